What follows belongs to an exercise in optimizing a design on an open flow for small area and a short achievable clock period; a production flow would make more cautious choices. Where RTL was checked, it was by simulation tests only, not by an equivalence proof against the original. The runs stand in the order in which they began. Some may have run side by side, so a run need not build on the results above it, and the first need not be the original design. The series may have gaps, and a smaller design here may also do less where the tests do not look. For runs 2 to 14, 16, 18, 19, 40 to 43, 51 to 54, 63, 64 and 73 to 78, only the layout was checked, not whether the RTL still works. Power is estimated from default activity; no workload was simulated.

==> design/flow/design.v <==
`timescale 1ns / 1ps
module config_manager(
    input wire clk, 
    input wire reset, 
    input wire cfg_we, 
    input wire [1:0] cfg_addr, 
    input wire [31:0] cfg_wdata, 
    output reg [31:0] trading_threshold, 
    output reg [31:0] risk_min, 
    output reg [31:0] risk_max
    );
    always @(posedge clk or posedge reset) begin 
        if (reset) begin 
            trading_threshold <= 32'd1000;  
            risk_min <= 32'd1000;  
            risk_max <= 32'd5000;  
        end else if (cfg_we) begin 
            case (cfg_addr) 
                2'd0: trading_threshold <= cfg_wdata; 
                2'd1: risk_min <= cfg_wdata; 
                2'd2: risk_max <= cfg_wdata; 
                default: ; 
            endcase 
        end 
    end 
endmodule
`timescale 1ns / 1ps
module market_data_interface(
    input wire clk, 
    input wire reset, 
    input wire [63:0] raw_market_data, 
    input wire raw_valid, 
    output reg [63:0] parsed_data, 
    output reg parsed_valid
    );
    reg [63:0] stage1_data; 
    reg stage1_valid;
    always @(posedge clk or posedge reset) begin 
        if (reset) begin 
            stage1_data <= 64'b0;
            stage1_valid <= 1'b0;
        end else if (raw_valid) begin 
            stage1_data <= raw_market_data;
            stage1_valid <= 1'b1;
        end else begin 
            stage1_valid <= 1'b0;
        end 
    end
    always @(posedge clk or posedge reset) begin 
        if (reset) begin 
            parsed_data <= 64'b0; 
            parsed_valid <= 1'b0; 
        end else begin 
            parsed_data <= stage1_data; 
            parsed_valid <= stage1_valid; 
        end 
    end 
endmodule
`timescale 1ns / 1ps
module trading_engine(
    input wire clk, 
    input wire reset, 
    input wire [31:0] trading_threshold, 
    input wire [63:0] market_data, 
    input wire data_valid, 
    output reg [63:0] candidate_order, 
    output reg candidate_valid
    );
    reg [7:0] stage1_msg_type; 
    reg [23:0] stage1_instrument_id;
    reg [31:0] stage1_price; 
    reg stage1_valid; 
    always @(posedge clk or posedge reset) begin 
        if (reset) begin 
            stage1_msg_type <= 8'b0; 
            stage1_instrument_id <= 24'b0; 
            stage1_price <= 32'b0; 
            stage1_valid <= 1'b0; 
        end else if (data_valid) begin 
            stage1_msg_type <= market_data[63:56]; 
            stage1_instrument_id <= market_data[55:32]; 
            stage1_price <= market_data[31:0]; 
            stage1_valid <= 1'b1;
        end else begin
            stage1_valid <= 1'b0; 
        end 
     end 
     always @(posedge clk or posedge reset) begin
        if (reset) begin 
            candidate_order <= 64'b0; 
            candidate_valid <= 1'b0; 
        end else if (stage1_valid) begin 
            if (stage1_msg_type == 8'h01 && stage1_price < trading_threshold) begin 
                candidate_order <= {stage1_msg_type, stage1_instrument_id, stage1_price}; 
                candidate_valid <= 1'b1; 
            end else begin 
                candidate_valid <= 1'b0; 
            end 
        end else begin 
            candidate_valid <= 1'b0; 
        end     
     end   
endmodule
`timescale 1ns / 1ps
module risk_manager(
    input wire clk, 
    input wire reset, 
    input wire [31:0] risk_min, 
    input wire [31:0] risk_max, 
    input wire [63:0] candidate_order, 
    input wire candidate_valid, 
    output reg [63:0] approved_order, 
    output reg approved_valid
    );
    reg [31:0] stage1_price; 
    reg [63:0] stage1_order; 
    reg stage1_valid; 
    always @(posedge clk or posedge reset) begin 
        if (reset) begin 
            stage1_price <= 32'b0; 
            stage1_order <= 64'b0; 
            stage1_valid <= 1'b0; 
        end else if (candidate_valid) begin 
            stage1_price <= candidate_order[31:0]; 
            stage1_order <= candidate_order; 
            stage1_valid <= 1'b1; 
        end else begin 
            stage1_valid <= 1'b0; 
        end 
    end 
    always @(posedge clk or posedge reset) begin 
        if (reset) begin 
            approved_order <= 64'b0; 
            approved_valid <= 1'b0; 
        end else if (stage1_valid) begin 
            if (stage1_price >= risk_min && stage1_price <= risk_max) begin 
                approved_order <= stage1_order; 
                approved_valid <= 1'b1; 
            end else begin 
                approved_valid <= 1'b0; 
            end 
        end else begin  
            approved_valid <= 1'b0; 
        end
    end  
endmodule
`timescale 1ns / 1ps
module order_formatter(
    input wire clk, 
    input wire reset, 
    input wire [63:0] approved_order, 
    input wire approved_valid, 
    output reg [127:0] formatted_order, 
    output reg formatted_valid
    );
    reg [31:0] order_seq; 
    reg approved_valid_pipe; 
    reg [63:0] approved_order_pipe; 
    always @(posedge clk or posedge reset) begin 
        if (reset) begin 
            approved_order_pipe <= 64'b0; 
            approved_valid_pipe <= 1'b0; 
        end else begin 
            approved_order_pipe <= approved_order; 
            approved_valid_pipe <= approved_valid; 
        end 
    end 
    always @(posedge clk or posedge reset) begin 
        if (reset) begin 
            order_seq <= 32'd0;
            formatted_order <= 128'b0; 
            formatted_valid <= 1'b0; 
        end else if (approved_valid_pipe) begin 
            order_seq <= order_seq + 1; 
            formatted_order <= {order_seq, approved_order_pipe, 32'd0};
            formatted_valid <= 1'b1; 
        end else begin 
            formatted_valid <= 1'b0;
        end 
     end 
endmodule
`timescale 1ns / 1ps
module async_fifo(
    input wire wr_clk, 
    input wire rd_clk, 
    input wire reset, 
    input wire [127:0] wr_data, 
    input wire wr_en, 
    output reg [127:0] rd_data,
    output reg rd_valid, 
    output reg fifo_full, 
    output reg fifo_empty
    );
    parameter DEPTH = 16; 
    parameter ADDR_WIDTH = 4;  
    reg [127:0] mem [0:DEPTH-1]; 
    reg [ADDR_WIDTH:0] wr_ptr; 
    reg [ADDR_WIDTH:0] rd_ptr; 
    always @(posedge wr_clk or posedge reset) begin 
        if (reset) begin 
            wr_ptr <= 0; 
        end else if (wr_en && !fifo_full) begin 
            mem[wr_ptr[ADDR_WIDTH-1:0]] <= wr_data; 
            wr_ptr <= wr_ptr + 1; 
        end
    end 
    always @(posedge rd_clk or posedge reset) begin  
        if (reset) begin 
            rd_ptr <= 0; 
            rd_valid <= 1'b0; 
        end else begin 
            if (!fifo_empty) begin 
                rd_data <= mem[rd_ptr[ADDR_WIDTH-1:0]]; 
                rd_ptr <= rd_ptr + 1; 
                rd_valid <= 1'b1; 
            end else begin 
                rd_valid <= 1'b0; 
            end 
        end 
    end 
    always @(*) begin
        fifo_empty = (wr_ptr == rd_ptr); 
        fifo_full = ((wr_ptr - rd_ptr) == DEPTH); 
    end 
endmodule
`timescale 1ns / 1ps
module network_interface(
    input wire core_clk, 
    input wire reset, 
    input wire [127:0] formatted_order, 
    input wire formatted_valid, 
    output wire [127:0] tx_data,
    output wire tx_valid
    );
    wire fifo_full;
    wire fifo_empty; 
    wire rd_valid; 
    wire [127:0] rd_data; 
    async_fifo fifo_inst(
        .wr_clk(core_clk), 
        .rd_clk(core_clk), 
        .reset(reset), 
        .wr_data(formatted_order), 
        .wr_en(formatted_valid), 
        .rd_data(rd_data), 
        .rd_valid(rd_valid), 
        .fifo_full(fifo_full), 
        .fifo_empty(fifo_empty)
    ); 
    assign tx_data = rd_data; 
    assign tx_valid = rd_valid; 
endmodule
`timescale 1ns / 1ps
module mg_transceiver(
    input wire tx_clk, 
    input wire reset, 
    input wire [127:0] tx_data_in, 
    input wire tx_valid_in, 
    output reg [127:0] mg_tx_data, 
    output reg mg_tx_valid
    );
    always @(posedge tx_clk or posedge reset) begin 
        if (reset) begin 
            mg_tx_data <= 128'b0;
            mg_tx_valid <= 1'b0; 
        end else begin 
            mg_tx_data <= tx_data_in; 
            mg_tx_valid <= tx_valid_in; 
        end 
     end 
endmodule
`timescale 1ns / 1ps
module hft_fpga_low_latency(
    input wire core_clk, 
    input wire reset, 
    input wire cfg_we, 
    input wire [1:0] cfg_addr, 
    input wire [31:0] cfg_wdata, 
    input wire [63:0] raw_market_data, 
    input wire raw_valid, 
    output wire [127:0] mg_tx_data, 
    output wire mg_tx_valid
    );
    wire [63:0] parsed_data; 
    wire parsed_valid;
    wire [63:0] candidate_order; 
    wire candidate_valid; 
    wire [63:0] approved_order; 
    wire approved_valid; 
    wire [127:0] formatted_order; 
    wire formatted_valid; 
    wire [31:0] trading_threshold; 
    wire [31:0] risk_min; 
    wire [31:0] risk_max;
    config_manager u_config_manager (
        .clk(core_clk), 
        .reset(reset), 
        .cfg_we(cfg_we), 
        .cfg_addr(cfg_addr), 
        .cfg_wdata(cfg_wdata), 
        .trading_threshold(trading_threshold), 
        .risk_min(risk_min), 
        .risk_max(risk_max)
    ); 
    market_data_interface u_market_data_interface (
        .clk(core_clk), 
        .reset(reset), 
        .raw_market_data(raw_market_data), 
        .raw_valid(raw_valid), 
        .parsed_data(parsed_data), 
        .parsed_valid(parsed_valid)
    );
    trading_engine u_trading_engine (
        .clk(core_clk), 
        .reset(reset), 
        .trading_threshold(trading_threshold), 
        .market_data(parsed_data), 
        .data_valid(parsed_valid), 
        .candidate_order(candidate_order), 
        .candidate_valid(candidate_valid)
    ); 
    risk_manager u_risk_manager (
        .clk(core_clk), 
        .reset(reset), 
        .risk_min(risk_min), 
        .risk_max(risk_max), 
        .candidate_order(candidate_order), 
        .candidate_valid(candidate_valid), 
        .approved_order(approved_order), 
        .approved_valid(approved_valid)
    ); 
    order_formatter u_order_formatter (
        .clk(core_clk), 
        .reset(reset), 
        .approved_order(approved_order),
        .approved_valid(approved_valid), 
        .formatted_order(formatted_order), 
        .formatted_valid(formatted_valid)
    ); 
    wire [127:0] tx_data; 
    wire tx_valid; 
    network_interface u_network_interface (
        .core_clk(core_clk), 
        .reset(reset), 
        .formatted_order(formatted_order), 
        .formatted_valid(formatted_valid), 
        .tx_data(tx_data), 
        .tx_valid(tx_valid)
    ); 
    mg_transceiver u_mg_transceiver (
        .tx_clk(core_clk), 
        .reset(reset), 
        .tx_data_in(tx_data), 
        .tx_valid_in(tx_valid), 
        .mg_tx_data(mg_tx_data), 
        .mg_tx_valid(mg_tx_valid)
    ); 
endmodule
==> design/flow/run.sh <==
#!/bin/bash
# synth_recipe.tcl (not shown) runs the flow's synth.tcl, then flattens the netlist and writes it again
# the make line also repeats each setting of config.mk as NAME=value (left out here)
make -C /OpenROAD-flow-scripts/flow DESIGN_CONFIG=/design/flow/config.mk WORK_HOME=/design/flow/orfs CLKGATE_MAP_FILE= SYNTH_SCRIPT=/design/flow/synth_recipe.tcl finish
==> design/flow/config.mk <==
export PLATFORM = sky130hd
export DESIGN_NAME = hft_fpga_low_latency
export DESIGN_NICKNAME = hft_fpga_low_latency
export VERILOG_FILES = /design/flow/design.v
export SDC_FILE = /design/flow/constraint.sdc
export NUM_CORES = 4
export LEC_CHECK = 0
export CAP_MARGIN = 20
export CORE_MARGIN = 2
export CORE_UTILIZATION = 40
export SLEW_MARGIN = 20
==> design/flow/constraint.sdc <==
create_clock -name core_clock -period 4.0 [get_ports {core_clk}]
set_input_delay 0.8000 -clock core_clock [delete_from_list [all_inputs] [get_ports {core_clk}]]
set_output_delay 0.8000 -clock core_clock [all_outputs]
set_load 0.01 [all_outputs]
==> results of run 1 <==
-- final timing paths --
check	startpoint	endpoint	slack, ps
worst max-delay path	u_network_interface.fifo_inst.rd_ptr[1]	u_network_interface.fifo_inst.mem[12][120]	480
worst min-delay path	u_network_interface.fifo_inst.rd_data[93]	u_mg_transceiver.mg_tx_data[93]	350
worst max register to register	u_network_interface.fifo_inst.rd_ptr[1]	u_network_interface.fifo_inst.mem[12][120]	480
worst min register to register	u_network_interface.fifo_inst.rd_data[93]	u_mg_transceiver.mg_tx_data[93]	350
max in group asynchronous	reset	u_market_data_interface.parsed_valid	2080
min in group asynchronous	reset	u_order_formatter.formatted_order[41]	940
-- cell families (layout without fill, tap and decap cells) --
| kind of cell | after synthesis | count (layout) | share of synthesized area |
|---|---|---|---|
| and+or+nand+nor | 605 | 605 | 0.0318 |
| AOI/OAI and AO/OA | 953 | 953 | 0.0783 |
| buffers and inverters | 405 | 962 | 0.0204 |
| DFF | 2420 | 2420 | 0.777 |
| muxes | 561 | 561 | 0.0729 |
| xor gates and xnor gates | 41 | 41 | 0.00406 |
| other | 1 | 44 | 0.0000424 |
| adders and majority gates | 109 | 109 | 0.0154 |
-- critical path: cells and delay by family, from the launching register on --
kind,cells,cell delay [ps]
buffers and inverters,3,670
AO/OA/AOI/OAI,4,710
flip-flops,1,440
AND/OR/NAND/NOR,3,970
adder cells (fa/ha/maj),1,370
-- report_power, final --
group	internal (mW)	total [mW]	leakage (nW)	switching, mW
logic	3.13	9.90	9.54	6.77
registers	28.2	29.0	28.6	0.869
clock network	12.8	22.2	3.83	9.46
-- metal layers --
layer,vias up,GRT usage
li1,20600,-
met3,409,0.0426
met4,4,0.0639
met1,25600,0.302
met5,-,0
met2,2694,0.341
-- final cells by class --
type,instances,area [µm²],area share
clock buffers,329,6640,0.0641
flip-flops and latches,2420,68800,0.664
repair buffers,409,4600,0.0444
multi-input cells,2301,18300,0.176
inverters,111,420,0.00406
clock inverters,113,1180,0.0114
well taps,2958,3700,0.0357
diodes,12,30.0,0.000290
-- flip-flops by register name (all words and copies together), names as in the netlist, 5 cells and up --
signal / cells
u_network_interface.fifo_inst.mem: 1536
u_mg_transceiver.mg_tx_data: 96
u_network_interface.fifo_inst.rd_data: 96
u_order_formatter.formatted_order: 96
u_market_data_interface.parsed_data: 64
u_market_data_interface.stage1_data: 64
u_order_formatter.approved_order_pipe: 64
u_risk_manager.approved_order: 64
u_risk_manager.stage1_order: 64
u_trading_engine.candidate_order: 64
u_config_manager.risk_max: 32
u_config_manager.risk_min: 32
u_config_manager.trading_threshold: 32
u_order_formatter.order_seq: 32
u_trading_engine.stage1_price: 32
u_trading_engine.stage1_instrument_id: 24
u_trading_engine.stage1_msg_type: 8
u_network_interface.fifo_inst.rd_ptr: 5
u_network_interface.fifo_inst.wr_ptr: 5
-- per-stage QoR --
stage / setup slack, ps / utilization
global route: 317 / 0.471
global placement: 542 / 0.436
detailed placement: 584 / 0.436
CTS: 555 / 0.471
floorplan: -7600 / -
finish: 483 / 0.471
-- cell usage in the layout (no fill, tap or decap), drive strengths merged, types with 9 or more instances in the layout --
master,count
o21ai,139
xor2,13
clkdlybuf4s50,197
nor2,174
ha,109
buf,212
dfstp,17
conb,32
a221o,9
a22oi,319
and2,22
mux2,498
edfxtp,1632
inv,116
clkinv,79
a31oi,36
nor2b,12
clkbuf,329
a41oi,10
mux2i,61
nand4,45
a22o,74
a221oi,84
a222oi,83
a21o,12
and3,52
nand3,67
xnor2,28
a21oi,124
nand2,190
clkinvlp,10
diode,12
a211oi,22
nor3,17
bufinv,19
dfrtp,771
==> impl_metrics.xml, run 1 <==
<?xml version="1.0" encoding="UTF-8"?>
<metrics>
  <group name="setup_path">
    <metric name="crit_type" unit="">flip-flop to flip-flop</metric>
    <metric name="crit_path_end_kind" unit="">flip-flop</metric>
    <metric name="crit_fanout" unit="">25</metric>
    <metric name="critPathArrivalTime" unit="ps">4050</metric>
    <metric name="critical-path-slowest-cell" unit="">sky130_fd_sc_hd__and3_4</metric>
    <metric name="worst_path_required" unit="ps">4530</metric>
    <metric name="chain_of_cells_forming_the_critical_path" unit="">inv_1, ha_1, nor2b_1, o21ai_0, a21oi_1, a32oi_1, o21ai_1, nor2_1, buf_4, and3_4, buf_12</metric>
    <metric name="cp_slowest_stage_delay" unit="ps">640</metric>
    <metric name="startpoint_type" unit="">flip-flop</metric>
    <metric name="r2r.worst_path.cells" unit="">11</metric>
  </group>
  <group name="routing">
    <metric name="first_pass_drt_iterations" unit="">9</metric>
    <metric name="wl_met2" unit="µm">114000</metric>
    <metric name="wirelength" unit="µm">246000</metric>
    <metric name="drc" unit="">0</metric>
    <metric name="via_count" unit="">49300</metric>
    <metric name="final_antenna_net_count" unit="">0</metric>
    <metric name="route.met3.wl" unit="µm">24000</metric>
    <metric name="initialDrtViolationCount" unit="">6568</metric>
    <metric name="wl_met1" unit="µm">100000</metric>
    <metric name="route.detailed.vias_per_inst" unit="">5.70</metric>
    <metric name="dr.max_layer_used" unit="">met5</metric>
    <metric name="routedWlPerCell" unit="µm">28.4</metric>
  </group>
  <group name="timing">
    <metric name="rsz0062_at_grt" unit="">false</metric>
    <metric name="tightestPinTransition" unit="ps">930</metric>
    <metric name="relSlewSlack" unit="">0.380</metric>
    <metric name="setup_viol_count_final" unit="">0</metric>
    <metric name="fin_worst_hold_slack" unit="ps">346</metric>
    <metric name="finalHoldViolations" unit="">0</metric>
    <metric name="fin_crit_sh" unit="">0.879</metric>
    <metric name="timing.final.crit_period" unit="ps">3520</metric>
    <metric name="skew" unit="ps">49.7</metric>
    <metric name="final_slew_violations" unit="">0</metric>
    <metric name="final.setup.tns" unit="ps">0</metric>
    <metric name="maxClockFrequency" unit="GHz">0.284</metric>
  </group>
  <group name="job">
    <metric name="maxCapViolCount" unit="">0</metric>
  </group>
  <group name="logic_synthesis">
    <metric name="cell_count_after_synthesis" unit="">5095</metric>
    <metric name="synth_top_flop_cell" unit="">sky130_fd_sc_hd__edfxtp_1</metric>
    <metric name="postSynthAreaPerCell" unit="µm²">17.4</metric>
    <metric name="synth_top_area_cell" unit="">sky130_fd_sc_hd__edfxtp_1</metric>
    <metric name="largest_cells_by_area_after_synthesis" unit="">sky130_fd_sc_hd__edfxtp_1 55%, sky130_fd_sc_hd__dfrtp_1 22%, sky130_fd_sc_hd__mux2_2 5.7%</metric>
    <metric name="count_of_yosys_warnings_during_synthesis" unit="">8</metric>
    <metric name="async_reset_ff_frac" unit="">0.326</metric>
    <metric name="number_of_synthesized_flops_with_an_enable_pin" unit="">1632</metric>
    <metric name="synthDistinctLibCells" unit="">63</metric>
    <metric name="synth_common_cells" unit="">1632 x sky130_fd_sc_hd__edfxtp_1, 771 x sky130_fd_sc_hd__dfrtp_1, 448 x sky130_fd_sc_hd__mux2_2</metric>
    <metric name="seq_area_frac_synth" unit="">0.777</metric>
    <metric name="netlist.area_leader.share" unit="">0.554</metric>
    <metric name="synth_seq_cells" unit="">2420</metric>
    <metric name="post-synth-top-count-cell" unit="">sky130_fd_sc_hd__edfxtp_1</metric>
    <metric name="post_synth_instance_area" unit="µm²">88500</metric>
  </group>
  <group name="outcome">
    <metric name="outcome" unit="">finished clean</metric>
  </group>
  <group name="clock_tree">
    <metric name="post_cts_resize_count" unit="">0</metric>
    <metric name="clkSinkCount" unit="">2420</metric>
    <metric name="insertion_delay" unit="ps">870</metric>
    <metric name="cts_hold_repair.buffers" unit="">0</metric>
    <metric name="max-clock-path-buffers" unit="">3</metric>
    <metric name="cts-htree-levels" unit="">4</metric>
    <metric name="cts_tree" unit="">done</metric>
    <metric name="cts_buffer_count" unit="">232</metric>
    <metric name="cts_setup_buffers" unit="">0</metric>
    <metric name="clock_tree.root_cell" unit="">sky130_fd_sc_hd__clkbuf_16</metric>
    <metric name="clkTransAtPathRegs" unit="ps">70</metric>
  </group>
  <group name="floorplanning">
    <metric name="chipWidth" unit="µm">474</metric>
    <metric name="ios" unit="">231</metric>
    <metric name="floorplan.initialDensity" unit="">0.403</metric>
    <metric name="fp.dieH" unit="µm">474</metric>
    <metric name="floorplan_die_area" unit="µm²">225000</metric>
    <metric name="row_count" unit="">172</metric>
    <metric name="design.core.area" unit="µm²">220000</metric>
  </group>
  <group name="cells_and_area">
    <metric name="finish.instance_area" unit="µm²">104000</metric>
    <metric name="fillerInstances" unit="">18400</metric>
    <metric name="layoutNonFillerInstCount" unit="">8653</metric>
    <metric name="area_growth_syn_to_layout" unit="%">17.1</metric>
    <metric name="layout.nets" unit="">5686</metric>
    <metric name="drive_gt1_frac" unit="">0.201</metric>
  </group>
  <group name="placement">
    <metric name="placed_cells" unit="">8199</metric>
    <metric name="dp_hpwl" unit="µm">145000</metric>
    <metric name="io_buffers" unit="">198</metric>
    <metric name="post_dp_cell_area" unit="µm²">95700</metric>
    <metric name="place_congestion" unit="">0.845</metric>
  </group>
  <group name="global_route">
    <metric name="gr-total-overflow" unit="">0</metric>
    <metric name="largest_net_degree_at_the_start_of_global_routing" unit="">90</metric>
    <metric name="grt_antenna_before_repair" unit="">11</metric>
    <metric name="grt_pass1_vias" unit="">48700</metric>
    <metric name="grt_use_total" unit="">0.215</metric>
    <metric name="grt_pass1_wl" unit="µm">351000</metric>
  </group>
  <group name="power">
    <metric name="power_per_cell_area" unit="nW/µm²">591</metric>
    <metric name="cellLeakagePower" unit="nW">41.9</metric>
    <metric name="power_after_layout" unit="mW">61.2</metric>
    <metric name="max-vdd-ir-drop" unit="V">0.000571</metric>
  </group>
  <group name="worst_hold_path">
    <metric name="hold_crit_class" unit="">flip-flop to flip-flop</metric>
    <metric name="hold_path_cells" unit="">0</metric>
  </group>
</metrics>
Testbench counts, summed over its fixed seeds: latency cycles 35,673, orders 3,243.
==> run 2, diff against run 1 <==
==> design/flow/design.v (replaced) <==
`timescale 1ns / 1ps
module hft_fpga_low_latency(
    input wire core_clk,
    input wire reset,
    input wire cfg_we,
    input wire [1:0] cfg_addr,
    input wire [31:0] cfg_wdata,
    input wire [63:0] raw_market_data,
    input wire raw_valid,
    output wire [127:0] mg_tx_data,
    output wire mg_tx_valid
    );
    reg [31:0] trading_threshold;
    reg [31:0] risk_min;
    reg [31:0] risk_max;
    always @(posedge core_clk or posedge reset) begin
        if (reset) begin
            trading_threshold <= 32'd1000;
            risk_min <= 32'd1000;
            risk_max <= 32'd5000;
        end else if (cfg_we) begin
            case (cfg_addr)
                2'd0: trading_threshold <= cfg_wdata;
                2'd1: risk_min <= cfg_wdata;
                2'd2: risk_max <= cfg_wdata;
                default: ;
            endcase
        end
    end
    wire [31:0] price = raw_market_data[31:0];
    wire approve = raw_valid && (raw_market_data[63:56] == 8'h01) &&
                   (price < trading_threshold) &&
                   (price >= risk_min) && (price <= risk_max);
    reg [63:0] order_data;
    always @(posedge core_clk) begin
        order_data <= raw_market_data;
    end
    reg [31:0] order_seq;
    reg order_valid;
    always @(posedge core_clk or posedge reset) begin
        if (reset) begin
            order_seq <= 32'hffff_ffff;
            order_valid <= 1'b0;
        end else begin
            order_valid <= approve;
            if (approve)
                order_seq <= order_seq + 32'd1;
        end
    end
    assign mg_tx_data = {order_seq, order_data, 32'h0000_0000};
    assign mg_tx_valid = order_valid;
endmodule
==> impl_metrics.xml, run 2 <==
<?xml version="1.0" encoding="UTF-8"?>
<metrics>
  <group name="outcome">
    <metric name="outcome" unit="">finished clean</metric>
  </group>
  <group name="setup_path">
    <metric name="cp_slowest_stage_delay" unit="ps">500</metric>
    <metric name="path_delay_family" unit="">simple AND/OR/NAND/NOR gates</metric>
    <metric name="crit_fanout" unit="">30</metric>
    <metric name="critical_path.n_buffers_inverters" unit="">2</metric>
    <metric name="crit-reg2reg-launch" unit="">risk_max[9]</metric>
  </group>
  <group name="floorplanning">
    <metric name="ios" unit="">231</metric>
    <metric name="chipWidth" unit="µm">156</metric>
  </group>
  <group name="worst_hold_path">
    <metric name="min-delay-start" unit="">risk_min[22]</metric>
    <metric name="min_delay_worst_endpoint" unit="">risk_min[22]</metric>
  </group>
  <group name="global_route">
    <metric name="busiest_layer" unit="">met2</metric>
    <metric name="grt_pass1_vias" unit="">6559</metric>
    <metric name="grt_use_total" unit="">0.182</metric>
  </group>
  <group name="cells_and_area">
    <metric name="multi_input_area" unit="µm²">4030</metric>
    <metric name="area_growth_syn_to_layout" unit="%">30.9</metric>
    <metric name="mostFrequentLayoutCell" unit="">sky130_fd_sc_hd__clkdlybuf4s50_1</metric>
  </group>
  <group name="job">
    <metric name="maxCapViolCount" unit="">0</metric>
  </group>
  <group name="timing">
    <metric name="finalHoldViolations" unit="">0</metric>
    <metric name="final.setup.tns" unit="ps">0</metric>
    <metric name="relSlewSlack" unit="">0.354</metric>
    <metric name="setup_viol_count_final" unit="">0</metric>
  </group>
  <group name="logic_synthesis">
    <metric name="seq_area_frac_synth" unit="">0.498</metric>
    <metric name="synthDistinctLibCells" unit="">45</metric>
    <metric name="netlist.area_leader.share" unit="">0.218</metric>
    <metric name="number_of_synthesized_flops_with_an_enable_pin" unit="">0</metric>
    <metric name="postSynthAreaPerCell" unit="µm²">10.9</metric>
    <metric name="cell_count_after_synthesis" unit="">842</metric>
    <metric name="synth_common_cells" unit="">104 x sky130_fd_sc_hd__inv_1, 96 x sky130_fd_sc_hd__ha_1, 80 x sky130_fd_sc_hd__dfrtp_1</metric>
    <metric name="synth_top_flop_cell" unit="">sky130_fd_sc_hd__dfrtp_1</metric>
  </group>
  <group name="routing">
    <metric name="final_antenna_net_count" unit="">0</metric>
    <metric name="first_pass_drt_iterations" unit="">4</metric>
  </group>
  <group name="power">
    <metric name="power_after_layout" unit="mW">5.03</metric>
  </group>
  <group name="placement">
    <metric name="placed_cells" unit="">1314</metric>
  </group>
  <group name="clock_tree">
    <metric name="cts-htree-levels" unit="">4</metric>
  </group>
</metrics>
run 2: cell count changes after synthesis, sizes merged, moves of 80 or more:
cell / before / now
nor2: 174 / 7
clkbuf: 180 / 14
a22oi: 319 / 0
nand2: 190 / 67
a222oi: 83 / 0
o21ai: 139 / 44
dfrtp: 771 / 80
a21oi: 124 / 40
a221oi: 84 / 4
mux2: 498 / 66
edfxtp: 1632 / 0
run 2: worst max-delay path by stage:
stage,start,to
after floorplan,raw_market_data[31],order_seq[15]
after global placement,raw_market_data[8],order_seq[18]
after detailed placement,raw_market_data[30],order_seq[15]
after CTS,raw_market_data[30],order_seq[15]
after global routing,raw_market_data[9],order_seq[15]
final,raw_market_data[30],order_seq[15]
run 2: cell families after synthesis:
logic type | share of synthesized area
AO/OA/AOI/OAI | 0.0659
other | 0.000408
buffers and inverters | 0.0786
multiplexers | 0.0809
adder cells (fa/ha/maj) | 0.131
XOR/XNOR | 0.0296
AND/OR/NAND/NOR | 0.116
flip-flops | 0.498
run 2: power breakdown:
group / internal, mW / switching (mW) / total, mW
clock network: 0.959 / 0.798 / 1.76
logic: 0.487 / 0.529 / 1.02
registers: 2.18 / 0.0797 / 2.26
total: 3.62 / 1.41 / 5.03
==> run 3, diff against run 2 <==
==> design/flow/design.v (replaced) <==
`timescale 1ns / 1ps
module ucmp_lt #(
    parameter W = 32
    ) (
    input wire [W-1:0] a,
    input wire [W-1:0] b,
    output wire lt
    );
    localparam L = $clog2(W);
    wire [W-1:0] l [0:L];
    wire [W-1:0] e [0:L];
    assign l[0] = ~a & b;
    assign e[0] = ~(a ^ b);
    genvar k, i;
    generate
        for (k = 1; k <= L; k = k + 1) begin : lvl
            for (i = 0; i < (W >> k); i = i + 1) begin : node
                assign l[k][i] = l[k-1][2*i+1] | (e[k-1][2*i+1] & l[k-1][2*i]);
                assign e[k][i] = e[k-1][2*i+1] & e[k-1][2*i];
            end
            if ((W >> k) < W) begin : pad
                assign l[k][W-1:(W >> k)] = {(W - (W >> k)){1'b0}};
                assign e[k][W-1:(W >> k)] = {(W - (W >> k)){1'b0}};
            end
        end
    endgenerate
    assign lt = l[L][0];
endmodule
`timescale 1ns / 1ps
module hft_fpga_low_latency(
    input wire core_clk,
    input wire reset,
    input wire cfg_we,
    input wire [1:0] cfg_addr,
    input wire [31:0] cfg_wdata,
    input wire [63:0] raw_market_data,
    input wire raw_valid,
    output wire [127:0] mg_tx_data,
    output wire mg_tx_valid
    );
    reg [31:0] trading_threshold;
    reg [31:0] risk_min;
    reg [31:0] risk_max;
    always @(posedge core_clk) begin
        if (reset) begin
            trading_threshold <= 32'd1000;
            risk_min <= 32'd1000;
            risk_max <= 32'd5000;
        end else if (cfg_we) begin
            case (cfg_addr)
                2'd0: trading_threshold <= cfg_wdata;
                2'd1: risk_min <= cfg_wdata;
                2'd2: risk_max <= cfg_wdata;
                default: ;
            endcase
        end
    end
    wire [31:0] price = raw_market_data[31:0];
    wire below_threshold;    
    wire below_min;          
    wire above_max;          
    ucmp_lt #(.W(32)) u_cmp_thr (.a(price), .b(trading_threshold), .lt(below_threshold));
    ucmp_lt #(.W(32)) u_cmp_min (.a(price), .b(risk_min), .lt(below_min));
    ucmp_lt #(.W(32)) u_cmp_max (.a(risk_max), .b(price), .lt(above_max));
    wire approve = raw_valid && (raw_market_data[63:56] == 8'h01) &&
                   below_threshold && !below_min && !above_max;
    reg [55:0] order_data;
    always @(posedge core_clk) begin
        order_data <= raw_market_data[55:0];
    end
    reg [31:0] order_seq;
    reg order_valid;
    always @(posedge core_clk or posedge reset) begin
        if (reset) begin
            order_seq <= 32'd0;
            order_valid <= 1'b0;
        end else begin
            order_valid <= approve;
            order_seq <= order_seq + {31'd0, order_valid};
        end
    end
    assign mg_tx_data = {order_seq, 8'h01, order_data, 32'h0000_0000};
    assign mg_tx_valid = order_valid;
endmodule
==> design/flow/flow/run.sh (new file) <==
#!/bin/bash
# Standard ORFS layout, with plain buf_1 cells as the port buffers
# (the default port buffer is a 10 um2 delay buffer).
set -euo pipefail
bash standard.sh synth > synth.log 2>&1
bash standard.sh finish BUFFER_PORTS_ARGS="-buffer_cell sky130_fd_sc_hd__buf_1" > layout.log 2>&1
==> design/flow/standard.sh (new file) <==
#!/bin/bash
# synth_recipe.tcl (not shown) runs the flow's synth.tcl, then flattens the netlist and writes it again
# the make line also repeats each setting of config.mk as NAME=value (left out here)
make -C /OpenROAD-flow-scripts/flow DESIGN_CONFIG=/design/flow/config.mk WORK_HOME=/design/flow/orfs CLKGATE_MAP_FILE= SYNTH_SCRIPT=/design/flow/synth_recipe.tcl "${@:-finish}"
--- a/design/flow/config.mk
+++ b/design/flow/config.mk
@@ -8,4 +8,5 @@
 export CAP_MARGIN = 20
 export CORE_MARGIN = 2
 export CORE_UTILIZATION = 40
+export CTS_BUF_LIST = sky130_fd_sc_hd__clkbuf_4 sky130_fd_sc_hd__clkbuf_8
 export SLEW_MARGIN = 20
removed: design/flow/run.sh
==> impl_metrics.xml, run 3 <==
<?xml version="1.0" encoding="UTF-8"?>
<metrics>
  <group name="logic_synthesis">
    <metric name="synth_seq_cells" unit="">185</metric>
    <metric name="number_of_synthesized_flops_with_an_enable_pin" unit="">0</metric>
    <metric name="synth_fa_ha_area_frac" unit="">0.142</metric>
    <metric name="cell_count_after_synthesis" unit="">931</metric>
    <metric name="count_of_yosys_warnings_during_synthesis" unit="">2</metric>
    <metric name="main_combinational_cell_family_by_area_after_synthesis" unit="">simple AND/OR/NAND/NOR gates</metric>
  </group>
  <group name="job">
    <metric name="maxCapViolCount" unit="">0</metric>
  </group>
  <group name="routing">
    <metric name="first_pass_drt_iterations" unit="">5</metric>
    <metric name="wirelength" unit="µm">20800</metric>
    <metric name="wl_met2" unit="µm">9880</metric>
    <metric name="initialDrtViolationCount" unit="">270</metric>
    <metric name="routedWlPerCell" unit="µm">14.9</metric>
    <metric name="dr.max_layer_used" unit="">met4</metric>
    <metric name="route.met3.wl" unit="µm">1400</metric>
  </group>
  <group name="power">
    <metric name="power_dissipated_by_switching_net_loads" unit="mW">0.954</metric>
    <metric name="power.combinational.total" unit="mW">0.378</metric>
    <metric name="cellLeakagePower" unit="nW">4.13</metric>
    <metric name="power_sequential" unit="mW">1.94</metric>
  </group>
  <group name="floorplanning">
    <metric name="fp.dieH" unit="µm">149</metric>
    <metric name="chipWidth" unit="µm">149</metric>
  </group>
  <group name="clock_tree">
    <metric name="post_cts_resize_count" unit="">0</metric>
    <metric name="max-clock-path-buffers" unit="">2</metric>
    <metric name="cts_setup_buffers" unit="">0</metric>
  </group>
  <group name="setup_path">
    <metric name="crit-reg2reg-launch" unit="">risk_max[31]</metric>
    <metric name="critPathArrivalTime" unit="ps">2920</metric>
    <metric name="path_delay_family" unit="">compound AO/OA/AOI/OAI gates</metric>
  </group>
  <group name="timing">
    <metric name="timing.final.crit_period" unit="ps">2610</metric>
    <metric name="rsz0062_at_grt" unit="">false</metric>
  </group>
  <group name="worst_hold_path">
    <metric name="hold_crit_class" unit="">input pin to asynchronous set/reset pin</metric>
  </group>
  <group name="cells_and_area">
    <metric name="mostFrequentLayoutCells" unit="">221 x sky130_fd_sc_hd__nand2_1, 189 x sky130_fd_sc_hd__buf_1, 152 x sky130_fd_sc_hd__dfxtp_1</metric>
    <metric name="fillerInstances" unit="">2068</metric>
  </group>
  <group name="outcome">
    <metric name="outcome" unit="">finished clean</metric>
  </group>
  <group name="placement">
    <metric name="place_congestion" unit="">0.833</metric>
  </group>
  <group name="global_route">
    <metric name="fraction_of_met2_tracks_used_by_global_routing" unit="">0.313</metric>
  </group>
</metrics>
==> run 3: cell count changes in the layout (fill, tap and decap cells not counted), sizes merged, moves of 19 or more <==
| cell | delta |
|---|---|
| a21oi | +68 |
| buf | +183 |
| clkdlybuf4s50 | -198 |
| dfrtp | -47 |
| dfstp | -49 |
| dfxtp | +88 |
| inv | -41 |
| mux2 | -66 |
| nand2 | +154 |
| o21ai | -32 |
| xor2 | -19 |
==> run 3: path summary, 6_finish.rpt <==
check / slack, ps / cells after the start / endpoint
setup reg to reg: 1480 / 8 / order_valid
hold / removal: 420 / 2 / order_seq[13]
min in group core_clock: 430 / 1 / order_data[35]
hold reg to reg: 460 / 2 / risk_max[5]
max in group asynchronous: 2820 / 3 / order_seq[27]
setup / recovery: 1390 / 8 / order_valid
==> run 3: area by class of cell <==
class | count | share of cell area
repair buffers | 195 | 0.0782
inverters | 68 | 0.0265
well taps | 270 | 0.0351
diodes | 2 | 0.000520
clock buffers | 18 | 0.0251
multi-input cells | 645 | 0.412
flip-flops and latches | 185 | 0.402
clock inverters | 14 | 0.0204
==> run 3: through the flow <==
stage,hold slack (ps),util,area (µm²)
3_5_place_dp,447,0.451,9180
3_3_place_gp,443,0.451,9180
4_1_cts,400,0.472,9610
6_report,420,0.472,9620
2_1_floorplan,431,-,8500
5_1_grt,401,0.472,9620
==> run 4, diff against run 3 <==
--- a/design/flow/config.mk
+++ b/design/flow/config.mk
@@ -5,6 +5,7 @@
 export SDC_FILE = /design/flow/constraint.sdc
 export NUM_CORES = 4
 export LEC_CHECK = 0
+export ABC_CLOCK_PERIOD_IN_PS = 1500
 export CAP_MARGIN = 20
 export CORE_MARGIN = 2
 export CORE_UTILIZATION = 40
==> impl_metrics.xml, run 4 <==
<?xml version="1.0" encoding="UTF-8"?>
<metrics>
  <group name="power">
    <metric name="cellLeakagePower" unit="nW">4.13</metric>
    <metric name="dominant_power_group" unit="">sequential cells</metric>
    <metric name="max-vdd-ir-drop" unit="V">0.000234</metric>
    <metric name="power.share.switching" unit="">0.259</metric>
    <metric name="power.share.clock" unit="">0.372</metric>
  </group>
  <group name="routing">
    <metric name="dr.max_layer_used" unit="">met4</metric>
    <metric name="wirelength" unit="µm">20800</metric>
    <metric name="via_count" unit="">6722</metric>
    <metric name="route.detailed.vias_per_inst" unit="">4.81</metric>
    <metric name="first_pass_drt_iterations" unit="">5</metric>
  </group>
  <group name="logic_synthesis">
    <metric name="cell_count_after_synthesis" unit="">931</metric>
    <metric name="seq_area_frac_synth" unit="">0.463</metric>
    <metric name="synth_top_flop_cell" unit="">sky130_fd_sc_hd__dfxtp_1</metric>
  </group>
  <group name="outcome">
    <metric name="outcome" unit="">finished clean</metric>
  </group>
  <group name="global_route">
    <metric name="grt_pass1_wl" unit="µm">33000</metric>
    <metric name="grt_pass1_vias" unit="">6472</metric>
  </group>
  <group name="placement">
    <metric name="placed_cells" unit="">1363</metric>
  </group>
  <group name="cells_and_area">
    <metric name="drive_gt1_frac" unit="">0.0409</metric>
    <metric name="seq_area_frac" unit="">0.402</metric>
    <metric name="mostFrequentLayoutCells" unit="">221 x sky130_fd_sc_hd__nand2_1, 189 x sky130_fd_sc_hd__buf_1, 152 x sky130_fd_sc_hd__dfxtp_1</metric>
    <metric name="seqCellArea" unit="µm²">3870</metric>
    <metric name="finish.instance_area" unit="µm²">9620</metric>
    <metric name="layout.nets" unit="">1309</metric>
  </group>
  <group name="floorplanning">
    <metric name="fp.dieH" unit="µm">149</metric>
    <metric name="floorplan_die_area" unit="µm²">22100</metric>
  </group>
  <group name="clock_tree">
    <metric name="cts_hold_repair.buffers" unit="">0</metric>
    <metric name="clkSinkCount" unit="">185</metric>
    <metric name="cts-htree-levels" unit="">4</metric>
    <metric name="insertion_delay" unit="ps">460</metric>
  </group>
  <group name="setup_path">
    <metric name="crit_path_end_kind" unit="">flip-flop</metric>
    <metric name="cp_slowest_stage_delay" unit="ps">510</metric>
    <metric name="critical-path-slowest-cell" unit="">sky130_fd_sc_hd__nor4b_1</metric>
  </group>
  <group name="timing">
    <metric name="rsz0062_at_grt" unit="">false</metric>
    <metric name="skew" unit="ps">14.1</metric>
  </group>
</metrics>
==> run 4: cell counts in the layout (fill, tap and decap cells not counted) <==
Identical to the previous run, type by type.
==> run 4: path summary, 6_finish.rpt <==
path                                     start             end  slack, ps  cells after the start
max reg2reg                       risk_max[31]     order_valid       1480                      8
min                                      reset   order_seq[13]        420                      2
max in group asynchronous                reset   order_seq[27]       2820                      3
min in group core_clock    raw_market_data[35]  order_data[35]        430                      1
min reg2reg                        risk_max[5]     risk_max[5]        460                      2
max                        raw_market_data[31]     order_valid       1390                      8
==> run 4: through the flow <==
step | setup slack, ps | hold slack, ps | util
global placement | 1100 | 443 | 0.451
finish | 1390 | 420 | 0.472
detailed placement | 983 | 447 | 0.451
CTS | 1470 | 400 | 0.472
global route | 1250 | 401 | 0.472
floorplan | 1420 | 431 | -
==> run 4: logic make-up (layout without fill, tap and decap cells) <==
| family | after synthesis | count (layout) | synth area share |
|---|---|---|---|
| compound gates | 155 | 155 | 0.105 |
| xor+xnor | 30 | 30 | 0.0314 |
| fa+ha+maj | 95 | 95 | 0.142 |
| buf+inv | 139 | 295 | 0.0813 |
| flops | 185 | 185 | 0.463 |
| other cells | 2 | 42 | 0.000898 |
| simple gates | 325 | 325 | 0.176 |
==> run 5, diff against run 4 <==
--- a/design/flow/config.mk
+++ b/design/flow/config.mk
@@ -10,4 +10,5 @@
 export CORE_MARGIN = 2
 export CORE_UTILIZATION = 40
 export CTS_BUF_LIST = sky130_fd_sc_hd__clkbuf_4 sky130_fd_sc_hd__clkbuf_8
+export SETUP_SLACK_MARGIN = 2.2
 export SLEW_MARGIN = 20
==> impl_metrics.xml, run 5 <==
<?xml version="1.0" encoding="UTF-8"?>
<metrics>
  <group name="outcome">
    <metric name="outcome" unit="">finished clean</metric>
  </group>
  <group name="placement">
    <metric name="placed_cells" unit="">1363</metric>
    <metric name="place_congestion" unit="">0.805</metric>
    <metric name="post_dp_cell_area" unit="µm²">9300</metric>
    <metric name="dp_worst_setup_slack" unit="ps">1070</metric>
  </group>
  <group name="setup_path">
    <metric name="critPathArrivalTime" unit="ps">2560</metric>
    <metric name="crit_path_end_kind" unit="">flip-flop</metric>
    <metric name="path_delay_family" unit="">simple AND/OR/NAND/NOR gates</metric>
    <metric name="critical-path-slowest-cell" unit="">sky130_fd_sc_hd__or4_4</metric>
  </group>
  <group name="routing">
    <metric name="first_pass_drt_iterations" unit="">4</metric>
    <metric name="final_antenna_net_count" unit="">0</metric>
  </group>
  <group name="floorplanning">
    <metric name="fp.dieH" unit="µm">149</metric>
    <metric name="row_count" unit="">52</metric>
  </group>
  <group name="logic_synthesis">
    <metric name="postSynthAreaPerCell" unit="µm²">8.98</metric>
    <metric name="synth_top_area_cell" unit="">sky130_fd_sc_hd__dfxtp_1</metric>
    <metric name="main_combinational_cell_family_by_area_after_synthesis" unit="">simple AND/OR/NAND/NOR gates</metric>
    <metric name="count_of_yosys_warnings_during_synthesis" unit="">2</metric>
    <metric name="synthDistinctLibCells" unit="">52</metric>
    <metric name="largest_cells_by_area_after_synthesis" unit="">sky130_fd_sc_hd__dfxtp_1 36%, sky130_fd_sc_hd__ha_1 14%, sky130_fd_sc_hd__nand2_1 9.9%</metric>
  </group>
  <group name="job">
    <metric name="maxCapViolCount" unit="">0</metric>
  </group>
  <group name="timing">
    <metric name="rsz0062_at_grt" unit="">true</metric>
    <metric name="maxClockFrequency" unit="GHz">0.449</metric>
    <metric name="fin_crit_sh" unit="">0.557</metric>
    <metric name="skew" unit="ps">10.8</metric>
    <metric name="tightestPinTransition" unit="ps">845</metric>
  </group>
  <group name="clock_tree">
    <metric name="max-clock-path-buffers" unit="">2</metric>
    <metric name="cts-htree-levels" unit="">4</metric>
    <metric name="insertion_delay" unit="ps">470</metric>
    <metric name="clkTransAtPathRegs" unit="ps">90</metric>
    <metric name="clock_tree.root_cell" unit="">sky130_fd_sc_hd__clkbuf_8</metric>
  </group>
  <group name="global_route">
    <metric name="gr-total-overflow" unit="">0</metric>
  </group>
  <group name="cells_and_area">
    <metric name="finish.instance_area" unit="µm²">10300</metric>
  </group>
  <group name="power">
    <metric name="power.share.clock" unit="">0.352</metric>
    <metric name="max-vdd-ir-drop" unit="V">0.000187</metric>
  </group>
</metrics>
[run 5: metal layers]
metal	global-route usage	vias up	share of wire
met5	0	-	0
met2	0.332	145	0.50
li1	-	3512	-
met1	0.233	3190	0.43
met4	0.0514	0	0.014
met3	0.0408	23	0.051
[run 5: layout make-up]
| type | count | area [µm²] |
|---|---|---|
| Fill cell | 1974 | 10100 |
| Multi-Input combinational cell | 645 | 4190 |
| Sequential cell | 185 | 3870 |
| Timing Repair Buffer | 244 | 1220 |
| Tap cell | 270 | 338 |
| Clock buffer | 20 | 263 |
| Inverter | 68 | 255 |
| Clock inverter | 12 | 126 |
| Antenna cell | 1 | 2.50 |
[run 5: path summary, 6_finish.rpt]
| check | slack [ps] | cells past startpoint | start | to |
|---|---|---|---|---|
| setup / recovery | 1770 | 8 | raw_market_data[26] | order_valid |
| hold reg to reg | 460 | 2 | risk_max[17] | risk_max[17] |
| max in group asynchronous | 2850 | 3 | reset | order_seq[19] |
| setup reg to reg | 1830 | 8 | risk_max[27] | order_valid |
| hold / removal | 370 | 2 | reset | order_valid |
| min in group core_clock | 410 | 1 | raw_market_data[33] | order_data[33] |
[run 5: what timing repair did]
action,4_1_cts,5_1_grt
pin swaps,11,12
gates cloned,0,0
setup endpoints to repair,66,73
endpoints found under the hold margin,0,0
buffers inserted,37,12
gates resized for setup,29,60
==> run 6, diff against run 5 <==
--- a/design/flow/design.v
+++ b/design/flow/design.v
@@ -1,31 +1,3 @@
-`timescale 1ns / 1ps
-module ucmp_lt #(
-    parameter W = 32
-    ) (
-    input wire [W-1:0] a,
-    input wire [W-1:0] b,
-    output wire lt
-    );
-    localparam L = $clog2(W);
-    wire [W-1:0] l [0:L];
-    wire [W-1:0] e [0:L];
-    assign l[0] = ~a & b;
-    assign e[0] = ~(a ^ b);
-    genvar k, i;
-    generate
-        for (k = 1; k <= L; k = k + 1) begin : lvl
-            for (i = 0; i < (W >> k); i = i + 1) begin : node
-                assign l[k][i] = l[k-1][2*i+1] | (e[k-1][2*i+1] & l[k-1][2*i]);
-                assign e[k][i] = e[k-1][2*i+1] & e[k-1][2*i];
-            end
-            if ((W >> k) < W) begin : pad
-                assign l[k][W-1:(W >> k)] = {(W - (W >> k)){1'b0}};
-                assign e[k][W-1:(W >> k)] = {(W - (W >> k)){1'b0}};
-            end
-        end
-    endgenerate
-    assign lt = l[L][0];
-endmodule
 `timescale 1ns / 1ps
 module hft_fpga_low_latency(
     input wire core_clk,
@@ -59,9 +31,9 @@
     wire below_threshold;    
     wire below_min;          
     wire above_max;          
-    ucmp_lt #(.W(32)) u_cmp_thr (.a(price), .b(trading_threshold), .lt(below_threshold));
-    ucmp_lt #(.W(32)) u_cmp_min (.a(price), .b(risk_min), .lt(below_min));
-    ucmp_lt #(.W(32)) u_cmp_max (.a(risk_max), .b(price), .lt(above_max));
+    assign below_threshold = price < trading_threshold;
+    assign below_min = price < risk_min;
+    assign above_max = risk_max < price;
     wire approve = raw_valid && (raw_market_data[63:56] == 8'h01) &&
                    below_threshold && !below_min && !above_max;
     reg [55:0] order_data;
--- a/design/flow/config.mk
+++ b/design/flow/config.mk
@@ -5,7 +5,7 @@
 export SDC_FILE = /design/flow/constraint.sdc
 export NUM_CORES = 4
 export LEC_CHECK = 0
-export ABC_CLOCK_PERIOD_IN_PS = 1500
+export ABC_AREA = 1
 export CAP_MARGIN = 20
 export CORE_MARGIN = 2
 export CORE_UTILIZATION = 40
==> impl_metrics.xml, run 6 <==
<?xml version="1.0" encoding="UTF-8"?>
<metrics>
  <group name="power">
    <metric name="power.share.switching" unit="">0.298</metric>
    <metric name="power_sequential" unit="mW">1.95</metric>
    <metric name="dominant_power_group" unit="">sequential cells</metric>
  </group>
  <group name="timing">
    <metric name="fin_ws" unit="ps">2060</metric>
    <metric name="relSlewSlack" unit="">0.637</metric>
    <metric name="setup_viol_count_final" unit="">0</metric>
    <metric name="fin_worst_hold_slack" unit="ps">396</metric>
    <metric name="final.setup.tns" unit="ps">0</metric>
    <metric name="fin_crit_sh" unit="">0.484</metric>
  </group>
  <group name="logic_synthesis">
    <metric name="number_of_synthesized_flops_with_an_enable_pin" unit="">0</metric>
    <metric name="synth_common_cells" unit="">152 x sky130_fd_sc_hd__dfxtp_1, 129 x sky130_fd_sc_hd__nand2_1, 122 x sky130_fd_sc_hd__inv_1</metric>
    <metric name="count_of_yosys_warnings_during_synthesis" unit="">1</metric>
    <metric name="synth_top_area_cell" unit="">sky130_fd_sc_hd__dfxtp_1</metric>
    <metric name="postSynthAreaPerCell" unit="µm²">8.59</metric>
    <metric name="synth_seq_cells" unit="">185</metric>
  </group>
  <group name="floorplanning">
    <metric name="row_count" unit="">53</metric>
    <metric name="floorplan.initialDensity" unit="">0.407</metric>
    <metric name="chipWidth" unit="µm">150</metric>
    <metric name="design.core.area" unit="µm²">21000</metric>
  </group>
  <group name="setup_path">
    <metric name="worst-r2r-setup-slack" unit="ps">2150</metric>
    <metric name="critical_path.n_buffers_inverters" unit="">2</metric>
    <metric name="worst_path_required" unit="ps">3200</metric>
  </group>
  <group name="worst_hold_path">
    <metric name="hold_crit_class" unit="">input pin to asynchronous set/reset pin</metric>
  </group>
  <group name="clock_tree">
    <metric name="max-clock-path-buffers" unit="">2</metric>
    <metric name="cts-htree-levels" unit="">4</metric>
    <metric name="clock_tree.root_cell" unit="">sky130_fd_sc_hd__clkbuf_8</metric>
  </group>
  <group name="routing">
    <metric name="wirelength" unit="µm">20500</metric>
    <metric name="routedWlPerCell" unit="µm">13.4</metric>
    <metric name="first_pass_drt_iterations" unit="">4</metric>
    <metric name="drc" unit="">0</metric>
  </group>
  <group name="placement">
    <metric name="placed_cells" unit="">1438</metric>
  </group>
  <group name="job">
    <metric name="maxCapViolCount" unit="">0</metric>
  </group>
  <group name="outcome">
    <metric name="outcome" unit="">finished clean</metric>
  </group>
  <group name="global_route">
    <metric name="grt_antenna_before_repair" unit="">1</metric>
  </group>
</metrics>
==> run 6: cell count changes in the layout (fill, tap and decap cells not counted), sizes merged, moves of 9 or more <==
cell	previous run	this run
xor2	6	20
nand2	221	131
a21oi	108	96
o21ai	12	91
nand3	27	18
inv	77	129
buf	203	171
clkbuf	61	97
xnor2	24	10
nor2	16	105
==> run 6: metrics by stage <==
stage	cell area [µm²]	power (mW)
2_1_floorplan	8770	2.30
3_3_place_gp	9460	2.43
3_5_place_dp	9460	2.44
4_1_cts	10300	3.69
5_1_grt	10600	3.88
6_report	10600	3.66
==> run 6: layer usage <==
metal  global-route usage  part of all wire
met1                0.238              0.46
met2                0.304              0.48
met3               0.0376             0.048
met4               0.0453            0.0088
met5                    0                 0
==> run 6: cells by family after synthesis <==
group,after synthesis,share of synthesized area
buffers and inverters,192,0.102
flip-flops,185,0.452
XOR/XNOR,30,0.0307
AND/OR/NAND/NOR,288,0.151
adder cells (fa/ha/maj),95,0.139
other,2,0.000878
AO/OA/AOI/OAI,204,0.124
==> run 6: cell type report <==
type / count / area [µm²]
Tap cell: 275 / 344
Sequential cell: 185 / 3890
Clock buffer: 17 / 234
Antenna cell: 1 / 2.50
Timing Repair Buffer: 251 / 1370
Timing Repair inverter: 2 / 15.0
Inverter: 124 / 475
Fill cell: 2025 / 10400
Clock inverter: 15 / 156
Multi-Input combinational cell: 657 / 4140
==> run 7, diff against run 6 <==
--- a/design/flow/config.mk
+++ b/design/flow/config.mk
@@ -10,5 +10,4 @@
 export CORE_MARGIN = 2
 export CORE_UTILIZATION = 40
 export CTS_BUF_LIST = sky130_fd_sc_hd__clkbuf_4 sky130_fd_sc_hd__clkbuf_8
-export SETUP_SLACK_MARGIN = 2.2
 export SLEW_MARGIN = 20
==> impl_metrics.xml, run 7 <==
<?xml version="1.0" encoding="UTF-8"?>
<metrics>
  <group name="outcome">
    <metric name="outcome" unit="">finished clean</metric>
  </group>
  <group name="setup_path">
    <metric name="critPathArrivalTime" unit="ps">2370</metric>
    <metric name="startpoint_type" unit="">flip-flop</metric>
    <metric name="timing.critical_path.to" unit="">order_seq[30]</metric>
    <metric name="worst-r2r-setup-slack" unit="ps">2000</metric>
  </group>
  <group name="placement">
    <metric name="placed_cells" unit="">1438</metric>
    <metric name="post_dp_cell_area" unit="µm²">9410</metric>
    <metric name="place_congestion" unit="">0.798</metric>
  </group>
  <group name="logic_synthesis">
    <metric name="post-synth-top-count-cell" unit="">sky130_fd_sc_hd__dfxtp_1</metric>
    <metric name="count_of_yosys_warnings_during_synthesis" unit="">1</metric>
    <metric name="number_of_synthesized_flops_with_an_enable_pin" unit="">0</metric>
    <metric name="seq_area_frac_synth" unit="">0.452</metric>
  </group>
  <group name="routing">
    <metric name="wirelength" unit="µm">18900</metric>
    <metric name="drc" unit="">0</metric>
    <metric name="route.detailed.vias_per_inst" unit="">4.62</metric>
  </group>
  <group name="timing">
    <metric name="fin_crit_sh" unit="">0.500</metric>
    <metric name="tightestPinTransition" unit="ps">772</metric>
    <metric name="rsz0062_at_grt" unit="">false</metric>
    <metric name="fin_worst_hold_slack" unit="ps">315</metric>
    <metric name="timing.final.crit_period" unit="ps">2000</metric>
    <metric name="maxClockFrequency" unit="GHz">0.500</metric>
    <metric name="fin_ws" unit="ps">2000</metric>
  </group>
  <group name="clock_tree">
    <metric name="cts_hold_repair.buffers" unit="">0</metric>
    <metric name="insertion_delay" unit="ps">470</metric>
    <metric name="clock_tree.root_cell" unit="">sky130_fd_sc_hd__clkbuf_8</metric>
    <metric name="clkSinkCount" unit="">185</metric>
  </group>
  <group name="worst_hold_path">
    <metric name="hold_crit_class" unit="">input pin to asynchronous set/reset pin</metric>
  </group>
  <group name="global_route">
    <metric name="grt_pass1_wl" unit="µm">30300</metric>
    <metric name="busiest_layer" unit="">met2</metric>
  </group>
  <group name="floorplanning">
    <metric name="chipWidth" unit="µm">150</metric>
  </group>
  <group name="power">
    <metric name="power.share.clock" unit="">0.351</metric>
    <metric name="max-vdd-ir-drop" unit="V">0.000188</metric>
  </group>
  <group name="job">
    <metric name="maxCapViolCount" unit="">0</metric>
  </group>
  <group name="cells_and_area">
    <metric name="final_util" unit="">0.468</metric>
  </group>
</metrics>
[run 7: cell types whose count changed in the layout (fill, tap and decap cells not counted), sizes merged]
| cell | change |
|---|---|
| buf | +27 |
| clkbuf | -80 |
| diode | -1 |
| bufinv | +1 |
| clkinvlp | -4 |
| inv | +1 |
[run 7: critical path, stage by stage, from the launching register on]
cell and delay [ps]:
sky130_fd_sc_hd__dfrtp_1 460, sky130_fd_sc_hd__ha_1 210, sky130_fd_sc_hd__ha_1 190, sky130_fd_sc_hd__nand2_1 120
sky130_fd_sc_hd__nor2_4 160, sky130_fd_sc_hd__nand4_4 150, sky130_fd_sc_hd__nor2_4 170, sky130_fd_sc_hd__nand3_4 130
sky130_fd_sc_hd__nor2_4 120, sky130_fd_sc_hd__nand3_2 70, sky130_fd_sc_hd__xnor2_1 120
[run 7: layout make-up]
class,count,area [µm²],area share
clock buffer,17,234,0.0238
inverter,124,467,0.0474
sequential,185,3870,0.393
timing repair buffer,198,793,0.0805
tap,275,344,0.0349
clock inverter,15,181,0.0184
multi-input combinational,657,3960,0.402
[run 7: cell families after synthesis]
family | share of synthesized area
AOI/OAI and AO/OA | 0.124
xor gates and xnor gates | 0.0307
adders and majority gates | 0.139
buffers and inverters | 0.102
DFF | 0.452
other | 0.000878
and+or+nand+nor | 0.151
==> run 8, diff against run 7 <==
--- a/design/flow/design.v
+++ b/design/flow/design.v
@@ -42,13 +42,21 @@
     end
     reg [31:0] order_seq;
     reg order_valid;
+    wire [31:0] seq_ones_below;
+    assign seq_ones_below[0] = 1'b1;
+    genvar gi;
+    generate
+        for (gi = 1; gi < 32; gi = gi + 1) begin : g_ones
+            assign seq_ones_below[gi] = &order_seq[gi-1:0];
+        end
+    endgenerate
     always @(posedge core_clk or posedge reset) begin
         if (reset) begin
             order_seq <= 32'd0;
             order_valid <= 1'b0;
         end else begin
             order_valid <= approve;
-            order_seq <= order_seq + {31'd0, order_valid};
+            order_seq <= order_seq ^ ({32{order_valid}} & seq_ones_below);
         end
     end
     assign mg_tx_data = {order_seq, 8'h01, order_data, 32'h0000_0000};
==> impl_metrics.xml, run 8 <==
<?xml version="1.0" encoding="UTF-8"?>
<metrics>
  <group name="job">
    <metric name="maxCapViolCount" unit="">0</metric>
  </group>
  <group name="clock_tree">
    <metric name="cts_buffer_count" unit="">17</metric>
    <metric name="insertion_delay" unit="ps">460</metric>
    <metric name="clkTransAtPathRegs" unit="ps">90</metric>
    <metric name="cts_hold_repair.buffers" unit="">0</metric>
  </group>
  <group name="global_route">
    <metric name="largest_net_degree_at_the_start_of_global_routing" unit="">50</metric>
    <metric name="busiest_layer" unit="">met2</metric>
    <metric name="grt_pass1_vias" unit="">6168</metric>
    <metric name="gr-total-overflow" unit="">0</metric>
  </group>
  <group name="timing">
    <metric name="timing.final.crit_period" unit="ps">1990</metric>
    <metric name="fin_ws" unit="ps">2010</metric>
    <metric name="setup_viol_count_final" unit="">0</metric>
    <metric name="fin_crit_sh" unit="">0.497</metric>
    <metric name="final.setup.tns" unit="ps">0</metric>
  </group>
  <group name="placement">
    <metric name="io_buffers" unit="">190</metric>
    <metric name="post_dp_cell_area" unit="µm²">9370</metric>
  </group>
  <group name="logic_synthesis">
    <metric name="synthDistinctLibCells" unit="">40</metric>
    <metric name="count_of_yosys_warnings_during_synthesis" unit="">1</metric>
    <metric name="netlist.area_leader.share" unit="">0.358</metric>
  </group>
  <group name="power">
    <metric name="power_dissipated_by_switching_net_loads" unit="mW">0.981</metric>
    <metric name="pwr.group.clock" unit="mW">1.43</metric>
    <metric name="power.combinational.total" unit="mW">0.424</metric>
    <metric name="max-vdd-ir-drop" unit="V">0.000187</metric>
  </group>
  <group name="routing">
    <metric name="final_antenna_net_count" unit="">0</metric>
    <metric name="wirelength" unit="µm">18900</metric>
    <metric name="route.detailed.vias_per_inst" unit="">4.58</metric>
  </group>
  <group name="setup_path">
    <metric name="worst-r2r-setup-slack" unit="ps">2330</metric>
    <metric name="critical-path-slowest-cell" unit="">sky130_fd_sc_hd__dfrtp_1</metric>
    <metric name="path_delay_family" unit="">flip-flops</metric>
    <metric name="critPathArrivalTime" unit="ps">1190</metric>
  </group>
  <group name="outcome">
    <metric name="outcome" unit="">finished clean</metric>
  </group>
  <group name="cells_and_area">
    <metric name="layout.nets" unit="">1371</metric>
    <metric name="count_of_inserted_antenna_diode_cells" unit="">0</metric>
    <metric name="finish.instance_area" unit="µm²">9830</metric>
  </group>
</metrics>
==> run 8: routing by layer <==
layer	vias up	wire (µm)
met5	-	0
met4	0	133
met3	12	907
met2	147	8610
met1	3019	9280
li1	3520	-
==> run 8: logic make-up after synthesis <==
logic type / Yosys count / share of synthesized area
AOI/OAI and AO/OA: 210 / 0.129
xor gates and xnor gates: 24 / 0.0247
buffers and inverters: 202 / 0.107
adders and majority gates: 94 / 0.138
DFF: 185 / 0.455
and+or+nand+nor: 269 / 0.145
other: 2 / 0.000884
==> run 8: area by class of cell <==
cell class	instances	area (µm²)
fillers	2130	11100
flip-flops and latches	185	3870
multi-input cells	637	3860
repair buffers	200	788
inverters	134	503
well taps	275	344
clock buffers	21	277
clock inverters	11	180
==> run 8: worst reg2reg max path, delay by kind of cell, from the launching register on <==
family | cells | cell delay (ps)
AO/OA/AOI/OAI | 2 | 260
buffers and inverters | 1 | 50
AND/OR/NAND/NOR | 7 | 690
flip-flops | 1 | 320
adder cells (fa/ha/maj) | 1 | 280
==> run 8: path summary, 6_finish.rpt <==
path,startpoint,end,cells past startpoint
max reg2reg,trading_threshold[5],order_valid,11
max in group asynchronous,reset,order_seq[27],3
min in group core_clock,raw_market_data[53],order_data[53],1
min reg2reg,risk_min[10],risk_min[10],2
max,order_valid,mg_tx_valid,1
min,reset,order_valid,2
==> run 9, diff against run 8 <==
--- a/design/flow/config.mk
+++ b/design/flow/config.mk
@@ -9,5 +9,7 @@
 export CAP_MARGIN = 20
 export CORE_MARGIN = 2
 export CORE_UTILIZATION = 40
-export CTS_BUF_LIST = sky130_fd_sc_hd__clkbuf_4 sky130_fd_sc_hd__clkbuf_8
+export CTS_BUF_LIST = sky130_fd_sc_hd__clkbuf_16
+export CTS_CLUSTER_DIAMETER = 200
+export CTS_CLUSTER_SIZE = 40
 export SLEW_MARGIN = 20
==> impl_metrics.xml, run 9 <==
<?xml version="1.0" encoding="UTF-8"?>
<metrics>
  <group name="logic_synthesis">
    <metric name="largest_cells_by_area_after_synthesis" unit="">sky130_fd_sc_hd__dfxtp_1 36%, sky130_fd_sc_hd__ha_1 14%, sky130_fd_sc_hd__dfrtp_1 9.7%</metric>
    <metric name="cell_count_after_synthesis" unit="">986</metric>
    <metric name="seq_area_frac_synth" unit="">0.455</metric>
    <metric name="async_reset_ff_frac" unit="">0.178</metric>
    <metric name="number_of_synthesized_flops_with_an_enable_pin" unit="">0</metric>
    <metric name="synthDistinctLibCells" unit="">40</metric>
    <metric name="post_synth_instance_area" unit="µm²">8500</metric>
  </group>
  <group name="global_route">
    <metric name="grt_antenna_before_repair" unit="">0</metric>
    <metric name="grt_pass1_wl" unit="µm">29900</metric>
    <metric name="busiest_layer" unit="">met2</metric>
    <metric name="gr-total-overflow" unit="">0</metric>
    <metric name="grt_use_total" unit="">0.169</metric>
  </group>
  <group name="routing">
    <metric name="drc" unit="">0</metric>
    <metric name="via_count" unit="">6722</metric>
    <metric name="dr.max_layer_used" unit="">met4</metric>
    <metric name="first_pass_drt_iterations" unit="">4</metric>
    <metric name="routedWlPerCell" unit="µm">12.9</metric>
  </group>
  <group name="cells_and_area">
    <metric name="nNonClkBuffers" unit="">200</metric>
    <metric name="layout.nets" unit="">1371</metric>
    <metric name="multi_input_gate_count" unit="">637</metric>
  </group>
  <group name="clock_tree">
    <metric name="clkTransAtPathRegs" unit="ps">60</metric>
    <metric name="cts_tree" unit="">done</metric>
    <metric name="cts_setup_buffers" unit="">0</metric>
    <metric name="clock_tree.root_cell" unit="">sky130_fd_sc_hd__clkbuf_16</metric>
  </group>
  <group name="floorplanning">
    <metric name="floorplan.initialDensity" unit="">0.406</metric>
  </group>
  <group name="timing">
    <metric name="fin_worst_hold_slack" unit="ps">347</metric>
    <metric name="finalHoldViolations" unit="">0</metric>
    <metric name="rsz0062_at_grt" unit="">false</metric>
    <metric name="maxClockFrequency" unit="GHz">0.511</metric>
    <metric name="tightestPinTransition" unit="ps">668</metric>
  </group>
  <group name="placement">
    <metric name="post_dp_cell_area" unit="µm²">9370</metric>
    <metric name="dp_hpwl" unit="µm">14300</metric>
  </group>
  <group name="setup_path">
    <metric name="critPathArrivalTime" unit="ps">2310</metric>
  </group>
  <group name="outcome">
    <metric name="outcome" unit="">finished clean</metric>
  </group>
</metrics>
-- run 9: cell counts after synthesis --
No cell type changed its count.
-- run 9: worst paths after layout --
kind,start,end,slack (ps),cells after the start
worst max-delay path,cfg_addr[1],trading_threshold[29],2040,7
worst min-delay path,reset,order_valid,350,2
worst max register to register,trading_threshold[5],order_valid,2340,11
worst min register to register,risk_min[10],risk_min[10],460,2
max in group asynchronous,reset,order_seq[24],2800,3
min in group core_clock,risk_min[10],risk_min[10],460,2
-- run 9: cells by family after synthesis --
logic type	Yosys count	synth area share
XOR/XNOR	24	0.0247
AND/OR/NAND/NOR	269	0.145
AO/OA/AOI/OAI	210	0.129
other	2	0.000884
adder cells (fa/ha/maj)	94	0.138
buffers and inverters	202	0.107
flip-flops	185	0.455
-- run 9: power breakdown --
part / switching [mW] / leakage (nW) / internal, mW
Sequential: 0.0215 / 1.72 / 1.92
Combinational: 0.273 / 2.54 / 0.150
Clock: 0.740 / 0.305 / 1.02
-- run 9: metrics by stage --
step                      power (mW)  setup WS (ps)  cells
after floorplan                 2.28           1310   1024
after global placement          2.40           1670   1431
after detailed placement        2.41           1610   1431
after CTS                       4.19           2020   1463
after global routing            4.33           1880   1463
final                           4.13           2040   1463
==> run 10, diff against run 9 <==
--- a/design/flow/config.mk
+++ b/design/flow/config.mk
@@ -9,7 +9,6 @@
 export CAP_MARGIN = 20
 export CORE_MARGIN = 2
 export CORE_UTILIZATION = 40
-export CTS_BUF_LIST = sky130_fd_sc_hd__clkbuf_16
-export CTS_CLUSTER_DIAMETER = 200
-export CTS_CLUSTER_SIZE = 40
+export CTS_BUF_LIST = sky130_fd_sc_hd__clkbuf_4 sky130_fd_sc_hd__clkbuf_8
+export SETUP_SLACK_MARGIN = 2.15
 export SLEW_MARGIN = 20
==> impl_metrics.xml, run 10 <==
<?xml version="1.0" encoding="UTF-8"?>
<metrics>
  <group name="outcome">
    <metric name="outcome" unit="">finished clean</metric>
  </group>
  <group name="setup_path">
    <metric name="crit_startpoint" unit="">order_seq[23]</metric>
    <metric name="crit_fanout" unit="">2</metric>
    <metric name="critPathArrivalTime" unit="ps">1020</metric>
    <metric name="cp_slowest_stage_delay" unit="ps">430</metric>
  </group>
  <group name="timing">
    <metric name="setup_viol_count_final" unit="">0</metric>
  </group>
  <group name="cells_and_area">
    <metric name="drive_gt1_frac" unit="">0.132</metric>
    <metric name="largest_register_ff_count" unit="">56</metric>
  </group>
  <group name="routing">
    <metric name="routedWlPerCell" unit="µm">13.1</metric>
    <metric name="final_antenna_net_count" unit="">0</metric>
    <metric name="wl_met2" unit="µm">9010</metric>
    <metric name="first_pass_drt_iterations" unit="">4</metric>
    <metric name="route.detailed.vias_per_inst" unit="">4.60</metric>
  </group>
  <group name="global_route">
    <metric name="grt_use_total" unit="">0.178</metric>
    <metric name="fraction_of_met2_tracks_used_by_global_routing" unit="">0.279</metric>
    <metric name="gr-total-overflow" unit="">0</metric>
  </group>
  <group name="power">
    <metric name="power.combinational.total" unit="mW">0.445</metric>
    <metric name="power_dissipated_by_switching_net_loads" unit="mW">0.997</metric>
    <metric name="cellLeakagePower" unit="nW">4.85</metric>
    <metric name="power_sequential" unit="mW">1.94</metric>
    <metric name="power.share.switching" unit="">0.256</metric>
  </group>
  <group name="logic_synthesis">
    <metric name="post_synth_mux_area_share" unit="">0</metric>
    <metric name="largest_cells_by_area_after_synthesis" unit="">sky130_fd_sc_hd__dfxtp_1 36%, sky130_fd_sc_hd__ha_1 14%, sky130_fd_sc_hd__dfrtp_1 9.7%</metric>
    <metric name="postSynthAreaPerCell" unit="µm²">8.62</metric>
    <metric name="post_synth_instance_area" unit="µm²">8500</metric>
    <metric name="cell_count_after_synthesis" unit="">986</metric>
  </group>
  <group name="floorplanning">
    <metric name="floorplan.initialDensity" unit="">0.406</metric>
    <metric name="chipWidth" unit="µm">150</metric>
  </group>
  <group name="clock_tree">
    <metric name="insertion_delay" unit="ps">470</metric>
    <metric name="clkTransAtPathRegs" unit="ps">110</metric>
    <metric name="max-clock-path-buffers" unit="">2</metric>
  </group>
  <group name="placement">
    <metric name="dp_hpwl" unit="µm">14100</metric>
    <metric name="place_congestion" unit="">0.760</metric>
  </group>
  <group name="job">
    <metric name="maxCapViolCount" unit="">0</metric>
  </group>
</metrics>
run 10: changes by cell type in the layout (fill, tap and decap cells not counted), sizes merged, moves of 2 or more:
cell and delta:
buf +9, clkbuf +31, diode +2, inv -5, clkinvlp +6, bufinv +3
run 10: layout make-up:
class                           instances  area [µm²]  area share
Antenna cell                            2        5.00    0.000483
Clock buffer                           18         241      0.0233
Tap cell                              275         344      0.0332
Timing Repair inverter                  3        20.0     0.00193
Clock inverter                         14         241      0.0233
Timing Repair Buffer                  240        1190       0.115
Sequential cell                       185        3870       0.374
Inverter                              134         517      0.0499
Multi-Input combinational cell        637        3930       0.379
run 10: worst min path at each step:
| stage | end | slack, ps | cells after the start |
|---|---|---|---|
| after global routing | order_seq[15] | 370 | 2 |
| after floorplan | risk_min[10] | 430 | 2 |
| after CTS | order_data[42] | 390 | 1 |
| after global placement | trading_threshold[13] | 440 | 2 |
| after detailed placement | risk_min[23] | 450 | 2 |
| final | order_seq[21] | 390 | 2 |
run 10: through the flow:
step	power (mW)	util	hold slack (ps)	std cells
finish	3.90	0.495	391	1508
global route	4.10	0.494	368	1507
CTS	3.93	0.482	385	1491
detailed placement	2.41	0.447	448	1428
global placement	2.40	0.447	445	1428
floorplan	2.28	-	433	1024
==> run 11, diff against run 10 <==
--- a/design/flow/config.mk
+++ b/design/flow/config.mk
@@ -10,5 +10,5 @@
 export CORE_MARGIN = 2
 export CORE_UTILIZATION = 40
 export CTS_BUF_LIST = sky130_fd_sc_hd__clkbuf_4 sky130_fd_sc_hd__clkbuf_8
-export SETUP_SLACK_MARGIN = 2.15
+export SETUP_SLACK_MARGIN = 2.3
 export SLEW_MARGIN = 20
==> impl_metrics.xml, run 11 <==
<?xml version="1.0" encoding="UTF-8"?>
<metrics>
  <group name="worst_hold_path">
    <metric name="hold_crit_class" unit="">input pin to flip-flop</metric>
  </group>
  <group name="routing">
    <metric name="drc" unit="">0</metric>
    <metric name="wl_met1" unit="µm">9350</metric>
    <metric name="routedWlPerCell" unit="µm">13.3</metric>
    <metric name="first_pass_drt_iterations" unit="">5</metric>
    <metric name="route.detailed.vias_per_inst" unit="">4.58</metric>
  </group>
  <group name="setup_path">
    <metric name="worst_path_required" unit="ps">3200</metric>
    <metric name="startpoint_type" unit="">flip-flop</metric>
    <metric name="path_delay_family" unit="">flip-flops</metric>
    <metric name="cp_slowest_stage_delay" unit="ps">450</metric>
  </group>
  <group name="floorplanning">
    <metric name="fp.dieH" unit="µm">150</metric>
    <metric name="design.core.area" unit="µm²">21000</metric>
  </group>
  <group name="global_route">
    <metric name="grt_pass1_wl" unit="µm">31500</metric>
    <metric name="grt_pass1_vias" unit="">6448</metric>
    <metric name="fraction_of_met2_tracks_used_by_global_routing" unit="">0.299</metric>
    <metric name="gr-total-overflow" unit="">0</metric>
    <metric name="gr-usage-met1" unit="">0.233</metric>
  </group>
  <group name="cells_and_area">
    <metric name="mostFrequentLayoutCell" unit="">sky130_fd_sc_hd__nand2_1</metric>
    <metric name="nNonClkBuffers" unit="">250</metric>
    <metric name="seq_area_frac" unit="">0.363</metric>
    <metric name="final.signal_inverter_count" unit="">135</metric>
    <metric name="layout.nets" unit="">1422</metric>
    <metric name="clock_cell_share_of_area" unit="">0.0400</metric>
    <metric name="largest_register_ff_count" unit="">56</metric>
  </group>
  <group name="logic_synthesis">
    <metric name="post_synth_instance_area" unit="µm²">8500</metric>
    <metric name="count_of_yosys_warnings_during_synthesis" unit="">1</metric>
    <metric name="synth_common_cells" unit="">161 x sky130_fd_sc_hd__nand2_1, 152 x sky130_fd_sc_hd__dfxtp_1, 133 x sky130_fd_sc_hd__inv_1</metric>
    <metric name="postSynthAreaPerCell" unit="µm²">8.62</metric>
    <metric name="netlist.area_leader.share" unit="">0.358</metric>
  </group>
  <group name="power">
    <metric name="max-vdd-ir-drop" unit="V">0.000197</metric>
  </group>
  <group name="timing">
    <metric name="final_slew_violations" unit="">0</metric>
    <metric name="maxClockFrequency" unit="GHz">0.544</metric>
    <metric name="skew" unit="ps">13.3</metric>
  </group>
  <group name="outcome">
    <metric name="outcome" unit="">finished clean</metric>
  </group>
</metrics>
[run 11: cell counts after synthesis]
No cell type changed its count.
[run 11: metrics by stage]
stage,power [mW],area [µm²],setup WS [ps],instances
6_report,3.79,10700,2160,1514
5_1_grt,4.00,10700,2110,1514
2_1_floorplan,2.29,8730,2210,1024
3_5_place_dp,2.42,9440,1360,1429
3_3_place_gp,2.41,9440,1400,1429
4_1_cts,3.82,10300,2110,1494
[run 11: cells by family after synthesis]
logic type	share of synthesized area
AND/OR/NAND/NOR	0.145
XOR/XNOR	0.0247
AO/OA/AOI/OAI	0.129
adder cells (fa/ha/maj)	0.138
buffers and inverters	0.107
other	0.000884
flip-flops	0.455
[run 11: repair_timing]
action / CTS / global route
endpoints found under the setup margin: 199 / 146
buffers inserted: 32 / 20
resized for setup: 106 / 82
cloned: 1 / 0
pin swaps: 1 / 9
[run 11: final timing paths]
check | startpoint | end | slack, ps | cells past startpoint
min | raw_market_data[48] | order_data[48] | 430 | 1
min reg2reg | trading_threshold[10] | trading_threshold[10] | 460 | 2
min in group asynchronous | reset | order_valid | 650 | 3
max | order_valid | mg_tx_valid | 2160 | 1
max in group asynchronous | reset | order_seq[23] | 2660 | 4
max reg2reg | order_seq[3] | order_seq[26] | 2300 | 9
[run 11: power by group]
group / internal (mW) / switching [mW]
clock network: 0.683 / 0.691
logic: 0.181 / 0.285
registers: 1.92 / 0.0232
==> run 12, diff against run 11 <==
--- a/design/flow/design.v
+++ b/design/flow/design.v
@@ -1,3 +1,29 @@
+`timescale 1ns / 1ps
+module ucmp_lt #(
+    parameter W = 32
+    ) (
+    input wire [W-1:0] a,
+    input wire [W-1:0] b,
+    output wire lt
+    );
+    localparam L = $clog2(W);
+    wire [W-1:0] l [0:L];    
+    wire [W-1:0] g [0:L];    
+    assign l[0] = ~a & b;
+    assign g[0] = a & ~b;
+    genvar k, i;
+    generate
+        for (k = 1; k <= L; k = k + 1) begin : lvl
+            for (i = 0; i < (W >> k); i = i + 1) begin : node
+                assign l[k][i] = l[k-1][2*i+1] | (~g[k-1][2*i+1] & l[k-1][2*i]);
+                assign g[k][i] = g[k-1][2*i+1] | (~l[k-1][2*i+1] & g[k-1][2*i]);
+            end
+            assign l[k][W-1:(W >> k)] = {(W - (W >> k)){1'b0}};
+            assign g[k][W-1:(W >> k)] = {(W - (W >> k)){1'b0}};
+        end
+    endgenerate
+    assign lt = l[L][0];
+endmodule
 `timescale 1ns / 1ps
 module hft_fpga_low_latency(
     input wire core_clk,
@@ -31,9 +57,9 @@
     wire below_threshold;    
     wire below_min;          
     wire above_max;          
-    assign below_threshold = price < trading_threshold;
-    assign below_min = price < risk_min;
-    assign above_max = risk_max < price;
+    ucmp_lt #(.W(32)) u_cmp_thr (.a(price), .b(trading_threshold), .lt(below_threshold));
+    ucmp_lt #(.W(32)) u_cmp_min (.a(price), .b(risk_min), .lt(below_min));
+    ucmp_lt #(.W(32)) u_cmp_max (.a(risk_max), .b(price), .lt(above_max));
     wire approve = raw_valid && (raw_market_data[63:56] == 8'h01) &&
                    below_threshold && !below_min && !above_max;
     reg [55:0] order_data;
--- a/design/flow/config.mk
+++ b/design/flow/config.mk
@@ -10,5 +10,4 @@
 export CORE_MARGIN = 2
 export CORE_UTILIZATION = 40
 export CTS_BUF_LIST = sky130_fd_sc_hd__clkbuf_4 sky130_fd_sc_hd__clkbuf_8
-export SETUP_SLACK_MARGIN = 2.3
 export SLEW_MARGIN = 20
==> impl_metrics.xml, run 12 <==
<?xml version="1.0" encoding="UTF-8"?>
<metrics>
  <group name="outcome">
    <metric name="outcome" unit="">finished clean</metric>
  </group>
  <group name="cells_and_area">
    <metric name="count_of_inserted_antenna_diode_cells" unit="">0</metric>
    <metric name="finish.instance_area" unit="µm²">9460</metric>
    <metric name="final.signal_inverter_count" unit="">127</metric>
    <metric name="drive_gt1_frac" unit="">0.0400</metric>
    <metric name="layoutNonFillerInstCount" unit="">1594</metric>
    <metric name="final_util" unit="">0.469</metric>
    <metric name="multi_input_area" unit="µm²">3580</metric>
  </group>
  <group name="routing">
    <metric name="wirelength" unit="µm">19200</metric>
    <metric name="via_count" unit="">7295</metric>
    <metric name="route.detailed.vias_per_inst" unit="">4.58</metric>
  </group>
  <group name="clock_tree">
    <metric name="insertion_delay" unit="ps">450</metric>
    <metric name="clock_tree.root_cell" unit="">sky130_fd_sc_hd__clkbuf_8</metric>
    <metric name="clkTransAtPathRegs" unit="ps">90</metric>
    <metric name="cts_setup_buffers" unit="">0</metric>
  </group>
  <group name="timing">
    <metric name="rsz0062_at_grt" unit="">false</metric>
    <metric name="setup_viol_count_final" unit="">0</metric>
    <metric name="fin_worst_hold_slack" unit="ps">417</metric>
    <metric name="tightestPinTransition" unit="ps">933</metric>
  </group>
  <group name="placement">
    <metric name="placed_cells" unit="">1562</metric>
    <metric name="dp_hpwl" unit="µm">14200</metric>
  </group>
  <group name="global_route">
    <metric name="globalRouteMet3Util" unit="">0.0360</metric>
    <metric name="largest_net_degree_at_the_start_of_global_routing" unit="">57</metric>
    <metric name="busiest_layer" unit="">met2</metric>
  </group>
  <group name="power">
    <metric name="max-vdd-ir-drop" unit="V">0.000219</metric>
    <metric name="power_per_cell_area" unit="nW/µm²">392</metric>
    <metric name="cellLeakagePower" unit="nW">4.49</metric>
    <metric name="power.share.switching" unit="">0.264</metric>
    <metric name="power.share.clock" unit="">0.358</metric>
  </group>
  <group name="setup_path">
    <metric name="cp_slowest_stage_delay" unit="ps">920</metric>
    <metric name="chain_of_cells_forming_the_critical_path" unit="">buf_1, nor3_2, clkinv_1, buf_4, nor2_1, nor2_1</metric>
  </group>
  <group name="floorplanning">
    <metric name="fp.dieH" unit="µm">147</metric>
  </group>
  <group name="job">
    <metric name="maxCapViolCount" unit="">0</metric>
  </group>
  <group name="logic_synthesis">
    <metric name="seq_area_frac_synth" unit="">0.473</metric>
  </group>
</metrics>
==> run 12: cell count changes after synthesis, sizes merged, moves of 5 or more <==
cell	previous run	this run
ha	94	1
nor2	44	140
a21oi	124	85
nand3	26	51
nand2	165	293
nand4	13	3
nor3	13	8
inv	134	125
a21boi	1	7
o21ai	66	107
==> run 12: logic make-up (layout without fill, tap and decap cells) <==
group           after synthesis  after routing  synth area share
xor+xnor                     24             24            0.0257
compound gates              220            220             0.142
fa+ha+maj                     1              1           0.00153
other cells                   2             40          0.000918
buf+inv                     195            356             0.108
flops                       185            185             0.473
simple gates                498            498             0.249
==> run 12: power groups by stage <==
stage                     clock [mW]  combinational [mW]  sequential, mW
final                           1.33               0.425            1.96
after global routing            1.45               0.492            1.97
after CTS                       1.37               0.429            1.96
after detailed placement           0               0.427            2.00
after global placement             0               0.422            2.00
after floorplan                    0               0.290            2.01
==> run 12: how the worst max path moves through the flow <==
stage	from	end	slack (ps)	cells after the start
floorplan	reset	trading_threshold[8]	1280	4
global placement	cfg_addr[0]	risk_min[22]	1230	7
detailed placement	cfg_addr[0]	risk_min[23]	1180	7
CTS	cfg_addr[0]	risk_min[23]	1690	7
global route	cfg_we	trading_threshold[17]	1150	6
finish	cfg_addr[0]	trading_threshold[4]	1430	6
==> run 13, diff against run 12 <==
--- a/design/flow/config.mk
+++ b/design/flow/config.mk
@@ -10,4 +10,5 @@
 export CORE_MARGIN = 2
 export CORE_UTILIZATION = 40
 export CTS_BUF_LIST = sky130_fd_sc_hd__clkbuf_4 sky130_fd_sc_hd__clkbuf_8
+export SETUP_SLACK_MARGIN = 2.15
 export SLEW_MARGIN = 20
==> impl_metrics.xml, run 13 <==
<?xml version="1.0" encoding="UTF-8"?>
<metrics>
  <group name="logic_synthesis">
    <metric name="synthDistinctLibCells" unit="">35</metric>
    <metric name="synth_fa_ha_area_frac" unit="">0.00153</metric>
    <metric name="synth_common_cells" unit="">290 x sky130_fd_sc_hd__nand2_1, 152 x sky130_fd_sc_hd__dfxtp_1, 134 x sky130_fd_sc_hd__nor2_1</metric>
    <metric name="synth_seq_cells" unit="">185</metric>
    <metric name="post_synth_mux_area_share" unit="">0</metric>
    <metric name="cell_count_after_synthesis" unit="">1125</metric>
    <metric name="async_reset_ff_frac" unit="">0.178</metric>
    <metric name="largest_cells_by_area_after_synthesis" unit="">sky130_fd_sc_hd__dfxtp_1 37%, sky130_fd_sc_hd__nand2_1 13%, sky130_fd_sc_hd__dfrtp_1 10%</metric>
  </group>
  <group name="power">
    <metric name="pwr.group.clock" unit="mW">1.32</metric>
    <metric name="power.share.clock" unit="">0.357</metric>
    <metric name="power_after_layout" unit="mW">3.70</metric>
  </group>
  <group name="outcome">
    <metric name="outcome" unit="">finished clean</metric>
  </group>
  <group name="routing">
    <metric name="via_count" unit="">7459</metric>
    <metric name="drc" unit="">0</metric>
    <metric name="route.detailed.vias_per_inst" unit="">4.55</metric>
    <metric name="wirelength" unit="µm">19100</metric>
  </group>
  <group name="worst_hold_path">
    <metric name="hold_crit_class" unit="">input pin to flip-flop</metric>
  </group>
  <group name="timing">
    <metric name="fin_crit_sh" unit="">0.467</metric>
    <metric name="fin_worst_hold_slack" unit="ps">408</metric>
    <metric name="fin_ws" unit="ps">2130</metric>
  </group>
  <group name="placement">
    <metric name="dp_worst_setup_slack" unit="ps">1500</metric>
    <metric name="post_dp_cell_area" unit="µm²">9050</metric>
  </group>
  <group name="global_route">
    <metric name="grt_use_total" unit="">0.177</metric>
  </group>
  <group name="cells_and_area">
    <metric name="layout.nets" unit="">1461</metric>
    <metric name="count_of_inserted_antenna_diode_cells" unit="">0</metric>
    <metric name="nNonClkBuffers" unit="">243</metric>
    <metric name="seqCellArea" unit="µm²">3870</metric>
    <metric name="multi_input_area" unit="µm²">3610</metric>
    <metric name="fillerInstances" unit="">2074</metric>
  </group>
  <group name="clock_tree">
    <metric name="insertion_delay" unit="ps">470</metric>
    <metric name="cts-htree-levels" unit="">4</metric>
  </group>
  <group name="floorplanning">
    <metric name="floorplan.initialDensity" unit="">0.406</metric>
    <metric name="fp.dieH" unit="µm">147</metric>
  </group>
  <group name="setup_path">
    <metric name="critPathArrivalTime" unit="ps">1070</metric>
  </group>
</metrics>
run 13: cell count changes in the layout (fill, tap and decap cells not counted), sizes merged:
cell      previous run  this run
buf                197       227
clkbuf              21        35
clkinv               9         3
inv                125       131
clkinvlp             1         5
bufinv               3         2
run 13: what timing repair did:
action                                  CTS  global route
resized for setup                         7            34
setup buffers                            27            18
gates cloned                              1             0
endpoints found under the setup margin   52            48
pin swaps                                 0             8
run 13: layer usage:
layer,GRT usage,share of wire,vias up
met3,0.0326,0.048,17
li1,-,-,3945
met4,0.0505,0.011,0
met1,0.241,0.48,3310
met2,0.291,0.46,187
met5,0,0,-
run 13: path summary, 6_finish.rpt:
| kind | start | slack [ps] | to | depth (start not counted) |
|---|---|---|---|---|
| setup / recovery | order_valid | 2130 | mg_tx_valid | 1 |
| setup reg to reg | order_seq[1] | 2260 | order_seq[31] | 10 |
| max in group asynchronous | reset | 3050 | order_seq[28] | 3 |
| hold reg to reg | risk_min[0] | 460 | risk_min[0] | 2 |
| min in group asynchronous | reset | 610 | order_seq[11] | 3 |
| hold / removal | raw_market_data[44] | 410 | order_data[44] | 1 |
run 13: kinds of logic after synthesis:
family,Yosys count
buf+inv,195
flops,185
fa+ha+maj,1
simple gates,498
xor+xnor,24
other cells,2
compound gates,220
==> run 14, diff against run 13 <==
--- a/design/flow/config.mk
+++ b/design/flow/config.mk
@@ -9,6 +9,8 @@
 export CAP_MARGIN = 20
 export CORE_MARGIN = 2
 export CORE_UTILIZATION = 40
-export CTS_BUF_LIST = sky130_fd_sc_hd__clkbuf_4 sky130_fd_sc_hd__clkbuf_8
+export CTS_BUF_LIST = sky130_fd_sc_hd__clkbuf_8
+export CTS_CLUSTER_DIAMETER = 150
+export CTS_CLUSTER_SIZE = 30
 export SETUP_SLACK_MARGIN = 2.15
 export SLEW_MARGIN = 20
==> impl_metrics.xml, run 14 <==
<?xml version="1.0" encoding="UTF-8"?>
<metrics>
  <group name="worst_hold_path">
    <metric name="hold_crit_class" unit="">input pin to flip-flop</metric>
  </group>
  <group name="setup_path">
    <metric name="worst_r2r_endpoint" unit="">order_seq[31]</metric>
    <metric name="chain_of_cells_forming_the_critical_path" unit="">buf_2</metric>
    <metric name="critical_path.n_buffers_inverters" unit="">1</metric>
    <metric name="worstSetupPathDepth" unit="">1</metric>
  </group>
  <group name="logic_synthesis">
    <metric name="cell_count_after_synthesis" unit="">1125</metric>
    <metric name="synth_top_area_cell" unit="">sky130_fd_sc_hd__dfxtp_1</metric>
    <metric name="synthXorXnorAreaFrac" unit="">0.0257</metric>
    <metric name="postSynthAreaPerCell" unit="µm²">7.27</metric>
    <metric name="post-synth-top-count-cell" unit="">sky130_fd_sc_hd__nand2_1</metric>
    <metric name="number_of_synthesized_flops_with_an_enable_pin" unit="">0</metric>
  </group>
  <group name="cells_and_area">
    <metric name="area_growth_syn_to_layout" unit="%">21.0</metric>
    <metric name="finish.instance_area" unit="µm²">9900</metric>
    <metric name="mostFrequentLayoutCells" unit="">289 x sky130_fd_sc_hd__nand2_1, 168 x sky130_fd_sc_hd__buf_1, 152 x sky130_fd_sc_hd__dfxtp_1</metric>
    <metric name="drive_gt1_frac" unit="">0.0941</metric>
    <metric name="layout.nets" unit="">1461</metric>
  </group>
  <group name="timing">
    <metric name="relSlewSlack" unit="">0.557</metric>
    <metric name="setup_viol_count_final" unit="">0</metric>
    <metric name="fin_ws" unit="ps">2130</metric>
  </group>
  <group name="global_route">
    <metric name="gr-total-overflow" unit="">0</metric>
    <metric name="fraction_of_met2_tracks_used_by_global_routing" unit="">0.291</metric>
    <metric name="grt_antenna_before_repair" unit="">0</metric>
    <metric name="grt_pass1_wl" unit="µm">31200</metric>
    <metric name="globalRouteMet3Util" unit="">0.0326</metric>
  </group>
  <group name="power">
    <metric name="power.share.clock" unit="">0.355</metric>
    <metric name="power_dissipated_by_switching_net_loads" unit="mW">1.04</metric>
  </group>
  <group name="clock_tree">
    <metric name="clock_tree.root_cell" unit="">sky130_fd_sc_hd__clkbuf_8</metric>
    <metric name="cts_tree" unit="">done</metric>
    <metric name="max-clock-path-buffers" unit="">2</metric>
  </group>
  <group name="floorplanning">
    <metric name="design.core.area" unit="µm²">20200</metric>
  </group>
  <group name="routing">
    <metric name="route.detailed.vias_per_inst" unit="">4.54</metric>
  </group>
  <group name="outcome">
    <metric name="outcome" unit="">finished clean</metric>
  </group>
  <group name="placement">
    <metric name="io_buffers" unit="">190</metric>
    <metric name="dp_worst_setup_slack" unit="ps">1500</metric>
  </group>
</metrics>
-- run 14: timing repair --
item | 4_1_cts | 5_1_grt
endpoints found under the setup margin | 52 | 48
setup buffers | 27 | 18
gates resized for setup | 7 | 34
hold buffers | 0 | 0
gates cloned | 1 | 0
pin swaps | 0 | 8
-- run 14: power groups by stage --
stage                     Clock [mW]  Combinational (mW)  Sequential [mW]
final                           1.31               0.424             1.96
after global placement             0               0.418             2.00
after global routing            1.43               0.493             1.97
after detailed placement           0               0.423             2.00
after floorplan                    0               0.291             2.01
after CTS                       1.36               0.428             1.96
-- run 14: how the worst min path moves through the flow --
stage                        startpoint        endpoint  slack (ps)  cells past startpoint
detailed placement          risk_min[0]     risk_min[0]         440                      2
global route        raw_market_data[36]  order_data[36]         390                      1
finish              raw_market_data[44]  order_data[44]         410                      1
CTS                 raw_market_data[44]  order_data[44]         380                      1
floorplan                   risk_min[0]     risk_min[0]         430                      2
global placement            risk_min[0]     risk_min[0]         440                      2
-- run 14: final cells by class --
class / instances / area, µm² / area share
clock buffer: 18 / 248 / 0.0250
clock inverter: 14 / 161 / 0.0163
inverter: 127 / 482 / 0.0487
multi-input combinational: 783 / 3610 / 0.364
sequential: 185 / 3870 / 0.391
tap: 270 / 338 / 0.0341
timing repair buffer: 243 / 1190 / 0.120
timing repair inverter: 1 / 7.51 / 0.000758
==> run 15, diff against run 14 <==
--- a/design/flow/design.v
+++ b/design/flow/design.v
@@ -1,12 +1,12 @@
 `timescale 1ns / 1ps
 module ucmp_lt #(
-    parameter W = 32
+    parameter W = 32,
+    parameter L = 5          
     ) (
     input wire [W-1:0] a,
     input wire [W-1:0] b,
     output wire lt
     );
-    localparam L = $clog2(W);
     wire [W-1:0] l [0:L];    
     wire [W-1:0] g [0:L];    
     assign l[0] = ~a & b;
--- a/design/flow/config.mk
+++ b/design/flow/config.mk
@@ -9,8 +9,6 @@
 export CAP_MARGIN = 20
 export CORE_MARGIN = 2
 export CORE_UTILIZATION = 40
-export CTS_BUF_LIST = sky130_fd_sc_hd__clkbuf_8
-export CTS_CLUSTER_DIAMETER = 150
-export CTS_CLUSTER_SIZE = 30
+export CTS_BUF_LIST = sky130_fd_sc_hd__clkbuf_4 sky130_fd_sc_hd__clkbuf_8
 export SETUP_SLACK_MARGIN = 2.15
 export SLEW_MARGIN = 20
==> impl_metrics.xml, run 15 <==
<?xml version="1.0" encoding="UTF-8"?>
<metrics>
  <group name="logic_synthesis">
    <metric name="async_reset_ff_frac" unit="">0.178</metric>
    <metric name="synth_top_area_cell" unit="">sky130_fd_sc_hd__dfxtp_1</metric>
    <metric name="synth_top_flop_cell" unit="">sky130_fd_sc_hd__dfxtp_1</metric>
    <metric name="main_combinational_cell_family_by_area_after_synthesis" unit="">simple AND/OR/NAND/NOR gates</metric>
    <metric name="synth_fa_ha_area_frac" unit="">0.00153</metric>
  </group>
  <group name="clock_tree">
    <metric name="clkTransAtPathRegs" unit="ps">110</metric>
    <metric name="clkSinkCount" unit="">185</metric>
    <metric name="cts-htree-levels" unit="">4</metric>
    <metric name="clock_tree.root_cell" unit="">sky130_fd_sc_hd__clkbuf_8</metric>
    <metric name="cts_tree" unit="">done</metric>
  </group>
  <group name="power">
    <metric name="power_after_layout" unit="mW">3.70</metric>
    <metric name="power_per_cell_area" unit="nW/µm²">374</metric>
  </group>
  <group name="cells_and_area">
    <metric name="layout.nets" unit="">1461</metric>
    <metric name="drive_gt1_frac" unit="">0.0948</metric>
    <metric name="final_util" unit="">0.491</metric>
    <metric name="mostFrequentLayoutCell" unit="">sky130_fd_sc_hd__nand2_1</metric>
  </group>
  <group name="setup_path">
    <metric name="critical-path-slowest-cell" unit="">sky130_fd_sc_hd__dfrtp_1</metric>
    <metric name="startpoint_type" unit="">flip-flop</metric>
    <metric name="cp_slowest_stage_delay" unit="ps">440</metric>
    <metric name="path_delay_family" unit="">flip-flops</metric>
  </group>
  <group name="floorplanning">
    <metric name="chipWidth" unit="µm">147</metric>
  </group>
  <group name="routing">
    <metric name="wirelength" unit="µm">19100</metric>
    <metric name="final_antenna_net_count" unit="">0</metric>
    <metric name="routedWlPerCell" unit="µm">11.7</metric>
    <metric name="drc" unit="">0</metric>
  </group>
  <group name="global_route">
    <metric name="gr-usage-met1" unit="">0.241</metric>
    <metric name="grt_pass1_wl" unit="µm">31200</metric>
    <metric name="grt_pass1_vias" unit="">6605</metric>
    <metric name="busiest_layer" unit="">met2</metric>
    <metric name="grt_antenna_before_repair" unit="">0</metric>
  </group>
  <group name="timing">
    <metric name="relSlewSlack" unit="">0.557</metric>
    <metric name="rsz0062_at_grt" unit="">true</metric>
    <metric name="final.setup.tns" unit="ps">0</metric>
  </group>
  <group name="outcome">
    <metric name="outcome" unit="">finished clean</metric>
  </group>
</metrics>
## run 15: cell counts after synthesis
No cell type changed its count.
## run 15: final cells by class
type | instances | area (µm²)
repair buffers | 243 | 1190
clock inverters | 13 | 158
flip-flops and latches | 185 | 3870
multi-input cells | 783 | 3610
clock buffers | 19 | 255
repair inverters | 1 | 7.51
fillers | 2074 | 10300
inverters | 127 | 482
well taps | 270 | 338
## run 15: per-stage QoR
step | setup WS [ps] | hold WS [ps]
3_5_place_dp | 1500 | 445
2_1_floorplan | 2170 | 430
3_3_place_gp | 1560 | 441
4_1_cts | 2100 | 378
5_1_grt | 2090 | 388
6_report | 2130 | 408
## run 15: where the power goes
group,total (mW),switching [mW],internal (mW)
sequential,1.96,0.0322,1.93
combinational,0.424,0.284,0.140
clock,1.32,0.720,0.600
## run 15: worst min path at each step
| stage | depth (start not counted) | endpoint | slack [ps] |
|---|---|---|---|
| after detailed placement | 2 | risk_min[0] | 440 |
| after floorplan | 2 | risk_min[0] | 430 |
| after global routing | 1 | order_data[36] | 390 |
| after global placement | 2 | risk_min[0] | 440 |
| final | 1 | order_data[44] | 410 |
| after CTS | 1 | order_data[44] | 380 |
## run 15: metal layers
metal	part of all wire	wire length (µm)
met1	0.48	9160
met2	0.46	8840
met3	0.048	918
met4	0.011	213
met5	0	0
Testbench counts for the RTL of run 15, summed over its fixed seeds: latency cycles 3,243, orders 3,243.
==> run 16, diff against run 15 <==
--- a/design/flow/design.v
+++ b/design/flow/design.v
@@ -68,6 +68,7 @@
     end
     reg [31:0] order_seq;
     reg order_valid;
+    reg order_count;
     wire [31:0] seq_ones_below;
     assign seq_ones_below[0] = 1'b1;
     genvar gi;
@@ -76,13 +77,16 @@
             assign seq_ones_below[gi] = &order_seq[gi-1:0];
         end
     endgenerate
+    always @(posedge core_clk) begin
+        order_count <= approve && !reset;
+    end
     always @(posedge core_clk or posedge reset) begin
         if (reset) begin
             order_seq <= 32'd0;
             order_valid <= 1'b0;
         end else begin
             order_valid <= approve;
-            order_seq <= order_seq ^ ({32{order_valid}} & seq_ones_below);
+            order_seq <= order_seq ^ ({32{order_count}} & seq_ones_below);
         end
     end
     assign mg_tx_data = {order_seq, 8'h01, order_data, 32'h0000_0000};
==> impl_metrics.xml, run 16 <==
<?xml version="1.0" encoding="UTF-8"?>
<metrics>
  <group name="logic_synthesis">
    <metric name="synthDistinctLibCells" unit="">34</metric>
    <metric name="post-synth-top-count-cell" unit="">sky130_fd_sc_hd__nand2_1</metric>
    <metric name="number_of_synthesized_flops_with_an_enable_pin" unit="">0</metric>
    <metric name="synth_common_cells" unit="">312 x sky130_fd_sc_hd__nand2_1, 155 x sky130_fd_sc_hd__inv_1, 153 x sky130_fd_sc_hd__dfxtp_1</metric>
    <metric name="post_synth_instance_area" unit="µm²">8380</metric>
    <metric name="synth_seq_cells" unit="">186</metric>
  </group>
  <group name="clock_tree">
    <metric name="cts_tree" unit="">done</metric>
    <metric name="clkTransAtPathRegs" unit="ps">100</metric>
    <metric name="max-clock-path-buffers" unit="">2</metric>
  </group>
  <group name="cells_and_area">
    <metric name="finish.instance_area" unit="µm²">9980</metric>
    <metric name="drive_gt1_frac" unit="">0.0990</metric>
    <metric name="seqCellArea" unit="µm²">3890</metric>
    <metric name="layout.nets" unit="">1484</metric>
    <metric name="multi_input_area" unit="µm²">3650</metric>
  </group>
  <group name="setup_path">
    <metric name="timing.critical_path.to" unit="">mg_tx_data[113]</metric>
    <metric name="worstSetupPathDepth" unit="">1</metric>
    <metric name="r2r.worst_path.cells" unit="">11</metric>
    <metric name="crit_type" unit="">flip-flop to output port</metric>
    <metric name="startpoint_type" unit="">flip-flop</metric>
    <metric name="worst_path_required" unit="ps">3200</metric>
  </group>
  <group name="routing">
    <metric name="wl_met2" unit="µm">10000</metric>
    <metric name="routedWlPerCell" unit="µm">12.4</metric>
    <metric name="wirelength" unit="µm">20600</metric>
    <metric name="first_pass_drt_iterations" unit="">5</metric>
    <metric name="wl_met1" unit="µm">9550</metric>
  </group>
  <group name="placement">
    <metric name="post_dp_cell_area" unit="µm²">9250</metric>
  </group>
  <group name="outcome">
    <metric name="outcome" unit="">finished clean</metric>
  </group>
  <group name="floorplanning">
    <metric name="fp.dieH" unit="µm">149</metric>
  </group>
  <group name="timing">
    <metric name="final.setup.tns" unit="ps">0</metric>
    <metric name="rsz0062_at_grt" unit="">true</metric>
    <metric name="relSlewSlack" unit="">0.552</metric>
  </group>
  <group name="global_route">
    <metric name="fraction_of_met2_tracks_used_by_global_routing" unit="">0.322</metric>
    <metric name="globalRouteMet3Util" unit="">0.0405</metric>
  </group>
  <group name="power">
    <metric name="power_after_layout" unit="mW">3.63</metric>
  </group>
</metrics>
==> run 16: logic make-up (layout without fill, tap and decap cells) <==
| kind of cell | after synthesis | count (layout) | share of synthesized area |
|---|---|---|---|
| DFF | 186 | 186 | 0.464 |
| buffers and inverters | 227 | 421 | 0.120 |
| and+or+nand+nor | 500 | 500 | 0.247 |
| AOI/OAI and AO/OA | 217 | 217 | 0.136 |
| xor gates and xnor gates | 29 | 29 | 0.0303 |
| adders and majority gates | 1 | 1 | 0.00149 |
| other | 2 | 40 | 0.000897 |
==> run 16: final cells by class <==
class / count / area share
Sequential cell: 186 / 0.390
Multi-Input combinational cell: 787 / 0.366
Timing Repair Buffer: 232 / 0.112
Inverter: 156 / 0.0591
Tap cell: 270 / 0.0338
Clock buffer: 20 / 0.0263
Clock inverter: 12 / 0.0117
Timing Repair inverter: 1 / 0.000752
==> run 16: repair_timing <==
| action | 4_1_cts | 5_1_grt |
|---|---|---|
| endpoints found under the setup margin | 48 | 53 |
| endpoints found under the hold margin | 0 | 0 |
| cloned | 1 | 0 |
| hold buffers | 0 | 0 |
| gates resized for setup | 20 | 33 |
| setup buffers | 24 | 10 |
| pin swaps | 0 | 0 |
==> run 16: power breakdown <==
part | internal [mW] | switching (mW)
Combinational | 0.143 | 0.297
Clock | 0.532 | 0.688
Sequential | 1.94 | 0.0310
Total | 2.61 | 1.02
==> run 17, diff against run 16 <==
--- a/design/flow/design.v
+++ b/design/flow/design.v
@@ -68,7 +68,6 @@
     end
     reg [31:0] order_seq;
     reg order_valid;
-    reg order_count;
     wire [31:0] seq_ones_below;
     assign seq_ones_below[0] = 1'b1;
     genvar gi;
@@ -77,16 +76,13 @@
             assign seq_ones_below[gi] = &order_seq[gi-1:0];
         end
     endgenerate
-    always @(posedge core_clk) begin
-        order_count <= approve && !reset;
-    end
     always @(posedge core_clk or posedge reset) begin
         if (reset) begin
             order_seq <= 32'd0;
             order_valid <= 1'b0;
         end else begin
             order_valid <= approve;
-            order_seq <= order_seq ^ ({32{order_count}} & seq_ones_below);
+            order_seq <= order_seq ^ ({32{order_valid}} & seq_ones_below);
         end
     end
     assign mg_tx_data = {order_seq, 8'h01, order_data, 32'h0000_0000};
==> design/flow/flow/run.sh (replaced) <==
#!/bin/bash
# Standard ORFS layout, with plain buf_1 cells as the port buffers
# (the default port buffer is a 10 um2 delay buffer) and one tie cell per
# constant value instead of one per constant output.
set -euo pipefail
bash standard.sh synth > synth.log 2>&1
bash standard.sh finish BUFFER_PORTS_ARGS="-buffer_cell sky130_fd_sc_hd__buf_1" SKIP_REPAIR_TIE_FANOUT=1 > layout.log 2>&1
==> impl_metrics.xml, run 17 <==
<?xml version="1.0" encoding="UTF-8"?>
<metrics>
  <group name="global_route">
    <metric name="busiest_layer" unit="">met2</metric>
    <metric name="fraction_of_met2_tracks_used_by_global_routing" unit="">0.298</metric>
    <metric name="grt_pass1_vias" unit="">6825</metric>
  </group>
  <group name="logic_synthesis">
    <metric name="synthDistinctLibCells" unit="">35</metric>
    <metric name="number_of_synthesized_flops_with_an_enable_pin" unit="">0</metric>
    <metric name="netlist.area_leader.share" unit="">0.372</metric>
    <metric name="postSynthAreaPerCell" unit="µm²">7.27</metric>
    <metric name="seq_area_frac_synth" unit="">0.473</metric>
    <metric name="async_reset_ff_frac" unit="">0.178</metric>
  </group>
  <group name="setup_path">
    <metric name="crit_fanout" unit="">2</metric>
    <metric name="worst_r2r_endpoint" unit="">order_seq[31]</metric>
    <metric name="critical_path.n_buffers_inverters" unit="">1</metric>
    <metric name="crit_type" unit="">flip-flop to output port</metric>
    <metric name="crit-reg2reg-launch" unit="">order_seq[0]</metric>
    <metric name="path_delay_family" unit="">flip-flops</metric>
    <metric name="crit_startpoint" unit="">order_valid</metric>
  </group>
  <group name="clock_tree">
    <metric name="clock_tree.root_cell" unit="">sky130_fd_sc_hd__clkbuf_8</metric>
    <metric name="cts-htree-levels" unit="">4</metric>
    <metric name="cts_tree" unit="">done</metric>
    <metric name="max-clock-path-buffers" unit="">2</metric>
  </group>
  <group name="placement">
    <metric name="place_congestion" unit="">0.786</metric>
    <metric name="post_dp_cell_area" unit="µm²">8900</metric>
    <metric name="dp_hpwl" unit="µm">14000</metric>
  </group>
  <group name="power">
    <metric name="power.share.switching" unit="">0.278</metric>
    <metric name="dominant_power_group" unit="">sequential cells</metric>
    <metric name="power_dissipated_by_switching_net_loads" unit="mW">1.00</metric>
  </group>
  <group name="routing">
    <metric name="wl_met1" unit="µm">9610</metric>
    <metric name="dr.max_layer_used" unit="">met4</metric>
  </group>
  <group name="outcome">
    <metric name="outcome" unit="">finished clean</metric>
  </group>
  <group name="timing">
    <metric name="relSlewSlack" unit="">0.528</metric>
    <metric name="fin_crit_sh" unit="">0.464</metric>
    <metric name="timing.final.crit_period" unit="ps">1850</metric>
  </group>
  <group name="cells_and_area">
    <metric name="final_util" unit="">0.481</metric>
  </group>
  <group name="worst_hold_path">
    <metric name="hold_path_cells" unit="">1</metric>
  </group>
</metrics>
## run 17: repair_timing
item                                    4_1_cts  5_1_grt
endpoints found under the setup margin       23       58
hold buffers                                  0        0
endpoints found under the hold margin         0        0
gates resized for setup                       4       26
buffers inserted                             22       23
pin swaps                                     0        8
## run 17: cell families after synthesis
family,share of synthesized area
AOI/OAI and AO/OA,0.142
xor gates and xnor gates,0.0257
adders and majority gates,0.00153
buffers and inverters,0.108
DFF,0.473
other,0.000918
and+or+nand+nor,0.249
## run 17: worst max-delay path by stage
stage,endpoint,slack (ps),cells after the start
floorplan,trading_threshold[30],2170,5
global placement,risk_max[18],1760,5
detailed placement,trading_threshold[1],1750,5
CTS,mg_tx_valid,2130,1
global route,order_valid,2080,14
finish,mg_tx_valid,2150,1
## run 17: stage by stage
step	setup slack [ps]	hold slack (ps)	power, mW	cells
6_report	2150	424	3.60	1603
2_1_floorplan	2170	430	2.30	1125
4_1_cts	2130	392	3.66	1580
3_5_place_dp	1750	456	2.42	1526
3_3_place_gp	1760	442	2.42	1526
5_1_grt	2080	392	3.80	1603
## run 17: final cells by class
type / count / area (µm²)
fill: 2079 / 10500
sequential: 185 / 3870
multi-input combinational: 745 / 3470
timing repair buffer: 244 / 1150
inverter: 127 / 479
tap: 270 / 338
clock buffer: 20 / 269
clock inverter: 12 / 118
Testbench counts for the RTL of run 17, summed over its fixed seeds: latency cycles 3,243, orders 3,243.
==> run 18, diff against run 17 <==
--- a/design/flow/design.v
+++ b/design/flow/design.v
@@ -68,6 +68,7 @@
     end
     reg [31:0] order_seq;
     reg order_valid;
+    reg order_count;
     wire [31:0] seq_ones_below;
     assign seq_ones_below[0] = 1'b1;
     genvar gi;
@@ -76,13 +77,16 @@
             assign seq_ones_below[gi] = &order_seq[gi-1:0];
         end
     endgenerate
+    always @(posedge core_clk) begin
+        order_count <= approve && !reset;
+    end
     always @(posedge core_clk or posedge reset) begin
         if (reset) begin
             order_seq <= 32'd0;
             order_valid <= 1'b0;
         end else begin
             order_valid <= approve;
-            order_seq <= order_seq ^ ({32{order_valid}} & seq_ones_below);
+            order_seq <= order_seq ^ ({32{order_count}} & seq_ones_below);
         end
     end
     assign mg_tx_data = {order_seq, 8'h01, order_data, 32'h0000_0000};
==> impl_metrics.xml, run 18 <==
<?xml version="1.0" encoding="UTF-8"?>
<metrics>
  <group name="outcome">
    <metric name="outcome" unit="">finished clean</metric>
  </group>
  <group name="timing">
    <metric name="final.setup.tns" unit="ps">0</metric>
    <metric name="setup_viol_count_final" unit="">0</metric>
    <metric name="timing.final.crit_period" unit="ps">1820</metric>
    <metric name="rsz0062_at_grt" unit="">true</metric>
    <metric name="fin_crit_sh" unit="">0.455</metric>
  </group>
  <group name="cells_and_area">
    <metric name="n_sequential_cell" unit="">186</metric>
    <metric name="seq_area_frac" unit="">0.396</metric>
    <metric name="finish.instance_area" unit="µm²">9840</metric>
    <metric name="final_util" unit="">0.483</metric>
    <metric name="share_of_cell_area_taken_by_multi_input_logic_gates" unit="">0.358</metric>
  </group>
  <group name="logic_synthesis">
    <metric name="cell_count_after_synthesis" unit="">1162</metric>
    <metric name="synth_seq_cells" unit="">186</metric>
    <metric name="post_synth_mux_area_share" unit="">0</metric>
    <metric name="synthXorXnorAreaFrac" unit="">0.0303</metric>
    <metric name="synth_common_cells" unit="">312 x sky130_fd_sc_hd__nand2_1, 155 x sky130_fd_sc_hd__inv_1, 153 x sky130_fd_sc_hd__dfxtp_1</metric>
    <metric name="netlist.area_leader.share" unit="">0.366</metric>
  </group>
  <group name="floorplanning">
    <metric name="floorplan.initialDensity" unit="">0.411</metric>
    <metric name="nWellTaps" unit="">270</metric>
    <metric name="chipWidth" unit="µm">149</metric>
  </group>
  <group name="placement">
    <metric name="dp_worst_setup_slack" unit="ps">1660</metric>
    <metric name="dp_hpwl" unit="µm">14700</metric>
    <metric name="post_dp_cell_area" unit="µm²">9100</metric>
    <metric name="placed_cells" unit="">1559</metric>
  </group>
  <group name="global_route">
    <metric name="grt_antenna_before_repair" unit="">0</metric>
    <metric name="gr-total-overflow" unit="">0</metric>
    <metric name="globalRouteMet3Util" unit="">0.0405</metric>
  </group>
  <group name="clock_tree">
    <metric name="max-clock-path-buffers" unit="">2</metric>
    <metric name="cts-htree-levels" unit="">4</metric>
  </group>
  <group name="setup_path">
    <metric name="crit-reg2reg-launch" unit="">order_seq[2]</metric>
    <metric name="startpoint_type" unit="">flip-flop</metric>
    <metric name="crit_path_end_kind" unit="">output port</metric>
  </group>
  <group name="worst_hold_path">
    <metric name="min-delay-start" unit="">raw_market_data[51]</metric>
  </group>
  <group name="routing">
    <metric name="final_antenna_net_count" unit="">0</metric>
  </group>
</metrics>
-- run 18: changes by cell type after synthesis, sizes merged, moves of 3 or more --
cell / delta
o21a: -3
nor2: -30
inv: +30
nand2: +23
a31oi: -3
xnor2: +6
a21oi: +5
buf: +3
nand4: +5
-- run 18: logic make-up (layout without fill, tap and decap cells) --
logic type,after synthesis,in the layout
and+or+nand+nor,500,500
buffers and inverters,227,416
AOI/OAI and AO/OA,217,217
DFF,186,186
xor gates and xnor gates,29,29
other,2,2
adders and majority gates,1,1
-- run 18: repair_timing --
action,CTS,global route
setup buffers,23,7
endpoints found under the hold margin,0,0
setup endpoints to repair,29,65
pin swaps,0,2
gates resized for setup,12,43
-- run 18: how the worst max path moves through the flow --
stage / from / to / slack (ps) / depth (start not counted)
4_1_cts: order_seq[7] / mg_tx_data[103] / 2150 / 1
2_1_floorplan: raw_market_data[31] / order_count / 2180 / 11
6_report: order_seq[4] / mg_tx_data[100] / 2180 / 1
5_1_grt: order_seq[4] / mg_tx_data[100] / 2120 / 1
3_3_place_gp: reset / risk_max[1] / 1660 / 5
3_5_place_dp: reset / risk_min[20] / 1660 / 5
-- run 18: power breakdown --
part | switching (mW) | total (mW) | internal, mW
Combinational | 0.297 | 0.438 | 0.142
Sequential | 0.0312 | 1.97 | 1.94
Clock | 0.724 | 1.30 | 0.579
Total | 1.05 | 3.71 | 2.66
==> run 19, diff against run 18 <==
--- a/design/flow/config.mk
+++ b/design/flow/config.mk
@@ -8,7 +8,7 @@
 export ABC_AREA = 1
 export CAP_MARGIN = 20
 export CORE_MARGIN = 2
-export CORE_UTILIZATION = 40
+export CORE_UTILIZATION = 65
 export CTS_BUF_LIST = sky130_fd_sc_hd__clkbuf_4 sky130_fd_sc_hd__clkbuf_8
 export SETUP_SLACK_MARGIN = 2.15
 export SLEW_MARGIN = 20
==> impl_metrics.xml, run 19 <==
<?xml version="1.0" encoding="UTF-8"?>
<metrics>
  <group name="timing">
    <metric name="skew" unit="ps">8.53</metric>
    <metric name="maxClockFrequency" unit="GHz">0.543</metric>
  </group>
  <group name="setup_path">
    <metric name="worst_r2r_endpoint" unit="">order_seq[22]</metric>
    <metric name="crit_type" unit="">flip-flop to output port</metric>
    <metric name="critPathArrivalTime" unit="ps">1040</metric>
    <metric name="path_delay_family" unit="">flip-flops</metric>
    <metric name="startpoint_type" unit="">flip-flop</metric>
    <metric name="worst-r2r-setup-slack" unit="ps">2290</metric>
  </group>
  <group name="cells_and_area">
    <metric name="layout.nets" unit="">1437</metric>
    <metric name="area_growth_syn_to_layout" unit="%">14.5</metric>
    <metric name="drive_gt1_frac" unit="">0.0854</metric>
    <metric name="layoutNonFillerInstCount" unit="">1519</metric>
    <metric name="finish.instance_area" unit="µm²">9590</metric>
  </group>
  <group name="clock_tree">
    <metric name="cts_tree" unit="">done</metric>
    <metric name="cts_buffer_count" unit="">17</metric>
    <metric name="clock_tree.root_cell" unit="">sky130_fd_sc_hd__clkbuf_8</metric>
  </group>
  <group name="power">
    <metric name="power_per_cell_area" unit="nW/µm²">380</metric>
    <metric name="max-vdd-ir-drop" unit="V">0.000374</metric>
  </group>
  <group name="floorplanning">
    <metric name="ios" unit="">231</metric>
  </group>
  <group name="logic_synthesis">
    <metric name="post_synth_instance_area" unit="µm²">8380</metric>
    <metric name="number_of_synthesized_flops_with_an_enable_pin" unit="">0</metric>
    <metric name="largest_cells_by_area_after_synthesis" unit="">sky130_fd_sc_hd__dfxtp_1 37%, sky130_fd_sc_hd__nand2_1 14%, sky130_fd_sc_hd__dfrtp_1 9.9%</metric>
    <metric name="synthDistinctLibCells" unit="">34</metric>
  </group>
  <group name="routing">
    <metric name="dr.max_layer_used" unit="">met4</metric>
    <metric name="final_antenna_net_count" unit="">0</metric>
    <metric name="routedWlPerCell" unit="µm">12.4</metric>
    <metric name="route.detailed.vias_per_inst" unit="">5.10</metric>
    <metric name="route.met3.wl" unit="µm">1080</metric>
    <metric name="via_count" unit="">7743</metric>
  </group>
  <group name="global_route">
    <metric name="grt_antenna_before_repair" unit="">0</metric>
    <metric name="grt_use_total" unit="">0.272</metric>
    <metric name="fraction_of_met2_tracks_used_by_global_routing" unit="">0.469</metric>
    <metric name="globalRouteMet3Util" unit="">0.0654</metric>
  </group>
  <group name="outcome">
    <metric name="outcome" unit="">finished clean</metric>
  </group>
</metrics>
## run 19: changes by cell type in the layout (fill, tap and decap cells not counted), sizes merged
cell / change
clkbuf: +3
buf: -4
clkinvlp: +2
inv: -6
clkinv: +1
## run 19: power by group
part | switching, mW | internal (mW)
logic | 0.295 | 0.141
clock network | 0.653 | 0.591
registers | 0.0313 | 1.94
## run 19: kinds of logic after synthesis
family                   Yosys count  share of synthesized area
flip-flops                       186                      0.464
AND/OR/NAND/NOR                  500                      0.247
adder cells (fa/ha/maj)            1                    0.00149
XOR/XNOR                          29                     0.0303
buffers and inverters            227                      0.120
other                              2                   0.000897
AO/OA/AOI/OAI                    217                      0.136
## run 19: worst max path at each step
stage                              startpoint                    end  slack, ps  cells past startpoint
after CTS                       order_seq[24]        mg_tx_data[120]       2130                      1
after global placement                  reset   trading_threshold[4]       1550                      5
final                           order_seq[24]        mg_tx_data[120]       2160                      1
after floorplan           raw_market_data[31]            order_count       2180                     11
after detailed placement                reset  trading_threshold[31]       1540                      5
after global routing            order_seq[24]        mg_tx_data[120]       2110                      1
## run 19: layout make-up
type | count | area [µm²] | area share
sequential | 186 | 3890 | 0.406
multi-input combinational | 749 | 3490 | 0.364
timing repair buffer | 224 | 1000 | 0.104
inverter | 156 | 598 | 0.0623
clock buffer | 21 | 270 | 0.0282
tap | 172 | 215 | 0.0224
clock inverter | 11 | 120 | 0.0125
==> run 20, diff against run 19 <==
==> design/flow/design.v (replaced) <==
`timescale 1ns / 1ps
module cla_carry #(
    parameter W = 32,
    parameter L = 5          
    ) (
    input wire [W-1:0] g,
    input wire [W-1:0] p,
    output wire c
    );
    wire [W-1:0] gk [0:L];   
    wire [W-1:0] pk [0:L];   
    assign gk[0] = g;
    assign pk[0] = p;
    genvar k, i;
    generate
        for (k = 1; k <= L; k = k + 1) begin : lvl
            for (i = 0; i < (W >> k); i = i + 1) begin : node
                assign gk[k][i] = gk[k-1][2*i+1] | (pk[k-1][2*i+1] & gk[k-1][2*i]);
                assign pk[k][i] = pk[k-1][2*i+1] & pk[k-1][2*i];
            end
            assign gk[k][W-1:(W >> k)] = {(W - (W >> k)){1'b0}};
            assign pk[k][W-1:(W >> k)] = {(W - (W >> k)){1'b0}};
        end
    endgenerate
    assign c = gk[L][0];
endmodule
`timescale 1ns / 1ps
module hft_fpga_low_latency(
    input wire core_clk,
    input wire reset,
    input wire cfg_we,
    input wire [1:0] cfg_addr,
    input wire [31:0] cfg_wdata,
    input wire [63:0] raw_market_data,
    input wire raw_valid,
    output wire [127:0] mg_tx_data,
    output wire mg_tx_valid
    );
    reg [31:0] threshold_n;      
    reg [31:0] risk_min_n;       
    reg [31:0] risk_max_n;       
    always @(posedge core_clk) begin
        if (reset) begin
            threshold_n <= ~32'd1000;
            risk_min_n <= ~32'd1000;
            risk_max_n <= ~32'd5000;
        end else if (cfg_we) begin
            case (cfg_addr)
                2'd0: threshold_n <= ~cfg_wdata;
                2'd1: risk_min_n <= ~cfg_wdata;
                2'd2: risk_max_n <= ~cfg_wdata;
                default: ;
            endcase
        end
    end
    wire [31:0] price = raw_market_data[31:0];
    wire below_threshold;    
    wire below_min;          
    wire above_max;          
    cla_carry #(.W(32), .L(5)) u_cmp_thr (
        .g(~(threshold_n | price)), .p(~(threshold_n & price)), .c(below_threshold));
    cla_carry #(.W(32), .L(5)) u_cmp_min (
        .g(~(risk_min_n | price)), .p(~(risk_min_n & price)), .c(below_min));
    cla_carry #(.W(32), .L(5)) u_cmp_max (
        .g(price & risk_max_n), .p(price | risk_max_n), .c(above_max));
    wire approve = raw_valid && (raw_market_data[63:56] == 8'h01) &&
                   below_threshold && !below_min && !above_max;
    reg [55:0] order_data;
    always @(posedge core_clk) begin
        order_data <= raw_market_data[55:0];
    end
    reg [31:0] order_seq;
    reg order_valid;
    reg order_count;
    wire [31:0] seq_ones_below;
    assign seq_ones_below[0] = 1'b1;
    genvar gi;
    generate
        for (gi = 1; gi < 32; gi = gi + 1) begin : g_ones
            assign seq_ones_below[gi] = &order_seq[gi-1:0];
        end
    endgenerate
    always @(posedge core_clk) begin
        order_count <= approve && !reset;
    end
    always @(posedge core_clk or posedge reset) begin
        if (reset) begin
            order_seq <= 32'd0;
            order_valid <= 1'b0;
        end else begin
            order_valid <= approve;
            order_seq <= order_seq ^ ({32{order_count}} & seq_ones_below);
        end
    end
    assign mg_tx_data = {order_seq, 8'h01, order_data, 32'h0000_0000};
    assign mg_tx_valid = order_valid;
endmodule
--- a/design/flow/config.mk
+++ b/design/flow/config.mk
@@ -8,7 +8,7 @@
 export ABC_AREA = 1
 export CAP_MARGIN = 20
 export CORE_MARGIN = 2
-export CORE_UTILIZATION = 65
+export CORE_UTILIZATION = 40
 export CTS_BUF_LIST = sky130_fd_sc_hd__clkbuf_4 sky130_fd_sc_hd__clkbuf_8
 export SETUP_SLACK_MARGIN = 2.15
 export SLEW_MARGIN = 20
==> impl_metrics.xml, run 20 <==
<?xml version="1.0" encoding="UTF-8"?>
<metrics>
  <group name="outcome">
    <metric name="outcome" unit="">finished clean</metric>
  </group>
  <group name="floorplanning">
    <metric name="ios" unit="">231</metric>
    <metric name="fp.dieH" unit="µm">142</metric>
    <metric name="chipWidth" unit="µm">142</metric>
    <metric name="floorplan_die_area" unit="µm²">20100</metric>
  </group>
  <group name="setup_path">
    <metric name="cp_slowest_stage_delay" unit="ps">430</metric>
    <metric name="crit_path_end_kind" unit="">output port</metric>
    <metric name="startpoint_type" unit="">flip-flop</metric>
    <metric name="crit_type" unit="">flip-flop to output port</metric>
  </group>
  <group name="cells_and_area">
    <metric name="area_growth_syn_to_layout" unit="%">18.2</metric>
    <metric name="largest_register_ff_count" unit="">56</metric>
    <metric name="finish.instance_area" unit="µm²">8980</metric>
  </group>
  <group name="logic_synthesis">
    <metric name="seq_area_frac_synth" unit="">0.512</metric>
    <metric name="synth_fa_ha_area_frac" unit="">0.00165</metric>
    <metric name="synthSimpleGateAreaFrac" unit="">0.194</metric>
    <metric name="synth_top_area_cell" unit="">sky130_fd_sc_hd__dfxtp_1</metric>
    <metric name="count_of_yosys_warnings_during_synthesis" unit="">2</metric>
    <metric name="post_synthesis_compound_gate_area_fraction" unit="">0.175</metric>
    <metric name="synth_seq_cells" unit="">186</metric>
    <metric name="postSynthAreaPerCell" unit="µm²">8.02</metric>
  </group>
  <group name="timing">
    <metric name="final_slew_violations" unit="">0</metric>
    <metric name="maxClockFrequency" unit="GHz">0.546</metric>
    <metric name="tightestPinTransition" unit="ps">876</metric>
    <metric name="final.setup.tns" unit="ps">0</metric>
  </group>
  <group name="global_route">
    <metric name="grt_antenna_before_repair" unit="">0</metric>
  </group>
  <group name="power">
    <metric name="power_per_cell_area" unit="nW/µm²">402</metric>
    <metric name="comb_power_share" unit="">0.097</metric>
    <metric name="power_dissipated_by_switching_net_loads" unit="mW">0.976</metric>
  </group>
  <group name="routing">
    <metric name="final_antenna_net_count" unit="">0</metric>
  </group>
  <group name="placement">
    <metric name="post_dp_cell_area" unit="µm²">8230</metric>
    <metric name="placed_cells" unit="">1307</metric>
  </group>
  <group name="clock_tree">
    <metric name="clock_tree.root_cell" unit="">sky130_fd_sc_hd__clkbuf_8</metric>
    <metric name="clkTransAtPathRegs" unit="ps">110</metric>
    <metric name="cts-htree-levels" unit="">4</metric>
  </group>
</metrics>
-- run 20: cell types whose count changed after synthesis, sizes merged, moves of 6 or more --
cell	previous run	this run
a21oi	90	114
inv	155	55
nand2	316	172
clkbuf	28	20
nand3	53	33
or2	1	7
a21boi	6	0
buf	43	51
o22ai	0	8
o21ai	105	123
-- run 20: cell type report --
class / instances / area [µm²]
fill: 1877 / 9660
sequential: 186 / 3890
multi-input combinational: 634 / 3100
timing repair buffer: 231 / 1080
tap: 234 / 293
clock buffer: 18 / 241
inverter: 56 / 213
clock inverter: 14 / 160
-- run 20: repair_timing --
item,CTS,global route
pin swaps,1,5
endpoints found under the setup margin,67,57
buffers inserted,26,8
gates resized for setup,14,39
-- run 20: worst paths after layout --
path                                           from              end  slack [ps]  depth (start not counted)
min in group core_clock         raw_market_data[33]   order_data[33]         430                          1
worst max register to register         order_seq[0]    order_seq[15]        2290                         11
worst min register to register        risk_max_n[4]    risk_max_n[4]         480                          2
max in group asynchronous                     reset     order_seq[8]        2920                          3
worst max-delay path                  order_seq[28]  mg_tx_data[124]        2170                          1
worst min-delay path                          reset      order_valid         330                          2
-- run 20: metal layers --
layer | part of all wire | routed length (µm) | global-route usage
met5 | 0 | 0 | 0
met4 | 0.0068 | 121 | 0.0442
met3 | 0.049 | 873 | 0.0378
met2 | 0.47 | 8340 | 0.297
met1 | 0.48 | 8570 | 0.241
Testbench counts for the RTL of run 20, summed over its fixed seeds: latency cycles 3,243, orders 3,243.
==> run 21, diff against run 20 <==
--- a/design/flow/config.mk
+++ b/design/flow/config.mk
@@ -10,5 +10,5 @@
 export CORE_MARGIN = 2
 export CORE_UTILIZATION = 40
 export CTS_BUF_LIST = sky130_fd_sc_hd__clkbuf_4 sky130_fd_sc_hd__clkbuf_8
-export SETUP_SLACK_MARGIN = 2.15
+export SETUP_SLACK_MARGIN = 2.05
 export SLEW_MARGIN = 20
==> impl_metrics.xml, run 21 <==
<?xml version="1.0" encoding="UTF-8"?>
<metrics>
  <group name="power">
    <metric name="max-vdd-ir-drop" unit="V">0.000205</metric>
    <metric name="power_dissipated_by_switching_net_loads" unit="mW">0.974</metric>
    <metric name="dominant_power_group" unit="">sequential cells</metric>
    <metric name="pwr.group.clock" unit="mW">1.28</metric>
    <metric name="power.share.clock" unit="">0.355</metric>
    <metric name="power_per_cell_area" unit="nW/µm²">416</metric>
  </group>
  <group name="cells_and_area">
    <metric name="mostFrequentLayoutCell" unit="">sky130_fd_sc_hd__buf_1</metric>
    <metric name="finish.instance_area" unit="µm²">8660</metric>
    <metric name="area_growth_syn_to_layout" unit="%">14.0</metric>
    <metric name="layout.nets" unit="">1197</metric>
  </group>
  <group name="routing">
    <metric name="first_pass_drt_iterations" unit="">5</metric>
    <metric name="wl_met1" unit="µm">8450</metric>
    <metric name="initialDrtViolationCount" unit="">272</metric>
    <metric name="routedWlPerCell" unit="µm">13.0</metric>
  </group>
  <group name="logic_synthesis">
    <metric name="synth_seq_cells" unit="">186</metric>
    <metric name="number_of_synthesized_flops_with_an_enable_pin" unit="">0</metric>
    <metric name="cell_count_after_synthesis" unit="">947</metric>
    <metric name="count_of_yosys_warnings_during_synthesis" unit="">2</metric>
    <metric name="post-synth-top-count-cell" unit="">sky130_fd_sc_hd__nand2_1</metric>
  </group>
  <group name="timing">
    <metric name="fin_crit_sh" unit="">0.468</metric>
    <metric name="fin_worst_hold_slack" unit="ps">333</metric>
    <metric name="final_slew_violations" unit="">0</metric>
    <metric name="skew" unit="ps">21.2</metric>
    <metric name="tightestPinTransition" unit="ps">873</metric>
  </group>
  <group name="setup_path">
    <metric name="critical_path.n_buffers_inverters" unit="">1</metric>
    <metric name="critical-path-slowest-cell" unit="">sky130_fd_sc_hd__dfrtp_1</metric>
    <metric name="chain_of_cells_forming_the_critical_path" unit="">buf_1</metric>
  </group>
  <group name="global_route">
    <metric name="busiest_layer" unit="">met2</metric>
    <metric name="grt_pass1_wl" unit="µm">28400</metric>
  </group>
  <group name="floorplanning">
    <metric name="row_count" unit="">50</metric>
  </group>
  <group name="clock_tree">
    <metric name="insertion_delay" unit="ps">450</metric>
    <metric name="cts_buffer_count" unit="">17</metric>
  </group>
  <group name="placement">
    <metric name="io_buffers" unit="">190</metric>
  </group>
  <group name="outcome">
    <metric name="outcome" unit="">finished clean</metric>
  </group>
</metrics>
-- run 21: cells by family (layout without fill, tap and decap cells) --
group / Yosys count / in the layout / share of synthesized area
other cells: 2 / 2 / 0.000989
compound gates: 258 / 258 / 0.175
simple gates: 345 / 345 / 0.194
buf+inv: 127 / 287 / 0.0839
fa+ha+maj: 1 / 1 / 0.00165
xor+xnor: 28 / 28 / 0.0323
flops: 186 / 186 / 0.512
-- run 21: worst max-delay path by stage --
stage	startpoint	endpoint	slack [ps]	depth (start not counted)
2_1_floorplan	reset	risk_max_n[3]	2160	5
3_3_place_gp	cfg_addr[1]	risk_max_n[26]	1380	8
3_5_place_dp	cfg_addr[1]	risk_max_n[26]	1330	8
4_1_cts	order_seq[5]	mg_tx_data[101]	2060	1
5_1_grt	raw_market_data[31]	order_count	2060	10
6_report	order_seq[10]	mg_tx_data[106]	2130	1
-- run 21: area by class of cell --
class                   count  share of cell area
repair buffers            199              0.0903
well taps                 234              0.0338
clock inverters            14              0.0185
clock buffers              18              0.0279
flip-flops and latches    186               0.450
inverters                  56              0.0246
multi-input cells         634               0.355
-- run 21: repair_timing --
item,in CTS,in global routing
resized for setup,2,7
setup buffers,2,0
setup endpoints to repair,22,23
pin swaps,1,0
cloned,0,0
==> run 22, diff against run 21 <==
--- a/design/flow/design.v
+++ b/design/flow/design.v
@@ -81,16 +81,19 @@
         end
     endgenerate
     always @(posedge core_clk) begin
-        order_count <= approve && !reset;
+        if (reset) begin
+            order_seq <= 32'd0;
+            order_count <= 1'b0;
+        end else begin
+            order_seq <= order_seq ^ ({32{order_count}} & seq_ones_below);
+            order_count <= approve;
+        end
     end
     always @(posedge core_clk or posedge reset) begin
-        if (reset) begin
-            order_seq <= 32'd0;
+        if (reset)
             order_valid <= 1'b0;
-        end else begin
+        else
             order_valid <= approve;
-            order_seq <= order_seq ^ ({32{order_count}} & seq_ones_below);
-        end
     end
     assign mg_tx_data = {order_seq, 8'h01, order_data, 32'h0000_0000};
     assign mg_tx_valid = order_valid;
==> impl_metrics.xml, run 22 <==
<?xml version="1.0" encoding="UTF-8"?>
<metrics>
  <group name="outcome">
    <metric name="outcome" unit="">finished clean</metric>
  </group>
  <group name="setup_path">
    <metric name="worst-r2r-setup-slack" unit="ps">2280</metric>
    <metric name="r2r.worst_path.cells" unit="">9</metric>
    <metric name="critical-path-slowest-cell" unit="">sky130_fd_sc_hd__dfxtp_1</metric>
    <metric name="crit_path_end_kind" unit="">output port</metric>
  </group>
  <group name="logic_synthesis">
    <metric name="async_reset_ff_frac" unit="">0.00538</metric>
    <metric name="postSynthAreaPerCell" unit="µm²">7.66</metric>
    <metric name="synth_fa_ha_area_frac" unit="">0.00164</metric>
    <metric name="synth_top_area_cell" unit="">sky130_fd_sc_hd__dfxtp_1</metric>
    <metric name="post_synthesis_compound_gate_area_fraction" unit="">0.196</metric>
    <metric name="main_combinational_cell_family_by_area_after_synthesis" unit="">simple AND/OR/NAND/NOR gates</metric>
  </group>
  <group name="cells_and_area">
    <metric name="nClkBuffers" unit="">19</metric>
    <metric name="layout.cells.largest_class" unit="">sequential cells</metric>
    <metric name="layoutNonFillerInstCount" unit="">1392</metric>
    <metric name="finish.instance_area" unit="µm²">8730</metric>
    <metric name="largest_register_ff_count" unit="">56</metric>
    <metric name="layout.nets" unit="">1248</metric>
    <metric name="fillerInstances" unit="">1950</metric>
    <metric name="final.signal_inverter_count" unit="">65</metric>
  </group>
  <group name="timing">
    <metric name="skew" unit="ps">11.7</metric>
    <metric name="final.setup.tns" unit="ps">0</metric>
    <metric name="finalHoldViolations" unit="">0</metric>
    <metric name="relSlewSlack" unit="">0.289</metric>
  </group>
  <group name="placement">
    <metric name="dp_hpwl" unit="µm">12400</metric>
  </group>
  <group name="clock_tree">
    <metric name="cts_tree" unit="">done</metric>
    <metric name="post_cts_resize_count" unit="">1</metric>
  </group>
  <group name="global_route">
    <metric name="grt_pass1_wl" unit="µm">28800</metric>
    <metric name="fraction_of_met2_tracks_used_by_global_routing" unit="">0.293</metric>
    <metric name="gr-usage-met1" unit="">0.231</metric>
  </group>
  <group name="floorplanning">
    <metric name="floorplan.initialDensity" unit="">0.408</metric>
    <metric name="ios" unit="">231</metric>
  </group>
  <group name="power">
    <metric name="power_per_cell_area" unit="nW/µm²">411</metric>
    <metric name="power.share.switching" unit="">0.265</metric>
  </group>
  <group name="worst_hold_path">
    <metric name="hold_crit_class" unit="">input pin to asynchronous set/reset pin</metric>
  </group>
</metrics>
[run 22: cell count changes after synthesis, moves of 6 or more]
cell / previous run / this run
sky130_fd_sc_hd__dfrtp_1: 33 / 1
sky130_fd_sc_hd__xor2_1: 15 / 0
sky130_fd_sc_hd__o21ai_0: 123 / 130
sky130_fd_sc_hd__xnor2_1: 13 / 1
sky130_fd_sc_hd__a21oi_1: 114 / 133
sky130_fd_sc_hd__or2_0: 0 / 6
sky130_fd_sc_hd__nand2_1: 172 / 190
sky130_fd_sc_hd__dfxtp_1: 153 / 185
sky130_fd_sc_hd__inv_1: 54 / 60
[run 22: worst max path at each step]
stage	slack, ps	cells past startpoint	to	from
2_1_floorplan	2220	6	risk_min_n[10]	cfg_addr[0]
3_3_place_gp	1590	8	threshold_n[20]	cfg_we
3_5_place_dp	1550	7	threshold_n[10]	cfg_addr[1]
4_1_cts	2050	7	threshold_n[10]	cfg_addr[1]
5_1_grt	2050	1	mg_tx_data[112]	order_seq[16]
6_report	2120	1	mg_tx_data[112]	order_seq[16]
[run 22: routing by layer]
| metal | share of wire | vias to the layer above |
|---|---|---|
| met2 | 0.45 | 170 |
| met4 | 0.015 | 0 |
| met1 | 0.48 | 3008 |
| li1 | - | 3599 |
| met3 | 0.051 | 18 |
| met5 | 0 | - |
Testbench counts for the RTL of run 22, summed over its fixed seeds: latency cycles 3,243, orders 3,243.
==> run 23, diff against run 22 <==
--- a/design/flow/config.mk
+++ b/design/flow/config.mk
@@ -10,5 +10,5 @@
 export CORE_MARGIN = 2
 export CORE_UTILIZATION = 40
 export CTS_BUF_LIST = sky130_fd_sc_hd__clkbuf_4 sky130_fd_sc_hd__clkbuf_8
-export SETUP_SLACK_MARGIN = 2.05
+export SETUP_SLACK_MARGIN = 2.1
 export SLEW_MARGIN = 20
==> impl_metrics.xml, run 23 <==
<?xml version="1.0" encoding="UTF-8"?>
<metrics>
  <group name="global_route">
    <metric name="grt_pass1_wl" unit="µm">29100</metric>
    <metric name="grt_pass1_vias" unit="">6053</metric>
    <metric name="fraction_of_met2_tracks_used_by_global_routing" unit="">0.298</metric>
    <metric name="gr-usage-met1" unit="">0.233</metric>
    <metric name="grt_use_total" unit="">0.179</metric>
    <metric name="gr-total-overflow" unit="">0</metric>
  </group>
  <group name="clock_tree">
    <metric name="clkSinkCount" unit="">186</metric>
    <metric name="cts_tree" unit="">done</metric>
    <metric name="clock_tree.root_cell" unit="">sky130_fd_sc_hd__clkbuf_8</metric>
  </group>
  <group name="logic_synthesis">
    <metric name="seq_area_frac_synth" unit="">0.487</metric>
    <metric name="synth_top_area_cell" unit="">sky130_fd_sc_hd__dfxtp_1</metric>
    <metric name="synth_common_cells" unit="">190 x sky130_fd_sc_hd__nand2_1, 185 x sky130_fd_sc_hd__dfxtp_1, 133 x sky130_fd_sc_hd__a21oi_1</metric>
    <metric name="post-synth-top-count-cell" unit="">sky130_fd_sc_hd__nand2_1</metric>
    <metric name="number_of_synthesized_flops_with_an_enable_pin" unit="">0</metric>
    <metric name="netlist.area_leader.share" unit="">0.484</metric>
  </group>
  <group name="cells_and_area">
    <metric name="multi_input_area" unit="µm²">3250</metric>
    <metric name="finish.instance_area" unit="µm²">8740</metric>
    <metric name="mostFrequentLayoutCell" unit="">sky130_fd_sc_hd__nand2_1</metric>
  </group>
  <group name="setup_path">
    <metric name="path_delay_family" unit="">flip-flops</metric>
    <metric name="crit_type" unit="">flip-flop to output port</metric>
    <metric name="crit-reg2reg-launch" unit="">order_count</metric>
  </group>
  <group name="floorplanning">
    <metric name="floorplan_die_area" unit="µm²">20300</metric>
    <metric name="fp.dieH" unit="µm">142</metric>
    <metric name="ios" unit="">231</metric>
  </group>
  <group name="placement">
    <metric name="dp_hpwl" unit="µm">12400</metric>
    <metric name="place_congestion" unit="">0.792</metric>
    <metric name="post_dp_cell_area" unit="µm²">8260</metric>
  </group>
  <group name="timing">
    <metric name="timing.final.crit_period" unit="ps">1840</metric>
    <metric name="fin_crit_sh" unit="">0.460</metric>
    <metric name="skew" unit="ps">11.4</metric>
    <metric name="final.setup.tns" unit="ps">0</metric>
  </group>
  <group name="outcome">
    <metric name="outcome" unit="">finished clean</metric>
  </group>
  <group name="power">
    <metric name="internal_power" unit="mW">2.64</metric>
    <metric name="cellLeakagePower" unit="nW">3.65</metric>
  </group>
</metrics>
run 23: cell type report:
class	instances	area share
well taps	234	0.0335
repair inverters	1	0.000859
diodes	1	0.000286
clock inverters	12	0.0157
repair buffers	200	0.0920
multi-input cells	676	0.372
flip-flops and latches	186	0.428
clock buffers	19	0.0292
inverters	64	0.0283
run 23: what timing repair did:
item / in CTS / in global routing
pin swaps: 0 / 1
cloned: 1 / 0
resized for setup: 8 / 10
setup buffers: 0 / 4
setup endpoints to repair: 27 / 42
run 23: stage by stage:
step	hold slack (ps)	cells	worst slack [ps]	total power, mW	utilization
4_1_cts	383	1388	2100	3.64	0.462
3_3_place_gp	452	1356	1590	2.36	0.440
5_1_grt	386	1392	2090	3.77	0.466
2_1_floorplan	442	999	2220	2.25	-
3_5_place_dp	460	1356	1550	2.36	0.440
6_report	419	1393	2160	3.59	0.466
run 23: layer usage:
layer,wire [µm],part of all wire
met5,0,0
met4,274,0.015
met3,762,0.043
met2,8040,0.45
met1,8710,0.49
run 23: worst paths after layout:
path / endpoint / slack, ps / cells after the start
max: mg_tx_data[108] / 2160 / 1
min: order_data[35] / 420 / 1
max reg2reg: order_seq[19] / 2280 / 9
min reg2reg: threshold_n[30] / 480 / 2
max in group asynchronous: order_valid / 3230 / 2
min in group asynchronous: order_valid / 430 / 2
==> run 24, diff against run 23 <==
--- a/design/flow/config.mk
+++ b/design/flow/config.mk
@@ -10,5 +10,5 @@
 export CORE_MARGIN = 2
 export CORE_UTILIZATION = 40
 export CTS_BUF_LIST = sky130_fd_sc_hd__clkbuf_4 sky130_fd_sc_hd__clkbuf_8
-export SETUP_SLACK_MARGIN = 2.1
+export SETUP_SLACK_MARGIN = 2.3
 export SLEW_MARGIN = 20
==> impl_metrics.xml, run 24 <==
<?xml version="1.0" encoding="UTF-8"?>
<metrics>
  <group name="setup_path">
    <metric name="crit-reg2reg-launch" unit="">order_seq[1]</metric>
    <metric name="worst-r2r-setup-slack" unit="ps">2200</metric>
    <metric name="critPathArrivalTime" unit="ps">1000</metric>
    <metric name="worst_path_required" unit="ps">3200</metric>
  </group>
  <group name="logic_synthesis">
    <metric name="seq_area_frac_synth" unit="">0.487</metric>
    <metric name="synthXorXnorAreaFrac" unit="">0.00114</metric>
    <metric name="synthSimpleGateAreaFrac" unit="">0.223</metric>
  </group>
  <group name="power">
    <metric name="power.share.clock" unit="">0.363</metric>
    <metric name="power_after_layout" unit="mW">3.69</metric>
    <metric name="internal_power" unit="mW">2.73</metric>
    <metric name="power_dissipated_by_switching_net_loads" unit="mW">0.955</metric>
    <metric name="comb_power_share" unit="">0.103</metric>
    <metric name="dominant_power_group" unit="">sequential cells</metric>
  </group>
  <group name="cells_and_area">
    <metric name="area_growth_syn_to_layout" unit="%">27.8</metric>
    <metric name="mostFrequentLayoutCell" unit="">sky130_fd_sc_hd__nand2_1</metric>
    <metric name="finish.instance_area" unit="µm²">9780</metric>
    <metric name="fillerInstances" unit="">1822</metric>
  </group>
  <group name="global_route">
    <metric name="grt_pass1_wl" unit="µm">28600</metric>
    <metric name="busiest_layer" unit="">met2</metric>
    <metric name="grt_pass1_vias" unit="">6076</metric>
    <metric name="grt_use_total" unit="">0.176</metric>
  </group>
  <group name="clock_tree">
    <metric name="clkTransAtPathRegs" unit="ps">100</metric>
    <metric name="clock_tree.root_cell" unit="">sky130_fd_sc_hd__clkbuf_8</metric>
    <metric name="cts-htree-levels" unit="">4</metric>
  </group>
  <group name="timing">
    <metric name="finalHoldViolations" unit="">0</metric>
  </group>
  <group name="worst_hold_path">
    <metric name="hold_crit_class" unit="">input pin to flip-flop</metric>
  </group>
  <group name="routing">
    <metric name="wl_met1" unit="µm">8490</metric>
    <metric name="route.met3.wl" unit="µm">905</metric>
    <metric name="via_count" unit="">6854</metric>
    <metric name="final_antenna_net_count" unit="">0</metric>
  </group>
  <group name="placement">
    <metric name="placed_cells" unit="">1355</metric>
  </group>
  <group name="floorplanning">
    <metric name="chipWidth" unit="µm">142</metric>
    <metric name="floorplan_die_area" unit="µm²">20300</metric>
  </group>
  <group name="outcome">
    <metric name="outcome" unit="">finished clean</metric>
  </group>
</metrics>
run 24: cell count changes in the layout (fill, tap and decap cells not counted), moves of 7 or more:
cell and change:
sky130_fd_sc_hd__buf_1 -110, sky130_fd_sc_hd__buf_6 +57, sky130_fd_sc_hd__buf_2 +42, sky130_fd_sc_hd__dfxtp_1 -38
sky130_fd_sc_hd__buf_4 +36, sky130_fd_sc_hd__dfxtp_2 +34, sky130_fd_sc_hd__clkbuf_2 +17, sky130_fd_sc_hd__nor2_1 -7
sky130_fd_sc_hd__o21ai_0 -7
run 24: final cells by class:
type | instances | area share
Antenna cell | 1 | 0.000256
Tap cell | 234 | 0.0299
Clock inverter | 12 | 0.0166
Sequential cell | 186 | 0.389
Timing Repair Buffer | 243 | 0.164
Multi-Input combinational cell | 676 | 0.349
Clock buffer | 19 | 0.0267
Inverter | 64 | 0.0252
run 24: what timing repair did:
| item | 4_1_cts | 5_1_grt |
|---|---|---|
| buffers inserted | 31 | 17 |
| gates resized for setup | 171 | 105 |
| endpoints found under the hold margin | 0 | 0 |
| setup endpoints to repair | 136 | 189 |
| hold buffers | 0 | 0 |
| pin swaps | 1 | 29 |
==> run 25, diff against run 24 <==
--- a/design/flow/config.mk
+++ b/design/flow/config.mk
@@ -8,7 +8,7 @@
 export ABC_AREA = 1
 export CAP_MARGIN = 20
 export CORE_MARGIN = 2
-export CORE_UTILIZATION = 40
+export CORE_UTILIZATION = 60
 export CTS_BUF_LIST = sky130_fd_sc_hd__clkbuf_4 sky130_fd_sc_hd__clkbuf_8
-export SETUP_SLACK_MARGIN = 2.3
+export SETUP_SLACK_MARGIN = 2.2
 export SLEW_MARGIN = 20
==> impl_metrics.xml, run 25 <==
<?xml version="1.0" encoding="UTF-8"?>
<metrics>
  <group name="routing">
    <metric name="routedWlPerCell" unit="µm">12.6</metric>
    <metric name="wirelength" unit="µm">17000</metric>
    <metric name="via_count" unit="">6870</metric>
    <metric name="first_pass_drt_iterations" unit="">6</metric>
    <metric name="drc" unit="">0</metric>
  </group>
  <group name="power">
    <metric name="cellLeakagePower" unit="nW">3.96</metric>
    <metric name="power.combinational.total" unit="mW">0.352</metric>
  </group>
  <group name="logic_synthesis">
    <metric name="synth_top_flop_cell" unit="">sky130_fd_sc_hd__dfxtp_1</metric>
    <metric name="synth_seq_cells" unit="">186</metric>
    <metric name="postSynthAreaPerCell" unit="µm²">7.66</metric>
    <metric name="netlist.area_leader.share" unit="">0.484</metric>
    <metric name="cell_count_after_synthesis" unit="">999</metric>
    <metric name="async_reset_ff_frac" unit="">0.00538</metric>
    <metric name="number_of_synthesized_flops_with_an_enable_pin" unit="">0</metric>
    <metric name="post_synth_instance_area" unit="µm²">7650</metric>
  </group>
  <group name="timing">
    <metric name="fin_worst_hold_slack" unit="ps">424</metric>
    <metric name="skew" unit="ps">11.3</metric>
    <metric name="fin_crit_sh" unit="">0.440</metric>
  </group>
  <group name="clock_tree">
    <metric name="clkSinkCount" unit="">186</metric>
    <metric name="insertion_delay" unit="ps">450</metric>
    <metric name="post_cts_resize_count" unit="">51</metric>
    <metric name="cts_setup_buffers" unit="">3</metric>
  </group>
  <group name="outcome">
    <metric name="outcome" unit="">finished clean</metric>
  </group>
  <group name="cells_and_area">
    <metric name="mostFrequentLayoutCell" unit="">sky130_fd_sc_hd__nand2_1</metric>
    <metric name="count_of_inserted_antenna_diode_cells" unit="">0</metric>
    <metric name="final_util" unit="">0.719</metric>
  </group>
  <group name="floorplanning">
    <metric name="floorplan_die_area" unit="µm²">13700</metric>
    <metric name="fp.dieH" unit="µm">117</metric>
    <metric name="design.core.area" unit="µm²">12500</metric>
  </group>
  <group name="setup_path">
    <metric name="worst_path_required" unit="ps">3200</metric>
    <metric name="cp_slowest_stage_delay" unit="ps">380</metric>
  </group>
  <group name="global_route">
    <metric name="gr-total-overflow" unit="">0</metric>
  </group>
  <group name="placement">
    <metric name="post_dp_cell_area" unit="µm²">8190</metric>
    <metric name="placed_cells" unit="">1294</metric>
  </group>
</metrics>
[run 25: changes by cell type in the layout (fill, tap and decap cells not counted), sizes merged]
cell	change
clkinvlp	+2
inv	-4
buf	-22
clkbuf	+1
diode	-1
[run 25: worst paths after layout]
| check | startpoint | end | slack [ps] | depth (start not counted) |
|---|---|---|---|---|
| min in group core_clock | raw_market_data[52] | order_data[52] | 440 | 1 |
| setup reg to reg | order_seq[0] | order_seq[13] | 2340 | 12 |
| max in group asynchronous | reset | order_valid | 3250 | 2 |
| hold reg to reg | order_seq[30] | order_seq[30] | 470 | 2 |
| setup / recovery | order_valid | mg_tx_valid | 2240 | 1 |
| hold / removal | reset | order_valid | 420 | 2 |
[run 25: kinds of logic after synthesis]
group	share of synthesized area
flops	0.487
fa+ha+maj	0.00163
other cells	0.000981
buf+inv	0.0898
xor+xnor	0.00114
compound gates	0.196
simple gates	0.223
[run 25: final cells by class]
cell class,instances,area [µm²],share of cell area
Timing Repair Buffer,220,1030,0.115
Clock inverter,10,140,0.0156
Tap cell,172,215,0.0239
Clock buffer,21,289,0.0321
Sequential cell,186,3790,0.421
Multi-Input combinational cell,676,3290,0.366
Inverter,64,248,0.0275
[run 25: metal layers]
layer	vias to the layer above	share of wire	global-route usage
li1	3619	-	-
met1	3062	0.44	0.309
met2	170	0.49	0.431
met3	19	0.053	0.0556
met4	0	0.018	0.0925
met5	-	0	0
==> run 26, diff against run 25 <==
--- a/design/flow/config.mk
+++ b/design/flow/config.mk
@@ -8,7 +8,7 @@
 export ABC_AREA = 1
 export CAP_MARGIN = 20
 export CORE_MARGIN = 2
-export CORE_UTILIZATION = 60
+export CORE_UTILIZATION = 40
 export CTS_BUF_LIST = sky130_fd_sc_hd__clkbuf_4 sky130_fd_sc_hd__clkbuf_8
 export SETUP_SLACK_MARGIN = 2.2
 export SLEW_MARGIN = 20
==> impl_metrics.xml, run 26 <==
<?xml version="1.0" encoding="UTF-8"?>
<metrics>
  <group name="outcome">
    <metric name="outcome" unit="">finished clean</metric>
  </group>
  <group name="routing">
    <metric name="via_count" unit="">6925</metric>
    <metric name="wl_met2" unit="µm">8300</metric>
    <metric name="routedWlPerCell" unit="µm">12.8</metric>
    <metric name="initialDrtViolationCount" unit="">285</metric>
    <metric name="drc" unit="">0</metric>
  </group>
  <group name="setup_path">
    <metric name="chain_of_cells_forming_the_critical_path" unit="">buf_6</metric>
  </group>
  <group name="floorplanning">
    <metric name="floorplan_die_area" unit="µm²">20300</metric>
    <metric name="chipWidth" unit="µm">142</metric>
    <metric name="fp.dieH" unit="µm">142</metric>
    <metric name="ios" unit="">231</metric>
  </group>
  <group name="power">
    <metric name="comb_power_share" unit="">0.098</metric>
    <metric name="power_per_cell_area" unit="nW/µm²">395</metric>
    <metric name="power_sequential" unit="mW">1.97</metric>
    <metric name="cellLeakagePower" unit="nW">3.97</metric>
    <metric name="power_after_layout" unit="mW">3.59</metric>
    <metric name="power_dissipated_by_switching_net_loads" unit="mW">0.951</metric>
    <metric name="power.share.clock" unit="">0.353</metric>
  </group>
  <group name="logic_synthesis">
    <metric name="netlist.area_leader.share" unit="">0.484</metric>
    <metric name="synth_top_area_cell" unit="">sky130_fd_sc_hd__dfxtp_1</metric>
    <metric name="synth_fa_ha_area_frac" unit="">0.00164</metric>
    <metric name="synth_top_flop_cell" unit="">sky130_fd_sc_hd__dfxtp_1</metric>
    <metric name="synthDistinctLibCells" unit="">43</metric>
    <metric name="post_synthesis_compound_gate_area_fraction" unit="">0.196</metric>
    <metric name="cell_count_after_synthesis" unit="">999</metric>
    <metric name="largest_cells_by_area_after_synthesis" unit="">sky130_fd_sc_hd__dfxtp_1 48%, sky130_fd_sc_hd__nand2_1 9.3%, sky130_fd_sc_hd__a21oi_1 8.7%</metric>
    <metric name="synth_common_cells" unit="">190 x sky130_fd_sc_hd__nand2_1, 185 x sky130_fd_sc_hd__dfxtp_1, 133 x sky130_fd_sc_hd__a21oi_1</metric>
    <metric name="number_of_synthesized_flops_with_an_enable_pin" unit="">0</metric>
  </group>
  <group name="cells_and_area">
    <metric name="final_util" unit="">0.483</metric>
    <metric name="finish.instance_area" unit="µm²">9070</metric>
  </group>
  <group name="global_route">
    <metric name="grt_antenna_before_repair" unit="">1</metric>
  </group>
  <group name="timing">
    <metric name="finalHoldViolations" unit="">0</metric>
    <metric name="tightestPinTransition" unit="ps">1050</metric>
  </group>
  <group name="clock_tree">
    <metric name="cts_tree" unit="">done</metric>
  </group>
</metrics>
-- run 26: cell counts after synthesis --
No cell type changed its count.
-- run 26: repair_timing --
item / in CTS / in global routing
gates cloned: 1 / 0
pin swaps: 0 / 1
setup buffers: 12 / 14
endpoints found under the setup margin: 61 / 102
resized for setup: 65 / 40
-- run 26: path summary, 6_finish.rpt --
check	start	to	slack (ps)	cells past startpoint
worst max-delay path	order_valid	mg_tx_valid	2240	1
worst min-delay path	raw_market_data[35]	order_data[35]	420	1
worst max register to register	order_count	order_seq[19]	2370	9
worst min register to register	order_seq[31]	order_seq[31]	470	2
max in group asynchronous	reset	order_valid	3230	2
min in group asynchronous	reset	order_valid	430	2
-- run 26: cell families after synthesis --
group | after synthesis
simple gates | 382
compound gates | 290
flops | 186
buf+inv | 137
other cells | 2
xor+xnor | 1
fa+ha+maj | 1
-- run 26: layer usage --
metal,GRT usage,vias up
li1,-,3647
met1,0.235,3098
met2,0.302,164
met3,0.0384,16
met4,0.0552,0
met5,0,-
-- run 26: final cells by class --
cell class              instances  area [µm²]  share of cell area
repair inverters                1        7.51            0.000827
inverters                      64         248              0.0273
clock buffers                  19         255              0.0281
flip-flops and latches        186        3780               0.417
well taps                     234         293              0.0323
diodes                          1        2.50            0.000276
repair buffers                222        1070               0.117
clock inverters                12         138              0.0152
multi-input cells             676        3280               0.362
==> run 27, diff against run 26 <==
--- a/design/flow/config.mk
+++ b/design/flow/config.mk
@@ -5,7 +5,7 @@
 export SDC_FILE = /design/flow/constraint.sdc
 export NUM_CORES = 4
 export LEC_CHECK = 0
-export ABC_AREA = 1
+export ABC_AREA = 0
 export CAP_MARGIN = 20
 export CORE_MARGIN = 2
 export CORE_UTILIZATION = 40
==> impl_metrics.xml, run 27 <==
<?xml version="1.0" encoding="UTF-8"?>
<metrics>
  <group name="outcome">
    <metric name="outcome" unit="">finished clean</metric>
  </group>
  <group name="placement">
    <metric name="place_congestion" unit="">0.840</metric>
    <metric name="dp_worst_setup_slack" unit="ps">874</metric>
    <metric name="dp_hpwl" unit="µm">12700</metric>
    <metric name="placed_cells" unit="">1131</metric>
  </group>
  <group name="setup_path">
    <metric name="path_delay_family" unit="">simple AND/OR/NAND/NOR gates</metric>
    <metric name="startpoint_type" unit="">input pin</metric>
    <metric name="cp_slowest_stage_delay" unit="ps">500</metric>
    <metric name="chain_of_cells_forming_the_critical_path" unit="">buf_8, nor2_1, or3_1, or4_4, a211oi_2, o221ai_2, a2111oi_4, nor4_1</metric>
  </group>
  <group name="routing">
    <metric name="routedWlPerCell" unit="µm">15.7</metric>
  </group>
  <group name="clock_tree">
    <metric name="clkSinkCount" unit="">186</metric>
    <metric name="max-clock-path-buffers" unit="">2</metric>
  </group>
  <group name="timing">
    <metric name="setup_viol_count_final" unit="">0</metric>
    <metric name="final.setup.tns" unit="ps">0</metric>
    <metric name="skew" unit="ps">6.25</metric>
    <metric name="maxClockFrequency" unit="GHz">0.453</metric>
  </group>
  <group name="logic_synthesis">
    <metric name="synthXorXnorAreaFrac" unit="">0.0373</metric>
    <metric name="main_combinational_cell_family_by_area_after_synthesis" unit="">compound AO/OA/AOI/OAI gates</metric>
    <metric name="post_synthesis_compound_gate_area_fraction" unit="">0.214</metric>
    <metric name="post_synth_instance_area" unit="µm²">7270</metric>
    <metric name="synth_top_flop_cell" unit="">sky130_fd_sc_hd__dfxtp_1</metric>
    <metric name="number_of_synthesized_flops_with_an_enable_pin" unit="">0</metric>
  </group>
  <group name="power">
    <metric name="power_after_layout" unit="mW">3.59</metric>
    <metric name="power.combinational.total" unit="mW">0.381</metric>
    <metric name="cellLeakagePower" unit="nW">3.71</metric>
    <metric name="power.share.clock" unit="">0.344</metric>
  </group>
  <group name="cells_and_area">
    <metric name="clock_cell_share_of_area" unit="">0.0432</metric>
    <metric name="seq_area_frac" unit="">0.424</metric>
    <metric name="largest_register_ff_count" unit="">56</metric>
    <metric name="layoutNonFillerInstCount" unit="">1207</metric>
    <metric name="multi_input_area" unit="µm²">3180</metric>
  </group>
  <group name="floorplanning">
    <metric name="nWellTaps" unit="">229</metric>
  </group>
  <group name="global_route">
    <metric name="gr-total-overflow" unit="">0</metric>
    <metric name="grt_pass1_vias" unit="">5683</metric>
  </group>
</metrics>
==> run 27: changes by cell type after synthesis, moves of 19 or more <==
cell and delta:
sky130_fd_sc_hd__a21oi_1 -120, sky130_fd_sc_hd__inv_1 -52, sky130_fd_sc_hd__nor2_1 -23, sky130_fd_sc_hd__o211ai_1 +82
sky130_fd_sc_hd__o21ai_0 -129, sky130_fd_sc_hd__o22ai_1 +19, sky130_fd_sc_hd__nand3_1 -19, sky130_fd_sc_hd__nand2_1 -65
==> run 27: metrics by stage <==
stage,utilization,hold WS [ps]
3_5_place_dp,0.439,472
2_1_floorplan,-,455
6_report,0.502,419
5_1_grt,0.502,395
3_3_place_gp,0.439,469
4_1_cts,0.482,392
==> run 27: path summary, 6_finish.rpt <==
check / startpoint / to / slack, ps / cells after the start
setup / recovery: raw_market_data[11] / order_count / 1790 / 8
hold / removal: reset / order_valid / 420 / 2
setup reg to reg: risk_max_n[11] / order_count / 1840 / 7
hold reg to reg: risk_min_n[2] / risk_min_n[2] / 500 / 2
max in group asynchronous: reset / order_valid / 3200 / 2
min in group core_clock: raw_market_data[37] / order_data[37] / 420 / 1
==> run 27: layer usage <==
layer | vias up | track usage | routed length (µm)
met1 | 2998 | 0.249 | 8380
met4 | 2 | 0.0569 | 262
met3 | 17 | 0.0490 | 1110
met5 | - | 0 | 12
met2 | 181 | 0.301 | 9130
li1 | 3202 | - | -
==> run 28, diff against run 27 <==
--- a/design/flow/config.mk
+++ b/design/flow/config.mk
@@ -5,10 +5,10 @@
 export SDC_FILE = /design/flow/constraint.sdc
 export NUM_CORES = 4
 export LEC_CHECK = 0
-export ABC_AREA = 0
+export ABC_AREA = 1
 export CAP_MARGIN = 20
 export CORE_MARGIN = 2
 export CORE_UTILIZATION = 40
 export CTS_BUF_LIST = sky130_fd_sc_hd__clkbuf_4 sky130_fd_sc_hd__clkbuf_8
-export SETUP_SLACK_MARGIN = 2.2
+export SETUP_SLACK_MARGIN = 2.25
 export SLEW_MARGIN = 20
==> impl_metrics.xml, run 28 <==
<?xml version="1.0" encoding="UTF-8"?>
<metrics>
  <group name="global_route">
    <metric name="gr-usage-met1" unit="">0.233</metric>
    <metric name="grt_antenna_before_repair" unit="">2</metric>
    <metric name="fraction_of_met2_tracks_used_by_global_routing" unit="">0.297</metric>
    <metric name="gr-total-overflow" unit="">0</metric>
  </group>
  <group name="floorplanning">
    <metric name="ios" unit="">231</metric>
    <metric name="floorplan.initialDensity" unit="">0.408</metric>
  </group>
  <group name="power">
    <metric name="pwr.group.clock" unit="mW">1.26</metric>
  </group>
  <group name="routing">
    <metric name="wl_met2" unit="µm">8620</metric>
    <metric name="first_pass_drt_iterations" unit="">6</metric>
    <metric name="final_antenna_net_count" unit="">0</metric>
  </group>
  <group name="setup_path">
    <metric name="worst_path_required" unit="ps">3200</metric>
    <metric name="critical-path-slowest-cell" unit="">sky130_fd_sc_hd__dfrtp_1</metric>
    <metric name="crit_type" unit="">flip-flop to output port</metric>
  </group>
  <group name="logic_synthesis">
    <metric name="count_of_yosys_warnings_during_synthesis" unit="">2</metric>
    <metric name="cell_count_after_synthesis" unit="">999</metric>
    <metric name="synth_seq_cells" unit="">186</metric>
    <metric name="netlist.area_leader.share" unit="">0.484</metric>
    <metric name="post-synth-top-count-cell" unit="">sky130_fd_sc_hd__nand2_1</metric>
  </group>
  <group name="cells_and_area">
    <metric name="area_growth_syn_to_layout" unit="%">26.1</metric>
    <metric name="multi_input_gate_count" unit="">676</metric>
    <metric name="seqCellArea" unit="µm²">3790</metric>
    <metric name="layout.buffer.nonclock.area_share" unit="">0.161</metric>
    <metric name="layout.nets" unit="">1291</metric>
  </group>
  <group name="clock_tree">
    <metric name="cts-htree-levels" unit="">4</metric>
    <metric name="cts_setup_buffers" unit="">30</metric>
    <metric name="post_cts_resize_count" unit="">164</metric>
  </group>
  <group name="placement">
    <metric name="dp_hpwl" unit="µm">12600</metric>
  </group>
  <group name="timing">
    <metric name="rsz0062_at_grt" unit="">true</metric>
    <metric name="fin_crit_sh" unit="">0.441</metric>
    <metric name="final.setup.tns" unit="ps">0</metric>
    <metric name="relSlewSlack" unit="">0.302</metric>
    <metric name="finalHoldViolations" unit="">0</metric>
    <metric name="fin_ws" unit="ps">2240</metric>
  </group>
  <group name="outcome">
    <metric name="outcome" unit="">finished clean</metric>
  </group>
</metrics>
[run 28: cell types whose count changed after synthesis, moves of 14 or more]
cell	previous run	this run
sky130_fd_sc_hd__o211ai_1	85	3
sky130_fd_sc_hd__inv_1	8	60
sky130_fd_sc_hd__nor2_1	81	104
sky130_fd_sc_hd__nand2_1	125	190
sky130_fd_sc_hd__a21oi_1	13	133
sky130_fd_sc_hd__a22oi_1	18	0
sky130_fd_sc_hd__o22ai_1	28	9
sky130_fd_sc_hd__xor2_1	16	0
sky130_fd_sc_hd__o21ai_0	1	130
sky130_fd_sc_hd__xnor2_1	15	1
sky130_fd_sc_hd__a211oi_1	17	0
sky130_fd_sc_hd__nand3_1	12	31
[run 28: worst paths after layout]
kind / startpoint / endpoint
worst min register to register: threshold_n[14] / threshold_n[14]
worst max-delay path: order_valid / mg_tx_valid
min in group core_clock: raw_market_data[54] / order_data[54]
max in group asynchronous: reset / order_valid
worst min-delay path: reset / order_valid
worst max register to register: order_seq[4] / order_seq[29]
[run 28: kinds of logic after synthesis]
| family | after synthesis | share of synthesized area |
|---|---|---|
| buf+inv | 137 | 0.0898 |
| other cells | 2 | 0.000981 |
| xor+xnor | 1 | 0.00114 |
| flops | 186 | 0.487 |
| fa+ha+maj | 1 | 0.00163 |
| simple gates | 382 | 0.223 |
| compound gates | 290 | 0.196 |
==> run 29, diff against run 28 <==
--- a/design/flow/config.mk
+++ b/design/flow/config.mk
@@ -9,6 +9,8 @@
 export CAP_MARGIN = 20
 export CORE_MARGIN = 2
 export CORE_UTILIZATION = 40
-export CTS_BUF_LIST = sky130_fd_sc_hd__clkbuf_4 sky130_fd_sc_hd__clkbuf_8
-export SETUP_SLACK_MARGIN = 2.25
+export CTS_BUF_LIST = sky130_fd_sc_hd__clkbuf_16
+export CTS_CLUSTER_DIAMETER = 100
+export CTS_CLUSTER_SIZE = 40
+export SETUP_SLACK_MARGIN = 2.2
 export SLEW_MARGIN = 20
==> impl_metrics.xml, run 29 <==
<?xml version="1.0" encoding="UTF-8"?>
<metrics>
  <group name="logic_synthesis">
    <metric name="synth_fa_ha_area_frac" unit="">0.00164</metric>
    <metric name="post-synth-top-count-cell" unit="">sky130_fd_sc_hd__nand2_1</metric>
    <metric name="async_reset_ff_frac" unit="">0.00538</metric>
    <metric name="main_combinational_cell_family_by_area_after_synthesis" unit="">simple AND/OR/NAND/NOR gates</metric>
    <metric name="synth_top_flop_cell" unit="">sky130_fd_sc_hd__dfxtp_1</metric>
    <metric name="number_of_synthesized_flops_with_an_enable_pin" unit="">0</metric>
    <metric name="synthDistinctLibCells" unit="">43</metric>
    <metric name="seq_area_frac_synth" unit="">0.487</metric>
    <metric name="post_synth_instance_area" unit="µm²">7650</metric>
  </group>
  <group name="cells_and_area">
    <metric name="largest_register_ff_count" unit="">56</metric>
  </group>
  <group name="power">
    <metric name="power.share.clock" unit="">0.415</metric>
    <metric name="power.share.switching" unit="">0.252</metric>
    <metric name="power_dissipated_by_switching_net_loads" unit="mW">1.00</metric>
    <metric name="share_seq_of_total_power" unit="">0.495</metric>
    <metric name="power_per_cell_area" unit="nW/µm²">439</metric>
  </group>
  <group name="setup_path">
    <metric name="critical_path.n_buffers_inverters" unit="">1</metric>
    <metric name="critPathArrivalTime" unit="ps">970</metric>
    <metric name="timing.critical_path.to" unit="">mg_tx_data[112]</metric>
    <metric name="r2r.worst_path.cells" unit="">8</metric>
  </group>
  <group name="timing">
    <metric name="tightestPinTransition" unit="ps">1050</metric>
    <metric name="maxClockFrequency" unit="GHz">0.565</metric>
    <metric name="rsz0062_at_grt" unit="">true</metric>
    <metric name="final_slew_violations" unit="">0</metric>
    <metric name="final.setup.tns" unit="ps">0</metric>
  </group>
  <group name="clock_tree">
    <metric name="clock_tree.root_cell" unit="">sky130_fd_sc_hd__clkbuf_16</metric>
    <metric name="clkTransAtPathRegs" unit="ps">70</metric>
    <metric name="cts_setup_buffers" unit="">1</metric>
    <metric name="insertion_delay" unit="ps">430</metric>
  </group>
  <group name="outcome">
    <metric name="outcome" unit="">finished clean</metric>
  </group>
  <group name="placement">
    <metric name="io_buffers" unit="">190</metric>
  </group>
  <group name="global_route">
    <metric name="largest_net_degree_at_the_start_of_global_routing" unit="">93</metric>
  </group>
  <group name="floorplanning">
    <metric name="chipWidth" unit="µm">142</metric>
  </group>
  <group name="routing">
    <metric name="routedWlPerCell" unit="µm">12.8</metric>
    <metric name="route.detailed.vias_per_inst" unit="">4.90</metric>
  </group>
</metrics>
[run 29: cell counts after synthesis]
No cell type changed its count.
[run 29: metal layers]
metal / track usage / vias up / part of all wire
met5: 0 / - / 0
met4: 0.0578 / 0 / 0.012
met3: 0.0367 / 13 / 0.047
met2: 0.304 / 171 / 0.46
met1: 0.232 / 3074 / 0.48
li1: - / 3610 / -
[run 29: stage by stage]
stage	util	instance area [µm²]	hold WS, ps	cells	total power [mW]
floorplan	-	7650	442	999	2.25
global placement	0.440	8260	452	1356	2.36
detailed placement	0.440	8260	460	1356	2.36
CTS	0.473	8880	433	1389	4.03
global route	0.484	9080	436	1400	4.17
finish	0.484	9080	457	1401	3.98
[run 29: cell type report]
cell class                 count  area [µm²]
timing repair buffer         208         918
antenna                        1        2.50
timing repair inverter         1        7.51
clock inverter                14         145
multi-input combinational    676        3280
fill                        1912        9690
tap                          234         293
inverter                      64         248
sequential                   186        3760
clock buffer                  17         425
[run 29: power by group through the flow]
| stage | registers (mW) | logic, mW | clock network, mW |
|---|---|---|---|
| after floorplan | 2.02 | 0.230 | 0 |
| after global placement | 2.02 | 0.344 | 0 |
| after detailed placement | 2.02 | 0.348 | 0 |
| after CTS | 1.97 | 0.353 | 1.70 |
| after global routing | 1.98 | 0.416 | 1.77 |
| final | 1.97 | 0.359 | 1.65 |
==> run 30, diff against run 29 <==
--- a/design/flow/config.mk
+++ b/design/flow/config.mk
@@ -9,8 +9,7 @@
 export CAP_MARGIN = 20
 export CORE_MARGIN = 2
 export CORE_UTILIZATION = 40
-export CTS_BUF_LIST = sky130_fd_sc_hd__clkbuf_16
-export CTS_CLUSTER_DIAMETER = 100
-export CTS_CLUSTER_SIZE = 40
+export CTS_BUF_LIST = sky130_fd_sc_hd__clkbuf_4 sky130_fd_sc_hd__clkbuf_8
+export GPL_TIMING_DRIVEN = 1
 export SETUP_SLACK_MARGIN = 2.2
 export SLEW_MARGIN = 20
==> impl_metrics.xml, run 30 <==
<?xml version="1.0" encoding="UTF-8"?>
<metrics>
  <group name="outcome">
    <metric name="outcome" unit="">finished clean</metric>
  </group>
  <group name="setup_path">
    <metric name="chain_of_cells_forming_the_critical_path" unit="">buf_6</metric>
    <metric name="crit_path_end_kind" unit="">output port</metric>
    <metric name="cp_slowest_stage_delay" unit="ps">380</metric>
    <metric name="worst_path_required" unit="ps">3200</metric>
    <metric name="startpoint_type" unit="">flip-flop</metric>
    <metric name="path_delay_family" unit="">flip-flops</metric>
  </group>
  <group name="global_route">
    <metric name="grt_antenna_before_repair" unit="">1</metric>
  </group>
  <group name="floorplanning">
    <metric name="row_count" unit="">50</metric>
    <metric name="chipWidth" unit="µm">142</metric>
  </group>
  <group name="clock_tree">
    <metric name="cts_hold_repair.buffers" unit="">0</metric>
    <metric name="cts_tree" unit="">done</metric>
    <metric name="clock_tree.root_cell" unit="">sky130_fd_sc_hd__clkbuf_8</metric>
    <metric name="max-clock-path-buffers" unit="">2</metric>
    <metric name="clkSinkCount" unit="">186</metric>
  </group>
  <group name="worst_hold_path">
    <metric name="hold_crit_class" unit="">input pin to flip-flop</metric>
  </group>
  <group name="routing">
    <metric name="first_pass_drt_iterations" unit="">5</metric>
    <metric name="initialDrtViolationCount" unit="">285</metric>
    <metric name="route.detailed.vias_per_inst" unit="">4.89</metric>
  </group>
  <group name="logic_synthesis">
    <metric name="postSynthAreaPerCell" unit="µm²">7.66</metric>
    <metric name="synthDistinctLibCells" unit="">43</metric>
  </group>
  <group name="cells_and_area">
    <metric name="layout.nets" unit="">1271</metric>
    <metric name="area_growth_syn_to_layout" unit="%">18.6</metric>
    <metric name="finish.instance_area" unit="µm²">9070</metric>
  </group>
  <group name="power">
    <metric name="cellLeakagePower" unit="nW">3.97</metric>
    <metric name="share_seq_of_total_power" unit="">0.549</metric>
    <metric name="power.share.clock" unit="">0.353</metric>
    <metric name="power_dissipated_by_switching_net_loads" unit="mW">0.951</metric>
  </group>
  <group name="placement">
    <metric name="post_dp_cell_area" unit="µm²">8260</metric>
    <metric name="placed_cells" unit="">1356</metric>
  </group>
  <group name="timing">
    <metric name="tightestPinTransition" unit="ps">1050</metric>
    <metric name="final.setup.tns" unit="ps">0</metric>
    <metric name="fin_worst_hold_slack" unit="ps">418</metric>
  </group>
  <group name="job">
    <metric name="maxCapViolCount" unit="">0</metric>
  </group>
</metrics>
run 30: cell counts after synthesis:
Identical to the previous run, type by type.
run 30: layout make-up:
| type | count | area [µm²] |
|---|---|---|
| Antenna cell | 1 | 2.50 |
| Sequential cell | 186 | 3780 |
| Clock inverter | 12 | 138 |
| Fill cell | 1925 | 9690 |
| Inverter | 64 | 248 |
| Clock buffer | 19 | 255 |
| Multi-Input combinational cell | 676 | 3280 |
| Timing Repair Buffer | 222 | 1070 |
| Timing Repair inverter | 1 | 7.51 |
| Tap cell | 234 | 293 |
run 30: path summary, 6_finish.rpt:
kind | slack (ps) | to | depth (start not counted)
worst max register to register | 2370 | order_seq[19] | 9
worst min register to register | 470 | order_seq[31] | 2
worst max-delay path | 2240 | mg_tx_valid | 1
min in group asynchronous | 430 | order_valid | 2
max in group asynchronous | 3230 | order_valid | 2
worst min-delay path | 420 | order_data[35] | 1
run 30: routing by layer:
layer	up-vias	track usage	wire length, µm
met4	0	0.0552	256
met3	16	0.0384	902
met1	3098	0.235	8670
met5	-	0	0
li1	3647	-	-
met2	164	0.302	8300
run 30: power by group through the flow:
stage               clock network (mW)  logic, mW  registers [mW]
floorplan                            0      0.230            2.02
finish                            1.26      0.353            1.97
CTS                               1.32      0.352            1.97
global route                      1.38      0.410            1.98
global placement                     0      0.344            2.02
detailed placement                   0      0.348            2.02
==> run 31, diff against run 30 <==
--- a/design/flow/config.mk
+++ b/design/flow/config.mk
@@ -10,6 +10,6 @@
 export CORE_MARGIN = 2
 export CORE_UTILIZATION = 40
 export CTS_BUF_LIST = sky130_fd_sc_hd__clkbuf_4 sky130_fd_sc_hd__clkbuf_8
-export GPL_TIMING_DRIVEN = 1
+export PLACE_DENSITY = 0.7
 export SETUP_SLACK_MARGIN = 2.2
 export SLEW_MARGIN = 20
==> impl_metrics.xml, run 31 <==
<?xml version="1.0" encoding="UTF-8"?>
<metrics>
  <group name="cells_and_area">
    <metric name="mostFrequentLayoutCell" unit="">sky130_fd_sc_hd__nand2_1</metric>
    <metric name="final.signal_inverter_count" unit="">66</metric>
    <metric name="nNonClkBuffers" unit="">231</metric>
    <metric name="multi_input_area" unit="µm²">3310</metric>
    <metric name="layout.nets" unit="">1281</metric>
  </group>
  <group name="setup_path">
    <metric name="crit_startpoint" unit="">order_seq[2]</metric>
    <metric name="critical_path.n_buffers_inverters" unit="">1</metric>
    <metric name="worst-r2r-setup-slack" unit="ps">2270</metric>
    <metric name="worst_r2r_endpoint" unit="">order_seq[29]</metric>
    <metric name="startpoint_type" unit="">flip-flop</metric>
    <metric name="path_delay_family" unit="">flip-flops</metric>
    <metric name="critPathArrivalTime" unit="ps">960</metric>
    <metric name="r2r.worst_path.cells" unit="">8</metric>
    <metric name="critical-path-slowest-cell" unit="">sky130_fd_sc_hd__dfxtp_4</metric>
  </group>
  <group name="floorplanning">
    <metric name="design.core.area" unit="µm²">18800</metric>
    <metric name="floorplan_die_area" unit="µm²">20300</metric>
    <metric name="chipWidth" unit="µm">142</metric>
    <metric name="nWellTaps" unit="">234</metric>
    <metric name="floorplan.initialDensity" unit="">0.408</metric>
  </group>
  <group name="placement">
    <metric name="dp_hpwl" unit="µm">12700</metric>
    <metric name="placed_cells" unit="">1356</metric>
  </group>
  <group name="logic_synthesis">
    <metric name="post_synthesis_compound_gate_area_fraction" unit="">0.196</metric>
    <metric name="post_synth_mux_area_share" unit="">0</metric>
    <metric name="synth_fa_ha_area_frac" unit="">0.00164</metric>
  </group>
  <group name="clock_tree">
    <metric name="max-clock-path-buffers" unit="">2</metric>
  </group>
  <group name="routing">
    <metric name="initialDrtViolationCount" unit="">311</metric>
    <metric name="route.detailed.vias_per_inst" unit="">4.90</metric>
  </group>
  <group name="power">
    <metric name="power_per_cell_area" unit="nW/µm²">393</metric>
    <metric name="power.share.clock" unit="">0.359</metric>
  </group>
  <group name="timing">
    <metric name="finalHoldViolations" unit="">0</metric>
  </group>
  <group name="global_route">
    <metric name="grt_use_total" unit="">0.176</metric>
    <metric name="grt_pass1_wl" unit="µm">28700</metric>
  </group>
  <group name="outcome">
    <metric name="outcome" unit="">finished clean</metric>
  </group>
  <group name="job">
    <metric name="maxCapViolCount" unit="">0</metric>
  </group>
</metrics>
==> run 31: cell count changes in the layout (fill, tap and decap cells not counted), moves of 2 or more <==
cell	previous run	this run
sky130_fd_sc_hd__dfxtp_4	6	8
sky130_fd_sc_hd__clkinvlp_4	5	7
sky130_fd_sc_hd__buf_6	7	11
sky130_fd_sc_hd__buf_4	30	39
sky130_fd_sc_hd__buf_1	143	125
sky130_fd_sc_hd__clkinv_4	1	4
sky130_fd_sc_hd__clkbuf_2	14	31
sky130_fd_sc_hd__buf_2	27	23
sky130_fd_sc_hd__clkinv_2	2	0
==> run 31: power groups by stage <==
stage               clock, mW  combinational [mW]  sequential (mW)
detailed placement          0               0.349             2.02
global route             1.42               0.414             1.98
finish                   1.31               0.364             1.97
CTS                      1.35               0.359             1.97
global placement            0               0.342             2.01
floorplan                   0               0.230             2.02
==> run 31: timing repair <==
action / 4_1_cts / 5_1_grt
buffers inserted: 13 / 22
hold buffers: 0 / 0
setup endpoints to repair: 72 / 116
pin swaps: 2 / 14
gates cloned: 2 / 0
gates resized for setup: 65 / 74
==> run 31: layer usage <==
layer / track usage / wire length (µm)
met5: 0 / 0
met4: 0.0479 / 227
met3: 0.0474 / 1030
met2: 0.300 / 8710
met1: 0.221 / 8600
==> run 32, diff against run 31 <==
==> design/flow/flow/run.sh (replaced) <==
#!/bin/bash
set -euo pipefail
cts_bufs=$(sed -n 's/^export CTS_BUF_LIST *= *//p' config.mk)
bash standard.sh synth > synth.log 2>&1
bash standard.sh finish \
  BUFFER_PORTS_ARGS="-buffer_cell sky130_fd_sc_hd__buf_1" \
  SKIP_REPAIR_TIE_FANOUT=1 \
  CTS_ARGS="-sink_clustering_enable -repair_clock_nets -dont_use_dummy_load -buf_list {$cts_bufs}" \
  > layout.log 2>&1
--- a/design/flow/config.mk
+++ b/design/flow/config.mk
@@ -10,6 +10,5 @@
 export CORE_MARGIN = 2
 export CORE_UTILIZATION = 40
 export CTS_BUF_LIST = sky130_fd_sc_hd__clkbuf_4 sky130_fd_sc_hd__clkbuf_8
-export PLACE_DENSITY = 0.7
 export SETUP_SLACK_MARGIN = 2.2
 export SLEW_MARGIN = 20
==> impl_metrics.xml, run 32 <==
<?xml version="1.0" encoding="UTF-8"?>
<metrics>
  <group name="setup_path">
    <metric name="crit_type" unit="">flip-flop to output port</metric>
    <metric name="critPathArrivalTime" unit="ps">960</metric>
    <metric name="worstSetupPathDepth" unit="">1</metric>
    <metric name="cp_slowest_stage_delay" unit="ps">370</metric>
  </group>
  <group name="logic_synthesis">
    <metric name="post-synth-top-count-cell" unit="">sky130_fd_sc_hd__nand2_1</metric>
    <metric name="number_of_synthesized_flops_with_an_enable_pin" unit="">0</metric>
    <metric name="synthDistinctLibCells" unit="">43</metric>
  </group>
  <group name="power">
    <metric name="power.share.switching" unit="">0.257</metric>
    <metric name="internal_power" unit="mW">2.43</metric>
    <metric name="power_dissipated_by_switching_net_loads" unit="mW">0.843</metric>
    <metric name="power.share.clock" unit="">0.290</metric>
    <metric name="comb_power_share" unit="">0.109</metric>
  </group>
  <group name="routing">
    <metric name="via_count" unit="">6872</metric>
    <metric name="wl_met2" unit="µm">8220</metric>
    <metric name="first_pass_drt_iterations" unit="">4</metric>
    <metric name="final_antenna_net_count" unit="">0</metric>
    <metric name="dr.max_layer_used" unit="">met4</metric>
    <metric name="routedWlPerCell" unit="µm">12.9</metric>
  </group>
  <group name="placement">
    <metric name="post_dp_cell_area" unit="µm²">8260</metric>
    <metric name="place_congestion" unit="">0.792</metric>
  </group>
  <group name="outcome">
    <metric name="outcome" unit="">finished clean</metric>
  </group>
  <group name="global_route">
    <metric name="grt_use_total" unit="">0.179</metric>
    <metric name="grt_antenna_before_repair" unit="">1</metric>
    <metric name="largest_net_degree_at_the_start_of_global_routing" unit="">93</metric>
    <metric name="busiest_layer" unit="">met2</metric>
  </group>
  <group name="timing">
    <metric name="relSlewSlack" unit="">0.279</metric>
    <metric name="timing.final.crit_period" unit="ps">1760</metric>
    <metric name="final.setup.tns" unit="ps">0</metric>
    <metric name="setup_viol_count_final" unit="">0</metric>
    <metric name="finalHoldViolations" unit="">0</metric>
  </group>
  <group name="clock_tree">
    <metric name="cts_buffer_count" unit="">17</metric>
  </group>
  <group name="cells_and_area">
    <metric name="layout.nets" unit="">1269</metric>
    <metric name="largest_register_ff_count" unit="">56</metric>
  </group>
  <group name="floorplanning">
    <metric name="floorplan_die_area" unit="µm²">20300</metric>
  </group>
</metrics>
[run 32: power by group through the flow]
stage               registers [mW]  logic, mW  clock network [mW]
floorplan                     2.02      0.230                   0
global placement              2.02      0.344                   0
detailed placement            2.02      0.348                   0
CTS                           1.97      0.352                1.00
global route                  1.98      0.414                1.06
finish                        1.97      0.357               0.948
[run 32: what timing repair did]
| action | CTS | global route |
|---|---|---|
| setup endpoints to repair | 61 | 107 |
| resized for setup | 60 | 54 |
| buffers inserted | 8 | 16 |
| cloned | 1 | 0 |
| pin swaps | 0 | 6 |
[run 32: layout make-up]
class	count	area [µm²]
Antenna cell	1	2.50
Clock buffer	17	234
Fill cell	1924	9870
Inverter	64	248
Multi-Input combinational cell	676	3280
Sequential cell	186	3780
Tap cell	234	293
Timing Repair Buffer	220	1050
Timing Repair inverter	1	7.51
[run 32: path summary, 6_finish.rpt]
| path | startpoint | endpoint |
|---|---|---|
| setup reg to reg | order_count | order_seq[19] |
| setup / recovery | order_seq[4] | mg_tx_data[100] |
| min in group asynchronous | reset | order_valid |
| hold reg to reg | threshold_n[30] | threshold_n[30] |
| max in group asynchronous | reset | order_valid |
| hold / removal | raw_market_data[33] | order_data[33] |
==> run 33, diff against run 32 <==
--- a/design/flow/config.mk
+++ b/design/flow/config.mk
@@ -9,6 +9,7 @@
 export CAP_MARGIN = 20
 export CORE_MARGIN = 2
 export CORE_UTILIZATION = 40
-export CTS_BUF_LIST = sky130_fd_sc_hd__clkbuf_4 sky130_fd_sc_hd__clkbuf_8
+export CTS_BUF_LIST = sky130_fd_sc_hd__clkbuf_8 sky130_fd_sc_hd__clkbuf_16
+export CTS_CLUSTER_SIZE = 30
 export SETUP_SLACK_MARGIN = 2.2
 export SLEW_MARGIN = 20
==> impl_metrics.xml, run 33 <==
<?xml version="1.0" encoding="UTF-8"?>
<metrics>
  <group name="logic_synthesis">
    <metric name="synth_fa_ha_area_frac" unit="">0.00164</metric>
    <metric name="synth_top_area_cell" unit="">sky130_fd_sc_hd__dfxtp_1</metric>
    <metric name="postSynthAreaPerCell" unit="µm²">7.66</metric>
    <metric name="synthDistinctLibCells" unit="">43</metric>
    <metric name="post_synth_mux_area_share" unit="">0</metric>
    <metric name="cell_count_after_synthesis" unit="">999</metric>
    <metric name="count_of_yosys_warnings_during_synthesis" unit="">2</metric>
    <metric name="async_reset_ff_frac" unit="">0.00538</metric>
  </group>
  <group name="timing">
    <metric name="finalHoldViolations" unit="">0</metric>
    <metric name="timing.final.crit_period" unit="ps">1770</metric>
    <metric name="maxClockFrequency" unit="GHz">0.566</metric>
    <metric name="rsz0062_at_grt" unit="">true</metric>
  </group>
  <group name="routing">
    <metric name="wl_met1" unit="µm">8540</metric>
    <metric name="wl_met2" unit="µm">8190</metric>
  </group>
  <group name="setup_path">
    <metric name="worst_path_required" unit="ps">3200</metric>
    <metric name="crit_type" unit="">flip-flop to output port</metric>
  </group>
  <group name="cells_and_area">
    <metric name="layout.cells.largest_class" unit="">sequential cells</metric>
    <metric name="largest_register_ff_count" unit="">56</metric>
    <metric name="layout.nets" unit="">1257</metric>
    <metric name="multi_input_gate_count" unit="">676</metric>
    <metric name="nClkBuffers" unit="">17</metric>
  </group>
  <group name="placement">
    <metric name="place_congestion" unit="">0.792</metric>
  </group>
  <group name="power">
    <metric name="power.share.switching" unit="">0.242</metric>
    <metric name="power.share.clock" unit="">0.368</metric>
    <metric name="power_after_layout" unit="mW">3.70</metric>
    <metric name="max-vdd-ir-drop" unit="V">0.000296</metric>
  </group>
  <group name="global_route">
    <metric name="gr-total-overflow" unit="">0</metric>
    <metric name="busiest_layer" unit="">met2</metric>
    <metric name="largest_net_degree_at_the_start_of_global_routing" unit="">93</metric>
  </group>
  <group name="worst_hold_path">
    <metric name="min-delay-start" unit="">raw_market_data[40]</metric>
  </group>
  <group name="clock_tree">
    <metric name="cts_hold_repair.buffers" unit="">0</metric>
    <metric name="insertion_delay" unit="ps">420</metric>
    <metric name="clkTransAtPathRegs" unit="ps">70</metric>
  </group>
  <group name="outcome">
    <metric name="outcome" unit="">finished clean</metric>
  </group>
</metrics>
-- run 33: cell types whose count changed in the layout (fill, tap and decap cells not counted), moves of 2 or more --
| cell | before | now |
|---|---|---|
| sky130_fd_sc_hd__nor2_1 | 102 | 99 |
| sky130_fd_sc_hd__dfxtp_4 | 6 | 1 |
| sky130_fd_sc_hd__buf_6 | 4 | 1 |
| sky130_fd_sc_hd__dfxtp_1 | 155 | 166 |
| sky130_fd_sc_hd__clkbuf_8 | 17 | 0 |
| sky130_fd_sc_hd__dfxtp_2 | 24 | 18 |
| sky130_fd_sc_hd__buf_2 | 25 | 9 |
| sky130_fd_sc_hd__buf_1 | 135 | 150 |
| sky130_fd_sc_hd__clkbuf_16 | 0 | 17 |
| sky130_fd_sc_hd__o21ai_0 | 127 | 125 |
| sky130_fd_sc_hd__o21ai_1 | 5 | 7 |
| sky130_fd_sc_hd__buf_4 | 29 | 17 |
| sky130_fd_sc_hd__nor2_2 | 3 | 6 |
| sky130_fd_sc_hd__clkbuf_2 | 25 | 29 |
-- run 33: final timing paths --
path	to	slack, ps	cells after the start
max	mg_tx_data[119]	2230	1
min	order_data[40]	460	1
max reg2reg	order_seq[31]	2330	8
min reg2reg	order_seq[4]	460	1
max in group asynchronous	order_valid	3170	2
min in group asynchronous	order_valid	480	2
==> run 34, diff against run 33 <==
--- a/design/flow/config.mk
+++ b/design/flow/config.mk
@@ -9,7 +9,6 @@
 export CAP_MARGIN = 20
 export CORE_MARGIN = 2
 export CORE_UTILIZATION = 40
-export CTS_BUF_LIST = sky130_fd_sc_hd__clkbuf_8 sky130_fd_sc_hd__clkbuf_16
-export CTS_CLUSTER_SIZE = 30
-export SETUP_SLACK_MARGIN = 2.2
+export CTS_BUF_LIST = sky130_fd_sc_hd__clkbuf_4 sky130_fd_sc_hd__clkbuf_8
+export SETUP_SLACK_MARGIN = 2.15
 export SLEW_MARGIN = 20
==> impl_metrics.xml, run 34 <==
<?xml version="1.0" encoding="UTF-8"?>
<metrics>
  <group name="setup_path">
    <metric name="critical-path-slowest-cell" unit="">sky130_fd_sc_hd__dfxtp_2</metric>
    <metric name="worst-r2r-setup-slack" unit="ps">2360</metric>
    <metric name="crit_type" unit="">flip-flop to output port</metric>
    <metric name="startpoint_type" unit="">flip-flop</metric>
    <metric name="critical_path.n_buffers_inverters" unit="">1</metric>
    <metric name="crit_path_end_kind" unit="">output port</metric>
  </group>
  <group name="timing">
    <metric name="finalHoldViolations" unit="">0</metric>
    <metric name="fin_worst_hold_slack" unit="ps">423</metric>
    <metric name="setup_viol_count_final" unit="">0</metric>
    <metric name="fin_ws" unit="ps">2210</metric>
    <metric name="maxClockFrequency" unit="GHz">0.558</metric>
  </group>
  <group name="clock_tree">
    <metric name="cts_buffer_count" unit="">17</metric>
    <metric name="cts_tree" unit="">done</metric>
    <metric name="max-clock-path-buffers" unit="">2</metric>
    <metric name="cts-htree-levels" unit="">4</metric>
  </group>
  <group name="global_route">
    <metric name="grt_antenna_before_repair" unit="">1</metric>
    <metric name="grt_pass1_vias" unit="">5990</metric>
    <metric name="grt_pass1_wl" unit="µm">28800</metric>
  </group>
  <group name="logic_synthesis">
    <metric name="async_reset_ff_frac" unit="">0.00538</metric>
    <metric name="synthDistinctLibCells" unit="">43</metric>
    <metric name="largest_cells_by_area_after_synthesis" unit="">sky130_fd_sc_hd__dfxtp_1 48%, sky130_fd_sc_hd__nand2_1 9.3%, sky130_fd_sc_hd__a21oi_1 8.7%</metric>
    <metric name="seq_area_frac_synth" unit="">0.487</metric>
    <metric name="synth_top_area_cell" unit="">sky130_fd_sc_hd__dfxtp_1</metric>
    <metric name="synthSimpleGateAreaFrac" unit="">0.223</metric>
    <metric name="number_of_synthesized_flops_with_an_enable_pin" unit="">0</metric>
    <metric name="cell_count_after_synthesis" unit="">999</metric>
    <metric name="post_synthesis_compound_gate_area_fraction" unit="">0.196</metric>
  </group>
  <group name="outcome">
    <metric name="outcome" unit="">finished clean</metric>
  </group>
  <group name="floorplanning">
    <metric name="ios" unit="">231</metric>
  </group>
  <group name="power">
    <metric name="power_after_layout" unit="mW">3.27</metric>
  </group>
  <group name="routing">
    <metric name="wirelength" unit="µm">17700</metric>
    <metric name="via_count" unit="">6777</metric>
  </group>
  <group name="worst_hold_path">
    <metric name="hold_crit_class" unit="">input pin to flip-flop</metric>
  </group>
  <group name="cells_and_area">
    <metric name="area_growth_syn_to_layout" unit="%">13.1</metric>
  </group>
</metrics>
[run 34: how the worst min path moves through the flow]
stage | startpoint | to | slack [ps] | cells past startpoint
finish | raw_market_data[33] | order_data[33] | 420 | 1
global route | raw_market_data[50] | order_data[50] | 390 | 1
CTS | raw_market_data[48] | order_data[48] | 380 | 1
detailed placement | threshold_n[30] | threshold_n[30] | 460 | 2
global placement | threshold_n[14] | threshold_n[14] | 450 | 2
floorplan | risk_max_n[0] | risk_max_n[0] | 440 | 2
[run 34: stage by stage]
step	instance area, µm²	cells
2_1_floorplan	7650	999
3_3_place_gp	8260	1356
3_5_place_dp	8260	1356
4_1_cts	8540	1375
5_1_grt	8650	1381
6_report	8650	1382
[run 34: final cells by class]
type                            instances  area (µm²)
Tap cell                              234         293
Sequential cell                       186        3760
Fill cell                            1967       10100
Inverter                               64         248
Timing Repair Buffer                  203         851
Clock buffer                           17         234
Antenna cell                            1        2.50
Multi-Input combinational cell        676        3260
Timing Repair inverter                  1        7.51
[run 34: routing by layer]
layer,up-vias,routed length [µm],track usage
met5,-,0,0
met3,17,804,0.0394
li1,3582,-,-
met1,3019,8660,0.233
met2,159,7970,0.295
met4,0,253,0.0568
[run 34: timing repair]
item	CTS	global route
setup buffers	1	6
setup endpoints to repair	40	63
pin swaps	0	1
resized for setup	20	29
endpoints found under the hold margin	0	0
gates cloned	1	0
==> run 35, diff against run 34 <==
--- a/design/flow/config.mk
+++ b/design/flow/config.mk
@@ -10,5 +10,5 @@
 export CORE_MARGIN = 2
 export CORE_UTILIZATION = 40
 export CTS_BUF_LIST = sky130_fd_sc_hd__clkbuf_4 sky130_fd_sc_hd__clkbuf_8
-export SETUP_SLACK_MARGIN = 2.15
+export SETUP_SLACK_MARGIN = 2.22
 export SLEW_MARGIN = 20
==> impl_metrics.xml, run 35 <==
<?xml version="1.0" encoding="UTF-8"?>
<metrics>
  <group name="clock_tree">
    <metric name="cts_tree" unit="">done</metric>
  </group>
  <group name="routing">
    <metric name="routedWlPerCell" unit="µm">12.8</metric>
    <metric name="route.detailed.vias_per_inst" unit="">4.87</metric>
    <metric name="initialDrtViolationCount" unit="">256</metric>
  </group>
  <group name="logic_synthesis">
    <metric name="cell_count_after_synthesis" unit="">999</metric>
    <metric name="synth_seq_cells" unit="">186</metric>
    <metric name="seq_area_frac_synth" unit="">0.487</metric>
    <metric name="post_synth_instance_area" unit="µm²">7650</metric>
    <metric name="post-synth-top-count-cell" unit="">sky130_fd_sc_hd__nand2_1</metric>
    <metric name="synthDistinctLibCells" unit="">43</metric>
  </group>
  <group name="floorplanning">
    <metric name="row_count" unit="">50</metric>
    <metric name="floorplan_die_area" unit="µm²">20300</metric>
    <metric name="nWellTaps" unit="">234</metric>
  </group>
  <group name="cells_and_area">
    <metric name="n_sequential_cell" unit="">186</metric>
    <metric name="mostFrequentLayoutCell" unit="">sky130_fd_sc_hd__nand2_1</metric>
    <metric name="clock_cell_share_of_area" unit="">0.0255</metric>
    <metric name="multi_input_area" unit="µm²">3320</metric>
    <metric name="drive_gt1_frac" unit="">0.192</metric>
    <metric name="area_growth_syn_to_layout" unit="%">19.8</metric>
    <metric name="mostFrequentLayoutCells" unit="">188 x sky130_fd_sc_hd__nand2_1, 145 x sky130_fd_sc_hd__dfxtp_1, 132 x sky130_fd_sc_hd__a21oi_1</metric>
  </group>
  <group name="setup_path">
    <metric name="crit_fanout" unit="">1</metric>
    <metric name="startpoint_type" unit="">flip-flop</metric>
  </group>
  <group name="power">
    <metric name="power.combinational.total" unit="mW">0.365</metric>
    <metric name="cellLeakagePower" unit="nW">4.06</metric>
    <metric name="max-vdd-ir-drop" unit="V">0.000217</metric>
    <metric name="power_sequential" unit="mW">1.97</metric>
  </group>
  <group name="placement">
    <metric name="dp_hpwl" unit="µm">12500</metric>
  </group>
  <group name="global_route">
    <metric name="largest_net_degree_at_the_start_of_global_routing" unit="">93</metric>
    <metric name="fraction_of_met2_tracks_used_by_global_routing" unit="">0.295</metric>
  </group>
  <group name="timing">
    <metric name="timing.final.crit_period" unit="ps">1750</metric>
    <metric name="relSlewSlack" unit="">0.307</metric>
  </group>
  <group name="worst_hold_path">
    <metric name="hold_crit_class" unit="">input pin to flip-flop</metric>
  </group>
  <group name="outcome">
    <metric name="outcome" unit="">finished clean</metric>
  </group>
  <group name="job">
    <metric name="maxCapViolCount" unit="">0</metric>
  </group>
</metrics>
==> run 35: metrics by stage <==
| step | worst slack (ps) | power (mW) | std cells | hold slack [ps] | util |
|---|---|---|---|---|---|
| 6_report | 2250 | 3.28 | 1405 | 411 | 0.489 |
| 5_1_grt | 2180 | 3.48 | 1404 | 366 | 0.488 |
| 4_1_cts | 2220 | 3.32 | 1388 | 378 | 0.466 |
| 3_5_place_dp | 1560 | 2.36 | 1356 | 460 | 0.441 |
| 3_3_place_gp | 1610 | 2.36 | 1356 | 454 | 0.441 |
| 2_1_floorplan | 2240 | 2.25 | 999 | 442 | - |
==> run 35: path summary, 6_finish.rpt <==
| check | to | slack [ps] | cells past startpoint |
|---|---|---|---|
| min | order_data[52] | 410 | 1 |
| max | mg_tx_valid | 2250 | 1 |
| max in group asynchronous | order_valid | 3210 | 2 |
| min reg2reg | order_seq[18] | 470 | 2 |
| min in group asynchronous | order_valid | 440 | 2 |
| max reg2reg | order_seq[25] | 2310 | 10 |
==> run 35: cells by family after synthesis <==
| logic type | share of synthesized area |
|---|---|
| AND/OR/NAND/NOR | 0.223 |
| AO/OA/AOI/OAI | 0.196 |
| buffers and inverters | 0.0898 |
| adder cells (fa/ha/maj) | 0.00163 |
| other | 0.000981 |
| flip-flops | 0.487 |
| XOR/XNOR | 0.00114 |
==> run 36, diff against run 35 <==
--- a/design/flow/config.mk
+++ b/design/flow/config.mk
@@ -10,5 +10,5 @@
 export CORE_MARGIN = 2
 export CORE_UTILIZATION = 40
 export CTS_BUF_LIST = sky130_fd_sc_hd__clkbuf_4 sky130_fd_sc_hd__clkbuf_8
-export SETUP_SLACK_MARGIN = 2.22
+export SETUP_SLACK_MARGIN = 2.1
 export SLEW_MARGIN = 20
==> impl_metrics.xml, run 36 <==
<?xml version="1.0" encoding="UTF-8"?>
<metrics>
  <group name="outcome">
    <metric name="outcome" unit="">finished clean</metric>
  </group>
  <group name="setup_path">
    <metric name="chain_of_cells_forming_the_critical_path" unit="">buf_1</metric>
    <metric name="crit_startpoint" unit="">order_seq[17]</metric>
    <metric name="worst_r2r_endpoint" unit="">order_seq[19]</metric>
    <metric name="path_delay_family" unit="">flip-flops</metric>
    <metric name="cp_slowest_stage_delay" unit="ps">410</metric>
    <metric name="critical-path-slowest-cell" unit="">sky130_fd_sc_hd__dfxtp_1</metric>
  </group>
  <group name="logic_synthesis">
    <metric name="post_synth_mux_area_share" unit="">0</metric>
    <metric name="synth_top_flop_cell" unit="">sky130_fd_sc_hd__dfxtp_1</metric>
    <metric name="post_synth_instance_area" unit="µm²">7650</metric>
    <metric name="netlist.area_leader.share" unit="">0.484</metric>
    <metric name="main_combinational_cell_family_by_area_after_synthesis" unit="">simple AND/OR/NAND/NOR gates</metric>
  </group>
  <group name="timing">
    <metric name="skew" unit="ps">27.7</metric>
    <metric name="fin_worst_hold_slack" unit="ps">424</metric>
    <metric name="final_slew_violations" unit="">0</metric>
  </group>
  <group name="power">
    <metric name="max-vdd-ir-drop" unit="V">0.000201</metric>
    <metric name="power_per_cell_area" unit="nW/µm²">382</metric>
  </group>
  <group name="clock_tree">
    <metric name="clkTransAtPathRegs" unit="ps">90</metric>
    <metric name="insertion_delay" unit="ps">460</metric>
  </group>
  <group name="floorplanning">
    <metric name="design.core.area" unit="µm²">18800</metric>
    <metric name="row_count" unit="">50</metric>
  </group>
  <group name="routing">
    <metric name="wirelength" unit="µm">17700</metric>
    <metric name="first_pass_drt_iterations" unit="">5</metric>
    <metric name="drc" unit="">0</metric>
  </group>
  <group name="global_route">
    <metric name="globalRouteMet3Util" unit="">0.0394</metric>
    <metric name="grt_pass1_vias" unit="">5990</metric>
    <metric name="grt_antenna_before_repair" unit="">1</metric>
    <metric name="gr-total-overflow" unit="">0</metric>
  </group>
  <group name="worst_hold_path">
    <metric name="min_delay_worst_endpoint" unit="">order_data[33]</metric>
  </group>
  <group name="cells_and_area">
    <metric name="final_util" unit="">0.457</metric>
    <metric name="mostFrequentLayoutCell" unit="">sky130_fd_sc_hd__nand2_1</metric>
    <metric name="drive_gt1_frac" unit="">0.0639</metric>
    <metric name="area_growth_syn_to_layout" unit="%">12.0</metric>
  </group>
  <group name="placement">
    <metric name="placed_cells" unit="">1356</metric>
  </group>
</metrics>
## run 36: changes by cell type in the layout (fill, tap and decap cells not counted), moves of 3 or more
cell and delta:
sky130_fd_sc_hd__buf_2 -26, sky130_fd_sc_hd__dfxtp_1 +30, sky130_fd_sc_hd__dfxtp_4 -10, sky130_fd_sc_hd__nor3_2 -4, sky130_fd_sc_hd__nor2_1 +3, sky130_fd_sc_hd__buf_4 -27, sky130_fd_sc_hd__clkbuf_2 -32, sky130_fd_sc_hd__nor3_1 +4
sky130_fd_sc_hd__buf_1 +82, sky130_fd_sc_hd__dfxtp_2 -20, sky130_fd_sc_hd__buf_6 -25, sky130_fd_sc_hd__o21ai_0 +3
## run 36: layout make-up
class / instances / area (µm²)
inverters: 64 / 248
multi-input cells: 676 / 3250
well taps: 234 / 293
repair inverters: 1 / 7.51
diodes: 1 / 2.50
flip-flops and latches: 186 / 3740
repair buffers: 198 / 793
fillers: 1975 / 10200
clock buffers: 17 / 234
## run 36: report_power, final
part	leakage (nW)	switching [mW]	internal, mW
registers	1.55	0.0422	1.93
clock network	0.122	0.572	0.377
logic	1.90	0.227	0.121
## run 36: repair_timing
action,CTS,global route
setup buffers,1,1
gates cloned,1,0
pin swaps,0,1
setup endpoints to repair,21,42
gates resized for setup,4,15
hold buffers,0,0
==> run 37, diff against run 36 <==
--- a/design/flow/config.mk
+++ b/design/flow/config.mk
@@ -8,7 +8,7 @@
 export ABC_AREA = 1
 export CAP_MARGIN = 20
 export CORE_MARGIN = 2
-export CORE_UTILIZATION = 40
+export CORE_UTILIZATION = 30
 export CTS_BUF_LIST = sky130_fd_sc_hd__clkbuf_4 sky130_fd_sc_hd__clkbuf_8
-export SETUP_SLACK_MARGIN = 2.1
+export SETUP_SLACK_MARGIN = 2.15
 export SLEW_MARGIN = 20
==> impl_metrics.xml, run 37 <==
<?xml version="1.0" encoding="UTF-8"?>
<metrics>
  <group name="timing">
    <metric name="fin_crit_sh" unit="">0.448</metric>
    <metric name="relSlewSlack" unit="">0.318</metric>
  </group>
  <group name="floorplanning">
    <metric name="ios" unit="">231</metric>
    <metric name="floorplan_die_area" unit="µm²">26800</metric>
  </group>
  <group name="cells_and_area">
    <metric name="layoutNonFillerInstCount" unit="">1482</metric>
    <metric name="count_of_inserted_antenna_diode_cells" unit="">2</metric>
    <metric name="nNonClkBuffers" unit="">205</metric>
    <metric name="fillerInstances" unit="">2727</metric>
    <metric name="share_of_cell_area_taken_by_multi_input_logic_gates" unit="">0.371</metric>
    <metric name="largest_register_ff_count" unit="">56</metric>
  </group>
  <group name="outcome">
    <metric name="outcome" unit="">finished clean</metric>
  </group>
  <group name="logic_synthesis">
    <metric name="post-synth-top-count-cell" unit="">sky130_fd_sc_hd__nand2_1</metric>
    <metric name="synthDistinctLibCells" unit="">43</metric>
    <metric name="post_synth_instance_area" unit="µm²">7650</metric>
    <metric name="post_synth_mux_area_share" unit="">0</metric>
    <metric name="seq_area_frac_synth" unit="">0.487</metric>
    <metric name="async_reset_ff_frac" unit="">0.00538</metric>
  </group>
  <group name="clock_tree">
    <metric name="cts_tree" unit="">done</metric>
    <metric name="insertion_delay" unit="ps">450</metric>
  </group>
  <group name="routing">
    <metric name="drc" unit="">0</metric>
    <metric name="routedWlPerCell" unit="µm">13.2</metric>
  </group>
  <group name="global_route">
    <metric name="largest_net_degree_at_the_start_of_global_routing" unit="">59</metric>
  </group>
  <group name="worst_hold_path">
    <metric name="min-delay-start" unit="">raw_market_data[49]</metric>
  </group>
</metrics>
[run 37: cell counts after synthesis]
Identical to the previous run, type by type.
[run 37: worst max-delay path, delay by kind of cell]
family / cells / cell delay [ps]
buf+inv: 4 / 890
compound gates: 1 / 310
simple gates: 1 / 150
[run 37: worst max-delay path by stage]
stage | start | endpoint | slack, ps
final | cfg_we | threshold_n[4] | 2210
after global routing | raw_market_data[29] | order_count | 2090
after detailed placement | raw_market_data[31] | order_count | 1420
after floorplan | cfg_addr[0] | risk_min_n[10] | 2220
after CTS | raw_market_data[31] | order_count | 2140
after global placement | raw_market_data[31] | order_count | 1420
[run 37: report_power, final]
part / switching [mW] / leakage [nW] / internal, mW
sequential: 0.0428 / 1.55 / 1.93
combinational: 0.241 / 2.03 / 0.128
clock: 0.596 / 0.122 / 0.378
[run 37: what timing repair did]
item / CTS / global route
resized for setup: 24 / 42
hold buffers: 0 / 0
pin swaps: 6 / 1
gates cloned: 2 / 0
setup buffers: 4 / 4
endpoints found under the setup margin: 53 / 44
[run 37: kinds of logic after synthesis]
logic type	after synthesis
compound gates	290
xor+xnor	1
fa+ha+maj	1
buf+inv	137
flops	186
other cells	2
simple gates	382
[run 37: layer usage]
layer,share of wire,track usage,up-vias
met3,0.058,0.0333,15
li1,-,-,3576
met4,0.014,0.0439,0
met1,0.47,0.191,3046
met2,0.46,0.244,191
met5,0,0,-
==> run 38, diff against run 37 <==
--- a/design/flow/config.mk
+++ b/design/flow/config.mk
@@ -8,7 +8,7 @@
 export ABC_AREA = 1
 export CAP_MARGIN = 20
 export CORE_MARGIN = 2
-export CORE_UTILIZATION = 30
+export CORE_UTILIZATION = 55
 export CTS_BUF_LIST = sky130_fd_sc_hd__clkbuf_4 sky130_fd_sc_hd__clkbuf_8
 export SETUP_SLACK_MARGIN = 2.15
 export SLEW_MARGIN = 20
==> impl_metrics.xml, run 38 <==
<?xml version="1.0" encoding="UTF-8"?>
<metrics>
  <group name="logic_synthesis">
    <metric name="synthXorXnorAreaFrac" unit="">0.00114</metric>
    <metric name="postSynthAreaPerCell" unit="µm²">7.66</metric>
    <metric name="largest_cells_by_area_after_synthesis" unit="">sky130_fd_sc_hd__dfxtp_1 48%, sky130_fd_sc_hd__nand2_1 9.3%, sky130_fd_sc_hd__a21oi_1 8.7%</metric>
    <metric name="synth_fa_ha_area_frac" unit="">0.00164</metric>
    <metric name="async_reset_ff_frac" unit="">0.00538</metric>
    <metric name="synth_top_flop_cell" unit="">sky130_fd_sc_hd__dfxtp_1</metric>
  </group>
  <group name="clock_tree">
    <metric name="clkTransAtPathRegs" unit="ps">90</metric>
    <metric name="cts_tree" unit="">done</metric>
    <metric name="clkSinkCount" unit="">186</metric>
  </group>
  <group name="routing">
    <metric name="first_pass_drt_iterations" unit="">4</metric>
    <metric name="route.met3.wl" unit="µm">791</metric>
    <metric name="wl_met2" unit="µm">7870</metric>
    <metric name="wl_met1" unit="µm">7810</metric>
  </group>
  <group name="cells_and_area">
    <metric name="area_growth_syn_to_layout" unit="%">11.5</metric>
    <metric name="mostFrequentLayoutCells" unit="">190 x sky130_fd_sc_hd__nand2_1, 169 x sky130_fd_sc_hd__buf_1, 166 x sky130_fd_sc_hd__dfxtp_1</metric>
    <metric name="largest_register_ff_count" unit="">56</metric>
  </group>
  <group name="power">
    <metric name="power.share.clock" unit="">0.286</metric>
    <metric name="max-vdd-ir-drop" unit="V">0.000236</metric>
  </group>
  <group name="setup_path">
    <metric name="path_delay_family" unit="">flip-flops</metric>
    <metric name="worst_r2r_endpoint" unit="">order_seq[13]</metric>
    <metric name="r2r.worst_path.cells" unit="">12</metric>
    <metric name="crit-reg2reg-launch" unit="">order_seq[3]</metric>
    <metric name="crit_fanout" unit="">1</metric>
    <metric name="cp_slowest_stage_delay" unit="ps">320</metric>
    <metric name="startpoint_type" unit="">flip-flop</metric>
    <metric name="worst_path_required" unit="ps">3200</metric>
  </group>
  <group name="timing">
    <metric name="setup_viol_count_final" unit="">0</metric>
    <metric name="relSlewSlack" unit="">0.308</metric>
  </group>
  <group name="worst_hold_path">
    <metric name="hold_crit_class" unit="">input pin to flip-flop</metric>
    <metric name="min-delay-start" unit="">raw_market_data[51]</metric>
  </group>
  <group name="placement">
    <metric name="dp_hpwl" unit="µm">12100</metric>
  </group>
  <group name="global_route">
    <metric name="grt_pass1_vias" unit="">5984</metric>
  </group>
  <group name="floorplanning">
    <metric name="floorplan_die_area" unit="µm²">14900</metric>
  </group>
  <group name="outcome">
    <metric name="outcome" unit="">finished clean</metric>
  </group>
</metrics>
[run 38: cell counts after synthesis]
Identical to the previous run, type by type.
[run 38: power by group through the flow]
stage,Combinational (mW),Clock (mW),Sequential (mW)
after detailed placement,0.345,0,2.02
after global routing,0.399,1.04,1.98
after global placement,0.341,0,2.01
after CTS,0.347,0.963,1.97
after floorplan,0.230,0,2.02
final,0.346,0.930,1.97
[run 38: layout make-up]
type | instances | area, µm²
fillers | 1343 | 5180
multi-input cells | 676 | 3250
repair buffers | 199 | 823
well taps | 180 | 225
clock buffers | 17 | 234
inverters | 64 | 244
flip-flops and latches | 186 | 3750
[run 38: worst register-to-register path: cells and delay by family (launching register included)]
family	cells	cell delay [ps]
simple gates	12	1220
flops	1	390
[run 38: repair_timing]
item / in CTS / in global routing
pin swaps: 0 / 1
setup endpoints to repair: 21 / 55
buffers inserted: 0 / 3
gates resized for setup: 11 / 34
[run 38: per-stage QoR]
stage	utilization	hold slack [ps]	worst slack, ps	instances
global route	0.622	397	2120	1322
detailed placement	0.597	462	1700	1302
floorplan	-	442	2220	999
global placement	0.597	453	1740	1302
finish	0.622	431	2200	1322
CTS	0.616	407	2150	1319
==> run 39, diff against run 38 <==
--- a/design/flow/config.mk
+++ b/design/flow/config.mk
@@ -10,5 +10,5 @@
 export CORE_MARGIN = 2
 export CORE_UTILIZATION = 55
 export CTS_BUF_LIST = sky130_fd_sc_hd__clkbuf_4 sky130_fd_sc_hd__clkbuf_8
-export SETUP_SLACK_MARGIN = 2.15
+export SETUP_SLACK_MARGIN = 2.2
 export SLEW_MARGIN = 20
==> impl_metrics.xml, run 39 <==
<?xml version="1.0" encoding="UTF-8"?>
<metrics>
  <group name="setup_path">
    <metric name="chain_of_cells_forming_the_critical_path" unit="">buf_2</metric>
    <metric name="worst-r2r-setup-slack" unit="ps">2330</metric>
    <metric name="r2r.worst_path.cells" unit="">9</metric>
  </group>
  <group name="routing">
    <metric name="via_count" unit="">6803</metric>
    <metric name="initialDrtViolationCount" unit="">241</metric>
    <metric name="routedWlPerCell" unit="µm">12.7</metric>
  </group>
  <group name="logic_synthesis">
    <metric name="synth_seq_cells" unit="">186</metric>
    <metric name="post-synth-top-count-cell" unit="">sky130_fd_sc_hd__nand2_1</metric>
    <metric name="seq_area_frac_synth" unit="">0.487</metric>
    <metric name="synthSimpleGateAreaFrac" unit="">0.223</metric>
    <metric name="number_of_synthesized_flops_with_an_enable_pin" unit="">0</metric>
    <metric name="synthDistinctLibCells" unit="">43</metric>
    <metric name="cell_count_after_synthesis" unit="">999</metric>
    <metric name="post_synthesis_compound_gate_area_fraction" unit="">0.196</metric>
    <metric name="main_combinational_cell_family_by_area_after_synthesis" unit="">simple AND/OR/NAND/NOR gates</metric>
    <metric name="post_synth_instance_area" unit="µm²">7650</metric>
  </group>
  <group name="floorplanning">
    <metric name="floorplan.initialDensity" unit="">0.558</metric>
    <metric name="chipWidth" unit="µm">122</metric>
    <metric name="fp.dieH" unit="µm">122</metric>
  </group>
  <group name="timing">
    <metric name="relSlewSlack" unit="">0.329</metric>
    <metric name="timing.final.crit_period" unit="ps">1750</metric>
    <metric name="finalHoldViolations" unit="">0</metric>
  </group>
  <group name="worst_hold_path">
    <metric name="hold_crit_class" unit="">input pin to asynchronous set/reset pin</metric>
  </group>
  <group name="job">
    <metric name="maxCapViolCount" unit="">0</metric>
  </group>
  <group name="cells_and_area">
    <metric name="mostFrequentLayoutCell" unit="">sky130_fd_sc_hd__nand2_1</metric>
  </group>
  <group name="global_route">
    <metric name="globalRouteMet3Util" unit="">0.0468</metric>
    <metric name="grt_antenna_before_repair" unit="">0</metric>
    <metric name="fraction_of_met2_tracks_used_by_global_routing" unit="">0.388</metric>
  </group>
  <group name="clock_tree">
    <metric name="clkTransAtPathRegs" unit="ps">80</metric>
    <metric name="max-clock-path-buffers" unit="">2</metric>
  </group>
  <group name="power">
    <metric name="power.share.switching" unit="">0.254</metric>
    <metric name="power_sequential" unit="mW">1.97</metric>
    <metric name="internal_power" unit="mW">2.42</metric>
  </group>
  <group name="outcome">
    <metric name="outcome" unit="">finished clean</metric>
  </group>
</metrics>
-- run 39: cell count changes in the layout (fill, tap and decap cells not counted), sizes merged --
cell      previous run  this run
clkinv               1         0
buf                181       195
clkbuf              35        31
inv                 62        61
clkinvlp             1         3
-- run 39: worst max-delay path by stage --
stage                         from         endpoint  slack, ps  cells after the start
4_1_cts              order_seq[19]  mg_tx_data[115]       2200                      1
5_1_grt               order_seq[0]    order_seq[13]       2180                     12
3_5_place_dp   raw_market_data[31]      order_count       1700                     10
6_report             order_seq[16]  mg_tx_data[112]       2250                      1
2_1_floorplan          cfg_addr[0]   risk_min_n[10]       2220                      6
3_3_place_gp   raw_market_data[31]      order_count       1740                     10
-- run 39: through the flow --
stage                     power (mW)  instance area, µm²  worst slack, ps  instances  hold slack [ps]
after global placement          2.36                8200             1740       1302              453
final                           3.25                8760             2250       1332              427
after floorplan                 2.25                7650             2220        999              442
after CTS                       3.28                8500             2200       1319              407
after detailed placement        2.36                8200             1700       1302              462
after global routing            3.41                8760             2180       1332              397
-- run 39: layout make-up --
type                       count  area [µm²]  area share
tap                          180         225      0.0257
multi-input combinational    676        3270       0.374
clock buffer                  17         234      0.0267
sequential                   186        3790       0.433
timing repair buffer         209         978       0.112
inverter                      64         251      0.0287
==> run 40, diff against run 39 <==
--- a/design/flow/design.v
+++ b/design/flow/design.v
@@ -71,7 +71,6 @@
     end
     reg [31:0] order_seq;
     reg order_valid;
-    reg order_count;
     wire [31:0] seq_ones_below;
     assign seq_ones_below[0] = 1'b1;
     genvar gi;
@@ -81,13 +80,10 @@
         end
     endgenerate
     always @(posedge core_clk) begin
-        if (reset) begin
+        if (reset)
             order_seq <= 32'd0;
-            order_count <= 1'b0;
-        end else begin
-            order_seq <= order_seq ^ ({32{order_count}} & seq_ones_below);
-            order_count <= approve;
-        end
+        else
+            order_seq <= order_seq ^ ({32{order_valid}} & seq_ones_below);
     end
     always @(posedge core_clk or posedge reset) begin
         if (reset)
--- a/design/flow/config.mk
+++ b/design/flow/config.mk
@@ -8,7 +8,7 @@
 export ABC_AREA = 1
 export CAP_MARGIN = 20
 export CORE_MARGIN = 2
-export CORE_UTILIZATION = 55
+export CORE_UTILIZATION = 40
 export CTS_BUF_LIST = sky130_fd_sc_hd__clkbuf_4 sky130_fd_sc_hd__clkbuf_8
-export SETUP_SLACK_MARGIN = 2.2
+export SETUP_SLACK_MARGIN = 2.15
 export SLEW_MARGIN = 20
==> impl_metrics.xml, run 40 <==
<?xml version="1.0" encoding="UTF-8"?>
<metrics>
  <group name="cells_and_area">
    <metric name="n_sequential_cell" unit="">185</metric>
    <metric name="seqCellArea" unit="µm²">3730</metric>
    <metric name="finish.instance_area" unit="µm²">8640</metric>
    <metric name="area_growth_syn_to_layout" unit="%">13.2</metric>
    <metric name="count_of_inserted_antenna_diode_cells" unit="">0</metric>
    <metric name="multi_input_area" unit="µm²">3250</metric>
    <metric name="multi_input_gate_count" unit="">691</metric>
    <metric name="mostFrequentLayoutCell" unit="">sky130_fd_sc_hd__nand2_1</metric>
    <metric name="final_util" unit="">0.462</metric>
  </group>
  <group name="placement">
    <metric name="dp_worst_setup_slack" unit="ps">1610</metric>
  </group>
  <group name="floorplanning">
    <metric name="chipWidth" unit="µm">142</metric>
    <metric name="design.core.area" unit="µm²">18700</metric>
    <metric name="ios" unit="">231</metric>
  </group>
  <group name="timing">
    <metric name="skew" unit="ps">25.7</metric>
    <metric name="setup_viol_count_final" unit="">0</metric>
    <metric name="finalHoldViolations" unit="">0</metric>
  </group>
  <group name="logic_synthesis">
    <metric name="synth_seq_cells" unit="">185</metric>
    <metric name="netlist.area_leader.share" unit="">0.483</metric>
    <metric name="largest_cells_by_area_after_synthesis" unit="">sky130_fd_sc_hd__dfxtp_1 48%, sky130_fd_sc_hd__nand2_1 9.9%, sky130_fd_sc_hd__a21oi_1 9.2%</metric>
    <metric name="cell_count_after_synthesis" unit="">1014</metric>
  </group>
  <group name="power">
    <metric name="cellLeakagePower" unit="nW">3.55</metric>
  </group>
  <group name="outcome">
    <metric name="outcome" unit="">finished clean</metric>
  </group>
  <group name="clock_tree">
    <metric name="clock_tree.root_cell" unit="">sky130_fd_sc_hd__clkbuf_8</metric>
    <metric name="cts-htree-levels" unit="">4</metric>
  </group>
  <group name="setup_path">
    <metric name="worstSetupPathDepth" unit="">1</metric>
    <metric name="crit_fanout" unit="">2</metric>
    <metric name="timing.critical_path.to" unit="">mg_tx_valid</metric>
    <metric name="critical_path.n_buffers_inverters" unit="">1</metric>
  </group>
  <group name="worst_hold_path">
    <metric name="hold_crit_class" unit="">input pin to flip-flop</metric>
  </group>
  <group name="global_route">
    <metric name="grt_pass1_wl" unit="µm">29100</metric>
    <metric name="gr-usage-met1" unit="">0.246</metric>
  </group>
  <group name="routing">
    <metric name="wirelength" unit="µm">18200</metric>
    <metric name="via_count" unit="">6828</metric>
    <metric name="first_pass_drt_iterations" unit="">5</metric>
  </group>
</metrics>
[run 40: cell types whose count changed after synthesis, sizes merged, moves of 4 or more]
cell / previous run / this run
nand3: 33 / 40
nand2: 194 / 203
a21oi: 133 / 141
nor3: 12 / 17
o21ai: 132 / 126
a31oi: 5 / 1
[run 40: where the power goes]
group / leakage, nW / internal [mW] / switching, mW
Sequential: 1.54 / 1.92 / 0.0421
Clock: 0.122 / 0.377 / 0.566
Combinational: 1.89 / 0.121 / 0.234
[run 40: cell families (layout without fill, tap and decap cells)]
| logic type | Yosys count | count (layout) | share of synthesized area |
|---|---|---|---|
| and+or+nand+nor | 405 | 405 | 0.232 |
| adders and majority gates | 1 | 1 | 0.00164 |
| AOI/OAI and AO/OA | 282 | 282 | 0.189 |
| buffers and inverters | 138 | 287 | 0.0892 |
| other | 2 | 2 | 0.000984 |
| xor gates and xnor gates | 1 | 1 | 0.00115 |
| DFF | 185 | 185 | 0.486 |
[run 40: per-stage QoR]
step / cells / power (mW)
2_1_floorplan: 1014 / 2.24
3_3_place_gp: 1371 / 2.35
3_5_place_dp: 1371 / 2.36
4_1_cts: 1396 / 3.31
5_1_grt: 1397 / 3.44
6_report: 1397 / 3.26
[run 40: timing repair]
action                     in CTS  in global routing
setup buffers                   6                  1
pin swaps                       1                  1
setup endpoints to repair      47                 40
cloned                          2                  0
gates resized for setup        12                 28
==> run 41, diff against run 40 <==
--- a/design/flow/config.mk
+++ b/design/flow/config.mk
@@ -10,5 +10,5 @@
 export CORE_MARGIN = 2
 export CORE_UTILIZATION = 40
 export CTS_BUF_LIST = sky130_fd_sc_hd__clkbuf_4 sky130_fd_sc_hd__clkbuf_8
-export SETUP_SLACK_MARGIN = 2.15
+export SETUP_SLACK_MARGIN = 2.18
 export SLEW_MARGIN = 20
==> impl_metrics.xml, run 41 <==
<?xml version="1.0" encoding="UTF-8"?>
<metrics>
  <group name="setup_path">
    <metric name="crit_path_end_kind" unit="">output port</metric>
    <metric name="worst_path_required" unit="ps">3200</metric>
    <metric name="critical_path.n_buffers_inverters" unit="">1</metric>
    <metric name="worstSetupPathDepth" unit="">1</metric>
  </group>
  <group name="worst_hold_path">
    <metric name="hold_path_cells" unit="">1</metric>
    <metric name="hold_crit_class" unit="">input pin to flip-flop</metric>
  </group>
  <group name="power">
    <metric name="power_dissipated_by_switching_net_loads" unit="mW">0.842</metric>
    <metric name="max-vdd-ir-drop" unit="V">0.000191</metric>
    <metric name="power.combinational.total" unit="mW">0.357</metric>
    <metric name="cellLeakagePower" unit="nW">3.64</metric>
  </group>
  <group name="global_route">
    <metric name="grt_antenna_before_repair" unit="">0</metric>
    <metric name="busiest_layer" unit="">met2</metric>
    <metric name="gr-total-overflow" unit="">0</metric>
    <metric name="fraction_of_met2_tracks_used_by_global_routing" unit="">0.288</metric>
    <metric name="grt_pass1_vias" unit="">5917</metric>
  </group>
  <group name="outcome">
    <metric name="outcome" unit="">finished clean</metric>
  </group>
  <group name="placement">
    <metric name="io_buffers" unit="">190</metric>
    <metric name="post_dp_cell_area" unit="µm²">8270</metric>
    <metric name="dp_hpwl" unit="µm">12800</metric>
  </group>
  <group name="logic_synthesis">
    <metric name="cell_count_after_synthesis" unit="">1014</metric>
    <metric name="seq_area_frac_synth" unit="">0.486</metric>
    <metric name="synthDistinctLibCells" unit="">37</metric>
  </group>
  <group name="clock_tree">
    <metric name="clkTransAtPathRegs" unit="ps">110</metric>
    <metric name="max-clock-path-buffers" unit="">2</metric>
  </group>
  <group name="cells_and_area">
    <metric name="mostFrequentLayoutCells" unit="">201 x sky130_fd_sc_hd__nand2_1, 159 x sky130_fd_sc_hd__dfxtp_1, 158 x sky130_fd_sc_hd__buf_1</metric>
    <metric name="mostFrequentLayoutCell" unit="">sky130_fd_sc_hd__nand2_1</metric>
  </group>
  <group name="floorplanning">
    <metric name="ios" unit="">231</metric>
    <metric name="chipWidth" unit="µm">142</metric>
    <metric name="floorplan_die_area" unit="µm²">20200</metric>
  </group>
  <group name="timing">
    <metric name="maxClockFrequency" unit="GHz">0.554</metric>
    <metric name="timing.final.crit_period" unit="ps">1800</metric>
    <metric name="rsz0062_at_grt" unit="">true</metric>
  </group>
  <group name="routing">
    <metric name="route.detailed.vias_per_inst" unit="">4.87</metric>
    <metric name="drc" unit="">0</metric>
  </group>
</metrics>
## run 41: logic make-up after synthesis
| group | Yosys count | synth area share |
|---|---|---|
| AO/OA/AOI/OAI | 282 | 0.189 |
| XOR/XNOR | 1 | 0.00115 |
| buffers and inverters | 138 | 0.0892 |
| AND/OR/NAND/NOR | 405 | 0.232 |
| flip-flops | 185 | 0.486 |
| adder cells (fa/ha/maj) | 1 | 0.00164 |
| other | 2 | 0.000984 |
## run 41: per-stage QoR
| stage | worst slack (ps) | instances |
|---|---|---|
| after floorplan | 2220 | 1014 |
| after global placement | 1630 | 1371 |
| after detailed placement | 1610 | 1371 |
| after CTS | 2160 | 1396 |
| after global routing | 2120 | 1400 |
| final | 2200 | 1400 |
## run 41: timing repair
action / 4_1_cts / 5_1_grt
hold buffers: 0 / 0
gates resized for setup: 24 / 50
cloned: 2 / 0
setup buffers: 6 / 4
setup endpoints to repair: 62 / 60
pin swaps: 1 / 1
## run 41: final cells by class
class                   count  area [µm²]
repair inverters            2        12.5
clock buffers              17         234
inverters                  65         255
repair buffers            206         915
fillers                  1908        9980
well taps                 234         293
multi-input cells         691        3260
flip-flops and latches    185        3750
## run 41: metal layers
layer  share of wire  vias to the layer above
met2            0.44                      193
met5               0                        -
li1                -                     3622
met3           0.055                       17
met1            0.49                     2987
met4           0.012                        0
==> run 42, diff against run 41 <==
--- a/design/flow/config.mk
+++ b/design/flow/config.mk
@@ -10,5 +10,5 @@
 export CORE_MARGIN = 2
 export CORE_UTILIZATION = 40
 export CTS_BUF_LIST = sky130_fd_sc_hd__clkbuf_4 sky130_fd_sc_hd__clkbuf_8
-export SETUP_SLACK_MARGIN = 2.18
+export SETUP_SLACK_MARGIN = 2.2
 export SLEW_MARGIN = 20
==> impl_metrics.xml, run 42 <==
<?xml version="1.0" encoding="UTF-8"?>
<metrics>
  <group name="logic_synthesis">
    <metric name="synth_fa_ha_area_frac" unit="">0.00164</metric>
    <metric name="cell_count_after_synthesis" unit="">1014</metric>
    <metric name="seq_area_frac_synth" unit="">0.486</metric>
    <metric name="synth_top_flop_cell" unit="">sky130_fd_sc_hd__dfxtp_1</metric>
    <metric name="async_reset_ff_frac" unit="">0.00541</metric>
    <metric name="largest_cells_by_area_after_synthesis" unit="">sky130_fd_sc_hd__dfxtp_1 48%, sky130_fd_sc_hd__nand2_1 9.9%, sky130_fd_sc_hd__a21oi_1 9.2%</metric>
  </group>
  <group name="cells_and_area">
    <metric name="mostFrequentLayoutCell" unit="">sky130_fd_sc_hd__nand2_1</metric>
    <metric name="finish.instance_area" unit="µm²">8830</metric>
    <metric name="fillerInstances" unit="">1909</metric>
    <metric name="area_growth_syn_to_layout" unit="%">15.7</metric>
  </group>
  <group name="routing">
    <metric name="first_pass_drt_iterations" unit="">6</metric>
    <metric name="final_antenna_net_count" unit="">0</metric>
  </group>
  <group name="clock_tree">
    <metric name="cts-htree-levels" unit="">4</metric>
    <metric name="clock_tree.root_cell" unit="">sky130_fd_sc_hd__clkbuf_8</metric>
    <metric name="cts_buffer_count" unit="">17</metric>
  </group>
  <group name="floorplanning">
    <metric name="floorplan_die_area" unit="µm²">20200</metric>
    <metric name="fp.dieH" unit="µm">142</metric>
  </group>
  <group name="setup_path">
    <metric name="timing.critical_path.to" unit="">mg_tx_valid</metric>
    <metric name="crit_path_end_kind" unit="">output port</metric>
    <metric name="r2r.worst_path.cells" unit="">11</metric>
    <metric name="worst_path_required" unit="ps">3200</metric>
    <metric name="path_delay_family" unit="">flip-flops</metric>
  </group>
  <group name="global_route">
    <metric name="busiest_layer" unit="">met2</metric>
    <metric name="globalRouteMet3Util" unit="">0.0323</metric>
  </group>
  <group name="worst_hold_path">
    <metric name="min_delay_worst_endpoint" unit="">order_data[51]</metric>
    <metric name="hold_path_cells" unit="">1</metric>
  </group>
  <group name="timing">
    <metric name="finalHoldViolations" unit="">0</metric>
    <metric name="timing.final.crit_period" unit="ps">1810</metric>
    <metric name="fin_crit_sh" unit="">0.453</metric>
    <metric name="rsz0062_at_grt" unit="">true</metric>
  </group>
  <group name="power">
    <metric name="cellLeakagePower" unit="nW">3.73</metric>
    <metric name="power.share.switching" unit="">0.259</metric>
    <metric name="internal_power" unit="mW">2.42</metric>
  </group>
  <group name="outcome">
    <metric name="outcome" unit="">finished clean</metric>
  </group>
</metrics>
==> run 42: cell counts after synthesis <==
Identical to the previous run, type by type.
==> run 42: final cells by class <==
class	instances	area share
multi-input combinational	691	0.369
inverter	65	0.0289
tap	234	0.0331
sequential	185	0.427
timing repair inverter	2	0.00142
clock buffer	17	0.0265
timing repair buffer	212	0.114
==> run 42: worst reg2reg max path: cells and delay by family (launching register included) <==
kind / cells / cell delay [ps]
DFF: 1 / 400
and+or+nand+nor: 9 / 970
buffers and inverters: 2 / 200
==> run 42: power groups by stage <==
stage,sequential [mW],clock (mW),combinational (mW)
2_1_floorplan,2.01,0,0.230
3_3_place_gp,2.01,0,0.348
3_5_place_dp,2.01,0,0.353
4_1_cts,1.96,0.989,0.359
5_1_grt,1.97,1.06,0.414
6_report,1.96,0.944,0.362
==> run 42: repair_timing <==
item / 4_1_cts / 5_1_grt
setup endpoints to repair: 70 / 78
pin swaps: 1 / 3
cloned: 2 / 0
setup buffers: 6 / 10
resized for setup: 40 / 63
==> run 42: logic make-up after synthesis <==
family	count (synthesis)
and+or+nand+nor	405
other	2
AOI/OAI and AO/OA	282
buffers and inverters	138
adders and majority gates	1
DFF	185
xor gates and xnor gates	1
==> run 43, diff against run 42 <==
--- a/design/flow/config.mk
+++ b/design/flow/config.mk
@@ -8,7 +8,7 @@
 export ABC_AREA = 1
 export CAP_MARGIN = 20
 export CORE_MARGIN = 2
-export CORE_UTILIZATION = 40
+export CORE_UTILIZATION = 55
 export CTS_BUF_LIST = sky130_fd_sc_hd__clkbuf_4 sky130_fd_sc_hd__clkbuf_8
 export SETUP_SLACK_MARGIN = 2.2
 export SLEW_MARGIN = 20
==> impl_metrics.xml, run 43 <==
<?xml version="1.0" encoding="UTF-8"?>
<metrics>
  <group name="outcome">
    <metric name="outcome" unit="">finished clean</metric>
  </group>
  <group name="routing">
    <metric name="routedWlPerCell" unit="µm">12.7</metric>
    <metric name="wirelength" unit="µm">17200</metric>
    <metric name="initialDrtViolationCount" unit="">337</metric>
    <metric name="wl_met2" unit="µm">8140</metric>
    <metric name="route.detailed.vias_per_inst" unit="">5.08</metric>
  </group>
  <group name="job">
    <metric name="maxCapViolCount" unit="">0</metric>
  </group>
  <group name="power">
    <metric name="dominant_power_group" unit="">sequential cells</metric>
    <metric name="share_seq_of_total_power" unit="">0.604</metric>
    <metric name="power.combinational.total" unit="mW">0.354</metric>
    <metric name="power_dissipated_by_switching_net_loads" unit="mW">0.828</metric>
    <metric name="pwr.group.clock" unit="mW">0.932</metric>
  </group>
  <group name="timing">
    <metric name="skew" unit="ps">33.5</metric>
    <metric name="fin_crit_sh" unit="">0.462</metric>
  </group>
  <group name="setup_path">
    <metric name="crit_startpoint" unit="">order_valid</metric>
    <metric name="crit-reg2reg-launch" unit="">order_valid</metric>
    <metric name="critPathArrivalTime" unit="ps">1050</metric>
    <metric name="timing.critical_path.to" unit="">mg_tx_valid</metric>
    <metric name="worst_path_required" unit="ps">3200</metric>
    <metric name="worstSetupPathDepth" unit="">1</metric>
    <metric name="critical-path-slowest-cell" unit="">sky130_fd_sc_hd__dfrtp_4</metric>
  </group>
  <group name="logic_synthesis">
    <metric name="async_reset_ff_frac" unit="">0.00541</metric>
    <metric name="count_of_yosys_warnings_during_synthesis" unit="">2</metric>
    <metric name="synth_top_area_cell" unit="">sky130_fd_sc_hd__dfxtp_1</metric>
    <metric name="main_combinational_cell_family_by_area_after_synthesis" unit="">simple AND/OR/NAND/NOR gates</metric>
    <metric name="synth_fa_ha_area_frac" unit="">0.00164</metric>
  </group>
  <group name="cells_and_area">
    <metric name="final_util" unit="">0.641</metric>
    <metric name="count_of_inserted_antenna_diode_cells" unit="">0</metric>
  </group>
  <group name="global_route">
    <metric name="globalRouteMet3Util" unit="">0.0538</metric>
    <metric name="largest_net_degree_at_the_start_of_global_routing" unit="">94</metric>
  </group>
  <group name="clock_tree">
    <metric name="cts_tree" unit="">done</metric>
    <metric name="clkSinkCount" unit="">185</metric>
    <metric name="clkTransAtPathRegs" unit="ps">100</metric>
  </group>
  <group name="placement">
    <metric name="dp_hpwl" unit="µm">12200</metric>
  </group>
</metrics>
-- run 43: cell count changes in the layout (fill, tap and decap cells not counted), moves of 2 or more --
cell                       before  now
sky130_fd_sc_hd__dfxtp_1      154  156
sky130_fd_sc_hd__dfxtp_2       19   22
sky130_fd_sc_hd__buf_2         16   19
sky130_fd_sc_hd__clkbuf_2      22   18
sky130_fd_sc_hd__dfxtp_4       11    6
sky130_fd_sc_hd__buf_1        145  147
sky130_fd_sc_hd__buf_4         19   26
-- run 43: cell families (layout without fill, tap and decap cells) --
group,Yosys count,after routing
adder cells (fa/ha/maj),1,1
XOR/XNOR,1,1
AO/OA/AOI/OAI,282,282
AND/OR/NAND/NOR,405,405
flip-flops,185,185
buffers and inverters,138,302
other,2,2
-- run 43: through the flow --
step	instance area (µm²)	setup WS (ps)	power [mW]	hold WS (ps)
finish	8790	2150	3.25	423
global route	8790	2100	3.42	378
CTS	8550	2120	3.28	396
detailed placement	8200	1640	2.35	462
global placement	8200	1700	2.35	452
floorplan	7630	2220	2.24	442
-- run 43: final cells by class --
type,count,area [µm²]
Clock buffer,17,234
Fill cell,1309,4930
Inverter,65,255
Multi-Input combinational cell,691,3260
Sequential cell,185,3760
Tap cell,180,225
Timing Repair Buffer,219,1050
Timing Repair inverter,1,7.51
==> run 44, diff against run 43 <==
--- a/design/flow/design.v
+++ b/design/flow/design.v
@@ -71,6 +71,7 @@
     end
     reg [31:0] order_seq;
     reg order_valid;
+    reg order_count;
     wire [31:0] seq_ones_below;
     assign seq_ones_below[0] = 1'b1;
     genvar gi;
@@ -80,10 +81,13 @@
         end
     endgenerate
     always @(posedge core_clk) begin
-        if (reset)
+        if (reset) begin
             order_seq <= 32'd0;
-        else
-            order_seq <= order_seq ^ ({32{order_valid}} & seq_ones_below);
+            order_count <= 1'b0;
+        end else begin
+            order_seq <= order_seq ^ ({32{order_count}} & seq_ones_below);
+            order_count <= approve;
+        end
     end
     always @(posedge core_clk or posedge reset) begin
         if (reset)
--- a/design/flow/config.mk
+++ b/design/flow/config.mk
@@ -8,7 +8,7 @@
 export ABC_AREA = 1
 export CAP_MARGIN = 20
 export CORE_MARGIN = 2
-export CORE_UTILIZATION = 55
+export CORE_UTILIZATION = 40
 export CTS_BUF_LIST = sky130_fd_sc_hd__clkbuf_4 sky130_fd_sc_hd__clkbuf_8
-export SETUP_SLACK_MARGIN = 2.2
+export SETUP_SLACK_MARGIN = 2.18
 export SLEW_MARGIN = 20
==> impl_metrics.xml, run 44 <==
<?xml version="1.0" encoding="UTF-8"?>
<metrics>
  <group name="global_route">
    <metric name="grt_pass1_wl" unit="µm">28900</metric>
    <metric name="grt_pass1_vias" unit="">5998</metric>
    <metric name="grt_antenna_before_repair" unit="">1</metric>
    <metric name="fraction_of_met2_tracks_used_by_global_routing" unit="">0.296</metric>
  </group>
  <group name="clock_tree">
    <metric name="cts-htree-levels" unit="">4</metric>
    <metric name="cts_buffer_count" unit="">17</metric>
  </group>
  <group name="floorplanning">
    <metric name="nWellTaps" unit="">234</metric>
    <metric name="floorplan_die_area" unit="µm²">20300</metric>
    <metric name="floorplan.initialDensity" unit="">0.408</metric>
  </group>
  <group name="outcome">
    <metric name="outcome" unit="">finished clean</metric>
  </group>
  <group name="setup_path">
    <metric name="worst_path_required" unit="ps">3200</metric>
    <metric name="crit_startpoint" unit="">order_seq[17]</metric>
  </group>
  <group name="logic_synthesis">
    <metric name="post-synth-top-count-cell" unit="">sky130_fd_sc_hd__nand2_1</metric>
    <metric name="synth_seq_cells" unit="">186</metric>
    <metric name="synthSimpleGateAreaFrac" unit="">0.223</metric>
    <metric name="post_synth_mux_area_share" unit="">0</metric>
    <metric name="synth_top_flop_cell" unit="">sky130_fd_sc_hd__dfxtp_1</metric>
    <metric name="postSynthAreaPerCell" unit="µm²">7.66</metric>
  </group>
  <group name="routing">
    <metric name="route.detailed.vias_per_inst" unit="">4.91</metric>
    <metric name="wl_met1" unit="µm">8620</metric>
  </group>
  <group name="timing">
    <metric name="rsz0062_at_grt" unit="">true</metric>
    <metric name="maxClockFrequency" unit="GHz">0.568</metric>
    <metric name="finalHoldViolations" unit="">0</metric>
  </group>
  <group name="job">
    <metric name="maxCapViolCount" unit="">0</metric>
  </group>
  <group name="cells_and_area">
    <metric name="mostFrequentLayoutCell" unit="">sky130_fd_sc_hd__nand2_1</metric>
    <metric name="area_growth_syn_to_layout" unit="%">14.5</metric>
    <metric name="multi_input_area" unit="µm²">3270</metric>
    <metric name="nNonClkBuffers" unit="">209</metric>
    <metric name="count_of_inserted_antenna_diode_cells" unit="">1</metric>
    <metric name="largest_register_ff_count" unit="">56</metric>
    <metric name="layout.cells.largest_class" unit="">sequential cells</metric>
    <metric name="layout.buffer.nonclock.area_share" unit="">0.106</metric>
    <metric name="layout.nets" unit="">1258</metric>
  </group>
  <group name="power">
    <metric name="power_per_cell_area" unit="nW/µm²">373</metric>
  </group>
</metrics>
==> run 44: cell count changes in the layout (fill, tap and decap cells not counted), moves of 3 or more <==
cell                      delta
sky130_fd_sc_hd__a21oi_1     -8
sky130_fd_sc_hd__a31oi_1     +4
sky130_fd_sc_hd__buf_1       +5
sky130_fd_sc_hd__buf_4       -9
sky130_fd_sc_hd__buf_6       -5
sky130_fd_sc_hd__nand2_1    -11
sky130_fd_sc_hd__nand3_1     -6
sky130_fd_sc_hd__nand4_1     -4
sky130_fd_sc_hd__nor2_1      -5
sky130_fd_sc_hd__nor3_1      -7
sky130_fd_sc_hd__o21ai_0     +3
sky130_fd_sc_hd__o21ai_1     +3
sky130_fd_sc_hd__or2_2       -3
==> run 44: per-stage QoR <==
step	hold slack, ps	instance area, µm²
after floorplan	442	7650
after global placement	452	8260
after detailed placement	460	8260
after CTS	381	8580
after global routing	388	8760
final	423	8760
==> run 44: timing repair <==
action	4_1_cts	5_1_grt
setup endpoints to repair	52	94
gates cloned	1	0
pin swaps	0	1
resized for setup	41	42
setup buffers	2	11
==> run 44: power breakdown <==
part | leakage (nW) | total [mW] | switching, mW | internal, mW
logic | 2.10 | 0.351 | 0.228 | 0.124
clock network | 0.122 | 0.946 | 0.570 | 0.377
registers | 1.56 | 1.97 | 0.0421 | 1.93
Testbench counts for the RTL of run 44, summed over its fixed seeds: latency cycles 3,243, orders 3,243.
==> run 45, diff against run 44 <==
--- a/design/flow/config.mk
+++ b/design/flow/config.mk
@@ -10,5 +10,5 @@
 export CORE_MARGIN = 2
 export CORE_UTILIZATION = 40
 export CTS_BUF_LIST = sky130_fd_sc_hd__clkbuf_4 sky130_fd_sc_hd__clkbuf_8
-export SETUP_SLACK_MARGIN = 2.18
+export SETUP_SLACK_MARGIN = 2.16
 export SLEW_MARGIN = 20
==> impl_metrics.xml, run 45 <==
<?xml version="1.0" encoding="UTF-8"?>
<metrics>
  <group name="worst_hold_path">
    <metric name="min-delay-start" unit="">raw_market_data[33]</metric>
  </group>
  <group name="floorplanning">
    <metric name="floorplan_die_area" unit="µm²">20300</metric>
    <metric name="ios" unit="">231</metric>
    <metric name="row_count" unit="">50</metric>
    <metric name="floorplan.initialDensity" unit="">0.408</metric>
  </group>
  <group name="global_route">
    <metric name="busiest_layer" unit="">met2</metric>
    <metric name="fraction_of_met2_tracks_used_by_global_routing" unit="">0.295</metric>
  </group>
  <group name="cells_and_area">
    <metric name="area_growth_syn_to_layout" unit="%">13.4</metric>
    <metric name="layout.nets" unit="">1252</metric>
    <metric name="final.signal_inverter_count" unit="">65</metric>
    <metric name="finish.instance_area" unit="µm²">8670</metric>
    <metric name="layout.buffer.nonclock.area_share" unit="">0.0988</metric>
  </group>
  <group name="clock_tree">
    <metric name="cts_buffer_count" unit="">17</metric>
    <metric name="cts-htree-levels" unit="">4</metric>
    <metric name="cts_tree" unit="">done</metric>
    <metric name="post_cts_resize_count" unit="">24</metric>
  </group>
  <group name="power">
    <metric name="power.share.clock" unit="">0.289</metric>
    <metric name="power.combinational.total" unit="mW">0.351</metric>
    <metric name="dominant_power_group" unit="">sequential cells</metric>
  </group>
  <group name="placement">
    <metric name="io_buffers" unit="">190</metric>
    <metric name="place_congestion" unit="">0.792</metric>
  </group>
  <group name="logic_synthesis">
    <metric name="synth_top_flop_cell" unit="">sky130_fd_sc_hd__dfxtp_1</metric>
    <metric name="post_synthesis_compound_gate_area_fraction" unit="">0.196</metric>
    <metric name="netlist.area_leader.share" unit="">0.484</metric>
  </group>
  <group name="outcome">
    <metric name="outcome" unit="">finished clean</metric>
  </group>
  <group name="setup_path">
    <metric name="crit_path_end_kind" unit="">output port</metric>
    <metric name="critical_path.n_buffers_inverters" unit="">1</metric>
    <metric name="crit_type" unit="">flip-flop to output port</metric>
    <metric name="chain_of_cells_forming_the_critical_path" unit="">clkbuf_2</metric>
    <metric name="cp_slowest_stage_delay" unit="ps">380</metric>
  </group>
  <group name="timing">
    <metric name="relSlewSlack" unit="">0.288</metric>
  </group>
  <group name="routing">
    <metric name="wirelength" unit="µm">17700</metric>
    <metric name="routedWlPerCell" unit="µm">12.8</metric>
    <metric name="via_count" unit="">6780</metric>
  </group>
</metrics>
==> run 45: cell types whose count changed in the layout (fill, tap and decap cells not counted), moves of 4 or more <==
cell | previous run | this run
sky130_fd_sc_hd__buf_1 | 152 | 166
sky130_fd_sc_hd__buf_2 | 18 | 9
sky130_fd_sc_hd__buf_4 | 17 | 11
sky130_fd_sc_hd__clkbuf_2 | 19 | 15
sky130_fd_sc_hd__dfxtp_1 | 158 | 162
sky130_fd_sc_hd__dfxtp_2 | 20 | 16
==> run 45: path summary, 6_finish.rpt <==
path / end / slack (ps)
hold / removal: order_data[33] / 420
min in group asynchronous: order_valid / 450
setup / recovery: mg_tx_data[99] / 2210
setup reg to reg: order_seq[19] / 2360
max in group asynchronous: order_valid / 3200
hold reg to reg: order_seq[4] / 470
==> run 45: worst reg2reg max path, cell delays in order (launching register included) <==
cell,delay [ps]
sky130_fd_sc_hd__dfxtp_1,380
sky130_fd_sc_hd__nand4_2,150
sky130_fd_sc_hd__nor2_4,180
sky130_fd_sc_hd__nand2_4,100
sky130_fd_sc_hd__nor2_8,140
sky130_fd_sc_hd__nand3_4,120
sky130_fd_sc_hd__nor2_8,170
sky130_fd_sc_hd__nand2_1,100
sky130_fd_sc_hd__o21ai_0,150
sky130_fd_sc_hd__a21oi_1,50
==> run 46, diff against run 45 <==
--- a/design/flow/config.mk
+++ b/design/flow/config.mk
@@ -10,5 +10,5 @@
 export CORE_MARGIN = 2
 export CORE_UTILIZATION = 40
 export CTS_BUF_LIST = sky130_fd_sc_hd__clkbuf_4 sky130_fd_sc_hd__clkbuf_8
-export SETUP_SLACK_MARGIN = 2.16
+export SETUP_SLACK_MARGIN = 2.19
 export SLEW_MARGIN = 20
==> impl_metrics.xml, run 46 <==
<?xml version="1.0" encoding="UTF-8"?>
<metrics>
  <group name="global_route">
    <metric name="grt_pass1_vias" unit="">5994</metric>
    <metric name="grt_use_total" unit="">0.179</metric>
  </group>
  <group name="power">
    <metric name="power_after_layout" unit="mW">3.27</metric>
  </group>
  <group name="logic_synthesis">
    <metric name="seq_area_frac_synth" unit="">0.487</metric>
    <metric name="cell_count_after_synthesis" unit="">999</metric>
    <metric name="async_reset_ff_frac" unit="">0.00538</metric>
    <metric name="synthDistinctLibCells" unit="">43</metric>
    <metric name="count_of_yosys_warnings_during_synthesis" unit="">2</metric>
    <metric name="largest_cells_by_area_after_synthesis" unit="">sky130_fd_sc_hd__dfxtp_1 48%, sky130_fd_sc_hd__nand2_1 9.3%, sky130_fd_sc_hd__a21oi_1 8.7%</metric>
    <metric name="synth_top_area_cell" unit="">sky130_fd_sc_hd__dfxtp_1</metric>
  </group>
  <group name="setup_path">
    <metric name="critPathArrivalTime" unit="ps">970</metric>
    <metric name="r2r.worst_path.cells" unit="">8</metric>
    <metric name="startpoint_type" unit="">flip-flop</metric>
    <metric name="worst_path_required" unit="ps">3200</metric>
    <metric name="worst-r2r-setup-slack" unit="ps">2350</metric>
    <metric name="cp_slowest_stage_delay" unit="ps">370</metric>
  </group>
  <group name="placement">
    <metric name="io_buffers" unit="">190</metric>
    <metric name="place_congestion" unit="">0.792</metric>
  </group>
  <group name="timing">
    <metric name="rsz0062_at_grt" unit="">true</metric>
    <metric name="timing.final.crit_period" unit="ps">1770</metric>
    <metric name="tightestPinTransition" unit="ps">1070</metric>
    <metric name="fin_worst_hold_slack" unit="ps">424</metric>
    <metric name="skew" unit="ps">27.6</metric>
    <metric name="final_slew_violations" unit="">0</metric>
  </group>
  <group name="worst_hold_path">
    <metric name="min_delay_worst_endpoint" unit="">order_data[33]</metric>
    <metric name="hold_crit_class" unit="">input pin to flip-flop</metric>
  </group>
  <group name="outcome">
    <metric name="outcome" unit="">finished clean</metric>
  </group>
  <group name="clock_tree">
    <metric name="cts_hold_repair.buffers" unit="">0</metric>
    <metric name="clkSinkCount" unit="">186</metric>
  </group>
  <group name="cells_and_area">
    <metric name="largest_register_ff_count" unit="">56</metric>
    <metric name="drive_gt1_frac" unit="">0.130</metric>
    <metric name="layout.nets" unit="">1262</metric>
  </group>
  <group name="routing">
    <metric name="via_count" unit="">6852</metric>
  </group>
  <group name="floorplanning">
    <metric name="row_count" unit="">50</metric>
  </group>
</metrics>
==> run 46: cell counts after synthesis <==
No cell type changed its count.
==> run 46: logic make-up after synthesis <==
kind of cell             after synthesis  share of synthesized area
AO/OA/AOI/OAI                        290                      0.196
buffers and inverters                137                     0.0898
adder cells (fa/ha/maj)                1                    0.00163
AND/OR/NAND/NOR                      382                      0.223
XOR/XNOR                               1                    0.00114
flip-flops                           186                      0.487
other                                  2                   0.000981
==> run 46: routing by layer <==
layer,global-route usage,vias up,routed length (µm)
met4,0.0558,0,253
met2,0.296,171,8120
met1,0.234,3062,8650
li1,-,3602,-
met3,0.0390,17,853
met5,0,-,0
==> run 46: cell type report <==
cell class	count	area [µm²]
Fill cell	1948	9970
Sequential cell	186	3780
Timing Repair Buffer	213	968
Tap cell	234	293
Clock buffer	17	234
Antenna cell	1	2.50
Inverter	64	248
Multi-Input combinational cell	676	3270
Timing Repair inverter	1	7.51
==> run 46: timing repair <==
item / CTS / global route
buffers inserted: 2 / 15
cloned: 1 / 0
pin swaps: 0 / 6
setup endpoints to repair: 58 / 95
gates resized for setup: 56 / 38
==> run 46: power by group <==
part / switching, mW / internal (mW)
Sequential: 0.0422 / 1.93
Clock: 0.571 / 0.377
Combinational: 0.229 / 0.125
Total: 0.843 / 2.43
==> run 47, diff against run 46 <==
--- a/design/flow/config.mk
+++ b/design/flow/config.mk
@@ -8,7 +8,7 @@
 export ABC_AREA = 1
 export CAP_MARGIN = 20
 export CORE_MARGIN = 2
-export CORE_UTILIZATION = 40
+export CORE_UTILIZATION = 65
 export CTS_BUF_LIST = sky130_fd_sc_hd__clkbuf_4 sky130_fd_sc_hd__clkbuf_8
-export SETUP_SLACK_MARGIN = 2.19
+export SETUP_SLACK_MARGIN = 2.18
 export SLEW_MARGIN = 20
==> impl_metrics.xml, run 47 <==
<?xml version="1.0" encoding="UTF-8"?>
<metrics>
  <group name="outcome">
    <metric name="outcome" unit="">finished clean</metric>
  </group>
  <group name="clock_tree">
    <metric name="cts-htree-levels" unit="">4</metric>
    <metric name="clkTransAtPathRegs" unit="ps">100</metric>
    <metric name="insertion_delay" unit="ps">460</metric>
    <metric name="cts_hold_repair.buffers" unit="">0</metric>
    <metric name="clock_tree.root_cell" unit="">sky130_fd_sc_hd__clkbuf_8</metric>
  </group>
  <group name="cells_and_area">
    <metric name="share_of_cell_area_taken_by_multi_input_logic_gates" unit="">0.382</metric>
    <metric name="mostFrequentLayoutCells" unit="">190 x sky130_fd_sc_hd__nand2_1, 167 x sky130_fd_sc_hd__dfxtp_1, 160 x sky130_fd_sc_hd__buf_1</metric>
    <metric name="count_of_inserted_antenna_diode_cells" unit="">0</metric>
    <metric name="drive_gt1_frac" unit="">0.105</metric>
    <metric name="final.signal_inverter_count" unit="">65</metric>
    <metric name="layout.nets" unit="">1256</metric>
    <metric name="layoutNonFillerInstCount" unit="">1294</metric>
  </group>
  <group name="power">
    <metric name="share_seq_of_total_power" unit="">0.605</metric>
    <metric name="max-vdd-ir-drop" unit="V">0.000286</metric>
    <metric name="power.share.switching" unit="">0.254</metric>
  </group>
  <group name="global_route">
    <metric name="grt_pass1_wl" unit="µm">27500</metric>
    <metric name="grt_antenna_before_repair" unit="">0</metric>
  </group>
  <group name="timing">
    <metric name="setup_viol_count_final" unit="">0</metric>
    <metric name="final_slew_violations" unit="">0</metric>
    <metric name="fin_ws" unit="ps">2200</metric>
    <metric name="relSlewSlack" unit="">0.337</metric>
    <metric name="rsz0062_at_grt" unit="">true</metric>
  </group>
  <group name="routing">
    <metric name="initialDrtViolationCount" unit="">484</metric>
    <metric name="wl_met2" unit="µm">8890</metric>
  </group>
  <group name="logic_synthesis">
    <metric name="number_of_synthesized_flops_with_an_enable_pin" unit="">0</metric>
    <metric name="post_synth_instance_area" unit="µm²">7650</metric>
  </group>
  <group name="placement">
    <metric name="dp_worst_setup_slack" unit="ps">1470</metric>
    <metric name="dp_hpwl" unit="µm">12000</metric>
    <metric name="place_congestion" unit="">0.839</metric>
  </group>
  <group name="setup_path">
    <metric name="critical_path.n_buffers_inverters" unit="">5</metric>
    <metric name="worst_path_required" unit="ps">4320</metric>
    <metric name="startpoint_type" unit="">input pin</metric>
  </group>
  <group name="job">
    <metric name="maxCapViolCount" unit="">0</metric>
  </group>
</metrics>
-- run 47: cell counts after synthesis --
No cell type changed its count.
-- run 47: timing repair --
action,in CTS,in global routing
endpoints found under the setup margin,91,56
gates cloned,1,3
setup buffers,4,5
gates resized for setup,34,29
pin swaps,1,1
-- run 47: worst paths after layout --
check / from / end / slack [ps] / cells after the start
worst min register to register: order_seq[4] / order_seq[4] / 460 / 1
worst max register to register: order_seq[7] / order_seq[31] / 2320 / 8
worst min-delay path: raw_market_data[32] / order_data[32] / 420 / 1
worst max-delay path: cfg_addr[0] / risk_min_n[26] / 2200 / 8
max in group asynchronous: reset / order_valid / 3230 / 2
min in group asynchronous: reset / order_valid / 440 / 2
-- run 47: power by group through the flow --
stage          Combinational [mW]  Sequential (mW)  Clock [mW]
6_report                    0.362             1.97       0.923
5_1_grt                     0.410             1.98        1.01
4_1_cts                     0.349             1.97       0.944
3_5_place_dp                0.343             2.02           0
3_3_place_gp                0.336             2.01           0
2_1_floorplan               0.230             2.02           0
-- run 47: kinds of logic after synthesis --
logic type | count (synthesis) | share of synthesized area
flops | 186 | 0.487
simple gates | 382 | 0.223
fa+ha+maj | 1 | 0.00163
buf+inv | 137 | 0.0898
xor+xnor | 1 | 0.00114
compound gates | 290 | 0.196
other cells | 2 | 0.000981
==> run 48, diff against run 47 <==
--- a/design/flow/config.mk
+++ b/design/flow/config.mk
@@ -8,7 +8,7 @@
 export ABC_AREA = 1
 export CAP_MARGIN = 20
 export CORE_MARGIN = 2
-export CORE_UTILIZATION = 65
-export CTS_BUF_LIST = sky130_fd_sc_hd__clkbuf_4 sky130_fd_sc_hd__clkbuf_8
+export CORE_UTILIZATION = 40
+export CTS_BUF_LIST = sky130_fd_sc_hd__clkbuf_8
 export SETUP_SLACK_MARGIN = 2.18
 export SLEW_MARGIN = 20
==> impl_metrics.xml, run 48 <==
<?xml version="1.0" encoding="UTF-8"?>
<metrics>
  <group name="timing">
    <metric name="fin_ws" unit="ps">2240</metric>
    <metric name="final_slew_violations" unit="">0</metric>
    <metric name="fin_crit_sh" unit="">0.440</metric>
    <metric name="setup_viol_count_final" unit="">0</metric>
    <metric name="finalHoldViolations" unit="">0</metric>
  </group>
  <group name="cells_and_area">
    <metric name="count_of_inserted_antenna_diode_cells" unit="">1</metric>
    <metric name="seq_area_frac" unit="">0.432</metric>
    <metric name="share_of_cell_area_taken_by_multi_input_logic_gates" unit="">0.373</metric>
    <metric name="seqCellArea" unit="µm²">3780</metric>
    <metric name="layout.buffer.nonclock.area_share" unit="">0.106</metric>
  </group>
  <group name="routing">
    <metric name="route.met3.wl" unit="µm">807</metric>
    <metric name="final_antenna_net_count" unit="">0</metric>
    <metric name="drc" unit="">0</metric>
  </group>
  <group name="logic_synthesis">
    <metric name="synth_fa_ha_area_frac" unit="">0.00164</metric>
    <metric name="synthXorXnorAreaFrac" unit="">0.00114</metric>
  </group>
  <group name="floorplanning">
    <metric name="chipWidth" unit="µm">142</metric>
    <metric name="design.core.area" unit="µm²">18800</metric>
    <metric name="row_count" unit="">50</metric>
    <metric name="fp.dieH" unit="µm">142</metric>
  </group>
  <group name="setup_path">
    <metric name="worst_path_required" unit="ps">3200</metric>
    <metric name="worst-r2r-setup-slack" unit="ps">2360</metric>
    <metric name="crit_startpoint" unit="">order_seq[17]</metric>
    <metric name="crit-reg2reg-launch" unit="">order_seq[7]</metric>
  </group>
  <group name="power">
    <metric name="share_seq_of_total_power" unit="">0.603</metric>
    <metric name="power_sequential" unit="mW">1.97</metric>
    <metric name="cellLeakagePower" unit="nW">3.78</metric>
    <metric name="power.combinational.total" unit="mW">0.351</metric>
  </group>
  <group name="global_route">
    <metric name="gr-usage-met1" unit="">0.234</metric>
    <metric name="largest_net_degree_at_the_start_of_global_routing" unit="">93</metric>
    <metric name="gr-total-overflow" unit="">0</metric>
  </group>
  <group name="outcome">
    <metric name="outcome" unit="">finished clean</metric>
  </group>
  <group name="clock_tree">
    <metric name="cts_buffer_count" unit="">17</metric>
    <metric name="cts-htree-levels" unit="">4</metric>
  </group>
  <group name="placement">
    <metric name="place_congestion" unit="">0.792</metric>
  </group>
</metrics>
run 48: cell types whose count changed in the layout (fill, tap and decap cells not counted), moves of 2 or more:
cell	before	now
sky130_fd_sc_hd__dfxtp_1	167	158
sky130_fd_sc_hd__dfxtp_4	3	7
sky130_fd_sc_hd__dfxtp_2	15	20
sky130_fd_sc_hd__buf_4	11	17
sky130_fd_sc_hd__buf_2	16	18
sky130_fd_sc_hd__clkbuf_2	14	19
sky130_fd_sc_hd__buf_1	160	152
sky130_fd_sc_hd__clkinvlp_4	5	3
run 48: worst reg2reg max path, cell delays in order (launching register included):
cell and delay (ps):
sky130_fd_sc_hd__dfxtp_1 360, sky130_fd_sc_hd__inv_1 140, sky130_fd_sc_hd__nor3_1 190, sky130_fd_sc_hd__nand2_1 110, sky130_fd_sc_hd__nor3_4 200, sky130_fd_sc_hd__buf_12 150
sky130_fd_sc_hd__nand4_1 100, sky130_fd_sc_hd__or2_0 220, sky130_fd_sc_hd__a21oi_1 110
run 48: metrics by stage:
stage | total power [mW] | cell area (µm²) | hold slack (ps) | utilization
floorplan | 2.25 | 7650 | 442 | -
global placement | 2.36 | 8260 | 452 | 0.440
detailed placement | 2.36 | 8260 | 460 | 0.440
CTS | 3.32 | 8580 | 381 | 0.457
global route | 3.45 | 8760 | 388 | 0.467
finish | 3.27 | 8760 | 423 | 0.467
==> run 49, diff against run 48 <==
--- a/design/flow/config.mk
+++ b/design/flow/config.mk
@@ -9,6 +9,6 @@
 export CAP_MARGIN = 20
 export CORE_MARGIN = 2
 export CORE_UTILIZATION = 40
-export CTS_BUF_LIST = sky130_fd_sc_hd__clkbuf_8
+export CTS_BUF_LIST = sky130_fd_sc_hd__clkbuf_16
 export SETUP_SLACK_MARGIN = 2.18
 export SLEW_MARGIN = 20
==> impl_metrics.xml, run 49 <==
<?xml version="1.0" encoding="UTF-8"?>
<metrics>
  <group name="logic_synthesis">
    <metric name="synthDistinctLibCells" unit="">43</metric>
    <metric name="synth_common_cells" unit="">190 x sky130_fd_sc_hd__nand2_1, 185 x sky130_fd_sc_hd__dfxtp_1, 133 x sky130_fd_sc_hd__a21oi_1</metric>
    <metric name="async_reset_ff_frac" unit="">0.00538</metric>
    <metric name="largest_cells_by_area_after_synthesis" unit="">sky130_fd_sc_hd__dfxtp_1 48%, sky130_fd_sc_hd__nand2_1 9.3%, sky130_fd_sc_hd__a21oi_1 8.7%</metric>
  </group>
  <group name="setup_path">
    <metric name="r2r.worst_path.cells" unit="">8</metric>
    <metric name="crit-reg2reg-launch" unit="">order_seq[7]</metric>
    <metric name="crit_startpoint" unit="">order_seq[15]</metric>
    <metric name="path_delay_family" unit="">flip-flops</metric>
    <metric name="crit_fanout" unit="">3</metric>
    <metric name="cp_slowest_stage_delay" unit="ps">370</metric>
  </group>
  <group name="worst_hold_path">
    <metric name="hold_crit_class" unit="">input pin to flip-flop</metric>
    <metric name="hold_path_cells" unit="">1</metric>
  </group>
  <group name="outcome">
    <metric name="outcome" unit="">finished clean</metric>
  </group>
  <group name="floorplanning">
    <metric name="floorplan_die_area" unit="µm²">20300</metric>
    <metric name="row_count" unit="">50</metric>
    <metric name="design.core.area" unit="µm²">18800</metric>
  </group>
  <group name="routing">
    <metric name="route.detailed.vias_per_inst" unit="">4.92</metric>
    <metric name="route.met3.wl" unit="µm">831</metric>
    <metric name="dr.max_layer_used" unit="">met4</metric>
  </group>
  <group name="global_route">
    <metric name="grt_use_total" unit="">0.179</metric>
    <metric name="grt_pass1_vias" unit="">6030</metric>
  </group>
  <group name="timing">
    <metric name="skew" unit="ps">14.5</metric>
    <metric name="maxClockFrequency" unit="GHz">0.562</metric>
    <metric name="finalHoldViolations" unit="">0</metric>
  </group>
  <group name="placement">
    <metric name="post_dp_cell_area" unit="µm²">8260</metric>
    <metric name="placed_cells" unit="">1356</metric>
    <metric name="dp_hpwl" unit="µm">12400</metric>
  </group>
  <group name="clock_tree">
    <metric name="cts_setup_buffers" unit="">1</metric>
    <metric name="clkTransAtPathRegs" unit="ps">70</metric>
    <metric name="post_cts_resize_count" unit="">13</metric>
  </group>
  <group name="power">
    <metric name="power.share.switching" unit="">0.242</metric>
    <metric name="share_seq_of_total_power" unit="">0.535</metric>
    <metric name="comb_power_share" unit="">0.097</metric>
  </group>
  <group name="cells_and_area">
    <metric name="area_growth_syn_to_layout" unit="%">15.9</metric>
  </group>
</metrics>
## run 49: cell count changes in the layout (fill, tap and decap cells not counted), moves of 6 or more
cell	previous run	this run
sky130_fd_sc_hd__dfxtp_1	158	170
sky130_fd_sc_hd__dfxtp_2	20	14
sky130_fd_sc_hd__dfxtp_4	7	1
sky130_fd_sc_hd__buf_1	152	166
sky130_fd_sc_hd__clkbuf_16	0	17
sky130_fd_sc_hd__clkbuf_8	17	0
sky130_fd_sc_hd__buf_4	17	11
sky130_fd_sc_hd__buf_2	18	5
## run 49: layout make-up
| type | count | area, µm² |
|---|---|---|
| fill | 1935 | 9900 |
| sequential | 186 | 3750 |
| multi-input combinational | 676 | 3280 |
| timing repair buffer | 203 | 867 |
| clock buffer | 17 | 425 |
| tap | 234 | 293 |
| inverter | 64 | 248 |
| timing repair inverter | 1 | 7.51 |
| antenna | 1 | 2.50 |
## run 49: cell families (layout without fill, tap and decap cells)
family                     count (synthesis)  count (layout)  synth area share
xor gates and xnor gates                   1               1           0.00114
other                                      2               3          0.000981
adders and majority gates                  1               1           0.00163
buffers and inverters                    137             285            0.0898
and+or+nand+nor                          382             382             0.223
AOI/OAI and AO/OA                        290             290             0.196
DFF                                      186             186             0.487
## run 49: metal layers
metal,up-vias,global-route usage
met5,-,0
li1,3585,-
met3,15,0.0373
met2,160,0.300
met4,0,0.0589
met1,3038,0.232
==> run 50, diff against run 49 <==
--- a/design/flow/config.mk
+++ b/design/flow/config.mk
@@ -8,7 +8,7 @@
 export ABC_AREA = 1
 export CAP_MARGIN = 20
 export CORE_MARGIN = 2
-export CORE_UTILIZATION = 40
-export CTS_BUF_LIST = sky130_fd_sc_hd__clkbuf_16
+export CORE_UTILIZATION = 75
+export CTS_BUF_LIST = sky130_fd_sc_hd__clkbuf_4 sky130_fd_sc_hd__clkbuf_8
 export SETUP_SLACK_MARGIN = 2.18
 export SLEW_MARGIN = 20
==> impl_metrics.xml, run 50 <==
<?xml version="1.0" encoding="UTF-8"?>
<metrics>
  <group name="cells_and_area">
    <metric name="fillerInstances" unit="">586</metric>
    <metric name="clock_cell_share_of_area" unit="">0.0274</metric>
    <metric name="layout.nets" unit="">1249</metric>
    <metric name="layout.cells.largest_class" unit="">sequential cells</metric>
    <metric name="layout.buffer.nonclock.area_share" unit="">0.100</metric>
    <metric name="multi_input_gate_count" unit="">676</metric>
  </group>
  <group name="routing">
    <metric name="route.detailed.vias_per_inst" unit="">5.67</metric>
    <metric name="initialDrtViolationCount" unit="">506</metric>
    <metric name="dr.max_layer_used" unit="">met4</metric>
    <metric name="wl_met1" unit="µm">7300</metric>
    <metric name="via_count" unit="">7246</metric>
  </group>
  <group name="power">
    <metric name="dominant_power_group" unit="">sequential cells</metric>
    <metric name="comb_power_share" unit="">0.111</metric>
    <metric name="power_dissipated_by_switching_net_loads" unit="mW">0.828</metric>
    <metric name="power_per_cell_area" unit="nW/µm²">381</metric>
    <metric name="cellLeakagePower" unit="nW">3.70</metric>
  </group>
  <group name="logic_synthesis">
    <metric name="seq_area_frac_synth" unit="">0.487</metric>
    <metric name="netlist.area_leader.share" unit="">0.484</metric>
    <metric name="synthXorXnorAreaFrac" unit="">0.00114</metric>
    <metric name="synth_fa_ha_area_frac" unit="">0.00164</metric>
    <metric name="number_of_synthesized_flops_with_an_enable_pin" unit="">0</metric>
  </group>
  <group name="outcome">
    <metric name="outcome" unit="">finished clean</metric>
  </group>
  <group name="timing">
    <metric name="timing.final.crit_period" unit="ps">1800</metric>
    <metric name="finalHoldViolations" unit="">0</metric>
    <metric name="tightestPinTransition" unit="ps">979</metric>
  </group>
  <group name="setup_path">
    <metric name="startpoint_type" unit="">flip-flop</metric>
    <metric name="crit_fanout" unit="">4</metric>
  </group>
  <group name="global_route">
    <metric name="grt_pass1_vias" unit="">6549</metric>
    <metric name="grt_antenna_before_repair" unit="">0</metric>
  </group>
  <group name="floorplanning">
    <metric name="row_count" unit="">36</metric>
    <metric name="ios" unit="">231</metric>
  </group>
  <group name="placement">
    <metric name="post_dp_cell_area" unit="µm²">8130</metric>
  </group>
  <group name="clock_tree">
    <metric name="clock_tree.root_cell" unit="">sky130_fd_sc_hd__clkbuf_8</metric>
    <metric name="cts_tree" unit="">done</metric>
  </group>
</metrics>
## run 50: logic make-up (layout without fill, tap and decap cells)
logic type                 Yosys count  count (layout)
and+or+nand+nor                    382             382
adders and majority gates            1               1
AOI/OAI and AO/OA                  290             290
buffers and inverters              137             282
xor gates and xnor gates             1               1
other                                2               2
DFF                                186             186
## run 50: worst max path at each step
stage / startpoint / to / slack (ps) / cells past startpoint
3_5_place_dp: cfg_addr[1] / risk_max_n[8] / 1490 / 5
3_3_place_gp: cfg_addr[0] / risk_max_n[12] / 1540 / 6
5_1_grt: cfg_addr[0] / risk_max_n[8] / 2150 / 6
6_report: order_seq[27] / mg_tx_data[123] / 2200 / 1
2_1_floorplan: cfg_addr[0] / risk_min_n[10] / 2220 / 6
4_1_cts: order_seq[23] / mg_tx_data[119] / 2180 / 1
## run 50: stage by stage
stage	cells	total power, mW	worst slack [ps]
2_1_floorplan	999	2.25	2220
3_3_place_gp	1254	2.35	1540
3_5_place_dp	1254	2.36	1490
4_1_cts	1272	3.25	2180
5_1_grt	1277	3.38	2150
6_report	1277	3.26	2200
## run 50: what timing repair did
action,in CTS,in global routing
buffers inserted,1,5
pin swaps,0,8
endpoints found under the hold margin,0,0
resized for setup,22,48
setup endpoints to repair,68,66
==> run 51, diff against run 50 <==
--- a/design/flow/design.v
+++ b/design/flow/design.v
@@ -72,12 +72,23 @@
     reg [31:0] order_seq;
     reg order_valid;
     reg order_count;
-    wire [31:0] seq_ones_below;
-    assign seq_ones_below[0] = 1'b1;
-    genvar gi;
+    wire [7:0] seq_group_ones;   
+    wire [7:0] seq_group_carry;  
+    wire [31:0] seq_toggle;
+    genvar gk;
     generate
-        for (gi = 1; gi < 32; gi = gi + 1) begin : g_ones
-            assign seq_ones_below[gi] = &order_seq[gi-1:0];
+        for (gk = 0; gk < 8; gk = gk + 1) begin : g_seq
+            wire [3:0] s = order_seq[4*gk+3:4*gk];
+            assign seq_group_ones[gk] = &s;
+            if (gk == 0) begin : g_first
+                assign seq_group_carry[gk] = order_count;
+            end else begin : g_next
+                assign seq_group_carry[gk] = order_count & (&seq_group_ones[gk-1:0]);
+            end
+            assign seq_toggle[4*gk]   = seq_group_carry[gk];
+            assign seq_toggle[4*gk+1] = seq_group_carry[gk] & s[0];
+            assign seq_toggle[4*gk+2] = seq_group_carry[gk] & s[0] & s[1];
+            assign seq_toggle[4*gk+3] = seq_group_carry[gk] & s[0] & s[1] & s[2];
         end
     endgenerate
     always @(posedge core_clk) begin
@@ -85,7 +96,7 @@
             order_seq <= 32'd0;
             order_count <= 1'b0;
         end else begin
-            order_seq <= order_seq ^ ({32{order_count}} & seq_ones_below);
+            order_seq <= order_seq ^ seq_toggle;
             order_count <= approve;
         end
     end
--- a/design/flow/config.mk
+++ b/design/flow/config.mk
@@ -8,7 +8,7 @@
 export ABC_AREA = 1
 export CAP_MARGIN = 20
 export CORE_MARGIN = 2
-export CORE_UTILIZATION = 75
+export CORE_UTILIZATION = 40
 export CTS_BUF_LIST = sky130_fd_sc_hd__clkbuf_4 sky130_fd_sc_hd__clkbuf_8
 export SETUP_SLACK_MARGIN = 2.18
 export SLEW_MARGIN = 20
==> impl_metrics.xml, run 51 <==
<?xml version="1.0" encoding="UTF-8"?>
<metrics>
  <group name="cells_and_area">
    <metric name="mostFrequentLayoutCells" unit="">161 x sky130_fd_sc_hd__dfxtp_1, 159 x sky130_fd_sc_hd__nand2_1, 148 x sky130_fd_sc_hd__buf_1</metric>
    <metric name="layout.nets" unit="">1234</metric>
    <metric name="largest_register_ff_count" unit="">56</metric>
    <metric name="fillerInstances" unit="">1871</metric>
  </group>
  <group name="timing">
    <metric name="finalHoldViolations" unit="">0</metric>
    <metric name="final_slew_violations" unit="">0</metric>
    <metric name="maxClockFrequency" unit="GHz">0.512</metric>
    <metric name="relSlewSlack" unit="">0.609</metric>
    <metric name="setup_viol_count_final" unit="">0</metric>
  </group>
  <group name="power">
    <metric name="pwr.group.clock" unit="mW">0.951</metric>
    <metric name="power_dissipated_by_switching_net_loads" unit="mW">0.853</metric>
    <metric name="max-vdd-ir-drop" unit="V">0.000199</metric>
  </group>
  <group name="placement">
    <metric name="place_congestion" unit="">0.791</metric>
  </group>
  <group name="floorplanning">
    <metric name="row_count" unit="">50</metric>
    <metric name="chipWidth" unit="µm">141</metric>
    <metric name="floorplan.initialDensity" unit="">0.404</metric>
  </group>
  <group name="logic_synthesis">
    <metric name="seq_area_frac_synth" unit="">0.498</metric>
    <metric name="synthSimpleGateAreaFrac" unit="">0.182</metric>
    <metric name="post_synth_mux_area_share" unit="">0</metric>
    <metric name="synthXorXnorAreaFrac" unit="">0.00936</metric>
    <metric name="count_of_yosys_warnings_during_synthesis" unit="">2</metric>
    <metric name="synth_common_cells" unit="">185 x sky130_fd_sc_hd__dfxtp_1, 160 x sky130_fd_sc_hd__nand2_1, 115 x sky130_fd_sc_hd__nor2_1</metric>
    <metric name="post_synth_instance_area" unit="µm²">7490</metric>
    <metric name="synthDistinctLibCells" unit="">37</metric>
  </group>
  <group name="setup_path">
    <metric name="cp_slowest_stage_delay" unit="ps">340</metric>
  </group>
  <group name="outcome">
    <metric name="outcome" unit="">finished clean</metric>
  </group>
  <group name="routing">
    <metric name="drc" unit="">0</metric>
    <metric name="first_pass_drt_iterations" unit="">5</metric>
    <metric name="wirelength" unit="µm">17800</metric>
  </group>
  <group name="global_route">
    <metric name="gr-total-overflow" unit="">0</metric>
    <metric name="globalRouteMet3Util" unit="">0.0526</metric>
    <metric name="gr-usage-met1" unit="">0.227</metric>
  </group>
  <group name="clock_tree">
    <metric name="max-clock-path-buffers" unit="">2</metric>
  </group>
  <group name="job">
    <metric name="maxCapViolCount" unit="">0</metric>
  </group>
</metrics>
## run 51: cell types whose count changed in the layout (fill, tap and decap cells not counted), sizes merged, moves of 7 or more
cell	before	now
nor2	110	119
o21ai	132	123
xnor2	1	8
a21oi	133	113
nand2	194	161
nand3	33	24
ha	1	24
or2	17	7
## run 51: cell type report
cell class / count / area, µm² / area share
sequential: 186 / 3780 / 0.426
multi-input combinational: 624 / 3320 / 0.375
timing repair buffer: 210 / 967 / 0.109
tap: 234 / 293 / 0.0330
inverter: 68 / 265 / 0.0299
clock buffer: 17 / 234 / 0.0264
timing repair inverter: 1 / 5.00 / 0.000565
antenna: 1 / 2.50 / 0.000282
## run 51: stage by stage
step                area, µm²  worst slack (ps)   util  cells  power [mW]
global route             8860              1920  0.479   1340        3.46
global placement         8130              1660  0.439   1307        2.37
floorplan                7490              2190      -    949        2.26
CTS                      8560              2040  0.462   1334        3.32
finish                   8860              2050  0.479   1341        3.28
detailed placement       8130              1600  0.439   1307        2.37
## run 51: worst paths after layout
kind	from	cells after the start	slack, ps	endpoint
setup reg to reg	order_seq[5]	11	2080	order_seq[31]
max in group asynchronous	reset	2	2950	order_valid
setup / recovery	order_seq[2]	3	2050	mg_tx_data[98]
min in group asynchronous	reset	2	710	order_valid
hold / removal	raw_market_data[50]	1	410	order_data[50]
hold reg to reg	risk_max_n[22]	2	480	risk_max_n[22]
==> run 52, diff against run 51 <==
--- a/design/flow/design.v
+++ b/design/flow/design.v
@@ -39,19 +39,18 @@
     reg [31:0] threshold_n;      
     reg [31:0] risk_min_n;       
     reg [31:0] risk_max_n;       
+    wire wr_threshold = reset | (cfg_we & (cfg_addr == 2'd0));
+    wire wr_risk_min = reset | (cfg_we & (cfg_addr == 2'd1));
+    wire wr_risk_max = reset | (cfg_we & (cfg_addr == 2'd2));
+    wire [31:0] wdata_1000_n = reset ? ~32'd1000 : ~cfg_wdata;
+    wire [31:0] wdata_5000_n = reset ? ~32'd5000 : ~cfg_wdata;
     always @(posedge core_clk) begin
-        if (reset) begin
-            threshold_n <= ~32'd1000;
-            risk_min_n <= ~32'd1000;
-            risk_max_n <= ~32'd5000;
-        end else if (cfg_we) begin
-            case (cfg_addr)
-                2'd0: threshold_n <= ~cfg_wdata;
-                2'd1: risk_min_n <= ~cfg_wdata;
-                2'd2: risk_max_n <= ~cfg_wdata;
-                default: ;
-            endcase
-        end
+        if (wr_threshold)
+            threshold_n <= wdata_1000_n;
+        if (wr_risk_min)
+            risk_min_n <= wdata_1000_n;
+        if (wr_risk_max)
+            risk_max_n <= wdata_5000_n;
     end
     wire [31:0] price = raw_market_data[31:0];
     wire below_threshold;    
==> impl_metrics.xml, run 52 <==
<?xml version="1.0" encoding="UTF-8"?>
<metrics>
  <group name="cells_and_area">
    <metric name="layout.cells.largest_class" unit="">sequential cells</metric>
    <metric name="seqCellArea" unit="µm²">4740</metric>
    <metric name="layout.buffer.nonclock.area_share" unit="">0.100</metric>
    <metric name="share_of_cell_area_taken_by_multi_input_logic_gates" unit="">0.287</metric>
    <metric name="n_sequential_cell" unit="">186</metric>
    <metric name="final.signal_inverter_count" unit="">60</metric>
  </group>
  <group name="outcome">
    <metric name="outcome" unit="">finished clean</metric>
  </group>
  <group name="global_route">
    <metric name="busiest_layer" unit="">met2</metric>
    <metric name="gr-usage-met1" unit="">0.204</metric>
    <metric name="largest_net_degree_at_the_start_of_global_routing" unit="">45</metric>
  </group>
  <group name="setup_path">
    <metric name="worst-r2r-setup-slack" unit="ps">2080</metric>
    <metric name="crit-reg2reg-launch" unit="">order_seq[3]</metric>
    <metric name="crit_path_end_kind" unit="">output port</metric>
    <metric name="critical-path-slowest-cell" unit="">sky130_fd_sc_hd__dfxtp_2</metric>
    <metric name="worst_path_required" unit="ps">3200</metric>
  </group>
  <group name="power">
    <metric name="power_dissipated_by_switching_net_loads" unit="mW">0.878</metric>
    <metric name="power.share.clock" unit="">0.267</metric>
    <metric name="max-vdd-ir-drop" unit="V">0.000202</metric>
  </group>
  <group name="clock_tree">
    <metric name="cts_tree" unit="">done</metric>
  </group>
  <group name="logic_synthesis">
    <metric name="post_synth_instance_area" unit="µm²">7620</metric>
    <metric name="synth_top_area_cell" unit="">sky130_fd_sc_hd__edfxtp_1</metric>
    <metric name="async_reset_ff_frac" unit="">0.00538</metric>
  </group>
  <group name="timing">
    <metric name="tightestPinTransition" unit="ps">681</metric>
    <metric name="rsz0062_at_grt" unit="">true</metric>
    <metric name="relSlewSlack" unit="">0.544</metric>
    <metric name="final_slew_violations" unit="">0</metric>
    <metric name="timing.final.crit_period" unit="ps">1940</metric>
  </group>
  <group name="routing">
    <metric name="via_count" unit="">5568</metric>
    <metric name="drc" unit="">0</metric>
    <metric name="wl_met1" unit="µm">7330</metric>
  </group>
  <group name="placement">
    <metric name="place_congestion" unit="">0.796</metric>
  </group>
  <group name="worst_hold_path">
    <metric name="min-delay-start" unit="">raw_market_data[36]</metric>
  </group>
  <group name="floorplanning">
    <metric name="nWellTaps" unit="">234</metric>
    <metric name="floorplan.initialDensity" unit="">0.407</metric>
  </group>
</metrics>
## run 52: cell types whose count changed after synthesis, sizes merged, moves of 2 or more
cell    delta
buf        -5
o21ai     -94
inv        -7
nand2     +52
clkbuf    -15
nor3       -2
nand3      +2
a21oi     -98
nor2      +17
dfxtp     -96
edfxtp    +96
## run 52: worst max path at each step
stage / from / to / slack (ps) / cells past startpoint
after floorplan: cfg_addr[1] / threshold_n[0] / 2140 / 3
after global placement: cfg_addr[1] / threshold_n[27] / 1580 / 4
after detailed placement: cfg_addr[1] / threshold_n[23] / 1570 / 4
after CTS: order_seq[6] / order_seq[31] / 2030 / 11
after global routing: order_seq[6] / order_seq[31] / 1900 / 11
final: order_seq[6] / mg_tx_data[102] / 2060 / 3
## run 52: stage by stage
stage | setup slack (ps) | cells | utilization
3_3_place_gp | 1580 | 1173 | 0.446
2_1_floorplan | 2140 | 798 | -
4_1_cts | 2030 | 1198 | 0.468
6_report | 2060 | 1204 | 0.481
3_5_place_dp | 1570 | 1173 | 0.446
5_1_grt | 1900 | 1203 | 0.481
## run 52: kinds of logic after synthesis
family	synth area share
xor gates and xnor gates	0.00920
buffers and inverters	0.0747
and+or+nand+nor	0.210
adders and majority gates	0.0394
DFF	0.616
AOI/OAI and AO/OA	0.0498
other	0.000986
==> run 53, diff against run 52 <==
--- a/design/flow/design.v
+++ b/design/flow/design.v
@@ -39,18 +39,19 @@
     reg [31:0] threshold_n;      
     reg [31:0] risk_min_n;       
     reg [31:0] risk_max_n;       
-    wire wr_threshold = reset | (cfg_we & (cfg_addr == 2'd0));
-    wire wr_risk_min = reset | (cfg_we & (cfg_addr == 2'd1));
-    wire wr_risk_max = reset | (cfg_we & (cfg_addr == 2'd2));
-    wire [31:0] wdata_1000_n = reset ? ~32'd1000 : ~cfg_wdata;
-    wire [31:0] wdata_5000_n = reset ? ~32'd5000 : ~cfg_wdata;
     always @(posedge core_clk) begin
-        if (wr_threshold)
-            threshold_n <= wdata_1000_n;
-        if (wr_risk_min)
-            risk_min_n <= wdata_1000_n;
-        if (wr_risk_max)
-            risk_max_n <= wdata_5000_n;
+        if (reset) begin
+            threshold_n <= ~32'd1000;
+            risk_min_n <= ~32'd1000;
+            risk_max_n <= ~32'd5000;
+        end else if (cfg_we) begin
+            case (cfg_addr)
+                2'd0: threshold_n <= ~cfg_wdata;
+                2'd1: risk_min_n <= ~cfg_wdata;
+                2'd2: risk_max_n <= ~cfg_wdata;
+                default: ;
+            endcase
+        end
     end
     wire [31:0] price = raw_market_data[31:0];
     wire below_threshold;    
@@ -72,24 +73,25 @@
     reg order_valid;
     reg order_count;
     wire [7:0] seq_group_ones;   
-    wire [7:0] seq_group_carry;  
-    wire [31:0] seq_toggle;
+    wire [7:0] seq_group_below;  
+    wire [31:0] seq_ones_below;  
     genvar gk;
     generate
         for (gk = 0; gk < 8; gk = gk + 1) begin : g_seq
             wire [3:0] s = order_seq[4*gk+3:4*gk];
             assign seq_group_ones[gk] = &s;
             if (gk == 0) begin : g_first
-                assign seq_group_carry[gk] = order_count;
+                assign seq_group_below[gk] = 1'b1;
             end else begin : g_next
-                assign seq_group_carry[gk] = order_count & (&seq_group_ones[gk-1:0]);
+                assign seq_group_below[gk] = &seq_group_ones[gk-1:0];
             end
-            assign seq_toggle[4*gk]   = seq_group_carry[gk];
-            assign seq_toggle[4*gk+1] = seq_group_carry[gk] & s[0];
-            assign seq_toggle[4*gk+2] = seq_group_carry[gk] & s[0] & s[1];
-            assign seq_toggle[4*gk+3] = seq_group_carry[gk] & s[0] & s[1] & s[2];
+            assign seq_ones_below[4*gk]   = seq_group_below[gk];
+            assign seq_ones_below[4*gk+1] = seq_group_below[gk] & s[0];
+            assign seq_ones_below[4*gk+2] = seq_group_below[gk] & s[0] & s[1];
+            assign seq_ones_below[4*gk+3] = seq_group_below[gk] & s[0] & s[1] & s[2];
         end
     endgenerate
+    wire [31:0] seq_toggle = {32{order_count}} & seq_ones_below;
     always @(posedge core_clk) begin
         if (reset) begin
             order_seq <= 32'd0;
==> impl_metrics.xml, run 53 <==
<?xml version="1.0" encoding="UTF-8"?>
<metrics>
  <group name="outcome">
    <metric name="outcome" unit="">finished clean</metric>
  </group>
  <group name="floorplanning">
    <metric name="ios" unit="">231</metric>
    <metric name="floorplan_die_area" unit="µm²">20200</metric>
    <metric name="chipWidth" unit="µm">142</metric>
  </group>
  <group name="global_route">
    <metric name="grt_antenna_before_repair" unit="">1</metric>
    <metric name="busiest_layer" unit="">met2</metric>
    <metric name="globalRouteMet3Util" unit="">0.0421</metric>
    <metric name="grt_pass1_vias" unit="">6025</metric>
  </group>
  <group name="power">
    <metric name="power.combinational.total" unit="mW">0.356</metric>
    <metric name="cellLeakagePower" unit="nW">3.82</metric>
    <metric name="power.share.switching" unit="">0.258</metric>
    <metric name="max-vdd-ir-drop" unit="V">0.000199</metric>
    <metric name="power.share.clock" unit="">0.290</metric>
    <metric name="share_seq_of_total_power" unit="">0.601</metric>
  </group>
  <group name="cells_and_area">
    <metric name="mostFrequentLayoutCells" unit="">184 x sky130_fd_sc_hd__nand2_1, 156 x sky130_fd_sc_hd__dfxtp_1, 143 x sky130_fd_sc_hd__buf_1</metric>
    <metric name="layout.nets" unit="">1268</metric>
    <metric name="layoutNonFillerInstCount" unit="">1397</metric>
  </group>
  <group name="timing">
    <metric name="tightestPinTransition" unit="ps">578</metric>
    <metric name="setup_viol_count_final" unit="">0</metric>
    <metric name="maxClockFrequency" unit="GHz">0.561</metric>
  </group>
  <group name="logic_synthesis">
    <metric name="synth_common_cells" unit="">188 x sky130_fd_sc_hd__nand2_1, 185 x sky130_fd_sc_hd__dfxtp_1, 138 x sky130_fd_sc_hd__a21oi_1</metric>
    <metric name="seq_area_frac_synth" unit="">0.489</metric>
    <metric name="netlist.area_leader.share" unit="">0.486</metric>
    <metric name="post_synth_instance_area" unit="µm²">7630</metric>
  </group>
  <group name="routing">
    <metric name="route.detailed.vias_per_inst" unit="">4.90</metric>
    <metric name="first_pass_drt_iterations" unit="">4</metric>
    <metric name="via_count" unit="">6842</metric>
    <metric name="wl_met1" unit="µm">8410</metric>
  </group>
  <group name="setup_path">
    <metric name="crit-reg2reg-launch" unit="">order_seq[16]</metric>
    <metric name="critical-path-slowest-cell" unit="">sky130_fd_sc_hd__dfxtp_4</metric>
    <metric name="r2r.worst_path.cells" unit="">10</metric>
  </group>
  <group name="placement">
    <metric name="dp_hpwl" unit="µm">12800</metric>
  </group>
  <group name="clock_tree">
    <metric name="cts_tree" unit="">done</metric>
    <metric name="cts_setup_buffers" unit="">7</metric>
  </group>
</metrics>
run 53: area by class of cell:
type                       count  area, µm²  share of cell area
clock buffer                  17        234              0.0263
inverter                      71        278              0.0312
multi-input combinational    674       3300               0.371
sequential                   186       3790               0.426
tap                          234        293              0.0329
timing repair buffer         214        997               0.112
timing repair inverter         1       5.00            0.000562
run 53: kinds of logic after synthesis:
| kind of cell | synth area share |
|---|---|
| AO/OA/AOI/OAI | 0.193 |
| other | 0.000985 |
| flip-flops | 0.489 |
| buffers and inverters | 0.0902 |
| AND/OR/NAND/NOR | 0.221 |
| adder cells (fa/ha/maj) | 0.00164 |
| XOR/XNOR | 0.00459 |
run 53: worst max-delay path by stage:
stage                     slack (ps)                start  cells after the start               to
after detailed placement        1630          cfg_addr[0]                      8   risk_min_n[14]
after CTS                       2100        order_seq[16]                      1  mg_tx_data[112]
after global placement          1680          cfg_addr[0]                      8   risk_min_n[27]
after global routing            2170        order_seq[16]                      9    order_seq[31]
final                           2220        order_seq[16]                      1  mg_tx_data[112]
after floorplan                 2180  raw_market_data[23]                      9      order_count
run 53: through the flow:
step                worst slack, ps  power, mW  hold slack (ps)
global placement               1680       2.36              451
global route                   2170       3.45              370
CTS                            2100       3.32              367
detailed placement             1630       2.37              461
finish                         2220       3.27              405
floorplan                      2180       2.25              442
==> run 54, diff against run 53 <==
--- a/design/flow/design.v
+++ b/design/flow/design.v
@@ -73,25 +73,24 @@
     reg order_valid;
     reg order_count;
     wire [7:0] seq_group_ones;   
-    wire [7:0] seq_group_below;  
-    wire [31:0] seq_ones_below;  
+    wire [7:0] seq_group_carry;  
+    wire [31:0] seq_toggle;
     genvar gk;
     generate
         for (gk = 0; gk < 8; gk = gk + 1) begin : g_seq
             wire [3:0] s = order_seq[4*gk+3:4*gk];
             assign seq_group_ones[gk] = &s;
             if (gk == 0) begin : g_first
-                assign seq_group_below[gk] = 1'b1;
+                assign seq_group_carry[gk] = order_count;
             end else begin : g_next
-                assign seq_group_below[gk] = &seq_group_ones[gk-1:0];
+                assign seq_group_carry[gk] = order_count & (&seq_group_ones[gk-1:0]);
             end
-            assign seq_ones_below[4*gk]   = seq_group_below[gk];
-            assign seq_ones_below[4*gk+1] = seq_group_below[gk] & s[0];
-            assign seq_ones_below[4*gk+2] = seq_group_below[gk] & s[0] & s[1];
-            assign seq_ones_below[4*gk+3] = seq_group_below[gk] & s[0] & s[1] & s[2];
+            assign seq_toggle[4*gk]   = seq_group_carry[gk];
+            assign seq_toggle[4*gk+1] = seq_group_carry[gk] & s[0];
+            assign seq_toggle[4*gk+2] = seq_group_carry[gk] & s[0] & s[1];
+            assign seq_toggle[4*gk+3] = seq_group_carry[gk] & s[0] & s[1] & s[2];
         end
     endgenerate
-    wire [31:0] seq_toggle = {32{order_count}} & seq_ones_below;
     always @(posedge core_clk) begin
         if (reset) begin
             order_seq <= 32'd0;
--- a/design/flow/config.mk
+++ b/design/flow/config.mk
@@ -10,5 +10,5 @@
 export CORE_MARGIN = 2
 export CORE_UTILIZATION = 40
 export CTS_BUF_LIST = sky130_fd_sc_hd__clkbuf_4 sky130_fd_sc_hd__clkbuf_8
-export SETUP_SLACK_MARGIN = 2.18
+export SETUP_SLACK_MARGIN = 2.2
 export SLEW_MARGIN = 20
==> impl_metrics.xml, run 54 <==
<?xml version="1.0" encoding="UTF-8"?>
<metrics>
  <group name="setup_path">
    <metric name="crit_fanout" unit="">4</metric>
    <metric name="chain_of_cells_forming_the_critical_path" unit="">nand4_1, nor3_2, nand3_1, inv_2, nand2_4, nor4_4, ha_2, ha_4, ha_4, xnor2_2, nor2_1</metric>
    <metric name="critPathMostFrequentCell" unit="">sky130_fd_sc_hd__ha_4</metric>
    <metric name="crit_type" unit="">flip-flop to flip-flop</metric>
    <metric name="worst_path_required" unit="ps">4300</metric>
  </group>
  <group name="clock_tree">
    <metric name="cts_buffer_count" unit="">17</metric>
  </group>
  <group name="outcome">
    <metric name="outcome" unit="">finished clean</metric>
  </group>
  <group name="routing">
    <metric name="route.met3.wl" unit="µm">1020</metric>
    <metric name="wl_met2" unit="µm">7480</metric>
    <metric name="first_pass_drt_iterations" unit="">4</metric>
  </group>
  <group name="timing">
    <metric name="setup_viol_count_final" unit="">0</metric>
    <metric name="final.setup.tns" unit="ps">0</metric>
  </group>
  <group name="cells_and_area">
    <metric name="finish.instance_area" unit="µm²">8720</metric>
    <metric name="area_growth_syn_to_layout" unit="%">16.4</metric>
    <metric name="largest_register_ff_count" unit="">56</metric>
    <metric name="final_util" unit="">0.471</metric>
  </group>
  <group name="power">
    <metric name="max-vdd-ir-drop" unit="V">0.000213</metric>
    <metric name="power_per_cell_area" unit="nW/µm²">376</metric>
    <metric name="internal_power" unit="mW">2.43</metric>
    <metric name="share_seq_of_total_power" unit="">0.602</metric>
  </group>
  <group name="floorplanning">
    <metric name="fp.dieH" unit="µm">141</metric>
    <metric name="row_count" unit="">50</metric>
    <metric name="floorplan_die_area" unit="µm²">19800</metric>
    <metric name="design.core.area" unit="µm²">18500</metric>
    <metric name="ios" unit="">231</metric>
  </group>
  <group name="logic_synthesis">
    <metric name="post-synth-top-count-cell" unit="">sky130_fd_sc_hd__dfxtp_1</metric>
    <metric name="synth_fa_ha_area_frac" unit="">0.0401</metric>
    <metric name="largest_cells_by_area_after_synthesis" unit="">sky130_fd_sc_hd__dfxtp_1 49%, sky130_fd_sc_hd__nand2_1 8.0%, sky130_fd_sc_hd__a21oi_1 7.6%</metric>
    <metric name="cell_count_after_synthesis" unit="">949</metric>
  </group>
  <group name="global_route">
    <metric name="gr-total-overflow" unit="">0</metric>
    <metric name="gr-usage-met1" unit="">0.230</metric>
    <metric name="grt_antenna_before_repair" unit="">1</metric>
    <metric name="grt_pass1_vias" unit="">5542</metric>
  </group>
  <group name="job">
    <metric name="maxCapViolCount" unit="">0</metric>
  </group>
</metrics>
-- run 54: power by group through the flow --
stage / sequential (mW) / clock [mW] / combinational [mW]
after global routing: 1.98 / 1.06 / 0.410
final: 1.97 / 0.947 / 0.358
after detailed placement: 2.02 / 0 / 0.354
after global placement: 2.01 / 0 / 0.350
after floorplan: 2.02 / 0 / 0.234
after CTS: 1.97 / 1.00 / 0.358
-- run 54: layout make-up --
type,count,area share
timing repair buffer,204,0.105
tap,234,0.0336
inverter,68,0.0296
clock buffer,17,0.0268
multi-input combinational,624,0.372
sequential,186,0.433
antenna,1,0.000287
-- run 54: how the worst max path moves through the flow --
stage | to | slack, ps | depth (start not counted)
CTS | order_seq[31] | 2090 | 11
global route | order_seq[31] | 1960 | 11
finish | order_seq[31] | 2110 | 11
global placement | threshold_n[21] | 1690 | 6
floorplan | order_seq[31] | 2200 | 11
detailed placement | threshold_n[14] | 1630 | 7
-- run 54: critical path: cells and delay by family, from the launching register on --
family	cells	cell delay (ps)
AND/OR/NAND/NOR	6	660
adder cells (fa/ha/maj)	3	490
flip-flops	1	370
XOR/XNOR	1	110
buffers and inverters	1	90
-- run 54: what timing repair did --
| item | in CTS | in global routing |
|---|---|---|
| setup endpoints to repair | 74 | 94 |
| gates resized for setup | 67 | 51 |
| buffers inserted | 2 | 8 |
| pin swaps | 0 | 2 |
==> run 55, diff against run 54 <==
--- a/design/flow/design.v
+++ b/design/flow/design.v
@@ -72,23 +72,12 @@
     reg [31:0] order_seq;
     reg order_valid;
     reg order_count;
-    wire [7:0] seq_group_ones;   
-    wire [7:0] seq_group_carry;  
-    wire [31:0] seq_toggle;
-    genvar gk;
+    wire [31:0] seq_ones_below;
+    assign seq_ones_below[0] = 1'b1;
+    genvar gi;
     generate
-        for (gk = 0; gk < 8; gk = gk + 1) begin : g_seq
-            wire [3:0] s = order_seq[4*gk+3:4*gk];
-            assign seq_group_ones[gk] = &s;
-            if (gk == 0) begin : g_first
-                assign seq_group_carry[gk] = order_count;
-            end else begin : g_next
-                assign seq_group_carry[gk] = order_count & (&seq_group_ones[gk-1:0]);
-            end
-            assign seq_toggle[4*gk]   = seq_group_carry[gk];
-            assign seq_toggle[4*gk+1] = seq_group_carry[gk] & s[0];
-            assign seq_toggle[4*gk+2] = seq_group_carry[gk] & s[0] & s[1];
-            assign seq_toggle[4*gk+3] = seq_group_carry[gk] & s[0] & s[1] & s[2];
+        for (gi = 1; gi < 32; gi = gi + 1) begin : g_ones
+            assign seq_ones_below[gi] = &order_seq[gi-1:0];
         end
     endgenerate
     always @(posedge core_clk) begin
@@ -96,7 +85,7 @@
             order_seq <= 32'd0;
             order_count <= 1'b0;
         end else begin
-            order_seq <= order_seq ^ seq_toggle;
+            order_seq <= order_seq ^ ({32{order_count}} & seq_ones_below);
             order_count <= approve;
         end
     end
--- a/design/flow/config.mk
+++ b/design/flow/config.mk
@@ -10,5 +10,6 @@
 export CORE_MARGIN = 2
 export CORE_UTILIZATION = 40
 export CTS_BUF_LIST = sky130_fd_sc_hd__clkbuf_4 sky130_fd_sc_hd__clkbuf_8
-export SETUP_SLACK_MARGIN = 2.2
+export GPL_ROUTABILITY_DRIVEN = 0
+export SETUP_SLACK_MARGIN = 2.18
 export SLEW_MARGIN = 20
==> impl_metrics.xml, run 55 <==
<?xml version="1.0" encoding="UTF-8"?>
<metrics>
  <group name="outcome">
    <metric name="outcome" unit="">finished clean</metric>
  </group>
  <group name="global_route">
    <metric name="gr-total-overflow" unit="">0</metric>
    <metric name="grt_pass1_wl" unit="µm">28900</metric>
    <metric name="grt_use_total" unit="">0.179</metric>
  </group>
  <group name="worst_hold_path">
    <metric name="min-delay-start" unit="">raw_market_data[33]</metric>
  </group>
  <group name="power">
    <metric name="comb_power_share" unit="">0.108</metric>
    <metric name="dominant_power_group" unit="">sequential cells</metric>
    <metric name="max-vdd-ir-drop" unit="V">0.000201</metric>
    <metric name="cellLeakagePower" unit="nW">3.78</metric>
    <metric name="internal_power" unit="mW">2.43</metric>
    <metric name="power_sequential" unit="mW">1.97</metric>
  </group>
  <group name="placement">
    <metric name="post_dp_cell_area" unit="µm²">8260</metric>
    <metric name="dp_hpwl" unit="µm">12400</metric>
  </group>
  <group name="logic_synthesis">
    <metric name="synth_top_area_cell" unit="">sky130_fd_sc_hd__dfxtp_1</metric>
    <metric name="synth_top_flop_cell" unit="">sky130_fd_sc_hd__dfxtp_1</metric>
    <metric name="count_of_yosys_warnings_during_synthesis" unit="">2</metric>
    <metric name="synth_seq_cells" unit="">186</metric>
    <metric name="post-synth-top-count-cell" unit="">sky130_fd_sc_hd__nand2_1</metric>
  </group>
  <group name="clock_tree">
    <metric name="max-clock-path-buffers" unit="">2</metric>
    <metric name="clock_tree.root_cell" unit="">sky130_fd_sc_hd__clkbuf_8</metric>
  </group>
  <group name="setup_path">
    <metric name="startpoint_type" unit="">flip-flop</metric>
    <metric name="chain_of_cells_forming_the_critical_path" unit="">clkbuf_2</metric>
    <metric name="crit_fanout" unit="">4</metric>
    <metric name="crit_startpoint" unit="">order_seq[17]</metric>
    <metric name="worst-r2r-setup-slack" unit="ps">2360</metric>
  </group>
  <group name="cells_and_area">
    <metric name="layoutNonFillerInstCount" unit="">1388</metric>
    <metric name="final_util" unit="">0.467</metric>
    <metric name="area_growth_syn_to_layout" unit="%">14.5</metric>
  </group>
  <group name="timing">
    <metric name="fin_crit_sh" unit="">0.440</metric>
    <metric name="timing.final.crit_period" unit="ps">1760</metric>
    <metric name="setup_viol_count_final" unit="">0</metric>
  </group>
  <group name="routing">
    <metric name="routedWlPerCell" unit="µm">12.8</metric>
    <metric name="route.detailed.vias_per_inst" unit="">4.91</metric>
    <metric name="first_pass_drt_iterations" unit="">4</metric>
  </group>
</metrics>
## run 55: changes by cell type after synthesis, sizes merged, moves of 2 or more
cell   delta
a21oi    +20
and3      -2
buf       +2
ha       -23
inv       -4
nand2    +33
nand3     +9
nand4     +5
nor2      -9
nor3      +6
o21ai     +9
or2      +10
xnor2     -7
## run 55: layer usage
layer  global-route usage  wire length (µm)  share of wire  vias up
li1                     -                 -              -     3599
met1                0.234              8620           0.49     3042
met2                0.296              8090           0.46      160
met3               0.0390               807          0.045       17
met4               0.0558               253          0.014        0
met5                    0                 0              0        -
## run 55: area by class of cell
cell class / count / area [µm²]
inverter: 64 / 248
sequential: 186 / 3780
fill: 1955 / 10000
tap: 234 / 293
timing repair buffer: 209 / 926
clock buffer: 17 / 234
multi-input combinational: 676 / 3270
antenna: 1 / 2.50
timing repair inverter: 1 / 7.51
## run 55: logic make-up after synthesis
kind of cell             synth area share
flip-flops                          0.487
buffers and inverters              0.0898
other                            0.000981
AO/OA/AOI/OAI                       0.196
adder cells (fa/ha/maj)           0.00163
AND/OR/NAND/NOR                     0.223
XOR/XNOR                          0.00114
## run 55: what timing repair did
| action | 4_1_cts | 5_1_grt |
|---|---|---|
| setup buffers | 2 | 11 |
| pin swaps | 0 | 1 |
| resized for setup | 41 | 42 |
| setup endpoints to repair | 52 | 94 |
| cloned | 1 | 0 |
Testbench counts for the RTL of run 55, summed over its fixed seeds: latency cycles 3,243, orders 3,243.
==> run 56, diff against run 55 <==
--- a/design/flow/config.mk
+++ b/design/flow/config.mk
@@ -10,6 +10,6 @@
 export CORE_MARGIN = 2
 export CORE_UTILIZATION = 40
 export CTS_BUF_LIST = sky130_fd_sc_hd__clkbuf_4 sky130_fd_sc_hd__clkbuf_8
-export GPL_ROUTABILITY_DRIVEN = 0
 export SETUP_SLACK_MARGIN = 2.18
 export SLEW_MARGIN = 20
+export TNS_END_PERCENT = 50
==> impl_metrics.xml, run 56 <==
<?xml version="1.0" encoding="UTF-8"?>
<metrics>
  <group name="outcome">
    <metric name="outcome" unit="">finished clean</metric>
  </group>
  <group name="cells_and_area">
    <metric name="clock_cell_share_of_area" unit="">0.0269</metric>
    <metric name="count_of_inserted_antenna_diode_cells" unit="">1</metric>
    <metric name="n_sequential_cell" unit="">186</metric>
    <metric name="mostFrequentLayoutCells" unit="">190 x sky130_fd_sc_hd__nand2_1, 167 x sky130_fd_sc_hd__buf_1, 167 x sky130_fd_sc_hd__dfxtp_1</metric>
  </group>
  <group name="timing">
    <metric name="fin_worst_hold_slack" unit="ps">423</metric>
    <metric name="timing.final.crit_period" unit="ps">1810</metric>
    <metric name="fin_ws" unit="ps">2190</metric>
  </group>
  <group name="placement">
    <metric name="dp_hpwl" unit="µm">12400</metric>
    <metric name="io_buffers" unit="">190</metric>
    <metric name="placed_cells" unit="">1356</metric>
  </group>
  <group name="clock_tree">
    <metric name="clkSinkCount" unit="">186</metric>
    <metric name="max-clock-path-buffers" unit="">2</metric>
    <metric name="post_cts_resize_count" unit="">14</metric>
    <metric name="cts-htree-levels" unit="">4</metric>
  </group>
  <group name="routing">
    <metric name="first_pass_drt_iterations" unit="">4</metric>
    <metric name="drc" unit="">0</metric>
    <metric name="dr.max_layer_used" unit="">met4</metric>
  </group>
  <group name="logic_synthesis">
    <metric name="post_synth_instance_area" unit="µm²">7650</metric>
    <metric name="synth_top_area_cell" unit="">sky130_fd_sc_hd__dfxtp_1</metric>
  </group>
  <group name="setup_path">
    <metric name="worst_path_required" unit="ps">3200</metric>
    <metric name="critical_path.n_buffers_inverters" unit="">1</metric>
    <metric name="path_delay_family" unit="">flip-flops</metric>
    <metric name="r2r.worst_path.cells" unit="">8</metric>
  </group>
  <group name="power">
    <metric name="power_dissipated_by_switching_net_loads" unit="mW">0.841</metric>
    <metric name="power.share.switching" unit="">0.257</metric>
    <metric name="share_seq_of_total_power" unit="">0.603</metric>
    <metric name="cellLeakagePower" unit="nW">3.69</metric>
  </group>
  <group name="worst_hold_path">
    <metric name="hold_crit_class" unit="">input pin to flip-flop</metric>
    <metric name="hold_path_cells" unit="">1</metric>
  </group>
  <group name="global_route">
    <metric name="grt_pass1_vias" unit="">5998</metric>
  </group>
  <group name="floorplanning">
    <metric name="floorplan.initialDensity" unit="">0.408</metric>
    <metric name="ios" unit="">231</metric>
    <metric name="design.core.area" unit="µm²">18800</metric>
  </group>
</metrics>
[run 56: cell counts after synthesis]
Identical to the previous run, type by type.
[run 56: kinds of logic after synthesis]
| kind of cell | after synthesis | share of synthesized area |
|---|---|---|
| other cells | 2 | 0.000981 |
| simple gates | 382 | 0.223 |
| buf+inv | 137 | 0.0898 |
| flops | 186 | 0.487 |
| fa+ha+maj | 1 | 0.00163 |
| xor+xnor | 1 | 0.00114 |
| compound gates | 290 | 0.196 |
[run 56: path summary, 6_finish.rpt]
check                                    start               to  slack (ps)
hold / removal             raw_market_data[33]   order_data[33]         420
hold reg to reg                threshold_n[30]  threshold_n[30]         470
min in group asynchronous                reset      order_valid         450
setup reg to reg                  order_seq[7]    order_seq[21]        2360
max in group asynchronous                reset      order_valid        3200
setup / recovery                 order_seq[15]  mg_tx_data[111]        2190
[run 56: power by group through the flow]
stage	Combinational [mW]	Clock [mW]	Sequential, mW
after CTS	0.351	1.00	1.97
after floorplan	0.230	0	2.02
after global routing	0.408	1.06	1.98
after global placement	0.344	0	2.02
after detailed placement	0.348	0	2.02
final	0.351	0.948	1.97
[run 56: routing by layer]
| metal | vias up | track usage |
|---|---|---|
| li1 | 3592 | - |
| met1 | 3023 | 0.234 |
| met2 | 162 | 0.296 |
| met3 | 17 | 0.0390 |
| met4 | 0 | 0.0558 |
| met5 | - | 0 |
==> run 57, diff against run 56 <==
--- a/design/flow/config.mk
+++ b/design/flow/config.mk
@@ -10,6 +10,6 @@
 export CORE_MARGIN = 2
 export CORE_UTILIZATION = 40
 export CTS_BUF_LIST = sky130_fd_sc_hd__clkbuf_4 sky130_fd_sc_hd__clkbuf_8
-export SETUP_SLACK_MARGIN = 2.18
+export SETUP_SLACK_MARGIN = 2.22
 export SLEW_MARGIN = 20
-export TNS_END_PERCENT = 50
+export TNS_END_PERCENT = 20
==> impl_metrics.xml, run 57 <==
<?xml version="1.0" encoding="UTF-8"?>
<metrics>
  <group name="clock_tree">
    <metric name="max-clock-path-buffers" unit="">2</metric>
    <metric name="cts_hold_repair.buffers" unit="">0</metric>
  </group>
  <group name="cells_and_area">
    <metric name="area_growth_syn_to_layout" unit="%">15.1</metric>
    <metric name="finish.instance_area" unit="µm²">8810</metric>
    <metric name="final_util" unit="">0.469</metric>
    <metric name="fillerInstances" unit="">1935</metric>
    <metric name="seqCellArea" unit="µm²">3770</metric>
  </group>
  <group name="power">
    <metric name="internal_power" unit="mW">2.43</metric>
    <metric name="power_dissipated_by_switching_net_loads" unit="mW">0.845</metric>
    <metric name="power.share.clock" unit="">0.291</metric>
    <metric name="power_sequential" unit="mW">1.97</metric>
  </group>
  <group name="timing">
    <metric name="setup_viol_count_final" unit="">0</metric>
    <metric name="tightestPinTransition" unit="ps">1040</metric>
    <metric name="rsz0062_at_grt" unit="">true</metric>
  </group>
  <group name="global_route">
    <metric name="grt_pass1_vias" unit="">5963</metric>
    <metric name="gr-usage-met1" unit="">0.229</metric>
  </group>
  <group name="setup_path">
    <metric name="crit_path_end_kind" unit="">output port</metric>
    <metric name="crit_startpoint" unit="">order_seq[9]</metric>
    <metric name="critical_path.n_buffers_inverters" unit="">1</metric>
    <metric name="critPathArrivalTime" unit="ps">1000</metric>
  </group>
  <group name="placement">
    <metric name="place_congestion" unit="">0.823</metric>
    <metric name="io_buffers" unit="">190</metric>
    <metric name="post_dp_cell_area" unit="µm²">8270</metric>
  </group>
  <group name="routing">
    <metric name="initialDrtViolationCount" unit="">276</metric>
    <metric name="route.detailed.vias_per_inst" unit="">4.86</metric>
  </group>
  <group name="floorplanning">
    <metric name="fp.dieH" unit="µm">142</metric>
    <metric name="row_count" unit="">50</metric>
  </group>
  <group name="logic_synthesis">
    <metric name="postSynthAreaPerCell" unit="µm²">7.66</metric>
    <metric name="synth_common_cells" unit="">190 x sky130_fd_sc_hd__nand2_1, 185 x sky130_fd_sc_hd__dfxtp_1, 133 x sky130_fd_sc_hd__a21oi_1</metric>
    <metric name="synth_top_area_cell" unit="">sky130_fd_sc_hd__dfxtp_1</metric>
    <metric name="post_synth_instance_area" unit="µm²">7650</metric>
  </group>
  <group name="worst_hold_path">
    <metric name="hold_path_cells" unit="">1</metric>
    <metric name="min-delay-start" unit="">raw_market_data[52]</metric>
  </group>
  <group name="outcome">
    <metric name="outcome" unit="">finished clean</metric>
  </group>
</metrics>
run 57: changes by cell type in the layout (fill, tap and decap cells not counted), moves of 4 or more:
| cell | previous run | this run |
|---|---|---|
| sky130_fd_sc_hd__buf_4 | 13 | 21 |
| sky130_fd_sc_hd__dfxtp_2 | 12 | 5 |
| sky130_fd_sc_hd__buf_6 | 1 | 8 |
| sky130_fd_sc_hd__buf_2 | 6 | 2 |
| sky130_fd_sc_hd__dfxtp_4 | 6 | 10 |
run 57: logic make-up after synthesis:
| logic type | after synthesis | share of synthesized area |
|---|---|---|
| fa+ha+maj | 1 | 0.00163 |
| compound gates | 290 | 0.196 |
| xor+xnor | 1 | 0.00114 |
| flops | 186 | 0.487 |
| buf+inv | 137 | 0.0898 |
| other cells | 2 | 0.000981 |
| simple gates | 382 | 0.223 |
run 57: what timing repair did:
action,in CTS,in global routing
setup buffers,4,13
pin swaps,1,3
endpoints found under the hold margin,0,0
cloned,1,0
endpoints found under the setup margin,73,131
gates resized for setup,4,73
run 57: layout make-up:
type                            instances  area share
Sequential cell                       186       0.428
Multi-Input combinational cell        676       0.372
Timing Repair Buffer                  213       0.111
Tap cell                              234      0.0332
Inverter                               64      0.0281
Clock buffer                           17      0.0266
Timing Repair inverter                  1    0.000852
Antenna cell                            1    0.000284
==> run 58, diff against run 57 <==
--- a/design/flow/config.mk
+++ b/design/flow/config.mk
@@ -12,4 +12,4 @@
 export CTS_BUF_LIST = sky130_fd_sc_hd__clkbuf_4 sky130_fd_sc_hd__clkbuf_8
 export SETUP_SLACK_MARGIN = 2.22
 export SLEW_MARGIN = 20
-export TNS_END_PERCENT = 20
+export TNS_END_PERCENT = 50
==> impl_metrics.xml, run 58 <==
<?xml version="1.0" encoding="UTF-8"?>
<metrics>
  <group name="outcome">
    <metric name="outcome" unit="">finished clean</metric>
  </group>
  <group name="cells_and_area">
    <metric name="nClkBuffers" unit="">17</metric>
    <metric name="nNonClkBuffers" unit="">231</metric>
    <metric name="mostFrequentLayoutCell" unit="">sky130_fd_sc_hd__nand2_1</metric>
    <metric name="count_of_inserted_antenna_diode_cells" unit="">1</metric>
    <metric name="multi_input_gate_count" unit="">676</metric>
    <metric name="largest_register_ff_count" unit="">56</metric>
    <metric name="multi_input_area" unit="µm²">3290</metric>
  </group>
  <group name="worst_hold_path">
    <metric name="hold_crit_class" unit="">input pin to asynchronous set/reset pin</metric>
  </group>
  <group name="floorplanning">
    <metric name="floorplan.initialDensity" unit="">0.408</metric>
    <metric name="fp.dieH" unit="µm">142</metric>
    <metric name="chipWidth" unit="µm">142</metric>
  </group>
  <group name="power">
    <metric name="cellLeakagePower" unit="nW">3.95</metric>
    <metric name="dominant_power_group" unit="">sequential cells</metric>
    <metric name="internal_power" unit="mW">2.43</metric>
    <metric name="power_sequential" unit="mW">1.97</metric>
    <metric name="comb_power_share" unit="">0.109</metric>
    <metric name="power.combinational.total" unit="mW">0.357</metric>
    <metric name="power_per_cell_area" unit="nW/µm²">361</metric>
    <metric name="power_dissipated_by_switching_net_loads" unit="mW">0.842</metric>
  </group>
  <group name="timing">
    <metric name="setup_viol_count_final" unit="">0</metric>
    <metric name="relSlewSlack" unit="">0.313</metric>
    <metric name="fin_crit_sh" unit="">0.440</metric>
  </group>
  <group name="setup_path">
    <metric name="chain_of_cells_forming_the_critical_path" unit="">buf_1</metric>
    <metric name="crit_type" unit="">flip-flop to output port</metric>
    <metric name="cp_slowest_stage_delay" unit="ps">350</metric>
  </group>
  <group name="global_route">
    <metric name="gr-total-overflow" unit="">0</metric>
    <metric name="gr-usage-met1" unit="">0.228</metric>
    <metric name="globalRouteMet3Util" unit="">0.0451</metric>
  </group>
  <group name="logic_synthesis">
    <metric name="synth_top_area_cell" unit="">sky130_fd_sc_hd__dfxtp_1</metric>
    <metric name="synth_seq_cells" unit="">186</metric>
  </group>
  <group name="placement">
    <metric name="post_dp_cell_area" unit="µm²">8270</metric>
    <metric name="placed_cells" unit="">1356</metric>
  </group>
  <group name="job">
    <metric name="maxCapViolCount" unit="">0</metric>
  </group>
</metrics>
## run 58: cell count changes in the layout (fill, tap and decap cells not counted), moves of 2 or more
cell and delta:
sky130_fd_sc_hd__buf_6 +13, sky130_fd_sc_hd__nand4_4 +2, sky130_fd_sc_hd__dfxtp_2 +24, sky130_fd_sc_hd__dfxtp_1 -19
sky130_fd_sc_hd__buf_4 +16, sky130_fd_sc_hd__buf_1 -20, sky130_fd_sc_hd__nand4_2 -2, sky130_fd_sc_hd__dfxtp_4 -5
sky130_fd_sc_hd__buf_2 +8
## run 58: kinds of logic after synthesis
family,after synthesis,share of synthesized area
and+or+nand+nor,382,0.223
buffers and inverters,137,0.0898
AOI/OAI and AO/OA,290,0.196
adders and majority gates,1,0.00163
other,2,0.000981
xor gates and xnor gates,1,0.00114
DFF,186,0.487
## run 58: path summary, 6_finish.rpt
check | start | endpoint | depth (start not counted)
setup reg to reg | order_seq[1] | order_seq[22] | 10
hold reg to reg | order_seq[28] | order_seq[28] | 2
max in group asynchronous | reset | order_valid | 2
setup / recovery | order_seq[30] | mg_tx_data[126] | 1
min in group core_clock | raw_market_data[52] | order_data[52] | 1
hold / removal | reset | order_valid | 2
## run 58: metal layers
metal	vias up	share of wire
met2	158	0.46
met5	-	0
met1	3032	0.48
li1	3630	-
met3	9	0.054
met4	0	0.0073
==> run 59, diff against run 58 <==
==> design/flow/flow/run.sh (replaced) <==
#!/bin/bash
set -euo pipefail
cts_bufs=$(sed -n 's/^export CTS_BUF_LIST *= *//p' config.mk)
bash standard.sh synth > synth.log 2>&1
bash standard.sh finish \
  BUFFER_PORTS_ARGS="-buffer_cell sky130_fd_sc_hd__buf_1" \
  SKIP_REPAIR_TIE_FANOUT=1 \
  CTS_ARGS="-sink_clustering_enable -repair_clock_nets -dont_use_dummy_load -root_buf sky130_fd_sc_hd__clkbuf_16 -buf_list {$cts_bufs}" \
  > layout.log 2>&1
--- a/design/flow/config.mk
+++ b/design/flow/config.mk
@@ -10,6 +10,5 @@
 export CORE_MARGIN = 2
 export CORE_UTILIZATION = 40
 export CTS_BUF_LIST = sky130_fd_sc_hd__clkbuf_4 sky130_fd_sc_hd__clkbuf_8
-export SETUP_SLACK_MARGIN = 2.22
+export SETUP_SLACK_MARGIN = 2.18
 export SLEW_MARGIN = 20
-export TNS_END_PERCENT = 50
==> impl_metrics.xml, run 59 <==
<?xml version="1.0" encoding="UTF-8"?>
<metrics>
  <group name="logic_synthesis">
    <metric name="post_synthesis_compound_gate_area_fraction" unit="">0.196</metric>
    <metric name="synth_top_area_cell" unit="">sky130_fd_sc_hd__dfxtp_1</metric>
    <metric name="post_synth_mux_area_share" unit="">0</metric>
    <metric name="synth_fa_ha_area_frac" unit="">0.00164</metric>
    <metric name="synth_seq_cells" unit="">186</metric>
    <metric name="main_combinational_cell_family_by_area_after_synthesis" unit="">simple AND/OR/NAND/NOR gates</metric>
    <metric name="post-synth-top-count-cell" unit="">sky130_fd_sc_hd__nand2_1</metric>
  </group>
  <group name="timing">
    <metric name="fin_crit_sh" unit="">0.441</metric>
    <metric name="maxClockFrequency" unit="GHz">0.566</metric>
    <metric name="fin_ws" unit="ps">2230</metric>
  </group>
  <group name="placement">
    <metric name="dp_hpwl" unit="µm">12400</metric>
    <metric name="io_buffers" unit="">190</metric>
    <metric name="post_dp_cell_area" unit="µm²">8260</metric>
  </group>
  <group name="routing">
    <metric name="initialDrtViolationCount" unit="">256</metric>
    <metric name="wl_met2" unit="µm">8020</metric>
  </group>
  <group name="clock_tree">
    <metric name="cts_tree" unit="">done</metric>
    <metric name="max-clock-path-buffers" unit="">2</metric>
  </group>
  <group name="global_route">
    <metric name="gr-total-overflow" unit="">0</metric>
    <metric name="grt_use_total" unit="">0.179</metric>
    <metric name="grt_pass1_wl" unit="µm">28900</metric>
  </group>
  <group name="cells_and_area">
    <metric name="area_growth_syn_to_layout" unit="%">14.2</metric>
    <metric name="drive_gt1_frac" unit="">0.0990</metric>
    <metric name="mostFrequentLayoutCells" unit="">189 x sky130_fd_sc_hd__nand2_1, 176 x sky130_fd_sc_hd__dfxtp_1, 166 x sky130_fd_sc_hd__buf_1</metric>
    <metric name="mostFrequentLayoutCell" unit="">sky130_fd_sc_hd__nand2_1</metric>
  </group>
  <group name="power">
    <metric name="max-vdd-ir-drop" unit="V">0.000231</metric>
    <metric name="power_per_cell_area" unit="nW/µm²">379</metric>
  </group>
  <group name="worst_hold_path">
    <metric name="min_delay_worst_endpoint" unit="">threshold_n[30]</metric>
  </group>
  <group name="outcome">
    <metric name="outcome" unit="">finished clean</metric>
  </group>
  <group name="floorplanning">
    <metric name="ios" unit="">231</metric>
  </group>
  <group name="setup_path">
    <metric name="worst_r2r_endpoint" unit="">order_seq[27]</metric>
    <metric name="crit-reg2reg-launch" unit="">order_seq[17]</metric>
    <metric name="critPathArrivalTime" unit="ps">970</metric>
    <metric name="r2r.worst_path.cells" unit="">9</metric>
    <metric name="crit_path_end_kind" unit="">output port</metric>
  </group>
</metrics>
run 59: cell counts after synthesis:
Identical to the previous run, type by type.
run 59: area by class of cell:
cell class                 count  share of cell area
timing repair inverter         1            0.000859
clock buffer                  17              0.0281
tap                          234              0.0335
antenna                        1            0.000286
sequential                   186               0.428
timing repair buffer         207               0.103
multi-input combinational    676               0.377
inverter                      64              0.0283
run 59: cell families after synthesis:
group           Yosys count
flops                   186
simple gates            382
xor+xnor                  1
compound gates          290
fa+ha+maj                 1
buf+inv                 137
other cells               2
run 59: power breakdown:
part / switching [mW] / internal [mW]
Combinational: 0.231 / 0.131
Clock: 0.571 / 0.403
Sequential: 0.0424 / 1.93
Total: 0.845 / 2.47
run 59: worst max path at each step:
stage / from / end / slack (ps) / cells after the start
6_report: order_seq[12] / mg_tx_data[108] / 2230 / 1
5_1_grt: order_seq[17] / order_seq[27] / 2140 / 9
4_1_cts: cfg_we / threshold_n[24] / 2160 / 6
3_5_place_dp: cfg_addr[1] / threshold_n[10] / 1550 / 7
3_3_place_gp: cfg_we / threshold_n[20] / 1590 / 8
2_1_floorplan: cfg_addr[0] / risk_min_n[10] / 2220 / 6
run 59: repair_timing:
action                     in CTS  in global routing
gates resized for setup         7                 62
setup endpoints to repair      31                100
hold buffers                    0                  0
pin swaps                       1                 15
gates cloned                    1                  0
buffers inserted                3                  8
==> run 60, diff against run 59 <==
--- a/design/flow/config.mk
+++ b/design/flow/config.mk
@@ -10,5 +10,5 @@
 export CORE_MARGIN = 2
 export CORE_UTILIZATION = 40
 export CTS_BUF_LIST = sky130_fd_sc_hd__clkbuf_4 sky130_fd_sc_hd__clkbuf_8
-export SETUP_SLACK_MARGIN = 2.18
+export SETUP_SLACK_MARGIN = 2.22
 export SLEW_MARGIN = 20
==> impl_metrics.xml, run 60 <==
<?xml version="1.0" encoding="UTF-8"?>
<metrics>
  <group name="outcome">
    <metric name="outcome" unit="">finished clean</metric>
  </group>
  <group name="global_route">
    <metric name="largest_net_degree_at_the_start_of_global_routing" unit="">93</metric>
    <metric name="grt_pass1_wl" unit="µm">28400</metric>
    <metric name="fraction_of_met2_tracks_used_by_global_routing" unit="">0.289</metric>
    <metric name="gr-usage-met1" unit="">0.228</metric>
  </group>
  <group name="floorplanning">
    <metric name="ios" unit="">231</metric>
  </group>
  <group name="power">
    <metric name="share_seq_of_total_power" unit="">0.595</metric>
    <metric name="power.share.clock" unit="">0.296</metric>
  </group>
  <group name="timing">
    <metric name="fin_worst_hold_slack" unit="ps">467</metric>
    <metric name="finalHoldViolations" unit="">0</metric>
    <metric name="final.setup.tns" unit="ps">0</metric>
    <metric name="tightestPinTransition" unit="ps">752</metric>
    <metric name="fin_ws" unit="ps">2280</metric>
    <metric name="fin_crit_sh" unit="">0.430</metric>
  </group>
  <group name="logic_synthesis">
    <metric name="synth_common_cells" unit="">190 x sky130_fd_sc_hd__nand2_1, 185 x sky130_fd_sc_hd__dfxtp_1, 133 x sky130_fd_sc_hd__a21oi_1</metric>
    <metric name="post_synth_mux_area_share" unit="">0</metric>
    <metric name="synth_seq_cells" unit="">186</metric>
    <metric name="synth_top_area_cell" unit="">sky130_fd_sc_hd__dfxtp_1</metric>
    <metric name="synthDistinctLibCells" unit="">43</metric>
  </group>
  <group name="cells_and_area">
    <metric name="area_growth_syn_to_layout" unit="%">14.4</metric>
    <metric name="finish.instance_area" unit="µm²">8760</metric>
    <metric name="mostFrequentLayoutCell" unit="">sky130_fd_sc_hd__nand2_1</metric>
  </group>
  <group name="clock_tree">
    <metric name="insertion_delay" unit="ps">390</metric>
    <metric name="clkSinkCount" unit="">186</metric>
    <metric name="post_cts_resize_count" unit="">16</metric>
  </group>
  <group name="routing">
    <metric name="drc" unit="">0</metric>
    <metric name="initialDrtViolationCount" unit="">262</metric>
  </group>
  <group name="setup_path">
    <metric name="cp_slowest_stage_delay" unit="ps">380</metric>
    <metric name="startpoint_type" unit="">flip-flop</metric>
    <metric name="crit_path_end_kind" unit="">output port</metric>
    <metric name="crit_type" unit="">flip-flop to output port</metric>
    <metric name="crit_fanout" unit="">4</metric>
  </group>
  <group name="placement">
    <metric name="dp_worst_setup_slack" unit="ps">1560</metric>
    <metric name="place_congestion" unit="">0.823</metric>
  </group>
</metrics>
-- run 60: power by group through the flow --
| stage | logic, mW | registers, mW | clock network (mW) |
|---|---|---|---|
| after floorplan | 0.230 | 2.02 | 0 |
| after global placement | 0.344 | 2.02 | 0 |
| after detailed placement | 0.348 | 2.02 | 0 |
| after CTS | 0.353 | 1.97 | 1.02 |
| after global routing | 0.416 | 1.98 | 1.10 |
| final | 0.361 | 1.97 | 0.979 |
-- run 60: logic make-up after synthesis --
logic type | Yosys count
xor gates and xnor gates | 1
other | 2
adders and majority gates | 1
AOI/OAI and AO/OA | 290
and+or+nand+nor | 382
DFF | 186
buffers and inverters | 137
-- run 60: final timing paths --
| path | from | to | slack, ps | cells past startpoint |
|---|---|---|---|---|
| min in group asynchronous | reset | order_valid | 520 | 2 |
| min | order_seq[18] | order_seq[18] | 470 | 2 |
| max reg2reg | order_seq[1] | order_seq[19] | 2340 | 9 |
| max in group asynchronous | reset | order_valid | 3150 | 2 |
| min reg2reg | order_seq[18] | order_seq[18] | 470 | 2 |
| max | order_seq[9] | mg_tx_data[105] | 2280 | 1 |
-- run 60: area by class of cell --
type	count	area (µm²)
Fill cell	1934	10000
Sequential cell	186	3750
Multi-Input combinational cell	676	3300
Timing Repair Buffer	206	901
Tap cell	234	293
Inverter	64	251
Clock buffer	17	245
Timing Repair inverter	1	7.51
Antenna cell	1	2.50
==> run 61, diff against run 60 <==
--- a/design/flow/config.mk
+++ b/design/flow/config.mk
@@ -10,5 +10,5 @@
 export CORE_MARGIN = 2
 export CORE_UTILIZATION = 40
 export CTS_BUF_LIST = sky130_fd_sc_hd__clkbuf_4 sky130_fd_sc_hd__clkbuf_8
-export SETUP_SLACK_MARGIN = 2.22
+export SETUP_SLACK_MARGIN = 2.21
 export SLEW_MARGIN = 20
==> impl_metrics.xml, run 61 <==
<?xml version="1.0" encoding="UTF-8"?>
<metrics>
  <group name="outcome">
    <metric name="outcome" unit="">finished clean</metric>
  </group>
  <group name="floorplanning">
    <metric name="floorplan.initialDensity" unit="">0.408</metric>
    <metric name="fp.dieH" unit="µm">142</metric>
    <metric name="ios" unit="">231</metric>
    <metric name="nWellTaps" unit="">234</metric>
    <metric name="chipWidth" unit="µm">142</metric>
  </group>
  <group name="global_route">
    <metric name="fraction_of_met2_tracks_used_by_global_routing" unit="">0.297</metric>
    <metric name="gr-total-overflow" unit="">0</metric>
    <metric name="grt_pass1_vias" unit="">5996</metric>
  </group>
  <group name="logic_synthesis">
    <metric name="post_synth_instance_area" unit="µm²">7650</metric>
    <metric name="synth_seq_cells" unit="">186</metric>
    <metric name="async_reset_ff_frac" unit="">0.00538</metric>
  </group>
  <group name="cells_and_area">
    <metric name="fillerInstances" unit="">1960</metric>
    <metric name="mostFrequentLayoutCells" unit="">187 x sky130_fd_sc_hd__nand2_1, 166 x sky130_fd_sc_hd__dfxtp_1, 158 x sky130_fd_sc_hd__buf_1</metric>
    <metric name="final.signal_inverter_count" unit="">65</metric>
    <metric name="n_sequential_cell" unit="">186</metric>
    <metric name="seq_area_frac" unit="">0.427</metric>
  </group>
  <group name="routing">
    <metric name="route.detailed.vias_per_inst" unit="">4.88</metric>
    <metric name="wirelength" unit="µm">17700</metric>
    <metric name="initialDrtViolationCount" unit="">225</metric>
    <metric name="first_pass_drt_iterations" unit="">5</metric>
  </group>
  <group name="power">
    <metric name="share_seq_of_total_power" unit="">0.596</metric>
    <metric name="power_per_cell_area" unit="nW/µm²">376</metric>
  </group>
  <group name="setup_path">
    <metric name="crit_type" unit="">flip-flop to output port</metric>
    <metric name="worstSetupPathDepth" unit="">1</metric>
    <metric name="r2r.worst_path.cells" unit="">8</metric>
  </group>
  <group name="clock_tree">
    <metric name="max-clock-path-buffers" unit="">2</metric>
    <metric name="cts_buffer_count" unit="">17</metric>
    <metric name="cts-htree-levels" unit="">4</metric>
  </group>
  <group name="worst_hold_path">
    <metric name="min_delay_worst_endpoint" unit="">threshold_n[30]</metric>
  </group>
  <group name="placement">
    <metric name="placed_cells" unit="">1356</metric>
    <metric name="io_buffers" unit="">190</metric>
    <metric name="dp_worst_setup_slack" unit="ps">1550</metric>
  </group>
  <group name="timing">
    <metric name="final_slew_violations" unit="">0</metric>
  </group>
</metrics>
[run 61: cell counts after synthesis]
Identical to the previous run, type by type.
[run 61: cells by family after synthesis]
group | Yosys count | synth area share
flip-flops | 186 | 0.487
buffers and inverters | 137 | 0.0898
AND/OR/NAND/NOR | 382 | 0.223
XOR/XNOR | 1 | 0.00114
adder cells (fa/ha/maj) | 1 | 0.00163
other | 2 | 0.000981
AO/OA/AOI/OAI | 290 | 0.196
[run 61: worst max path at each step]
stage	startpoint	to
detailed placement	cfg_addr[1]	threshold_n[10]
global placement	cfg_we	threshold_n[20]
floorplan	cfg_addr[0]	risk_min_n[10]
CTS	cfg_we	threshold_n[24]
finish	order_seq[23]	mg_tx_data[119]
global route	raw_market_data[23]	order_count
[run 61: power groups by stage]
stage                     Combinational [mW]  Sequential (mW)  Clock (mW)
after floorplan                        0.230             2.02           0
after global placement                 0.344             2.02           0
after detailed placement               0.348             2.02           0
after CTS                              0.353             1.97        1.03
after global routing                   0.423             1.98        1.09
final                                  0.366             1.97       0.973
[run 61: timing repair]
item	4_1_cts	5_1_grt
pin swaps	1	18
hold endpoints to repair	0	0
cloned	1	0
setup buffers	3	10
setup endpoints to repair	41	108
gates resized for setup	16	78
==> run 62, diff against run 61 <==
--- a/design/flow/config.mk
+++ b/design/flow/config.mk
@@ -10,5 +10,5 @@
 export CORE_MARGIN = 2
 export CORE_UTILIZATION = 40
 export CTS_BUF_LIST = sky130_fd_sc_hd__clkbuf_4 sky130_fd_sc_hd__clkbuf_8
-export SETUP_SLACK_MARGIN = 2.21
+export SETUP_SLACK_MARGIN = 2.24
 export SLEW_MARGIN = 20
==> impl_metrics.xml, run 62 <==
<?xml version="1.0" encoding="UTF-8"?>
<metrics>
  <group name="clock_tree">
    <metric name="clkTransAtPathRegs" unit="ps">70</metric>
    <metric name="cts_hold_repair.buffers" unit="">0</metric>
    <metric name="cts_tree" unit="">done</metric>
    <metric name="insertion_delay" unit="ps">380</metric>
  </group>
  <group name="power">
    <metric name="share_seq_of_total_power" unit="">0.592</metric>
    <metric name="comb_power_share" unit="">0.114</metric>
    <metric name="power.share.switching" unit="">0.257</metric>
    <metric name="max-vdd-ir-drop" unit="V">0.000208</metric>
    <metric name="cellLeakagePower" unit="nW">3.83</metric>
  </group>
  <group name="logic_synthesis">
    <metric name="synth_top_area_cell" unit="">sky130_fd_sc_hd__dfxtp_1</metric>
    <metric name="cell_count_after_synthesis" unit="">999</metric>
    <metric name="post_synth_instance_area" unit="µm²">7650</metric>
  </group>
  <group name="routing">
    <metric name="initialDrtViolationCount" unit="">224</metric>
    <metric name="drc" unit="">0</metric>
    <metric name="route.met3.wl" unit="µm">758</metric>
    <metric name="route.detailed.vias_per_inst" unit="">4.88</metric>
    <metric name="final_antenna_net_count" unit="">0</metric>
  </group>
  <group name="global_route">
    <metric name="grt_use_total" unit="">0.175</metric>
    <metric name="largest_net_degree_at_the_start_of_global_routing" unit="">93</metric>
    <metric name="grt_pass1_vias" unit="">5956</metric>
  </group>
  <group name="setup_path">
    <metric name="worst_path_required" unit="ps">4220</metric>
    <metric name="worstSetupPathDepth" unit="">12</metric>
    <metric name="cp_slowest_stage_delay" unit="ps">240</metric>
    <metric name="worst-r2r-setup-slack" unit="ps">2350</metric>
    <metric name="critPathMostFrequentCell" unit="">sky130_fd_sc_hd__nand2_1</metric>
    <metric name="critPathArrivalTime" unit="ps">1950</metric>
  </group>
  <group name="outcome">
    <metric name="outcome" unit="">finished clean</metric>
  </group>
  <group name="cells_and_area">
    <metric name="multi_input_gate_count" unit="">676</metric>
    <metric name="nClkBuffers" unit="">17</metric>
  </group>
  <group name="timing">
    <metric name="rsz0062_at_grt" unit="">true</metric>
    <metric name="final_slew_violations" unit="">0</metric>
  </group>
  <group name="floorplanning">
    <metric name="ios" unit="">231</metric>
    <metric name="floorplan.initialDensity" unit="">0.408</metric>
  </group>
  <group name="job">
    <metric name="maxCapViolCount" unit="">0</metric>
  </group>
</metrics>
run 62: changes by cell type in the layout (fill, tap and decap cells not counted), moves of 4 or more:
cell	previous run	this run
sky130_fd_sc_hd__o21ai_0	125	121
sky130_fd_sc_hd__dfxtp_1	166	160
sky130_fd_sc_hd__o21ai_1	7	11
sky130_fd_sc_hd__buf_4	18	11
sky130_fd_sc_hd__buf_1	158	151
sky130_fd_sc_hd__buf_2	4	10
sky130_fd_sc_hd__dfxtp_2	18	22
sky130_fd_sc_hd__buf_6	2	6
run 62: path summary, 6_finish.rpt:
check / end
setup / recovery: order_count
hold / removal: risk_max_n[0]
setup reg to reg: order_seq[16]
hold reg to reg: risk_max_n[0]
max in group asynchronous: order_valid
min in group asynchronous: order_valid
run 62: metrics by stage:
| step | power, mW | std cells | area, µm² | util | hold WS [ps] |
|---|---|---|---|---|---|
| floorplan | 2.25 | 999 | 7660 | - | 442 |
| finish | 3.33 | 1391 | 8960 | 0.477 | 469 |
| global placement | 2.36 | 1356 | 8270 | 0.441 | 452 |
| global route | 3.51 | 1390 | 8960 | 0.477 | 465 |
| CTS | 3.36 | 1377 | 8610 | 0.459 | 470 |
| detailed placement | 2.37 | 1356 | 8270 | 0.441 | 461 |
run 62: what timing repair did:
item                       CTS  global route
setup buffers                3            10
pin swaps                    1            17
setup endpoints to repair   63           117
gates cloned                 1             2
resized for setup           31            94
==> run 63, diff against run 62 <==
--- a/design/flow/design.v
+++ b/design/flow/design.v
@@ -83,17 +83,17 @@
     always @(posedge core_clk) begin
         if (reset) begin
             order_seq <= 32'd0;
-            order_count <= 1'b0;
+            order_valid <= 1'b0;
         end else begin
             order_seq <= order_seq ^ ({32{order_count}} & seq_ones_below);
-            order_count <= approve;
+            order_valid <= approve;
         end
     end
     always @(posedge core_clk or posedge reset) begin
         if (reset)
-            order_valid <= 1'b0;
+            order_count <= 1'b0;
         else
-            order_valid <= approve;
+            order_count <= approve;
     end
     assign mg_tx_data = {order_seq, 8'h01, order_data, 32'h0000_0000};
     assign mg_tx_valid = order_valid;
--- a/design/flow/config.mk
+++ b/design/flow/config.mk
@@ -10,5 +10,5 @@
 export CORE_MARGIN = 2
 export CORE_UTILIZATION = 40
 export CTS_BUF_LIST = sky130_fd_sc_hd__clkbuf_4 sky130_fd_sc_hd__clkbuf_8
-export SETUP_SLACK_MARGIN = 2.24
+export SETUP_SLACK_MARGIN = 2.22
 export SLEW_MARGIN = 20
==> impl_metrics.xml, run 63 <==
<?xml version="1.0" encoding="UTF-8"?>
<metrics>
  <group name="outcome">
    <metric name="outcome" unit="">finished clean</metric>
  </group>
  <group name="cells_and_area">
    <metric name="multi_input_area" unit="µm²">3300</metric>
    <metric name="mostFrequentLayoutCell" unit="">sky130_fd_sc_hd__nand2_1</metric>
    <metric name="n_sequential_cell" unit="">186</metric>
    <metric name="layout.buffer.nonclock.area_share" unit="">0.107</metric>
    <metric name="count_of_inserted_antenna_diode_cells" unit="">1</metric>
    <metric name="area_growth_syn_to_layout" unit="%">14.7</metric>
    <metric name="nClkBuffers" unit="">17</metric>
  </group>
  <group name="logic_synthesis">
    <metric name="synthDistinctLibCells" unit="">43</metric>
    <metric name="synth_seq_cells" unit="">186</metric>
    <metric name="largest_cells_by_area_after_synthesis" unit="">sky130_fd_sc_hd__dfxtp_1 48%, sky130_fd_sc_hd__nand2_1 9.3%, sky130_fd_sc_hd__a21oi_1 8.7%</metric>
    <metric name="post_synth_instance_area" unit="µm²">7650</metric>
    <metric name="async_reset_ff_frac" unit="">0.00538</metric>
    <metric name="post-synth-top-count-cell" unit="">sky130_fd_sc_hd__nand2_1</metric>
  </group>
  <group name="floorplanning">
    <metric name="floorplan_die_area" unit="µm²">20300</metric>
    <metric name="fp.dieH" unit="µm">142</metric>
  </group>
  <group name="worst_hold_path">
    <metric name="hold_crit_class" unit="">flip-flop to flip-flop</metric>
  </group>
  <group name="routing">
    <metric name="drc" unit="">0</metric>
    <metric name="route.met3.wl" unit="µm">906</metric>
    <metric name="routedWlPerCell" unit="µm">12.6</metric>
    <metric name="via_count" unit="">6648</metric>
    <metric name="wl_met1" unit="µm">8410</metric>
  </group>
  <group name="clock_tree">
    <metric name="cts_buffer_count" unit="">17</metric>
    <metric name="insertion_delay" unit="ps">380</metric>
  </group>
  <group name="timing">
    <metric name="tightestPinTransition" unit="ps">753</metric>
    <metric name="maxClockFrequency" unit="GHz">0.579</metric>
    <metric name="fin_crit_sh" unit="">0.432</metric>
  </group>
  <group name="placement">
    <metric name="place_congestion" unit="">0.788</metric>
  </group>
  <group name="job">
    <metric name="maxCapViolCount" unit="">0</metric>
  </group>
  <group name="global_route">
    <metric name="largest_net_degree_at_the_start_of_global_routing" unit="">93</metric>
    <metric name="gr-total-overflow" unit="">0</metric>
    <metric name="fraction_of_met2_tracks_used_by_global_routing" unit="">0.288</metric>
  </group>
  <group name="setup_path">
    <metric name="r2r.worst_path.cells" unit="">9</metric>
    <metric name="worst_path_required" unit="ps">3200</metric>
  </group>
</metrics>
-- run 63: cell families (layout without fill, tap and decap cells) --
logic type	Yosys count	count (layout)	synth area share
compound gates	290	290	0.196
other cells	2	3	0.000981
fa+ha+maj	1	1	0.00163
flops	186	186	0.487
xor+xnor	1	1	0.00114
buf+inv	137	289	0.0898
simple gates	382	382	0.223
-- run 63: report_power, final --
part	leakage, nW	internal [mW]	switching [mW]
combinational	2.07	0.133	0.233
sequential	1.55	1.93	0.0413
clock	0.127	0.403	0.565
-- run 63: worst paths after layout --
path | to | slack (ps)
max in group asynchronous | order_count | 3090
worst max-delay path | mg_tx_data[101] | 2270
worst min-delay path | order_seq[4] | 460
worst min register to register | order_seq[4] | 460
min in group asynchronous | order_count | 540
worst max register to register | order_seq[19] | 2400
-- run 63: per-stage QoR --
| step | setup WS, ps | power [mW] | std cells | instance area (µm²) |
|---|---|---|---|---|
| 2_1_floorplan | 2240 | 2.25 | 999 | 7660 |
| 3_3_place_gp | 1780 | 2.36 | 1356 | 8270 |
| 3_5_place_dp | 1710 | 2.37 | 1356 | 8270 |
| 4_1_cts | 2220 | 3.35 | 1376 | 8580 |
| 5_1_grt | 2140 | 3.49 | 1385 | 8780 |
| 6_report | 2270 | 3.31 | 1386 | 8780 |
==> run 64, diff against run 63 <==
--- a/design/flow/config.mk
+++ b/design/flow/config.mk
@@ -10,5 +10,5 @@
 export CORE_MARGIN = 2
 export CORE_UTILIZATION = 40
 export CTS_BUF_LIST = sky130_fd_sc_hd__clkbuf_4 sky130_fd_sc_hd__clkbuf_8
-export SETUP_SLACK_MARGIN = 2.22
+export SETUP_SLACK_MARGIN = 2.21
 export SLEW_MARGIN = 20
==> impl_metrics.xml, run 64 <==
<?xml version="1.0" encoding="UTF-8"?>
<metrics>
  <group name="power">
    <metric name="power.share.clock" unit="">0.293</metric>
    <metric name="power.combinational.total" unit="mW">0.372</metric>
    <metric name="comb_power_share" unit="">0.112</metric>
    <metric name="internal_power" unit="mW">2.47</metric>
    <metric name="power_after_layout" unit="mW">3.32</metric>
    <metric name="pwr.group.clock" unit="mW">0.972</metric>
  </group>
  <group name="worst_hold_path">
    <metric name="hold_crit_class" unit="">flip-flop to flip-flop</metric>
  </group>
  <group name="logic_synthesis">
    <metric name="synthSimpleGateAreaFrac" unit="">0.223</metric>
    <metric name="synthXorXnorAreaFrac" unit="">0.00114</metric>
    <metric name="number_of_synthesized_flops_with_an_enable_pin" unit="">0</metric>
    <metric name="async_reset_ff_frac" unit="">0.00538</metric>
    <metric name="post_synth_mux_area_share" unit="">0</metric>
    <metric name="cell_count_after_synthesis" unit="">999</metric>
  </group>
  <group name="placement">
    <metric name="placed_cells" unit="">1356</metric>
    <metric name="io_buffers" unit="">190</metric>
    <metric name="dp_hpwl" unit="µm">12600</metric>
  </group>
  <group name="routing">
    <metric name="initialDrtViolationCount" unit="">321</metric>
    <metric name="drc" unit="">0</metric>
  </group>
  <group name="floorplanning">
    <metric name="row_count" unit="">50</metric>
    <metric name="floorplan_die_area" unit="µm²">20300</metric>
  </group>
  <group name="timing">
    <metric name="relSlewSlack" unit="">0.314</metric>
    <metric name="final.setup.tns" unit="ps">0</metric>
    <metric name="tightestPinTransition" unit="ps">1030</metric>
  </group>
  <group name="setup_path">
    <metric name="worst_r2r_endpoint" unit="">order_seq[29]</metric>
    <metric name="r2r.worst_path.cells" unit="">9</metric>
    <metric name="critical_path.n_buffers_inverters" unit="">1</metric>
  </group>
  <group name="cells_and_area">
    <metric name="layout.nets" unit="">1260</metric>
    <metric name="finish.instance_area" unit="µm²">8840</metric>
    <metric name="mostFrequentLayoutCell" unit="">sky130_fd_sc_hd__nand2_1</metric>
  </group>
  <group name="clock_tree">
    <metric name="cts_hold_repair.buffers" unit="">0</metric>
    <metric name="post_cts_resize_count" unit="">22</metric>
    <metric name="cts_buffer_count" unit="">17</metric>
    <metric name="clkTransAtPathRegs" unit="ps">80</metric>
  </group>
  <group name="outcome">
    <metric name="outcome" unit="">finished clean</metric>
  </group>
</metrics>
-- run 64: layer usage --
| metal | wire (µm) | track usage | up-vias | share of wire |
|---|---|---|---|---|
| li1 | - | - | 3585 | - |
| met1 | 8490 | 0.240 | 2917 | 0.47 |
| met2 | 8200 | 0.288 | 174 | 0.46 |
| met3 | 998 | 0.0491 | 13 | 0.056 |
| met4 | 179 | 0.0422 | 0 | 0.010 |
| met5 | 0 | 0 | - | 0 |
-- run 64: worst max-delay path by stage --
| stage | cells after the start | startpoint | slack, ps | endpoint |
|---|---|---|---|---|
| finish | 1 | order_seq[23] | 2260 | mg_tx_data[119] |
| global route | 9 | order_seq[17] | 2180 | order_seq[29] |
| CTS | 11 | raw_market_data[29] | 2210 | order_valid |
| detailed placement | 7 | cfg_addr[1] | 1570 | risk_min_n[18] |
| global placement | 8 | cfg_addr[0] | 1610 | risk_min_n[14] |
| floorplan | 6 | cfg_addr[0] | 2220 | risk_min_n[10] |
-- run 64: area by class of cell --
class / count / area [µm²]
Antenna cell: 1 / 2.50
Clock buffer: 17 / 245
Inverter: 64 / 248
Multi-Input combinational cell: 676 / 3320
Timing Repair inverter: 2 / 15.0
Fill cell: 1933 / 9930
Sequential cell: 186 / 3740
Timing Repair Buffer: 210 / 970
Tap cell: 234 / 293
==> run 65, diff against run 64 <==
--- a/design/flow/design.v
+++ b/design/flow/design.v
@@ -83,17 +83,17 @@
     always @(posedge core_clk) begin
         if (reset) begin
             order_seq <= 32'd0;
-            order_valid <= 1'b0;
+            order_count <= 1'b0;
         end else begin
             order_seq <= order_seq ^ ({32{order_count}} & seq_ones_below);
-            order_valid <= approve;
+            order_count <= approve;
         end
     end
     always @(posedge core_clk or posedge reset) begin
         if (reset)
-            order_count <= 1'b0;
+            order_valid <= 1'b0;
         else
-            order_count <= approve;
+            order_valid <= approve;
     end
     assign mg_tx_data = {order_seq, 8'h01, order_data, 32'h0000_0000};
     assign mg_tx_valid = order_valid;
==> design/flow/flow/run.sh (replaced) <==
#!/bin/bash
set -euo pipefail
cts_bufs=$(sed -n 's/^export CTS_BUF_LIST *= *//p' config.mk)
cts_size=$(sed -n 's/^export CTS_CLUSTER_SIZE *= *//p' config.mk)
cts_diam=$(sed -n 's/^export CTS_CLUSTER_DIAMETER *= *//p' config.mk)
cts_more=""
if [[ -n "$cts_size" ]]; then cts_more="$cts_more -sink_clustering_size $cts_size"; fi
if [[ -n "$cts_diam" ]]; then cts_more="$cts_more -sink_clustering_max_diameter $cts_diam"; fi
bash standard.sh synth > synth.log 2>&1
bash standard.sh finish \
  BUFFER_PORTS_ARGS="-buffer_cell sky130_fd_sc_hd__buf_1" \
  SKIP_REPAIR_TIE_FANOUT=1 \
  CTS_ARGS="-sink_clustering_enable -repair_clock_nets -dont_use_dummy_load -root_buf sky130_fd_sc_hd__clkbuf_16 -buf_list {$cts_bufs}$cts_more" \
  > layout.log 2>&1
--- a/design/flow/config.mk
+++ b/design/flow/config.mk
@@ -10,5 +10,6 @@
 export CORE_MARGIN = 2
 export CORE_UTILIZATION = 40
 export CTS_BUF_LIST = sky130_fd_sc_hd__clkbuf_4 sky130_fd_sc_hd__clkbuf_8
-export SETUP_SLACK_MARGIN = 2.21
+export CTS_CLUSTER_SIZE = 10
+export SETUP_SLACK_MARGIN = 2.22
 export SLEW_MARGIN = 20
==> impl_metrics.xml, run 65 <==
<?xml version="1.0" encoding="UTF-8"?>
<metrics>
  <group name="logic_synthesis">
    <metric name="synth_common_cells" unit="">190 x sky130_fd_sc_hd__nand2_1, 185 x sky130_fd_sc_hd__dfxtp_1, 133 x sky130_fd_sc_hd__a21oi_1</metric>
    <metric name="postSynthAreaPerCell" unit="µm²">7.66</metric>
    <metric name="netlist.area_leader.share" unit="">0.484</metric>
    <metric name="seq_area_frac_synth" unit="">0.487</metric>
    <metric name="synth_seq_cells" unit="">186</metric>
    <metric name="count_of_yosys_warnings_during_synthesis" unit="">2</metric>
    <metric name="synthSimpleGateAreaFrac" unit="">0.223</metric>
  </group>
  <group name="floorplanning">
    <metric name="floorplan.initialDensity" unit="">0.408</metric>
    <metric name="ios" unit="">231</metric>
    <metric name="design.core.area" unit="µm²">18800</metric>
    <metric name="fp.dieH" unit="µm">142</metric>
    <metric name="row_count" unit="">50</metric>
    <metric name="chipWidth" unit="µm">142</metric>
    <metric name="nWellTaps" unit="">234</metric>
  </group>
  <group name="timing">
    <metric name="maxClockFrequency" unit="GHz">0.582</metric>
    <metric name="fin_worst_hold_slack" unit="ps">467</metric>
  </group>
  <group name="cells_and_area">
    <metric name="count_of_inserted_antenna_diode_cells" unit="">1</metric>
    <metric name="clock_cell_share_of_area" unit="">0.0280</metric>
    <metric name="area_growth_syn_to_layout" unit="%">14.4</metric>
    <metric name="nClkBuffers" unit="">17</metric>
    <metric name="final.signal_inverter_count" unit="">65</metric>
    <metric name="fillerInstances" unit="">1934</metric>
    <metric name="multi_input_gate_count" unit="">676</metric>
  </group>
  <group name="setup_path">
    <metric name="critPathArrivalTime" unit="ps">920</metric>
    <metric name="cp_slowest_stage_delay" unit="ps">380</metric>
  </group>
  <group name="routing">
    <metric name="route.detailed.vias_per_inst" unit="">4.84</metric>
    <metric name="dr.max_layer_used" unit="">met4</metric>
    <metric name="routedWlPerCell" unit="µm">12.8</metric>
  </group>
  <group name="outcome">
    <metric name="outcome" unit="">finished clean</metric>
  </group>
  <group name="power">
    <metric name="cellLeakagePower" unit="nW">3.71</metric>
  </group>
  <group name="worst_hold_path">
    <metric name="hold_crit_class" unit="">flip-flop to flip-flop</metric>
    <metric name="hold_path_cells" unit="">2</metric>
  </group>
  <group name="placement">
    <metric name="post_dp_cell_area" unit="µm²">8270</metric>
  </group>
  <group name="global_route">
    <metric name="grt_pass1_wl" unit="µm">28400</metric>
  </group>
</metrics>
-- run 65: cell counts after synthesis --
Identical to the previous run, type by type.
-- run 65: timing repair --
action                                  CTS  global route
pin swaps                                 1             7
hold buffers                              0             0
endpoints found under the setup margin   47           107
hold endpoints to repair                  0             0
cloned                                    1             0
gates resized for setup                  16            58
setup buffers                             4             6
-- run 65: routing by layer --
metal,global-route usage,up-vias
met5,0,-
met4,0.0422,0
met3,0.0451,9
met2,0.289,158
met1,0.228,2963
li1,-,3577
-- run 65: metrics by stage --
step,setup WS (ps),utilization,instances
floorplan,2240,-,999
global placement,1610,0.441,1356
detailed placement,1560,0.441,1356
CTS,2220,0.458,1378
global route,2190,0.466,1384
finish,2280,0.467,1385
-- run 65: final timing paths --
path                                from               to  slack, ps
min in group asynchronous          reset      order_valid        520
hold / removal             order_seq[18]    order_seq[18]        470
hold reg to reg            order_seq[18]    order_seq[18]        470
max in group asynchronous          reset      order_valid       3150
setup reg to reg            order_seq[1]    order_seq[19]       2340
setup / recovery            order_seq[9]  mg_tx_data[105]       2280
-- run 65: report_power, final --
| part | internal (mW) | switching, mW |
|---|---|---|
| clock | 0.403 | 0.576 |
| combinational | 0.128 | 0.233 |
| sequential | 1.93 | 0.0421 |
| total | 2.46 | 0.850 |
Testbench counts for the RTL of run 65, summed over its fixed seeds: latency cycles 3,243, orders 3,243.
==> run 66, diff against run 65 <==
--- a/design/flow/config.mk
+++ b/design/flow/config.mk
@@ -10,6 +10,6 @@
 export CORE_MARGIN = 2
 export CORE_UTILIZATION = 40
 export CTS_BUF_LIST = sky130_fd_sc_hd__clkbuf_4 sky130_fd_sc_hd__clkbuf_8
-export CTS_CLUSTER_SIZE = 10
+export CTS_CLUSTER_DIAMETER = 50
 export SETUP_SLACK_MARGIN = 2.22
 export SLEW_MARGIN = 20
==> impl_metrics.xml, run 66 <==
<?xml version="1.0" encoding="UTF-8"?>
<metrics>
  <group name="cells_and_area">
    <metric name="layoutNonFillerInstCount" unit="">1385</metric>
    <metric name="mostFrequentLayoutCells" unit="">189 x sky130_fd_sc_hd__nand2_1, 170 x sky130_fd_sc_hd__dfxtp_1, 162 x sky130_fd_sc_hd__buf_1</metric>
  </group>
  <group name="setup_path">
    <metric name="crit_startpoint" unit="">order_seq[9]</metric>
    <metric name="crit-reg2reg-launch" unit="">order_seq[1]</metric>
    <metric name="path_delay_family" unit="">flip-flops</metric>
    <metric name="crit_path_end_kind" unit="">output port</metric>
    <metric name="crit_fanout" unit="">4</metric>
    <metric name="startpoint_type" unit="">flip-flop</metric>
  </group>
  <group name="worst_hold_path">
    <metric name="min_delay_worst_endpoint" unit="">order_seq[18]</metric>
  </group>
  <group name="floorplanning">
    <metric name="chipWidth" unit="µm">142</metric>
    <metric name="row_count" unit="">50</metric>
    <metric name="floorplan_die_area" unit="µm²">20300</metric>
    <metric name="design.core.area" unit="µm²">18800</metric>
    <metric name="ios" unit="">231</metric>
    <metric name="floorplan.initialDensity" unit="">0.408</metric>
  </group>
  <group name="power">
    <metric name="power_after_layout" unit="mW">3.31</metric>
    <metric name="power_per_cell_area" unit="nW/µm²">378</metric>
    <metric name="internal_power" unit="mW">2.46</metric>
    <metric name="power.share.clock" unit="">0.296</metric>
    <metric name="cellLeakagePower" unit="nW">3.71</metric>
  </group>
  <group name="placement">
    <metric name="dp_worst_setup_slack" unit="ps">1560</metric>
  </group>
  <group name="global_route">
    <metric name="fraction_of_met2_tracks_used_by_global_routing" unit="">0.289</metric>
  </group>
  <group name="timing">
    <metric name="fin_crit_sh" unit="">0.430</metric>
    <metric name="fin_worst_hold_slack" unit="ps">467</metric>
    <metric name="final_slew_violations" unit="">0</metric>
    <metric name="rsz0062_at_grt" unit="">true</metric>
  </group>
  <group name="routing">
    <metric name="route.met3.wl" unit="µm">978</metric>
    <metric name="wl_met1" unit="µm">8590</metric>
    <metric name="drc" unit="">0</metric>
    <metric name="initialDrtViolationCount" unit="">262</metric>
  </group>
  <group name="outcome">
    <metric name="outcome" unit="">finished clean</metric>
  </group>
  <group name="logic_synthesis">
    <metric name="synth_top_flop_cell" unit="">sky130_fd_sc_hd__dfxtp_1</metric>
    <metric name="synth_top_area_cell" unit="">sky130_fd_sc_hd__dfxtp_1</metric>
    <metric name="post_synth_instance_area" unit="µm²">7650</metric>
  </group>
</metrics>
## run 66: cell counts in the layout (fill, tap and decap cells not counted)
Identical to the previous run, type by type.
## run 66: logic make-up (layout without fill, tap and decap cells)
| group | Yosys count | in the layout | synth area share |
|---|---|---|---|
| fa+ha+maj | 1 | 1 | 0.00163 |
| compound gates | 290 | 290 | 0.196 |
| xor+xnor | 1 | 1 | 0.00114 |
| simple gates | 382 | 382 | 0.223 |
| buf+inv | 137 | 288 | 0.0898 |
| other cells | 2 | 3 | 0.000981 |
| flops | 186 | 186 | 0.487 |
## run 66: power by group through the flow
stage | registers (mW) | clock network, mW | logic [mW]
6_report | 1.97 | 0.979 | 0.361
5_1_grt | 1.98 | 1.10 | 0.416
4_1_cts | 1.97 | 1.02 | 0.353
3_5_place_dp | 2.02 | 0 | 0.348
3_3_place_gp | 2.02 | 0 | 0.344
2_1_floorplan | 2.02 | 0 | 0.230
## run 66: what timing repair did
action | in CTS | in global routing
pin swaps | 1 | 7
gates resized for setup | 16 | 58
setup buffers | 4 | 6
hold buffers | 0 | 0
gates cloned | 1 | 0
endpoints found under the setup margin | 47 | 107
## run 66: area by class of cell
type	count	area (µm²)
repair buffers	206	901
inverters	64	251
clock buffers	17	245
multi-input cells	676	3300
diodes	1	2.50
flip-flops and latches	186	3750
repair inverters	1	7.51
fillers	1934	10000
well taps	234	293
==> run 67, diff against run 66 <==
--- a/design/flow/config.mk
+++ b/design/flow/config.mk
@@ -10,6 +10,6 @@
 export CORE_MARGIN = 2
 export CORE_UTILIZATION = 40
 export CTS_BUF_LIST = sky130_fd_sc_hd__clkbuf_4 sky130_fd_sc_hd__clkbuf_8
-export CTS_CLUSTER_DIAMETER = 50
+export CTS_CLUSTER_SIZE = 25
 export SETUP_SLACK_MARGIN = 2.22
 export SLEW_MARGIN = 20
==> impl_metrics.xml, run 67 <==
<?xml version="1.0" encoding="UTF-8"?>
<metrics>
  <group name="global_route">
    <metric name="grt_antenna_before_repair" unit="">1</metric>
    <metric name="gr-total-overflow" unit="">0</metric>
  </group>
  <group name="logic_synthesis">
    <metric name="count_of_yosys_warnings_during_synthesis" unit="">2</metric>
    <metric name="post_synth_mux_area_share" unit="">0</metric>
    <metric name="postSynthAreaPerCell" unit="µm²">7.66</metric>
    <metric name="synthXorXnorAreaFrac" unit="">0.00114</metric>
    <metric name="post_synth_instance_area" unit="µm²">7650</metric>
    <metric name="largest_cells_by_area_after_synthesis" unit="">sky130_fd_sc_hd__dfxtp_1 48%, sky130_fd_sc_hd__nand2_1 9.3%, sky130_fd_sc_hd__a21oi_1 8.7%</metric>
  </group>
  <group name="routing">
    <metric name="via_count" unit="">6707</metric>
  </group>
  <group name="placement">
    <metric name="dp_worst_setup_slack" unit="ps">1560</metric>
    <metric name="dp_hpwl" unit="µm">12500</metric>
  </group>
  <group name="cells_and_area">
    <metric name="finish.instance_area" unit="µm²">8760</metric>
    <metric name="largest_register_ff_count" unit="">56</metric>
    <metric name="drive_gt1_frac" unit="">0.109</metric>
    <metric name="layout.nets" unit="">1255</metric>
  </group>
  <group name="timing">
    <metric name="final.setup.tns" unit="ps">0</metric>
    <metric name="maxClockFrequency" unit="GHz">0.582</metric>
    <metric name="finalHoldViolations" unit="">0</metric>
    <metric name="rsz0062_at_grt" unit="">true</metric>
    <metric name="fin_worst_hold_slack" unit="ps">467</metric>
  </group>
  <group name="setup_path">
    <metric name="crit_type" unit="">flip-flop to output port</metric>
    <metric name="startpoint_type" unit="">flip-flop</metric>
    <metric name="chain_of_cells_forming_the_critical_path" unit="">clkbuf_2</metric>
    <metric name="cp_slowest_stage_delay" unit="ps">380</metric>
  </group>
  <group name="clock_tree">
    <metric name="cts_hold_repair.buffers" unit="">0</metric>
    <metric name="clkTransAtPathRegs" unit="ps">90</metric>
    <metric name="clock_tree.root_cell" unit="">sky130_fd_sc_hd__clkbuf_16</metric>
    <metric name="cts_tree" unit="">done</metric>
  </group>
  <group name="power">
    <metric name="max-vdd-ir-drop" unit="V">0.000250</metric>
    <metric name="power.share.switching" unit="">0.257</metric>
  </group>
  <group name="floorplanning">
    <metric name="row_count" unit="">50</metric>
  </group>
  <group name="outcome">
    <metric name="outcome" unit="">finished clean</metric>
  </group>
  <group name="worst_hold_path">
    <metric name="min-delay-start" unit="">order_seq[18]</metric>
  </group>
  <group name="job">
    <metric name="maxCapViolCount" unit="">0</metric>
  </group>
</metrics>
run 67: cell counts after synthesis:
Identical to the previous run, type by type.
run 67: routing by layer:
layer / global-route usage / share of wire / vias to the layer above
met5: 0 / 0 / -
met3: 0.0451 / 0.055 / 9
li1: - / - / 3577
met1: 0.228 / 0.49 / 2963
met4: 0.0422 / 0.0072 / 0
met2: 0.289 / 0.45 / 158
run 67: timing repair:
action | CTS | global route
pin swaps | 1 | 7
resized for setup | 16 | 58
cloned | 1 | 0
endpoints found under the setup margin | 47 | 107
setup buffers | 4 | 6
run 67: final cells by class:
type / instances / area [µm²] / area share
diodes: 1 / 2.50 / 0.000286
multi-input cells: 676 / 3300 / 0.377
clock buffers: 17 / 245 / 0.0280
flip-flops and latches: 186 / 3750 / 0.428
inverters: 64 / 251 / 0.0287
repair inverters: 1 / 7.51 / 0.000857
repair buffers: 206 / 901 / 0.103
well taps: 234 / 293 / 0.0334
run 67: power by group through the flow:
stage | registers (mW) | clock network (mW) | logic, mW
after floorplan | 2.02 | 0 | 0.230
after global placement | 2.02 | 0 | 0.344
after detailed placement | 2.02 | 0 | 0.348
after CTS | 1.97 | 1.02 | 0.353
after global routing | 1.98 | 1.10 | 0.416
final | 1.97 | 0.979 | 0.361
==> run 68, diff against run 67 <==
--- a/design/flow/config.mk
+++ b/design/flow/config.mk
@@ -10,6 +10,7 @@
 export CORE_MARGIN = 2
 export CORE_UTILIZATION = 40
 export CTS_BUF_LIST = sky130_fd_sc_hd__clkbuf_4 sky130_fd_sc_hd__clkbuf_8
-export CTS_CLUSTER_SIZE = 25
+export CTS_CLUSTER_DIAMETER = 80
+export CTS_CLUSTER_SIZE = 20
 export SETUP_SLACK_MARGIN = 2.22
 export SLEW_MARGIN = 20
==> impl_metrics.xml, run 68 <==
<?xml version="1.0" encoding="UTF-8"?>
<metrics>
  <group name="routing">
    <metric name="route.detailed.vias_per_inst" unit="">4.84</metric>
    <metric name="initialDrtViolationCount" unit="">262</metric>
    <metric name="drc" unit="">0</metric>
    <metric name="routedWlPerCell" unit="µm">12.8</metric>
  </group>
  <group name="outcome">
    <metric name="outcome" unit="">finished clean</metric>
  </group>
  <group name="timing">
    <metric name="fin_worst_hold_slack" unit="ps">467</metric>
    <metric name="fin_ws" unit="ps">2280</metric>
    <metric name="fin_crit_sh" unit="">0.430</metric>
    <metric name="setup_viol_count_final" unit="">0</metric>
  </group>
  <group name="power">
    <metric name="power.share.switching" unit="">0.257</metric>
    <metric name="power_after_layout" unit="mW">3.31</metric>
    <metric name="cellLeakagePower" unit="nW">3.71</metric>
  </group>
  <group name="setup_path">
    <metric name="crit_path_end_kind" unit="">output port</metric>
    <metric name="worst_path_required" unit="ps">3200</metric>
    <metric name="startpoint_type" unit="">flip-flop</metric>
    <metric name="crit_type" unit="">flip-flop to output port</metric>
    <metric name="worst_r2r_endpoint" unit="">order_seq[19]</metric>
    <metric name="critPathArrivalTime" unit="ps">920</metric>
  </group>
  <group name="cells_and_area">
    <metric name="largest_register_ff_count" unit="">56</metric>
    <metric name="final_util" unit="">0.467</metric>
    <metric name="drive_gt1_frac" unit="">0.109</metric>
  </group>
  <group name="floorplanning">
    <metric name="fp.dieH" unit="µm">142</metric>
  </group>
  <group name="worst_hold_path">
    <metric name="hold_crit_class" unit="">flip-flop to flip-flop</metric>
  </group>
  <group name="global_route">
    <metric name="grt_pass1_wl" unit="µm">28400</metric>
    <metric name="grt_use_total" unit="">0.174</metric>
    <metric name="gr-usage-met1" unit="">0.228</metric>
  </group>
  <group name="logic_synthesis">
    <metric name="netlist.area_leader.share" unit="">0.484</metric>
    <metric name="largest_cells_by_area_after_synthesis" unit="">sky130_fd_sc_hd__dfxtp_1 48%, sky130_fd_sc_hd__nand2_1 9.3%, sky130_fd_sc_hd__a21oi_1 8.7%</metric>
    <metric name="post_synthesis_compound_gate_area_fraction" unit="">0.196</metric>
    <metric name="post-synth-top-count-cell" unit="">sky130_fd_sc_hd__nand2_1</metric>
    <metric name="post_synth_mux_area_share" unit="">0</metric>
    <metric name="synth_top_area_cell" unit="">sky130_fd_sc_hd__dfxtp_1</metric>
  </group>
  <group name="clock_tree">
    <metric name="clkSinkCount" unit="">186</metric>
    <metric name="cts_hold_repair.buffers" unit="">0</metric>
  </group>
</metrics>
run 68: area by class of cell:
cell class	count	area (µm²)
clock buffers	17	245
well taps	234	293
repair buffers	206	901
repair inverters	1	7.51
diodes	1	2.50
fillers	1934	10000
multi-input cells	676	3300
flip-flops and latches	186	3750
inverters	64	251
run 68: power groups by stage:
| stage | registers [mW] | clock network [mW] | logic [mW] |
|---|---|---|---|
| 3_5_place_dp | 2.02 | 0 | 0.348 |
| 6_report | 1.97 | 0.979 | 0.361 |
| 2_1_floorplan | 2.02 | 0 | 0.230 |
| 3_3_place_gp | 2.02 | 0 | 0.344 |
| 5_1_grt | 1.98 | 1.10 | 0.416 |
| 4_1_cts | 1.97 | 1.02 | 0.353 |
run 68: worst max-delay path by stage:
stage / start / endpoint / slack [ps] / cells after the start
6_report: order_seq[9] / mg_tx_data[105] / 2280 / 1
3_5_place_dp: cfg_addr[1] / threshold_n[11] / 1560 / 7
5_1_grt: raw_market_data[31] / order_count / 2190 / 12
4_1_cts: cfg_we / threshold_n[26] / 2220 / 6
2_1_floorplan: cfg_addr[1] / threshold_n[12] / 2240 / 5
3_3_place_gp: cfg_addr[1] / threshold_n[23] / 1610 / 7
run 68: metal layers:
layer / share of wire / routed length (µm)
met5: 0 / 0
met4: 0.0072 / 128
met3: 0.055 / 978
met2: 0.45 / 7980
met1: 0.49 / 8590
==> run 69, diff against run 68 <==
==> design/flow/flow/run.sh (replaced) <==
#!/bin/bash
set -euo pipefail
cts_bufs=$(sed -n 's/^export CTS_BUF_LIST *= *//p' config.mk)
bash standard.sh synth > synth.log 2>&1
bash standard.sh finish \
  BUFFER_PORTS_ARGS="-buffer_cell sky130_fd_sc_hd__buf_1" \
  SKIP_REPAIR_TIE_FANOUT=1 \
  CTS_ARGS="-sink_clustering_enable -repair_clock_nets -dont_use_dummy_load -root_buf sky130_fd_sc_hd__clkbuf_16 -buf_list {$cts_bufs}" \
  > layout.log 2>&1
--- a/design/flow/config.mk
+++ b/design/flow/config.mk
@@ -10,7 +10,5 @@
 export CORE_MARGIN = 2
 export CORE_UTILIZATION = 40
 export CTS_BUF_LIST = sky130_fd_sc_hd__clkbuf_4 sky130_fd_sc_hd__clkbuf_8
-export CTS_CLUSTER_DIAMETER = 80
-export CTS_CLUSTER_SIZE = 20
-export SETUP_SLACK_MARGIN = 2.22
+export SETUP_SLACK_MARGIN = 2.23
 export SLEW_MARGIN = 20
==> impl_metrics.xml, run 69 <==
<?xml version="1.0" encoding="UTF-8"?>
<metrics>
  <group name="routing">
    <metric name="final_antenna_net_count" unit="">0</metric>
    <metric name="route.detailed.vias_per_inst" unit="">4.85</metric>
    <metric name="drc" unit="">0</metric>
  </group>
  <group name="cells_and_area">
    <metric name="final_util" unit="">0.468</metric>
    <metric name="final.signal_inverter_count" unit="">65</metric>
    <metric name="drive_gt1_frac" unit="">0.116</metric>
    <metric name="mostFrequentLayoutCell" unit="">sky130_fd_sc_hd__nand2_1</metric>
    <metric name="mostFrequentLayoutCells" unit="">189 x sky130_fd_sc_hd__nand2_1, 170 x sky130_fd_sc_hd__dfxtp_1, 157 x sky130_fd_sc_hd__buf_1</metric>
    <metric name="seqCellArea" unit="µm²">3750</metric>
    <metric name="fillerInstances" unit="">1931</metric>
  </group>
  <group name="setup_path">
    <metric name="crit_type" unit="">flip-flop to output port</metric>
    <metric name="crit_path_end_kind" unit="">output port</metric>
    <metric name="crit-reg2reg-launch" unit="">order_seq[1]</metric>
    <metric name="critPathArrivalTime" unit="ps">920</metric>
    <metric name="critical-path-slowest-cell" unit="">sky130_fd_sc_hd__dfxtp_1</metric>
    <metric name="crit_fanout" unit="">5</metric>
  </group>
  <group name="timing">
    <metric name="tightestPinTransition" unit="ps">759</metric>
    <metric name="timing.final.crit_period" unit="ps">1720</metric>
    <metric name="relSlewSlack" unit="">0.494</metric>
    <metric name="skew" unit="ps">29.3</metric>
    <metric name="final.setup.tns" unit="ps">0</metric>
  </group>
  <group name="power">
    <metric name="power_dissipated_by_switching_net_loads" unit="mW">0.851</metric>
    <metric name="power_per_cell_area" unit="nW/µm²">377</metric>
    <metric name="max-vdd-ir-drop" unit="V">0.000250</metric>
    <metric name="share_seq_of_total_power" unit="">0.595</metric>
  </group>
  <group name="logic_synthesis">
    <metric name="post-synth-top-count-cell" unit="">sky130_fd_sc_hd__nand2_1</metric>
    <metric name="number_of_synthesized_flops_with_an_enable_pin" unit="">0</metric>
    <metric name="synth_common_cells" unit="">190 x sky130_fd_sc_hd__nand2_1, 185 x sky130_fd_sc_hd__dfxtp_1, 133 x sky130_fd_sc_hd__a21oi_1</metric>
  </group>
  <group name="clock_tree">
    <metric name="insertion_delay" unit="ps">390</metric>
  </group>
  <group name="outcome">
    <metric name="outcome" unit="">finished clean</metric>
  </group>
  <group name="global_route">
    <metric name="gr-total-overflow" unit="">0</metric>
    <metric name="grt_antenna_before_repair" unit="">1</metric>
  </group>
  <group name="floorplanning">
    <metric name="floorplan.initialDensity" unit="">0.408</metric>
    <metric name="floorplan_die_area" unit="µm²">20300</metric>
  </group>
</metrics>
==> run 69: cell count changes in the layout (fill, tap and decap cells not counted), sizes merged <==
cell,delta
buf,-4
clkbuf,+4
==> run 69: logic make-up after synthesis <==
kind of cell	share of synthesized area
and+or+nand+nor	0.223
AOI/OAI and AO/OA	0.196
DFF	0.487
buffers and inverters	0.0898
other	0.000981
xor gates and xnor gates	0.00114
adders and majority gates	0.00163
==> run 69: worst max path at each step <==
| stage | endpoint | from | depth (start not counted) |
|---|---|---|---|
| 2_1_floorplan | threshold_n[12] | cfg_addr[1] | 5 |
| 3_5_place_dp | threshold_n[11] | cfg_addr[1] | 7 |
| 3_3_place_gp | threshold_n[23] | cfg_addr[1] | 7 |
| 5_1_grt | order_count | raw_market_data[31] | 12 |
| 4_1_cts | threshold_n[26] | cfg_we | 6 |
| 6_report | mg_tx_data[100] | order_seq[4] | 1 |
==> run 69: per-layer routing <==
layer / up-vias / global-route usage / share of wire
li1: 3576 / - / -
met1: 2983 / 0.228 / 0.48
met2: 152 / 0.289 / 0.46
met3: 11 / 0.0451 / 0.053
met4: 0 / 0.0422 / 0.0082
met5: - / 0 / 0
==> run 69: repair_timing <==
action,in CTS,in global routing
gates resized for setup,16,70
hold buffers,0,0
pin swaps,1,7
buffers inserted,4,6
cloned,1,0
setup endpoints to repair,47,115
==> run 70, diff against run 69 <==
--- a/design/flow/config.mk
+++ b/design/flow/config.mk
@@ -10,5 +10,5 @@
 export CORE_MARGIN = 2
 export CORE_UTILIZATION = 40
 export CTS_BUF_LIST = sky130_fd_sc_hd__clkbuf_4 sky130_fd_sc_hd__clkbuf_8
-export SETUP_SLACK_MARGIN = 2.23
+export SETUP_SLACK_MARGIN = 2.2
 export SLEW_MARGIN = 20
==> impl_metrics.xml, run 70 <==
<?xml version="1.0" encoding="UTF-8"?>
<metrics>
  <group name="logic_synthesis">
    <metric name="netlist.area_leader.share" unit="">0.484</metric>
    <metric name="seq_area_frac_synth" unit="">0.487</metric>
    <metric name="synthDistinctLibCells" unit="">43</metric>
    <metric name="cell_count_after_synthesis" unit="">999</metric>
    <metric name="async_reset_ff_frac" unit="">0.00538</metric>
    <metric name="synth_top_area_cell" unit="">sky130_fd_sc_hd__dfxtp_1</metric>
    <metric name="largest_cells_by_area_after_synthesis" unit="">sky130_fd_sc_hd__dfxtp_1 48%, sky130_fd_sc_hd__nand2_1 9.3%, sky130_fd_sc_hd__a21oi_1 8.7%</metric>
  </group>
  <group name="global_route">
    <metric name="grt_use_total" unit="">0.179</metric>
    <metric name="grt_pass1_vias" unit="">5996</metric>
    <metric name="globalRouteMet3Util" unit="">0.0390</metric>
    <metric name="fraction_of_met2_tracks_used_by_global_routing" unit="">0.297</metric>
    <metric name="grt_antenna_before_repair" unit="">1</metric>
    <metric name="gr-usage-met1" unit="">0.234</metric>
  </group>
  <group name="clock_tree">
    <metric name="clock_tree.root_cell" unit="">sky130_fd_sc_hd__clkbuf_16</metric>
    <metric name="insertion_delay" unit="ps">390</metric>
    <metric name="clkTransAtPathRegs" unit="ps">80</metric>
    <metric name="cts_buffer_count" unit="">17</metric>
  </group>
  <group name="floorplanning">
    <metric name="row_count" unit="">50</metric>
    <metric name="fp.dieH" unit="µm">142</metric>
  </group>
  <group name="outcome">
    <metric name="outcome" unit="">finished clean</metric>
  </group>
  <group name="timing">
    <metric name="timing.final.crit_period" unit="ps">1750</metric>
    <metric name="skew" unit="ps">26.6</metric>
    <metric name="rsz0062_at_grt" unit="">true</metric>
    <metric name="final_slew_violations" unit="">0</metric>
  </group>
  <group name="cells_and_area">
    <metric name="area_growth_syn_to_layout" unit="%">14.8</metric>
    <metric name="layoutNonFillerInstCount" unit="">1388</metric>
    <metric name="drive_gt1_frac" unit="">0.110</metric>
  </group>
  <group name="routing">
    <metric name="wl_met2" unit="µm">8030</metric>
    <metric name="dr.max_layer_used" unit="">met4</metric>
    <metric name="via_count" unit="">6792</metric>
  </group>
  <group name="setup_path">
    <metric name="chain_of_cells_forming_the_critical_path" unit="">buf_1</metric>
    <metric name="crit_path_end_kind" unit="">output port</metric>
    <metric name="crit_fanout" unit="">4</metric>
    <metric name="critical_path.n_buffers_inverters" unit="">1</metric>
  </group>
</metrics>
run 70: cell counts after synthesis:
No cell type changed its count.
run 70: final timing paths:
kind	startpoint	endpoint	slack, ps	cells past startpoint
setup / recovery	order_seq[23]	mg_tx_data[119]	2250	1
hold / removal	threshold_n[30]	threshold_n[30]	470	2
setup reg to reg	order_seq[7]	order_seq[22]	2370	8
hold reg to reg	threshold_n[30]	threshold_n[30]	470	2
max in group asynchronous	reset	order_valid	3130	2
min in group asynchronous	reset	order_valid	530	2
run 70: layout make-up:
class	instances	area [µm²]	area share
sequential	186	3750	0.427
multi-input combinational	676	3310	0.377
timing repair buffer	209	928	0.106
tap	234	293	0.0333
inverter	64	248	0.0282
clock buffer	17	245	0.0279
timing repair inverter	1	7.51	0.000854
antenna	1	2.50	0.000285
run 70: where the power goes:
| group | leakage, nW | switching [mW] | total [mW] | internal, mW |
|---|---|---|---|---|
| clock network | 0.127 | 0.570 | 0.973 | 0.403 |
| logic | 2.05 | 0.232 | 0.365 | 0.133 |
| registers | 1.55 | 0.0426 | 1.97 | 1.93 |
run 70: cells by family after synthesis:
logic type / share of synthesized area
AOI/OAI and AO/OA: 0.196
and+or+nand+nor: 0.223
xor gates and xnor gates: 0.00114
adders and majority gates: 0.00163
other: 0.000981
DFF: 0.487
buffers and inverters: 0.0898
==> run 71, diff against run 70 <==
--- a/design/flow/config.mk
+++ b/design/flow/config.mk
@@ -8,7 +8,7 @@
 export ABC_AREA = 1
 export CAP_MARGIN = 20
 export CORE_MARGIN = 2
-export CORE_UTILIZATION = 40
+export CORE_UTILIZATION = 35
 export CTS_BUF_LIST = sky130_fd_sc_hd__clkbuf_4 sky130_fd_sc_hd__clkbuf_8
-export SETUP_SLACK_MARGIN = 2.2
+export SETUP_SLACK_MARGIN = 2.22
 export SLEW_MARGIN = 20
==> impl_metrics.xml, run 71 <==
<?xml version="1.0" encoding="UTF-8"?>
<metrics>
  <group name="placement">
    <metric name="dp_hpwl" unit="µm">13200</metric>
    <metric name="placed_cells" unit="">1402</metric>
  </group>
  <group name="power">
    <metric name="power_dissipated_by_switching_net_loads" unit="mW">0.851</metric>
    <metric name="power.share.switching" unit="">0.256</metric>
    <metric name="power_per_cell_area" unit="nW/µm²">371</metric>
    <metric name="share_seq_of_total_power" unit="">0.594</metric>
  </group>
  <group name="clock_tree">
    <metric name="cts_buffer_count" unit="">17</metric>
    <metric name="cts_hold_repair.buffers" unit="">0</metric>
  </group>
  <group name="setup_path">
    <metric name="cp_slowest_stage_delay" unit="ps">330</metric>
    <metric name="critical-path-slowest-cell" unit="">sky130_fd_sc_hd__dfrtp_1</metric>
    <metric name="worst_r2r_endpoint" unit="">order_seq[13]</metric>
    <metric name="startpoint_type" unit="">flip-flop</metric>
    <metric name="critPathArrivalTime" unit="ps">940</metric>
  </group>
  <group name="worst_hold_path">
    <metric name="min-delay-start" unit="">order_seq[4]</metric>
  </group>
  <group name="timing">
    <metric name="fin_crit_sh" unit="">0.436</metric>
    <metric name="timing.final.crit_period" unit="ps">1740</metric>
    <metric name="fin_ws" unit="ps">2260</metric>
    <metric name="finalHoldViolations" unit="">0</metric>
    <metric name="relSlewSlack" unit="">0.317</metric>
  </group>
  <group name="floorplanning">
    <metric name="fp.dieH" unit="µm">152</metric>
    <metric name="row_count" unit="">54</metric>
    <metric name="design.core.area" unit="µm²">21600</metric>
    <metric name="ios" unit="">231</metric>
  </group>
  <group name="global_route">
    <metric name="grt_pass1_wl" unit="µm">30000</metric>
    <metric name="largest_net_degree_at_the_start_of_global_routing" unit="">93</metric>
    <metric name="grt_antenna_before_repair" unit="">1</metric>
  </group>
  <group name="routing">
    <metric name="wirelength" unit="µm">18200</metric>
    <metric name="first_pass_drt_iterations" unit="">5</metric>
    <metric name="via_count" unit="">6862</metric>
  </group>
  <group name="logic_synthesis">
    <metric name="seq_area_frac_synth" unit="">0.487</metric>
    <metric name="async_reset_ff_frac" unit="">0.00538</metric>
  </group>
  <group name="cells_and_area">
    <metric name="layoutNonFillerInstCount" unit="">1440</metric>
    <metric name="mostFrequentLayoutCell" unit="">sky130_fd_sc_hd__nand2_1</metric>
  </group>
  <group name="outcome">
    <metric name="outcome" unit="">finished clean</metric>
  </group>
</metrics>
-- run 71: cell types whose count changed in the layout (fill, tap and decap cells not counted), moves of 2 or more --
cell                      change
sky130_fd_sc_hd__dfxtp_2      +3
sky130_fd_sc_hd__buf_1        -6
sky130_fd_sc_hd__buf_4        +5
sky130_fd_sc_hd__o21ai_0      -2
sky130_fd_sc_hd__buf_2        +3
sky130_fd_sc_hd__inv_2        +2
sky130_fd_sc_hd__dfxtp_1      -4
sky130_fd_sc_hd__buf_8        +3
sky130_fd_sc_hd__inv_1        -3
-- run 71: final cells by class --
type                       instances  area, µm²  share of cell area
inverter                          64        248              0.0276
timing repair buffer             217       1030               0.115
tap                              280        350              0.0391
clock buffer                      17        245              0.0274
sequential                       186       3760               0.419
multi-input combinational        676       3330               0.372
-- run 71: routing by layer --
| layer | up-vias | share of wire | global-route usage |
|---|---|---|---|
| li1 | 3601 | - | - |
| met1 | 3068 | 0.47 | 0.200 |
| met2 | 167 | 0.46 | 0.260 |
| met3 | 24 | 0.061 | 0.0425 |
| met4 | 2 | 0.014 | 0.0463 |
| met5 | - | 0.00060 | 0 |
-- run 71: timing repair --
item	in CTS	in global routing
hold endpoints to repair	0	0
resized for setup	22	87
setup buffers	4	16
pin swaps	7	20
setup endpoints to repair	59	59
==> run 72, diff against run 71 <==
--- a/design/flow/config.mk
+++ b/design/flow/config.mk
@@ -8,7 +8,7 @@
 export ABC_AREA = 1
 export CAP_MARGIN = 20
 export CORE_MARGIN = 2
-export CORE_UTILIZATION = 35
+export CORE_UTILIZATION = 50
 export CTS_BUF_LIST = sky130_fd_sc_hd__clkbuf_4 sky130_fd_sc_hd__clkbuf_8
 export SETUP_SLACK_MARGIN = 2.22
 export SLEW_MARGIN = 20
==> impl_metrics.xml, run 72 <==
<?xml version="1.0" encoding="UTF-8"?>
<metrics>
  <group name="placement">
    <metric name="dp_worst_setup_slack" unit="ps">1680</metric>
    <metric name="io_buffers" unit="">190</metric>
    <metric name="placed_cells" unit="">1310</metric>
  </group>
  <group name="worst_hold_path">
    <metric name="min_delay_worst_endpoint" unit="">order_seq[4]</metric>
    <metric name="hold_crit_class" unit="">flip-flop to flip-flop</metric>
  </group>
  <group name="setup_path">
    <metric name="worstSetupPathDepth" unit="">1</metric>
    <metric name="crit_type" unit="">flip-flop to output port</metric>
    <metric name="crit-reg2reg-launch" unit="">order_seq[1]</metric>
    <metric name="chain_of_cells_forming_the_critical_path" unit="">buf_1</metric>
    <metric name="path_delay_family" unit="">flip-flops</metric>
    <metric name="worst-r2r-setup-slack" unit="ps">2360</metric>
  </group>
  <group name="clock_tree">
    <metric name="max-clock-path-buffers" unit="">2</metric>
    <metric name="cts-htree-levels" unit="">4</metric>
    <metric name="clkTransAtPathRegs" unit="ps">80</metric>
  </group>
  <group name="power">
    <metric name="internal_power" unit="mW">2.46</metric>
    <metric name="power.share.clock" unit="">0.294</metric>
    <metric name="share_seq_of_total_power" unit="">0.597</metric>
    <metric name="power_per_cell_area" unit="nW/µm²">380</metric>
    <metric name="max-vdd-ir-drop" unit="V">0.000227</metric>
  </group>
  <group name="timing">
    <metric name="setup_viol_count_final" unit="">0</metric>
    <metric name="maxClockFrequency" unit="GHz">0.574</metric>
  </group>
  <group name="logic_synthesis">
    <metric name="synth_seq_cells" unit="">186</metric>
    <metric name="synth_common_cells" unit="">190 x sky130_fd_sc_hd__nand2_1, 185 x sky130_fd_sc_hd__dfxtp_1, 133 x sky130_fd_sc_hd__a21oi_1</metric>
    <metric name="post-synth-top-count-cell" unit="">sky130_fd_sc_hd__nand2_1</metric>
    <metric name="seq_area_frac_synth" unit="">0.487</metric>
  </group>
  <group name="cells_and_area">
    <metric name="count_of_inserted_antenna_diode_cells" unit="">0</metric>
  </group>
  <group name="global_route">
    <metric name="grt_pass1_wl" unit="µm">28000</metric>
    <metric name="largest_net_degree_at_the_start_of_global_routing" unit="">93</metric>
    <metric name="globalRouteMet3Util" unit="">0.0513</metric>
  </group>
  <group name="routing">
    <metric name="final_antenna_net_count" unit="">0</metric>
    <metric name="first_pass_drt_iterations" unit="">5</metric>
    <metric name="initialDrtViolationCount" unit="">234</metric>
  </group>
  <group name="outcome">
    <metric name="outcome" unit="">finished clean</metric>
  </group>
  <group name="floorplanning">
    <metric name="design.core.area" unit="µm²">15100</metric>
  </group>
</metrics>
[run 72: through the flow]
| step | instance area [µm²] | util |
|---|---|---|
| after CTS | 8550 | 0.566 |
| final | 8700 | 0.576 |
| after global routing | 8700 | 0.576 |
| after floorplan | 7660 | - |
| after global placement | 8210 | 0.544 |
| after detailed placement | 8210 | 0.544 |
[run 72: final cells by class]
class | instances | area (µm²)
inverter | 64 | 251
fill | 1509 | 6390
clock buffer | 17 | 245
tap | 188 | 235
multi-input combinational | 676 | 3300
timing repair buffer | 205 | 907
sequential | 186 | 3760
[run 72: cell families after synthesis]
kind of cell    Yosys count  synth area share
compound gates          290             0.196
xor+xnor                  1           0.00114
fa+ha+maj                 1           0.00163
buf+inv                 137            0.0898
flops                   186             0.487
other cells               2          0.000981
simple gates            382             0.223
[run 72: timing repair]
item | CTS | global route
buffers inserted | 5 | 4
endpoints found under the setup margin | 67 | 47
endpoints found under the hold margin | 0 | 0
cloned | 0 | 0
pin swaps | 1 | 13
gates resized for setup | 19 | 72
[run 72: power groups by stage]
stage,sequential (mW),combinational (mW),clock (mW)
3_3_place_gp,2.02,0.346,0
5_1_grt,1.98,0.409,1.09
4_1_cts,1.97,0.354,1.01
6_report,1.97,0.359,0.973
3_5_place_dp,2.02,0.349,0
2_1_floorplan,2.02,0.230,0
==> run 73, diff against run 72 <==
--- a/design/flow/design.v
+++ b/design/flow/design.v
@@ -1,7 +1,8 @@
 `timescale 1ns / 1ps
 module cla_carry #(
     parameter W = 32,
-    parameter L = 5          
+    parameter L = 5,         
+    parameter CI = 0         
     ) (
     input wire [W-1:0] g,
     input wire [W-1:0] p,
@@ -22,7 +23,7 @@
             assign pk[k][W-1:(W >> k)] = {(W - (W >> k)){1'b0}};
         end
     endgenerate
-    assign c = gk[L][0];
+    assign c = gk[L][0] | (CI != 0 && pk[L][0]);
 endmodule
 `timescale 1ns / 1ps
 module hft_fpga_low_latency(
@@ -56,15 +57,15 @@
     wire [31:0] price = raw_market_data[31:0];
     wire below_threshold;    
     wire below_min;          
-    wire above_max;          
-    cla_carry #(.W(32), .L(5)) u_cmp_thr (
+    wire within_max;         
+    cla_carry #(.W(32), .L(5), .CI(0)) u_cmp_thr (
         .g(~(threshold_n | price)), .p(~(threshold_n & price)), .c(below_threshold));
-    cla_carry #(.W(32), .L(5)) u_cmp_min (
+    cla_carry #(.W(32), .L(5), .CI(0)) u_cmp_min (
         .g(~(risk_min_n | price)), .p(~(risk_min_n & price)), .c(below_min));
-    cla_carry #(.W(32), .L(5)) u_cmp_max (
-        .g(price & risk_max_n), .p(price | risk_max_n), .c(above_max));
+    cla_carry #(.W(32), .L(5), .CI(1)) u_cmp_max (
+        .g(~(risk_max_n | price)), .p(~(risk_max_n & price)), .c(within_max));
     wire approve = raw_valid && (raw_market_data[63:56] == 8'h01) &&
-                   below_threshold && !below_min && !above_max;
+                   below_threshold && !below_min && within_max;
     reg [55:0] order_data;
     always @(posedge core_clk) begin
         order_data <= raw_market_data[55:0];
--- a/design/flow/config.mk
+++ b/design/flow/config.mk
@@ -8,7 +8,7 @@
 export ABC_AREA = 1
 export CAP_MARGIN = 20
 export CORE_MARGIN = 2
-export CORE_UTILIZATION = 50
+export CORE_UTILIZATION = 40
 export CTS_BUF_LIST = sky130_fd_sc_hd__clkbuf_4 sky130_fd_sc_hd__clkbuf_8
-export SETUP_SLACK_MARGIN = 2.22
+export SETUP_SLACK_MARGIN = 2.25
 export SLEW_MARGIN = 20
==> impl_metrics.xml, run 73 <==
<?xml version="1.0" encoding="UTF-8"?>
<metrics>
  <group name="outcome">
    <metric name="outcome" unit="">finished clean</metric>
  </group>
  <group name="clock_tree">
    <metric name="insertion_delay" unit="ps">380</metric>
  </group>
  <group name="routing">
    <metric name="dr.max_layer_used" unit="">met5</metric>
    <metric name="via_count" unit="">6864</metric>
    <metric name="wirelength" unit="µm">18400</metric>
    <metric name="routedWlPerCell" unit="µm">12.7</metric>
  </group>
  <group name="cells_and_area">
    <metric name="fillerInstances" unit="">1937</metric>
    <metric name="seqCellArea" unit="µm²">3770</metric>
    <metric name="area_growth_syn_to_layout" unit="%">17.9</metric>
    <metric name="clock_cell_share_of_area" unit="">0.0270</metric>
  </group>
  <group name="logic_synthesis">
    <metric name="synth_common_cells" unit="">217 x sky130_fd_sc_hd__nand2_1, 185 x sky130_fd_sc_hd__dfxtp_1, 143 x sky130_fd_sc_hd__a21oi_1</metric>
    <metric name="number_of_synthesized_flops_with_an_enable_pin" unit="">0</metric>
    <metric name="count_of_yosys_warnings_during_synthesis" unit="">3</metric>
    <metric name="synthSimpleGateAreaFrac" unit="">0.234</metric>
    <metric name="seq_area_frac_synth" unit="">0.483</metric>
  </group>
  <group name="placement">
    <metric name="place_congestion" unit="">0.796</metric>
  </group>
  <group name="setup_path">
    <metric name="timing.critical_path.to" unit="">mg_tx_data[126]</metric>
    <metric name="worst_path_required" unit="ps">3200</metric>
    <metric name="r2r.worst_path.cells" unit="">9</metric>
    <metric name="worst_r2r_endpoint" unit="">order_seq[11]</metric>
  </group>
  <group name="timing">
    <metric name="final_slew_violations" unit="">0</metric>
    <metric name="tightestPinTransition" unit="ps">530</metric>
    <metric name="finalHoldViolations" unit="">0</metric>
    <metric name="rsz0062_at_grt" unit="">true</metric>
    <metric name="maxClockFrequency" unit="GHz">0.590</metric>
    <metric name="relSlewSlack" unit="">0.647</metric>
    <metric name="timing.final.crit_period" unit="ps">1690</metric>
  </group>
  <group name="power">
    <metric name="max-vdd-ir-drop" unit="V">0.000244</metric>
    <metric name="power_after_layout" unit="mW">3.32</metric>
  </group>
  <group name="floorplanning">
    <metric name="floorplan.initialDensity" unit="">0.410</metric>
    <metric name="ios" unit="">231</metric>
    <metric name="chipWidth" unit="µm">143</metric>
    <metric name="nWellTaps" unit="">260</metric>
  </group>
  <group name="global_route">
    <metric name="gr-usage-met1" unit="">0.235</metric>
  </group>
</metrics>
run 73: cell count changes after synthesis, moves of 3 or more:
cell / change
sky130_fd_sc_hd__nand2_1: +27
sky130_fd_sc_hd__inv_1: +3
sky130_fd_sc_hd__nor2_1: +14
sky130_fd_sc_hd__a21oi_1: +10
sky130_fd_sc_hd__nand3_2: +4
sky130_fd_sc_hd__o21ai_0: -7
sky130_fd_sc_hd__inv_2: +3
sky130_fd_sc_hd__nand4_1: +5
sky130_fd_sc_hd__nand2_4: -3
run 73: through the flow:
step | utilization | worst slack, ps | hold slack [ps] | instance area [µm²] | cells
final | 0.483 | 2310 | 456 | 9100 | 1455
after global routing | 0.483 | 2200 | 459 | 9090 | 1454
after CTS | 0.463 | 2200 | 472 | 8710 | 1439
after detailed placement | 0.443 | 1690 | 463 | 8350 | 1418
after global placement | 0.443 | 1730 | 452 | 8350 | 1418
after floorplan | - | 2310 | 443 | 7720 | 1036
run 73: what timing repair did:
action,4_1_cts,5_1_grt
gates resized for setup,43,119
gates cloned,1,0
setup endpoints to repair,134,130
endpoints found under the hold margin,0,0
pin swaps,1,24
setup buffers,3,15
run 73: report_power, final:
group	switching, mW	internal, mW	total [mW]
registers	0.0433	1.93	1.97
clock network	0.566	0.404	0.970
logic	0.241	0.134	0.375
total	0.850	2.47	3.32
==> run 74, diff against run 73 <==
--- a/design/flow/config.mk
+++ b/design/flow/config.mk
@@ -10,5 +10,5 @@
 export CORE_MARGIN = 2
 export CORE_UTILIZATION = 40
 export CTS_BUF_LIST = sky130_fd_sc_hd__clkbuf_4 sky130_fd_sc_hd__clkbuf_8
-export SETUP_SLACK_MARGIN = 2.25
+export SETUP_SLACK_MARGIN = 2.22
 export SLEW_MARGIN = 20
==> impl_metrics.xml, run 74 <==
<?xml version="1.0" encoding="UTF-8"?>
<metrics>
  <group name="outcome">
    <metric name="outcome" unit="">finished clean</metric>
  </group>
  <group name="setup_path">
    <metric name="cp_slowest_stage_delay" unit="ps">360</metric>
    <metric name="critical-path-slowest-cell" unit="">sky130_fd_sc_hd__dfxtp_2</metric>
    <metric name="critical_path.n_buffers_inverters" unit="">1</metric>
    <metric name="critPathArrivalTime" unit="ps">2010</metric>
    <metric name="worst_path_required" unit="ps">4260</metric>
    <metric name="path_delay_family" unit="">simple AND/OR/NAND/NOR gates</metric>
  </group>
  <group name="floorplanning">
    <metric name="nWellTaps" unit="">260</metric>
    <metric name="floorplan_die_area" unit="µm²">20400</metric>
    <metric name="floorplan.initialDensity" unit="">0.410</metric>
  </group>
  <group name="cells_and_area">
    <metric name="count_of_inserted_antenna_diode_cells" unit="">0</metric>
    <metric name="final.signal_inverter_count" unit="">72</metric>
    <metric name="layout.buffer.nonclock.area_share" unit="">0.109</metric>
    <metric name="n_sequential_cell" unit="">186</metric>
    <metric name="finish.instance_area" unit="µm²">8950</metric>
    <metric name="share_of_cell_area_taken_by_multi_input_logic_gates" unit="">0.375</metric>
    <metric name="largest_register_ff_count" unit="">56</metric>
  </group>
  <group name="routing">
    <metric name="wirelength" unit="µm">18700</metric>
    <metric name="initialDrtViolationCount" unit="">279</metric>
  </group>
  <group name="logic_synthesis">
    <metric name="synth_top_area_cell" unit="">sky130_fd_sc_hd__dfxtp_1</metric>
    <metric name="cell_count_after_synthesis" unit="">1036</metric>
    <metric name="number_of_synthesized_flops_with_an_enable_pin" unit="">0</metric>
  </group>
  <group name="clock_tree">
    <metric name="clkSinkCount" unit="">186</metric>
    <metric name="cts-htree-levels" unit="">4</metric>
    <metric name="max-clock-path-buffers" unit="">2</metric>
  </group>
  <group name="placement">
    <metric name="post_dp_cell_area" unit="µm²">8340</metric>
    <metric name="dp_hpwl" unit="µm">13300</metric>
    <metric name="placed_cells" unit="">1418</metric>
    <metric name="place_congestion" unit="">0.787</metric>
  </group>
  <group name="timing">
    <metric name="finalHoldViolations" unit="">0</metric>
    <metric name="final.setup.tns" unit="ps">0</metric>
    <metric name="maxClockFrequency" unit="GHz">0.569</metric>
    <metric name="fin_ws" unit="ps">2240</metric>
  </group>
  <group name="power">
    <metric name="cellLeakagePower" unit="nW">3.75</metric>
  </group>
</metrics>
==> run 74: what timing repair did <==
item	4_1_cts	5_1_grt
hold buffers	0	0
resized for setup	18	83
gates cloned	1	1
hold endpoints to repair	0	0
setup endpoints to repair	94	86
pin swaps	2	10
setup buffers	5	13
==> run 74: per-layer routing <==
layer / wire, µm / vias up / GRT usage
li1: - / 3686 / -
met5: 16 / - / 0
met1: 8910 / 3065 / 0.238
met3: 1160 / 16 / 0.0516
met4: 184 / 2 / 0.0427
met2: 8480 / 182 / 0.305
==> run 74: final timing paths <==
| kind | startpoint | slack, ps | to | cells after the start |
|---|---|---|---|---|
| worst min-delay path | order_seq[4] | 460 | order_seq[4] | 1 |
| worst max-delay path | order_seq[1] | 2240 | order_seq[11] | 10 |
| worst min register to register | order_seq[4] | 460 | order_seq[4] | 1 |
| worst max register to register | order_seq[1] | 2240 | order_seq[11] | 10 |
| max in group asynchronous | reset | 3140 | order_valid | 2 |
| min in group asynchronous | reset | 530 | order_valid | 2 |
==> run 74: cells by family after synthesis <==
family,synth area share
and+or+nand+nor,0.234
AOI/OAI and AO/OA,0.184
DFF,0.483
buffers and inverters,0.0946
other,0.000974
xor gates and xnor gates,0.00114
adders and majority gates,0.00162
==> run 75, diff against run 74 <==
--- a/design/flow/config.mk
+++ b/design/flow/config.mk
@@ -10,5 +10,5 @@
 export CORE_MARGIN = 2
 export CORE_UTILIZATION = 40
 export CTS_BUF_LIST = sky130_fd_sc_hd__clkbuf_4 sky130_fd_sc_hd__clkbuf_8
-export SETUP_SLACK_MARGIN = 2.22
+export SETUP_SLACK_MARGIN = 2.27
 export SLEW_MARGIN = 20
==> impl_metrics.xml, run 75 <==
<?xml version="1.0" encoding="UTF-8"?>
<metrics>
  <group name="logic_synthesis">
    <metric name="post_synthesis_compound_gate_area_fraction" unit="">0.184</metric>
    <metric name="synthXorXnorAreaFrac" unit="">0.00114</metric>
    <metric name="number_of_synthesized_flops_with_an_enable_pin" unit="">0</metric>
    <metric name="netlist.area_leader.share" unit="">0.480</metric>
    <metric name="synth_common_cells" unit="">217 x sky130_fd_sc_hd__nand2_1, 185 x sky130_fd_sc_hd__dfxtp_1, 143 x sky130_fd_sc_hd__a21oi_1</metric>
    <metric name="main_combinational_cell_family_by_area_after_synthesis" unit="">simple AND/OR/NAND/NOR gates</metric>
  </group>
  <group name="setup_path">
    <metric name="critical-path-slowest-cell" unit="">sky130_fd_sc_hd__dfxtp_4</metric>
    <metric name="path_delay_family" unit="">flip-flops</metric>
    <metric name="worstSetupPathDepth" unit="">1</metric>
    <metric name="worst_r2r_endpoint" unit="">order_seq[19]</metric>
    <metric name="worst_path_required" unit="ps">3200</metric>
    <metric name="cp_slowest_stage_delay" unit="ps">360</metric>
    <metric name="crit_type" unit="">flip-flop to output port</metric>
  </group>
  <group name="routing">
    <metric name="via_count" unit="">6942</metric>
    <metric name="final_antenna_net_count" unit="">0</metric>
    <metric name="routedWlPerCell" unit="µm">12.8</metric>
  </group>
  <group name="floorplanning">
    <metric name="ios" unit="">231</metric>
    <metric name="chipWidth" unit="µm">143</metric>
    <metric name="fp.dieH" unit="µm">143</metric>
  </group>
  <group name="cells_and_area">
    <metric name="final_util" unit="">0.492</metric>
  </group>
  <group name="power">
    <metric name="power_dissipated_by_switching_net_loads" unit="mW">0.853</metric>
    <metric name="max-vdd-ir-drop" unit="V">0.000242</metric>
    <metric name="cellLeakagePower" unit="nW">3.97</metric>
  </group>
  <group name="global_route">
    <metric name="grt_antenna_before_repair" unit="">2</metric>
  </group>
  <group name="timing">
    <metric name="finalHoldViolations" unit="">0</metric>
    <metric name="tightestPinTransition" unit="ps">527</metric>
    <metric name="maxClockFrequency" unit="GHz">0.596</metric>
    <metric name="rsz0062_at_grt" unit="">true</metric>
  </group>
  <group name="placement">
    <metric name="io_buffers" unit="">190</metric>
    <metric name="dp_worst_setup_slack" unit="ps">1690</metric>
  </group>
  <group name="worst_hold_path">
    <metric name="hold_crit_class" unit="">flip-flop to flip-flop</metric>
    <metric name="min-delay-start" unit="">order_seq[4]</metric>
  </group>
  <group name="outcome">
    <metric name="outcome" unit="">finished clean</metric>
  </group>
  <group name="clock_tree">
    <metric name="cts_buffer_count" unit="">17</metric>
  </group>
</metrics>
==> run 75: layer usage <==
layer  wire length [µm]  global-route usage  part of all wire
met2               8610               0.290              0.46
met4                162              0.0396            0.0086
met3               1160              0.0513             0.062
met5                 13                   0           0.00069
met1               8810               0.233              0.47
==> run 75: area by class of cell <==
type | instances | area [µm²] | share of cell area
Multi-Input combinational cell | 706 | 3490 | 0.377
Inverter | 70 | 270 | 0.0292
Tap cell | 260 | 325 | 0.0351
Timing Repair Buffer | 226 | 1130 | 0.122
Sequential cell | 186 | 3790 | 0.409
Clock buffer | 17 | 245 | 0.0265
Antenna cell | 1 | 2.50 | 0.000270
Timing Repair inverter | 1 | 7.51 | 0.000810
==> run 75: power groups by stage <==
stage	Sequential [mW]	Combinational [mW]	Clock (mW)
CTS	1.97	0.346	1.02
detailed placement	2.02	0.341	0
global route	1.98	0.433	1.09
floorplan	2.02	0.221	0
global placement	2.02	0.336	0
finish	1.97	0.379	0.970
==> run 75: what timing repair did <==
item                       4_1_cts  5_1_grt
resized for setup               51      152
setup buffers                    3       27
hold endpoints to repair         0        0
gates cloned                     0        1
setup endpoints to repair      142      150
pin swaps                        1       32
==> run 76, diff against run 75 <==
--- a/design/flow/config.mk
+++ b/design/flow/config.mk
@@ -10,5 +10,5 @@
 export CORE_MARGIN = 2
 export CORE_UTILIZATION = 40
 export CTS_BUF_LIST = sky130_fd_sc_hd__clkbuf_4 sky130_fd_sc_hd__clkbuf_8
-export SETUP_SLACK_MARGIN = 2.27
+export SETUP_SLACK_MARGIN = 2.18
 export SLEW_MARGIN = 20
==> impl_metrics.xml, run 76 <==
<?xml version="1.0" encoding="UTF-8"?>
<metrics>
  <group name="global_route">
    <metric name="busiest_layer" unit="">met2</metric>
    <metric name="globalRouteMet3Util" unit="">0.0446</metric>
    <metric name="grt_antenna_before_repair" unit="">0</metric>
  </group>
  <group name="timing">
    <metric name="relSlewSlack" unit="">0.601</metric>
    <metric name="setup_viol_count_final" unit="">0</metric>
    <metric name="maxClockFrequency" unit="GHz">0.559</metric>
  </group>
  <group name="logic_synthesis">
    <metric name="synth_common_cells" unit="">217 x sky130_fd_sc_hd__nand2_1, 185 x sky130_fd_sc_hd__dfxtp_1, 143 x sky130_fd_sc_hd__a21oi_1</metric>
    <metric name="post_synth_mux_area_share" unit="">0</metric>
    <metric name="async_reset_ff_frac" unit="">0.00538</metric>
    <metric name="post_synth_instance_area" unit="µm²">7710</metric>
    <metric name="largest_cells_by_area_after_synthesis" unit="">sky130_fd_sc_hd__dfxtp_1 48%, sky130_fd_sc_hd__nand2_1 11%, sky130_fd_sc_hd__a21oi_1 9.3%</metric>
    <metric name="synth_top_flop_cell" unit="">sky130_fd_sc_hd__dfxtp_1</metric>
    <metric name="synth_seq_cells" unit="">186</metric>
    <metric name="seq_area_frac_synth" unit="">0.483</metric>
  </group>
  <group name="floorplanning">
    <metric name="fp.dieH" unit="µm">143</metric>
  </group>
  <group name="cells_and_area">
    <metric name="fillerInstances" unit="">1971</metric>
    <metric name="mostFrequentLayoutCell" unit="">sky130_fd_sc_hd__nand2_1</metric>
    <metric name="seqCellArea" unit="µm²">3750</metric>
    <metric name="area_growth_syn_to_layout" unit="%">14.8</metric>
  </group>
  <group name="clock_tree">
    <metric name="clkSinkCount" unit="">186</metric>
    <metric name="cts_hold_repair.buffers" unit="">0</metric>
    <metric name="clock_tree.root_cell" unit="">sky130_fd_sc_hd__clkbuf_16</metric>
    <metric name="post_cts_resize_count" unit="">4</metric>
  </group>
  <group name="placement">
    <metric name="io_buffers" unit="">190</metric>
  </group>
  <group name="routing">
    <metric name="route.met3.wl" unit="µm">985</metric>
    <metric name="first_pass_drt_iterations" unit="">4</metric>
    <metric name="drc" unit="">0</metric>
  </group>
  <group name="setup_path">
    <metric name="startpoint_type" unit="">flip-flop</metric>
    <metric name="worst_path_required" unit="ps">3200</metric>
  </group>
  <group name="power">
    <metric name="power.share.switching" unit="">0.255</metric>
    <metric name="power_dissipated_by_switching_net_loads" unit="mW">0.839</metric>
    <metric name="internal_power" unit="mW">2.46</metric>
  </group>
  <group name="worst_hold_path">
    <metric name="hold_path_cells" unit="">2</metric>
  </group>
  <group name="outcome">
    <metric name="outcome" unit="">finished clean</metric>
  </group>
</metrics>
run 76: changes by cell type in the layout (fill, tap and decap cells not counted), sizes merged:
cell	change
buf	-1
clkinv	-1
clkbuf	-14
clkinvlp	+1
diode	-1
run 76: area by class of cell:
class | count | share of cell area
clock buffers | 17 | 0.0277
inverters | 70 | 0.0309
multi-input cells | 706 | 0.376
flip-flops and latches | 186 | 0.423
well taps | 260 | 0.0367
repair buffers | 211 | 0.105
repair inverters | 1 | 0.000848
run 76: worst reg2reg max path, stage by stage (launching register included):
cell and delay, ps:
sky130_fd_sc_hd__dfxtp_1 350, sky130_fd_sc_hd__nand4_1 200, sky130_fd_sc_hd__nor2_4 220, sky130_fd_sc_hd__nand2_4 90, sky130_fd_sc_hd__nor2_4 170, sky130_fd_sc_hd__nand3_4 120
sky130_fd_sc_hd__nor2_4 200, sky130_fd_sc_hd__nand3_2 110, sky130_fd_sc_hd__and3_1 170
run 76: power groups by stage:
stage | combinational, mW | clock (mW) | sequential [mW]
floorplan | 0.221 | 0 | 2.02
global route | 0.407 | 1.09 | 1.98
CTS | 0.343 | 1.02 | 1.97
detailed placement | 0.340 | 0 | 2.02
finish | 0.352 | 0.968 | 1.97
global placement | 0.335 | 0 | 2.02
==> run 77, diff against run 76 <==
--- a/design/flow/design.v
+++ b/design/flow/design.v
@@ -1,8 +1,7 @@
 `timescale 1ns / 1ps
 module cla_carry #(
     parameter W = 32,
-    parameter L = 5,         
-    parameter CI = 0         
+    parameter L = 5          
     ) (
     input wire [W-1:0] g,
     input wire [W-1:0] p,
@@ -23,7 +22,7 @@
             assign pk[k][W-1:(W >> k)] = {(W - (W >> k)){1'b0}};
         end
     endgenerate
-    assign c = gk[L][0] | (CI != 0 && pk[L][0]);
+    assign c = gk[L][0];
 endmodule
 `timescale 1ns / 1ps
 module hft_fpga_low_latency(
@@ -40,32 +39,31 @@
     reg [31:0] threshold_n;      
     reg [31:0] risk_min_n;       
     reg [31:0] risk_max_n;       
+    wire wr_threshold = reset | (cfg_we & (cfg_addr == 2'd0));
+    wire wr_risk_min = reset | (cfg_we & (cfg_addr == 2'd1));
+    wire wr_risk_max = reset | (cfg_we & (cfg_addr == 2'd2));
+    wire [31:0] wdata_1000_n = reset ? ~32'd1000 : ~cfg_wdata;
+    wire [31:0] wdata_5000_n = reset ? ~32'd5000 : ~cfg_wdata;
     always @(posedge core_clk) begin
-        if (reset) begin
-            threshold_n <= ~32'd1000;
-            risk_min_n <= ~32'd1000;
-            risk_max_n <= ~32'd5000;
-        end else if (cfg_we) begin
-            case (cfg_addr)
-                2'd0: threshold_n <= ~cfg_wdata;
-                2'd1: risk_min_n <= ~cfg_wdata;
-                2'd2: risk_max_n <= ~cfg_wdata;
-                default: ;
-            endcase
-        end
+        if (wr_threshold)
+            threshold_n <= wdata_1000_n;
+        if (wr_risk_min)
+            risk_min_n <= wdata_1000_n;
+        if (wr_risk_max)
+            risk_max_n <= wdata_5000_n;
     end
     wire [31:0] price = raw_market_data[31:0];
     wire below_threshold;    
     wire below_min;          
-    wire within_max;         
-    cla_carry #(.W(32), .L(5), .CI(0)) u_cmp_thr (
+    wire above_max;          
+    cla_carry #(.W(32), .L(5)) u_cmp_thr (
         .g(~(threshold_n | price)), .p(~(threshold_n & price)), .c(below_threshold));
-    cla_carry #(.W(32), .L(5), .CI(0)) u_cmp_min (
+    cla_carry #(.W(32), .L(5)) u_cmp_min (
         .g(~(risk_min_n | price)), .p(~(risk_min_n & price)), .c(below_min));
-    cla_carry #(.W(32), .L(5), .CI(1)) u_cmp_max (
-        .g(~(risk_max_n | price)), .p(~(risk_max_n & price)), .c(within_max));
+    cla_carry #(.W(32), .L(5)) u_cmp_max (
+        .g(price & risk_max_n), .p(price | risk_max_n), .c(above_max));
     wire approve = raw_valid && (raw_market_data[63:56] == 8'h01) &&
-                   below_threshold && !below_min && within_max;
+                   below_threshold && !below_min && !above_max;
     reg [55:0] order_data;
     always @(posedge core_clk) begin
         order_data <= raw_market_data[55:0];
--- a/design/flow/config.mk
+++ b/design/flow/config.mk
@@ -10,5 +10,5 @@
 export CORE_MARGIN = 2
 export CORE_UTILIZATION = 40
 export CTS_BUF_LIST = sky130_fd_sc_hd__clkbuf_4 sky130_fd_sc_hd__clkbuf_8
-export SETUP_SLACK_MARGIN = 2.18
+export SETUP_SLACK_MARGIN = 2.22
 export SLEW_MARGIN = 20
==> impl_metrics.xml, run 77 <==
<?xml version="1.0" encoding="UTF-8"?>
<metrics>
  <group name="setup_path">
    <metric name="crit_type" unit="">flip-flop to output port</metric>
    <metric name="path_delay_family" unit="">flip-flops</metric>
    <metric name="chain_of_cells_forming_the_critical_path" unit="">buf_1</metric>
    <metric name="crit_fanout" unit="">4</metric>
  </group>
  <group name="logic_synthesis">
    <metric name="number_of_synthesized_flops_with_an_enable_pin" unit="">96</metric>
    <metric name="synth_top_area_cell" unit="">sky130_fd_sc_hd__edfxtp_1</metric>
    <metric name="largest_cells_by_area_after_synthesis" unit="">sky130_fd_sc_hd__edfxtp_1 37%, sky130_fd_sc_hd__dfxtp_1 23%, sky130_fd_sc_hd__nand2_1 12%</metric>
    <metric name="netlist.area_leader.share" unit="">0.369</metric>
    <metric name="synth_top_flop_cell" unit="">sky130_fd_sc_hd__edfxtp_1</metric>
  </group>
  <group name="power">
    <metric name="power_after_layout" unit="mW">3.55</metric>
    <metric name="power_per_cell_area" unit="nW/µm²">395</metric>
  </group>
  <group name="placement">
    <metric name="place_congestion" unit="">0.792</metric>
    <metric name="dp_hpwl" unit="µm">12000</metric>
    <metric name="post_dp_cell_area" unit="µm²">8560</metric>
  </group>
  <group name="timing">
    <metric name="fin_ws" unit="ps">2280</metric>
    <metric name="skew" unit="ps">28.4</metric>
    <metric name="timing.final.crit_period" unit="ps">1720</metric>
    <metric name="fin_crit_sh" unit="">0.431</metric>
    <metric name="setup_viol_count_final" unit="">0</metric>
    <metric name="rsz0062_at_grt" unit="">true</metric>
  </group>
  <group name="worst_hold_path">
    <metric name="hold_crit_class" unit="">flip-flop to flip-flop</metric>
  </group>
  <group name="clock_tree">
    <metric name="cts_tree" unit="">done</metric>
  </group>
  <group name="floorplanning">
    <metric name="row_count" unit="">51</metric>
    <metric name="floorplan_die_area" unit="µm²">20700</metric>
    <metric name="ios" unit="">231</metric>
    <metric name="fp.dieH" unit="µm">144</metric>
    <metric name="floorplan.initialDensity" unit="">0.404</metric>
  </group>
  <group name="routing">
    <metric name="final_antenna_net_count" unit="">0</metric>
    <metric name="wirelength" unit="µm">16400</metric>
    <metric name="first_pass_drt_iterations" unit="">4</metric>
  </group>
  <group name="cells_and_area">
    <metric name="finish.instance_area" unit="µm²">8990</metric>
    <metric name="largest_register_ff_count" unit="">56</metric>
  </group>
  <group name="global_route">
    <metric name="grt_pass1_vias" unit="">5375</metric>
  </group>
  <group name="outcome">
    <metric name="outcome" unit="">finished clean</metric>
  </group>
</metrics>
-- run 77: final timing paths --
kind	cells past startpoint	slack (ps)	start	to
worst min-delay path	1	470	order_seq[16]	order_seq[16]
max in group asynchronous	3	3130	reset	order_valid
worst max-delay path	1	2280	order_seq[26]	mg_tx_data[122]
worst min register to register	1	470	order_seq[16]	order_seq[16]
worst max register to register	8	2420	order_seq[11]	order_seq[22]
min in group asynchronous	3	610	reset	order_valid
-- run 77: logic make-up (layout without fill, tap and decap cells) --
group,after synthesis,count (layout)
AND/OR/NAND/NOR,450,450
flip-flops,186,186
buffers and inverters,114,274
AO/OA/AOI/OAI,97,97
other,2,3
adder cells (fa/ha/maj),1,1
XOR/XNOR,1,1
-- run 77: where the power goes --
group / switching [mW] / internal (mW) / leakage [nW]
clock network: 0.552 / 0.403 / 0.127
logic: 0.269 / 0.140 / 1.86
registers: 0.0500 / 2.14 / 1.71
-- run 77: final cells by class --
class	count	area, µm²	area share
sequential	186	4710	0.524
multi-input combinational	551	2620	0.291
timing repair buffer	196	825	0.0917
tap	265	332	0.0369
inverter	61	254	0.0283
clock buffer	17	245	0.0273
antenna	1	2.50	0.000278
-- run 77: layer usage --
metal,vias up,part of all wire,GRT usage
li1,3068,-,-
met1,2627,0.44,0.197
met2,168,0.47,0.272
met3,11,0.078,0.0640
met4,2,0.0069,0.0516
met5,-,0.00067,0
==> run 78, diff against run 77 <==
--- a/design/flow/config.mk
+++ b/design/flow/config.mk
@@ -10,5 +10,5 @@
 export CORE_MARGIN = 2
 export CORE_UTILIZATION = 40
 export CTS_BUF_LIST = sky130_fd_sc_hd__clkbuf_4 sky130_fd_sc_hd__clkbuf_8
-export SETUP_SLACK_MARGIN = 2.22
+export SETUP_SLACK_MARGIN = 2.2
 export SLEW_MARGIN = 20
==> impl_metrics.xml, run 78 <==
<?xml version="1.0" encoding="UTF-8"?>
<metrics>
  <group name="setup_path">
    <metric name="startpoint_type" unit="">flip-flop</metric>
    <metric name="crit_fanout" unit="">4</metric>
    <metric name="path_delay_family" unit="">flip-flops</metric>
    <metric name="cp_slowest_stage_delay" unit="ps">390</metric>
  </group>
  <group name="placement">
    <metric name="place_congestion" unit="">0.802</metric>
    <metric name="dp_hpwl" unit="µm">11900</metric>
  </group>
  <group name="timing">
    <metric name="finalHoldViolations" unit="">0</metric>
    <metric name="timing.final.crit_period" unit="ps">1750</metric>
  </group>
  <group name="logic_synthesis">
    <metric name="number_of_synthesized_flops_with_an_enable_pin" unit="">96</metric>
    <metric name="synth_fa_ha_area_frac" unit="">0.00160</metric>
    <metric name="synthDistinctLibCells" unit="">42</metric>
    <metric name="synth_top_area_cell" unit="">sky130_fd_sc_hd__edfxtp_1</metric>
    <metric name="post-synth-top-count-cell" unit="">sky130_fd_sc_hd__nand2_1</metric>
  </group>
  <group name="cells_and_area">
    <metric name="nNonClkBuffers" unit="">201</metric>
    <metric name="seqCellArea" unit="µm²">4700</metric>
    <metric name="final_util" unit="">0.465</metric>
    <metric name="mostFrequentLayoutCell" unit="">sky130_fd_sc_hd__nand2_1</metric>
    <metric name="count_of_inserted_antenna_diode_cells" unit="">0</metric>
    <metric name="area_growth_syn_to_layout" unit="%">15.1</metric>
    <metric name="nClkBuffers" unit="">17</metric>
    <metric name="layout.nets" unit="">1121</metric>
  </group>
  <group name="clock_tree">
    <metric name="cts_buffer_count" unit="">17</metric>
    <metric name="cts_hold_repair.buffers" unit="">0</metric>
    <metric name="clock_tree.root_cell" unit="">sky130_fd_sc_hd__clkbuf_16</metric>
    <metric name="post_cts_resize_count" unit="">13</metric>
  </group>
  <group name="worst_hold_path">
    <metric name="hold_crit_class" unit="">flip-flop to flip-flop</metric>
  </group>
  <group name="floorplanning">
    <metric name="nWellTaps" unit="">265</metric>
    <metric name="row_count" unit="">51</metric>
  </group>
  <group name="outcome">
    <metric name="outcome" unit="">finished clean</metric>
  </group>
  <group name="routing">
    <metric name="route.detailed.vias_per_inst" unit="">4.53</metric>
    <metric name="final_antenna_net_count" unit="">0</metric>
  </group>
  <group name="global_route">
    <metric name="fraction_of_met2_tracks_used_by_global_routing" unit="">0.264</metric>
  </group>
  <group name="power">
    <metric name="power_per_cell_area" unit="nW/µm²">395</metric>
    <metric name="power_sequential" unit="mW">2.19</metric>
  </group>
</metrics>
[run 78: changes by cell type in the layout (fill, tap and decap cells not counted), moves of 2 or more]
cell / previous run / this run
sky130_fd_sc_hd__clkbuf_2: 23 / 15
sky130_fd_sc_hd__o21ai_0: 27 / 30
sky130_fd_sc_hd__buf_6: 2 / 0
sky130_fd_sc_hd__dfxtp_2: 14 / 9
sky130_fd_sc_hd__buf_4: 2 / 10
sky130_fd_sc_hd__buf_1: 159 / 166
sky130_fd_sc_hd__clkbuf_4: 0 / 2
sky130_fd_sc_hd__o21ai_1: 6 / 3
sky130_fd_sc_hd__dfxtp_1: 73 / 79
[run 78: worst paths after layout]
path	end	cells after the start	from	slack (ps)
worst max-delay path	mg_tx_data[104]	1	order_seq[8]	2250
worst min-delay path	order_seq[18]	2	order_seq[18]	480
worst max register to register	order_seq[29]	9	order_seq[7]	2310
worst min register to register	order_seq[18]	2	order_seq[18]	480
max in group asynchronous	order_valid	2	reset	3140
min in group asynchronous	order_valid	2	reset	550
[run 78: metrics by stage]
stage,total power [mW],hold WS [ps],cells
5_1_grt,3.76,468,1281
3_5_place_dp,2.63,468,1255
4_1_cts,3.60,476,1274
6_report,3.56,476,1281
2_1_floorplan,2.50,489,851
3_3_place_gp,2.63,464,1255
==> run 79, diff against run 78 <==
--- a/design/flow/design.v
+++ b/design/flow/design.v
@@ -39,18 +39,19 @@
     reg [31:0] threshold_n;      
     reg [31:0] risk_min_n;       
     reg [31:0] risk_max_n;       
-    wire wr_threshold = reset | (cfg_we & (cfg_addr == 2'd0));
-    wire wr_risk_min = reset | (cfg_we & (cfg_addr == 2'd1));
-    wire wr_risk_max = reset | (cfg_we & (cfg_addr == 2'd2));
-    wire [31:0] wdata_1000_n = reset ? ~32'd1000 : ~cfg_wdata;
-    wire [31:0] wdata_5000_n = reset ? ~32'd5000 : ~cfg_wdata;
     always @(posedge core_clk) begin
-        if (wr_threshold)
-            threshold_n <= wdata_1000_n;
-        if (wr_risk_min)
-            risk_min_n <= wdata_1000_n;
-        if (wr_risk_max)
-            risk_max_n <= wdata_5000_n;
+        if (reset) begin
+            threshold_n <= ~32'd1000;
+            risk_min_n <= ~32'd1000;
+            risk_max_n <= ~32'd5000;
+        end else if (cfg_we) begin
+            case (cfg_addr)
+                2'd0: threshold_n <= ~cfg_wdata;
+                2'd1: risk_min_n <= ~cfg_wdata;
+                2'd2: risk_max_n <= ~cfg_wdata;
+                default: ;
+            endcase
+        end
     end
     wire [31:0] price = raw_market_data[31:0];
     wire below_threshold;    
==> design/flow/flow/run.sh (replaced) <==
#!/bin/bash
set -euo pipefail
cts_bufs=$(sed -n 's/^export CTS_BUF_LIST *= *//p' config.mk)
bash standard.sh synth > synth.log 2>&1
bash standard.sh finish \
  BUFFER_PORTS_ARGS="-buffer_cell sky130_fd_sc_hd__buf_1" \
  SKIP_REPAIR_TIE_FANOUT=1 SKIP_GATE_CLONING=1 \
  CTS_ARGS="-sink_clustering_enable -repair_clock_nets -dont_use_dummy_load -root_buf sky130_fd_sc_hd__clkbuf_16 -buf_list {$cts_bufs}" \
  > layout.log 2>&1
--- a/design/flow/config.mk
+++ b/design/flow/config.mk
@@ -10,5 +10,5 @@
 export CORE_MARGIN = 2
 export CORE_UTILIZATION = 40
 export CTS_BUF_LIST = sky130_fd_sc_hd__clkbuf_4 sky130_fd_sc_hd__clkbuf_8
-export SETUP_SLACK_MARGIN = 2.2
+export SETUP_SLACK_MARGIN = 2.22
 export SLEW_MARGIN = 20
==> impl_metrics.xml, run 79 <==
<?xml version="1.0" encoding="UTF-8"?>
<metrics>
  <group name="floorplanning">
    <metric name="floorplan.initialDensity" unit="">0.408</metric>
    <metric name="chipWidth" unit="µm">142</metric>
  </group>
  <group name="global_route">
    <metric name="grt_pass1_vias" unit="">5953</metric>
    <metric name="globalRouteMet3Util" unit="">0.0451</metric>
    <metric name="grt_use_total" unit="">0.174</metric>
  </group>
  <group name="worst_hold_path">
    <metric name="min-delay-start" unit="">order_seq[18]</metric>
    <metric name="min_delay_worst_endpoint" unit="">order_seq[18]</metric>
  </group>
  <group name="cells_and_area">
    <metric name="multi_input_area" unit="µm²">3310</metric>
    <metric name="seqCellArea" unit="µm²">3750</metric>
  </group>
  <group name="timing">
    <metric name="fin_ws" unit="ps">2280</metric>
    <metric name="setup_viol_count_final" unit="">0</metric>
    <metric name="tightestPinTransition" unit="ps">750</metric>
    <metric name="rsz0062_at_grt" unit="">true</metric>
    <metric name="fin_worst_hold_slack" unit="ps">467</metric>
  </group>
  <group name="placement">
    <metric name="io_buffers" unit="">190</metric>
    <metric name="placed_cells" unit="">1356</metric>
  </group>
  <group name="outcome">
    <metric name="outcome" unit="">finished clean</metric>
  </group>
  <group name="routing">
    <metric name="routedWlPerCell" unit="µm">12.7</metric>
    <metric name="wirelength" unit="µm">17700</metric>
    <metric name="first_pass_drt_iterations" unit="">5</metric>
  </group>
  <group name="setup_path">
    <metric name="crit-reg2reg-launch" unit="">order_seq[1]</metric>
    <metric name="worst-r2r-setup-slack" unit="ps">2340</metric>
    <metric name="crit_fanout" unit="">4</metric>
    <metric name="worst_r2r_endpoint" unit="">order_seq[19]</metric>
    <metric name="chain_of_cells_forming_the_critical_path" unit="">clkbuf_2</metric>
  </group>
  <group name="logic_synthesis">
    <metric name="synth_seq_cells" unit="">186</metric>
    <metric name="post-synth-top-count-cell" unit="">sky130_fd_sc_hd__nand2_1</metric>
    <metric name="post_synth_instance_area" unit="µm²">7650</metric>
    <metric name="count_of_yosys_warnings_during_synthesis" unit="">2</metric>
    <metric name="synthDistinctLibCells" unit="">43</metric>
  </group>
  <group name="power">
    <metric name="power_after_layout" unit="mW">3.31</metric>
    <metric name="max-vdd-ir-drop" unit="V">0.000251</metric>
  </group>
  <group name="clock_tree">
    <metric name="cts_hold_repair.buffers" unit="">0</metric>
  </group>
  <group name="job">
    <metric name="maxCapViolCount" unit="">0</metric>
  </group>
</metrics>
-- run 79: cell types whose count changed after synthesis, moves of 3 or more --
| cell | previous run | this run |
|---|---|---|
| sky130_fd_sc_hd__dfxtp_1 | 89 | 185 |
| sky130_fd_sc_hd__edfxtp_1 | 96 | 0 |
| sky130_fd_sc_hd__o21ai_0 | 34 | 130 |
| sky130_fd_sc_hd__a21oi_1 | 38 | 133 |
| sky130_fd_sc_hd__nand2_1 | 248 | 190 |
| sky130_fd_sc_hd__clkbuf_1 | 10 | 22 |
| sky130_fd_sc_hd__nor2_1 | 115 | 104 |
| sky130_fd_sc_hd__buf_1 | 0 | 7 |
| sky130_fd_sc_hd__inv_1 | 57 | 60 |
-- run 79: cell families after synthesis --
logic type | after synthesis | synth area share
fa+ha+maj | 1 | 0.00163
other cells | 2 | 0.000981
xor+xnor | 1 | 0.00114
buf+inv | 137 | 0.0898
flops | 186 | 0.487
compound gates | 290 | 0.196
simple gates | 382 | 0.223
-- run 79: cell type report --
class	count	share of cell area
clock buffer	17	0.0280
timing repair buffer	207	0.104
sequential	186	0.428
antenna	2	0.000571
tap	234	0.0334
inverter	64	0.0287
multi-input combinational	676	0.377
-- run 79: power by group --
part / internal, mW / leakage [nW] / switching (mW)
clock: 0.403 / 0.127 / 0.576
combinational: 0.129 / 2.04 / 0.233
sequential: 1.93 / 1.55 / 0.0422
Testbench counts for the RTL of run 79, summed over its fixed seeds: latency cycles 3,243, orders 3,243.
==> run 80, diff against run 79 <==
==> design/flow/flow/run.sh (replaced) <==
#!/bin/bash
set -euo pipefail
cts_bufs=$(sed -n 's/^export CTS_BUF_LIST *= *//p' config.mk)
bash standard.sh synth > synth.log 2>&1
bash standard.sh finish \
  BUFFER_PORTS_ARGS="-buffer_cell sky130_fd_sc_hd__buf_1" \
  SKIP_REPAIR_TIE_FANOUT=1 SETUP_MOVE_SEQUENCE=unbuffer,sizeup,swap,buffer \
  CTS_ARGS="-sink_clustering_enable -repair_clock_nets -dont_use_dummy_load -root_buf sky130_fd_sc_hd__clkbuf_16 -buf_list {$cts_bufs}" \
  > layout.log 2>&1
==> impl_metrics.xml, run 80 <==
<?xml version="1.0" encoding="UTF-8"?>
<metrics>
  <group name="outcome">
    <metric name="outcome" unit="">finished clean</metric>
  </group>
  <group name="setup_path">
    <metric name="timing.critical_path.to" unit="">threshold_n[4]</metric>
    <metric name="chain_of_cells_forming_the_critical_path" unit="">buf_8, inv_4, nor3_2, buf_4, clkinvlp_4, buf_12, a21oi_1, o21ai_0</metric>
  </group>
  <group name="logic_synthesis">
    <metric name="number_of_synthesized_flops_with_an_enable_pin" unit="">0</metric>
    <metric name="netlist.area_leader.share" unit="">0.484</metric>
    <metric name="synth_top_area_cell" unit="">sky130_fd_sc_hd__dfxtp_1</metric>
    <metric name="seq_area_frac_synth" unit="">0.487</metric>
    <metric name="synth_seq_cells" unit="">186</metric>
  </group>
  <group name="cells_and_area">
    <metric name="layout.nets" unit="">1251</metric>
    <metric name="final.signal_inverter_count" unit="">64</metric>
    <metric name="layout.cells.largest_class" unit="">sequential cells</metric>
    <metric name="clock_cell_share_of_area" unit="">0.0279</metric>
    <metric name="seq_area_frac" unit="">0.428</metric>
    <metric name="mostFrequentLayoutCell" unit="">sky130_fd_sc_hd__nand2_1</metric>
  </group>
  <group name="floorplanning">
    <metric name="fp.dieH" unit="µm">142</metric>
    <metric name="row_count" unit="">50</metric>
    <metric name="floorplan.initialDensity" unit="">0.408</metric>
  </group>
  <group name="power">
    <metric name="cellLeakagePower" unit="nW">3.70</metric>
    <metric name="share_seq_of_total_power" unit="">0.595</metric>
    <metric name="dominant_power_group" unit="">sequential cells</metric>
    <metric name="power_after_layout" unit="mW">3.32</metric>
  </group>
  <group name="global_route">
    <metric name="grt_use_total" unit="">0.173</metric>
    <metric name="gr-total-overflow" unit="">0</metric>
  </group>
  <group name="clock_tree">
    <metric name="cts_hold_repair.buffers" unit="">0</metric>
    <metric name="max-clock-path-buffers" unit="">2</metric>
    <metric name="cts_buffer_count" unit="">17</metric>
  </group>
  <group name="placement">
    <metric name="io_buffers" unit="">190</metric>
    <metric name="place_congestion" unit="">0.823</metric>
    <metric name="post_dp_cell_area" unit="µm²">8270</metric>
  </group>
  <group name="worst_hold_path">
    <metric name="hold_path_cells" unit="">2</metric>
  </group>
  <group name="routing">
    <metric name="route.detailed.vias_per_inst" unit="">4.85</metric>
    <metric name="via_count" unit="">6701</metric>
    <metric name="initialDrtViolationCount" unit="">256</metric>
  </group>
  <group name="timing">
    <metric name="finalHoldViolations" unit="">0</metric>
  </group>
</metrics>
==> run 80: cell count changes in the layout (fill, tap and decap cells not counted) <==
cell | before | now
sky130_fd_sc_hd__a21oi_1 | 131 | 126
sky130_fd_sc_hd__a21oi_2 | 2 | 7
sky130_fd_sc_hd__buf_1 | 162 | 161
sky130_fd_sc_hd__buf_12 | 1 | 2
sky130_fd_sc_hd__buf_4 | 11 | 7
sky130_fd_sc_hd__diode_2 | 2 | 1
sky130_fd_sc_hd__inv_1 | 57 | 56
sky130_fd_sc_hd__inv_4 | 0 | 1
sky130_fd_sc_hd__o21ai_0 | 126 | 120
sky130_fd_sc_hd__o21ai_1 | 5 | 11
==> run 80: logic make-up (layout without fill, tap and decap cells) <==
family	after synthesis	count (layout)	share of synthesized area
AO/OA/AOI/OAI	290	290	0.196
XOR/XNOR	1	1	0.00114
adder cells (fa/ha/maj)	1	1	0.00163
buffers and inverters	137	284	0.0898
flip-flops	186	186	0.487
other	2	3	0.000981
AND/OR/NAND/NOR	382	382	0.223
==> run 80: routing by layer <==
layer	track usage	wire length (µm)	vias up
li1	-	-	3572
met1	0.227	8400	2953
met2	0.286	8040	167
met3	0.0454	1040	9
met4	0.0427	127	0
met5	0	0	-

[what the ideal ports hide]
The flow's constraints put no driver on any port. The routed layouts listed below were extracted and timed again, unchanged, in two steps.
Step 1 sets driving cells, clkbuf_16 on the clock port and buf_2 on the other inputs (assumed; they add their load-dependent delay and slew).
Step 2, shift: input delay + t, output delay - t, t = (earliest + latest rising clock arrival at the registers) / 2. This alone moves slack from input paths to output paths.
Slacks: no drivers / after step 1 / after step 2; pairs: no drivers / after step 1.
run | t (ns) | slack for setup (ns) | hold WS [ns] | worst setup path at the end
run 1 | 0.933 | 0.483 / 0.483 / 0.483 | 0.346 / 0.346 / 0.346 | register to register
run 2 | 0.466 | 0.614 / 0.633 / 0.167 | 0.506 / 0.506 / 0.506 | input to register
run 3 | 0.489 | 1.393 / 1.387 / 0.898 | 0.420 / 0.404 / 0.459 | input to register
run 4 | 0.489 | 1.393 / 1.387 / 0.898 | 0.420 / 0.404 / 0.459 | input to register
run 5 | 0.497 | 1.771 / 1.782 / 1.284 | 0.365 / 0.355 / 0.458 | input to register
run 6 | 0.500 | 2.064 / 2.025 / 1.794 | 0.396 / 0.376 / 0.463 | input to register
run 7 | 0.506 | 2.000 / 2.000 / 1.671 | 0.315 / 0.293 / 0.461 | input to register
run 8 | 0.488 | 2.014 / 1.978 / 1.595 | 0.312 / 0.297 / 0.460 | input to register
run 9 | 0.463 | 2.043 / 2.014 / 1.596 | 0.347 / 0.327 / 0.456 | input to register
run 10 | 0.492 | 2.176 / 2.143 / 1.757 | 0.391 / 0.382 / 0.459 | input to register
run 11 | 0.494 | 2.161 / 2.120 / 1.780 | 0.430 / 0.410 / 0.462 | input to register
run 12 | 0.492 | 1.432 / 1.448 / 0.956 | 0.417 / 0.403 / 0.469 | input to register
run 13 | 0.503 | 2.134 / 2.094 / 1.797 | 0.408 / 0.391 / 0.459 | input to register
run 14 | 0.503 | 2.134 / 2.094 / 1.797 | 0.408 / 0.390 / 0.459 | input to register
run 15 | 0.503 | 2.134 / 2.094 / 1.797 | 0.408 / 0.391 / 0.459 | input to register
run 16 | 0.491 | 2.179 / 2.141 / 1.811 | 0.420 / 0.405 / 0.469 | input to register
run 17 | 0.493 | 2.145 / 2.103 / 1.818 | 0.424 / 0.405 / 0.466 | input to register
run 18 | 0.492 | 2.181 / 2.145 / 1.808 | 0.418 / 0.402 / 0.460 | input to register
run 19 | 0.489 | 2.158 / 2.129 / 1.752 | 0.367 / 0.359 / 0.470 | input to register
run 20 | 0.480 | 2.168 / 2.131 / 1.818 | 0.334 / 0.318 / 0.477 | input to register
run 21 | 0.481 | 2.129 / 2.092 / 1.711 | 0.333 / 0.317 / 0.474 | input to register
run 22 | 0.489 | 2.119 / 2.083 / 1.807 | 0.420 / 0.406 / 0.475 | input to register
run 23 | 0.490 | 2.159 / 2.123 / 1.801 | 0.419 / 0.405 / 0.476 | input to register
run 24 | 0.482 | 2.203 / 2.164 / 1.926 | 0.431 / 0.414 / 0.473 | input to register
run 25 | 0.484 | 2.242 / 2.205 / 1.819 | 0.424 / 0.411 / 0.470 | input to register
run 26 | 0.490 | 2.238 / 2.203 / 1.855 | 0.418 / 0.404 / 0.472 | input to register
run 27 | 0.489 | 1.794 / 1.776 / 1.287 | 0.419 / 0.404 / 0.495 | input to register
run 28 | 0.495 | 2.236 / 2.198 / 1.864 | 0.373 / 0.365 / 0.482 | input to register
run 29 | 0.464 | 2.231 / 2.189 / 1.882 | 0.457 / 0.437 / 0.462 | input to register
run 30 | 0.490 | 2.238 / 2.203 / 1.855 | 0.418 / 0.404 / 0.472 | input to register
run 31 | 0.485 | 2.245 / 2.211 / 1.804 | 0.419 / 0.406 / 0.470 | input to register
run 32 | 0.479 | 2.243 / 2.207 / 1.866 | 0.424 / 0.411 / 0.471 | input to register
run 33 | 0.457 | 2.233 / 2.189 / 1.893 | 0.461 / 0.440 / 0.463 | input to register
run 34 | 0.480 | 2.209 / 2.173 / 1.793 | 0.423 / 0.410 / 0.467 | input to register
run 35 | 0.488 | 2.252 / 2.216 / 1.836 | 0.411 / 0.397 / 0.471 | input to register
run 36 | 0.480 | 2.173 / 2.137 / 1.798 | 0.424 / 0.411 / 0.470 | input to register
run 37 | 0.476 | 2.209 / 2.182 / 1.750 | 0.432 / 0.415 / 0.468 | input to register
run 38 | 0.478 | 2.204 / 2.168 / 1.810 | 0.431 / 0.419 / 0.472 | input to register
run 39 | 0.479 | 2.246 / 2.209 / 1.864 | 0.427 / 0.414 / 0.466 | input to register
run 40 | 0.480 | 2.190 / 2.154 / 1.770 | 0.418 / 0.405 / 0.472 | input to register
run 41 | 0.478 | 2.195 / 2.159 / 1.764 | 0.417 / 0.405 / 0.459 | input to register
run 42 | 0.483 | 2.187 / 2.150 / 1.845 | 0.416 / 0.403 / 0.468 | input to register
run 43 | 0.479 | 2.151 / 2.113 / 1.808 | 0.423 / 0.407 / 0.466 | input to register
run 44 | 0.480 | 2.240 / 2.204 / 1.842 | 0.423 / 0.410 / 0.470 | input to register
run 45 | 0.479 | 2.213 / 2.178 / 1.793 | 0.423 / 0.410 / 0.467 | input to register
run 46 | 0.479 | 2.234 / 2.198 / 1.854 | 0.424 / 0.411 / 0.469 | input to register
run 47 | 0.481 | 2.198 / 2.182 / 1.731 | 0.420 / 0.410 / 0.462 | input to register
run 48 | 0.480 | 2.240 / 2.204 / 1.842 | 0.423 / 0.410 / 0.470 | input to register
run 49 | 0.457 | 2.222 / 2.179 / 1.881 | 0.461 / 0.440 / 0.462 | input to register
run 50 | 0.461 | 2.199 / 2.166 / 1.831 | 0.436 / 0.425 / 0.474 | input to register
run 51 | 0.490 | 2.045 / 2.008 / 1.857 | 0.405 / 0.392 / 0.475 | input to register
run 52 | 0.480 | 2.055 / 2.019 / 1.788 | 0.415 / 0.401 / 0.522 | input to register
run 53 | 0.494 | 2.219 / 2.181 / 1.865 | 0.405 / 0.390 / 0.474 | input to register
run 54 | 0.488 | 2.111 / 2.096 / 1.795 | 0.409 / 0.392 / 0.469 | input to register
run 55 | 0.480 | 2.240 / 2.204 / 1.842 | 0.423 / 0.410 / 0.470 | input to register
run 56 | 0.480 | 2.186 / 2.151 / 1.842 | 0.423 / 0.410 / 0.470 | input to register
run 57 | 0.489 | 2.203 / 2.168 / 1.845 | 0.410 / 0.397 / 0.474 | input to register
run 58 | 0.487 | 2.240 / 2.204 / 1.842 | 0.396 / 0.384 / 0.468 | input to register
run 59 | 0.410 | 2.234 / 2.194 / 1.910 | 0.469 / 0.469 / 0.469 | input to register
run 60 | 0.415 | 2.281 / 2.241 / 1.905 | 0.467 / 0.467 / 0.467 | input to register
run 61 | 0.411 | 2.264 / 2.223 / 1.923 | 0.470 / 0.470 / 0.470 | input to register
run 62 | 0.405 | 2.273 / 2.234 / 1.882 | 0.469 / 0.469 / 0.469 | input to register
run 63 | 0.412 | 2.273 / 2.228 / 1.900 | 0.459 / 0.459 / 0.459 | input to register
run 64 | 0.413 | 2.263 / 2.221 / 1.876 | 0.474 / 0.474 / 0.474 | input to register
run 65 | 0.415 | 2.281 / 2.241 / 1.905 | 0.467 / 0.467 / 0.467 | input to register
run 66 | 0.415 | 2.281 / 2.241 / 1.905 | 0.467 / 0.467 / 0.467 | input to register
run 67 | 0.415 | 2.281 / 2.241 / 1.905 | 0.467 / 0.467 / 0.467 | input to register
run 68 | 0.415 | 2.281 / 2.241 / 1.905 | 0.467 / 0.467 / 0.467 | input to register
run 69 | 0.415 | 2.281 / 2.241 / 1.901 | 0.468 / 0.468 / 0.468 | input to register
run 70 | 0.411 | 2.246 / 2.206 / 1.915 | 0.470 / 0.470 / 0.470 | input to register
run 71 | 0.415 | 2.257 / 2.214 / 1.853 | 0.455 / 0.455 / 0.455 | input to register
run 72 | 0.414 | 2.258 / 2.216 / 1.902 | 0.463 / 0.463 / 0.463 | input to register
run 73 | 0.413 | 2.305 / 2.259 / 1.957 | 0.456 / 0.456 / 0.456 | input to register
run 74 | 0.414 | 2.244 / 2.236 / 1.903 | 0.464 / 0.464 / 0.464 | input to register
run 75 | 0.413 | 2.322 / 2.276 / 1.943 | 0.461 / 0.461 / 0.461 | input to register
run 76 | 0.420 | 2.210 / 2.167 / 1.864 | 0.475 / 0.467 / 0.475 | input to register
run 77 | 0.410 | 2.275 / 2.231 / 1.891 | 0.466 / 0.466 / 0.466 | input to register
run 78 | 0.410 | 2.251 / 2.206 / 1.869 | 0.476 / 0.476 / 0.476 | input to register
run 79 | 0.416 | 2.280 / 2.241 / 1.895 | 0.467 / 0.467 / 0.467 | input to register
run 80 | 0.415 | 2.173 / 2.141 / 1.726 | 0.467 / 0.467 / 0.467 | input to register
After both steps setup and hold are still met in every run listed. The setup slack of run 27, which loses most, moves by -0.018 ns with the drivers and by -0.507 ns with both steps.
